From an optimization exercise on the open Yosys and OpenROAD flow, aimed at a short achievable clock period and few clock cycles; shortcuts taken in it are not production practice. At most, simulation tests tie the RTL to the original design; equivalence was not proved. Runs are listed by start time; runs that overlapped did not see each other's results, and the first one shown may already differ from the original design. Not every run is shown, and edits may drop behaviour that the tests do not exercise. Only the layout flow was run in runs 5 to 17, 20 to 23, 29 to 33, 35 to 40, 42 to 44, 47, 50, 51, 56, 59 to 62, 65 to 67, 71 and 72; the RTL was not checked for function there. The clock port is modelled as an ideal driver; clocking choices that lean on that would not hold on a real chip. Power and IR drop assume default switching activity.

`flow/run.sh`:
```
#!/bin/bash
# synth_recipe.tcl (not shown) runs the flow's synth.tcl, then flattens the netlist and writes it again
# the make line also repeats each setting of config.mk as NAME=value (left out here)
make -C /OpenROAD-flow-scripts/flow DESIGN_CONFIG=/design/flow/config.mk WORK_HOME=/design/flow/orfs CLKGATE_MAP_FILE= SYNTH_SCRIPT=/design/flow/synth_recipe.tcl finish
```
`flow/config.mk`:
```
export PLATFORM = sky130hd
export DESIGN_NAME = MIPS_DLX
export DESIGN_NICKNAME = MIPS_DLX
export VERILOG_FILES = /design/flow/design.v
export SDC_FILE = /design/flow/constraint.sdc
export NUM_CORES = 8
export LEC_CHECK = 0
export CAP_MARGIN = 20
export CORE_MARGIN = 2
export CORE_UTILIZATION = 40
export SLEW_MARGIN = 20
```
`flow/constraint.sdc`:
```
create_clock -name core_clock -period 10.0 [get_ports {clock}]
set_input_delay 2.0000 -clock core_clock [delete_from_list [all_inputs] [get_ports {clock}]]
set_output_delay 2.0000 -clock core_clock [all_outputs]
set_load 0.01 [all_outputs]
```
`flow/design.v`:
```
`timescale 1ps / 1ps
module adder(
							in_a,
							in_b,
							sum
							);
parameter width = 10;
input  [width-1:0]in_a;
input  [width-1:0]in_b;
output [width-1:0]sum;
assign sum = in_a + in_b;
endmodule
`timescale 1ps / 1ps
module mux_2to1(in_a,in_b,sel,out);
parameter bus_size = 10;
input [bus_size-1:0]in_a;
input [bus_size-1:0]in_b;
input sel;
output reg [bus_size-1:0]out;
always@(sel,in_a,in_b)
begin
	case (sel)
	2'b0: out = in_a;	
	2'b1: out = in_b;
	endcase
end
endmodule
`timescale 1ns / 1ps
module mux_3to1(in_a,in_b,in_c,sel,out);
parameter bus_size = 10;
input [bus_size-1:0]in_a;
input [bus_size-1:0]in_b;
input [bus_size-1:0]in_c;
input [1:0]sel;
output reg [bus_size-1:0]out;
always@(sel,in_a,in_b, in_c)
begin
	case (sel)
	2'b00: out = in_a;	
	2'b10: out = in_b;
	2'b01: out = in_c;
	default: out = in_a;
	endcase
end
endmodule
`timescale 1ps / 1ps
module PC(
					input clock,
					input reset,
					input enable,
					input PC_write,
					input [9:0] PC_new,			 
					output reg [9:0]PC_current		 
					);
always@ (posedge clock)
begin
	if(reset)
		PC_current<=0;
	else if(enable)
		begin
			if(PC_write)
				PC_current<=PC_new;
			else
				PC_current<=PC_current;
		end
	else
		begin
			PC_current<=PC_current;
		end
end
endmodule
`timescale 1ns / 1ps
module instruction_fetch(
												input clock,
												input reset,
												input enable,
												input PC_sel,
												input jump_sel,
												input PC_write,
												input [9:0] branch_address,
												input [9:0] jump_address,
												input [31:0]imem_data,	 
												output [31:0]instruc,
												output [9:0]PC_current
												);
wire [9:0] PC;
wire [9:0] PC_plus_1;
wire PC_enable;
assign instruc = imem_data;
mux_3to1 #(9+1) mux_PC (
    .in_a(PC_plus_1), 
    .in_b(branch_address), 
    .in_c(jump_address), 
    .sel({PC_sel,jump_sel}), 
    .out(PC)
    );
PC pc_reg(
					.clock(clock),
					.reset(reset),
					.enable(enable),
					.PC_write(PC_write),
					.PC_new(PC),			 
					.PC_current(PC_current)		 
					 );
adder #(9+1) add_1(
									.in_a(PC_current),
									.in_b({{9{1'b0}},1'b1}),
									.sum(PC_plus_1)
									 );
endmodule
`timescale 1ns / 1ps
module IF_ID(
							input clock,
							input reset,
							input enable,
							input [31:0]instruc_in,
							input [9:0]PC_plus_1_in,
							input IF_ID_write,
							input branch_taken,
							input jump_sel,
							output reg[31:0]instruc_out,
							output reg[9:0]PC_plus_1_out
							);
always@(posedge clock)
begin
	if(reset)
		begin
			instruc_out <= 0;
			PC_plus_1_out <= 0;
		end
	else if(enable)
		begin
			if(branch_taken || jump_sel)  
				begin
					instruc_out <= 0;
					PC_plus_1_out <= 0;
				end
			else if(!IF_ID_write)
				begin
					instruc_out <= instruc_out;
					PC_plus_1_out <= PC_plus_1_out;
				end
			else
				begin
					instruc_out <= instruc_in;
					PC_plus_1_out <= PC_plus_1_in;  
				end
		end
end
endmodule
`timescale 1ps / 1ps
module register_bank(input reg_write,
							input clock,
							input [4:0] ra,
							input [4:0] rb,
							input [4:0] rw,  
							input [31:0] busw,
							output [31:0] bus_a,
							output [31:0] bus_b
    );
reg [31:0] registro[0:31];
assign bus_a = (ra == 0) ? 32'd0 : registro[ra];
assign bus_b = (rb == 0) ? 32'd0 : registro[rb];
always @(negedge clock) 
	begin
		if(reg_write == 1 && rw != 0)
			registro[rw] <= busw;
	end
endmodule
`timescale 1ns / 1ps
module comparer(a,b,cmp_out);
parameter BUS_SIZE = 10;
input [BUS_SIZE-1:0] a,b;
output cmp_out;
assign cmp_out = (a == b);
endmodule
`timescale 1ns / 1ps
module branch_logic(
							input [1:0] DE_control,
							input cmp,
							output reg PC_sel
							);
always @(*)
PC_sel = ((DE_control[0] ~^ cmp) & DE_control[1]);
endmodule
`timescale 1ps / 1ps
module control_unit(input [5:0] opcode,
							output reg [1:0] DE_control,
							output reg [3:0] EX_control,
							output reg [1:0] M_control,  
							output reg [1:0] WB_control
    );
always@(opcode)
begin
	case (opcode)
	6'b100011:  
		begin
			EX_control = 4'b0100;
			M_control = 2'b10;
			WB_control = 2'b10;
			DE_control = 2'b00;
		end
	6'b101011:   
		begin
			EX_control = 4'b0100;
			M_control = 2'b01;
			WB_control = 2'b00;
			DE_control = 2'b00;
		end
	6'b000100:  
		begin
			EX_control = 4'b0001;
			M_control = 2'b00;
			WB_control = 2'b00;
			DE_control = 2'b11;
		end
	6'b000101:  
		begin
			EX_control = 4'b0001;
			M_control = 2'b00;
			WB_control = 2'b00;
			DE_control = 2'b10;
		end
	6'b000000:  
		begin
			EX_control = 4'b1010;
			M_control = 2'b00;
			WB_control = 2'b11;
			DE_control = 2'b00;
		end
	6'b001000:  
		begin
			EX_control = 4'b0111;
			M_control = 2'b00;
			WB_control = 2'b11;
			DE_control = 2'b00;
		end	
	6'b001100:  
		begin
			EX_control = 4'b0111;
			M_control = 2'b00;
			WB_control = 2'b11;
			DE_control = 2'b00;
		end	
	6'b001010:  
		begin
			EX_control = 4'b0111;
			M_control = 2'b00;
			WB_control = 2'b11;
			DE_control = 2'b00;
		end	
	6'b001101:  
		begin
			EX_control = 4'b0111;
			M_control = 2'b00;
			WB_control = 2'b11;
			DE_control = 2'b00;
		end	
	6'b001110:  
		begin
			EX_control = 4'b0111;
			M_control = 2'b00;
			WB_control = 2'b11;
			DE_control = 2'b00;
		end	
	default: 
		begin
			EX_control = 4'b0000;
			M_control = 2'b00;
			WB_control = 2'b00;
			DE_control = 2'b00;
		end
	endcase
end
endmodule
`timescale 1ns / 1ps
module jump_decode(
											input [5:0] opcode,
											output reg jump_sel
										);
always@(opcode)
begin
	case (opcode)
	6'b000010:  
		begin
			jump_sel = 1;
		end
	default: 
		begin
			jump_sel = 0;
		end
	endcase
end
endmodule
`timescale 1ps / 1ps
module instruction_decode(
									input [31:0] instruc,
									input clock,
									input [9:0] current_PC,
									input [4:0] rw,
									input reg_write,
									input [31:0] busw,
									input mux_ctrl_signal_sel,
									output [3:0] EX_control,
									output [1:0] M_control,
									output [1:0] WB_control,
									output [31:0] bus_a,
									output [31:0] bus_b,
									output [31:0] immed_ext,
									output [9:0] branch_address,
									output [9:0] jump_address,
									output branch_sel, 
									output jump_sel
									);
assign immed_ext = {{16{instruc[15]}},{instruc[15:0]}};
wire cmp_out;
wire [1:0] DE_control;
comparer #(32) branch_cmp(
														.a(bus_a),
														.b(bus_b),
														.cmp_out(cmp_out)
														);
branch_logic branch_log(
							.DE_control(DE_control),
							.cmp(cmp_out),
							.PC_sel(branch_sel)
							);
adder #(9+1) add(
								.in_a(current_PC),
								.in_b(immed_ext[9:0]),
								.sum(branch_address)
								 );
register_bank registers(
							.reg_write(reg_write),
							.clock(clock),
							.ra(instruc[25:21]),
							.rb(instruc[20:16]),
							.rw(rw),  
							.busw(busw),
							.bus_a(bus_a),
							.bus_b(bus_b)
    );
wire [3:0] EX_control_out;
wire [1:0] M_control_out;
wire [1:0] WB_control_out;
control_unit ctrl_unit( .opcode(instruc[31:26]),
							.DE_control(DE_control),
							.EX_control(EX_control_out),
							.M_control(M_control_out),
							.WB_control(WB_control_out)
    );
wire [7:0] control;
mux_2to1 #(8) mux_ctrl_signal (
    .in_a(8'b0), 
    .in_b({EX_control_out,M_control_out,WB_control_out}), 
    .sel(mux_ctrl_signal_sel), 
    .out(control)
    );
assign EX_control = control[7:4];
assign M_control = control[3:2];
assign WB_control = control[1:0];
jump_decode jump_decode (
													 .opcode(instruc[31:26]), 
													 .jump_sel(jump_sel)
													 );
assign jump_address = instruc[9:0];
endmodule
`timescale 1ns / 1ps
module ID_EX(  
							input clock,
								input reset,
							input enable,
							input [3:0] EX_control_in,
							input [1:0] M_control_in,
							input [1:0] WB_control_in,
							input [31:0] bus_a_in,
							input [31:0] bus_b_in,
							input [31:0] immed_ext_in,
							input [31:0] instruc_in,
							output reg [3:0] EX_control_out,
							output reg [1:0] M_control_out,
							output reg [1:0] WB_control_out,
							output reg [31:0] bus_a_out,
							output reg [31:0] bus_b_out,
							output reg [31:0] immed_ext_out,
							output reg [31:0] instruc_out
							);
always@(posedge clock)
	begin
		if(reset)
			begin
				EX_control_out <= 0;
				M_control_out <= 0;
				WB_control_out <= 0;
				bus_a_out <= 0;
				bus_b_out <= 0;
				immed_ext_out <= 0;
				instruc_out <= 0;
			end
		else if(enable)
			begin
				EX_control_out <= EX_control_in;
				M_control_out <= M_control_in;
				WB_control_out <= WB_control_in;
				bus_a_out <= bus_a_in;
				bus_b_out <= bus_b_in;
				immed_ext_out <= immed_ext_in;
				instruc_out <= instruc_in;
			end
		else
			begin
				EX_control_out <= EX_control_out;
				M_control_out <= M_control_out;
				WB_control_out <= WB_control_out;
				bus_a_out <= bus_a_out;
				bus_b_out <= bus_b_out;
				immed_ext_out <= immed_ext_out;
				instruc_out <= instruc_out;
			end
	end
endmodule
`timescale 1ps / 1ps
module alu(a,b,op,rdo,zero);
	parameter b_dat = 32;
	parameter b_op = 4;
	input [b_dat-1:0] a,b;
	output [b_dat-1:0] rdo; 
	output zero ; 
	input [b_op-1:0] op ; 
	wire [b_dat:0] resultado;
	assign resultado = funcion_alu(a,b,op);
	assign rdo = resultado[b_dat-1:0]; 
	assign zero = bandera_Z(rdo) ; 
function [b_dat:0] funcion_alu; 
	input [b_dat-1:0] a,b ;
	input [b_op-1:0] op ; 
	case ( op ) 
		4'b0010: funcion_alu = a + b;
		4'b0110: funcion_alu = a - b;
		4'b0000: funcion_alu = a & b;
		4'b0001: funcion_alu = a | b;
		4'b0011: funcion_alu = {1'b0,~(a | b)}; 
		4'b0100: funcion_alu = a ^ b;
		4'b1100: funcion_alu = $signed(a) >>> b;
		4'b1010: funcion_alu = a >> b;
		4'b0101: funcion_alu = a << b;
		4'b1001: funcion_alu = $signed(a) << b[4:0];
		4'b1011: funcion_alu = a >> b[4:0];
		4'b1101: funcion_alu = $signed(a) >>> b[4:0];
		4'b1110: funcion_alu = $unsigned(a) + $unsigned(b);
		4'b1111: funcion_alu = $unsigned(a) - $unsigned(b);
		4'b0111: funcion_alu = $signed(a) < $signed(b);
		4'b1000: funcion_alu = $unsigned(a) < $unsigned(b);
		default : begin
			funcion_alu = {b_dat+1{1'b0}};
			$display("Operacion Ilegal Detectada!!"); 
		end
	endcase
endfunction
function bandera_Z ; 
	input [b_dat-1:0] res ;
	begin
		bandera_Z = (res == {b_dat+1{1'b0}});
	end 
endfunction 
endmodule
`timescale 1ps / 1ps
module ALU_ctrl(input [5:0] op,
					input [5:0] funct,
					input [1:0] ALU_op,
					output reg [3:0] ALU_ctrl
    );
always@(funct, ALU_op, op)
begin
	if(ALU_op == 2'b11)  
		begin
			case(op)
			6'b001000: ALU_ctrl = 4'b0010;	 
			6'b001100: ALU_ctrl = 4'b0000;	 
			6'b001101: ALU_ctrl = 4'b0001;	 
			6'b001110: ALU_ctrl = 4'b0100;	 
			6'b001010: ALU_ctrl = 4'b0111;	 
			default: ALU_ctrl = 4'b0010;
			endcase
		end
	else
	casex({funct,ALU_op})
	8'bXXXXXX00:  
		begin
			ALU_ctrl = 4'b0010;
		end
	8'bXXXXXX01:  
		begin
			ALU_ctrl = 4'b0110;
		end
	8'b10000010:  
		begin
			ALU_ctrl = 4'b0010;
		end
	8'b10001010:  
		begin
			ALU_ctrl = 4'b0110;
		end
	8'b10010010:  
		begin
			ALU_ctrl = 4'b0000;
		end
	8'b10010110:  
		begin
			ALU_ctrl = 4'b0001;
		end
	8'b10101010:  
		begin
			ALU_ctrl = 4'b0111;
		end
	8'b00010010:  
		begin
			ALU_ctrl = 4'b1001;
		end
	8'b10011110:  
		begin
			ALU_ctrl = 4'b0011;
		end
	8'b10011010:  
		begin
			ALU_ctrl = 4'b0100;
		end
	8'b00011010:  
		begin
			ALU_ctrl = 4'b1011;
		end
	8'b00011110:  
		begin
			ALU_ctrl = 4'b1101;
		end
	8'b00000010:  
		begin
			ALU_ctrl = 4'b0101;
		end
	8'b00001010:  
		begin
			ALU_ctrl = 4'b1010;
		end
	8'b00001110:  
		begin
			ALU_ctrl = 4'b1100;
		end
	8'b10000110:  
		begin
			ALU_ctrl = 4'b1110;
		end
	8'b10001110:  
		begin
			ALU_ctrl = 4'b1111;
		end
	8'b10101110:  
		begin
			ALU_ctrl = 4'b1000;
		end
	default: 
		begin
			ALU_ctrl = 4'b0000; 
		end
	endcase
end
endmodule
`timescale 1ps / 1ps
module execution( 
									input  [3:0] EX_control,
									input  [1:0] sel_a_forwarding,
									input  [1:0] sel_b_forwarding,
									input [31:0] bus_a,
									input [31:0] bus_b,
									input	[31:0] alu_out_forwarded,
									input	[31:0] bus_w_forwarded,
									input [31:0] immed_ext,
									input [31:0] instruc,
									output zero,
									output [31:0] ALU_out,
									output [31:0] data_write,  
									output [4:0] WB_register  
									);
wire [3:0] ALU_ctrl;
wire [31:0] ALU_a;
wire [31:0] ALU_b;
wire [31:0] mux_b_mux;
assign data_write=mux_b_mux;
alu ALU(
				.a(ALU_a),
				.b(ALU_b),
				.op(ALU_ctrl),
				.rdo(ALU_out),
				.zero(zero)
				);
mux_3to1 #(32) mux_op_a (
													 .in_a(bus_a), 
													 .in_b(alu_out_forwarded), 
													 .in_c(bus_w_forwarded), 
													 .sel(sel_a_forwarding), 
													 .out(ALU_a)
													 );
mux_3to1 #(32) mux_op_b (
													 .in_a(bus_b), 
													 .in_b(alu_out_forwarded), 
													 .in_c(bus_w_forwarded), 
													 .sel(sel_b_forwarding), 
													 .out(mux_b_mux)
													 );
mux_2to1 #(32) mux_alu_src (
														.in_a(mux_b_mux),
														.in_b(immed_ext),
														.sel(EX_control[2]), 
														.out(ALU_b)
														 );
mux_2to1 #(5) mux_reg_dst (
														.in_a(instruc[20:16]),
														.in_b(instruc[15:11]),
														.sel(EX_control[3]),
														.out(WB_register)
														 );
ALU_ctrl alu_ctrl(
								.op(instruc[31:26]),
								.funct(instruc[5:0]),
								.ALU_op(EX_control[1:0]),
								.ALU_ctrl(ALU_ctrl)
								);
endmodule
`timescale 1ns / 1ps
module EX_MEM(
								input clock,
								input reset,
								input enable,
								input [1:0] M_control_in,
								input [1:0] WB_control_in,
								input [31:0] ALU_out_in,
								input [31:0] data_write_in,
								input [4:0] rw_in,
								output reg [1:0] M_control_out,
								output reg [1:0] WB_control_out,
								output reg [31:0] ALU_out_out,
								output reg [31:0] data_write_out,
								output reg [4:0] rw_out
								);
always@(posedge clock)
	begin
		if(reset)
			begin
				M_control_out <= 0;
				WB_control_out <= 0;
				ALU_out_out <= 0;
				data_write_out <= 0;
				rw_out <= 0;
			end
		else if(enable)
			begin
				M_control_out <= M_control_in;
				WB_control_out <= WB_control_in;
				ALU_out_out <= ALU_out_in;
				data_write_out <= data_write_in;
				rw_out <= rw_in;
			end
		else
			begin
				M_control_out <= M_control_out;
				WB_control_out <= WB_control_out;
				ALU_out_out <= ALU_out_out;
				data_write_out <= data_write_out;
				rw_out <= rw_out;
			end
	end
endmodule
`timescale 1ns / 1ps
module MEM_WB( 
									input clock,
								input reset,
									input enable,
									input [1:0] WB_control_in,
									input [31:0] data_from_mem_in,
									input [31:0] data_from_ALU_in,
									input [4:0] rw_in,
									output reg[1:0] WB_control_out,
									output reg[31:0] data_from_mem_out,
									output reg[31:0] data_from_ALU_out,
									output reg [4:0] rw_out
									);
always@(posedge clock)
	begin
		if(reset)
			begin
				WB_control_out <= 0;
				data_from_mem_out <= 0;
				data_from_ALU_out <= 0;
				rw_out <= 0;
			end
		else if(enable)
			begin
				WB_control_out <= WB_control_in;
				data_from_mem_out <= data_from_mem_in;
				data_from_ALU_out <= data_from_ALU_in;
				rw_out <= rw_in;
			end
		else
			begin
				WB_control_out <= WB_control_out;
				data_from_mem_out <= data_from_mem_out;
				data_from_ALU_out <= data_from_ALU_out;
				rw_out <= rw_out;
			end
	end
endmodule
`timescale 1ns / 1ps
module write_back(
						input WB_control,
						input [31:0]data_from_mem,
						input [31:0]data_from_ALU,
						output [31:0]bus_w
    );
mux_2to1 #(32) mux (
	.in_a(data_from_mem),
	.in_b(data_from_ALU),
	.sel(WB_control),
	.out(bus_w)
    );
endmodule
`timescale 1ns / 1ps
module forwarding_unit(input [4:0] rt,
							  input [4:0] rs,
							  input [4:0] rw_EX_MEM,
							  input [4:0] rw_MEM_WB,
							  input write_reg_MEM_ctrl,	 
							  input write_reg_WB_ctrl,	 
							  output reg [1:0] mux_ALU_a,
							  output reg [1:0] mux_ALU_b);
	always @ (*)
	begin
		if(write_reg_MEM_ctrl
		&& (rw_EX_MEM !=0) 
		&& (rw_EX_MEM == rs))
			mux_ALU_a = 2'b10;
		else if(write_reg_WB_ctrl
				&& (rw_MEM_WB !=0) 
				&& (rw_MEM_WB == rs))
					mux_ALU_a = 2'b01;
		else 
			mux_ALU_a = 2'b00;
		if(write_reg_MEM_ctrl 
			&& (rw_EX_MEM !=0) 
			&& (rw_EX_MEM == rt))
			mux_ALU_b = 2'b10;
		else if(write_reg_WB_ctrl 
			&& (rw_MEM_WB !=0)
			&& (rw_MEM_WB == rt))
			mux_ALU_b = 2'b01;
		else
			mux_ALU_b = 2'b00;	
	end
endmodule
`timescale 1ns / 1ps
module hazard_detection_unit(input mem_read_MEM_ctrl,	 
										input [5:0] opcode_IF_ID,
										input [4:0] rs_IF_ID,
										input [4:0] rt_IF_ID,
										input [4:0] rt_ID_EX,
										input reg_write_ID_EX,		 
										input [4:0] rw_ID_EX,
										input reg_write_EX_MEM,		 
										input [4:0] rw_EX_MEM,
										output reg PC_write,
										output reg mux_ctrl_signal_sel,
										output reg IF_ID_write
										);
wire is_branch = (opcode_IF_ID == 6'b000100) || (opcode_IF_ID == 6'b000101);
wire branch_hazard = is_branch
	&& ((reg_write_ID_EX && (rw_ID_EX != 0) && ((rw_ID_EX == rs_IF_ID) || (rw_ID_EX == rt_IF_ID)))
	||  (reg_write_EX_MEM && (rw_EX_MEM != 0) && ((rw_EX_MEM == rs_IF_ID) || (rw_EX_MEM == rt_IF_ID))));
always @ *
begin
	if( (mem_read_MEM_ctrl
	&& ((rt_ID_EX == rs_IF_ID)
	||(rt_ID_EX == rt_IF_ID)))
	|| branch_hazard)
		begin
			PC_write = 0;
			mux_ctrl_signal_sel = 0;
			IF_ID_write = 0;
		end
	else
		begin
			PC_write = 1;
			mux_ctrl_signal_sel = 1;
			IF_ID_write = 1;
		end
end
endmodule
`timescale 1ps / 1ps
module MIPS_DLX(
									input clock,
									input reset,						 
									input enable,
									output [9:0] imem_addr,		 
									input [31:0] imem_data,			 
									output [9:0] dmem_addr,			 
									output [31:0] dmem_wdata,
									output dmem_we,					 
									input [31:0] dmem_rdata			 
									);
wire [31:0] instruc;
wire [9:0] PC_plus_1;
wire [9:0] branch_address;
wire [9:0] jump_address;
wire PC_sel;
wire jump_sel;
wire PC_write;
wire branch_sel_ID;
wire jump_sel_ID;
assign PC_sel = branch_sel_ID & PC_write;
assign jump_sel = jump_sel_ID & PC_write;
instruction_fetch IF_instance (
														.clock(clock),
														.reset(reset),
														.enable(enable),
														.PC_sel(PC_sel), 
														.jump_sel(jump_sel), 
														.PC_write(PC_write), 
														.branch_address(branch_address), 
														.jump_address(jump_address), 
														.imem_data(imem_data),
														.instruc(instruc), 
														.PC_current(PC_plus_1)
														);
assign imem_addr = PC_plus_1;	 
wire [31:0] instruc_latch_IF_ID;
wire [9:0] PC_plus_1_latch;
wire IF_ID_write;
IF_ID IF_ID_latch(
								.clock(clock),
								.reset(reset),
								.enable(enable),
								.instruc_in(instruc),
								.IF_ID_write(IF_ID_write),
								.branch_taken(PC_sel),
								.jump_sel(jump_sel),
								.PC_plus_1_in(PC_plus_1),
								.instruc_out(instruc_latch_IF_ID),
								.PC_plus_1_out(PC_plus_1_latch)
								);
wire [31:0] bus_a, bus_b, immed_ext;
wire [3:0]EX_control;
wire [1:0]M_control;
wire [1:0]WB_control;
wire [31:0] busw;
wire [4:0] rw_latch_MEM_WB;
wire [1:0] WB_control_latch_MEM_WB; 
wire mux_ctrl_signal_sel;
instruction_decode ID_instance(
									.instruc(instruc_latch_IF_ID),
									.clock(clock),
									.rw(rw_latch_MEM_WB),
									.current_PC(PC_plus_1_latch),
									.busw(busw),
									.mux_ctrl_signal_sel(mux_ctrl_signal_sel),
									.reg_write(WB_control_latch_MEM_WB[1]),
									.EX_control(EX_control),
									.M_control(M_control),  
									.WB_control(WB_control),
									.bus_a(bus_a),
									.bus_b(bus_b),
									.immed_ext(immed_ext),
									.branch_address(branch_address), 
									.jump_address(jump_address),
									.branch_sel(branch_sel_ID),
									.jump_sel(jump_sel_ID)
    );
wire [31:0] instruc_latch_ID_EX;
wire [31:0] bus_a_latch, bus_b_latch, immed_ext_latch;
wire [3:0]EX_control_latch;
wire [31:0] busw_latch;
wire [1:0]M_control_latch_ID_EX;
wire [1:0]WB_control_latch_ID_EX; 
ID_EX ID_EX_latch (
									.clock(clock),
									.reset(reset),
									.enable(enable), 
									.EX_control_in(EX_control), 
									.M_control_in(M_control), 
									.WB_control_in(WB_control), 
									.bus_a_in(bus_a), 
									.bus_b_in(bus_b), 
									.immed_ext_in(immed_ext), 
									.instruc_in(instruc_latch_IF_ID), 
									.EX_control_out(EX_control_latch), 
									.M_control_out(M_control_latch_ID_EX), 
									.WB_control_out(WB_control_latch_ID_EX), 
									.bus_a_out(bus_a_latch), 
									.bus_b_out(bus_b_latch), 
									.immed_ext_out(immed_ext_latch), 
									.instruc_out(instruc_latch_ID_EX)
									);
wire [31:0] data_write;
wire [31:0]ALU_out;
wire [31:0] ALU_out_latch;		
wire [4:0] rw;
wire [1:0] forward_sel_a;
wire [1:0] forward_sel_b;
execution EX_instance (
							 .EX_control(EX_control_latch), 
							 .sel_a_forwarding(forward_sel_a), 
							 .sel_b_forwarding(forward_sel_b), 
							 .bus_a(bus_a_latch), 
							 .bus_b(bus_b_latch), 
							 .alu_out_forwarded(ALU_out_latch), 
							 .bus_w_forwarded(busw), 
							 .immed_ext(immed_ext_latch), 
							 .instruc(instruc_latch_ID_EX), 
							 .zero(), 
							 .ALU_out(ALU_out), 
							 .data_write(data_write), 
							 .WB_register(rw)
							 );
wire [31:0] data_write_latch;
wire [1:0] M_control_latch_EX_MEM;
wire [1:0] WB_control_latch_EX_MEM; 
wire [4:0] rw_latch_EX_MEM;
EX_MEM EX_MEM_latch (
												.clock(clock),
									.reset(reset),
												.enable(enable), 
												.M_control_in(M_control_latch_ID_EX), 
												.WB_control_in(WB_control_latch_ID_EX), 
												.ALU_out_in(ALU_out), 
												.data_write_in(data_write), 
												.rw_in(rw), 
												.M_control_out(M_control_latch_EX_MEM), 
												.WB_control_out(WB_control_latch_EX_MEM), 
												.ALU_out_out(ALU_out_latch), 
												.data_write_out(data_write_latch), 
												.rw_out(rw_latch_EX_MEM)
												);
wire[31:0]data_from_mem;
wire[31:0]data_from_ALU;
assign dmem_addr = ALU_out_latch[9:0];
assign dmem_wdata = data_write_latch;
assign dmem_we = M_control_latch_EX_MEM[0] & enable;
assign data_from_mem = dmem_rdata;
assign data_from_ALU = ALU_out_latch;
wire[31:0] data_from_mem_latch;
wire[31:0] data_from_ALU_latch;
MEM_WB MEM_WB_latch  (
													.clock(clock),
									.reset(reset),
													.enable(enable), 
													.WB_control_in(WB_control_latch_EX_MEM), 
													.data_from_mem_in(data_from_mem), 
													.data_from_ALU_in(data_from_ALU), 
													.rw_in(rw_latch_EX_MEM), 
													.WB_control_out(WB_control_latch_MEM_WB), 
													.data_from_mem_out(data_from_mem_latch), 
													.data_from_ALU_out(data_from_ALU_latch), 
													.rw_out(rw_latch_MEM_WB)
													);
write_back WB_instance(
												.WB_control(WB_control_latch_MEM_WB[0]),
												.data_from_mem(data_from_mem_latch),
												.data_from_ALU(data_from_ALU_latch),
												.bus_w(busw)
												);
forwarding_unit forward_unit (
														 .rt(instruc_latch_ID_EX[20:16]), 
														 .rs(instruc_latch_ID_EX[25:21]), 
														 .rw_EX_MEM(rw_latch_EX_MEM), 
														 .rw_MEM_WB(rw_latch_MEM_WB), 
														 .write_reg_MEM_ctrl(WB_control_latch_EX_MEM[1]), 
														 .write_reg_WB_ctrl(WB_control_latch_MEM_WB[1]), 
														 .mux_ALU_a(forward_sel_a), 
														 .mux_ALU_b(forward_sel_b)
														 );
hazard_detection_unit hazard_detection_unit (
																					 .mem_read_MEM_ctrl(M_control_latch_ID_EX[1]),
																					 .rs_IF_ID(instruc_latch_IF_ID[25:21]),
																					 .rt_IF_ID(instruc_latch_IF_ID[20:16]),
																					 .rt_ID_EX(instruc_latch_ID_EX[20:16]),
																					 .opcode_IF_ID(instruc_latch_IF_ID[31:26]),
																					 .reg_write_ID_EX(WB_control_latch_ID_EX[1]),
																					 .rw_ID_EX(rw),
																					 .reg_write_EX_MEM(WB_control_latch_EX_MEM[1]),
																					 .rw_EX_MEM(rw_latch_EX_MEM),
																					 .PC_write(PC_write),
																					 .mux_ctrl_signal_sel(mux_ctrl_signal_sel),
																					 .IF_ID_write(IF_ID_write)
																					 );
endmodule
```
==> results of run 1 <==
flip-flops by register name (all words and copies together), names as in the netlist:
| signal | cells |
|---|---|
| MEM_WB_latch.rw_out | 5 |
| IF_ID_latch.instruc_out | 32 |
| ID_EX_latch.bus_a_out | 32 |
| EX_MEM_latch.M_control_out | 1 |
| ID_EX_latch.instruc_out | 17 |
| ID_EX_latch.EX_control_out | 4 |
| ID_EX_latch.bus_b_out | 32 |
| IF_instance.pc_reg.PC_current | 10 |
| EX_MEM_latch.data_write_out | 32 |
| ID_EX_latch.immed_ext_out | 15 |
| MEM_WB_latch.data_from_ALU_out | 32 |
| MEM_WB_latch.data_from_mem_out | 32 |
| ID_EX_latch.M_control_out | 2 |
| EX_MEM_latch.rw_out | 5 |
| MEM_WB_latch.WB_control_out | 2 |
| ID_EX_latch.WB_control_out | 2 |
| IF_ID_latch.PC_plus_1_out | 10 |
| EX_MEM_latch.WB_control_out | 2 |
| EX_MEM_latch.ALU_out_out | 32 |
| ID_instance.registers.registro | 1024 |
layout make-up:
cell class | instances | area [µm²]
diodes | 5 | 12.51
clock buffers | 170 | 4038
clock inverters | 1122 | 4880
fillers | 15450 | 91270
inverters | 134 | 515.5
multi-input cells | 3293 | 32830
flip-flops and latches | 1323 | 36770
well taps | 2340 | 2928
repair buffers | 333 | 3058
layer usage:
layer	routed length (µm)	GRT usage, %	vias up
li1	-	-	22670
met1	99260	35.83	27310
met2	125300	45.58	2984
met3	22950	6.792	653
met4	18790	20.26	6
met5	33	0	-
what timing repair did:
item | CTS | global route
pin swaps | 3 | 8
endpoints found under the setup margin | 52 | 52
gates resized for setup | 10 | 20
power groups by stage:
stage	combinational [mW]	clock (mW)	sequential [mW]
2_1_floorplan	1.64	0.606	6.18
3_3_place_gp	2.58	0.606	6.28
3_5_place_dp	2.58	0.606	6.28
4_1_cts	2.60	7.49	6.20
5_1_grt	2.79	8.00	6.20
6_report	2.68	7.33	6.20
cells in the mapped netlist, drive strengths merged (30+ instances only):
cell	number	area share, %
a211oi	45	0.48
a21oi	163	1.2
a22oi	58	0.61
buf	156	1.0
clkbuf	265	1.4
dfxtp	299	8.4
edfxtp	1024	43
ha	110	1.9
inv	133	0.70
mux2	30	0.48
mux2i	435	6.1
mux4	644	20
nand2	214	1.1
nand2b	30	0.26
nand3	89	0.63
nor2	530	2.8
nor3	60	0.42
o211ai	32	0.34
o21ai	211	1.5
o221ai	50	0.62
o22ai	40	0.35
xnor2	53	0.65
xor2	48	0.59
final timing paths:
| check | slack, ns | cells past startpoint | start | end |
|---|---|---|---|---|
| setup / recovery | 0.16 | 17 | ID_instance.registers.registro[31][14] | IF_instance.pc_reg.PC_current[3] |
| hold / removal | 0.48 | 2 | ID_EX_latch.WB_control_out[0] | ID_EX_latch.WB_control_out[0] |
| setup reg to reg | 0.16 | 17 | ID_instance.registers.registro[31][14] | IF_instance.pc_reg.PC_current[3] |
| hold reg to reg | 0.48 | 2 | ID_EX_latch.WB_control_out[0] | ID_EX_latch.WB_control_out[0] |
cells in the final DEF, fill, tap and decap left out, types with 45 or more instances in the layout:
cell type,instances
inv_1,1173
o221ai_1,45
dfxtp_1,288
nor2_1,490
edfxtp_1,1024
ha_1,109
nand2_1,214
buf_4,194
clkbuf_16,157
o21ai_0,207
nand3_1,89
a22oi_1,58
xnor2_1,53
clkdlybuf4s50_1,117
mux2i_1,425
a21oi_1,162
nor3_1,60
a211oi_1,45
mux4_2,644
cells by family (layout without fill, tap and decap cells):
family / count (synthesis) / in the layout
buffers and inverters: 556 / 1759
flip-flops: 1323 / 1323
other: 1 / 37
multiplexers: 1109 / 1109
AND/OR/NAND/NOR: 1072 / 1072
XOR/XNOR: 101 / 101
adder cells (fa/ha/maj): 113 / 113
AO/OA/AOI/OAI: 866 / 866
stage by stage:
step | cell area, µm² | hold slack, ns | util, % | setup WS (ns) | total power, mW
6_report | 85040 | 0.4767 | 48.23 | 0.1564 | 16.22
5_1_grt | 85020 | 0.5028 | 48.22 | -0.01509 | 16.99
4_1_cts | 84900 | 0.4788 | 48.15 | 0.003020 | 16.29
3_5_place_dp | 75940 | 0.4679 | 43.07 | -0.3618 | 9.468
3_3_place_gp | 75910 | 0.4600 | 43.05 | -1.323 | 9.467
2_1_floorplan | 71220 | 0.4456 | - | 0.8043 | 8.416
worst reg2reg max path, stage by stage (launching register included):
cell and delay (ns):
edfxtp_1 0.41, mux4_2 0.50, mux4_2 0.53, mux2i_1 0.25
buf_4 0.17, nor2_1 0.06, xnor2_1 0.18, nand4_1 0.36
or4_4 0.75, xor2_1 0.19, or2_4 0.29, ha_4 0.28
buf_12 0.13, inv_1 0.08, or3_1 0.34, o21ai_0 0.08
a22oi_1 0.11, nor2_1 0.09
==> run_results.csv, run 1 <==
group,metric,value,unit
synth,postSynthCellCount,5141,
place,dp_hpwl,171.9,mm
synth,synth_simple_gate_area_share,6.672,%
power,ir_worst_vdd,0.1825,mV
timing,skew,0.06531,ns
timing,hold_viol_final,0,
clocking,htree_levels,4,
clocking,clk_latency,0.82,ns
hold_path,hp-class,"reg -> reg",
synth,yosys.area_share.adder,2.020,%
setup_path,crit_arrival,10.59,ns
power,seqPwrFrac,38.3,%
clocking,clockRootBuffer,"clkbuf_16",
power,power_density,190.7,nW/µm²
global_route,gr-total-overflow,0,
timing,worst_slew_pin_slew,1.366,ns
floorplanning,rows,154,
setup_path,required,10.74,ns
synth,ys_seq_area_share,51.66,%
setup_path,critPathLaunchType,"flop",
power,combPwrFrac,16.5,%
synth,ys_ff_latch,1323,
global_route,track_usage,29.16,%
finish,layout.nets,6437,
finish,finalNonFillerCells,8720,
global_route,antenna_found_initial,6,
clocking,cts_tree,"built",
synth,synth_area,71110,µm²
synth,ys_types,89,
place,port_buffers,119,
timing,finalSetupViolations,0,
power,clock_power_share,45.2,%
timing,slew_headroom,7.952,%
clocking,cts_hold_buf,0,
setup_path,crit_slowest_cell,"or4_4",
synth,synth_top_family_by_area,"multiplexers",
place,place_congestion,1.025,
synth,syn_area_per_cell,13.83,µm²
synth,synthFlopType,"edfxtp_1",
routing,postRouteAntennaNets,0,
setup_path,worst-path-buf-inv,3,
synth,yosys_warnings,18,
setup_path,critPathKind,"reg -> reg",
routing,firstDrtPassIters,6,
power,switching_share,32.38,%
timing,finalMaxSlewViolations,0,
setup_path,end_kind,"flop",
routing,first_iter_violations,6501,
floorplanning,die_h,425.6,µm
routing,vias_per_cell,6.149,
routing,vias,53620,
synth,async_reset_ff_share,0,%
synth,synth_xor_area_share,1.244,%
global_route,grt_max_degree,99,
finish,area_delta_synth_final,19.59,%
floorplanning,core-area,176300,µm²
setup_path,crit_family,"simple AND/OR/NAND/NOR gates",
clocking,cts_sinks,1323,
routing,drt-wirelength-per-cell,30.54,µm
power,p_sw,5.251,mW
clocking,path_clk_slew,0.06,ns
global_route,grt_pass1_vias,54410,
synth,synthMuxAreaShare,27.00,%
floorplanning,num_io_pins,120,
floorplanning,start_util,40.33,%
power,internal_power,10.97,mW
setup_path,path_cells,"mux4_2 > mux4_2 > mux2i_1 > buf_4 > nor2_1 > xnor2_1 > nand4_1 > or4_4 > xor2_1 > or2_4 > ha_4 > buf_12 > inv_1 > or3_1 > o21ai_0 > a22oi_1 > nor2_1",
floorplanning,die-area,181200,µm²
clocking,numCtsBuffers,148,
timing,final.setup.tns,0,ns
power,leakage,33.00,nW
setup_path,critPathMaxFanout,16,
run_status,status,"timing/DRC/antenna clean",
clocking,cts_setup_buffers,0,
global_route,grt_first_pass_wirelength,378.6,mm
routing,routed_wl,266.3,mm
routing,drc_errors,0,
clocking,clockBufferDepth,3,
finish,drive_gt1_share,19.78,%
synth,synth-edff-count,1024,
synth,synth_compound_area_share,8.265,%
run,cap_violations,0,
setup_path,slowest_delay,0.75,ns
floorplanning,dieWidth,425.6,µm
place,placed_cells,7424,
Testbench counts, summed over its fixed seeds: cycles 44,514.
--- run 2: outline of the changes from run 1 ---
flow/design.v: 991 -> 174 lines; modules unchanged: 0
  MIPS_DLX: edited, 196 -> 173 lines, shown in part
  removed: adder, mux_2to1, mux_3to1, PC, instruction_fetch, IF_ID, register_bank, comparer, branch_logic, control_unit, jump_decode, instruction_decode, ID_EX, alu, ALU_ctrl, execution, EX_MEM, MEM_WB and 3 more
  code outside the modules changed too, not shown
==> module MIPS_DLX as of run 2, first 29 of 173 lines <==
module MIPS_DLX(
	input         clock,
	input         reset,
	input         enable,
	output [9:0]  imem_addr,
	input  [31:0] imem_data,
	output [9:0]  dmem_addr,
	output [31:0] dmem_wdata,
	output        dmem_we,
	input  [31:0] dmem_rdata
);
reg [9:0]  pc;
reg        e_we, e_load, e_store, e_br, e_bne, e_pred;
reg [4:0]  e_dst;
reg [9:0]  e_alt;
reg        e_fa_ld, e_fa_res, e_fb_ld, e_fb_res, e_fc_ld, e_fc_res;
reg [31:0] e_a, e_b, e_c;         
reg [9:0]  e_imm;
reg        e_sub, e_arith, e_and, e_or, e_xor, e_nor, e_slt, e_sltu;
reg        e_sll, e_sr, e_sra, e_big;
reg        m_we, m_load, m_store;
reg [4:0]  m_dst;
reg [31:0] m_res;
reg [9:0]  m_addr;
reg [31:0] m_wdata;
reg [31:0] rf [1:31];
wire [31:0] m_data = m_load ? dmem_rdata : m_res;
assign dmem_addr  = m_addr;
assign dmem_wdata = m_wdata;
==> run 2 against run 1 <==
  * Still clean on timing, DRC and antenna
  * Sequential share of layout area grew 6.5 points
  * Global-route usage fell by 3.4 points
  * Sequential cell count down 94
  * Routed wire length is 18% lower
  * Via count fell by 18%
  * Die area decreased by 7.8%
  * Total power shrank 20%
  * Clock-buffer cell count rose by 3
  * Clock power fell by 32%
  * Critical path depth down 1
  * Register-to-register slack improved by 4.0 ns
  * Worst setup slack gained 3.6 ns
  * Critical path type is now in -> reg
  * Largest power group is now registers
  * Highest routed layer unchanged
==> run_results.csv, run 2 <==
group,metric,value,unit
run_status,status,"timing/DRC/antenna clean",
finish,multi_input_area_share,36.77,%
routing,vias,43830,
finish,seqCellArea,36740,µm²
routing,firstDrtPassIters,8,
power,p_sw,3.550,mW
floorplanning,rows,148,
synth,synth-edff-count,1212,
setup_path,critPathMaxFanout,42,
run,cap_violations,0,
finish,drive_gt1_share,20.55,%
synth,synthMuxAreaShare,22.61,%
finish,seq_cells,1229,
synth,synth_top_family_by_area,"multiplexers",
synth,synthFlopType,"edfxtp_1",
finish,fillCellCount,14390,
finish,clkbuf_count,173,
global_route,antenna_found_initial,15,
synth,yosysMostFrequentCell,"edfxtp_1",
floorplanning,start_util,40.28,%
finish,dominant_cells,"flip-flops and latches",
setup_path,path_depth,16,
power,internal_power,9.465,mW
synth,syn_area_per_cell,14.59,µm²
finish,finalNonFillerCells,6829,
routing,first_iter_violations,5688,
finish,layout.nets,4719,
synth,async_reset_ff_share,0,%
routing,postRouteAntennaNets,0,
setup_path,timing.rr.end,"m_res[0]",
power,seqPwrFrac,45.5,%
setup_path,timing.rr.start,"e_fc_res",
global_route,grt_max_degree,85,
power,combPwrFrac,16.3,%
clocking,numCtsBuffers,137,
finish,clock_area_share,5.895,%
timing,finalMaxSlewViolations,0,
power,p_seq,5.93,mW
synth,yosys_warnings,1,
setup_path,critPathKind,"in -> reg",
synth,synth_xor_area_share,1.872,%
finish,n_all_inverters,159,
setup_path,regToRegSetupSlack,4.15,ns
setup_path,rr_worst_depth,17,
finish,largest-register,"rf",
finish,stdcell_area,73820,µm²
synth,synthTopCellsByCount,"edfxtp_1, mux4_2, mux2i_1",
place,place_congestion,0.9501,
floorplanning,num_io_pins,120,
-- run 2: cell types whose count changed after synthesis, moves of 84 or more --
cell / previous run / this run
dfxtp_1: 299 / 17
nor2_1: 530 / 258
mux4_2: 644 / 445
edfxtp_1: 1024 / 1212
a21oi_1: 162 / 327
a22o_1: 1 / 94
mux2i_1: 435 / 351
-- run 2: stage by stage --
stage	setup WS [ns]	utilization, %
after floorplan	4.145	-
after global routing	3.554	45.40
after global placement	3.089	42.70
after detailed placement	3.110	42.70
final	3.764	45.41
after CTS	3.914	45.37
-- run 2: worst register-to-register path, stage by stage, from the launching register on --
cell and delay, ns:
edfxtp_1 0.77, buf_4 0.41, nor2_2 0.08, buf_4 0.22, a21o_1 0.22, buf_4 0.26, inv_2 0.69, xnor2_1 0.17
ha_1 0.40, and3_1 0.19, a32o_1 0.28, o2111ai_1 0.40, nand4_1 0.23, a31o_2 0.36, a21oi_1 0.26, o31a_1 0.18
xnor2_1 0.09, a311o_1 0.36
-- run 2: worst min path at each step --
stage          cells after the start      end  slack (ns)
2_1_floorplan                      2  e_store        0.44
3_3_place_gp                       2     e_br        0.46
3_5_place_dp                       2     e_br        0.46
4_1_cts                            2     e_br        0.48
5_1_grt                            2     e_br        0.52
6_report                           2     e_br        0.48
-- run 2: per-layer routing --
layer	wire, µm	up-vias	GRT usage [%]
met5	62	-	0
met4	8333	10	9.594
met1	88370	22790	35.28
li1	-	18230	-
met3	20670	488	5.465
met2	101700	2315	40.37
Testbench counts for the RTL of run 2, summed over its fixed seeds: cycles 31,486.
==> run 3, diff against run 2 <==
--- a/flow/config.mk
+++ b/flow/config.mk
@@ -5,7 +5,9 @@
 export SDC_FILE = /design/flow/constraint.sdc
 export NUM_CORES = 8
 export LEC_CHECK = 0
+export ABC_CLOCK_PERIOD_IN_PS = 4000
 export CAP_MARGIN = 20
 export CORE_MARGIN = 2
 export CORE_UTILIZATION = 40
+export SETUP_SLACK_MARGIN = 5
 export SLEW_MARGIN = 20
==> run 3 against run 2 <==
  * Critical path type unchanged
  * Core utilization up 0.82 points
  * Highest routed layer unchanged
  * Sequential power hardly changed
  * Clock skew up 0.0059 ns
  * Worst setup slack better by 1.1 ns
  * Non-clock buffer count increased by 60
  * Routed wire length up 4.1%
  * Combinational power increased by 7%
  * Largest cell class unchanged
  * Area after synthesis stayed put
  * Critical path depth decreased by 9
  * Via count increased by 1.7%
==> run_results.csv, run 3 <==
group,metric,value,unit
hold_path,min_to,"e_store",
power,power_density,174.5,nW/µm²
finish,final_cell_mix,"edfxtp_1, mux4_2, mux2i_1",
synth,syn_area_per_cell,14.59,µm²
setup_path,end_kind,"flop",
global_route,grt_pass1_vias,43730,
floorplanning,start_util,40.28,%
power,combPwrFrac,17.4,%
global_route,antenna_found_initial,11,
setup_path,crit_slowest_cell,"o32ai_1",
clocking,numCtsBuffers,137,
setup_path,critPathLaunchType,"input pin",
run,cap_violations,0,
setup_path,critPathMaxFanout,63,
synth,yosys_warnings,1,
global_route,grt_first_pass_wirelength,322.3,mm
routing,postRouteAntennaNets,0,
synth,ys_top_cells_by_area,"edfxtp_1, mux4_2, mux2i_1",
hold_path,hp-class,"reg -> reg",
synth,postSynthCellCount,4487,
synth,synthFlopType,"edfxtp_1",
synth,synth_area,65480,µm²
setup_path,crit_start,"imem_data[17]",
setup_path,timing.rr.start,"e_fc_ld",
timing,hold_viol_final,0,
setup_path,required,10.41,ns
synth,synth_xor_area_share,1.872,%
finish,finalNonFillerCells,6884,
finish,fillCellCount,14210,
run_status,status,"timing/DRC/antenna clean",
setup_path,regToRegSetupSlack,5.26,ns
clocking,cts_sinks,1229,
timing,skew,0.03913,ns
power,switching_share,27.64,%
routing,vias,44580,
setup_path,crit_family,"compound AO/OA/AOI/OAI gates",
timing,finalSetupViolations,0,
finish,stdcell_area,75160,µm²
setup_path,rr_worst_depth,17,
synth,async_reset_ff_share,0,%
routing,routed_wl,228.0,mm
synth,yosysTopAreaCell,"edfxtp_1",
clocking,path_clk_slew,0.06,ns
synth,synthTopCellsByCount,"edfxtp_1, mux4_2, mux2i_1",
synth,ys_ff_latch,1229,
synth,ys_seq_area_share,56.10,%
setup_path,worst-path-buf-inv,2,
power,p_comb,2.28,mW
power,power-top-group,"registers",
==> run 3: changes by cell type in the layout (fill, tap and decap cells not counted), moves of 7 or more <==
cell / previous run / this run
o21ai_0: 159 / 152
clkinv_1: 33 / 26
buf_4: 131 / 164
a21oi_1: 326 / 298
clkdlybuf4s50_1: 108 / 100
a21oi_2: 1 / 20
bufbuf_16: 0 / 10
a21oi_4: 1 / 10
clkinv_2: 17 / 25
ha_1: 115 / 106
==> run 3: metal layers <==
metal  vias up  GRT usage (%)  part of all wire [%]
li1      18350              -                     -
met1     23270          36.40                    40
met2      2445          42.39                    47
met3       511          4.795                   8.9
met4         4          10.59                   4.5
met5         -              0                0.0096
==> run 3: worst max path at each step <==
stage                     slack [ns]        end
after floorplan                 4.64   m_res[0]
after global placement          3.33  m_res[28]
after detailed placement        3.34  m_res[28]
after CTS                       4.92  m_res[28]
after global routing            4.89   m_res[0]
final                           4.88     e_b[3]
==> run 3: cell type report <==
type / instances / share of cell area [%]
Antenna cell: 7 / 0.02331
Clock buffer: 171 / 4.828
Clock inverter: 75 / 0.9006
Inverter: 159 / 0.8490
Multi-Input combinational cell: 2757 / 36.69
Sequential cell: 1229 / 48.88
Tap cell: 2175 / 3.621
Timing Repair Buffer: 310 / 4.198
Timing Repair inverter: 1 / 0.01165
==> run 3: repair_timing <==
item | 4_1_cts | 5_1_grt
endpoints found under the setup margin | 53 | 30
endpoints found under the hold margin | 0 | 0
cloned | 11 | 2
pin swaps | 12 | 18
buffers inserted | 15 | 28
resized for setup | 88 | 50
==> run 4, diff against run 3 <==
--- a/flow/config.mk
+++ b/flow/config.mk
@@ -5,7 +5,6 @@
 export SDC_FILE = /design/flow/constraint.sdc
 export NUM_CORES = 8
 export LEC_CHECK = 0
-export ABC_CLOCK_PERIOD_IN_PS = 4000
 export CAP_MARGIN = 20
 export CORE_MARGIN = 2
 export CORE_UTILIZATION = 40
==> run 4 against run 3 <==
  * Still clean
  * Routed wire length did not move
  * Register-to-register slack about the same
  * Non-clock buffer count stayed put
  * Sequential cell count unchanged
  * Clock power about the same
  * Area after synthesis is the same
  * Sequential power about the same
  * Clock skew is the same
  * Fmax did not move
  * Via count stayed put
==> run_results.csv, run 4 <==
group,metric,value,unit
run_status,status,"timing/DRC/antenna clean",
clocking,cts_sinks,1229,
clocking,clockRootBuffer,"clkbuf_16",
routing,vias,44580,
timing,slew_headroom,11.47,%
finish,largest-register,"rf",
setup_path,path_cells,"buf_8 > buf_4 > mux4_2 > mux2i_1 > a21oi_1 > nor3_1 > o32ai_1",
synth,ys_ff_latch,1229,
clocking,cts_tree,"built",
synth,ys_seq_area_share,56.10,%
finish,final_cell_mix,"edfxtp_1, mux4_2, mux2i_1",
setup_path,critPathKind,"in -> reg",
synth,synth_top_area_share,55.58,%
synth,yosys_warnings,1,
synth,yosysTopAreaCell,"edfxtp_1",
routing,postRouteAntennaNets,0,
global_route,grt_first_pass_wirelength,322.3,mm
timing,fin_hold_ws,0.4691,ns
synth,synth_area,65480,µm²
clocking,htree_levels,4,
setup_path,rr_worst_depth,17,
hold_path,min_to,"e_store",
synth,synth-edff-count,1212,
power,p_total,13.12,mW
floorplanning,dieWidth,408.6,µm
routing,drt-wirelength-per-cell,33.12,µm
place,pre_cts_slack,3.340,ns
synth,synthTopCellsByCount,"edfxtp_1, mux4_2, mux2i_1",
floorplanning,start_util,40.28,%
synth,yosysMostFrequentCell,"edfxtp_1",
setup_path,end_kind,"flop",
place,dp_hpwl,143.1,mm
global_route,track_usage,26.69,%
clocking,path_clk_slew,0.06,ns
finish,layout_commonest_cell,"edfxtp_1",
floorplanning,rows,148,
routing,top_layer,"met5",
routing,first_iter_violations,5843,
place,place_congestion,0.9430,
global_route,gr-total-overflow,0,
setup_path,crit_arrival,5.53,ns
power,ir_worst_vdd,0.1522,mV
synth,synthFlopType,"edfxtp_1",
global_route,antenna_found_initial,11,
finish,fin_util,46.23,%
setup_path,required,10.41,ns
synth,syn_area_per_cell,14.59,µm²
floorplanning,core-area,162600,µm²
routing,drc_errors,0,
synth,postSynthCellCount,4487,
hold_path,whs_path_depth,2,
floorplanning,die-area,167000,µm²
clocking,clk_latency,0.80,ns
setup_path,timing.rr.start,"e_fc_ld",
setup_path,crit_slowest_cell,"o32ai_1",
floorplanning,die_h,408.6,µm
finish,layout.nets,4780,
finish,drive_gt1_share,23.31,%
finish,stdcell_area,75160,µm²
timing,finalMaxSlewViolations,0,
setup_path,timing.rr.end,"m_res[29]",
setup_path,worst-path-buf-inv,2,
floorplanning,num_io_pins,120,
timing,hold_viol_final,0,
routing,wl_met3,20.20,mm
global_route,grt_max_degree,108,
synth,ys_types,79,
finish,largest_register_ffs,992,
finish,finalNonFillerCells,6884,
global_route,grt_pass1_vias,43730,
finish,area_delta_synth_final,14.78,%
## run 4: cell counts after synthesis
No cell type changed its count.
## run 4: area by class of cell
cell class / instances / area [µm²]
repair inverters: 1 / 8.758
flip-flops and latches: 1229 / 36740
repair buffers: 310 / 3156
clock inverters: 75 / 676.9
well taps: 2175 / 2721
inverters: 159 / 638.1
diodes: 7 / 17.52
fillers: 14210 / 87430
clock buffers: 171 / 3628
multi-input cells: 2757 / 27580
## run 4: worst max path at each step
stage	from	endpoint	cells past startpoint
final	imem_data[17]	e_b[3]	7
after CTS	dmem_rdata[1]	m_res[28]	16
after global routing	dmem_rdata[15]	m_res[0]	11
after detailed placement	dmem_rdata[0]	m_res[28]	17
after floorplan	dmem_rdata[2]	m_res[0]	18
after global placement	dmem_rdata[0]	m_res[28]	17
## run 4: logic make-up after synthesis
family,Yosys count,synth area share (%)
mux,909,22.61
flops,1229,56.10
simple gates,609,4.158
buf+inv,501,2.992
compound gates,981,9.978
fa+ha+maj,118,2.289
xor+xnor,140,1.872
## run 4: metal layers
metal  vias up  GRT usage, %
met3       511         4.795
met4         4         10.59
met2      2445         42.39
met5         -             0
met1     23270         36.40
li1      18350             -
## run 4: report_power, final
group	internal, mW	leakage (nW)	switching, mW
Clock	2.77	2.11	2.13
Combinational	0.862	12.2	1.42
Sequential	5.86	11.0	0.0766
## run 4: timing repair
action,in CTS,in global routing
setup buffers,15,28
pin swaps,12,18
setup endpoints to repair,53,30
gates resized for setup,88,50
endpoints found under the hold margin,0,0
cloned,11,2
--- run 5: outline of the changes from run 4 ---
flow/design.v: 174 -> 219 lines; modules unchanged: 0
  MIPS_DLX: edited, 173 -> 218 lines, not shown
removed: flow/run.sh
==> flow/flow/run.sh (new file) <==
#!/bin/bash
# Standard ORFS layout, with repair_timing asked for more setup slack than the default.
set -euo pipefail
bash standard.sh SETUP_SLACK_MARGIN=6 finish > standard.log 2>&1
==> flow/standard.sh (new file) <==
#!/bin/bash
# synth_recipe.tcl (not shown) runs the flow's synth.tcl, then flattens the netlist and writes it again
# the make line also repeats each setting of config.mk as NAME=value (left out here)
make -C /OpenROAD-flow-scripts/flow DESIGN_CONFIG=/design/flow/config.mk WORK_HOME=/design/flow/orfs CLKGATE_MAP_FILE= SYNTH_SCRIPT=/design/flow/synth_recipe.tcl "${@:-finish}"
==> run 5 against run 4 <==
  * Sequential cell count rose by 294
  * Combinational power increased by 32%
  * First-iteration DRC count increased by 15%
  * Fmax grew 2.0%
  * Total power rose by 23%
  * Clock power is 18% higher
  * Critical path depth increased by 9
  * Routed wire length increased by 22%
  * Area after synthesis grew 20%
==> run_results.csv, run 5 <==
group,metric,value,unit
place,placed_cells,7799,
setup_path,crit_family,"compound AO/OA/AOI/OAI gates",
finish,final_cell_mix,"edfxtp_1, mux4_2, nor2_1",
finish,largest-register,"rf",
synth,synth-edff-count,1469,
synth,synth_area,78400,µm²
power,p_seq,7.32,mW
finish,layout_commonest_cell,"edfxtp_1",
clocking,clockBufferDepth,3,
synth,ys_top_cells_by_area,"edfxtp_1, mux4_2, mux2i_1",
setup_path,critPathKind,"in -> reg",
synth,synth_top_area_share,56.27,%
global_route,grt_first_pass_wirelength,390.7,mm
routing,wl_met3,27.10,mm
timing,slew_headroom,24.30,%
routing,met1Wirelength,108.3,mm
global_route,gr-max-usage-layer,"met2",
clocking,cts_sinks,1523,
power,seqPwrFrac,45.4,%
clocking,path_clk_slew,0.06,ns
clocking,clk_latency,0.84,ns
power,clock_power_share,35.9,%
setup_path,path_depth,16,
power,p_total,16.12,mW
synth,synthFlopType,"edfxtp_1",
power,power_clock,5.79,mW
synth,ys_seq_area_share,57.65,%
clocking,cts_resized,674,
clocking,cts_setup_buffers,191,
floorplanning,die-area,199600,µm²
floorplanning,rows,162,
synth,yosysTopAreaCell,"edfxtp_1",
finish,drive_gt1_share,30.62,%
timing,finalMaxSlewViolations,0,
synth,yosysMostFrequentCell,"edfxtp_1",
setup_path,path_cells,"buf_2 > a22o_1 > a21oi_4 > xnor2_2 > ha_4 > a21oi_4 > o211ai_1 > a311oi_2 > o31ai_4 > o31a_1 > o211a_4 > or4_4 > a31oi_4 > buf_12 > mux2i_2 > o21a_1",
finish,fin_util,47.99,%
run_status,status,"timing/DRC/antenna clean",
routing,drc_errors,0,
setup_path,crit_arrival,5.77,ns
finish,finalNonFillerCells,8360,
setup_path,crit_end,"pc[6]",
global_route,antenna_found_initial,15,
routing,top_layer,"met5",
place,dp_hpwl,169.5,mm
setup_path,timing.rr.start,"e_fa_ld",
finish,fillCellCount,16620,
routing,first_iter_violations,6728,
timing,hold_viol_final,0,
setup_path,slowest_delay,0.57,ns
finish,largest_register_ffs,992,
setup_path,timing.rr.end,"pc[6]",
routing,route.met2.wl,129.0,mm
timing,worst_slew_pin_slew,1.136,ns
finish,stdcell_area,93480,µm²
setup_path,required,10.75,ns
place,place_congestion,0.9468,
setup_path,worst-path-buf-inv,2,
setup_path,critPathLaunchType,"input pin",
power,ir_worst_vdd,0.1794,mV
setup_path,crit_start,"dmem_rdata[23]",
place,place_area,82900,µm²
timing,fin_hold_ws,0.4614,ns
floorplanning,die_h,446.7,µm
floorplanning,num_io_pins,120,
synth,synthTopCellsByCount,"edfxtp_1, mux4_2, nor2_1",
routing,postRouteAntennaNets,0,
floorplanning,dieWidth,446.7,µm
finish,area_delta_synth_final,19.23,%
routing,routed_wl,278.9,mm
clocking,cts_hold_buf,0,
==> run 5: cell count changes after synthesis, moves of 40 or more <==
cell / previous run / this run
o211ai_1: 28 / 68
o32ai_1: 44 / 0
a21oi_1: 327 / 269
a22oi_1: 26 / 81
a211oi_1: 32 / 119
nor2_1: 258 / 403
mux4_2: 445 / 535
nand2_1: 149 / 285
mux2_2: 113 / 69
o21ai_0: 160 / 97
edfxtp_1: 1212 / 1469
==> run 5: area by class of cell <==
type / instances / area (µm²) / share of cell area (%)
Sequential cell: 1523 / 45210 / 48.36
Multi-Input combinational cell: 3276 / 34020 / 36.40
Timing Repair Buffer: 499 / 5330 / 5.702
Clock buffer: 208 / 4320 / 4.622
Tap cell: 2624 / 3283 / 3.512
Clock inverter: 83 / 690.7 / 0.7389
Inverter: 140 / 588.1 / 0.6291
Timing Repair inverter: 2 / 17.52 / 0.01874
Antenna cell: 5 / 12.51 / 0.01339
==> run 5: worst min-delay path: cells and delay by family, from the launching register on <==
family / cells / cell delay [ns]
compound gates: 1 / 0.05
flops: 1 / 0.31
simple gates: 1 / 0.05
==> run 5: kinds of logic (layout without fill, tap and decap cells) <==
group	count (synthesis)	after routing	synth area share, %
compound gates	987	990	8.679
xor+xnor	137	137	1.551
fa+ha+maj	122	122	1.976
buf+inv	529	932	2.721
flops	1523	1523	57.65
mux	963	963	20.94
other cells	0	5	0
simple gates	1062	1064	6.483
==> run 6, diff against run 5 <==
==> flow/run.sh (new file) <==
#!/bin/bash
# synth_recipe.tcl (not shown) runs the flow's synth.tcl, then flattens the netlist and writes it again
# the make line also repeats each setting of config.mk as NAME=value (left out here)
make -C /OpenROAD-flow-scripts/flow DESIGN_CONFIG=/design/flow/config.mk WORK_HOME=/design/flow/orfs CLKGATE_MAP_FILE= SYNTH_SCRIPT=/design/flow/synth_recipe.tcl finish
removed: flow/flow/run.sh
removed: flow/standard.sh
==> run 6 against run 5 <==
  * Still clean on timing, DRC and antenna
  * Sequential power about the same
  * Critical path type unchanged
  * Sequential share of layout area increased by 1.7 points
  * Total power shrank 1.1%
  * Core utilization is 1.7 points lower
  * Highest routed layer unchanged
  * Synthesized cell count is the same
  * Critical path depth rose by 1
  * Fmax fell by 1.5%
==> run_results.csv, run 6 <==
group,metric,value,unit
finish,clock_area_share,5.738,%
finish,stdcell_area,90240,µm²
floorplanning,rows,162,
clocking,htree_levels,4,
timing,worst_slew_pin_slew,1.139,ns
routing,vias,52600,
routing,routed_wl,270.4,mm
finish,multiInputGateArea,32660,µm²
place,pre_cts_slack,2.848,ns
global_route,track_usage,26.64,%
floorplanning,die-area,199600,µm²
synth,synth-edff-count,1469,
timing,slew_headroom,21.89,%
synth,yosys_warnings,1,
floorplanning,num_io_pins,120,
finish,seqCellArea,45200,µm²
routing,postRouteAntennaNets,0,
finish,clkbuf_count,204,
clocking,cts_tree,"built",
timing,final.setup.tns,0,ns
timing,finalSetupViolations,0,
finish,final_cell_mix,"edfxtp_1, mux4_2, nor2_1",
run_status,status,"timing/DRC/antenna clean",
finish,multi_input_gates,3271,
routing,vias_per_cell,6.394,
clocking,numCtsBuffers,161,
power,ir_worst_vdd,0.1819,mV
floorplanning,nWellTaps,2624,
finish,seq-cell-share,50.09,%
finish,buffer_area_share,3.629,%
clocking,cts_sinks,1523,
setup_path,end_kind,"flop",
synth,syn_area_per_cell,14.73,µm²
synth,synth_top_area_share,56.27,%
hold_path,hp-class,"reg -> reg",
clocking,clockBufferDepth,3,
floorplanning,dieWidth,446.7,µm
power,p_total,15.95,mW
synth,ys_ff_latch,1523,
clocking,clk_latency,0.82,ns
place,dp_hpwl,167.8,mm
setup_path,crit_start,"dmem_rdata[31]",
finish,largest-register,"rf",
place,place_congestion,0.9929,
timing,fin_hold_ws,0.4684,ns
power,leakage,29.98,nW
global_route,gr-total-overflow,0,
finish,n_all_inverters,144,
finish,seq_cells,1523,
setup_path,timing.rr.start,"e_fc_ld",
global_route,grt_pass1_vias,50870,
setup_path,critPathKind,"in -> reg",
synth,async_reset_ff_share,0,%
finish,area_delta_synth_final,15.10,%
finish,fillCellCount,16770,
clocking,clockRootBuffer,"clkbuf_16",
synth,postSynthCellCount,5323,
finish,dominant_cells,"flip-flops and latches",
synth,synthFlopType,"edfxtp_1",
setup_path,crit_arrival,5.77,ns
finish,buffers,359,
finish,layout_commonest_cell,"edfxtp_1",
finish,finalNonFillerCells,8226,
synth,yosysTopAreaCell,"edfxtp_1",
timing,finalMaxSlewViolations,0,
timing,skew,0.03735,ns
floorplanning,die_h,446.7,µm
routing,firstDrtPassIters,6,
synth,synth_area,78400,µm²
routing,drt-wirelength-per-cell,32.87,µm
synth,synthTopCellsByCount,"edfxtp_1, mux4_2, nor2_1",
==> run 6: where the power goes <==
part           switching [mW]  internal (mW)  total (mW)
Sequential              0.109           7.21        7.32
Clock                    2.57           3.37        5.94
Combinational            1.67           1.03        2.70
==> run 6: cell families after synthesis <==
family,count (synthesis),share of synthesized area [%]
adders and majority gates,122,1.976
and+or+nand+nor,1062,6.483
DFF,1523,57.65
buffers and inverters,529,2.721
xor gates and xnor gates,137,1.551
muxes,963,20.94
AOI/OAI and AO/OA,987,8.679
==> run 6: timing repair <==
item	CTS	global route
resized for setup	279	75
setup endpoints to repair	131	74
pin swaps	67	48
setup buffers	88	22
endpoints found under the hold margin	0	0
cloned	9	1
==> run 6: path summary, 6_finish.rpt <==
check	to	slack (ns)	cells after the start
worst max-delay path	flop	4.90	17
worst min-delay path	bp_v[8]	0.47	2
worst max register to register	flop	5.08	19
worst min register to register	bp_v[8]	0.47	2
==> run 6: critical path: stages <==
cell	delay (ns)
clkdlybuf4s50_1	0.56
a22o_1	0.28
a21oi_1	0.12
buf_4	0.18
inv_1	0.05
ha_1	0.23
nor4_4	0.27
nand4_1	0.13
or4_1	0.56
o22ai_1	0.16
a31oi_1	0.07
o31ai_1	0.17
or4_4	0.25
a31oi_4	0.13
clkbuf_16	0.21
nor4_1	0.30
nor3_2	0.09
==> run 6: layer usage <==
metal	GRT usage (%)	vias up	wire length [µm]
met1	36.20	27410	107000
met5	0	-	57
met2	41.56	2883	124900
met4	12.26	8	13670
met3	4.947	602	24750
li1	-	21700	-
--- run 7: outline of the changes from run 6 ---
flow/design.v: 219 -> 244 lines; modules unchanged: 0
  MIPS_DLX: edited, 218 -> 243 lines, not shown
removed: flow/run.sh
==> flow/flow/run.sh (new file) <==
#!/bin/bash
# Standard ORFS layout, with repair_timing asked for more setup slack than the default.
set -euo pipefail
bash standard.sh SETUP_SLACK_MARGIN=6 finish > standard.log 2>&1
==> flow/standard.sh (new file) <==
#!/bin/bash
# synth_recipe.tcl (not shown) runs the flow's synth.tcl, then flattens the netlist and writes it again
# the make line also repeats each setting of config.mk as NAME=value (left out here)
make -C /OpenROAD-flow-scripts/flow DESIGN_CONFIG=/design/flow/config.mk WORK_HOME=/design/flow/orfs CLKGATE_MAP_FILE= SYNTH_SCRIPT=/design/flow/synth_recipe.tcl "${@:-finish}"
--- a/flow/config.mk
+++ b/flow/config.mk
@@ -8,5 +8,4 @@
 export CAP_MARGIN = 20
 export CORE_MARGIN = 2
 export CORE_UTILIZATION = 40
-export SETUP_SLACK_MARGIN = 5
 export SLEW_MARGIN = 20
==> run 7 against run 6 <==
  * Clock power up 3%
  * Clock skew up 0.019 ns
  * Cell area up 4.2%
  * Highest routed layer is now met4
==> run_results.csv, run 7 <==
group,metric,value,unit
synth,synth_area,78950,µm²
synth,yosysMostFrequentCell,"edfxtp_1",
synth,ys_types,95,
synth,postSynthCellCount,5329,
finish,drive_gt1_share,30.10,%
power,power_density,174.9,nW/µm²
timing,hold_viol_final,0,
setup_path,slowest_delay,0.33,ns
timing,worst_slew_pin_slew,1.150,ns
synth,synth_simple_gate_area_share,5.683,%
synth,synth_compound_area_share,7.393,%
routing,drt-wirelength-per-cell,33.53,µm
place,port_buffers,119,
setup_path,path_depth,14,
synth,ys_top_cells_by_area,"edfxtp_1, mux4_2, mux2i_1",
clocking,numCtsBuffers,165,
global_route,antenna_found_initial,26,
place,place_area,83390,µm²
finish,final_cell_mix,"edfxtp_1, mux4_2, nand2_1",
timing,finalMaxSlewViolations,0,
finish,area_delta_synth_final,19.08,%
finish,fin_util,47.77,%
place,dp_hpwl,167.8,mm
setup_path,critPathLaunchType,"input pin",
clocking,cts_sinks,1533,
global_route,grt_max_degree,68,
power,switching_share,27.69,%
setup_path,rr_worst_depth,16,
finish,fillCellCount,16810,
floorplanning,num_io_pins,120,
synth,syn_area_per_cell,14.82,µm²
clocking,clk_latency,0.87,ns
power,p_comb,2.99,mW
routing,drc_errors,0,
hold_path,hp-class,"reg -> reg",
floorplanning,die-area,200900,µm²
setup_path,path_cells,"clkdlybuf4s15_2 > mux2i_4 > xnor2_1 > ha_4 > and3_4 > and4_4 > a32oi_4 > o21a_1 > mux2_4 > o2111ai_4 > a311oi_2 > buf_4 > or2_4 > o311ai_4",
setup_path,critPathKind,"in -> reg",
finish,seqCellArea,45510,µm²
synth,yosys_warnings,1,
global_route,track_usage,27.39,%
finish,layout_commonest_cell,"edfxtp_1",
clocking,htree_levels,4,
power,leakage,31.38,nW
floorplanning,die_h,448.3,µm
timing,fin_hold_ws,0.4629,ns
run,cap_violations,0,
power,seqPwrFrac,44.6,%
timing,skew,0.05607,ns
clocking,cts_tree,"built",
clocking,clockBufferDepth,3,
floorplanning,dieWidth,448.3,µm
global_route,gr-total-overflow,0,
clocking,cts_hold_buf,0,
routing,routed_wl,280.6,mm
run_status,status,"timing/DRC/antenna clean",
power,ir_worst_vdd,0.1590,mV
clocking,clockRootBuffer,"clkbuf_16",
setup_path,crit_slowest_cell,"mux2_4",
power,p_total,16.45,mW
global_route,grt_pass1_vias,51640,
synth,synthMuxAreaShare,22.67,%
finish,finalNonFillerCells,8368,
setup_path,crit_family,"compound AO/OA/AOI/OAI gates",
setup_path,regToRegSetupSlack,5.49,ns
routing,first_iter_violations,6776,
place,placed_cells,7828,
routing,vias,52970,
setup_path,end_kind,"flop",
synth,synth_xor_area_share,1.859,%
synth,synthFlopType,"edfxtp_1",
==> run 7: cell count changes in the layout (fill, tap and decap cells not counted), sizes merged, moves of 70 or more <==
cell	change
buf	+103
nand2	+99
mux2	+85
nor2	-81
o21ai	+78
a21oi	-70
==> run 7: timing repair <==
action,in CTS,in global routing
gates cloned,25,8
pin swaps,94,65
setup endpoints to repair,246,452
buffers inserted,138,54
gates resized for setup,624,153
==> run 7: area by class of cell <==
class | instances | share of cell area, %
diodes | 11 | 0.02928
clock buffers | 220 | 4.686
clock inverters | 79 | 1.030
inverters | 153 | 0.6774
multi-input cells | 3270 | 36.20
flip-flops and latches | 1533 | 48.41
well taps | 2640 | 3.514
repair buffers | 462 | 5.449
==> run 7: worst min-delay path by stage <==
stage	from	end	slack [ns]	depth (start not counted)
after floorplan	bp_v[10]	bp_v[10]	0.43	2
after global placement	bp_v[10]	bp_v[10]	0.44	2
after detailed placement	bp_v[18]	bp_v[18]	0.45	2
after CTS	bp_v[18]	bp_v[18]	0.47	2
after global routing	bp_v[25]	bp_v[25]	0.49	2
final	bp_v[31]	bp_v[31]	0.46	2
==> run 7: per-layer routing <==
layer / track usage, % / part of all wire, % / vias to the layer above
met1: 36.63 / 39 / 27750
met5: 0 / 0 / -
met2: 44.76 / 48 / 2762
li1: - / - / 21860
met4: 11.04 / 4.6 / 0
met3: 4.305 / 8.4 / 603
==> run 8, diff against run 7 <==
--- a/flow/config.mk
+++ b/flow/config.mk
@@ -5,6 +5,7 @@
 export SDC_FILE = /design/flow/constraint.sdc
 export NUM_CORES = 8
 export LEC_CHECK = 0
+export ABC_CLOCK_PERIOD_IN_PS = 3000
 export CAP_MARGIN = 20
 export CORE_MARGIN = 2
 export CORE_UTILIZATION = 40
==> run 8 against run 7 <==
  * Hold slack did not move
  * Via count unchanged
  * Core utilization unchanged
  * Register-to-register slack hardly changed
  * Sequential share of layout area is the same
  * Fmax stayed put
  * Global-route usage did not move
  * First-iteration DRC count unchanged
==> run_results.csv, run 8 <==
group,metric,value,unit
timing,skew,0.05607,ns
global_route,gr-max-usage-layer,"met2",
setup_path,crit_family,"compound AO/OA/AOI/OAI gates",
setup_path,worst-path-buf-inv,2,
setup_path,rr_worst_depth,16,
routing,route.met2.wl,134.8,mm
clocking,numCtsBuffers,165,
clocking,cts_setup_buffers,138,
place,dp_hpwl,167.8,mm
floorplanning,start_util,40.12,%
synth,yosys_warnings,1,
setup_path,crit_start,"dmem_rdata[6]",
finish,area_delta_synth_final,19.08,%
finish,layout_commonest_cell,"edfxtp_1",
timing,finalSetupViolations,0,
floorplanning,rows,163,
setup_path,timing.rr.start,"e_fa_res",
hold_path,holdCritStartpoint,"bp_v[31]",
clocking,clockBufferDepth,3,
synth,synth_area,78950,µm²
setup_path,critPathLaunchType,"input pin",
synth,yosys.area_share.adder,1.991,%
synth,ys_seq_area_share,57.62,%
floorplanning,core-area,196800,µm²
setup_path,end_kind,"flop",
setup_path,critPathMaxFanout,5,
finish,largest_register_ffs,992,
place,port_buffers,119,
routing,drt-wirelength-per-cell,33.53,µm
power,leakage,31.38,nW
global_route,grt_use_met3,4.305,%
routing,vias,52970,
routing,postRouteAntennaNets,0,
timing,fin_hold_ws,0.4629,ns
run_status,status,"timing/DRC/antenna clean",
power,power_density,174.9,nW/µm²
synth,syn_area_per_cell,14.82,µm²
timing,slew_headroom,21.15,%
routing,wl_met3,23.47,mm
global_route,track_usage,27.39,%
setup_path,required,10.74,ns
place,place_congestion,0.9404,
setup_path,slowest_delay,0.33,ns
routing,met1Wirelength,109.5,mm
synth,synthTopCellsByCount,"edfxtp_1, mux4_2, mux2i_1",
synth,synth_top_area_share,56.25,%
setup_path,critPathKind,"in -> reg",
setup_path,path_depth,14,
finish,final_cell_mix,"edfxtp_1, mux4_2, nand2_1",
synth,yosysTopAreaCell,"edfxtp_1",
hold_path,hp-class,"reg -> reg",
routing,first_iter_violations,6776,
floorplanning,die-area,200900,µm²
synth,synthFlopType,"edfxtp_1",
global_route,grt_max_degree,68,
routing,firstDrtPassIters,5,
clocking,cts_hold_buf,0,
clocking,cts_resized,624,
synth,ys_types,95,
clocking,clk_latency,0.87,ns
synth,synth-edff-count,1479,
setup_path,crit_slowest_cell,"mux2_4",
clocking,htree_levels,4,
synth,ys_ff_latch,1533,
synth,async_reset_ff_share,0,%
synth,synth_top_family_by_area,"multiplexers",
synth,synth_xor_area_share,1.859,%
routing,vias_per_cell,6.330,
finish,layout.nets,5775,
synth,ys_top_cells_by_area,"edfxtp_1, mux4_2, mux2i_1",
finish,drive_gt1_share,30.10,%
run 8: cell counts after synthesis:
Identical to the previous run, type by type.
run 8: worst min-delay path: cells and delay by family (launching register included):
kind	cells	cell delay (ns)
flops	1	0.32
simple gates	2	0.10
run 8: final cells by class:
class	instances	area [µm²]
fill	16810	102800
sequential	1533	45510
multi-input combinational	3270	34030
timing repair buffer	462	5122
clock buffer	220	4405
tap	2640	3303
clock inverter	79	968.4
inverter	153	636.9
antenna	11	27.53
run 8: through the flow:
step	setup WS, ns	std cells	total power [mW]	cell area [µm²]	util, %
2_1_floorplan	4.879	5329	9.014	80080	-
3_3_place_gp	2.524	7828	9.854	83390	42.37
3_5_place_dp	2.537	7828	9.855	83390	42.37
4_1_cts	5.426	8290	16.34	92720	47.11
5_1_grt	5.353	8364	16.92	94000	47.76
6_report	5.405	8368	16.45	94010	47.77
run 8: final timing paths:
kind,endpoint,slack [ns]
max,flop,5.41
min,bp_v[31],0.46
max reg2reg,flop,5.49
min reg2reg,bp_v[31],0.46
run 8: logic make-up after synthesis:
logic type                 count (synthesis)
xor gates and xnor gates                 166
AOI/OAI and AO/OA                        872
muxes                                   1098
adders and majority gates                124
DFF                                     1533
and+or+nand+nor                         1005
buffers and inverters                    531
run 8: where the power goes:
| part | switching, mW | internal (mW) | leakage [nW] |
|---|---|---|---|
| sequential | 0.0869 | 7.25 | 13.8 |
| clock | 2.69 | 3.42 | 2.57 |
| combinational | 1.78 | 1.22 | 15.0 |
==> run 9, diff against run 8 <==
--- a/flow/design.v
+++ b/flow/design.v
@@ -130,12 +130,12 @@
 wire fwd_b = e_we & (e_dst == rt);
 wire same = rs == rt;
 wire spred = is_beq ? (same | ins[15]) : ~same;
-reg        bp_v   [0:31];
-reg [4:0]  bp_tag [0:31];
-reg [1:0]  bp_ctr [0:31];
+reg [31:0]  bp_v;
+reg [159:0] bp_tag;
+reg [63:0]  bp_ctr;
 wire [4:0] bp_i   = pc[4:0];
-wire       bp_hit = bp_v[bp_i] & (bp_tag[bp_i] == pc[9:5]);
-wire [1:0] bp_c   = bp_ctr[bp_i];
+wire       bp_hit = bp_v[bp_i] & (bp_tag[bp_i*5 +: 5] == pc[9:5]);
+wire [1:0] bp_c   = bp_ctr[bp_i*2 +: 2];
 wire dpred = bp_hit ? bp_c[1] : spred;
 wire [4:0] zr       = (rt == 5'd0) ? rs : rt;
 wire       early_ok = is_br & ~same & ((rt == 5'd0) | (rs == 5'd0)) &
@@ -223,18 +223,17 @@
 wire [1:0] ctr0  = e_hit ? e_ctr : (e_spred ? 2'b10 : 2'b01);
 wire [1:0] ctr1  = taken ? ((ctr0 == 2'b11) ? 2'b11 : ctr0 + 2'b01)
                          : ((ctr0 == 2'b00) ? 2'b00 : ctr0 - 2'b01);
-integer k;
 always @(posedge clock) begin
 	if (reset) begin
-		for (k = 0; k < 32; k = k + 1) bp_v[k] <= 1'b0;
+		bp_v <= 32'd0;
 	end else if (enable && e_br) begin
 		bp_v[e_pc[4:0]] <= 1'b1;
 	end
 end
 always @(posedge clock) begin
 	if (enable && e_br) begin
-		bp_tag[e_pc[4:0]] <= e_pc[9:5];
-		bp_ctr[e_pc[4:0]] <= ctr1;
+		bp_tag[e_pc[4:0]*5 +: 5] <= e_pc[9:5];
+		bp_ctr[e_pc[4:0]*2 +: 2] <= ctr1;
 	end
 end
 always @(posedge clock) begin
==> flow/flow/run.sh (replaced) <==
#!/bin/bash
# Standard ORFS layout with two changes: Yosys maps adders as plain logic
# (no full/half-adder cells), and repair_timing aims for more setup slack.
set -euo pipefail
bash standard.sh ADDER_MAP_FILE= SETUP_SLACK_MARGIN=6 finish > standard.log 2>&1
--- a/flow/config.mk
+++ b/flow/config.mk
@@ -5,7 +5,6 @@
 export SDC_FILE = /design/flow/constraint.sdc
 export NUM_CORES = 8
 export LEC_CHECK = 0
-export ABC_CLOCK_PERIOD_IN_PS = 3000
 export CAP_MARGIN = 20
 export CORE_MARGIN = 2
 export CORE_UTILIZATION = 40
==> run 9 against run 8 <==
  * Still clean
  * Non-clock buffer count grew 132
  * Clock-buffer cell count is the same
  * Via count grew 12%
  * Sequential power shrank 0.8%
  * Area after synthesis grew 3.2%
  * Hold slack gained 0.0033 ns
  * Routed wire length grew 6.4%
  * Worst setup slack lost 0.19 ns
  * Clock power shrank 2%
  * Combinational power grew 2%
  * Global-route usage grew 0.70 points
  * Sequential cell count shrank 5
  * Critical path type unchanged
  * Largest cell class unchanged
==> run_results.csv, run 9 <==
group,metric,value,unit
run_status,status,"timing/DRC/antenna clean",
finish,largest_register_ffs,992,
floorplanning,dieWidth,455.2,µm
finish,area_delta_synth_final,19.86,%
clocking,clockBufferDepth,3,
synth,synth_top_area_share,54.53,%
finish,stdcell_area,97630,µm²
clocking,htree_levels,4,
run,cap_violations,0,
global_route,met1_usage,37.68,%
power,power-top-group,"registers",
setup_path,end_kind,"flop",
power,power_clock,6.01,mW
timing,worst_slew_pin_slew,1.080,ns
synth,yosysTopAreaCell,"edfxtp_1",
timing,skew,0.06882,ns
routing,vias_per_cell,6.469,
hold_path,hp-class,"reg -> reg",
finish,multi_input_gates,4034,
finish,layout_commonest_cell,"edfxtp_1",
clocking,cts_hold_buf,0,
synth,async_reset_ff_share,0,%
power,p_sw,4.566,mW
finish,fin_util,48.25,%
clocking,clockRootBuffer,"clkbuf_16",
floorplanning,num_io_pins,120,
setup_path,required,10.69,ns
power,combPwrFrac,18.7,%
global_route,grt_pass1_vias,57000,
setup_path,crit_start,"dmem_rdata[3]",
finish,multi_input_area_share,37.71,%
setup_path,crit_slowest_cell,"mux2i_4",
routing,firstDrtPassIters,6,
synth,synthTopCellsByCount,"edfxtp_1, nand2_1, mux4_2",
place,port_buffers,119,
synth,ys_types,97,
setup_path,worst_path_most_repeated_cell,"buf_12",
routing,route.met2.wl,137.7,mm
finish,fillCellCount,17380,
setup_path,critPathLaunchType,"input pin",
global_route,gr-max-usage-layer,"met2",
synth,ys_seq_area_share,55.73,%
finish,multiInputGateArea,36820,µm²
setup_path,worst-path-buf-inv,3,
global_route,use_met2,44.01,%
power,leakage,32.45,nW
place,place_area,85970,µm²
clocking,cts_sinks,1528,
global_route,grt_first_pass_wirelength,419.9,mm
timing,finalMaxSlewViolations,0,
setup_path,crit_family,"compound AO/OA/AOI/OAI gates",
global_route,gr-total-overflow,0,
clocking,cts_tree,"built",
finish,clock_area_share,5.374,%
timing,final.setup.tns,0,ns
power,p_seq,7.28,mW
synth,yosys_warnings,1,
setup_path,timing.rr.start,"e_sub",
routing,met1Wirelength,115.6,mm
timing,slew_headroom,25.93,%
finish,n_antenna_cell,9,
floorplanning,core-area,202300,µm²
setup_path,regToRegSetupSlack,5.28,ns
timing,setup_ws,5.219,ns
routing,wl_met3,28.18,mm
global_route,antenna_found_initial,34,
finish,seq_cells,1528,
finish,clkbuf_count,220,
routing,postRouteAntennaNets,0,
floorplanning,nWellTaps,2672,
routing,vias,59580,
==> run 9: cell count changes after synthesis, sizes merged, moves of 35 or more <==
| cell | before | now |
|---|---|---|
| nand2 | 384 | 629 |
| mux4 | 527 | 490 |
| o32ai | 2 | 52 |
| o21ai | 178 | 411 |
| nor2 | 322 | 426 |
| clkbuf | 217 | 324 |
| ha | 120 | 0 |
| mux2 | 151 | 192 |
| mux2i | 420 | 385 |
| xnor2 | 115 | 197 |
| inv | 152 | 70 |
| a21oi | 199 | 327 |
==> run 9: final timing paths <==
path               to  cells past startpoint
max reg2reg     pc[0]                     16
max             pc[0]                     18
min          bp_v[31]                      2
min reg2reg  bp_v[31]                      2
==> run 9: repair_timing <==
item | CTS | global route
pin swaps | 142 | 101
gates cloned | 27 | 4
setup buffers | 219 | 65
endpoints found under the setup margin | 439 | 174
endpoints found under the hold margin | 0 | 0
gates resized for setup | 795 | 198
==> run 9: per-stage QoR <==
step	std cells	hold WS [ns]
global placement	8586	0.4430
global route	9208	0.4899
detailed placement	8587	0.4530
floorplan	6110	0.4315
CTS	9132	0.4678
finish	9210	0.4662
==> run 9: logic make-up (layout without fill, tap and decap cells) <==
kind of cell	count (synthesis)	after routing	share of synthesized area, %
mux	1067	1067	21.09
xor+xnor	236	236	2.547
flops	1528	1528	55.73
buf+inv	549	967	2.727
simple gates	1403	1403	7.391
compound gates	1295	1296	10.10
fa+ha+maj	32	32	0.4132
other cells	0	9	0
==> run 10, diff against run 9 <==
--- a/flow/design.v
+++ b/flow/design.v
@@ -22,7 +22,7 @@
 reg [9:0]  e_imm;
 reg        e_sub, e_arith, e_and, e_or, e_xor, e_nor, e_slt, e_sltu;
 reg        e_sll, e_sr, e_sra, e_big;
-reg        e_ek_addi, e_ek_andi, e_ek_slt, e_ek_sltu, e_ezk;
+reg        e_ek_addi, e_ek_andi, e_ezk;
 reg [31:0] e_negimm;
 reg        m_we, m_load, m_store;
 reg [4:0]  m_dst;
@@ -81,8 +81,7 @@
 wire        taken      = (a == b) ^ e_bne;
 wire        mispredict = e_br & (taken ^ e_pred);
 wire [9:0]  addr       = a[9:0] + e_imm;
-wire        ezero      = (e_ek_addi & (a == e_negimm)) | (e_ek_andi & ~|(a & c)) |
-                         (e_ek_slt & ~lt) | (e_ek_sltu & ~ltu);
+wire        ezero      = (e_ek_addi & (a == e_negimm)) | (e_ek_andi & ~|(a & c));
 wire [31:0] ins   = imem_data;
 wire [5:0]  op    = ins[31:26];
 wire [4:0]  rs    = ins[25:21];
@@ -197,9 +196,7 @@
 		e_big    <= f_sll | f_srl | f_sra;
 		e_ek_addi <= is_addi;
 		e_ek_andi <= is_andi;
-		e_ek_slt  <= f_slt | is_slti;
-		e_ek_sltu <= f_sltu;
-		e_ezk     <= is_addi | is_andi | f_slt | is_slti | f_sltu;
+		e_ezk     <= is_addi | is_andi;
 		e_negimm  <= 32'd0 - imm;
 	end
 end
==> run 10 against run 9 <==
  * Cell area increased by 0.88%
  * First-iteration DRC count shrank 0.20%
  * Die area shrank 0.18%
  * Critical path depth up 1
  * Sequential cell count did not move
  * Clock skew is 0.012 ns lower
  * Global-route usage up 0.56 points
  * Clock power rose by 4.8%
  * Fmax is essentially flat
  * Routed wire length rose by 2.2%
  * Clock-buffer cell count down 15
  * Combinational power decreased by 2%
  * Highest routed layer unchanged
==> run_results.csv, run 10 <==
group,metric,value,unit
run_status,status,"timing/DRC/antenna clean",
synth,postSynthCellCount,6112,
routing,drc_errors,0,
routing,wl_met3,32.55,mm
synth,ys_top_cells_by_area,"edfxtp_1, mux4_2, mux2i_1",
run,cap_violations,0,
routing,vias_per_cell,6.526,
clocking,htree_levels,4,
setup_path,crit_slowest_cell,"or3_4",
synth,synth_simple_gate_area_share,7.087,%
floorplanning,start_util,40.23,%
place,dp_hpwl,180.8,mm
timing,finalMaxSlewViolations,0,
setup_path,crit_arrival,5.33,ns
clocking,cts_sinks,1528,
synth,synth_top_family_by_area,"multiplexers",
routing,first_iter_violations,8371,
synth,ys_types,84,
routing,vias,60170,
synth,ys_ff_latch,1528,
timing,setup_ws,5.217,ns
finish,drive_gt1_share,30.34,%
finish,finalNonFillerCells,9220,
timing,hold_viol_final,0,
timing,final.setup.tns,0,ns
power,power_clock,6.30,mW
setup_path,critPathMaxFanout,3,
global_route,met1_usage,38.38,%
synth,synth_xor_area_share,2.488,%
place,placed_cells,8563,
global_route,use_met2,44.63,%
power,combPwrFrac,18.0,%
finish,fillCellCount,17200,
synth,yosysTopAreaCell,"edfxtp_1",
clocking,cts_tree,"built",
floorplanning,dieWidth,454.8,µm
setup_path,end_kind,"flop",
floorplanning,rows,165,
finish,area_delta_synth_final,21.13,%
synth,synth-edff-count,1479,
power,power-top-group,"registers",
clocking,clockRootBuffer,"clkbuf_16",
power,p_seq,7.28,mW
clocking,numCtsBuffers,169,
routing,firstDrtPassIters,8,
clocking,cts_hold_buf,0,
routing,routed_wl,304.8,mm
timing,slew_headroom,15.36,%
routing,drt-wirelength-per-cell,33.06,µm
place,pre_cts_slack,3.350,ns
power,seqPwrFrac,43.9,%
floorplanning,num_io_pins,120,
setup_path,worst-path-buf-inv,7,
synth,synthFlopType,"edfxtp_1",
synth,async_reset_ff_share,0,%
hold_path,hp-class,"reg -> reg",
setup_path,path_cells,"buf_12 > buf_4 > buf_6 > buf_6 > nand2b_4 > buf_6 > buf_6 > o211ai_1 > o211ai_1 > o22ai_4 > o2111ai_2 > o211ai_1 > buf_4 > a2111oi_4 > or3_4 > or3_4 > nand3_4 > xnor2_2 > a221o_1",
synth,yosys_warnings,1,
finish,largest_register_ffs,992,
finish,largest-register,"rf",
power,p_sw,4.613,mW
setup_path,critPathKind,"in -> reg",
routing,top_layer,"met5",
finish,stdcell_area,98490,µm²
synth,synth_compound_area_share,10.15,%
timing,worst_slew_pin_slew,1.265,ns
routing,postRouteAntennaNets,0,
global_route,grt_max_degree,167,
setup_path,worst_path_most_repeated_cell,"buf_6",
setup_path,critPathLaunchType,"input pin",
global_route,grt_pass1_vias,57380,
## run 10: cell types whose count changed in the layout (fill, tap and decap cells not counted), moves of 12 or more
cell | previous run | this run
o221ai_1 | 22 | 6
diode_2 | 9 | 23
o21ai_1 | 87 | 64
o21ai_2 | 60 | 77
o22ai_1 | 31 | 67
nand2_1 | 594 | 529
o22a_1 | 19 | 7
nor3_1 | 49 | 62
mux2i_1 | 367 | 400
nand2b_1 | 25 | 13
clkinv_2 | 18 | 36
clkbuf_1 | 48 | 32
nand2_2 | 22 | 34
## run 10: cell type report
cell class | instances | area, µm² | area share (%)
multi-input cells | 4024 | 37180 | 37.75
clock inverters | 104 | 1089 | 1.105
repair buffers | 587 | 6658 | 6.760
diodes | 23 | 57.56 | 0.05844
clock buffers | 205 | 4427 | 4.495
inverters | 77 | 319.1 | 0.3240
flip-flops and latches | 1528 | 45410 | 46.11
well taps | 2672 | 3343 | 3.395
## run 10: what timing repair did
action / CTS / global route
endpoints found under the hold margin: 0 / 0
setup endpoints to repair: 1212 / 320
pin swaps: 143 / 126
resized for setup: 771 / 211
buffers inserted: 235 / 47
gates cloned: 34 / 8
## run 10: path summary, 6_finish.rpt
kind	from	endpoint	slack (ns)	cells after the start
max	dmem_rdata[0]	m_res[31]	5.22	19
min reg2reg	bp_v[18]	bp_v[18]	0.47	2
min	bp_v[18]	bp_v[18]	0.47	2
max reg2reg	e_fa_res	m_addr[9]	5.43	13
==> run 11, diff against run 10 <==
--- a/flow/design.v
+++ b/flow/design.v
@@ -26,10 +26,17 @@
 reg [31:0] e_negimm;
 reg        m_we, m_load, m_store;
 reg [4:0]  m_dst;
-reg [31:0] m_res;
+reg [31:0] m_sum, m_log, m_shl, m_shr;
+reg        m_lt, m_big, m_sgn;
+reg        m_s_arith, m_s_log, m_s_shl, m_s_shr;
 reg [9:0]  m_addr;
 reg [31:0] m_wdata;
 reg [31:0] rf [1:31];
+wire [31:0] m_res = ({32{m_s_arith}} & m_sum)
+                  | ({32{m_s_log}}   & m_log)
+                  | ({32{m_s_shl}}   & m_shl)
+                  | ({32{m_s_shr}}   & (m_big ? {32{m_sgn}} : m_shr))
+                  | {31'd0, m_lt};
 wire [31:0] m_data = m_load ? dmem_rdata : m_res;
 assign dmem_addr  = m_addr;
 assign dmem_wdata = m_wdata;
@@ -65,19 +72,13 @@
 wire        lt   = (a[31] ^ c[31]) ? a[31] : sum[31];
 wire        ltu  = ~sum[32];
 wire [4:0]  sh   = c[4:0];
-wire        big  = e_big & (|c[31:5]);
+wire        big  = |c[31:5];
 wire [31:0] shl  = a << sh;
 wire [32:0] shr  = $signed({e_sra & a[31], a}) >>> sh;
-wire [31:0] res_shl = big ? 32'd0 : shl;
-wire [31:0] res_shr = big ? {32{e_sra & a[31]}} : shr[31:0];
-wire [31:0] res = ({32{e_arith}} & sum[31:0])
-                | ({32{e_and}}   & (a & c))
-                | ({32{e_or}}    & (a | c))
-                | ({32{e_xor}}   & (a ^ c))
-                | ({32{e_nor}}   & ~(a | c))
-                | {31'd0, (e_slt & lt) | (e_sltu & ltu)}
-                | ({32{e_sll}}   & res_shl)
-                | ({32{e_sr}}    & res_shr);
+wire [31:0] logic_res = ({32{e_and}} & (a & c))
+                      | ({32{e_or}}  & (a | c))
+                      | ({32{e_xor}} & (a ^ c))
+                      | ({32{e_nor}} & ~(a | c));
 wire        taken      = (a == b) ^ e_bne;
 wire        mispredict = e_br & (taken ^ e_pred);
 wire [9:0]  addr       = a[9:0] + e_imm;
@@ -212,7 +213,17 @@
 always @(posedge clock) begin
 	if (enable) begin
 		m_dst   <= e_dst;
-		m_res   <= res;
+		m_sum   <= sum[31:0];
+		m_log   <= logic_res;
+		m_shl   <= shl;
+		m_shr   <= shr[31:0];
+		m_lt    <= (e_slt & lt) | (e_sltu & ltu);
+		m_big   <= e_big & big;
+		m_sgn   <= e_sra & a[31];
+		m_s_arith <= e_arith;
+		m_s_log   <= e_and | e_or | e_xor | e_nor;
+		m_s_shl   <= e_sll & ~(e_big & big);
+		m_s_shr   <= e_sr;
 		m_addr  <= addr;
 		m_wdata <= b;
 	end
==> flow/flow/run.sh (replaced) <==
#!/bin/bash
# Standard ORFS layout, with repair_timing asked for more setup slack than the default.
set -euo pipefail
bash standard.sh SETUP_SLACK_MARGIN=5.6 finish > standard.log 2>&1
==> run 11 against run 10 <==
  * Still clean
  * Clock-buffer cell count up 17
  * Total power up 5.7%
  * Register-to-register slack worse by 0.52 ns
  * Largest cell class unchanged
==> run_results.csv, run 11 <==
group,metric,value,unit
run_status,status,"timing/DRC/antenna clean",
timing,finalSetupViolations,0,
routing,first_iter_violations,8312,
run,cap_violations,0,
synth,synthFlopType,"edfxtp_1",
finish,drive_gt1_share,22.53,%
power,ir_worst_vdd,0.1714,mV
timing,hold_viol_final,0,
finish,largest_register_ffs,992,
floorplanning,rows,169,
routing,met1Wirelength,119.0,mm
clocking,clk_latency,0.87,ns
synth,yosys_warnings,1,
global_route,grt_pass1_vias,56420,
finish,stdcell_area,97530,µm²
routing,vias_per_cell,6.471,
setup_path,timing.rr.start,"m_s_arith",
finish,n_antenna_cell,11,
routing,drt-wirelength-per-cell,32.96,µm
setup_path,critPathLaunchType,"input pin",
global_route,gr-total-overflow,0,
finish,n_all_inverters,166,
floorplanning,core-area,211500,µm²
global_route,grt_use_met3,6.188,%
finish,multi_input_gates,3786,
clocking,cts_sinks,1631,
place,port_buffers,119,
global_route,grt_max_degree,145,
timing,setup_ws,4.873,ns
synth,ys_ff_latch,1631,
global_route,grt_first_pass_wirelength,422.6,mm
floorplanning,nWellTaps,2821,
setup_path,critPathMaxFanout,6,
setup_path,timing.rr.end,"bp_ctr[56]",
synth,synthTopCellsByCount,"edfxtp_1, mux4_2, nand2_1",
finish,dominant_cells,"flip-flops and latches",
finish,area_delta_synth_final,14.89,%
synth,postSynthCellCount,6017,
power,leakage,33.00,nW
setup_path,rr_worst_depth,16,
timing,skew,0.08130,ns
setup_path,crit_start,"dmem_rdata[17]",
routing,routed_wl,300.2,mm
finish,multi_input_area_share,36.10,%
global_route,use_met2,42.10,%
finish,seqCellArea,48500,µm²
hold_path,min_to,"m_s_shr",
setup_path,regToRegSetupSlack,4.91,ns
finish,layout.nets,6337,
finish,fillCellCount,18470,
finish,seq-cell-share,49.72,%
power,p_total,17.53,mW
global_route,track_usage,27.04,%
routing,top_layer,"met5",
routing,firstDrtPassIters,7,
synth,yosysMostFrequentCell,"edfxtp_1",
synth,synth_area,84890,µm²
routing,wl_met3,32.22,mm
place,place_congestion,0.9800,
timing,final.setup.tns,0,ns
setup_path,critPathKind,"in -> reg",
clocking,numCtsBuffers,170,
synth,async_reset_ff_share,0,%
place,dp_hpwl,189.4,mm
power,power_density,179.7,nW/µm²
synth,synth_top_area_share,55.96,%
finish,largest-register,"rf",
finish,layout_commonest_cell,"edfxtp_1",
clocking,cts_tree,"built",
finish,seq_cells,1631,
clocking,path_clk_slew,0.07,ns
## run 11: report_power, final
group          switching (mW)  internal, mW  total, mW
registers               0.124          7.90       8.02
logic                    1.91          1.05       2.96
clock network            2.83          3.71       6.55
## run 11: worst max-delay path, stage by stage
cell	delay [ns]
clkdlybuf4s50_1	0.62
a22oi_1	0.31
o21ai_2	0.15
ha_1	0.33
nor4_4	0.49
nand4_1	0.23
nor3_4	0.30
nor3_1	0.09
nor2b_1	0.15
or4_4	0.55
o21ai_4	0.27
mux2i_1	0.25
o21ai_1	0.08
## run 11: logic make-up after synthesis
kind of cell	share of synthesized area, %
flip-flops	57.12
AO/OA/AOI/OAI	10.09
AND/OR/NAND/NOR	6.392
multiplexers	19.85
buffers and inverters	2.853
XOR/XNOR	1.789
adder cells (fa/ha/maj)	1.912
## run 11: stage by stage
stage	utilization (%)	cells
after global placement	42.34	8658
after global routing	46.12	9104
after CTS	45.72	9047
after detailed placement	42.34	8658
final	46.13	9108
after floorplan	-	6017
## run 11: worst max path at each step
stage	to	slack, ns
6_report	pc[2]	4.87
5_1_grt	pc[1]	4.77
4_1_cts	m_lt	4.92
3_5_place_dp	bp_ctr[0]	2.96
3_3_place_gp	bp_ctr[16]	2.98
2_1_floorplan	m_lt	4.77
## run 11: what timing repair did
| action | CTS | global route |
|---|---|---|
| gates cloned | 16 | 6 |
| gates resized for setup | 195 | 105 |
| pin swaps | 37 | 39 |
| setup buffers | 68 | 44 |
| endpoints found under the setup margin | 264 | 134 |
==> run 12, diff against run 11 <==
==> flow/run.sh (new file) <==
#!/bin/bash
# synth_recipe.tcl (not shown) runs the flow's synth.tcl, then flattens the netlist and writes it again
# the make line also repeats each setting of config.mk as NAME=value (left out here)
make -C /OpenROAD-flow-scripts/flow DESIGN_CONFIG=/design/flow/config.mk WORK_HOME=/design/flow/orfs CLKGATE_MAP_FILE= SYNTH_SCRIPT=/design/flow/synth_recipe.tcl finish
--- a/flow/config.mk
+++ b/flow/config.mk
@@ -8,4 +8,5 @@
 export CAP_MARGIN = 20
 export CORE_MARGIN = 2
 export CORE_UTILIZATION = 40
+export SETUP_SLACK_MARGIN = 5
 export SLEW_MARGIN = 20
removed: flow/flow/run.sh
removed: flow/standard.sh
==> run 12 against run 11 <==
  * Hold slack got worse by 0.00056 ns
  * Critical path depth rose by 6
  * Critical endpoint is now m_lt
  * Non-clock buffer count fell by 13
  * Largest cell class unchanged
  * Sequential share of layout area rose by 0.32 points
  * Synthesized cell count did not move
  * Total power fell by 1.6%
  * Worst setup slack got worse by 0.26 ns
  * Sequential cell count did not move
  * Clock-buffer cell count fell by 2
  * Core utilization fell by 0.29 points
  * Still clean on timing, DRC and antenna
  * Register-to-register slack got worse by 0.29 ns
  * Final cell count barely moved
==> run_results.csv, run 12 <==
group,metric,value,unit
setup_path,crit_start,"m_s_arith",
power,clock_power_share,36.7,%
timing,skew,0.04449,ns
run,cap_violations,0,
synth,ys_ff_latch,1631,
floorplanning,die-area,215900,µm²
place,place_congestion,0.9363,
synth,synth_top_family_by_area,"multiplexers",
hold_path,min_to,"m_s_shr",
routing,routed_wl,297.3,mm
synth,yosysMostFrequentCell,"edfxtp_1",
synth,async_reset_ff_share,0,%
power,switching_share,27.84,%
floorplanning,dieWidth,464.7,µm
global_route,grt_first_pass_wirelength,419.7,mm
finish,fillCellCount,18560,
setup_path,critPathKind,"reg -> reg",
place,placed_cells,8662,
clocking,cts_hold_buf,0,
synth,ys_seq_area_share,57.12,%
global_route,grt_max_degree,147,
setup_path,timing.rr.start,"m_s_arith",
timing,setup_ws,4.617,ns
global_route,track_usage,26.87,%
synth,postSynthCellCount,6017,
setup_path,required,10.58,ns
synth,ys_types,98,
clocking,path_clk_slew,0.06,ns
synth,synth_xor_area_share,1.789,%
synth,yosys_warnings,1,
power,combPwrFrac,16.8,%
floorplanning,core-area,211500,µm²
clocking,cts_setup_buffers,58,
setup_path,critPathMaxFanout,9,
routing,vias_per_cell,6.434,
clocking,numCtsBuffers,175,
run_status,status,"timing/DRC/antenna clean",
clocking,cts_sinks,1631,
finish,area_delta_synth_final,14.16,%
power,p_sw,4.805,mW
finish,largest_register_ffs,992,
global_route,antenna_found_initial,18,
setup_path,crit_end,"m_lt",
synth,synth-edff-count,1582,
routing,first_iter_violations,8551,
finish,final_cell_mix,"edfxtp_1, mux4_2, nand2_1",
place,dp_hpwl,188.1,mm
timing,fin_hold_ws,0.4281,ns
floorplanning,die_h,464.7,µm
power,internal_power,12.45,mW
hold_path,whs_path_depth,0,
timing,worst_slew_pin_slew,1.252,ns
synth,yosysTopAreaCell,"edfxtp_1",
global_route,grt_pass1_vias,56100,
finish,drive_gt1_share,21.78,%
setup_path,rr_worst_depth,19,
power,leakage,32.78,nW
timing,finalSetupViolations,0,
timing,finalMaxSlewViolations,0,
clocking,clockRootBuffer,"clkbuf_16",
floorplanning,num_io_pins,120,
synth,synth_simple_gate_area_share,6.392,%
setup_path,regToRegSetupSlack,4.62,ns
routing,drt-wirelength-per-cell,32.67,µm
finish,layout_commonest_cell,"edfxtp_1",
synth,synth_compound_area_share,10.09,%
setup_path,end_kind,"flop",
hold_path,holdCritStartpoint,"e_sr",
power,ir_worst_vdd,0.1952,mV
finish,finalNonFillerCells,9101,
setup_path,path_depth,19,
## run 12: cell counts after synthesis
Identical to the previous run, type by type.
## run 12: final cells by class
class / instances / area share, %
Timing Repair Buffer: 375 / 3.765
Clock buffer: 220 / 4.778
Sequential cell: 1631 / 50.04
Antenna cell: 14 / 0.03615
Multi-Input combinational cell: 3782 / 36.17
Clock inverter: 93 / 0.9050
Inverter: 165 / 0.6623
Tap cell: 2821 / 3.642
## run 12: power groups by stage
stage	sequential [mW]	clock, mW	combinational (mW)
after floorplan	8.09	0	1.67
after global placement	8.16	0	2.62
after detailed placement	8.16	0	2.63
after CTS	8.02	6.42	2.76
after global routing	8.03	6.68	3.05
final	8.02	6.34	2.89
## run 12: per-layer routing
layer | share of wire, % | up-vias | track usage [%]
met5 | 0.015 | - | 0
met4 | 3.9 | 6 | 9.937
met3 | 9.5 | 560 | 4.711
met2 | 46 | 3408 | 41.67
met1 | 40 | 30380 | 37.85
li1 | - | 24200 | -
## run 12: cell families after synthesis
kind of cell / after synthesis
flops: 1631
compound gates: 1258
simple gates: 1232
mux: 988
xor+xnor: 171
buf+inv: 609
fa+ha+maj: 128
## run 12: stage by stage
| step | power, mW | area, µm² | utilization, % |
|---|---|---|---|
| floorplan | 9.762 | 85040 | - |
| global placement | 10.78 | 89430 | 42.29 |
| detailed placement | 10.79 | 89440 | 42.30 |
| CTS | 17.20 | 96150 | 45.47 |
| global route | 17.76 | 96900 | 45.82 |
| finish | 17.26 | 96920 | 45.83 |
--- run 13: outline of the changes from run 12 ---
flow/design.v: 251 -> 314 lines; modules unchanged: 0
  dlx_add32: new, 24 lines, not shown
  dlx_eq32: new, 3 lines
  dlx_lmux: new, 3 lines
  MIPS_DLX: edited, 250 -> 283 lines, not shown
==> module dlx_eq32 as of run 13 <==
module dlx_eq32(input [31:0] x, input [31:0] y, output eq);
	assign eq = (x == y);
endmodule
==> module dlx_lmux as of run 13 <==
module dlx_lmux #(parameter W = 1) (input s, input [W-1:0] d1, input [W-1:0] d0, output [W-1:0] y);
	assign y = s ? d1 : d0;
endmodule
--- a/flow/config.mk
+++ b/flow/config.mk
@@ -10,3 +10,4 @@
 export CORE_UTILIZATION = 40
 export SETUP_SLACK_MARGIN = 5
 export SLEW_MARGIN = 20
+export SYNTH_HIERARCHICAL = 1
==> run 13 against run 12 <==
  * Clock skew rose by 0.0095 ns
  * Sequential power grew 7.0%
  * Worst setup slack better by 0.22 ns
  * Die area grew 9.7%
  * Highest routed layer unchanged
  * Final cell count is 11% higher
  * Total power grew 12%
  * Still clean on timing, DRC and antenna
  * Register-to-register slack gained 0.22 ns
  * Largest cell class unchanged
  * Clock power grew about 10%
  * Via count is 13% higher
  * Sequential cell count grew 89
  * Synthesized cell count grew 13%
==> run_results.csv, run 13 <==
group,metric,value,unit
setup_path,crit_slowest_cell,"edfxtp_1",
routing,route.met2.wl,159.5,mm
clocking,cts_resized,153,
place,dp_hpwl,221.1,mm
synth,synth_top_area_share,53.79,%
routing,vias,65890,
synth,postSynthCellCount,6791,
synth,yosysTopAreaCell,"edfxtp_1",
clocking,path_clk_slew,0.06,ns
clocking,cts_setup_buffers,27,
finish,layout.nets,7194,
routing,drt-wirelength-per-cell,34.57,µm
routing,routed_wl,350.7,mm
setup_path,required,10.63,ns
global_route,antenna_found_initial,34,
global_route,gr-total-overflow,0,
synth,synth_top_family_by_area,"multiplexers",
floorplanning,die_h,486.6,µm
place,placed_cells,9723,
global_route,grt_max_degree,158,
synth,yosysMostFrequentCell,"edfxtp_1",
synth,yosys.area_share.adder,2.691,%
floorplanning,dieWidth,486.6,µm
clocking,htree_levels,4,
timing,final.setup.tns,0,ns
synth,synth-edff-count,1669,
run_status,status,"timing/DRC/antenna clean",
synth,synth_simple_gate_area_share,6.713,%
synth,ys_ff_latch,1720,
setup_path,end_kind,"flop",
finish,area_delta_synth_final,14.23,%
setup_path,worst-path-buf-inv,2,
global_route,gr-max-usage-layer,"met2",
setup_path,critPathKind,"reg -> reg",
synth,synthFlopType,"edfxtp_1",
synth,syn_area_per_cell,13.72,µm²
floorplanning,die-area,236800,µm²
global_route,grt_pass1_vias,63150,
synth,synth_area,93170,µm²
synth,ys_types,90,
setup_path,worst_path_most_repeated_cell,"a31oi_4",
setup_path,crit_family,"compound AO/OA/AOI/OAI gates",
synth,synthMuxAreaShare,20.43,%
synth,async_reset_ff_share,0,%
power,leakage,36.30,nW
power,power_density,181.5,nW/µm²
global_route,met1_usage,38.95,%
synth,ys_top_cells_by_area,"edfxtp_1, mux4_2, mux2i_1",
finish,largest-register,"rf",
setup_path,critPathMaxFanout,16,
floorplanning,num_io_pins,120,
floorplanning,rows,177,
place,place_congestion,1.004,
finish,drive_gt1_share,20.64,%
clocking,cts_sinks,1720,
hold_path,hp-class,"reg -> reg",
synth,ys_seq_area_share,54.89,%
timing,finalMaxSlewViolations,0,
timing,skew,0.05397,ns
hold_path,whs_path_depth,0,
finish,finalNonFillerCells,10140,
place,port_buffers,119,
finish,layout_commonest_cell,"edfxtp_1",
setup_path,critPathLaunchType,"flop",
timing,slew_headroom,13.05,%
floorplanning,start_util,40.14,%
clocking,cts_tree,"built",
timing,hold_viol_final,0,
hold_path,min_to,"m_s_shr",
routing,firstDrtPassIters,8,
clocking,cts_hold_buf,0,
## run 13: through the flow
stage	total power [mW]	setup WS, ns	utilization, %	hold WS (ns)	cell area, µm²
2_1_floorplan	10.79	5.002	-	0.4003	93250
3_3_place_gp	12.16	3.168	42.40	0.4054	98410
6_report	19.32	4.835	45.85	0.4400	106400
4_1_cts	19.20	4.863	45.45	0.4378	105500
5_1_grt	19.86	4.826	45.85	0.4588	106400
3_5_place_dp	12.17	3.180	42.42	0.4261	98460
## run 13: logic make-up after synthesis
kind of cell,count (synthesis)
DFF,1720
and+or+nand+nor,1397
muxes,1202
buffers and inverters,579
xor gates and xnor gates,381
adders and majority gates,196
AOI/OAI and AO/OA,1316
## run 13: area by class of cell
cell class	count	area, µm²
fill	20470	125700
sequential	1720	51150
multi-input combinational	4493	41020
clock buffer	236	4916
tap	3043	3807
timing repair buffer	385	3754
clock inverter	107	1181
inverter	148	570.5
antenna	10	25.02
## run 13: worst max path at each step
| stage | startpoint | to | slack, ns | cells after the start |
|---|---|---|---|---|
| final | m_big | m_lt | 4.84 | 19 |
| after global routing | m_big | m_lt | 4.83 | 19 |
| after CTS | m_big | m_lt | 4.86 | 17 |
| after detailed placement | dmem_rdata[0] | m_lt | 3.18 | 15 |
| after global placement | dmem_rdata[0] | m_lt | 3.17 | 15 |
| after floorplan | imem_data[18] | pc[0] | 5.00 | 16 |
## run 13: power by group
group / switching [mW] / internal (mW)
registers: 0.182 / 8.40
logic: 2.43 / 1.31
clock network: 3.04 / 3.96
total: 5.65 / 13.7
==> run 14, diff against run 13 <==
--- a/flow/config.mk
+++ b/flow/config.mk
@@ -10,4 +10,3 @@
 export CORE_UTILIZATION = 40
 export SETUP_SLACK_MARGIN = 5
 export SLEW_MARGIN = 20
-export SYNTH_HIERARCHICAL = 1
==> run 14 against run 13 <==
  * Register-to-register slack improved by 0.02 ns
  * Via count decreased by 2.3%
  * Area after synthesis decreased by 0.20%
  * Sequential cell count unchanged
  * Critical endpoint is now bp_ctr[35]
  * Synthesized cell count decreased by 1.6%
  * Critical path depth decreased by 5
  * Clock-buffer cell count decreased by 3
==> run_results.csv, run 14 <==
group,metric,value,unit
routing,vias,64340,
place,place_area,98020,µm²
clocking,path_clk_slew,0.06,ns
finish,layout_commonest_cell,"edfxtp_1",
floorplanning,num_io_pins,120,
finish,final_cell_mix,"edfxtp_1, mux4_2, nand2_1",
power,ir_worst_vdd,0.1585,mV
synth,yosysMostFrequentCell,"edfxtp_1",
synth,yosys_warnings,2,
setup_path,worst_path_most_repeated_cell,"buf_4",
clocking,clockBufferDepth,3,
clocking,htree_levels,4,
global_route,antenna_found_initial,23,
routing,first_iter_violations,8042,
floorplanning,die-area,236300,µm²
run_status,status,"timing/DRC/antenna clean",
clocking,clk_latency,0.88,ns
timing,worst_slew_pin_slew,1.240,ns
synth,postSynthCellCount,6684,
setup_path,crit_arrival,5.75,ns
global_route,gr-total-overflow,0,
finish,drive_gt1_share,25.01,%
synth,synth_simple_gate_area_share,6.152,%
timing,finalMaxSlewViolations,0,
timing,finalSetupViolations,0,
setup_path,timing.rr.start,"m_big",
finish,layout.nets,7066,
timing,setup_ws,4.843,ns
setup_path,critPathLaunchType,"input pin",
clocking,cts_tree,"built",
synth,synthTopCellsByCount,"edfxtp_1, mux4_2, nand2_1",
timing,hold_viol_final,0,
synth,synthMuxAreaShare,21.27,%
place,placed_cells,9557,
routing,vias_per_cell,6.427,
finish,stdcell_area,106800,µm²
power,p_total,19.67,mW
hold_path,min_to,"bp_v[10]",
hold_path,holdCritStartpoint,"bp_v[10]",
synth,yosys.area_share.adder,2.594,%
clocking,cts_hold_buf,0,
synth,ys_seq_area_share,55.00,%
finish,area_delta_synth_final,14.83,%
power,power_density,184.2,nW/µm²
synth,yosysTopAreaCell,"edfxtp_1",
synth,synth_top_family_by_area,"multiplexers",
floorplanning,core-area,230600,µm²
routing,postRouteAntennaNets,0,
timing,fin_hold_ws,0.4627,ns
==> run 14: cell types whose count changed after synthesis, moves of 52 or more <==
cell / delta
mux2_2: +174
mux2i_1: -189
nand2_1: -72
xor2_1: -156
a21oi_1: +66
a22oi_1: -52
inv_1: +54
xnor2_1: +101
==> run 14: routing by layer <==
layer  vias to the layer above  share of wire, %  wire [µm]  track usage, %
met2                      3668                46     157300           44.39
li1                      26700                 -          -               -
met3                       817               9.7      33570           6.186
met4                         8               6.5      22480           15.95
met1                     33150                38     132300           37.48
met5                         -             0.014         47               0
==> run 14: repair_timing <==
action / 4_1_cts / 5_1_grt
setup endpoints to repair: 162 / 121
hold endpoints to repair: 0 / 0
gates resized for setup: 243 / 79
cloned: 5 / 2
pin swaps: 49 / 29
setup buffers: 65 / 13
==> run 14: cell type report <==
cell class	count	area, µm²	area share, %
Timing Repair Buffer	395	3846	3.602
Clock inverter	120	1473	1.379
Antenna cell	12	30.03	0.02812
Clock buffer	233	4923	4.611
Multi-Input combinational cell	4307	40800	38.21
Sequential cell	1720	51150	47.90
Inverter	199	768.2	0.7195
Tap cell	3026	3786	3.546
==> run 14: where the power goes <==
group          internal (mW)  switching [mW]
combinational           1.35            2.42
sequential              8.41           0.260
clock                   4.13            3.11
total                   13.9            5.79
==> run 14: critical path, delay by kind of cell <==
kind                      cells  cell delay, ns
muxes                         1            0.30
AOI/OAI and AO/OA             6            1.35
buffers and inverters         3            0.91
xor gates and xnor gates      1            0.16
and+or+nand+nor               3            1.00
--- run 15: outline of the changes from run 14 ---
new, not shown: flow/flow/run.sh
removed: flow/run.sh
==> flow/standard.sh (new file) <==
#!/bin/bash
# synth_recipe.tcl (not shown) runs the flow's synth.tcl, then flattens the netlist and writes it again
# the make line also repeats each setting of config.mk as NAME=value (left out here)
make -C /OpenROAD-flow-scripts/flow DESIGN_CONFIG=/design/flow/config.mk WORK_HOME=/design/flow/orfs CLKGATE_MAP_FILE= SYNTH_SCRIPT=/design/flow/synth_recipe.tcl "${@:-finish}"
--- a/flow/config.mk
+++ b/flow/config.mk
@@ -8,5 +8,4 @@
 export CAP_MARGIN = 20
 export CORE_MARGIN = 2
 export CORE_UTILIZATION = 40
-export SETUP_SLACK_MARGIN = 5
 export SLEW_MARGIN = 20
==> run 15 against run 14 <==
  * Still clean on timing, DRC and antenna
  * Worst setup slack worse by 0.15 ns
  * Clock skew is 0.0070 ns lower
  * Die area hardly changed
  * Final cell count is 1.1% higher
  * Area after synthesis hardly changed
  * Clock power is 3.9% lower
  * Fmax is 2.8% lower
  * Combinational power hardly changed
  * Register-to-register slack worse by 0.17 ns
  * Critical path type is now reg -> reg
==> run_results.csv, run 15 <==
group,metric,value,unit
run_status,status,"timing/DRC/antenna clean",
finish,fin_util,45.93,%
floorplanning,num_io_pins,120,
finish,drive_gt1_share,24.66,%
finish,area_delta_synth_final,13.89,%
synth,synth_simple_gate_area_share,6.155,%
clocking,htree_levels,4,
synth,synthMuxAreaShare,21.27,%
setup_path,crit_start,"m_s_shl",
finish,fillCellCount,20310,
global_route,grt_use_met3,6.009,%
power,p_total,19.42,mW
clocking,clockRootBuffer,"clkbuf_16",
power,power-top-group,"registers",
finish,stdcell_area,105900,µm²
hold_path,holdCritStartpoint,"bp_v[22]",
finish,largest-register,"rf",
clocking,cts_sinks,1720,
setup_path,crit_end,"bp_ctr[42]",
power,clock_power_share,35.8,%
setup_path,crit_arrival,5.90,ns
global_route,gr-max-usage-layer,"met2",
power,p_seq,8.73,mW
routing,routed_wl,352.3,mm
setup_path,critPathKind,"reg -> reg",
timing,skew,0.06460,ns
global_route,antenna_found_initial,29,
clocking,path_clk_slew,0.06,ns
routing,drc_errors,0,
timing,finalMaxSlewViolations,0,
setup_path,timing.rr.start,"m_s_shl",
timing,hold_viol_final,0,
power,p_sw,5.818,mW
global_route,use_met2,44.91,%
floorplanning,core-area,230600,µm²
place,pre_cts_slack,3.144,ns
global_route,gr-total-overflow,0,
power,power_density,183.4,nW/µm²
synth,ys_ff_latch,1720,
clocking,cts_tree,"built",
finish,final_cell_mix,"edfxtp_1, mux4_2, nand2_1",
synth,ys_top_cells_by_area,"edfxtp_1, mux4_2, mux2_2",
synth,ys_seq_area_share,55.00,%
global_route,grt_first_pass_wirelength,488.7,mm
synth,syn_area_per_cell,13.91,µm²
setup_path,required,10.59,ns
setup_path,timing.rr.end,"bp_ctr[42]",
power,ir_worst_vdd,0.1411,mV
routing,first_iter_violations,9228,
routing,firstDrtPassIters,7,
setup_path,critPathMaxFanout,12,
place,dp_hpwl,240.6,mm
routing,met1Wirelength,135.2,mm
setup_path,regToRegSetupSlack,4.69,ns
timing,fin_hold_ws,0.4657,ns
synth,synth_xor_area_share,3.071,%
synth,ys_types,97,
synth,yosysTopAreaCell,"edfxtp_1",
finish,layout_commonest_cell,"edfxtp_1",
timing,finalSetupViolations,0,
power,combPwrFrac,19.2,%
setup_path,rr_worst_depth,17,
finish,layout.nets,7171,
power,p_comb,3.74,mW
floorplanning,rows,176,
timing,setup_ws,4.693,ns
routing,postRouteAntennaNets,0,
place,place_area,96970,µm²
power,power_clock,6.96,mW
routing,route.met2.wl,159.1,mm
floorplanning,start_util,40.33,%
[run 15: cell types whose count changed after synthesis]
cell / previous run / this run
o21ai_0: 310 / 311
nor2_2: 1 / 2
clkbuf_1: 313 / 321
nor2_1: 377 / 376
o21ai_1: 8 / 7
buf_1: 94 / 84
buf_4: 8 / 7
buf_2: 37 / 40
[run 15: final cells by class]
| type | instances | area [µm²] | area share, % |
|---|---|---|---|
| flip-flops and latches | 1720 | 51150 | 48.30 |
| well taps | 3026 | 3786 | 3.575 |
| inverters | 199 | 778.2 | 0.7349 |
| diodes | 16 | 40.04 | 0.03781 |
| clock buffers | 238 | 5050 | 4.768 |
| repair buffers | 496 | 3020 | 2.852 |
| multi-input cells | 4306 | 41000 | 38.71 |
| clock inverters | 118 | 1084 | 1.023 |
[run 15: timing repair]
| action | in CTS | in global routing |
|---|---|---|
| pin swaps | 36 | 80 |
| cloned | 2 | 2 |
| setup buffers | 72 | 89 |
| setup endpoints to repair | 348 | 246 |
| resized for setup | 205 | 201 |
[run 15: worst max-delay path: stages (launching register included)]
cell,delay [ns]
edfxtp_1,0.39
buf_1,0.10
buf_4,0.17
buf_4,0.22
a22oi_2,0.31
o2111ai_4,0.29
buf_2,0.24
mux2i_4,0.30
o21ai_2,0.27
xnor2_1,0.26
nor4_2,0.32
nand4_1,0.40
o31a_1,0.56
xor2_2,0.31
maj3_2,0.32
mux2i_4,0.10
buf_6,0.16
mux2_1,0.31
--- run 16: outline of the changes from run 15 ---
flow/design.v: 314 -> 227 lines; modules unchanged: 0
  MIPS_DLX: edited, 283 -> 226 lines, shown in part
  removed: dlx_add32, dlx_eq32, dlx_lmux
==> module MIPS_DLX, changes in run 16, first 23 of 276 lines <==
@@ -14,87 +14,54 @@
 reg        e_mis_eq, e_mis_ne;            
 reg        e_pred, e_bne;
 reg [4:0]  e_dst;
-reg [9:0]  e_alt;                         
+reg [9:0]  e_pc1, e_tgt;                  
 reg [9:0]  e_pc;
 reg        e_hit, e_spred;
 reg [1:0]  e_ctr;
-reg        e_fa_ld, e_fa_res, e_fb_ld, e_fb_res, e_fc_ld, e_fc_res;
+reg        e_fa, e_fb, e_fc;              
 reg [31:0] e_a, e_b, e_c;                 
-reg [9:0]  e_imm;
 reg        e_sub, e_arith, e_and, e_or, e_xor, e_nor, e_slt, e_sltu;
 reg        e_sll, e_sr, e_sra, e_big;
-reg        e_ek_addi, e_ek_andi, e_ezk;
+reg        e_ek_addi, e_ek_andi, e_ek_slt, e_ek_sltu, e_ek_ld, e_ezk;
 reg [31:0] e_negimm;
-reg        m_we, m_load, m_store;
+reg [9:0]  x_base, x_off;                 
+reg [31:0] x_wdata;
+reg        m_we;
 reg [4:0]  m_dst;
changed, not shown: flow/flow/run.sh
==> run 16 against run 15 <==
  * Non-clock buffer count up 14
  * Core utilization up 0.30 points
  * Critical path depth down 5
  * Critical endpoint is now dmem_addr[9]
  * Largest power group unchanged
==> run_results.csv, run 16 <==
group,metric,value,unit
finish,fillCellCount,17460,
power,p_total,16.12,mW
timing,hold_viol_final,0,
synth,async_reset_ff_share,0,%
clocking,clockRootBuffer,"clkbuf_16",
run_status,status,"timing/DRC/antenna clean",
routing,vias_per_cell,6.402,
clocking,cts_hold_buf,0,
floorplanning,start_util,40.21,%
global_route,gr-total-overflow,0,
synth,synth_area,81270,µm²
place,place_congestion,0.9728,
finish,largest-register,"rf",
place,pre_cts_slack,3.479,ns
setup_path,critPathMaxFanout,2,
timing,fin_hold_ws,0.4649,ns
power,clock_power_share,36.8,%
power,p_seq,7.36,mW
finish,final_cell_mix,"edfxtp_1, mux4_2, nand2_1",
global_route,met1_usage,35.54,%
global_route,grt_first_pass_wirelength,391.6,mm
setup_path,critPathKind,"reg -> out",
clocking,cts_tree,"built",
power,leakage,30.52,nW
timing,finalSetupViolations,0,
setup_path,worst-path-buf-inv,1,
global_route,grt_use_met3,4.991,%
global_route,grt_pass1_vias,52200,
synth,ys_seq_area_share,55.78,%
floorplanning,die_h,454.8,µm
power,power_clock,5.92,mW
global_route,antenna_found_initial,22,
routing,postRouteAntennaNets,0,
timing,slew_headroom,17.04,%
routing,routed_wl,281.3,mm
finish,layout.nets,5880,
setup_path,crit_slowest_cell,"edfxtp_1",
place,place_area,84910,µm²
synth,yosys_warnings,1,
setup_path,slowest_delay,0.43,ns
power,power-top-group,"registers",
synth,synthFlopType,"edfxtp_1",
power,p_comb,2.84,mW
power,p_sw,4.569,mW
synth,synth_top_area_share,54.57,%
finish,layout_commonest_cell,"edfxtp_1",
clocking,htree_levels,4,
clocking,path_clk_slew,0.06,ns
timing,worst_slew_pin_slew,1.240,ns
setup_path,path_cells,"ha_1 > a21o_1 > a21oi_2 > o21bai_1 > a21oi_2 > nor2b_1 > o21a_1 > o21ai_1 > nand2b_1 > a21oi_2 > xnor2_1 > buf_2",
finish,largest_register_ffs,992,
finish,stdcell_area,93440,µm²
synth,syn_area_per_cell,15.03,µm²
synth,yosysMostFrequentCell,"edfxtp_1",
routing,top_layer,"met5",
clocking,numCtsBuffers,162,
timing,setup_ws,5.035,ns
routing,drt-wirelength-per-cell,33.08,µm
setup_path,critPathLaunchType,"flop",
clocking,clockBufferDepth,3,
synth,ys_types,93,
place,port_buffers,119,
timing,finalMaxSlewViolations,0,
synth,yosysTopAreaCell,"edfxtp_1",
hold_path,hp-class,"reg -> reg",
routing,route.met2.wl,130.7,mm
setup_path,end_kind,"output pin",
timing,skew,0.07497,ns
setup_path,crit_family,"compound AO/OA/AOI/OAI gates",
routing,met1Wirelength,108.6,mm
finish,finalNonFillerCells,8502,
## run 16: cell count changes after synthesis, moves of 92 or more
cell | previous run | this run
a21oi_1 | 336 | 217
nand2_1 | 473 | 331
mux2_2 | 305 | 213
a22oi_1 | 139 | 17
edfxtp_1 | 1669 | 1477
inv_1 | 193 | 101
o21ai_0 | 311 | 199
## run 16: layout make-up
cell class | count | area [µm²] | share of cell area (%)
Clock inverter | 101 | 927.1 | 0.9922
Antenna cell | 8 | 20.02 | 0.02142
Clock buffer | 198 | 4269 | 4.569
Inverter | 110 | 432.9 | 0.4633
Tap cell | 2672 | 3343 | 3.578
Timing Repair Buffer | 510 | 3706 | 3.966
Sequential cell | 1526 | 45350 | 48.53
Multi-Input combinational cell | 3377 | 35400 | 37.88
## run 16: repair_timing
action,in CTS,in global routing
cloned,12,10
pin swaps,25,44
gates resized for setup,247,154
setup endpoints to repair,781,343
buffers inserted,99,99
## run 16: final timing paths
path              startpoint            to  slack, ns  cells past startpoint
setup / recovery   x_base[1]  dmem_addr[9]       5.03                     12
hold / removal      bp_v[11]      bp_v[11]       0.46                      2
setup reg to reg        e_fc    x_wdata[5]       5.54                     11
hold reg to reg     bp_v[11]      bp_v[11]       0.46                      2
## run 16: cells by family after synthesis
logic type	synth area share, %
and+or+nand+nor	5.715
adders and majority gates	1.980
xor gates and xnor gates	2.285
muxes	25.16
AOI/OAI and AO/OA	6.563
DFF	55.78
buffers and inverters	2.522
==> run 17, diff against run 16 <==
--- a/flow/design.v
+++ b/flow/design.v
@@ -206,18 +206,32 @@
 wire [1:0] ctr0  = e_hit ? e_ctr : (e_spred ? 2'b10 : 2'b01);
 wire [1:0] ctr_t = (ctr0 == 2'b11) ? 2'b11 : ctr0 + 2'b01;
 wire [1:0] ctr_n = (ctr0 == 2'b00) ? 2'b00 : ctr0 - 2'b01;
-wire [1:0] ctr1  = taken ? ctr_t : ctr_n;
+reg        u_v;
+reg [9:0]  u_pc;
+reg [1:0]  u_ctr;
+always @(posedge clock) begin
+	if (reset)
+		u_v <= 1'b0;
+	else if (enable)
+		u_v <= e_br;
+end
+always @(posedge clock) begin
+	if (enable) begin
+		u_pc  <= e_pc;
+		u_ctr <= taken ? ctr_t : ctr_n;
+	end
+end
 always @(posedge clock) begin
 	if (reset) begin
 		bp_v <= 32'd0;
-	end else if (enable && e_br) begin
-		bp_v[e_pc[4:0]] <= 1'b1;
-	end
-end
-always @(posedge clock) begin
-	if (enable && e_br) begin
-		bp_tag[e_pc[4:0]*5 +: 5] <= e_pc[9:5];
-		bp_ctr[e_pc[4:0]*2 +: 2] <= ctr1;
+	end else if (enable && u_v) begin
+		bp_v[u_pc[4:0]] <= 1'b1;
+	end
+end
+always @(posedge clock) begin
+	if (enable && u_v) begin
+		bp_tag[u_pc[4:0]*5 +: 5] <= u_pc[9:5];
+		bp_ctr[u_pc[4:0]*2 +: 2] <= u_ctr;
 	end
 end
 always @(posedge clock) begin
==> run 17 against run 16 <==
  * Final cell count grew 4.0%
  * Combinational power is essentially flat
  * Core utilization shrank 0.27 points
  * Clock power is essentially flat
  * Total power grew 0.29%
  * Sequential share of layout area grew 0.19 points
  * First-iteration DRC count grew 9.2%
  * Sequential cell count grew 13
  * Worst setup slack lost 0.081 ns
  * Cell area grew 0.44%
  * Critical path depth grew 26
  * Synthesized cell count grew 6.1%
  * Largest power group unchanged
  * Highest routed layer is now met4
==> run_results.csv, run 17 <==
group,metric,value,unit
run_status,status,"timing/DRC/antenna clean",
power,seqPwrFrac,46.0,%
timing,slew_headroom,17.90,%
finish,multi_input_area_share,38.01,%
setup_path,timing.rr.end,"pc[3]",
routing,met1Wirelength,112.1,mm
setup_path,required,10.67,ns
routing,vias_per_cell,6.411,
global_route,grt_pass1_vias,54520,
finish,n_antenna_cell,12,
place,pre_cts_slack,3.632,ns
finish,multiInputGateArea,35680,µm²
setup_path,critPathKind,"reg -> reg",
floorplanning,dieWidth,456.5,µm
power,ir_worst_vdd,0.1177,mV
clocking,numCtsBuffers,163,
finish,multi_input_gates,3667,
finish,dominant_cells,"flip-flops and latches",
finish,n_all_inverters,128,
timing,final.setup.tns,0,ns
synth,syn_area_per_cell,14.28,µm²
global_route,grt_max_degree,191,
timing,worst_slew_pin_slew,1.230,ns
finish,layout.nets,6202,
clocking,cts_tree,"built",
timing,skew,0.04664,ns
synth,ys_types,86,
setup_path,rr_worst_depth,38,
synth,synth-edff-count,1489,
finish,largest_register_ffs,992,
setup_path,timing.rr.start,"x_off[0]",
global_route,met1_usage,36.51,%
hold_path,hp-class,"reg -> reg",
setup_path,regToRegSetupSlack,4.95,ns
synth,ys_seq_area_share,55.82,%
global_route,gr-total-overflow,0,
finish,area_delta_synth_final,14.60,%
routing,drc_errors,0,
clocking,clk_latency,0.83,ns
routing,wl_met3,28.45,mm
floorplanning,num_io_pins,120,
finish,buffer_area_share,3.608,%
timing,finalSetupViolations,0,
finish,buffers,510,
finish,final_cell_mix,"edfxtp_1, mux4_2, mux2i_1",
clocking,path_clk_slew,0.06,ns
clocking,cts_hold_buf,0,
routing,postRouteAntennaNets,0,
setup_path,crit_family,"buffers and inverters",
clocking,cts_sinks,1539,
finish,drive_gt1_share,23.94,%
hold_path,min_to,"u_pc[4]",
finish,clkbuf_count,210,
synth,ys_ff_latch,1539,
synth,yosysTopAreaCell,"edfxtp_1",
setup_path,critPathLaunchType,"flop",
place,port_buffers,119,
setup_path,crit_slowest_cell,"edfxtp_1",
routing,firstDrtPassIters,9,
floorplanning,die_h,456.5,µm
global_route,grt_use_met3,4.942,%
finish,seq-cell-share,48.72,%
finish,clock_area_share,5.517,%
place,place_area,85590,µm²
synth,synthTopCellsByCount,"edfxtp_1, mux4_2, mux2i_1",
global_route,track_usage,27.02,%
finish,largest-register,"rf",
clocking,clockBufferDepth,3,
synth,yosysMostFrequentCell,"edfxtp_1",
hold_path,holdCritStartpoint,"e_pc[4]",
power,power_density,172.3,nW/µm²
run 17: cell types whose count changed after synthesis, moves of 22 or more:
cell      previous run  this run
a211oi_1            56        97
nand2_1            331       426
mux2i_1            360       484
nor2_1             306       374
mux4_2             623       510
clkbuf_1           244       272
a221oi_1             8        30
a21oi_1            217       265
a22o_1              48        16
run 17: timing repair:
action / in CTS / in global routing
buffers inserted: 112 / 65
setup endpoints to repair: 853 / 75
gates cloned: 14 / 5
pin swaps: 38 / 60
gates resized for setup: 227 / 155
run 17: worst max path at each step:
| stage | start | to | slack [ns] | depth (start not counted) |
|---|---|---|---|---|
| detailed placement | enable | rf[23][23] | 3.63 | 4 |
| floorplan | imem_data[22] | pc[9] | 5.35 | 12 |
| finish | x_off[0] | pc[3] | 4.95 | 38 |
| CTS | x_base[0] | dmem_addr[9] | 5.04 | 13 |
| global route | x_off[0] | pc[3] | 4.72 | 38 |
| global placement | enable | rf[23][23] | 3.66 | 4 |
run 17: power groups by stage:
stage	combinational, mW	sequential, mW	clock (mW)
after floorplan	1.56	7.52	0
after global placement	2.41	7.58	0
after detailed placement	2.42	7.58	0
after CTS	2.62	7.43	5.99
after global routing	2.94	7.43	6.23
final	2.81	7.43	5.92
run 17: logic make-up after synthesis:
family / after synthesis / synth area share, %
compound gates: 940 / 7.520
simple gates: 1156 / 6.292
buf+inv: 534 / 2.597
xor+xnor: 212 / 2.267
fa+ha+maj: 127 / 1.965
flops: 1539 / 55.82
mux: 1227 / 23.54
--- run 18: outline of the changes from run 17 ---
flow/design.v: 241 -> 247 lines; modules unchanged: 0
  MIPS_DLX: edited, 240 -> 246 lines, shown in part
==> module MIPS_DLX, changes in run 18, first 22 of 41 lines <==
@@ -24,14 +24,15 @@
 reg        e_sll, e_sr, e_sra, e_big;
 reg        e_ek_addi, e_ek_andi, e_ek_slt, e_ek_sltu, e_ek_ld, e_ezk;
 reg [31:0] e_negimm;
-reg [9:0]  x_base, x_off;                 
+reg [4:0]  x_lo, x_hi0, x_hi1;
+reg        x_c;
 reg [31:0] x_wdata;
 reg        m_we;
 reg [4:0]  m_dst;
 reg [31:0] m_res;
 reg [31:0] rf [1:31];
 wire [31:0] R = dmem_rdata;
-assign dmem_addr  = x_base + x_off;
+assign dmem_addr  = {x_c ? x_hi1 : x_hi0, x_lo};
 assign dmem_wdata = x_wdata;
 assign dmem_we    = e_store & enable;
 wire [31:0] a = e_fa ? m_res : e_a;
@@ -111,6 +112,9 @@
 wire       e_addsub = e_arith;                   
 wire       stall    = is_mem & fwd_a & ~e_load & ~e_addsub;
 wire [9:0] base     = fwd_a ? (e_load ? R[9:0] : sum10) : val_a[9:0];
changed, not shown: flow/flow/run.sh
==> run 18 against run 17 <==
  * Still clean
  * Non-clock buffer count decreased by 138
  * First-iteration DRC count shrank 0.25%
  * Clock power is 4.2% higher
  * Cell area is 2.4% lower
  * Register-to-register slack about the same
  * Highest routed layer is now met5
  * Die area shrank 0.40%
  * Total power grew 1.7%
  * Critical path depth shrank 26
  * Sequential cell count is 3 lower
==> run_results.csv, run 18 <==
group,metric,value,unit
floorplanning,dieWidth,455.6,µm
synth,synth-edff-count,1486,
synth,syn_area_per_cell,13.61,µm²
routing,firstDrtPassIters,10,
timing,setup_ws,4.956,ns
finish,final_cell_mix,"edfxtp_1, nand2_1, mux2i_1",
power,p_total,16.44,mW
clocking,htree_levels,4,
place,placed_cells,8544,
power,power_density,179.4,nW/µm²
power,power_clock,6.17,mW
finish,largest-register,"rf",
global_route,grt_first_pass_wirelength,414.0,mm
clocking,cts_sinks,1536,
clocking,numCtsBuffers,166,
power,internal_power,11.71,mW
floorplanning,die_h,455.6,µm
finish,fillCellCount,17910,
global_route,use_met2,42.41,%
power,combPwrFrac,17.0,%
synth,yosys_warnings,1,
finish,stdcell_area,91640,µm²
power,seqPwrFrac,45.5,%
global_route,track_usage,27.57,%
setup_path,worst-path-buf-inv,3,
setup_path,crit_slowest_cell,"o21ai_0",
setup_path,crit_family,"compound AO/OA/AOI/OAI gates",
power,p_comb,2.79,mW
synth,synth_top_area_share,54.71,%
finish,layout_commonest_cell,"edfxtp_1",
synth,ys_top_cells_by_area,"edfxtp_1, mux4_2, mux2i_1",
setup_path,worst_path_most_repeated_cell,"o21ai_0",
timing,finalMaxSlewViolations,0,
power,leakage,30.46,nW
timing,hold_viol_final,0,
finish,largest_register_ffs,992,
finish,drive_gt1_share,17.76,%
synth,ys_seq_area_share,55.94,%
routing,routed_wl,294.1,mm
routing,vias_per_cell,6.442,
global_route,grt_max_degree,141,
routing,drc_errors,0,
synth,yosysMostFrequentCell,"edfxtp_1",
synth,yosysTopAreaCell,"edfxtp_1",
synth,synthFlopType,"edfxtp_1",
place,place_congestion,1.006,
setup_path,required,10.56,ns
clocking,cts_resized,95,
run_status,status,"timing/DRC/antenna clean",
timing,worst_slew_pin_slew,1.183,ns
synth,ys_ff_latch,1536,
setup_path,slowest_delay,0.71,ns
place,dp_hpwl,195.7,mm
setup_path,end_kind,"flop",
run,cap_violations,0,
synth,synth_area,81560,µm²
timing,skew,0.06636,ns
setup_path,critPathLaunchType,"flop",
synth,postSynthCellCount,5994,
routing,first_iter_violations,7722,
global_route,met1_usage,37.44,%
global_route,grt_use_met3,6.145,%
place,port_buffers,119,
clocking,path_clk_slew,0.06,ns
global_route,grt_pass1_vias,55620,
place,pre_cts_slack,2.990,ns
setup_path,critPathMaxFanout,46,
floorplanning,core-area,202500,µm²
routing,postRouteAntennaNets,0,
synth,synthTopCellsByCount,"edfxtp_1, nand2_1, mux2i_1",
synth,async_reset_ff_share,0,%
run 18: changes by cell type after synthesis, moves of 30 or more:
cell / change
nor2_1: -53
mux4_2: -80
a221oi_1: +45
a32o_1: +30
a22o_1: +34
a22oi_1: +38
mux2_2: -103
buf_1: -35
nand2_1: +194
o21ai_0: +56
buf_2: +54
a32oi_1: +31
run 18: final timing paths:
check                           cells past startpoint  slack [ns]  startpoint           to
worst max-delay path                               12        4.96        e_fc  x_wdata[26]
worst min-delay path                                0        0.41     e_pc[1]      u_pc[1]
worst max register to register                     12        4.96        e_fc  x_wdata[26]
worst min register to register                      0        0.41     e_pc[1]      u_pc[1]
run 18: logic make-up (layout without fill, tap and decap cells):
group                    Yosys count  count (layout)  share of synthesized area [%]
XOR/XNOR                         221             221                          2.373
other                              0               5                              0
AO/OA/AOI/OAI                   1161            1161                          9.643
adder cells (fa/ha/maj)          130             130                          2.028
buffers and inverters            573             814                          2.872
flip-flops                      1536            1536                          55.94
multiplexers                    1068            1068                          20.12
AND/OR/NAND/NOR                 1305            1309                          7.026
run 18: area by class of cell:
class                      count  area [µm²]  area share [%]
timing repair buffer         372        2376           2.593
sequential                  1536       45630           49.80
clock inverter                99        1064           1.161
multi-input combinational   3889       34290           37.41
inverter                     138       565.5          0.6171
antenna                        5       12.51         0.01365
clock buffer                 205        4362           4.759
tap                         2672        3343           3.648
run 18: routing by layer:
metal  share of wire, %  vias up
met5              0.039        -
met4                5.1       18
met3                9.6      676
met2                 45     3245
met1                 40    29570
li1                   -    23930
Testbench counts for the RTL of run 18, summed over its fixed seeds: cycles 30,452.
==> run 19, diff against run 18 <==
==> flow/flow/run.sh (replaced) <==
#!/bin/bash
# Standard ORFS layout with delay cells kept out of the netlist and
# repair_timing asked for more setup slack than the default.
set -euo pipefail
DONT_USE="sky130_fd_sc_hd__probe_p_8 sky130_fd_sc_hd__probec_p_8 sky130_fd_sc_hd__lpflow_bleeder_1 sky130_fd_sc_hd__lpflow_clkbufkapwr_1 sky130_fd_sc_hd__lpflow_clkbufkapwr_16 sky130_fd_sc_hd__lpflow_clkbufkapwr_2 sky130_fd_sc_hd__lpflow_clkbufkapwr_4 sky130_fd_sc_hd__lpflow_clkbufkapwr_8 sky130_fd_sc_hd__lpflow_clkinvkapwr_1 sky130_fd_sc_hd__lpflow_clkinvkapwr_16 sky130_fd_sc_hd__lpflow_clkinvkapwr_2 sky130_fd_sc_hd__lpflow_clkinvkapwr_4 sky130_fd_sc_hd__lpflow_clkinvkapwr_8 sky130_fd_sc_hd__lpflow_decapkapwr_12 sky130_fd_sc_hd__lpflow_decapkapwr_3 sky130_fd_sc_hd__lpflow_decapkapwr_4 sky130_fd_sc_hd__lpflow_decapkapwr_6 sky130_fd_sc_hd__lpflow_decapkapwr_8 sky130_fd_sc_hd__lpflow_inputiso0n_1 sky130_fd_sc_hd__lpflow_inputiso0p_1 sky130_fd_sc_hd__lpflow_inputiso1n_1 sky130_fd_sc_hd__lpflow_inputiso1p_1 sky130_fd_sc_hd__lpflow_inputisolatch_1 sky130_fd_sc_hd__lpflow_isobufsrc_1 sky130_fd_sc_hd__lpflow_isobufsrc_16 sky130_fd_sc_hd__lpflow_isobufsrc_2 sky130_fd_sc_hd__lpflow_isobufsrc_4 sky130_fd_sc_hd__lpflow_isobufsrc_8 sky130_fd_sc_hd__lpflow_isobufsrckapwr_16 sky130_fd_sc_hd__lpflow_lsbuf_lh_hl_isowell_tap_1 sky130_fd_sc_hd__lpflow_lsbuf_lh_hl_isowell_tap_2 sky130_fd_sc_hd__lpflow_lsbuf_lh_hl_isowell_tap_4 sky130_fd_sc_hd__lpflow_lsbuf_lh_isowell_4 sky130_fd_sc_hd__lpflow_lsbuf_lh_isowell_tap_1 sky130_fd_sc_hd__lpflow_lsbuf_lh_isowell_tap_2 sky130_fd_sc_hd__lpflow_lsbuf_lh_isowell_tap_4 sky130_fd_sc_hd__fill_1 sky130_fd_sc_hd__fill_2 sky130_fd_sc_hd__fill_4 sky130_fd_sc_hd__fill_8  sky130_fd_sc_hd__clkdlybuf4s15_1 sky130_fd_sc_hd__clkdlybuf4s15_2 sky130_fd_sc_hd__clkdlybuf4s18_1 sky130_fd_sc_hd__clkdlybuf4s18_2 sky130_fd_sc_hd__clkdlybuf4s25_1 sky130_fd_sc_hd__clkdlybuf4s25_2 sky130_fd_sc_hd__clkdlybuf4s50_1 sky130_fd_sc_hd__clkdlybuf4s50_2 sky130_fd_sc_hd__dlygate4sd1_1 sky130_fd_sc_hd__dlygate4sd2_1 sky130_fd_sc_hd__dlygate4sd3_1 sky130_fd_sc_hd__dlymetal6s2s_1 sky130_fd_sc_hd__dlymetal6s4s_1 sky130_fd_sc_hd__dlymetal6s6s_1"
bash standard.sh "DONT_USE_CELLS=$DONT_USE" SETUP_SLACK_MARGIN=5.6 finish > standard.log 2>&1
==> run 19 against run 18 <==
  * Fmax rose by 11%
  * Synthesized cell count did not move
  * Clock power shrank 0.6%
  * Total power up 1.3%
  * Sequential cell count is the same
  * Clock skew rose by 0.0040 ns
==> run_results.csv, run 19 <==
group,metric,value,unit
floorplanning,num_io_pins,120,
finish,layout.nets,6527,
finish,stdcell_area,94900,µm²
setup_path,timing.rr.start,"e_fa",
finish,largest_register_ffs,992,
power,ir_worst_vdd,0.1283,mV
synth,synth_simple_gate_area_share,7.026,%
timing,setup_ws,5.475,ns
global_route,gr-total-overflow,0,
clocking,clk_latency,0.85,ns
run,cap_violations,0,
clocking,path_clk_slew,0.06,ns
routing,drc_errors,0,
setup_path,required,10.53,ns
power,p_total,16.66,mW
clocking,cts_resized,292,
finish,fin_util,46.86,%
routing,vias,59370,
global_route,use_met2,43.58,%
global_route,antenna_found_initial,12,
timing,fin_hold_ws,0.4190,ns
floorplanning,die_h,455.6,µm
floorplanning,die-area,207500,µm²
synth,ys_ff_latch,1536,
timing,finalSetupViolations,0,
global_route,grt_use_met3,6.508,%
place,placed_cells,8545,
power,power_density,175.5,nW/µm²
synth,synth_top_family_by_area,"multiplexers",
setup_path,crit_start,"imem_data[21]",
setup_path,critPathKind,"in -> reg",
clocking,cts_sinks,1536,
place,place_area,85070,µm²
synth,synthMuxAreaShare,20.12,%
synth,yosysMostFrequentCell,"edfxtp_1",
timing,final.setup.tns,0,ns
finish,final_cell_mix,"edfxtp_1, nand2_1, mux2i_1",
floorplanning,start_util,40.27,%
setup_path,critPathMaxFanout,6,
place,pre_cts_slack,3.330,ns
routing,first_iter_violations,9120,
routing,drt-wirelength-per-cell,33.02,µm
synth,yosysTopAreaCell,"edfxtp_1",
floorplanning,dieWidth,455.6,µm
timing,slew_headroom,20.33,%
synth,synth_area,81560,µm²
finish,area_delta_synth_final,16.35,%
setup_path,critPathLaunchType,"input pin",
place,place_congestion,1.024,
synth,yosys.area_share.adder,2.028,%
synth,synth-edff-count,1486,
clocking,cts_setup_buffers,126,
finish,fillCellCount,17630,
clocking,htree_levels,4,
timing,finalMaxSlewViolations,0,
setup_path,crit_arrival,5.06,ns
global_route,grt_max_degree,187,
synth,syn_area_per_cell,13.61,µm²
routing,postRouteAntennaNets,0,
global_route,track_usage,27.87,%
finish,layout_commonest_cell,"edfxtp_1",
clocking,clockBufferDepth,3,
global_route,grt_pass1_vias,56110,
synth,synth_compound_area_share,9.643,%
synth,postSynthCellCount,5994,
routing,routed_wl,301.9,mm
synth,ys_seq_area_share,55.94,%
synth,ys_top_cells_by_area,"edfxtp_1, mux4_2, mux2i_1",
hold_path,holdCritStartpoint,"e_pc[8]",
run_status,status,"timing/DRC/antenna clean",
finish,drive_gt1_share,21.36,%
[run 19: worst paths after layout]
kind,endpoint
worst min-delay path,u_pc[8]
worst min register to register,u_pc[8]
worst max-delay path,x_lo[4]
worst max register to register,pc[0]
[run 19: cell families after synthesis]
kind of cell,count (synthesis)
buffers and inverters,573
adders and majority gates,130
muxes,1068
xor gates and xnor gates,221
and+or+nand+nor,1305
DFF,1536
AOI/OAI and AO/OA,1161
[run 19: layout make-up]
class                           count  area (µm²)  area share [%]
Antenna cell                        3       7.507        0.007910
Clock buffer                      220        4533           4.777
Clock inverter                     88       877.1          0.9242
Inverter                          138       603.1          0.6355
Multi-Input combinational cell   3899       35500           37.40
Sequential cell                  1536       45640           48.09
Tap cell                         2672        3343           3.523
Timing Repair Buffer              588        4405           4.642
[run 19: power by group]
part           leakage [nW]  total (mW)  switching, mW  internal (mW)
registers              13.8        7.46          0.183           7.28
logic                  15.3        3.07           1.97           1.10
clock network          2.62        6.13           2.66           3.47
[run 19: metal layers]
metal | wire length, µm | share of wire (%)
met5 | 218 | 0.072
met4 | 17020 | 5.6
met3 | 34050 | 11
met2 | 137200 | 45
met1 | 113400 | 38
[run 19: critical path, cell delays in order]
cell and delay [ns]:
clkbuf_16 0.15, buf_8 0.14, buf_8 0.13, buf_16 0.14, buf_6 0.13, mux2i_1 0.13, a221oi_2 0.34, nor2_1 0.07
o211ai_1 0.43, a32o_2 0.42, nor2_1 0.07, a21oi_1 0.15, ha_1 0.30, a21o_1 0.22, a21oi_2 0.14, xnor2_1 0.07
==> run 20, diff against run 19 <==
--- a/flow/design.v
+++ b/flow/design.v
@@ -241,7 +241,7 @@
 	end
 end
 always @(posedge clock) begin
-	if (enable && m_we)
+	if (m_we)
 		rf[m_dst] <= m_res;
 end
 endmodule
==> run 20 against run 19 <==
  * Still clean on timing, DRC and antenna
  * Worst setup slack lost 0.026 ns
  * Sequential share of layout area rose by 0.23 points
  * Critical path depth fell by 1
  * Clock-buffer cell count fell by 13
  * Total power decreased by 0.40%
  * Synthesized cell count increased by 0.27%
  * Critical endpoint is now x_hi1[4]
==> run_results.csv, run 20 <==
group,metric,value,unit
place,place_congestion,1.015,
synth,syn_area_per_cell,13.63,µm²
global_route,antenna_found_initial,18,
finish,drive_gt1_share,21.84,%
synth,synth_top_family_by_area,"multiplexers",
floorplanning,num_io_pins,120,
clocking,htree_levels,4,
synth,async_reset_ff_share,0,%
synth,synth_xor_area_share,2.353,%
setup_path,worst_path_most_repeated_cell,"xnor2_1",
routing,first_iter_violations,8756,
setup_path,crit_start,"imem_data[21]",
setup_path,end_kind,"flop",
synth,ys_seq_area_share,55.72,%
synth,synth_simple_gate_area_share,7.149,%
finish,area_delta_synth_final,15.33,%
clocking,cts_tree,"built",
routing,firstDrtPassIters,9,
synth,ys_ff_latch,1536,
clocking,clk_latency,0.82,ns
global_route,gr-total-overflow,0,
synth,postSynthCellCount,6010,
hold_path,hp-class,"reg -> reg",
power,leakage,31.35,nW
clocking,cts_hold_buf,0,
place,dp_hpwl,190.0,mm
routing,drc_errors,0,
timing,skew,0.06037,ns
setup_path,critPathKind,"in -> reg",
finish,final_cell_mix,"edfxtp_1, nand2_1, mux4_2",
setup_path,slowest_delay,0.53,ns
synth,yosys_warnings,1,
setup_path,crit_slowest_cell,"mux4_2",
synth,synthFlopType,"edfxtp_1",
synth,synth_top_area_share,54.49,%
synth,yosysMostFrequentCell,"edfxtp_1",
timing,fin_hold_ws,0.4172,ns
floorplanning,die_h,456.5,µm
global_route,grt_max_degree,122,
run,cap_violations,0,
floorplanning,core-area,204000,µm²
power,power_density,175.7,nW/µm²
clocking,clockBufferDepth,3,
power,p_total,16.59,mW
finish,stdcell_area,94440,µm²
floorplanning,dieWidth,456.5,µm
routing,vias_per_cell,6.466,
clocking,clockRootBuffer,"clkbuf_16",
finish,largest-register,"rf",
floorplanning,start_util,40.15,%
setup_path,worst-path-buf-inv,3,
setup_path,crit_arrival,5.10,ns
floorplanning,die-area,208400,µm²
global_route,grt_pass1_vias,56550,
place,pre_cts_slack,3.133,ns
timing,worst_slew_pin_slew,1.246,ns
setup_path,critPathLaunchType,"input pin",
setup_path,timing.rr.end,"pc[9]",
setup_path,rr_worst_depth,18,
global_route,grt_first_pass_wirelength,416.3,mm
timing,hold_viol_final,0,
clocking,path_clk_slew,0.06,ns
synth,synth-edff-count,1486,
timing,setup_ws,5.449,ns
synth,ys_top_cells_by_area,"edfxtp_1, mux4_2, mux2i_1",
setup_path,path_cells,"clkbuf_16 > bufbuf_16 > mux4_2 > mux4_2 > nor2_2 > o41ai_2 > buf_4 > nor2_4 > a21oi_1 > ha_1 > a21o_1 > a21oi_2 > xnor2_1 > xnor2_1 > xnor2_1",
setup_path,crit_family,"multiplexers",
run_status,status,"timing/DRC/antenna clean",
place,port_buffers,119,
finish,layout.nets,6464,
setup_path,required,10.55,ns
[run 20: metrics by stage]
stage	cells	util, %
after global placement	8564	41.87
after CTS	9000	45.61
final	9104	46.31
after detailed placement	8568	41.92
after floorplan	6010	-
after global routing	9103	46.30
[run 20: worst reg2reg max path, delay by kind of cell (launching register included)]
family / cells / cell delay [ns]
adders and majority gates: 1 / 0.24
buffers and inverters: 6 / 0.97
AOI/OAI and AO/OA: 4 / 0.68
DFF: 1 / 0.34
and+or+nand+nor: 6 / 1.82
muxes: 1 / 0.36
[run 20: power by group]
part	internal, mW	switching [mW]	total, mW
combinational	1.07	1.98	3.05
clock	3.40	2.67	6.08
sequential	7.29	0.183	7.47
[run 20: timing repair]
item / in CTS / in global routing
pin swaps: 23 / 38
resized for setup: 249 / 169
setup endpoints to repair: 316 / 74
setup buffers: 106 / 81
gates cloned: 25 / 9
[run 20: layout make-up]
class / instances / area, µm²
fill: 17890 / 109500
sequential: 1536 / 45640
multi-input combinational: 3907 / 35600
clock buffer: 207 / 4285
timing repair buffer: 518 / 3925
tap: 2688 / 3363
clock inverter: 94 / 1006
inverter: 141 / 586.8
antenna: 11 / 27.53
timing repair inverter: 2 / 13.76
[run 20: metal layers]
layer / routed length (µm) / track usage (%) / vias up
met4: 17170 / 13.45 / 8
li1: - / - / 24240
met2: 135800 / 42.63 / 3908
met5: 46 / 0 / -
met3: 32290 / 5.863 / 789
met1: 113200 / 37.11 / 29920
==> run 21, diff against run 20 <==
--- a/flow/design.v
+++ b/flow/design.v
@@ -28,8 +28,6 @@
 reg [4:0]  x_lo, x_hi0, x_hi1;
 reg        x_c;
 reg [31:0] x_wdata;
-reg        m_we;
-reg [4:0]  m_dst;
 reg [31:0] m_res;
 reg [31:0] rf [1:31];
 wire [31:0] R = dmem_rdata;
@@ -104,10 +102,8 @@
 wire [31:0] imm = {{16{ins[15]}}, ins[15:0]};
 wire [31:0] rf_a = (rs == 5'd0) ? 32'd0 : rf[rs];
 wire [31:0] rf_b = (rt == 5'd0) ? 32'd0 : rf[rt];
-wire        byp_a = m_we & (m_dst == rs);
-wire        byp_b = m_we & (m_dst == rt);
-wire [31:0] val_a = byp_a ? m_res : rf_a;
-wire [31:0] val_b = byp_b ? m_res : rf_b;
+wire [31:0] val_a = rf_a;
+wire [31:0] val_b = rf_b;
 wire fwd_a = e_we & (e_dst == rs);
 wire fwd_b = e_we & (e_dst == rt);
 wire       e_addsub = e_arith;                   
@@ -198,16 +194,8 @@
 	end
 end
 always @(posedge clock) begin
-	if (reset)
-		m_we <= 1'b0;
-	else if (enable)
-		m_we <= e_we;
-end
-always @(posedge clock) begin
-	if (enable) begin
-		m_dst <= e_dst;
+	if (enable)
 		m_res <= res;
-	end
 end
 wire [1:0] ctr0  = e_hit ? e_ctr : (e_spred ? 2'b10 : 2'b01);
 wire [1:0] ctr_t = (ctr0 == 2'b11) ? 2'b11 : ctr0 + 2'b01;
@@ -241,7 +229,7 @@
 	end
 end
 always @(posedge clock) begin
-	if (m_we)
-		rf[m_dst] <= m_res;
+	if (e_we)
+		rf[e_dst] <= res;
 end
 endmodule
==> run 21 against run 20 <==
  * Still clean
  * Hold slack improved by 0.0058 ns
  * Synthesized cell count is 10% lower
  * Core utilization up 0.74 points
  * Sequential share of layout area about the same
  * Worst setup slack improved by 0.021 ns
  * Non-clock buffer count shrank 20
  * Register-to-register slack got worse by 0.03 ns
  * Via count decreased by 7.9%
  * First-iteration DRC count is 21% lower
  * Area after synthesis down 1.5%
==> run_results.csv, run 21 <==
group,metric,value,unit
power,leakage,31.52,nW
routing,firstDrtPassIters,7,
synth,ys_seq_area_share,56.37,%
finish,final_cell_mix,"edfxtp_1, mux4_2, nand2_1",
synth,yosys_warnings,1,
routing,vias,54210,
global_route,grt_first_pass_wirelength,394.0,mm
place,port_buffers,119,
finish,layout_commonest_cell,"edfxtp_1",
routing,routed_wl,281.8,mm
global_route,grt_max_degree,132,
finish,drive_gt1_share,28.63,%
place,place_congestion,0.9759,
setup_path,end_kind,"flop",
routing,met1Wirelength,105.9,mm
floorplanning,die-area,205200,µm²
floorplanning,dieWidth,453.0,µm
setup_path,crit_family,"compound AO/OA/AOI/OAI gates",
setup_path,slowest_delay,0.49,ns
run,cap_violations,0,
setup_path,path_depth,13,
place,dp_hpwl,175.8,mm
hold_path,min_to,"u_pc[5]",
synth,ys_types,91,
setup_path,crit_slowest_cell,"xor2_1",
clocking,path_clk_slew,0.06,ns
run_status,status,"timing/DRC/antenna clean",
setup_path,worst-path-buf-inv,3,
global_route,met1_usage,35.30,%
setup_path,rr_worst_depth,13,
global_route,gr-max-usage-layer,"met2",
timing,finalSetupViolations,0,
setup_path,critPathLaunchType,"flop",
clocking,cts_tree,"built",
finish,fillCellCount,17170,
setup_path,regToRegSetupSlack,5.47,ns
clocking,cts_sinks,1530,
synth,synthFlopType,"edfxtp_1",
setup_path,required,10.70,ns
timing,hold_viol_final,0,
global_route,antenna_found_initial,12,
routing,drc_errors,0,
synth,yosysMostFrequentCell,"edfxtp_1",
synth,ys_top_cells_by_area,"edfxtp_1, mux4_2, mux2i_1",
setup_path,timing.rr.end,"pc[7]",
global_route,gr-total-overflow,0,
setup_path,critPathKind,"reg -> reg",
synth,synth_simple_gate_area_share,6.232,%
timing,skew,0.07010,ns
synth,ys_ff_latch,1530,
clocking,htree_levels,4,
routing,drt-wirelength-per-cell,33.22,µm
global_route,use_met2,42.47,%
synth,synth_top_family_by_area,"multiplexers",
synth,postSynthCellCount,5388,
synth,yosysTopAreaCell,"edfxtp_1",
routing,wl_met3,28.32,mm
synth,synth_area,80630,µm²
power,power_density,182.5,nW/µm²
routing,vias_per_cell,6.390,
setup_path,critPathMaxFanout,10,
clocking,clockRootBuffer,"clkbuf_16",
synth,synth_top_area_share,55.15,%
finish,largest-register,"rf",
hold_path,holdCritStartpoint,"e_pc[5]",
synth,syn_area_per_cell,14.97,µm²
floorplanning,core-area,200100,µm²
floorplanning,num_io_pins,120,
finish,largest_register_ffs,992,
synth,synthTopCellsByCount,"edfxtp_1, mux4_2, nand2_1",
timing,worst_slew_pin_slew,1.152,ns
[run 21: cell count changes in the layout (fill, tap and decap cells not counted), moves of 27 or more]
cell,delta
a21oi_1,-48
mux2_2,+45
mux4_2,+168
o21ai_0,-133
nand2_1,-158
a211oi_1,-75
a22oi_1,-41
mux2i_1,-126
a22o_1,-31
a221oi_1,-36
buf_1,-32
xnor2_1,-27
[run 21: timing repair]
action | 4_1_cts | 5_1_grt
gates cloned | 30 | 9
buffers inserted | 127 | 64
pin swaps | 46 | 49
resized for setup | 340 | 165
endpoints found under the setup margin | 1183 | 737
[run 21: where the power goes]
part	switching, mW	internal, mW	total, mW
registers	0.187	7.39	7.58
logic	2.22	1.30	3.52
clock network	2.65	3.43	6.08
[run 21: final cells by class]
class	count	share of cell area [%]
Tap cell	2656	3.531
Antenna cell	8	0.02127
Clock buffer	185	4.364
Clock inverter	108	1.298
Multi-Input combinational cell	3380	37.71
Inverter	117	0.5331
Timing Repair Buffer	498	4.213
Timing Repair inverter	2	0.01861
Sequential cell	1530	48.31
[run 21: stage by stage]
step	util (%)	setup WS, ns	hold slack (ns)	power, mW	instances
3_3_place_gp	42.24	3.190	0.4015	10.52	7952
4_1_cts	46.40	5.499	0.4187	16.96	8403
3_5_place_dp	42.25	3.235	0.4052	10.53	7953
5_1_grt	47.04	5.445	0.4273	17.63	8478
2_1_floorplan	-	4.834	0.4003	9.456	5388
6_report	47.04	5.470	0.4230	17.17	8484
==> run 22, diff against run 21 <==
==> flow/flow/run.sh (replaced) <==
#!/bin/bash
# Standard ORFS layout with delay cells kept out of the netlist and
# repair_timing asked for more setup slack than the default.
set -euo pipefail
DONT_USE="sky130_fd_sc_hd__probe_p_8 sky130_fd_sc_hd__probec_p_8 sky130_fd_sc_hd__lpflow_bleeder_1 sky130_fd_sc_hd__lpflow_clkbufkapwr_1 sky130_fd_sc_hd__lpflow_clkbufkapwr_16 sky130_fd_sc_hd__lpflow_clkbufkapwr_2 sky130_fd_sc_hd__lpflow_clkbufkapwr_4 sky130_fd_sc_hd__lpflow_clkbufkapwr_8 sky130_fd_sc_hd__lpflow_clkinvkapwr_1 sky130_fd_sc_hd__lpflow_clkinvkapwr_16 sky130_fd_sc_hd__lpflow_clkinvkapwr_2 sky130_fd_sc_hd__lpflow_clkinvkapwr_4 sky130_fd_sc_hd__lpflow_clkinvkapwr_8 sky130_fd_sc_hd__lpflow_decapkapwr_12 sky130_fd_sc_hd__lpflow_decapkapwr_3 sky130_fd_sc_hd__lpflow_decapkapwr_4 sky130_fd_sc_hd__lpflow_decapkapwr_6 sky130_fd_sc_hd__lpflow_decapkapwr_8 sky130_fd_sc_hd__lpflow_inputiso0n_1 sky130_fd_sc_hd__lpflow_inputiso0p_1 sky130_fd_sc_hd__lpflow_inputiso1n_1 sky130_fd_sc_hd__lpflow_inputiso1p_1 sky130_fd_sc_hd__lpflow_inputisolatch_1 sky130_fd_sc_hd__lpflow_isobufsrc_1 sky130_fd_sc_hd__lpflow_isobufsrc_16 sky130_fd_sc_hd__lpflow_isobufsrc_2 sky130_fd_sc_hd__lpflow_isobufsrc_4 sky130_fd_sc_hd__lpflow_isobufsrc_8 sky130_fd_sc_hd__lpflow_isobufsrckapwr_16 sky130_fd_sc_hd__lpflow_lsbuf_lh_hl_isowell_tap_1 sky130_fd_sc_hd__lpflow_lsbuf_lh_hl_isowell_tap_2 sky130_fd_sc_hd__lpflow_lsbuf_lh_hl_isowell_tap_4 sky130_fd_sc_hd__lpflow_lsbuf_lh_isowell_4 sky130_fd_sc_hd__lpflow_lsbuf_lh_isowell_tap_1 sky130_fd_sc_hd__lpflow_lsbuf_lh_isowell_tap_2 sky130_fd_sc_hd__lpflow_lsbuf_lh_isowell_tap_4 sky130_fd_sc_hd__fill_1 sky130_fd_sc_hd__fill_2 sky130_fd_sc_hd__fill_4 sky130_fd_sc_hd__fill_8  sky130_fd_sc_hd__clkdlybuf4s15_1 sky130_fd_sc_hd__clkdlybuf4s15_2 sky130_fd_sc_hd__clkdlybuf4s18_1 sky130_fd_sc_hd__clkdlybuf4s18_2 sky130_fd_sc_hd__clkdlybuf4s25_1 sky130_fd_sc_hd__clkdlybuf4s25_2 sky130_fd_sc_hd__clkdlybuf4s50_1 sky130_fd_sc_hd__clkdlybuf4s50_2 sky130_fd_sc_hd__dlygate4sd1_1 sky130_fd_sc_hd__dlygate4sd2_1 sky130_fd_sc_hd__dlygate4sd3_1 sky130_fd_sc_hd__dlymetal6s2s_1 sky130_fd_sc_hd__dlymetal6s4s_1 sky130_fd_sc_hd__dlymetal6s6s_1"
bash standard.sh "DONT_USE_CELLS=$DONT_USE" SETUP_SLACK_MARGIN=5.8 finish > standard.log 2>&1
==> run 22 against run 21 <==
  * Still clean
  * Core utilization rose by 1.0 points
  * Via count increased by 1.7%
  * Die area is the same
  * Routed wire length grew 2.3%
  * Fmax is 0.92% lower
  * Combinational power increased by 9.1%
  * Register-to-register slack lost 0.04 ns
  * Total power increased by 2.2%
  * Hold slack worse by 0.025 ns
  * Final cell count is 1.4% higher
  * Clock-buffer cell count increased by 13
  * Synthesized cell count is the same
  * Highest routed layer is now met5
==> run_results.csv, run 22 <==
group,metric,value,unit
finish,final_cell_mix,"edfxtp_1, mux4_2, nand2_1",
synth,synthFlopType,"edfxtp_1",
setup_path,crit_family,"compound AO/OA/AOI/OAI gates",
synth,async_reset_ff_share,0,%
finish,buffers,609,
timing,worst_slew_pin_slew,1.161,ns
finish,n_antenna_cell,13,
setup_path,critPathMaxFanout,17,
global_route,grt_max_degree,171,
finish,area_delta_synth_final,19.32,%
synth,postSynthCellCount,5388,
floorplanning,rows,164,
setup_path,path_cells,"buf_12 > mux2i_4 > buf_12 > inv_16 > mux2i_4 > fa_2 > a211oi_2 > o211ai_1 > buf_2 > a41oi_2 > nor2b_1 > a41oi_1 > xnor2_1 > nand2_1 > nand4_1 > buf_6 > buf_2 > mux2_2",
finish,fin_util,48.09,%
floorplanning,dieWidth,453.0,µm
routing,drc_errors,0,
routing,first_iter_violations,7787,
run,cap_violations,0,
finish,multiInputGateArea,36010,µm²
power,clock_power_share,35.0,%
setup_path,crit_slowest_cell,"a41oi_1",
clocking,clk_latency,0.81,ns
timing,finalMaxSlewViolations,0,
global_route,gr-total-overflow,0,
place,place_area,84620,µm²
run_status,status,"timing/DRC/antenna clean",
global_route,antenna_found_initial,20,
finish,largest_register_ffs,992,
finish,finalNonFillerCells,8607,
floorplanning,core-area,200100,µm²
synth,yosys_warnings,1,
place,pre_cts_slack,3.142,ns
finish,multi_input_gates,3383,
synth,ys_types,91,
routing,drt-wirelength-per-cell,33.49,µm
setup_path,crit_arrival,5.13,ns
synth,yosysMostFrequentCell,"edfxtp_1",
finish,layout_commonest_cell,"edfxtp_1",
setup_path,critPathKind,"reg -> reg",
synth,ys_ff_latch,1530,
clocking,clockBufferDepth,3,
finish,seqCellArea,45460,µm²
routing,vias,55130,
clocking,cts_hold_buf,0,
power,switching_share,29.29,%
clocking,cts_tree,"built",
finish,dominant_cells,"flip-flops and latches",
floorplanning,nWellTaps,2656,
clocking,clockRootBuffer,"clkbuf_16",
setup_path,worst-path-buf-inv,6,
timing,slew_headroom,21.86,%
place,dp_hpwl,176.0,mm
power,internal_power,12.41,mW
finish,largest-register,"rf",
finish,layout.nets,5998,
power,power-top-group,"registers",
power,p_comb,3.84,mW
routing,postRouteAntennaNets,0,
floorplanning,num_io_pins,120,
synth,synth_top_area_share,55.15,%
power,power_clock,6.13,mW
place,place_congestion,0.9611,
power,p_sw,5.138,mW
global_route,grt_pass1_vias,53740,
finish,seq_cells,1530,
floorplanning,die_h,453.0,µm
synth,yosysTopAreaCell,"edfxtp_1",
finish,buffer_area_share,5.721,%
finish,fillCellCount,17020,
power,power_density,182.3,nW/µm²
clocking,cts_sinks,1530,
-- run 22: worst register-to-register path: cells and delay by family (launching register included) --
family                     cells  cell delay [ns]
DFF                            1             0.38
adders and majority gates      1             0.40
muxes                          3             0.77
buffers and inverters          6             0.95
and+or+nand+nor                3             0.33
xor gates and xnor gates       1             0.17
AOI/OAI and AO/OA              4             1.30
-- run 22: routing by layer --
layer  wire, µm  GRT usage [%]  vias to the layer above
li1           -              -                    22430
met1     107600          36.72                    28550
met2     134000          43.65                     3483
met3      30830          5.530                      669
met4      15830          12.51                        2
met5          7              0                        -
-- run 22: kinds of logic after synthesis --
kind of cell / after synthesis / share of synthesized area, %
adders and majority gates: 129 / 2.036
AOI/OAI and AO/OA: 691 / 5.468
DFF: 1530 / 56.37
muxes: 1190 / 25.10
xor gates and xnor gates: 222 / 2.411
buffers and inverters: 488 / 2.382
and+or+nand+nor: 1138 / 6.232
-- run 22: path summary, 6_finish.rpt --
kind | startpoint | endpoint | slack, ns | cells past startpoint
min reg2reg | e_pc[7] | u_pc[7] | 0.40 | 0
max | e_fc | x_wdata[16] | 5.43 | 18
min | e_pc[7] | u_pc[7] | 0.40 | 0
max reg2reg | e_fc | x_wdata[16] | 5.43 | 18
-- run 22: what timing repair did --
action	4_1_cts	5_1_grt
resized for setup	539	175
setup buffers	185	86
cloned	54	9
endpoints found under the setup margin	1205	868
pin swaps	79	55
==> run 23, diff against run 22 <==
==> flow/flow/run.sh (replaced) <==
#!/bin/bash
# Standard ORFS layout with delay cells kept out of the netlist and
# repair_timing asked for more setup slack than the default.
set -euo pipefail
DONT_USE="sky130_fd_sc_hd__probe_p_8 sky130_fd_sc_hd__probec_p_8 sky130_fd_sc_hd__lpflow_bleeder_1 sky130_fd_sc_hd__lpflow_clkbufkapwr_1 sky130_fd_sc_hd__lpflow_clkbufkapwr_16 sky130_fd_sc_hd__lpflow_clkbufkapwr_2 sky130_fd_sc_hd__lpflow_clkbufkapwr_4 sky130_fd_sc_hd__lpflow_clkbufkapwr_8 sky130_fd_sc_hd__lpflow_clkinvkapwr_1 sky130_fd_sc_hd__lpflow_clkinvkapwr_16 sky130_fd_sc_hd__lpflow_clkinvkapwr_2 sky130_fd_sc_hd__lpflow_clkinvkapwr_4 sky130_fd_sc_hd__lpflow_clkinvkapwr_8 sky130_fd_sc_hd__lpflow_decapkapwr_12 sky130_fd_sc_hd__lpflow_decapkapwr_3 sky130_fd_sc_hd__lpflow_decapkapwr_4 sky130_fd_sc_hd__lpflow_decapkapwr_6 sky130_fd_sc_hd__lpflow_decapkapwr_8 sky130_fd_sc_hd__lpflow_inputiso0n_1 sky130_fd_sc_hd__lpflow_inputiso0p_1 sky130_fd_sc_hd__lpflow_inputiso1n_1 sky130_fd_sc_hd__lpflow_inputiso1p_1 sky130_fd_sc_hd__lpflow_inputisolatch_1 sky130_fd_sc_hd__lpflow_isobufsrc_1 sky130_fd_sc_hd__lpflow_isobufsrc_16 sky130_fd_sc_hd__lpflow_isobufsrc_2 sky130_fd_sc_hd__lpflow_isobufsrc_4 sky130_fd_sc_hd__lpflow_isobufsrc_8 sky130_fd_sc_hd__lpflow_isobufsrckapwr_16 sky130_fd_sc_hd__lpflow_lsbuf_lh_hl_isowell_tap_1 sky130_fd_sc_hd__lpflow_lsbuf_lh_hl_isowell_tap_2 sky130_fd_sc_hd__lpflow_lsbuf_lh_hl_isowell_tap_4 sky130_fd_sc_hd__lpflow_lsbuf_lh_isowell_4 sky130_fd_sc_hd__lpflow_lsbuf_lh_isowell_tap_1 sky130_fd_sc_hd__lpflow_lsbuf_lh_isowell_tap_2 sky130_fd_sc_hd__lpflow_lsbuf_lh_isowell_tap_4 sky130_fd_sc_hd__fill_1 sky130_fd_sc_hd__fill_2 sky130_fd_sc_hd__fill_4 sky130_fd_sc_hd__fill_8  sky130_fd_sc_hd__clkdlybuf4s15_1 sky130_fd_sc_hd__clkdlybuf4s15_2 sky130_fd_sc_hd__clkdlybuf4s18_1 sky130_fd_sc_hd__clkdlybuf4s18_2 sky130_fd_sc_hd__clkdlybuf4s25_1 sky130_fd_sc_hd__clkdlybuf4s25_2 sky130_fd_sc_hd__clkdlybuf4s50_1 sky130_fd_sc_hd__clkdlybuf4s50_2 sky130_fd_sc_hd__dlygate4sd1_1 sky130_fd_sc_hd__dlygate4sd2_1 sky130_fd_sc_hd__dlygate4sd3_1 sky130_fd_sc_hd__dlymetal6s2s_1 sky130_fd_sc_hd__dlymetal6s4s_1 sky130_fd_sc_hd__dlymetal6s6s_1"
bash standard.sh "DONT_USE_CELLS=$DONT_USE" SETUP_SLACK_MARGIN=5.6 SETUP_MOVE_SEQUENCE=unbuffer,sizeup,swap,clone,split finish > standard.log 2>&1
==> run 23 against run 22 <==
  * Now fails the layout checks on capacitance limit, slew limit
  * Total power shrank 2.5%
  * Hold slack gained 0.021 ns
  * Fmax shrank 16%
  * Non-clock buffer count shrank 281
  * Core utilization shrank 1.6 points
  * Clock-buffer cell count shrank 13
  * Cell area shrank 3.3%
  * Routed wire length shrank 1.5%
  * Sequential share of layout area grew 1.6 points
  * Via count shrank 2.4%
==> run_results.csv, run 23 <==
group,metric,value,unit
setup_path,slowest_delay,0.62,ns
routing,vias_per_cell,6.453,
synth,yosysMostFrequentCell,"edfxtp_1",
finish,area_delta_synth_final,15.44,%
floorplanning,die-area,205200,µm²
synth,yosys.area_share.adder,2.036,%
finish,fillCellCount,17240,
setup_path,critPathKind,"reg -> reg",
run_status,so_faults,"capacitance limit, slew limit",
finish,seqCellArea,45460,µm²
setup_path,path_cells,"mux2i_4 > buf_12 > inv_16 > mux2i_4 > fa_2 > a211oi_2 > o211ai_1 > and4b_1 > a221oi_2 > buf_4 > nor2_2 > nor4_1 > buf_2 > o211ai_1 > a41o_2 > o211a_1 > a311o_1",
place,placed_cells,7953,
setup_path,crit_end,"pc[3]",
synth,synth_simple_gate_area_share,6.232,%
routing,drc_errors,0,
routing,vias,53800,
clocking,clockBufferDepth,3,
clocking,cts_setup_buffers,4,
routing,first_iter_violations,7245,
routing,postRouteAntennaNets,0,
setup_path,crit_slowest_cell,"edfxtp_1",
place,place_area,84530,µm²
synth,synth_xor_area_share,2.411,%
finish,final_cell_mix,"edfxtp_1, mux4_2, nand2_1",
power,leakage,31.03,nW
run_status,status,"complete, but fails checks",
synth,yosysTopAreaCell,"edfxtp_1",
clocking,cts_tree,"built",
global_route,gr-max-usage-layer,"met2",
synth,async_reset_ff_share,0,%
timing,hold_viol_final,0,
synth,ys_seq_area_share,56.37,%
synth,ys_types,91,
timing,finalMaxSlewViolations,23,
floorplanning,die_h,453.0,µm
synth,ys_ff_latch,1530,
finish,layout.nets,5740,
floorplanning,core-area,200100,µm²
global_route,use_met2,42.27,%
finish,stdcell_area,93080,µm²
synth,synth_top_area_share,55.15,%
routing,routed_wl,283.9,mm
run,cap_violations,2,
timing,fin_hold_ws,0.4194,ns
setup_path,rr_worst_depth,17,
clocking,cts_resized,296,
finish,drive_gt1_share,27.33,%
global_route,track_usage,26.64,%
place,place_congestion,0.9759,
setup_path,crit_family,"compound AO/OA/AOI/OAI gates",
synth,synthMuxAreaShare,25.10,%
timing,slew_headroom,-6.245,%
setup_path,path_depth,17,
setup_path,critPathMaxFanout,8,
global_route,grt_use_met3,5.002,%
global_route,grt_first_pass_wirelength,391.9,mm
clocking,clk_latency,0.84,ns
synth,yosys_warnings,1,
power,power_density,183.7,nW/µm²
place,pre_cts_slack,3.235,ns
finish,fin_util,46.53,%
hold_path,hp-class,"reg -> reg",
setup_path,critPathLaunchType,"flop",
synth,synth_compound_area_share,5.468,%
synth,synth_area,80630,µm²
global_route,grt_pass1_vias,52430,
setup_path,timing.rr.end,"pc[3]",
place,dp_hpwl,175.8,mm
timing,finalSetupViolations,0,
setup_path,regToRegSetupSlack,4.57,ns
timing,skew,0.07541,ns
[run 23: area by class of cell]
| type | instances | area share, % |
|---|---|---|
| Clock buffer | 185 | 4.413 |
| Timing Repair Buffer | 328 | 3.136 |
| Inverter | 117 | 0.5498 |
| Sequential cell | 1530 | 48.84 |
| Timing Repair inverter | 5 | 0.04301 |
| Antenna cell | 5 | 0.01344 |
| Multi-Input combinational cell | 3403 | 38.12 |
| Clock inverter | 108 | 1.312 |
| Tap cell | 2656 | 3.570 |
[run 23: where the power goes]
part / internal [mW] / total (mW) / switching, mW
clock network: 3.43 / 6.08 / 2.65
logic: 1.19 / 3.44 / 2.25
registers: 7.39 / 7.58 / 0.191
total: 12.0 / 17.1 / 5.09
[run 23: metal layers]
metal / wire (µm) / share of wire [%]
met4: 14980 / 5.3
met1: 108300 / 38
met3: 28700 / 10
met5: 16 / 0.0056
met2: 131900 / 46
[run 23: worst min path at each step]
| stage | startpoint | to | slack, ns | depth (start not counted) |
|---|---|---|---|---|
| after detailed placement | e_pc[5] | u_pc[5] | 0.41 | 0 |
| final | e_pc[9] | u_pc[9] | 0.42 | 0 |
| after floorplan | e_pc[0] | u_pc[0] | 0.40 | 0 |
| after global placement | e_pc[0] | u_pc[0] | 0.40 | 0 |
| after CTS | e_pc[7] | u_pc[7] | 0.42 | 0 |
| after global routing | e_pc[5] | u_pc[5] | 0.43 | 0 |
--- run 24: outline of the changes from run 23 ---
flow/design.v: 235 -> 240 lines; modules unchanged: 0
  MIPS_DLX: edited, 234 -> 239 lines, shown in part
==> module MIPS_DLX, changes in run 24, first 22 of 49 lines <==
@@ -27,11 +27,12 @@
 reg [4:0]  x_lo, x_hi0, x_hi1;
 reg        x_c;
 reg [31:0] x_wdata;
+reg        x_sfwd;                        
 reg [31:0] m_res;
 reg [31:0] rf [1:31];
 wire [31:0] R = dmem_rdata;
 assign dmem_addr  = {x_c ? x_hi1 : x_hi0, x_lo};
-assign dmem_wdata = x_wdata;
+assign dmem_wdata = x_sfwd ? m_res : x_wdata;
 assign dmem_we    = e_store & enable;
 wire [31:0] a = e_fa ? m_res : e_a;
 wire [31:0] b = e_fb ? m_res : e_b;
@@ -55,10 +56,14 @@
                 | ({32{e_sll}}   & res_shl)
                 | ({32{e_sr}}    & res_shr)
                 | ({32{e_load}}  & R);
-wire        eq         = (a == b);
+wire        eq_rr      = (e_a == e_b);
+wire        eq_mr      = (m_res == e_b);
+wire        eq_rm      = (e_a == m_res);
changed, not shown: flow/flow/run.sh
==> run 24 against run 23 <==
  * The run now finishes clean
  * First-iteration DRC count increased by 2.3%
  * Sequential cell count decreased by 32
  * Fmax increased by 21%
  * Via count decreased by 1.4%
  * Largest power group unchanged
==> run_results.csv, run 24 <==
group,metric,value,unit
run_status,status,"timing/DRC/antenna clean",
routing,wl_met3,25.33,mm
global_route,grt_max_degree,115,
place,place_congestion,0.9569,
setup_path,crit_slowest_cell,"mux4_2",
finish,layout_commonest_cell,"edfxtp_1",
global_route,grt_pass1_vias,51520,
finish,buffer_area_share,3.520,%
clocking,cts_resized,215,
floorplanning,die-area,201200,µm²
finish,clkbuf_count,206,
setup_path,regToRegSetupSlack,5.52,ns
synth,ys_types,93,
routing,drt-wirelength-per-cell,32.88,µm
power,p_sw,4.793,mW
routing,vias_per_cell,6.372,
synth,syn_area_per_cell,14.85,µm²
floorplanning,nWellTaps,2640,
power,switching_share,29.46,%
finish,multi_input_area_share,37.51,%
power,p_seq,7.39,mW
clocking,cts_tree,"built",
finish,drive_gt1_share,25.29,%
routing,route.met2.wl,127.7,mm
power,p_total,16.27,mW
setup_path,critPathKind,"in -> reg",
hold_path,holdCritStartpoint,"e_pc[8]",
power,clock_power_share,35.5,%
floorplanning,num_io_pins,120,
finish,seq_cells,1498,
setup_path,critPathLaunchType,"input pin",
setup_path,slowest_delay,0.50,ns
setup_path,rr_worst_depth,16,
setup_path,worst-path-buf-inv,4,
global_route,gr-total-overflow,0,
synth,ys_seq_area_share,56.29,%
global_route,met1_usage,36.29,%
setup_path,path_depth,17,
synth,synth_area,79040,µm²
finish,buffers,407,
global_route,grt_use_met3,4.230,%
finish,largest-register,"rf",
clocking,numCtsBuffers,161,
timing,skew,0.08022,ns
power,power_clock,5.77,mW
floorplanning,rows,163,
clocking,cts_setup_buffers,66,
finish,layout.nets,5740,
synth,postSynthCellCount,5323,
setup_path,end_kind,"flop",
finish,seq-cell-share,49.15,%
timing,worst_slew_pin_slew,1.301,ns
routing,top_layer,"met4",
setup_path,crit_start,"imem_data[21]",
clocking,htree_levels,4,
global_route,gr-max-usage-layer,"met2",
power,ir_worst_vdd,0.1921,mV
power,p_comb,3.11,mW
place,dp_hpwl,176.6,mm
synth,synthFlopType,"edfxtp_1",
synth,ys_top_cells_by_area,"edfxtp_1, mux4_2, mux2i_1",
clocking,path_clk_slew,0.06,ns
setup_path,timing.rr.end,"rf[29][29]",
setup_path,crit_arrival,5.03,ns
power,seqPwrFrac,45.4,%
finish,clock_area_share,5.601,%
setup_path,worst_path_most_repeated_cell,"xnor2_1",
finish,largest_register_ffs,992,
synth,yosysTopAreaCell,"edfxtp_1",
synth,async_reset_ff_share,0,%
routing,firstDrtPassIters,9,
-- run 24: per-stage QoR --
| stage | cells | util (%) | hold slack [ns] | setup WS [ns] | area [µm²] |
|---|---|---|---|---|---|
| 4_1_cts | 8270 | 45.49 | 0.4169 | 5.486 | 89530 |
| 6_report | 8324 | 46.01 | 0.4155 | 5.510 | 90540 |
| 3_3_place_gp | 7882 | 42.00 | 0.4017 | 3.291 | 82660 |
| 2_1_floorplan | 5323 | - | 0.4003 | 4.004 | 79540 |
| 3_5_place_dp | 7895 | 42.13 | 0.4045 | 3.452 | 82920 |
| 5_1_grt | 8323 | 46.01 | 0.4196 | 5.401 | 90540 |
-- run 24: logic make-up (layout without fill, tap and decap cells) --
kind of cell               count (synthesis)  in the layout  share of synthesized area (%)
DFF                                     1498           1498                          56.29
and+or+nand+nor                         1131           1132                          6.323
muxes                                   1079           1080                          24.06
AOI/OAI and AO/OA                        801            803                          6.411
buffers and inverters                    478            829                          2.534
xor gates and xnor gates                 206            206                          2.283
adders and majority gates                130            130                          2.093
other                                      0              6                              0
-- run 24: worst reg2reg max path, cell delays in order (launching register included) --
cell	delay, ns
edfxtp_1	0.36
buf_6	0.18
clkbuf_4	0.22
mux2i_1	0.23
buf_4	0.22
inv_1	0.08
ha_1	0.41
nand4_1	0.16
or4_1	0.55
o211ai_4	0.29
a21boi_1	0.11
o21bai_1	0.19
a21oi_2	0.11
o31ai_2	0.25
mux2i_1	0.14
a221o_2	0.50
buf_6	0.23
Testbench counts for the RTL of run 24, summed over its fixed seeds: cycles 30,452.
==> run 25, diff against run 24 <==
==> flow/flow/run.sh (replaced) <==
#!/bin/bash
# Standard ORFS layout with delay cells kept out of the netlist and
# repair_timing asked for more setup slack than the default.
set -euo pipefail
DONT_USE="sky130_fd_sc_hd__probe_p_8 sky130_fd_sc_hd__probec_p_8 sky130_fd_sc_hd__lpflow_bleeder_1 sky130_fd_sc_hd__lpflow_clkbufkapwr_1 sky130_fd_sc_hd__lpflow_clkbufkapwr_16 sky130_fd_sc_hd__lpflow_clkbufkapwr_2 sky130_fd_sc_hd__lpflow_clkbufkapwr_4 sky130_fd_sc_hd__lpflow_clkbufkapwr_8 sky130_fd_sc_hd__lpflow_clkinvkapwr_1 sky130_fd_sc_hd__lpflow_clkinvkapwr_16 sky130_fd_sc_hd__lpflow_clkinvkapwr_2 sky130_fd_sc_hd__lpflow_clkinvkapwr_4 sky130_fd_sc_hd__lpflow_clkinvkapwr_8 sky130_fd_sc_hd__lpflow_decapkapwr_12 sky130_fd_sc_hd__lpflow_decapkapwr_3 sky130_fd_sc_hd__lpflow_decapkapwr_4 sky130_fd_sc_hd__lpflow_decapkapwr_6 sky130_fd_sc_hd__lpflow_decapkapwr_8 sky130_fd_sc_hd__lpflow_inputiso0n_1 sky130_fd_sc_hd__lpflow_inputiso0p_1 sky130_fd_sc_hd__lpflow_inputiso1n_1 sky130_fd_sc_hd__lpflow_inputiso1p_1 sky130_fd_sc_hd__lpflow_inputisolatch_1 sky130_fd_sc_hd__lpflow_isobufsrc_1 sky130_fd_sc_hd__lpflow_isobufsrc_16 sky130_fd_sc_hd__lpflow_isobufsrc_2 sky130_fd_sc_hd__lpflow_isobufsrc_4 sky130_fd_sc_hd__lpflow_isobufsrc_8 sky130_fd_sc_hd__lpflow_isobufsrckapwr_16 sky130_fd_sc_hd__lpflow_lsbuf_lh_hl_isowell_tap_1 sky130_fd_sc_hd__lpflow_lsbuf_lh_hl_isowell_tap_2 sky130_fd_sc_hd__lpflow_lsbuf_lh_hl_isowell_tap_4 sky130_fd_sc_hd__lpflow_lsbuf_lh_isowell_4 sky130_fd_sc_hd__lpflow_lsbuf_lh_isowell_tap_1 sky130_fd_sc_hd__lpflow_lsbuf_lh_isowell_tap_2 sky130_fd_sc_hd__lpflow_lsbuf_lh_isowell_tap_4 sky130_fd_sc_hd__fill_1 sky130_fd_sc_hd__fill_2 sky130_fd_sc_hd__fill_4 sky130_fd_sc_hd__fill_8  sky130_fd_sc_hd__clkdlybuf4s15_1 sky130_fd_sc_hd__clkdlybuf4s15_2 sky130_fd_sc_hd__clkdlybuf4s18_1 sky130_fd_sc_hd__clkdlybuf4s18_2 sky130_fd_sc_hd__clkdlybuf4s25_1 sky130_fd_sc_hd__clkdlybuf4s25_2 sky130_fd_sc_hd__clkdlybuf4s50_1 sky130_fd_sc_hd__clkdlybuf4s50_2 sky130_fd_sc_hd__dlygate4sd1_1 sky130_fd_sc_hd__dlygate4sd2_1 sky130_fd_sc_hd__dlygate4sd3_1 sky130_fd_sc_hd__dlymetal6s2s_1 sky130_fd_sc_hd__dlymetal6s4s_1 sky130_fd_sc_hd__dlymetal6s6s_1"
bash standard.sh "DONT_USE_CELLS=$DONT_USE" SETUP_SLACK_MARGIN=5.4 finish > standard.log 2>&1
==> run 25 against run 24 <==
  * Sequential share of layout area grew 0.18 points
  * Cell area shrank 0.36%
  * Clock-buffer cell count shrank 12
  * First-iteration DRC count fell by 4.1%
  * Routed wire length decreased by 0.69%
  * Critical path type is now reg -> reg
  * Largest cell class unchanged
==> run_results.csv, run 25 <==
group,metric,value,unit
run,cap_violations,0,
floorplanning,core-area,196800,µm²
clocking,cts_setup_buffers,47,
power,clock_power_share,37.2,%
power,internal_power,11.85,mW
clocking,clockRootBuffer,"clkbuf_16",
setup_path,required,10.44,ns
synth,yosys_warnings,1,
run_status,status,"timing/DRC/antenna clean",
power,power_density,184.3,nW/µm²
synth,synth-edff-count,1449,
routing,vias,52910,
synth,yosysMostFrequentCell,"edfxtp_1",
timing,slew_headroom,20.08,%
power,p_seq,7.39,mW
power,combPwrFrac,18.3,%
power,ir_worst_vdd,0.1524,mV
timing,skew,0.06728,ns
power,seqPwrFrac,44.5,%
synth,synth_top_area_share,55.05,%
synth,ys_seq_area_share,56.29,%
power,power-top-group,"registers",
power,p_sw,4.775,mW
clocking,cts_resized,169,
routing,drt-wirelength-per-cell,32.78,µm
finish,largest_register_ffs,992,
synth,yosysTopAreaCell,"edfxtp_1",
global_route,gr-total-overflow,0,
setup_path,crit_arrival,5.07,ns
routing,firstDrtPassIters,10,
clocking,cts_sinks,1498,
timing,finalSetupViolations,0,
routing,postRouteAntennaNets,0,
setup_path,critPathLaunchType,"flop",
place,place_congestion,0.9636,
synth,synthFlopType,"edfxtp_1",
setup_path,critPathMaxFanout,33,
finish,area_delta_synth_final,14.14,%
power,p_comb,3.05,mW
synth,synth_compound_area_share,6.411,%
timing,worst_slew_pin_slew,1.199,ns
finish,layout_commonest_cell,"edfxtp_1",
clocking,path_clk_slew,0.06,ns
finish,layout.nets,5708,
synth,synthMuxAreaShare,24.06,%
setup_path,crit_slowest_cell,"o221ai_4",
floorplanning,rows,163,
floorplanning,die-area,201200,µm²
power,switching_share,28.73,%
synth,synth_area,79040,µm²
clocking,clockBufferDepth,3,
clocking,cts_hold_buf,0,
setup_path,end_kind,"flop",
timing,fin_hold_ws,0.3674,ns
timing,final.setup.tns,0,ns
clocking,numCtsBuffers,163,
synth,synth_simple_gate_area_share,6.323,%
setup_path,critPathKind,"reg -> reg",
clocking,cts_tree,"built",
synth,synth_top_family_by_area,"multiplexers",
global_route,grt_first_pass_wirelength,382.7,mm
floorplanning,dieWidth,448.5,µm
routing,first_iter_violations,7113,
synth,synthTopCellsByCount,"edfxtp_1, mux4_2, nand2_1",
routing,vias_per_cell,6.380,
synth,ys_ff_latch,1498,
synth,syn_area_per_cell,14.85,µm²
setup_path,path_cells,"buf_6 > bufbuf_16 > nor4_2 > nand4_1 > a221o_1 > o21a_1 > buf_1 > nand2b_1 > nor2_1 > nand2_1 > o221ai_4",
global_route,grt_pass1_vias,51310,
timing,finalMaxSlewViolations,0,
global_route,antenna_found_initial,20,
==> run 25: cell counts after synthesis <==
No cell type changed its count.
==> run 25: cell type report <==
type | count | area [µm²] | area share, %
clock inverters | 103 | 1210 | 1.341
repair inverters | 2 | 10.01 | 0.01110
flip-flops and latches | 1498 | 44500 | 49.33
repair buffers | 375 | 2711 | 3.005
well taps | 2640 | 3303 | 3.661
inverters | 123 | 493.0 | 0.5464
clock buffers | 194 | 4247 | 4.707
diodes | 9 | 22.52 | 0.02496
multi-input cells | 3349 | 33720 | 37.37
==> run 25: stage by stage <==
stage | setup slack, ns | util [%] | cells
finish | 5.372 | 45.84 | 8293
floorplan | 4.004 | - | 5323
CTS | 5.276 | 45.47 | 8239
global route | 5.131 | 45.83 | 8290
detailed placement | 3.090 | 42.00 | 7883
global placement | 3.099 | 41.97 | 7881
==> run 25: path summary, 6_finish.rpt <==
kind                               from   endpoint  slack (ns)  depth (start not counted)
worst max-delay path               e_fc  rf[20][5]        5.37                         11
worst min-delay path            e_pc[4]    u_pc[4]        0.37                          0
worst max register to register     e_fc  rf[20][5]        5.37                         11
worst min register to register  e_pc[4]    u_pc[4]        0.37                          0
==> run 25: critical path, delay by kind of cell, from the launching register on <==
family          cells  cell delay [ns]
buf+inv             3             0.85
simple gates        5             1.42
compound gates      3             1.46
flops               1             0.45
==> run 25: routing by layer <==
metal	up-vias	part of all wire, %	GRT usage (%)
met5	-	0.021	0
met4	8	4.8	11.40
met3	545	9.6	4.402
met2	3147	46	40.83
met1	27560	40	36.71
li1	21650	-	-
==> run 26, diff against run 25 <==
==> flow/flow/run.sh (replaced) <==
#!/bin/bash
# Standard ORFS layout with delay cells kept out of the netlist and
# repair_timing asked for more setup slack than the default.
set -euo pipefail
DONT_USE="sky130_fd_sc_hd__probe_p_8 sky130_fd_sc_hd__probec_p_8 sky130_fd_sc_hd__lpflow_bleeder_1 sky130_fd_sc_hd__lpflow_clkbufkapwr_1 sky130_fd_sc_hd__lpflow_clkbufkapwr_16 sky130_fd_sc_hd__lpflow_clkbufkapwr_2 sky130_fd_sc_hd__lpflow_clkbufkapwr_4 sky130_fd_sc_hd__lpflow_clkbufkapwr_8 sky130_fd_sc_hd__lpflow_clkinvkapwr_1 sky130_fd_sc_hd__lpflow_clkinvkapwr_16 sky130_fd_sc_hd__lpflow_clkinvkapwr_2 sky130_fd_sc_hd__lpflow_clkinvkapwr_4 sky130_fd_sc_hd__lpflow_clkinvkapwr_8 sky130_fd_sc_hd__lpflow_decapkapwr_12 sky130_fd_sc_hd__lpflow_decapkapwr_3 sky130_fd_sc_hd__lpflow_decapkapwr_4 sky130_fd_sc_hd__lpflow_decapkapwr_6 sky130_fd_sc_hd__lpflow_decapkapwr_8 sky130_fd_sc_hd__lpflow_inputiso0n_1 sky130_fd_sc_hd__lpflow_inputiso0p_1 sky130_fd_sc_hd__lpflow_inputiso1n_1 sky130_fd_sc_hd__lpflow_inputiso1p_1 sky130_fd_sc_hd__lpflow_inputisolatch_1 sky130_fd_sc_hd__lpflow_isobufsrc_1 sky130_fd_sc_hd__lpflow_isobufsrc_16 sky130_fd_sc_hd__lpflow_isobufsrc_2 sky130_fd_sc_hd__lpflow_isobufsrc_4 sky130_fd_sc_hd__lpflow_isobufsrc_8 sky130_fd_sc_hd__lpflow_isobufsrckapwr_16 sky130_fd_sc_hd__lpflow_lsbuf_lh_hl_isowell_tap_1 sky130_fd_sc_hd__lpflow_lsbuf_lh_hl_isowell_tap_2 sky130_fd_sc_hd__lpflow_lsbuf_lh_hl_isowell_tap_4 sky130_fd_sc_hd__lpflow_lsbuf_lh_isowell_4 sky130_fd_sc_hd__lpflow_lsbuf_lh_isowell_tap_1 sky130_fd_sc_hd__lpflow_lsbuf_lh_isowell_tap_2 sky130_fd_sc_hd__lpflow_lsbuf_lh_isowell_tap_4 sky130_fd_sc_hd__fill_1 sky130_fd_sc_hd__fill_2 sky130_fd_sc_hd__fill_4 sky130_fd_sc_hd__fill_8  sky130_fd_sc_hd__clkdlybuf4s15_1 sky130_fd_sc_hd__clkdlybuf4s15_2 sky130_fd_sc_hd__clkdlybuf4s18_1 sky130_fd_sc_hd__clkdlybuf4s18_2 sky130_fd_sc_hd__clkdlybuf4s25_1 sky130_fd_sc_hd__clkdlybuf4s25_2 sky130_fd_sc_hd__clkdlybuf4s50_1 sky130_fd_sc_hd__clkdlybuf4s50_2 sky130_fd_sc_hd__dlygate4sd1_1 sky130_fd_sc_hd__dlygate4sd2_1 sky130_fd_sc_hd__dlygate4sd3_1 sky130_fd_sc_hd__dlymetal6s2s_1 sky130_fd_sc_hd__dlymetal6s4s_1 sky130_fd_sc_hd__dlymetal6s6s_1"
bash standard.sh "DONT_USE_CELLS=$DONT_USE" SETUP_SLACK_MARGIN=5.6 SLEW_MARGIN=75 CAP_MARGIN=75 finish > standard.log 2>&1
==> run 26 against run 25 <==
  * First-iteration DRC count grew 5.4%
  * Fmax grew 1.4%
  * Clock power shrank 5.3%
  * Sequential cell count is the same
  * Synthesized cell count is the same
  * Critical path type unchanged
  * Critical path depth grew 14
  * Non-clock buffer count grew 479
  * Routed wire length grew 2.2%
==> run_results.csv, run 26 <==
group,metric,value,unit
power,power_density,173.8,nW/µm²
setup_path,end_kind,"flop",
floorplanning,dieWidth,448.5,µm
timing,hold_viol_final,0,
finish,layout.nets,6182,
setup_path,timing.rr.start,"e_fc",
setup_path,worst_path_most_repeated_cell,"buf_1",
global_route,track_usage,26.78,%
synth,synth-edff-count,1449,
run_status,status,"timing/DRC/antenna clean",
timing,fin_hold_ws,0.4179,ns
clocking,path_clk_slew,0.06,ns
global_route,gr-total-overflow,0,
routing,routed_wl,277.7,mm
finish,largest-register,"rf",
place,place_congestion,0.9569,
finish,stdcell_area,97490,µm²
routing,wl_met3,26.70,mm
synth,yosysTopAreaCell,"edfxtp_1",
setup_path,required,10.56,ns
routing,firstDrtPassIters,9,
finish,final_cell_mix,"edfxtp_1, mux4_2, nand2_1",
setup_path,critPathLaunchType,"flop",
floorplanning,start_util,40.16,%
routing,route.met2.wl,130.6,mm
setup_path,timing.rr.end,"rf[17][29]",
setup_path,slowest_delay,0.53,ns
synth,ys_types,93,
setup_path,critPathKind,"reg -> reg",
finish,n_all_inverters,124,
synth,yosys.area_share.adder,2.093,%
place,port_buffers,119,
synth,async_reset_ff_share,0,%
setup_path,crit_family,"compound AO/OA/AOI/OAI gates",
hold_path,hp-class,"reg -> reg",
finish,clock_area_share,5.205,%
synth,yosysMostFrequentCell,"edfxtp_1",
clocking,cts_tree,"built",
synth,postSynthCellCount,5323,
routing,drt-wirelength-per-cell,31.72,µm
global_route,met1_usage,36.15,%
floorplanning,die_h,448.5,µm
routing,met1Wirelength,107.0,mm
finish,n_antenna_cell,5,
hold_path,whs_path_depth,0,
synth,synth_simple_gate_area_share,6.323,%
finish,drive_gt1_share,35.53,%
run,cap_violations,0,
clocking,cts_sinks,1498,
synth,synth_top_area_share,55.05,%
global_route,grt_max_degree,42,
routing,postRouteAntennaNets,0,
synth,syn_area_per_cell,14.85,µm²
timing,slew_headroom,42.52,%
synth,yosys_warnings,1,
finish,buffer_area_share,8.406,%
clocking,clk_latency,0.82,ns
floorplanning,die-area,201200,µm²
synth,synth_area,79040,µm²
finish,seq_cells,1498,
synth,ys_seq_area_share,56.29,%
setup_path,worst-path-buf-inv,12,
finish,dominant_cells,"flip-flops and latches",
finish,multi_input_area_share,36.80,%
place,place_area,89360,µm²
finish,fillCellCount,16360,
synth,synthMuxAreaShare,24.06,%
global_route,grt_pass1_vias,53830,
global_route,gr-max-usage-layer,"met2",
finish,largest_register_ffs,992,
finish,multi_input_gates,3348,
[run 26: repair_timing]
action / 4_1_cts / 5_1_grt
hold buffers: 0 / 0
pin swaps: 41 / 72
setup buffers: 95 / 75
hold endpoints to repair: 0 / 0
resized for setup: 142 / 201
cloned: 11 / 13
endpoints found under the setup margin: 743 / 502
[run 26: how the worst max path moves through the flow]
stage / depth (start not counted) / slack [ns] / start / end
after global routing: 25 / 5.30 / e_fc / rf[17][29]
final: 25 / 5.44 / e_fc / rf[17][29]
after detailed placement: 17 / 4.24 / imem_data[22] / x_hi1[4]
after CTS: 4 / 5.45 / enable / dmem_we
after global placement: 12 / 3.29 / imem_data[21] / pc[5]
after floorplan: 3 / 4.00 / enable / bp_ctr[0]
[run 26: through the flow]
stage | setup slack (ns) | instances | power (mW) | utilization (%)
finish | 5.435 | 8756 | 16.95 | 49.54
global route | 5.301 | 8753 | 17.43 | 49.53
CTS | 5.447 | 8649 | 16.66 | 48.70
detailed placement | 4.239 | 8256 | 10.70 | 45.41
global placement | 3.291 | 7882 | 10.25 | 42.00
floorplan | 4.004 | 5323 | 9.221 | -
[run 26: power breakdown]
group          leakage [nW]  internal (mW)  switching [mW]
clock                  2.46           3.29            2.55
sequential             13.7           7.23           0.132
combinational          17.2           1.49            2.25
==> run 27, diff against run 26 <==
==> flow/flow/run.sh (replaced) <==
#!/bin/bash
# Standard ORFS layout with delay cells kept out of the netlist and
# repair_timing asked for more setup slack than the default.
set -euo pipefail
DONT_USE="sky130_fd_sc_hd__probe_p_8 sky130_fd_sc_hd__probec_p_8 sky130_fd_sc_hd__lpflow_bleeder_1 sky130_fd_sc_hd__lpflow_clkbufkapwr_1 sky130_fd_sc_hd__lpflow_clkbufkapwr_16 sky130_fd_sc_hd__lpflow_clkbufkapwr_2 sky130_fd_sc_hd__lpflow_clkbufkapwr_4 sky130_fd_sc_hd__lpflow_clkbufkapwr_8 sky130_fd_sc_hd__lpflow_clkinvkapwr_1 sky130_fd_sc_hd__lpflow_clkinvkapwr_16 sky130_fd_sc_hd__lpflow_clkinvkapwr_2 sky130_fd_sc_hd__lpflow_clkinvkapwr_4 sky130_fd_sc_hd__lpflow_clkinvkapwr_8 sky130_fd_sc_hd__lpflow_decapkapwr_12 sky130_fd_sc_hd__lpflow_decapkapwr_3 sky130_fd_sc_hd__lpflow_decapkapwr_4 sky130_fd_sc_hd__lpflow_decapkapwr_6 sky130_fd_sc_hd__lpflow_decapkapwr_8 sky130_fd_sc_hd__lpflow_inputiso0n_1 sky130_fd_sc_hd__lpflow_inputiso0p_1 sky130_fd_sc_hd__lpflow_inputiso1n_1 sky130_fd_sc_hd__lpflow_inputiso1p_1 sky130_fd_sc_hd__lpflow_inputisolatch_1 sky130_fd_sc_hd__lpflow_isobufsrc_1 sky130_fd_sc_hd__lpflow_isobufsrc_16 sky130_fd_sc_hd__lpflow_isobufsrc_2 sky130_fd_sc_hd__lpflow_isobufsrc_4 sky130_fd_sc_hd__lpflow_isobufsrc_8 sky130_fd_sc_hd__lpflow_isobufsrckapwr_16 sky130_fd_sc_hd__lpflow_lsbuf_lh_hl_isowell_tap_1 sky130_fd_sc_hd__lpflow_lsbuf_lh_hl_isowell_tap_2 sky130_fd_sc_hd__lpflow_lsbuf_lh_hl_isowell_tap_4 sky130_fd_sc_hd__lpflow_lsbuf_lh_isowell_4 sky130_fd_sc_hd__lpflow_lsbuf_lh_isowell_tap_1 sky130_fd_sc_hd__lpflow_lsbuf_lh_isowell_tap_2 sky130_fd_sc_hd__lpflow_lsbuf_lh_isowell_tap_4 sky130_fd_sc_hd__fill_1 sky130_fd_sc_hd__fill_2 sky130_fd_sc_hd__fill_4 sky130_fd_sc_hd__fill_8  sky130_fd_sc_hd__clkdlybuf4s15_1 sky130_fd_sc_hd__clkdlybuf4s15_2 sky130_fd_sc_hd__clkdlybuf4s18_1 sky130_fd_sc_hd__clkdlybuf4s18_2 sky130_fd_sc_hd__clkdlybuf4s25_1 sky130_fd_sc_hd__clkdlybuf4s25_2 sky130_fd_sc_hd__clkdlybuf4s50_1 sky130_fd_sc_hd__clkdlybuf4s50_2 sky130_fd_sc_hd__dlygate4sd1_1 sky130_fd_sc_hd__dlygate4sd2_1 sky130_fd_sc_hd__dlygate4sd3_1 sky130_fd_sc_hd__dlymetal6s2s_1 sky130_fd_sc_hd__dlymetal6s4s_1 sky130_fd_sc_hd__dlymetal6s6s_1"
bash standard.sh "DONT_USE_CELLS=$DONT_USE" SETUP_SLACK_MARGIN=5.6 SLEW_MARGIN=50 CAP_MARGIN=50 finish > standard.log 2>&1
==> run 27 against run 26 <==
  * Routed wire length is 2.2% lower
  * Final cell count is 4.6% lower
  * Synthesized cell count unchanged
  * Die area is the same
  * Area after synthesis stayed put
  * Global-route usage shrank 0.50 points
  * Sequential share of layout area grew 3.0 points
  * Critical path type is now in -> reg
  * Critical endpoint is now x_hi1[4]
==> run_results.csv, run 27 <==
group,metric,value,unit
run_status,status,"timing/DRC/antenna clean",
finish,layout_commonest_cell,"edfxtp_1",
synth,ys_ff_latch,1498,
routing,wl_met3,25.81,mm
timing,slew_headroom,38.58,%
power,leakage,30.81,nW
setup_path,regToRegSetupSlack,5.62,ns
finish,final_cell_mix,"edfxtp_1, mux4_2, nand2_1",
floorplanning,dieWidth,448.5,µm
power,p_sw,4.759,mW
power,power_clock,6.01,mW
power,p_comb,3.09,mW
place,port_buffers,119,
finish,fin_util,46.43,%
timing,setup_ws,5.539,ns
floorplanning,start_util,40.16,%
synth,yosysTopAreaCell,"edfxtp_1",
setup_path,critPathMaxFanout,6,
global_route,use_met2,41.25,%
synth,synthFlopType,"edfxtp_1",
global_route,gr-max-usage-layer,"met2",
setup_path,crit_slowest_cell,"mux4_2",
routing,vias_per_cell,6.362,
setup_path,timing.rr.start,"e_fc",
power,combPwrFrac,18.7,%
synth,yosysMostFrequentCell,"edfxtp_1",
place,dp_hpwl,179.2,mm
finish,finalNonFillerCells,8350,
finish,largest-register,"rf",
timing,finalSetupViolations,0,
timing,finalMaxSlewViolations,0,
setup_path,worst_path_most_repeated_cell,"xnor2_1",
synth,ys_types,93,
hold_path,holdCritStartpoint,"e_pc[2]",
clocking,cts_tree,"built",
power,ir_worst_vdd,0.2020,mV
synth,postSynthCellCount,5323,
synth,syn_area_per_cell,14.85,µm²
hold_path,whs_path_depth,0,
setup_path,crit_family,"multiplexers",
power,seqPwrFrac,44.8,%
timing,skew,0.07353,ns
clocking,clockRootBuffer,"clkbuf_16",
place,place_congestion,0.9569,
synth,ys_top_cells_by_area,"edfxtp_1, mux4_2, mux2i_1",
clocking,htree_levels,4,
routing,met1Wirelength,105.7,mm
setup_path,critPathLaunchType,"input pin",
floorplanning,die_h,448.5,µm
power,p_seq,7.39,mW
clocking,clk_latency,0.85,ns
power,switching_share,28.87,%
clocking,cts_sinks,1498,
place,place_area,83830,µm²
setup_path,rr_worst_depth,16,
power,power-top-group,"registers",
floorplanning,core-area,196800,µm²
global_route,met1_usage,36.32,%
global_route,grt_pass1_vias,51630,
floorplanning,num_io_pins,120,
synth,synth_area,79040,µm²
synth,synthTopCellsByCount,"edfxtp_1, mux4_2, nand2_1",
global_route,grt_first_pass_wirelength,383.8,mm
power,internal_power,11.73,mW
clocking,clockBufferDepth,3,
hold_path,hp-class,"reg -> reg",
place,placed_cells,7928,
routing,routed_wl,271.7,mm
synth,synth-edff-count,1449,
routing,postRouteAntennaNets,0,
setup_path,crit_arrival,5.00,ns
==> run 27: cell counts after synthesis <==
No cell type changed its count.
==> run 27: final cells by class <==
class                   count  area (µm²)
inverters                 123       485.5
clock inverters           103        1142
flip-flops and latches   1498       44510
diodes                      7       17.52
well taps                2640        3303
repair buffers            436        3865
fillers                 16950      105400
clock buffers             195        4177
multi-input cells        3348       33890
==> run 27: worst max-delay path by stage <==
stage | start | end | slack [ns] | depth (start not counted)
global placement | imem_data[21] | pc[5] | 3.29 | 12
CTS | e_fc | x_hi1[4] | 5.45 | 19
global route | imem_data[21] | x_hi1[4] | 5.48 | 15
detailed placement | imem_data[21] | x_hi1[4] | 3.74 | 15
floorplan | enable | bp_ctr[0] | 4.00 | 3
finish | imem_data[21] | x_hi1[4] | 5.54 | 15
==> run 27: timing repair <==
action / 4_1_cts / 5_1_grt
buffers inserted: 39 / 55
endpoints found under the setup margin: 1111 / 820
gates cloned: 9 / 9
hold buffers: 0 / 0
resized for setup: 128 / 140
pin swaps: 11 / 21
==> run 27: kinds of logic (layout without fill, tap and decap cells) <==
family          after synthesis  in the layout  share of synthesized area (%)
compound gates              801            801                          6.411
flops                      1498           1498                          56.29
mux                        1079           1079                          24.06
buf+inv                     478            857                          2.534
xor+xnor                    206            206                          2.283
other cells                   0              7                              0
fa+ha+maj                   130            130                          2.093
simple gates               1131           1132                          6.323
--- run 28: outline of the changes from run 27 ---
changed, not shown: flow/flow/run.sh
==> flow/flow/post_cts.tcl (new file) <==
# Extra timing repair at the end of ORFS's CTS step (before 4_1_cts.odb is
# written): fix slow transitions, then more setup repair passes, then
# legalize the placement again.
puts "post_cts: extra repair"
estimate_parasitics -placement
repair_design -slew_margin 50 -cap_margin 50 -verbose
estimate_parasitics -placement
repair_timing -setup -setup_margin 5.6 -repair_tns 100 -verbose
detailed_placement
estimate_parasitics -placement
repair_timing -setup -setup_margin 5.6 -repair_tns 100 -verbose
detailed_placement
check_placement -verbose
report_worst_slack -max
==> flow/flow/post_grt.tcl (new file) <==
# Extra timing repair at the end of ORFS's global-route step, with global-route
# parasitics; the nets it changes are routed again incrementally.
puts "post_grt: extra repair"
estimate_parasitics -global_routing
repair_design -slew_margin 50 -cap_margin 50 -verbose
estimate_parasitics -global_routing
repair_timing -setup -setup_margin 5.6 -repair_tns 100 -verbose
global_route -start_incremental
detailed_placement
global_route -end_incremental
check_placement -verbose
estimate_parasitics -global_routing
report_worst_slack -max
==> run 28 against run 27 <==
  * Fmax increased by 0.24%
  * Sequential share of layout area is 0.080 points lower
  * Critical path depth down 2
  * Die area is the same
  * Combinational power is essentially flat
  * Still clean
  * Largest power group unchanged
  * Highest routed layer unchanged
  * Routed wire length up 0.16%
  * Final cell count increased by 0.26%
==> run_results.csv, run 28 <==
group,metric,value,unit
run_status,status,"timing/DRC/antenna clean",
setup_path,critPathLaunchType,"input pin",
global_route,gr-total-overflow,0,
timing,worst_slew_pin_slew,0.7605,ns
setup_path,regToRegSetupSlack,5.67,ns
finish,final_cell_mix,"edfxtp_1, mux4_2, nand2_1",
place,pre_cts_slack,3.737,ns
hold_path,min_to,"u_pc[2]",
finish,drive_gt1_share,26.52,%
power,switching_share,28.87,%
synth,synth_simple_gate_area_share,6.323,%
run,cap_violations,0,
synth,synthTopCellsByCount,"edfxtp_1, mux4_2, nand2_1",
finish,area_delta_synth_final,15.81,%
setup_path,timing.rr.end,"rf[3][29]",
power,p_total,16.51,mW
timing,final.setup.tns,0,ns
timing,finalMaxSlewViolations,0,
timing,fin_hold_ws,0.3876,ns
place,place_congestion,0.9569,
setup_path,required,10.54,ns
routing,routed_wl,272.1,mm
global_route,grt_first_pass_wirelength,385.7,mm
synth,syn_area_per_cell,14.85,µm²
power,ir_worst_vdd,0.2003,mV
synth,postSynthCellCount,5323,
clocking,path_clk_slew,0.06,ns
setup_path,crit_end,"x_hi1[4]",
synth,ys_seq_area_share,56.29,%
setup_path,rr_worst_depth,16,
finish,layout_commonest_cell,"edfxtp_1",
synth,synth_area,79040,µm²
timing,skew,0.07508,ns
timing,setup_ws,5.550,ns
hold_path,whs_path_depth,0,
synth,yosys.area_share.adder,2.093,%
hold_path,holdCritStartpoint,"e_pc[2]",
setup_path,crit_arrival,4.99,ns
synth,yosys_warnings,1,
floorplanning,start_util,40.16,%
routing,first_iter_violations,7376,
synth,synth_xor_area_share,2.283,%
global_route,antenna_found_initial,21,
floorplanning,rows,163,
finish,fin_util,46.51,%
hold_path,hp-class,"reg -> reg",
power,combPwrFrac,18.8,%
finish,layout.nets,5784,
global_route,grt_pass1_vias,51760,
floorplanning,die-area,201200,µm²
routing,drt-wirelength-per-cell,32.50,µm
floorplanning,core-area,196800,µm²
synth,synthMuxAreaShare,24.06,%
synth,async_reset_ff_share,0,%
synth,synth_top_area_share,55.05,%
synth,ys_top_cells_by_area,"edfxtp_1, mux4_2, mux2i_1",
setup_path,critPathKind,"in -> reg",
synth,yosysTopAreaCell,"edfxtp_1",
routing,vias,53130,
routing,firstDrtPassIters,9,
synth,ys_ff_latch,1498,
global_route,grt_max_degree,80,
floorplanning,dieWidth,448.5,µm
power,clock_power_share,36.4,%
synth,synth_top_family_by_area,"multiplexers",
place,dp_hpwl,179.2,mm
setup_path,critPathMaxFanout,6,
place,port_buffers,119,
clocking,cts_sinks,1498,
setup_path,end_kind,"flop",
synth,synth_compound_area_share,6.411,%
## run 28: cell counts after synthesis
Identical to the previous run, type by type.
## run 28: worst max-delay path, stage by stage
cell and delay [ns]:
clkbuf_16 0.18, buf_12 0.15, mux4_2 0.49, mux4_2 0.52, mux2i_4 0.31, nor2_2 0.08, a21o_1 0.20, ha_1 0.27
a21o_1 0.19, a21oi_2 0.16, xnor2_2 0.15, nand3_1 0.12, xnor2_1 0.14
## run 28: cells by family after synthesis
kind of cell	Yosys count
DFF	1498
muxes	1079
adders and majority gates	130
xor gates and xnor gates	206
AOI/OAI and AO/OA	801
buffers and inverters	478
and+or+nand+nor	1131
## run 28: final cells by class
cell class / count / area (µm²)
timing repair buffer: 456 / 3936
multi-input combinational: 3348 / 33960
inverter: 123 / 488.0
fill: 16960 / 105300
antenna: 8 / 20.02
clock buffer: 195 / 4177
clock inverter: 103 / 1142
timing repair inverter: 1 / 6.256
tap: 2640 / 3303
sequential: 1498 / 44510
## run 28: power groups by stage
stage | combinational [mW] | clock, mW | sequential (mW)
3_5_place_dp | 2.80 | 0 | 7.51
2_1_floorplan | 1.79 | 0 | 7.43
6_report | 3.11 | 6.01 | 7.39
3_3_place_gp | 2.72 | 0 | 7.53
## run 28: through the flow
step                area, µm²  cells
detailed placement      83830   7928
finish                  91540   8372
global placement        82660   7882
floorplan               79540   5323
## run 28: metal layers
metal  track usage, %  share of wire, %  vias up
li1                 -                 -    21810
met1            36.50                39    27650
met2            41.54                47     3155
met3            4.173               9.5      520
met4            11.59               4.8        2
met5                0            0.0048        -
--- run 29: outline of the changes from run 28 ---
flow/design.v: 240 -> 248 lines; modules unchanged: 0
  MIPS_DLX: edited, 239 -> 247 lines, shown in part
==> module MIPS_DLX, changes in run 29, first 18 of 51 lines <==
@@ -23,6 +23,7 @@
 reg        e_sub, e_arith, e_and, e_or, e_xor, e_nor, e_slt, e_sltu;
 reg        e_sll, e_sr, e_sra, e_big;
 reg        e_ek_addi, e_ek_andi, e_ek_slt, e_ek_sltu, e_ek_ld, e_ezk;
+reg        e_ek_sl;                       
 reg [31:0] e_negimm;
 reg [4:0]  x_lo, x_hi0, x_hi1;
 reg        x_c;
@@ -47,6 +48,14 @@
 wire [32:0] shr  = $signed({e_sra & a[31], a}) >>> sh;
 wire [31:0] res_shl = big ? 32'd0 : shl;
 wire [31:0] res_shr = big ? {32{e_sra & a[31]}} : shr[31:0];
+wire [9:0]  sum10 = a[9:0] + cx[9:0] + {9'd0, e_sub};
+wire [9:0]  res10 = ({10{e_arith}} & sum10)
+                  | ({10{e_and}}   & (a[9:0] & c[9:0]))
+                  | ({10{e_or}}    & (a[9:0] | c[9:0]))
+                  | ({10{e_xor}}   & (a[9:0] ^ c[9:0]))
+                  | ({10{e_nor}}   & ~(a[9:0] | c[9:0]))
changed, not shown: flow/flow/run.sh
removed: flow/flow/post_grt.tcl
==> run 29 against run 28 <==
  * Still clean
  * Core utilization grew 1.2 points
  * First-iteration DRC count grew 5.5%
  * Critical path depth grew 8
  * Fmax shrank 2.6%
  * Via count grew 3.0%
  * Global-route usage grew 2.5 points
  * Die area is essentially flat
  * Critical endpoint is now pc[9]
==> run_results.csv, run 29 <==
group,metric,value,unit
timing,worst_slew_pin_slew,0.8181,ns
synth,synthTopCellsByCount,"edfxtp_1, mux4_2, nand2_1",
setup_path,critPathLaunchType,"flop",
floorplanning,die-area,201000,µm²
routing,postRouteAntennaNets,0,
place,pre_cts_slack,3.545,ns
global_route,antenna_found_initial,10,
synth,yosys.area_share.adder,2.094,%
finish,largest-register,"rf",
timing,finalSetupViolations,0,
power,combPwrFrac,21.2,%
global_route,track_usage,28.95,%
setup_path,end_kind,"flop",
synth,synth_area,78970,µm²
power,ir_worst_vdd,0.1541,mV
power,switching_share,29.86,%
routing,drt-wirelength-per-cell,34.73,µm
clocking,cts_tree,"built",
floorplanning,dieWidth,448.3,µm
setup_path,required,10.70,ns
synth,syn_area_per_cell,14.82,µm²
finish,fin_util,47.67,%
routing,first_iter_violations,7781,
finish,largest_register_ffs,992,
synth,synthFlopType,"edfxtp_1",
floorplanning,rows,163,
run,cap_violations,0,
clocking,path_clk_slew,0.07,ns
routing,routed_wl,295.2,mm
finish,stdcell_area,93810,µm²
hold_path,whs_path_depth,0,
place,place_area,84050,µm²
setup_path,critPathMaxFanout,7,
finish,finalNonFillerCells,8501,
setup_path,slowest_delay,0.46,ns
timing,hold_viol_final,0,
synth,synth_top_family_by_area,"multiplexers",
timing,slew_headroom,45.46,%
floorplanning,start_util,40.13,%
synth,yosysTopAreaCell,"edfxtp_1",
floorplanning,num_io_pins,120,
synth,synth_top_area_share,55.13,%
run_status,status,"timing/DRC/antenna clean",
setup_path,crit_slowest_cell,"nor3b_4",
synth,postSynthCellCount,5328,
synth,async_reset_ff_share,0,%
power,clock_power_share,34.9,%
global_route,grt_first_pass_wirelength,408.1,mm
synth,ys_types,80,
global_route,grt_pass1_vias,52970,
timing,skew,0.06169,ns
floorplanning,die_h,448.3,µm
place,port_buffers,119,
power,p_sw,5.024,mW
power,p_total,16.83,mW
synth,synth_compound_area_share,6.687,%
timing,final.setup.tns,0,ns
place,placed_cells,7940,
clocking,clk_latency,0.84,ns
synth,synth_xor_area_share,2.262,%
power,power_density,179.4,nW/µm²
timing,finalMaxSlewViolations,0,
synth,ys_seq_area_share,56.38,%
finish,final_cell_mix,"edfxtp_1, mux4_2, nand2_1",
routing,vias_per_cell,6.438,
synth,synth_simple_gate_area_share,6.169,%
setup_path,critPathKind,"reg -> reg",
power,p_comb,3.57,mW
setup_path,path_cells,"buf_6 > buf_6 > clkbuf_2 > clkbuf_16 > buf_8 > mux2i_4 > inv_1 > ha_1 > nor4_4 > buf_4 > nand4_1 > nor3_1 > a311oi_1 > o211ai_1 > nor3b_4 > a31oi_4 > buf_2 > o311a_4 > buf_8 > and3_1 > a211oi_2",
global_route,grt_max_degree,147,
routing,vias,54730,
## run 29: cell types whose count changed in the layout (fill, tap and decap cells not counted), moves of 18 or more
cell / delta
mux2i_4: +23
nand2_1: -31
buf_2: +20
nor2_1: -41
o21ai_0: -62
a21oi_2: +26
xor2_1: -51
buf_1: +50
a22o_1: +33
nor4_1: -18
xnor2_1: +44
mux2i_2: -19
mux2_2: +29
mux2i_1: -24
## run 29: routing by layer
metal  global-route usage (%)  vias to the layer above  wire (µm)
met5                        0                        -         64
met4                    15.97                       10      19010
met3                    5.030                      650      28840
met2                    44.44                     3370     134000
met1                    39.20                    28550     113300
li1                         -                    22140          -
## run 29: final timing paths
path | from | endpoint | slack (ns)
hold / removal | e_pc[4] | u_pc[4] | 0.42
setup / recovery | e_fc | pc[9] | 5.43
hold reg to reg | e_pc[4] | u_pc[4] | 0.42
setup reg to reg | e_fc | pc[9] | 5.43
## run 29: worst max-delay path: cells and delay by family (launching register included)
kind,cells,cell delay (ns)
adders and majority gates,1,0.24
and+or+nand+nor,5,0.98
muxes,1,0.21
buffers and inverters,9,1.25
AOI/OAI and AO/OA,5,1.32
DFF,1,0.44
## run 29: final cells by class
cell class,count,area [µm²]
diodes,5,12.51
clock buffers,212,4250
clock inverters,88,864.6
fillers,16880,103000
inverters,124,573.1
multi-input cells,3342,34920
flip-flops and latches,1499,44530
well taps,2640,3303
repair buffers,590,5338
repair inverters,1,11.26
==> run 30, diff against run 29 <==
--- a/flow/design.v
+++ b/flow/design.v
@@ -121,9 +121,30 @@
 wire fwd_b = e_we & (e_dst == rt);
 wire       stall    = is_mem & fwd_a & e_ek_sl;
 wire [9:0] base     = fwd_a ? (e_load ? R[9:0] : res10) : val_a[9:0];
-wire [5:0] a_lo     = {1'b0, base[4:0]} + {1'b0, ins[4:0]};
-wire [4:0] a_hi0    = base[9:5] + ins[9:5];
-wire [4:0] a_hi1    = base[9:5] + ins[9:5] + 5'd1;
+function [5:0] add5;
+	input [4:0] x, y;
+	input       cin;
+	reg [4:0] p, g, gg, pp, gn, pn;
+	integer i, d;
+	begin
+		p = x ^ y;
+		g = x & y;
+		gg = g; gg[0] = g[0] | (p[0] & cin);
+		pp = p;
+		for (d = 1; d < 5; d = d * 2) begin
+			gn = gg; pn = pp;
+			for (i = d; i < 5; i = i + 1) begin
+				gn[i] = gg[i] | (pp[i] & gg[i-d]);
+				pn[i] = pp[i] & pp[i-d];
+			end
+			gg = gn; pp = pn;
+		end
+		add5 = {gg[4], p ^ {gg[3:0], cin}};
+	end
+endfunction
+wire [5:0] a_lo     = add5(base[4:0], ins[4:0], 1'b0);
+wire [5:0] a_hi0    = add5(base[9:5], ins[9:5], 1'b0);
+wire [5:0] a_hi1    = add5(base[9:5], ins[9:5], 1'b1);
 wire same  = rs == rt;
 wire spred = is_beq ? (same | ins[15]) : ~same;
 reg [31:0]  bp_v;
@@ -133,9 +154,8 @@
 wire       bp_hit = bp_v[bp_i] & (bp_tag[bp_i*5 +: 5] == pc[9:5]);
 wire [1:0] bp_c   = bp_ctr[bp_i*2 +: 2];
 wire       dpred  = bp_hit ? bp_c[1] : spred;
-wire [4:0] zr       = (rt == 5'd0) ? rs : rt;
-wire       early_ok = is_br & ~same & ((rt == 5'd0) | (rs == 5'd0)) &
-                      e_we & e_ezk & (e_dst == zr);
+wire       early_ok = is_br & ~same & e_ezk &
+                      (((rt == 5'd0) & fwd_a) | ((rs == 5'd0) & fwd_b));
 wire       pred     = early_ok ? (is_beq ? ezero : ~ezero) : dpred;
 wire [9:0] pc1 = pc + 10'd1;
 wire [9:0] tgt = pc + ins[9:0];
@@ -151,8 +171,9 @@
 always @(posedge clock) begin
 	if (reset) begin
 		e_we <= 1'b0; e_load <= 1'b0; e_store <= 1'b0; e_br <= 1'b0;
-		e_mis_eq <= 1'b0; e_mis_ne <= 1'b0;
+		e_mis_eq <= 1'b0; e_mis_ne <= 1'b0; e_ezk <= 1'b0;
 	end else if (enable) begin
+		e_ezk    <= we & ~kill & (is_addi | is_andi | f_slt | is_slti | f_sltu | is_lw);
 		e_we     <= we & ~kill;
 		e_load   <= is_lw & ~kill;
 		e_store  <= is_sw & ~kill;
@@ -196,12 +217,11 @@
 		e_ek_sltu <= f_sltu;
 		e_ek_ld   <= is_lw;
 		e_ek_sl   <= f_slt | is_slti | f_sltu;
-		e_ezk     <= is_addi | is_andi | f_slt | is_slti | f_sltu | is_lw;
 		e_negimm  <= 32'd0 - imm;
 		x_lo     <= a_lo[4:0];
 		x_c      <= a_lo[5];
-		x_hi0    <= a_hi0;
-		x_hi1    <= a_hi1;
+		x_hi0    <= a_hi0[4:0];
+		x_hi1    <= a_hi1[4:0];
 		x_wdata  <= val_b;
 		x_sfwd   <= fwd_b;
 	end
==> run 30 against run 29 <==
  * Fmax increased by 1.2%
  * Final cell count increased by 7.9%
  * Routed wire length increased by 2.2%
  * Still clean on timing, DRC and antenna
  * Via count increased by 8.4%
  * Critical path depth decreased by 3
  * Sequential share of layout area decreased by 0.39 points
  * Sequential power about the same
  * Global-route usage decreased by 0.28 points
==> run_results.csv, run 30 <==
group,metric,value,unit
global_route,met1_usage,37.72,%
finish,area_delta_synth_final,17.96,%
floorplanning,dieWidth,451.7,µm
global_route,antenna_found_initial,16,
setup_path,timing.rr.start,"e_fa",
hold_path,hp-class,"reg -> reg",
timing,worst_slew_pin_slew,0.9584,ns
synth,synth_compound_area_share,10.62,%
synth,yosys_warnings,1,
floorplanning,die_h,451.7,µm
synth,ys_ff_latch,1499,
routing,routed_wl,301.7,mm
synth,synthMuxAreaShare,20.12,%
setup_path,crit_arrival,5.03,ns
routing,drc_errors,0,
timing,setup_ws,5.485,ns
setup_path,required,10.52,ns
global_route,grt_use_met3,6.140,%
synth,yosys.area_share.adder,2.073,%
power,leakage,32.30,nW
floorplanning,start_util,40.19,%
setup_path,critPathMaxFanout,16,
global_route,use_met2,44.58,%
setup_path,critPathKind,"reg -> reg",
setup_path,worst-path-buf-inv,8,
setup_path,crit_family,"buffers and inverters",
routing,met1Wirelength,115.0,mm
finish,fin_util,47.41,%
synth,async_reset_ff_share,0,%
synth,ys_top_cells_by_area,"edfxtp_1, mux4_2, mux2i_1",
global_route,grt_first_pass_wirelength,422.6,mm
timing,skew,0.07020,ns
setup_path,critPathLaunchType,"flop",
finish,layout_commonest_cell,"edfxtp_1",
clocking,path_clk_slew,0.07,ns
power,ir_worst_vdd,0.1552,mV
synth,synth_xor_area_share,2.131,%
global_route,track_usage,28.67,%
setup_path,worst_path_most_repeated_cell,"buf_4",
synth,ys_seq_area_share,55.53,%
floorplanning,die-area,204000,µm²
synth,syn_area_per_cell,13.25,µm²
timing,finalSetupViolations,0,
place,pre_cts_slack,3.600,ns
global_route,grt_pass1_vias,57490,
routing,top_layer,"met5",
setup_path,slowest_delay,0.45,ns
run_status,status,"timing/DRC/antenna clean",
routing,wl_met3,31.31,mm
synth,synth_top_family_by_area,"multiplexers",
global_route,gr-total-overflow,0,
setup_path,end_kind,"flop",
routing,firstDrtPassIters,9,
synth,yosysMostFrequentCell,"edfxtp_1",
setup_path,rr_worst_depth,18,
synth,synth_area,80160,µm²
routing,vias_per_cell,6.470,
clocking,cts_sinks,1499,
synth,postSynthCellCount,6051,
floorplanning,core-area,199500,µm²
setup_path,crit_slowest_cell,"a221o_2",
clocking,clk_latency,0.84,ns
global_route,gr-max-usage-layer,"met2",
routing,vias,59340,
timing,slew_headroom,36.10,%
setup_path,regToRegSetupSlack,5.48,ns
clocking,cts_tree,"built",
synth,yosysTopAreaCell,"edfxtp_1",
timing,finalMaxSlewViolations,0,
finish,fillCellCount,17490,
finish,largest-register,"rf",
-- run 30: changes by cell type after synthesis, sizes merged, moves of 30 or more --
cell    change
mux4      -303
mux2i     +276
nor2       +61
mux2      +106
nor3       +40
a21oi     +178
a211oi     +33
buf        +44
nand2      -30
o221ai    +126
o22ai     +127
-- run 30: metrics by stage --
| step | power (mW) | hold slack, ns | instances | instance area [µm²] |
|---|---|---|---|---|
| floorplan | 9.209 | 0.4003 | 6051 | 80800 |
| global placement | 10.23 | 0.4014 | 8553 | 83570 |
| global route | 17.08 | 0.4213 | 9170 | 94560 |
| detailed placement | 10.29 | 0.4045 | 8623 | 85100 |
| finish | 16.63 | 0.4125 | 9172 | 94560 |
-- run 30: layout make-up --
type / instances / area [µm²] / share of cell area [%]
Antenna cell: 7 / 17.52 / 0.01852
Tap cell: 2656 / 3323 / 3.514
Inverter: 123 / 521.8 / 0.5517
Multi-Input combinational cell: 4005 / 35900 / 37.97
Clock inverter: 81 / 768.2 / 0.8124
Timing Repair inverter: 2 / 20.02 / 0.02117
Clock buffer: 208 / 4234 / 4.477
Timing Repair Buffer: 591 / 5254 / 5.556
Sequential cell: 1499 / 44520 / 47.08
-- run 30: power by group --
group | internal, mW | total [mW] | switching [mW]
Clock | 3.17 | 5.78 | 2.61
Sequential | 7.22 | 7.37 | 0.150
Combinational | 1.25 | 3.48 | 2.23
--- run 31: outline of the changes from run 30 ---
changed, not shown: flow/flow/run.sh
==> flow/flow/post_cts.tcl (replaced) <==
# Extra timing repair at the end of ORFS's CTS step (before 4_1_cts.odb is
# written): fix slow transitions, then more setup repair passes, then
# legalize the placement again.
puts "post_cts: extra repair"
estimate_parasitics -placement
repair_design -slew_margin 50 -cap_margin 50 -verbose
estimate_parasitics -placement
repair_timing -setup -setup_margin 5.8 -repair_tns 100 -verbose
detailed_placement
estimate_parasitics -placement
repair_timing -setup -setup_margin 5.8 -repair_tns 100 -verbose
detailed_placement
check_placement -verbose
report_worst_slack -max
==> run 31 against run 30 <==
  * Fmax shrank 2.3%
  * Non-clock buffer count grew 175
  * Clock-buffer cell count decreased by 12
  * Largest cell class unchanged
  * Total power up 3.5%
  * Cell area is 3.3% higher
  * Still clean
==> run_results.csv, run 31 <==
group,metric,value,unit
clocking,cts_tree,"built",
run_status,status,"timing/DRC/antenna clean",
setup_path,crit_arrival,5.14,ns
synth,synthTopCellsByCount,"edfxtp_1, mux2i_1, a21oi_1",
finish,seqCellArea,44530,µm²
power,power_density,176.2,nW/µm²
timing,finalMaxSlewViolations,0,
timing,fin_hold_ws,0.4169,ns
routing,wl_met3,35.81,mm
setup_path,required,10.51,ns
routing,top_layer,"met5",
timing,finalSetupViolations,0,
routing,postRouteAntennaNets,0,
global_route,antenna_found_initial,11,
setup_path,worst-path-buf-inv,5,
routing,drt-wirelength-per-cell,33.14,µm
global_route,track_usage,29.40,%
setup_path,worst_path_most_repeated_cell,"buf_6",
finish,area_delta_synth_final,21.82,%
floorplanning,rows,164,
timing,setup_ws,5.379,ns
timing,hold_viol_final,0,
timing,worst_slew_pin_slew,1.197,ns
setup_path,crit_family,"simple AND/OR/NAND/NOR gates",
finish,stdcell_area,97660,µm²
finish,layout_commonest_cell,"edfxtp_1",
clocking,clk_latency,0.84,ns
global_route,gr-max-usage-layer,"met2",
routing,met1Wirelength,115.3,mm
floorplanning,die-area,204000,µm²
setup_path,critPathKind,"reg -> reg",
routing,first_iter_violations,8618,
run,cap_violations,0,
synth,yosysTopAreaCell,"edfxtp_1",
routing,routed_wl,310.1,mm
floorplanning,core-area,199500,µm²
synth,synthFlopType,"edfxtp_1",
place,pre_cts_slack,3.848,ns
routing,route.met2.wl,139.8,mm
place,dp_hpwl,196.9,mm
finish,fin_util,48.96,%
power,p_total,17.21,mW
global_route,grt_first_pass_wirelength,433.7,mm
power,leakage,33.57,nW
synth,synth-edff-count,1449,
finish,multiInputGateArea,36920,µm²
synth,synth_area,80160,µm²
place,port_buffers,119,
floorplanning,dieWidth,451.7,µm
finish,largest_register_ffs,992,
floorplanning,start_util,40.19,%
hold_path,hp-class,"reg -> reg",
routing,vias_per_cell,6.529,
synth,synth_top_area_share,54.28,%
place,placed_cells,8624,
synth,postSynthCellCount,6051,
finish,layout.nets,6763,
floorplanning,num_io_pins,120,
synth,syn_area_per_cell,13.25,µm²
synth,ys_types,93,
setup_path,slowest_delay,0.62,ns
clocking,cts_sinks,1499,
setup_path,crit_slowest_cell,"or4_4",
global_route,grt_pass1_vias,59050,
place,place_area,85440,µm²
routing,firstDrtPassIters,8,
timing,final.setup.tns,0,ns
routing,vias,61100,
finish,largest-register,"rf",
timing,skew,0.05326,ns
synth,async_reset_ff_share,0,%
[run 31: cell types whose count changed in the layout (fill, tap and decap cells not counted), sizes merged, moves of 3 or more]
cell and change:
bufinv +3, inv -3, clkbuf +13, clkinvlp +5, clkinv +9, a221o +6, buf +154, bufbuf -4
a211o +4
[run 31: kinds of logic (layout without fill, tap and decap cells)]
kind of cell	Yosys count	in the layout	share of synthesized area, %
adder cells (fa/ha/maj)	130	130	2.073
XOR/XNOR	195	195	2.131
buffers and inverters	561	1182	2.856
flip-flops	1499	1499	55.53
multiplexers	1159	1159	20.12
AO/OA/AOI/OAI	1317	1337	10.62
AND/OR/NAND/NOR	1190	1195	6.677
other	0	5	0
[run 31: final timing paths]
| check | from | end | slack, ns | cells after the start |
|---|---|---|---|---|
| max | e_fc | rf[27][29] | 5.38 | 18 |
| min | e_pc[1] | u_pc[1] | 0.42 | 0 |
| max reg2reg | e_fc | rf[27][29] | 5.38 | 18 |
| min reg2reg | e_pc[1] | u_pc[1] | 0.42 | 0 |
[run 31: layout make-up]
class                   count  share of cell area (%)
diodes                      5                 0.01281
repair inverters            1                 0.01153
repair buffers            766                   7.361
well taps                2656                   3.403
inverters                 123                  0.5586
clock inverters            96                  0.8776
flip-flops and latches   1499                   45.59
multi-input cells        4016                   37.81
clock buffers             196                   4.375
[run 31: power by group]
group	internal (mW)	switching [mW]	leakage, nW
combinational	1.50	2.45	17.3
clock	3.29	2.59	2.51
sequential	7.22	0.154	13.8
total	12.0	5.20	33.6
--- run 32: outline of the changes from run 31 ---
changed, not shown: flow/flow/run.sh
==> flow/flow/post_cts.tcl (replaced) <==
# Extra timing repair at the end of ORFS's CTS step (before 4_1_cts.odb is
# written): fix slow transitions, then more setup repair passes, then
# legalize the placement again.
puts "post_cts: extra repair"
estimate_parasitics -placement
repair_design -slew_margin 50 -cap_margin 50 -verbose
estimate_parasitics -placement
repair_timing -setup -setup_margin 5.6 -repair_tns 100 -verbose
detailed_placement
estimate_parasitics -placement
repair_timing -setup -setup_margin 5.6 -repair_tns 100 -verbose
detailed_placement
check_placement -verbose
report_worst_slack -max
==> run 32 against run 31 <==
  * The run now fails in global routing (5_1_grt)
  * Area after synthesis did not move
  * Synthesized cell count unchanged
==> run_results.csv, run 32 <==
group,metric,value,unit
synth,ys_types,93,
floorplanning,die_h,330.9,µm
synth,yosys_warnings,1,
global_route,grt_max_degree,93,
synth,synthTopCellsByCount,"edfxtp_1, mux2i_1, a21oi_1",
place,place_congestion,1.051,
synth,postSynthCellCount,6051,
floorplanning,start_util,75.83,%
synth,ys_top_cells_by_area,"edfxtp_1, mux4_2, mux2i_1",
place,port_buffers,119,
synth,ys_seq_area_share,55.53,%
synth,synth_top_area_share,54.28,%
floorplanning,num_io_pins,120,
synth,syn_area_per_cell,13.25,µm²
global_route,gr-total-overflow,1641,
synth,synth-edff-count,1449,
floorplanning,dieWidth,330.9,µm
synth,synthFlopType,"edfxtp_1",
run_status,toolErrorMsg,"[ERROR GRT-0116] Global routing finished with congestion. Check the congestion regions in the DRC Viewer.",
synth,async_reset_ff_share,0,%
global_route,grt_first_pass_wirelength,710.6,mm
synth,yosysMostFrequentCell,"edfxtp_1",
floorplanning,rows,119,
global_route,track_usage,92.26,%
synth,yosysTopAreaCell,"edfxtp_1",
place,dp_hpwl,196.2,mm
global_route,grt_pass1_vias,85530,
run_status,stop_stage,"global routing (5_1_grt)",
run_status,status,"did not finish",
clocking,cts_sinks,1499,
synth,synth_area,80160,µm²
synth,ys_ff_latch,1499,
## run 32: worst max path at each step
stage | startpoint | end | slack [ns] | cells past startpoint
2_1_floorplan | imem_data[22] | x_c | 5.36 | 16
3_3_place_gp | imem_data[23] | x_hi0[4] | 3.47 | 16
3_5_place_dp | e_fc | x_hi1[4] | 3.86 | 19
## run 32: power groups by stage
stage,clock network [mW],registers (mW),logic (mW)
after detailed placement,0,7.50,2.72
after global placement,0,7.52,2.61
after floorplan,0,7.41,1.80
## run 32: cells by family after synthesis
group / Yosys count / share of synthesized area [%]
fa+ha+maj: 130 / 2.073
mux: 1159 / 20.12
buf+inv: 561 / 2.856
flops: 1499 / 55.53
simple gates: 1190 / 6.677
xor+xnor: 195 / 2.131
compound gates: 1317 / 10.62
## run 32: metal layers
| metal | GRT overflow | GRT usage, % |
|---|---|---|
| met4 | 536 | 91.61 |
| met1 | 201 | 91.81 |
| met2 | 697 | 98.73 |
| met3 | 180 | 87.14 |
| met5 | 27 | 74.96 |
## run 32: metrics by stage
stage | utilization (%) | instances | setup slack [ns] | area, µm² | total power [mW]
after detailed placement | 79.10 | 7365 | 3.855 | 83620 | 10.23
after floorplan | - | 6051 | 5.356 | 80800 | 9.209
after global placement | 77.46 | 7278 | 3.471 | 81880 | 10.13
==> run 33, diff against run 32 <==
==> flow/flow/run.sh (replaced) <==
#!/bin/bash
# Standard ORFS layout with delay cells kept out of the netlist and
# repair_timing asked for more setup slack than the default.
set -euo pipefail
DONT_USE="sky130_fd_sc_hd__probe_p_8 sky130_fd_sc_hd__probec_p_8 sky130_fd_sc_hd__lpflow_bleeder_1 sky130_fd_sc_hd__lpflow_clkbufkapwr_1 sky130_fd_sc_hd__lpflow_clkbufkapwr_16 sky130_fd_sc_hd__lpflow_clkbufkapwr_2 sky130_fd_sc_hd__lpflow_clkbufkapwr_4 sky130_fd_sc_hd__lpflow_clkbufkapwr_8 sky130_fd_sc_hd__lpflow_clkinvkapwr_1 sky130_fd_sc_hd__lpflow_clkinvkapwr_16 sky130_fd_sc_hd__lpflow_clkinvkapwr_2 sky130_fd_sc_hd__lpflow_clkinvkapwr_4 sky130_fd_sc_hd__lpflow_clkinvkapwr_8 sky130_fd_sc_hd__lpflow_decapkapwr_12 sky130_fd_sc_hd__lpflow_decapkapwr_3 sky130_fd_sc_hd__lpflow_decapkapwr_4 sky130_fd_sc_hd__lpflow_decapkapwr_6 sky130_fd_sc_hd__lpflow_decapkapwr_8 sky130_fd_sc_hd__lpflow_inputiso0n_1 sky130_fd_sc_hd__lpflow_inputiso0p_1 sky130_fd_sc_hd__lpflow_inputiso1n_1 sky130_fd_sc_hd__lpflow_inputiso1p_1 sky130_fd_sc_hd__lpflow_inputisolatch_1 sky130_fd_sc_hd__lpflow_isobufsrc_1 sky130_fd_sc_hd__lpflow_isobufsrc_16 sky130_fd_sc_hd__lpflow_isobufsrc_2 sky130_fd_sc_hd__lpflow_isobufsrc_4 sky130_fd_sc_hd__lpflow_isobufsrc_8 sky130_fd_sc_hd__lpflow_isobufsrckapwr_16 sky130_fd_sc_hd__lpflow_lsbuf_lh_hl_isowell_tap_1 sky130_fd_sc_hd__lpflow_lsbuf_lh_hl_isowell_tap_2 sky130_fd_sc_hd__lpflow_lsbuf_lh_hl_isowell_tap_4 sky130_fd_sc_hd__lpflow_lsbuf_lh_isowell_4 sky130_fd_sc_hd__lpflow_lsbuf_lh_isowell_tap_1 sky130_fd_sc_hd__lpflow_lsbuf_lh_isowell_tap_2 sky130_fd_sc_hd__lpflow_lsbuf_lh_isowell_tap_4 sky130_fd_sc_hd__fill_1 sky130_fd_sc_hd__fill_2 sky130_fd_sc_hd__fill_4 sky130_fd_sc_hd__fill_8  sky130_fd_sc_hd__clkdlybuf4s15_1 sky130_fd_sc_hd__clkdlybuf4s15_2 sky130_fd_sc_hd__clkdlybuf4s18_1 sky130_fd_sc_hd__clkdlybuf4s18_2 sky130_fd_sc_hd__clkdlybuf4s25_1 sky130_fd_sc_hd__clkdlybuf4s25_2 sky130_fd_sc_hd__clkdlybuf4s50_1 sky130_fd_sc_hd__clkdlybuf4s50_2 sky130_fd_sc_hd__dlygate4sd1_1 sky130_fd_sc_hd__dlygate4sd2_1 sky130_fd_sc_hd__dlygate4sd3_1 sky130_fd_sc_hd__dlymetal6s2s_1 sky130_fd_sc_hd__dlymetal6s4s_1 sky130_fd_sc_hd__dlymetal6s6s_1"
bash standard.sh "DONT_USE_CELLS=$DONT_USE" SETUP_SLACK_MARGIN=5.6 CORE_UTILIZATION=60 SLEW_MARGIN=50 CAP_MARGIN=50 POST_CTS_TCL="$PWD/flow/post_cts.tcl" finish > standard.log 2>&1
==> run 33 against run 32 <==
  * Now fails the layout checks on antenna rules
  * Area after synthesis stayed put
  * Synthesized cell count unchanged
==> run_results.csv, run 33 <==
group,metric,value,unit
run_status,status,"complete, but fails checks",
run_status,so_faults,"antenna rules",
setup_path,timing.rr.end,"rf[29][29]",
routing,vias,60180,
global_route,gr-total-overflow,0,
routing,drc_errors,0,
setup_path,critPathMaxFanout,15,
synth,synth_xor_area_share,2.131,%
finish,buffers,560,
power,power_clock,5.80,mW
timing,hold_viol_final,0,
clocking,clk_latency,0.81,ns
finish,seq-cell-share,47.75,%
synth,yosysTopAreaCell,"edfxtp_1",
timing,finalSetupViolations,0,
synth,synth_simple_gate_area_share,6.677,%
finish,layout_commonest_cell,"edfxtp_1",
finish,seq_cells,1499,
run,cap_violations,0,
routing,first_iter_violations,9326,
finish,final_cell_mix,"edfxtp_1, mux2i_1, nand2_1",
floorplanning,num_io_pins,120,
finish,clkbuf_count,195,
finish,dominant_cells,"flip-flops and latches",
finish,layout.nets,6539,
setup_path,critPathKind,"reg -> reg",
timing,finalMaxSlewViolations,0,
setup_path,path_depth,18,
synth,synth-edff-count,1449,
finish,drive_gt1_share,24.00,%
power,p_seq,7.39,mW
global_route,track_usage,41.66,%
synth,synth_area,80160,µm²
floorplanning,rows,134,
setup_path,crit_end,"rf[29][29]",
finish,n_antenna_cell,15,
floorplanning,die_h,369.5,µm
setup_path,worst_path_most_repeated_cell,"buf_6",
power,internal_power,11.73,mW
routing,postRouteAntennaNets,1,
setup_path,path_cells,"buf_6 > buf_16 > mux2i_4 > inv_2 > ha_4 > and3_4 > nand3_4 > or4_4 > a31oi_4 > o2111ai_2 > and2_4 > o22ai_4 > buf_6 > buf_6 > o22ai_4 > mux2i_4 > or4_4 > buf_12",
global_route,antenna_found_initial,10,
synth,yosys.area_share.adder,2.073,%
setup_path,crit_arrival,5.07,ns
power,p_comb,3.42,mW
finish,multi_input_area_share,38.45,%
timing,setup_ws,5.474,ns
power,power_density,178.1,nW/µm²
floorplanning,dieWidth,369.5,µm
setup_path,end_kind,"flop",
synth,synthTopCellsByCount,"edfxtp_1, mux2i_1, a21oi_1",
global_route,grt_max_degree,85,
setup_path,timing.rr.start,"e_fa",
synth,synth_top_family_by_area,"multiplexers",
synth,synthMuxAreaShare,20.12,%
synth,postSynthCellCount,6051,
finish,largest_register_ffs,992,
floorplanning,start_util,60.29,%
clocking,path_clk_slew,0.06,ns
floorplanning,die-area,136500,µm²
setup_path,crit_family,"simple AND/OR/NAND/NOR gates",
finish,fin_util,70.13,%
synth,syn_area_per_cell,13.25,µm²
setup_path,rr_worst_depth,18,
setup_path,regToRegSetupSlack,5.47,ns
finish,n_all_inverters,124,
power,switching_share,29.36,%
synth,synth_compound_area_share,10.62,%
setup_path,required,10.54,ns
place,place_congestion,1.032,
global_route,grt_pass1_vias,56860,
==> run 33: cell counts after synthesis <==
Identical to the previous run, type by type.
==> run 33: metrics by stage <==
stage | power, mW | cells | instance area, µm²
finish | 16.61 | 8251 | 93240
global route | 17.01 | 8238 | 93210
detailed placement | 10.24 | 7729 | 83830
global placement | 10.18 | 7661 | 82400
floorplan | 9.209 | 6051 | 80800
==> run 33: worst min-delay path by stage <==
stage / start / end / slack (ns) / depth (start not counted)
5_1_grt: e_pc[7] / u_pc[7] / 0.40 / 0
2_1_floorplan: e_pc[0] / u_pc[0] / 0.40 / 0
3_3_place_gp: e_pc[5] / u_pc[5] / 0.40 / 0
3_5_place_dp: e_pc[1] / u_pc[1] / 0.40 / 0
6_report: e_pc[7] / u_pc[7] / 0.38 / 0
==> run 33: cell families (layout without fill, tap and decap cells) <==
family / count (synthesis) / count (layout)
buffers and inverters: 561 / 967
muxes: 1159 / 1159
and+or+nand+nor: 1190 / 1195
DFF: 1499 / 1499
adders and majority gates: 130 / 130
AOI/OAI and AO/OA: 1317 / 1323
other: 0 / 15
xor gates and xnor gates: 195 / 195
==> run 33: routing by layer <==
metal	global-route usage, %	wire length [µm]	part of all wire, %
met4	22.13	17870	6.1
met5	0	23	0.0079
met3	11.33	37010	13
met1	56.32	107400	37
met2	61.85	129200	44
==> run 34, diff against run 33 <==
==> flow/design.v: back to that of run 24 <==
==> flow/flow/run.sh (replaced) <==
#!/bin/bash
# Standard ORFS layout with delay cells kept out of the netlist and
# repair_timing asked for more setup slack than the default.
set -euo pipefail
DONT_USE="sky130_fd_sc_hd__probe_p_8 sky130_fd_sc_hd__probec_p_8 sky130_fd_sc_hd__lpflow_bleeder_1 sky130_fd_sc_hd__lpflow_clkbufkapwr_1 sky130_fd_sc_hd__lpflow_clkbufkapwr_16 sky130_fd_sc_hd__lpflow_clkbufkapwr_2 sky130_fd_sc_hd__lpflow_clkbufkapwr_4 sky130_fd_sc_hd__lpflow_clkbufkapwr_8 sky130_fd_sc_hd__lpflow_clkinvkapwr_1 sky130_fd_sc_hd__lpflow_clkinvkapwr_16 sky130_fd_sc_hd__lpflow_clkinvkapwr_2 sky130_fd_sc_hd__lpflow_clkinvkapwr_4 sky130_fd_sc_hd__lpflow_clkinvkapwr_8 sky130_fd_sc_hd__lpflow_decapkapwr_12 sky130_fd_sc_hd__lpflow_decapkapwr_3 sky130_fd_sc_hd__lpflow_decapkapwr_4 sky130_fd_sc_hd__lpflow_decapkapwr_6 sky130_fd_sc_hd__lpflow_decapkapwr_8 sky130_fd_sc_hd__lpflow_inputiso0n_1 sky130_fd_sc_hd__lpflow_inputiso0p_1 sky130_fd_sc_hd__lpflow_inputiso1n_1 sky130_fd_sc_hd__lpflow_inputiso1p_1 sky130_fd_sc_hd__lpflow_inputisolatch_1 sky130_fd_sc_hd__lpflow_isobufsrc_1 sky130_fd_sc_hd__lpflow_isobufsrc_16 sky130_fd_sc_hd__lpflow_isobufsrc_2 sky130_fd_sc_hd__lpflow_isobufsrc_4 sky130_fd_sc_hd__lpflow_isobufsrc_8 sky130_fd_sc_hd__lpflow_isobufsrckapwr_16 sky130_fd_sc_hd__lpflow_lsbuf_lh_hl_isowell_tap_1 sky130_fd_sc_hd__lpflow_lsbuf_lh_hl_isowell_tap_2 sky130_fd_sc_hd__lpflow_lsbuf_lh_hl_isowell_tap_4 sky130_fd_sc_hd__lpflow_lsbuf_lh_isowell_4 sky130_fd_sc_hd__lpflow_lsbuf_lh_isowell_tap_1 sky130_fd_sc_hd__lpflow_lsbuf_lh_isowell_tap_2 sky130_fd_sc_hd__lpflow_lsbuf_lh_isowell_tap_4 sky130_fd_sc_hd__fill_1 sky130_fd_sc_hd__fill_2 sky130_fd_sc_hd__fill_4 sky130_fd_sc_hd__fill_8  sky130_fd_sc_hd__clkdlybuf4s15_1 sky130_fd_sc_hd__clkdlybuf4s15_2 sky130_fd_sc_hd__clkdlybuf4s18_1 sky130_fd_sc_hd__clkdlybuf4s18_2 sky130_fd_sc_hd__clkdlybuf4s25_1 sky130_fd_sc_hd__clkdlybuf4s25_2 sky130_fd_sc_hd__clkdlybuf4s50_1 sky130_fd_sc_hd__clkdlybuf4s50_2 sky130_fd_sc_hd__dlygate4sd1_1 sky130_fd_sc_hd__dlygate4sd2_1 sky130_fd_sc_hd__dlygate4sd3_1 sky130_fd_sc_hd__dlymetal6s2s_1 sky130_fd_sc_hd__dlymetal6s4s_1 sky130_fd_sc_hd__dlymetal6s6s_1"
bash standard.sh "DONT_USE_CELLS=$DONT_USE" SETUP_SLACK_MARGIN=5.6 SLEW_MARGIN=50 CAP_MARGIN=50 POST_CTS_TCL="$PWD/flow/post_cts.tcl" finish > standard.log 2>&1
==> run 34 against run 33 <==
  * Now clean on timing, DRC and antenna
  * Synthesized cell count is 12% lower
  * Via count is 12% lower
  * Critical path depth is 5 lower
  * Die area is 47% higher
  * Sequential power hardly changed
  * Worst setup slack better by 0.088 ns
  * First-iteration DRC count is 22% lower
  * Fmax is 2.0% higher
  * Routed wire length is 6.5% lower
  * Sequential cell count is 1 lower
  * Area after synthesis is 1.4% lower
==> run_results.csv, run 34 <==
group,metric,value,unit
setup_path,critPathMaxFanout,6,
synth,yosys_warnings,1,
power,p_seq,7.39,mW
run_status,status,"timing/DRC/antenna clean",
setup_path,worst-path-buf-inv,2,
setup_path,timing.rr.end,"rf[3][29]",
run,cap_violations,0,
power,power-top-group,"registers",
setup_path,path_cells,"clkbuf_16 > buf_12 > mux4_2 > mux4_2 > mux2i_4 > nor2_2 > a21o_1 > ha_1 > a21o_1 > a21oi_2 > xnor2_2 > nand3_1 > xnor2_1",
routing,vias_per_cell,6.354,
floorplanning,start_util,40.16,%
finish,fillCellCount,16950,
setup_path,timing.rr.start,"e_fc",
synth,synth_top_area_share,55.05,%
hold_path,hp-class,"reg -> reg",
synth,ys_seq_area_share,56.29,%
power,p_total,16.50,mW
floorplanning,die_h,448.5,µm
global_route,grt_max_degree,80,
synth,synthFlopType,"edfxtp_1",
synth,ys_types,93,
finish,multiInputGateArea,33940,µm²
global_route,grt_first_pass_wirelength,385.7,mm
power,p_sw,4.761,mW
finish,area_delta_synth_final,15.74,%
power,leakage,30.84,nW
power,combPwrFrac,18.8,%
hold_path,min_to,"u_pc[2]",
clocking,path_clk_slew,0.06,ns
timing,setup_ws,5.563,ns
routing,firstDrtPassIters,9,
finish,final_cell_mix,"edfxtp_1, mux4_2, nand2_1",
finish,seqCellArea,44510,µm²
timing,fin_hold_ws,0.3898,ns
routing,vias,53160,
finish,layout_commonest_cell,"edfxtp_1",
global_route,gr-total-overflow,0,
global_route,grt_pass1_vias,51760,
place,port_buffers,119,
setup_path,crit_family,"multiplexers",
finish,largest-register,"rf",
timing,slew_headroom,49.76,%
power,seqPwrFrac,44.8,%
synth,ys_top_cells_by_area,"edfxtp_1, mux4_2, mux2i_1",
finish,layout.nets,5779,
synth,synthTopCellsByCount,"edfxtp_1, mux4_2, nand2_1",
synth,postSynthCellCount,5323,
finish,drive_gt1_share,26.42,%
setup_path,rr_worst_depth,15,
floorplanning,die-area,201200,µm²
finish,largest_register_ffs,992,
routing,first_iter_violations,7242,
setup_path,crit_start,"imem_data[21]",
power,clock_power_share,36.4,%
timing,worst_slew_pin_slew,0.7326,ns
routing,drt-wirelength-per-cell,32.58,µm
hold_path,holdCritStartpoint,"e_pc[2]",
timing,finalMaxSlewViolations,0,
setup_path,required,10.54,ns
power,power_clock,6.00,mW
power,power_density,180.3,nW/µm²
timing,finalSetupViolations,0,
floorplanning,num_io_pins,120,
setup_path,slowest_delay,0.52,ns
power,switching_share,28.86,%
synth,synth_area,79040,µm²
clocking,cts_sinks,1498,
synth,ys_ff_latch,1498,
setup_path,regToRegSetupSlack,5.65,ns
place,place_congestion,0.9569,
setup_path,critPathLaunchType,"input pin",
run 34: cell count changes after synthesis, moves of 30 or more:
cell      previous run  this run
mux4_2             335       634
mux2i_1            583       330
a21oi_1            441       224
mux2_2             224        94
o22ai_1            136        11
o221ai_1           129        10
nand2_1            409       459
clkbuf_1           276       228
nor3_1              82        38
o21ai_0            231       262
xor2_1              64        95
buf_2               66        36
run 34: cell type report:
class | instances | area share (%)
diodes | 7 | 0.01915
clock inverters | 103 | 1.249
repair inverters | 1 | 0.006839
repair buffers | 451 | 4.262
clock buffers | 195 | 4.566
multi-input cells | 3348 | 37.10
flip-flops and latches | 1498 | 48.65
well taps | 2640 | 3.611
inverters | 123 | 0.5307
run 34: per-stage QoR:
stage               util, %  instance area, µm²  std cells
floorplan                 -               79540       5323
global placement      42.00               82660       7882
detailed placement    42.60               83830       7928
global route          46.48               91470       8365
finish                46.48               91480       8366
run 34: layer usage:
layer | global-route usage (%) | vias to the layer above | routed length, µm
met5 | 0 | - | 13
met4 | 11.59 | 2 | 13080
met3 | 4.173 | 527 | 24940
met2 | 41.54 | 3102 | 127700
met1 | 36.50 | 27740 | 106800
li1 | - | 21790 | -
run 34: cells by family after synthesis:
logic type / Yosys count / share of synthesized area, %
compound gates: 801 / 6.411
xor+xnor: 206 / 2.283
fa+ha+maj: 130 / 2.093
buf+inv: 478 / 2.534
flops: 1498 / 56.29
mux: 1079 / 24.06
simple gates: 1131 / 6.323
Testbench counts for the RTL of run 34, summed over its fixed seeds: cycles 30,452.
--- run 35: outline of the changes from run 34 ---
flow/design.v: 240 -> 341 lines; modules unchanged: 0
  MIPS_DLX: edited, 239 -> 340 lines, shown in part
==> module MIPS_DLX, changes in run 35, first 22 of 218 lines <==
@@ -12,6 +12,10 @@
 reg [9:0]  pc;
 reg        e_we, e_load, e_store, e_br;
 reg        e_mis_eq, e_mis_ne;            
+reg        e_fold, e_fbeq, e_fpred;       
+reg [9:0]  e_falt;                        
+reg [4:0]  e_fidx;
+reg [1:0]  e_fctr;
 reg        e_pred, e_bne;
 reg [4:0]  e_dst;
 reg [9:0]  e_pc1, e_tgt;                  
@@ -23,6 +27,7 @@
 reg        e_sub, e_arith, e_and, e_or, e_xor, e_nor, e_slt, e_sltu;
 reg        e_sll, e_sr, e_sra, e_big;
 reg        e_ek_addi, e_ek_andi, e_ek_slt, e_ek_sltu, e_ek_ld, e_ezk;
+reg        e_ek_sl;                       
 reg [31:0] e_negimm;
 reg [4:0]  x_lo, x_hi0, x_hi1;
 reg        x_c;
@@ -47,6 +52,14 @@
 wire [32:0] shr  = $signed({e_sra & a[31], a}) >>> sh;
 wire [31:0] res_shl = big ? 32'd0 : shl;
changed, not shown: flow/flow/run.sh
==> run 35 against run 34 <==
  * Still clean
  * Worst setup slack worse by 0.41 ns
  * Core utilization up 5.2 points
  * Via count up 91%
  * Clock skew up 0.042 ns
  * Critical path type is now reg -> reg
  * Largest cell class unchanged
==> run_results.csv, run 35 <==
group,metric,value,unit
routing,firstDrtPassIters,10,
setup_path,end_kind,"flop",
timing,skew,0.1145,ns
synth,yosys_warnings,1,
place,placed_cells,13420,
hold_path,holdCritStartpoint,"e_pc[8]",
finish,drive_gt1_share,35.36,%
routing,routed_wl,524.3,mm
routing,drc_errors,0,
run_status,status,"timing/DRC/antenna clean",
global_route,grt_use_met3,9.096,%
setup_path,rr_worst_depth,25,
setup_path,timing.rr.end,"fb_tgt[127]",
power,ir_worst_vdd,0.1521,mV
synth,ys_types,104,
place,pre_cts_slack,2.605,ns
power,switching_share,34.63,%
timing,fin_hold_ws,0.4193,ns
synth,ys_seq_area_share,54.99,%
setup_path,critPathKind,"reg -> reg",
synth,postSynthCellCount,9451,
timing,hold_viol_final,0,
power,internal_power,20.10,mW
finish,largest-register,"rf",
setup_path,required,10.61,ns
routing,postRouteAntennaNets,0,
setup_path,critPathLaunchType,"flop",
floorplanning,num_io_pins,120,
synth,yosysMostFrequentCell,"edfxtp_1",
synth,yosysTopAreaCell,"edfxtp_1",
hold_path,hp-class,"reg -> reg",
finish,stdcell_area,160900,µm²
floorplanning,die_h,562.9,µm
finish,layout.nets,10840,
floorplanning,die-area,316900,µm²
place,place_area,132200,µm²
synth,ys_ff_latch,2316,
power,leakage,56.33,nW
place,port_buffers,119,
synth,synth_top_area_share,53.64,%
clocking,path_clk_slew,0.06,ns
timing,worst_slew_pin_slew,0.9280,ns
setup_path,path_depth,25,
finish,layout_commonest_cell,"edfxtp_1",
synth,async_reset_ff_share,0,%
routing,vias_per_cell,6.769,
timing,setup_ws,5.148,ns
global_route,grt_first_pass_wirelength,718.1,mm
setup_path,crit_end,"fb_tgt[127]",
finish,largest_register_ffs,992,
synth,synthFlopType,"edfxtp_1",
global_route,gr-total-overflow,0,
power,p_sw,10.65,mW
synth,synth-edff-count,2232,
setup_path,crit_start,"pc[1]",
finish,area_delta_synth_final,28.74,%
floorplanning,start_util,40.13,%
setup_path,worst-path-buf-inv,9,
place,place_congestion,1.004,
finish,fin_util,51.66,%
clocking,clk_latency,0.95,ns
timing,finalSetupViolations,0,
finish,finalNonFillerCells,15000,
place,dp_hpwl,320.2,mm
timing,slew_headroom,37.86,%
clocking,cts_sinks,2316,
synth,synth_area,125000,µm²
power,combPwrFrac,31.5,%
synth,synthTopCellsByCount,"edfxtp_1, nand2_1, mux4_2",
setup_path,crit_arrival,5.46,ns
timing,final.setup.tns,0,ns
-- run 35: cell count changes in the layout (fill, tap and decap cells not counted), sizes merged, moves of 150 or more --
cell	previous run	this run
mux2i	335	509
buf	400	1392
a21oi	224	374
edfxtp	1449	2232
nor2	369	668
o21ai	268	636
a22o	34	352
nand2	459	1164
clkbuf	241	514
-- run 35: per-layer routing --
metal  wire length (µm)  up-vias
li1                   -    39930
met3              75620     1961
met2             225500     8410
met1             185600    51210
met5                106        -
met4              37520       14
-- run 35: layout make-up --
cell class | count | area [µm²]
inverter | 145 | 646.9
timing repair buffer | 1593 | 16630
tap | 4140 | 5180
timing repair inverter | 2 | 17.52
sequential | 2316 | 68730
clock buffer | 338 | 7156
antenna | 20 | 50.05
fill | 25700 | 150500
multi-input combinational | 6305 | 61060
clock inverter | 139 | 1391
-- run 35: power groups by stage --
stage | sequential, mW | combinational, mW | clock (mW)
6_report | 11.2 | 9.70 | 9.85
2_1_floorplan | 11.3 | 3.38 | 0
3_3_place_gp | 11.4 | 5.63 | 0
5_1_grt | 11.2 | 9.82 | 10.2
3_5_place_dp | 11.4 | 5.88 | 0
-- run 35: logic make-up after synthesis --
group                      share of synthesized area, %
AOI/OAI and AO/OA                                 11.48
xor gates and xnor gates                          1.752
adders and majority gates                         1.512
buffers and inverters                             2.808
DFF                                               54.99
muxes                                             19.63
and+or+nand+nor                                   7.837
==> run 36, diff against run 35 <==
--- a/flow/design.v
+++ b/flow/design.v
@@ -35,6 +35,9 @@
 reg [31:0] x_wdata;
 reg        x_sfwd;                        
 reg [31:0] m_res;
+reg        m_we;
+reg [4:0]  m_dst;
+reg [31:1] f_one, f_b0;                   
 reg [31:0] rf [1:31];
 wire [31:0] R = dmem_rdata;
 assign dmem_addr  = {x_c ? x_hi1 : x_hi0, x_lo};
@@ -182,7 +185,15 @@
 wire       fold_ok = fb_hit & ~is_br & ~is_j;
 wire       fold_j  = fold_ok & fb_isj;
 wire       fold_b  = fold_ok & ~fb_isj & we & x_ezk & (dst == fb_reg);
-wire       fpred   = fold_j | (fold_b & fb_c[1]);
+wire       x_dec1  = is_addi & (ins[15:0] == 16'hFFFF);
+wire       x_bit0  = is_andi & (ins[15:0] == 16'h0001);
+wire       m_wrs   = m_we & (m_dst == rs);
+wire       rs_one  = (rs != 5'd0) & (m_wrs ? (m_res == 32'd1) : f_one[rs]);
+wire       rs_b0   = (rs != 5'd0) & (m_wrs ? m_res[0] : f_b0[rs]);
+wire       x_known = (x_dec1 | x_bit0) & ~fwd_a;
+wire       x_zero  = x_dec1 ? rs_one : ~rs_b0;
+wire       fb_pred = x_known ? (fb_eq ? x_zero : ~x_zero) : fb_c[1];
+wire       fpred   = fold_j | (fold_b & fb_pred);
 wire [9:0] f_next = stall ? pc :
                     (fold_j | fold_b) ? (fpred ? fb_dst : pc2) :
                     (is_br & pred) ? tgt : (is_j ? ins[9:0] : pc1);
@@ -215,8 +226,8 @@
 		e_bne    <= is_bne;
 		e_pred   <= pred;
 		e_fbeq   <= fb_eq;
-		e_fpred  <= fb_c[1];
-		e_falt   <= fb_c[1] ? pc2 : fb_dst;
+		e_fpred  <= fb_pred;
+		e_falt   <= fb_pred ? pc2 : fb_dst;
 		e_fidx   <= fb_i;
 		e_fctr   <= fb_c;
 		e_pc1    <= pc1;
@@ -259,8 +270,22 @@
 	end
 end
 always @(posedge clock) begin
-	if (enable)
+	if (enable) begin
 		m_res <= res;
+		m_dst <= e_dst;
+	end
+end
+always @(posedge clock) begin
+	if (reset)
+		m_we <= 1'b0;
+	else if (enable)
+		m_we <= e_we;
+end
+always @(posedge clock) begin
+	if (m_we) begin
+		f_one[m_dst] <= (m_res == 32'd1);
+		f_b0[m_dst]  <= m_res[0];
+	end
 end
 wire [1:0] ctr0  = e_hit ? e_ctr : (e_spred ? 2'b10 : 2'b01);
 wire [1:0] ctr_t = (ctr0 == 2'b11) ? 2'b11 : ctr0 + 2'b01;
==> run 36 against run 35 <==
  * Hold slack got worse by 0.0059 ns
  * Sequential power barely moved
  * Fmax fell by 3.6%
  * Core utilization fell by 0.91 points
  * Largest cell class unchanged
  * Clock-buffer cell count rose by 9
  * Clock skew fell by 0.025 ns
  * Non-clock buffer count fell by 73
==> run_results.csv, run 36 <==
group,metric,value,unit
synth,async_reset_ff_share,0,%
clocking,cts_sinks,2385,
setup_path,crit_slowest_cell,"nor4_4",
timing,finalSetupViolations,0,
synth,yosysMostFrequentCell,"edfxtp_1",
global_route,antenna_found_initial,39,
synth,yosys_warnings,1,
synth,ys_top_cells_by_area,"edfxtp_1, mux4_2, mux2i_1",
timing,fin_hold_ws,0.4135,ns
setup_path,critPathKind,"reg -> reg",
timing,setup_ws,4.966,ns
power,power_density,197.0,nW/µm²
synth,synth-edff-count,2300,
timing,slew_headroom,40.87,%
global_route,gr-total-overflow,0,
power,seqPwrFrac,35.9,%
routing,drt-wirelength-per-cell,35.57,µm
synth,yosysTopAreaCell,"edfxtp_1",
routing,postRouteAntennaNets,0,
clocking,cts_tree,"built",
finish,drive_gt1_share,32.41,%
hold_path,holdCritStartpoint,"e_pc[3]",
setup_path,path_depth,27,
floorplanning,die_h,572.5,µm
place,place_area,136600,µm²
setup_path,slowest_delay,0.52,ns
finish,final_cell_mix,"edfxtp_1, nand2_1, mux4_2",
synth,synth_area,129300,µm²
power,p_seq,11.5,mW
floorplanning,start_util,40.22,%
power,p_comb,10.5,mW
floorplanning,die-area,327700,µm²
setup_path,worst_path_most_repeated_cell,"buf_6",
routing,drc_errors,0,
synth,synthTopCellsByCount,"edfxtp_1, nand2_1, o21ai_0",
global_route,grt_first_pass_wirelength,769.3,mm
timing,skew,0.08930,ns
setup_path,rr_worst_depth,27,
floorplanning,core-area,321400,µm²
power,p_sw,11.40,mW
setup_path,timing.rr.end,"fb_tgt[68]",
floorplanning,rows,208,
power,ir_worst_vdd,0.1830,mV
timing,finalMaxSlewViolations,0,
global_route,grt_max_degree,97,
synth,postSynthCellCount,10140,
finish,fin_util,50.75,%
setup_path,regToRegSetupSlack,4.97,ns
synth,ys_types,108,
finish,layout.nets,11460,
hold_path,whs_path_depth,0,
place,place_congestion,1.014,
power,power_clock,10.1,mW
run_status,status,"timing/DRC/antenna clean",
place,placed_cells,14240,
finish,area_delta_synth_final,26.18,%
synth,ys_seq_area_share,54.74,%
power,power-top-group,"registers",
power,clock_power_share,31.3,%
floorplanning,dieWidth,572.5,µm
floorplanning,num_io_pins,120,
run,cap_violations,0,
place,pre_cts_slack,3.061,ns
synth,syn_area_per_cell,12.75,µm²
clocking,path_clk_slew,0.07,ns
synth,synth_top_area_share,53.43,%
routing,vias,105700,
routing,firstDrtPassIters,21,
routing,routed_wl,561.0,mm
power,leakage,56.44,nW
synth,synthFlopType,"edfxtp_1",
## run 36: kinds of logic (layout without fill, tap and decap cells)
family	count (synthesis)	count (layout)	share of synthesized area, %
other	0	25	0
buffers and inverters	905	2180	2.952
adder cells (fa/ha/maj)	159	159	1.568
multiplexers	1495	1495	18.68
flip-flops	2385	2385	54.74
XOR/XNOR	250	250	1.705
AND/OR/NAND/NOR	2526	2538	8.317
AO/OA/AOI/OAI	2422	2436	12.03
## run 36: final cells by class
type | count | area, µm²
fillers | 27010 | 158300
flip-flops and latches | 2385 | 70800
multi-input cells | 6878 | 62990
repair buffers | 1520 | 14350
clock buffers | 347 | 7287
well taps | 4305 | 5386
clock inverters | 141 | 1419
inverters | 168 | 782.0
diodes | 25 | 62.56
repair inverters | 4 | 40.04
## run 36: worst reg2reg max path, delay by kind of cell, from the launching register on
family | cells | cell delay (ns)
adder cells (fa/ha/maj) | 4 | 0.83
AND/OR/NAND/NOR | 5 | 1.21
flip-flops | 1 | 0.38
buffers and inverters | 11 | 1.26
XOR/XNOR | 2 | 0.23
AO/OA/AOI/OAI | 5 | 0.89
## run 36: layer usage
layer  vias to the layer above  GRT usage, %  part of all wire (%)
met4                        16         21.51                   8.1
met1                     53300         41.98                    36
li1                      42170             -                     -
met5                         -        0.1029                 0.025
met2                      8139         49.86                    44
met3                      2062         8.143                    12
==> run 37, diff against run 36 <==
--- a/flow/design.v
+++ b/flow/design.v
@@ -318,11 +318,30 @@
 		bp_ctr[u_pc[4:0]*2 +: 2] <= u_ctr;
 	end
 end
-wire [9:0] pm1     = pc - 10'd1;
-wire [4:0] al_i    = pm1[4:0];
 wire       al_zt   = is_br & ~same & ((rt == 5'd0) | (rs == 5'd0));
+reg        a_v, a_j, a_beq, a_sp;
+reg [9:0]  a_pc, a_tgt;
+reg [4:0]  a_r;
+always @(posedge clock) begin
+	if (reset)
+		a_v <= 1'b0;
+	else if (enable)
+		a_v <= is_j | al_zt;
+end
+always @(posedge clock) begin
+	if (enable) begin
+		a_pc  <= pc;
+		a_j   <= is_j;
+		a_beq <= is_beq;
+		a_sp  <= spred;
+		a_r   <= (rt == 5'd0) ? rs : rt;
+		a_tgt <= is_j ? ins[9:0] : tgt;
+	end
+end
+wire [9:0] pm1     = a_pc - 10'd1;
+wire [4:0] al_i    = pm1[4:0];
 wire       al_have = fb_v[al_i] & (fb_tag[al_i*5 +: 5] == pm1[9:5]);
-wire       al      = (is_j | al_zt) & ~al_have;
+wire       al      = a_v & ~al_have;
 wire [1:0] fctr_t  = (e_fctr == 2'b11) ? 2'b11 : e_fctr + 2'b01;
 wire [1:0] fctr_n  = (e_fctr == 2'b00) ? 2'b00 : e_fctr - 2'b01;
 reg        fu_v;
@@ -350,11 +369,11 @@
 always @(posedge clock) begin
 	if (enable && al) begin
 		fb_tag[al_i*5 +: 5]   <= pm1[9:5];
-		fb_j[al_i]            <= is_j;
-		fb_beq[al_i]          <= is_beq;
-		fb_r[al_i*5 +: 5]     <= (rt == 5'd0) ? rs : rt;
-		fb_tgt[al_i*10 +: 10] <= is_j ? ins[9:0] : tgt;
-		fb_ctr[al_i*2 +: 2]   <= spred ? 2'b10 : 2'b01;
+		fb_j[al_i]            <= a_j;
+		fb_beq[al_i]          <= a_beq;
+		fb_r[al_i*5 +: 5]     <= a_r;
+		fb_tgt[al_i*10 +: 10] <= a_tgt;
+		fb_ctr[al_i*2 +: 2]   <= a_sp ? 2'b10 : 2'b01;
 	end else if (enable && fu_v) begin
 		fb_ctr[fu_i*2 +: 2]   <= fu_ctr;
 	end
==> run 37 against run 36 <==
  * Fmax rose by 3.3%
  * Non-clock buffer count decreased by 149
  * Combinational power fell by 24%
  * Synthesized cell count fell by 7.3%
  * Hold slack improved by 0.056 ns
  * Clock-buffer cell count shrank 8
  * Sequential power about the same
  * Core utilization is 0.94 points lower
  * Largest power group unchanged
==> run_results.csv, run 37 <==
group,metric,value,unit
power,switching_share,31.92,%
routing,first_iter_violations,14380,
finish,buffer_area_share,8.178,%
run,cap_violations,0,
setup_path,regToRegSetupSlack,5.13,ns
setup_path,timing.rr.end,"rf[25][21]",
timing,skew,0.08681,ns
power,power_density,186.0,nW/µm²
synth,yosysTopAreaCell,"edfxtp_1",
finish,seqCellArea,71320,µm²
synth,ys_top_cells_by_area,"edfxtp_1, mux4_2, mux2i_1",
finish,stdcell_area,160100,µm²
run_status,status,"timing/DRC/antenna clean",
setup_path,end_kind,"flop",
routing,postRouteAntennaNets,0,
timing,finalMaxSlewViolations,0,
floorplanning,dieWidth,572.6,µm
global_route,met1_usage,38.76,%
routing,routed_wl,504.7,mm
synth,synthTopCellsByCount,"edfxtp_1, nand2_1, mux4_2",
routing,met1Wirelength,184.2,mm
synth,synthFlopType,"edfxtp_1",
power,clock_power_share,33.8,%
global_route,gr-total-overflow,0,
timing,worst_slew_pin_slew,0.9469,ns
floorplanning,nWellTaps,4305,
synth,synth-edff-count,2317,
floorplanning,die-area,327900,µm²
setup_path,crit_slowest_cell,"edfxtp_1",
setup_path,critPathKind,"reg -> reg",
routing,drt-wirelength-per-cell,33.85,µm
timing,hold_viol_final,0,
finish,layout_commonest_cell,"edfxtp_1",
synth,syn_area_per_cell,13.76,µm²
synth,synth_top_area_share,53.79,%
power,p_sw,9.504,mW
global_route,grt_use_met3,6.595,%
setup_path,critPathLaunchType,"flop",
finish,multi_input_gates,6153,
finish,multiInputGateArea,60740,µm²
floorplanning,core-area,321400,µm²
synth,postSynthCellCount,9400,
synth,synth_top_family_by_area,"multiplexers",
floorplanning,num_io_pins,120,
power,seqPwrFrac,39.5,%
setup_path,worst_path_most_repeated_cell,"a21o_1",
routing,firstDrtPassIters,12,
setup_path,timing.rr.start,"e_fc",
finish,n_antenna_cell,30,
synth,yosys_warnings,1,
clocking,clk_latency,0.96,ns
timing,final.setup.tns,0,ns
synth,yosys.area_share.adder,1.538,%
finish,layout.nets,10590,
clocking,path_clk_slew,0.07,ns
routing,top_layer,"met5",
timing,finalSetupViolations,0,
finish,n_all_inverters,162,
finish,largest-register,"rf",
setup_path,required,10.68,ns
floorplanning,rows,208,
synth,yosysMostFrequentCell,"edfxtp_1",
global_route,track_usage,29.29,%
setup_path,slowest_delay,0.42,ns
place,place_area,136200,µm²
routing,vias_per_cell,6.617,
global_route,gr-max-usage-layer,"met2",
global_route,use_met2,44.76,%
finish,seq_cells,2403,
global_route,grt_max_degree,92,
setup_path,crit_start,"e_fc",
run 37: power groups by stage:
stage,Combinational [mW],Sequential [mW],Clock (mW)
after floorplan,3.09,11.8,0
after global placement,4.89,12.0,0
after detailed placement,5.07,12.0,0
after global routing,8.10,11.8,10.5
final,7.94,11.8,10.1
run 37: cells by family (layout without fill, tap and decap cells):
| group | after synthesis | in the layout |
|---|---|---|
| muxes | 1624 | 1625 |
| and+or+nand+nor | 2056 | 2060 |
| AOI/OAI and AO/OA | 2041 | 2051 |
| DFF | 2403 | 2403 |
| buffers and inverters | 859 | 2021 |
| adders and majority gates | 156 | 156 |
| other | 0 | 30 |
| xor gates and xnor gates | 261 | 261 |
run 37: worst min-delay path by stage:
stage | from | end | slack [ns] | cells past startpoint
after floorplan | e_fidx[3] | fu_i[3] | 0.42 | 0
after global placement | bp_v[11] | bp_v[11] | 0.44 | 2
after detailed placement | bp_v[22] | bp_v[22] | 0.46 | 2
after global routing | bp_v[1] | bp_v[1] | 0.49 | 2
final | bp_v[16] | bp_v[16] | 0.47 | 2
run 37: per-stage QoR:
stage / cells / worst slack [ns] / power, mW / hold WS, ns
global placement: 13390 / 2.734 / 16.87 / 0.4431
detailed placement: 13480 / 2.945 / 17.03 / 0.4557
finish: 14910 / 5.126 / 29.78 / 0.4693
global route: 14900 / 5.035 / 30.38 / 0.4904
floorplan: 9400 / 4.279 / 14.92 / 0.4244
--- run 38: outline of the changes from run 37 ---
flow/design.v: 385 -> 415 lines; modules unchanged: 0
  MIPS_DLX: edited, 384 -> 414 lines, shown in part
==> module MIPS_DLX, changes in run 38, first 19 of 118 lines <==
@@ -14,6 +14,9 @@
 reg        e_mis_eq, e_mis_ne;            
 reg        e_fold, e_fbeq, e_fpred;       
 reg [9:0]  e_falt;                        
+reg        e_fz;                          
+reg        e_fa2, e_fb2;                  
+reg [31:0] e_a2, e_b2;
 reg [4:0]  e_fidx;
 reg [1:0]  e_fctr;
 reg        e_pred, e_bne;
@@ -78,7 +81,10 @@
 wire        eq         = e_fa ? (e_fb ? 1'b1 : eq_mr) : (e_fb ? eq_rm : eq_rr);
 wire        taken      = eq ^ e_bne;
 wire        mispredict_b = eq ? e_mis_eq : e_mis_ne;
-wire        ftaken     = e_fbeq ? ezero : ~ezero;
+wire        eq2        = e_fa2 ? (e_fb2 ? 1'b1 : (m_res == e_b2)) :
+                                 (e_fb2 ? (e_a2 == m_res) : (e_a2 == e_b2));
+wire        fcond      = e_fz ? ezero : eq2;
+wire        ftaken     = e_fbeq ? fcond : ~fcond;
changed, not shown: flow/flow/run.sh
==> run 38 against run 37 <==
  * Area after synthesis increased by 30%
  * The run now fails in global routing (5_1_grt)
  * Synthesized cell count grew 44%
==> run_results.csv, run 38 <==
group,metric,value,unit
global_route,grt_max_degree,85,
place,port_buffers,119,
global_route,grt_first_pass_wirelength,1574,mm
global_route,grt_pass1_vias,176000,
synth,postSynthCellCount,13540,
place,place_area,177500,µm²
floorplanning,rows,237,
synth,ys_seq_area_share,50.22,%
floorplanning,die_h,651.5,µm
synth,yosys_warnings,1,
run_status,stop_stage,"global routing (5_1_grt)",
run_status,status,"did not finish",
synth,syn_area_per_cell,12.39,µm²
synth,ys_types,100,
place,pre_cts_slack,1.847,ns
synth,ys_top_cells_by_area,"edfxtp_1, mux4_2, mux2i_1",
synth,synth_top_area_share,49.19,%
run_status,toolErrorMsg,"[ERROR GRT-0116] Global routing finished with congestion. Check the congestion regions in the DRC Viewer.",
synth,synth-edff-count,2747,
synth,yosysTopAreaCell,"edfxtp_1",
floorplanning,num_io_pins,120,
floorplanning,dieWidth,651.5,µm
synth,synthTopCellsByCount,"edfxtp_1, nand2_1, mux4_2",
synth,synth_area,167700,µm²
synth,async_reset_ff_share,0,%
clocking,cts_sinks,2833,
synth,yosysMostFrequentCell,"edfxtp_1",
global_route,track_usage,53.28,%
global_route,gr-total-overflow,4234,
place,dp_hpwl,475.0,mm
place,placed_cells,18660,
floorplanning,start_util,40.22,%
place,place_congestion,1.073,
synth,ys_ff_latch,2833,
synth,synthFlopType,"edfxtp_1",
==> run 38: cell types whose count changed after synthesis, sizes merged, moves of 94 or more <==
cell    previous run  this run
nand2            909      1851
edfxtp          2317      2747
mux2i            444       775
a22o             433       741
clkbuf           476       751
nand3            110       322
a211oi            37       222
buf              223       389
mux4             863      1023
mux2             317       458
nor2             613       726
a311oi             4        98
==> run 38: worst min path at each step <==
stage	startpoint	to	depth (start not counted)
floorplan	e_fidx[3]	fu_i[3]	0
detailed placement	bp_v[1]	bp_v[1]	2
global placement	bp_v[4]	bp_v[4]	2
==> run 38: power groups by stage <==
stage | Clock [mW] | Combinational, mW | Sequential [mW]
global placement | 0 | 9.35 | 14.4
detailed placement | 0 | 9.73 | 14.4
floorplan | 0 | 5.82 | 14.1
==> run 38: kinds of logic after synthesis <==
| family | Yosys count | synth area share [%] |
|---|---|---|
| multiplexers | 2256 | 21.44 |
| AO/OA/AOI/OAI | 3061 | 12.77 |
| adder cells (fa/ha/maj) | 156 | 1.186 |
| buffers and inverters | 1336 | 3.291 |
| XOR/XNOR | 385 | 2.011 |
| flip-flops | 2833 | 50.22 |
| AND/OR/NAND/NOR | 3511 | 9.085 |
==> run 38: layer usage <==
layer	GRT overflow	track usage [%]
met4	805	46.12
met1	859	52.21
met5	103	35.25
met2	1734	63.41
met3	733	48.35
--- run 39: outline of the changes from run 38 ---
changed, not shown: flow/flow/run.sh
--- a/flow/design.v
+++ b/flow/design.v
@@ -200,7 +200,6 @@
 wire [31:0] g_b    = (fb_rti == 5'd0) ? 32'd0 : rf[fb_rti];
 wire        g_fa   = e_we & (e_dst == fb_rsi);
 wire        g_fb   = e_we & (e_dst == fb_rti);
-wire        g_eq   = (g_a == g_b);
 wire       x_dec1  = is_addi & (ins[15:0] == 16'hFFFF);
 wire       x_bit0  = is_andi & (ins[15:0] == 16'h0001);
 wire       m_wrs   = m_we & (m_dst == rs);
@@ -208,9 +207,7 @@
 wire       rs_b0   = (rs != 5'd0) & (m_wrs ? m_res[0] : f_b0[rs]);
 wire       x_known = (x_dec1 | x_bit0) & ~fwd_a;
 wire       x_zero  = x_dec1 ? rs_one : ~rs_b0;
-wire       g_known = ~g_fa & ~g_fb;
-wire       fb_pred = fold_z ? (x_known ? (fb_eq ? x_zero : ~x_zero) : fb_c[1])
-                            : (g_known ? (fb_eq ? g_eq : ~g_eq) : fb_c[1]);
+wire       fb_pred = (fold_z & x_known) ? (fb_eq ? x_zero : ~x_zero) : fb_c[1];
 wire       fpred   = fold_j | (fold_b & fb_pred);
 wire [9:0] f_next = stall ? pc :
                     (fold_j | fold_b) ? (fpred ? fb_dst : pc2) :
==> run 39 against run 38 <==
  * The run now finishes clean
  * Synthesized cell count grew 8.9%
  * Area after synthesis grew 1.2%
==> run_results.csv, run 39 <==
group,metric,value,unit
timing,final.setup.tns,0,ns
power,internal_power,25.36,mW
finish,area_delta_synth_final,22.03,%
setup_path,end_kind,"flop",
place,placed_cells,19830,
power,combPwrFrac,32.4,%
setup_path,crit_arrival,5.61,ns
synth,ys_top_cells_by_area,"edfxtp_1, mux4_2, nand2_1",
global_route,track_usage,33.24,%
power,p_total,39.49,mW
power,p_sw,14.13,mW
power,switching_share,35.78,%
synth,synthFlopType,"edfxtp_1",
floorplanning,rows,239,
finish,finalNonFillerCells,21570,
routing,routed_wl,768.1,mm
finish,drive_gt1_share,25.58,%
place,dp_hpwl,458.5,mm
setup_path,required,10.82,ns
synth,synth_xor_area_share,1.740,%
synth,synth_top_family_by_area,"multiplexers",
synth,yosysMostFrequentCell,"nand2_1",
timing,slew_headroom,39.37,%
finish,largest-register,"rf",
synth,syn_area_per_cell,11.51,µm²
global_route,antenna_found_initial,77,
power,leakage,71.67,nW
finish,layout.nets,15780,
power,p_comb,12.8,mW
floorplanning,die-area,429300,µm²
timing,skew,0.06666,ns
clocking,path_clk_slew,0.07,ns
synth,yosys.area_share.adder,1.173,%
clocking,cts_tree,"built",
timing,finalMaxSlewViolations,0,
routing,drt-wirelength-per-cell,35.60,µm
timing,finalSetupViolations,0,
place,place_area,178700,µm²
synth,yosysTopAreaCell,"edfxtp_1",
synth,yosys_warnings,1,
finish,layout_commonest_cell,"nand2_1",
synth,async_reset_ff_share,0,%
clocking,clk_latency,0.99,ns
global_route,grt_pass1_vias,135600,
global_route,grt_first_pass_wirelength,1031,mm
global_route,gr-total-overflow,0,
floorplanning,num_io_pins,120,
power,power_clock,12.6,mW
synth,ys_seq_area_share,49.64,%
finish,fin_util,48.92,%
synth,ys_ff_latch,2833,
place,port_buffers,119,
power,p_seq,14.1,mW
synth,synth_top_area_share,48.63,%
routing,first_iter_violations,29950,
synth,synth-edff-count,2747,
place,place_congestion,0.9790,
synth,synth_simple_gate_area_share,12.57,%
power,ir_worst_vdd,0.1892,mV
routing,postRouteAntennaNets,0,
routing,firstDrtPassIters,13,
finish,final_cell_mix,"nand2_1, edfxtp_1, mux4_2",
synth,synth_compound_area_share,12.71,%
setup_path,worst_path_most_repeated_cell,"buf_6",
finish,largest_register_ffs,992,
routing,vias,150000,
floorplanning,core-area,423100,µm²
power,power-top-group,"registers",
run_status,status,"timing/DRC/antenna clean",
synth,synthTopCellsByCount,"nand2_1, edfxtp_1, clkbuf_1",
routing,vias_per_cell,6.952,
-- run 39: cell types whose count changed after synthesis, moves of 45 or more --
cell	change
a211oi_1	-72
a21oi_1	+50
a311oi_1	+214
buf_2	-72
clkbuf_1	+212
mux2i_1	-137
mux4_2	-149
nand2_1	+1044
nand3_1	+323
nand4_1	-45
nor2_1	+75
nor3_1	+73
o21ai_0	-151
xor2_1	-81
-- run 39: area by class of cell --
cell class | count | area [µm²]
Fill cell | 36500 | 216100
Timing Repair Buffer | 1750 | 17490
Sequential cell | 2833 | 84230
Tap cell | 5663 | 7086
Timing Repair inverter | 2 | 17.52
Clock inverter | 191 | 2201
Multi-Input combinational cell | 10480 | 86370
Clock buffer | 397 | 8656
Antenna cell | 89 | 222.7
Inverter | 171 | 714.4
-- run 39: worst paths after layout --
kind,startpoint,end,slack [ns],depth (start not counted)
max,e_fa,pc[9],5.21,21
max reg2reg,e_fa,pc[9],5.21,21
min,bp_v[18],bp_v[18],0.46,2
min reg2reg,bp_v[18],bp_v[18],0.46,2
-- run 39: critical path, delay by kind of cell (launching register included) --
family                   cells  cell delay [ns]
adder cells (fa/ha/maj)      1             0.37
buffers and inverters        8             1.39
AND/OR/NAND/NOR              2             0.54
AO/OA/AOI/OAI                8             1.59
flip-flops                   1             0.37
multiplexers                 2             0.36
-- run 39: routing by layer --
metal / GRT usage, % / wire (µm)
met2: 47.70 / 316100
met4: 20.61 / 64430
met3: 12.40 / 124000
met1: 42.23 / 262500
met5: 1.347 / 1076
--- run 40: outline of the changes from run 39 ---
flow/design.v: 412 -> 411 lines; modules unchanged: 0
  MIPS_DLX: edited, 411 -> 410 lines, shown in part
==> module MIPS_DLX, changes in run 40, first 21 of 108 lines <==
@@ -17,7 +17,7 @@
 reg        e_fz;                          
 reg        e_fa2, e_fb2;                  
 reg [31:0] e_a2, e_b2;
-reg [4:0]  e_fidx;
+reg [3:0]  e_fidx;
 reg [1:0]  e_fctr;
 reg        e_pred, e_bne;
 reg [4:0]  e_dst;
@@ -29,7 +29,7 @@
 reg [31:0] e_a, e_b, e_c;                 
 reg        e_sub, e_arith, e_and, e_or, e_xor, e_nor, e_slt, e_sltu;
 reg        e_sll, e_sr, e_sra, e_big;
-reg        e_ek_addi, e_ek_andi, e_ek_slt, e_ek_sltu, e_ek_ld, e_ezk;
+reg        e_ek_addi, e_ek_andi, e_ek_ld, e_ezk;
 reg        e_ek_sl;                       
 reg [31:0] e_negimm;
 reg [4:0]  x_lo, x_hi0, x_hi1;
@@ -89,7 +89,7 @@
 wire        mispredict = mispredict_b | mispredict_f;
 wire        z_addi = e_fa ? (m_res == e_negimm) : (e_a == e_negimm);
==> run 40 against run 39 <==
  * Die area decreased by 17%
  * Hold slack improved by 0.0063 ns
  * Critical path depth unchanged
  * Cell area decreased by 20%
  * Non-clock buffer count decreased by 626
  * Fmax increased by 0.12%
  * Via count decreased by 27%
  * Clock-buffer cell count decreased by 106
  * Worst setup slack improved by 0.0055 ns
==> run_results.csv, run 40 <==
group,metric,value,unit
floorplanning,dieWidth,596.1,µm
synth,synth_simple_gate_area_share,7.047,%
timing,final.setup.tns,0,ns
setup_path,critPathMaxFanout,6,
routing,met1Wirelength,208.6,mm
run_status,status,"timing/DRC/antenna clean",
clocking,cts_tree,"built",
floorplanning,num_io_pins,120,
setup_path,path_cells,"buf_6 > buf_8 > buf_12 > buf_8 > mux2i_4 > xnor2_1 > ha_1 > nand2_1 > o21ai_2 > nand3_4 > a31oi_4 > buf_6 > a31oi_4 > buf_1 > o21ba_4 > nor2b_4 > nor2_1 > mux2_4 > a221o_4 > buf_6 > buf_8",
synth,synth_xor_area_share,2.132,%
power,combPwrFrac,31.2,%
global_route,grt_max_degree,112,
timing,finalMaxSlewViolations,0,
timing,slew_headroom,19.46,%
timing,skew,0.1521,ns
routing,top_layer,"met5",
power,p_sw,10.36,mW
synth,ys_types,108,
synth,ys_ff_latch,2273,
global_route,gr-max-usage-layer,"met2",
floorplanning,core-area,349200,µm²
power,internal_power,20.04,mW
global_route,use_met2,47.63,%
clocking,clk_latency,1.02,ns
routing,drc_errors,0,
place,dp_hpwl,368.5,mm
synth,synthTopCellsByCount,"edfxtp_1, nand2_1, mux4_2",
power,ir_worst_vdd,0.1858,mV
routing,wl_met3,69.08,mm
floorplanning,die-area,355300,µm²
routing,route.met2.wl,257.2,mm
routing,drt-wirelength-per-cell,36.19,µm
setup_path,end_kind,"flop",
timing,worst_slew_pin_slew,1.205,ns
synth,synth_top_family_by_area,"multiplexers",
finish,layout_commonest_cell,"edfxtp_1",
power,power_clock,9.50,mW
setup_path,crit_slowest_cell,"a221o_4",
synth,synth_area,140200,µm²
global_route,grt_pass1_vias,105300,
finish,largest-register,"rf",
routing,first_iter_violations,17190,
timing,finalSetupViolations,0,
setup_path,crit_family,"compound AO/OA/AOI/OAI gates",
routing,vias,109900,
power,leakage,57.30,nW
setup_path,worst-path-buf-inv,8,
routing,firstDrtPassIters,9,
clocking,path_clk_slew,0.06,ns
synth,yosysTopAreaCell,"edfxtp_1",
floorplanning,die_h,596.1,µm
global_route,grt_use_met3,7.440,%
synth,synthMuxAreaShare,27.44,%
synth,synth-edff-count,2203,
setup_path,critPathKind,"reg -> reg",
power,clock_power_share,31.3,%
timing,setup_ws,5.219,ns
finish,area_delta_synth_final,18.69,%
floorplanning,rows,217,
floorplanning,start_util,40.16,%
global_route,antenna_found_initial,42,
place,port_buffers,119,
synth,yosys_warnings,1,
synth,ys_top_cells_by_area,"edfxtp_1, mux4_2, mux2i_1",
routing,routed_wl,582.1,mm
synth,postSynthCellCount,10740,
power,p_seq,11.4,mW
routing,postRouteAntennaNets,0,
synth,yosys.area_share.adder,1.522,%
synth,synthFlopType,"edfxtp_1",
synth,synth_top_area_share,47.17,%
-- run 40: cell count changes in the layout (fill, tap and decap cells not counted), moves of 128 or more --
cell / before / now
nand3_1: 631 / 119
a22o_1: 703 / 371
buf_1: 513 / 332
mux4_2: 883 / 1047
nand2_1: 2809 / 1019
buf_2: 348 / 192
mux2i_1: 548 / 710
mux2_2: 415 / 575
edfxtp_1: 2747 / 2203
clkbuf_16: 414 / 286
a311oi_1: 217 / 1
o211ai_1: 53 / 207
nor2_1: 642 / 509
-- run 40: final cells by class --
cell class                      count  area, µm²
Fill cell                       30290     182700
Multi-Input combinational cell   7450      73120
Sequential cell                  2273      67580
Timing Repair Buffer             1124      11080
Clock buffer                      291       6474
Tap cell                         4599       5754
Clock inverter                    158       1639
Inverter                          164      739.5
Antenna cell                       24      60.06
-- run 40: through the flow --
step           hold slack [ns]  power (mW)  instance area, µm²  utilization [%]  std cells
2_1_floorplan           0.4244       16.30              140900                -      10740
3_3_place_gp            0.4422       18.97              145300            41.63      14890
3_5_place_dp            0.4541       19.15              147800            42.34      14990
5_1_grt                 0.4868       31.11              166400            47.66      16070
6_report                0.4682       30.39              166400            47.67      16080
-- run 40: worst paths after layout --
path / from / to / slack [ns] / cells after the start
min reg2reg: bp_v[13] / bp_v[13] / 0.47 / 2
min: bp_v[13] / bp_v[13] / 0.47 / 2
max: e_fc / rf[25][28] / 5.22 / 21
max reg2reg: e_fc / rf[25][28] / 5.22 / 21
==> run 41, diff against run 40 <==
--- a/flow/design.v
+++ b/flow/design.v
@@ -30,7 +30,7 @@
 reg [31:0] e_a, e_b, e_c;                 
 reg        e_sub, e_arith, e_and, e_or, e_xor, e_nor, e_slt, e_sltu;
 reg        e_sll, e_sr, e_sra, e_big;
-reg        e_ek_addi, e_ek_andi, e_ek_ld, e_ezk;
+reg        e_ek_addi, e_ek_andi, e_ek_slt, e_ek_sltu, e_ek_ld, e_ezk;
 reg        e_ek_sl;                       
 reg [31:0] e_negimm;
 reg [4:0]  x_lo, x_hi0, x_hi1;
@@ -90,7 +90,7 @@
 wire        mispredict = mispredict_b | mispredict_f;
 wire        z_addi = e_fa ? (m_res == e_negimm) : (e_a == e_negimm);
 wire        ezero = (e_ek_addi & z_addi) | (e_ek_andi & ~|(a & c)) |
-                    (e_ek_ld & ~|R);
+                    (e_ek_slt & ~lt) | (e_ek_sltu & ~ltu) | (e_ek_ld & ~|R);
 wire [31:0] ins   = imem_data;
 wire [5:0]  op    = ins[31:26];
 wire [4:0]  rs    = ins[25:21];
@@ -191,7 +191,7 @@
 wire       fb_z    = fb_zt[fb_i];
 wire [9:0] fb_dst  = fb_tgt[fb_i*10 +: 10];
 wire [1:0] fb_c    = fb_ctr[fb_i*2 +: 2];
-wire       x_ezk   = is_addi | is_andi | is_lw;
+wire       x_ezk   = is_addi | is_andi | f_slt | is_slti | f_sltu | is_lw;
 wire       fold_ok = fb_hit & ~is_br & ~is_j;
 wire       fold_j  = fold_ok & fb_isj;
 wire       fold_z  = fb_z & we & x_ezk & (dst == fb_reg);
@@ -227,7 +227,7 @@
 		e_mis_eq <= 1'b0; e_mis_ne <= 1'b0; e_ezk <= 1'b0; e_fold <= 1'b0;
 	end else if (enable) begin
 		e_fold   <= fold_b & ~kill;
-		e_ezk    <= we & ~kill & (is_addi | is_andi | is_lw);
+		e_ezk    <= we & ~kill & (is_addi | is_andi | f_slt | is_slti | f_sltu | is_lw);
 		e_we     <= we & ~kill;
 		e_load   <= is_lw & ~kill;
 		e_store  <= is_sw & ~kill;
@@ -277,6 +277,8 @@
 		e_big    <= f_sll | f_srl | f_sra;
 		e_ek_addi <= is_addi;
 		e_ek_andi <= is_andi;
+		e_ek_slt  <= f_slt | is_slti;
+		e_ek_sltu <= f_sltu;
 		e_ek_ld   <= is_lw;
 		e_ek_sl   <= f_slt | is_slti | f_sltu;
 		e_negimm  <= 32'd0 - imm;
==> run 41 against run 40 <==
  * Still clean
  * Core utilization is 0.57 points lower
  * Sequential cell count did not move
  * Area after synthesis decreased by 0.47%
  * Fmax is 0.57% higher
  * Sequential power barely moved
  * Final cell count up 0.49%
  * Via count is 1.5% higher
  * Register-to-register slack improved by 0.03 ns
  * Largest power group unchanged
  * Highest routed layer unchanged
==> run_results.csv, run 41 <==
group,metric,value,unit
finish,seq_cells,2273,
finish,dominant_cells,"multi-input gates",
synth,ys_ff_latch,2273,
finish,buffers,1051,
setup_path,end_kind,"flop",
floorplanning,nWellTaps,4578,
floorplanning,die_h,594.7,µm
timing,hold_viol_final,0,
finish,final_cell_mix,"edfxtp_1, nand2_1, mux4_2",
routing,wl_met3,76.91,mm
finish,layout.nets,11590,
global_route,grt_max_degree,141,
setup_path,path_cells,"buf_6 > buf_12 > or4bb_1 > o21ai_2 > nor2_2 > fa_2 > a21o_1 > a221oi_4 > o31ai_4 > nor3b_4 > o31a_1 > a311oi_4 > buf_6 > a31oi_4 > xnor2_2 > nor2_4 > buf_8 > or3_4 > buf_1 > a21oi_2 > o32ai_1",
routing,vias_per_cell,6.902,
global_route,use_met2,45.32,%
setup_path,critPathLaunchType,"flop",
global_route,grt_first_pass_wirelength,787.3,mm
floorplanning,rows,216,
place,port_buffers,119,
timing,finalSetupViolations,0,
finish,fillCellCount,30250,
finish,finalNonFillerCells,16160,
finish,fin_util,47.10,%
run,cap_violations,0,
finish,buffer_area_share,5.789,%
synth,synthFlopType,"edfxtp_1",
finish,n_all_inverters,168,
global_route,grt_use_met3,8.524,%
global_route,met1_usage,41.58,%
finish,largest_register_ffs,992,
routing,vias,111500,
setup_path,slowest_delay,0.45,ns
place,dp_hpwl,362.5,mm
power,internal_power,19.28,mW
timing,fin_hold_ws,0.4674,ns
timing,worst_slew_pin_slew,0.8554,ns
setup_path,crit_slowest_cell,"or4bb_1",
setup_path,crit_arrival,5.57,ns
clocking,path_clk_slew,0.06,ns
routing,drt-wirelength-per-cell,34.70,µm
timing,final.setup.tns,0,ns
setup_path,worst_path_most_repeated_cell,"buf_6",
run_status,status,"timing/DRC/antenna clean",
floorplanning,die-area,353700,µm²
finish,multi_input_area_share,43.96,%
global_route,gr-max-usage-layer,"met2",
finish,area_delta_synth_final,17.01,%
finish,seqCellArea,67580,µm²
power,p_sw,9.798,mW
global_route,antenna_found_initial,38,
synth,synth_area,139600,µm²
power,ir_worst_vdd,0.1870,mV
finish,n_antenna_cell,19,
synth,yosysMostFrequentCell,"edfxtp_1",
synth,synth-edff-count,2203,
power,combPwrFrac,29.0,%
global_route,gr-total-overflow,0,
synth,ys_seq_area_share,48.40,%
power,p_total,29.08,mW
clocking,cts_tree,"built",
floorplanning,start_util,40.25,%
synth,postSynthCellCount,11000,
routing,postRouteAntennaNets,0,
global_route,track_usage,30.51,%
floorplanning,num_io_pins,120,
clocking,cts_sinks,2273,
setup_path,critPathMaxFanout,6,
floorplanning,dieWidth,594.7,µm
place,pre_cts_slack,3.117,ns
global_route,grt_pass1_vias,106300,
finish,stdcell_area,163300,µm²
==> run 41: kinds of logic (layout without fill, tap and decap cells) <==
| family | Yosys count | in the layout | share of synthesized area [%] |
|---|---|---|---|
| adder cells (fa/ha/maj) | 167 | 167 | 1.529 |
| XOR/XNOR | 343 | 343 | 2.158 |
| AND/OR/NAND/NOR | 2670 | 2673 | 8.586 |
| buffers and inverters | 1116 | 1671 | 3.165 |
| other | 0 | 19 | 0 |
| multiplexers | 1931 | 1934 | 23.54 |
| AO/OA/AOI/OAI | 2501 | 2504 | 12.62 |
| flip-flops | 2273 | 2273 | 48.40 |
==> run 41: worst paths after layout <==
path                 from  cells after the start       to  slack, ns
hold / removal    bp_v[6]                      2  bp_v[6]       0.47
setup reg to reg     e_fa                     21    pc[9]       5.25
setup / recovery     e_fa                     21    pc[9]       5.25
hold reg to reg   bp_v[6]                      2  bp_v[6]       0.47
==> run 41: worst max-delay path, delay by kind of cell (launching register included) <==
family,cells,cell delay (ns)
AOI/OAI and AO/OA,9,1.66
buffers and inverters,5,0.79
DFF,1,0.41
xor gates and xnor gates,1,0.28
adders and majority gates,1,0.35
and+or+nand+nor,5,1.15
==> run 41: power groups by stage <==
stage                     logic [mW]  registers [mW]  clock network, mW
final                           8.42            11.3               9.32
after global routing            8.74            11.3               9.71
after detailed placement        7.07            11.6                  0
after global placement          6.80            11.6                  0
after floorplan                 4.55            11.3                  0
Testbench counts for the RTL of run 41, summed over its fixed seeds: cycles 26,046.
--- run 42: outline of the changes from run 41 ---
flow/design.v: 413 -> 430 lines; modules unchanged: 0
  MIPS_DLX: edited, 412 -> 429 lines, shown in part
==> module MIPS_DLX, changes in run 42, first 24 of 152 lines <==
@@ -17,6 +17,7 @@
 reg        e_fz;                          
 reg        e_fa2, e_fb2;                  
 reg [31:0] e_a2, e_b2;
+reg        e_wa2, e_wb2;                  
 reg [3:0]  e_fidx;
 reg [1:0]  e_fctr;
 reg        e_pred, e_bne;
@@ -27,6 +28,7 @@
 reg [1:0]  e_ctr;
 reg        e_fa, e_fb, e_fc;              
 reg [31:0] e_a, e_b, e_c;                 
+reg        e_wa, e_wb, e_wc;              
 reg        e_sub, e_arith, e_and, e_or, e_xor, e_nor, e_slt, e_sltu;
 reg        e_sll, e_sr, e_sra, e_big;
 reg        e_ek_addi, e_ek_andi, e_ek_slt, e_ek_sltu, e_ek_ld, e_ezk;
@@ -36,18 +38,23 @@
 reg        x_c;
 reg [31:0] x_wdata;
 reg        x_sfwd;                        
+reg        x_sfwd2;                       
 reg [31:0] m_res;
+reg [31:0] w_res;                         
 reg        m_we;
==> run 42 against run 41 <==
  * Still clean
  * Global-route usage grew 0.28 points
  * Synthesized cell count shrank 5.6%
  * Sequential share of layout area shrank 0.88 points
  * Cell area grew 3.8%
==> run_results.csv, run 42 <==
group,metric,value,unit
global_route,met1_usage,41.74,%
setup_path,required,10.79,ns
finish,buffer_area_share,6.458,%
timing,finalMaxSlewViolations,0,
finish,dominant_cells,"multi-input gates",
finish,stdcell_area,169600,µm²
routing,met1Wirelength,215.4,mm
synth,yosysTopAreaCell,"edfxtp_1",
finish,n_all_inverters,177,
synth,synthFlopType,"edfxtp_1",
synth,async_reset_ff_share,0,%
floorplanning,dieWidth,600.3,µm
power,leakage,57.17,nW
routing,top_layer,"met5",
setup_path,slowest_delay,0.62,ns
floorplanning,start_util,40.27,%
place,pre_cts_slack,3.136,ns
clocking,cts_tree,"built",
place,place_congestion,0.9962,
floorplanning,rows,218,
global_route,grt_use_met3,8.219,%
global_route,grt_pass1_vias,105300,
global_route,gr-total-overflow,0,
timing,fin_hold_ws,0.4648,ns
setup_path,crit_arrival,5.74,ns
global_route,use_met2,45.11,%
finish,layout_commonest_cell,"edfxtp_1",
setup_path,worst-path-buf-inv,5,
place,place_area,150000,µm²
finish,buffers,1276,
finish,final_cell_mix,"edfxtp_1, mux4_2, nand2_1",
setup_path,crit_slowest_cell,"nor2_1",
finish,multi_input_area_share,44.02,%
finish,seqCellArea,68680,µm²
setup_path,critPathKind,"reg -> reg",
finish,fillCellCount,30170,
power,combPwrFrac,29.7,%
synth,yosys_warnings,1,
power,internal_power,20.15,mW
routing,vias_per_cell,6.837,
run_status,status,"timing/DRC/antenna clean",
timing,worst_slew_pin_slew,0.8361,ns
hold_path,min_to,"bp_v[6]",
hold_path,holdCritStartpoint,"bp_v[6]",
synth,ys_seq_area_share,48.27,%
clocking,path_clk_slew,0.07,ns
floorplanning,core-area,353200,µm²
timing,final.setup.tns,0,ns
clocking,cts_sinks,2310,
setup_path,rr_worst_depth,17,
global_route,track_usage,30.80,%
synth,synth_area,142200,µm²
routing,firstDrtPassIters,8,
finish,layout.nets,11310,
synth,ys_top_cells_by_area,"edfxtp_1, mux4_2, mux2i_1",
setup_path,timing.rr.start,"x_sfwd2",
routing,routed_wl,578.6,mm
synth,synthTopCellsByCount,"edfxtp_1, mux4_2, nand2_1",
finish,drive_gt1_share,33.27,%
routing,wl_met3,75.03,mm
setup_path,timing.rr.end,"pc[4]",
timing,setup_ws,5.050,ns
synth,syn_area_per_cell,13.70,µm²
run,cap_violations,0,
power,ir_worst_vdd,0.1385,mV
finish,seq_cells,2310,
place,port_buffers,119,
global_route,grt_max_degree,96,
setup_path,critPathLaunchType,"flop",
routing,vias,109600,
synth,postSynthCellCount,10380,
-- run 42: cell count changes after synthesis, sizes merged, moves of 39 or more --
| cell | before | now |
|---|---|---|
| and2 | 255 | 37 |
| nor2 | 711 | 656 |
| mux4 | 1045 | 1235 |
| mux2 | 349 | 474 |
| a211oi | 526 | 195 |
| xnor2 | 181 | 235 |
| clkbuf | 683 | 554 |
| nand2 | 1131 | 778 |
| o21ai | 273 | 318 |
| a311oi | 105 | 15 |
| a21oi | 524 | 422 |
| o211ai | 46 | 85 |
| mux2i | 537 | 737 |
| a31oi | 181 | 59 |
-- run 42: how the worst max path moves through the flow --
stage / depth (start not counted) / slack, ns / end / from
floorplan: 16 / 4.76 / fb_ctr[0] / a_pc[0]
global placement: 14 / 2.73 / pc[0] / imem_data[22]
detailed placement: 18 / 3.14 / pc[6] / e_wc
global route: 23 / 4.97 / m_res[30] / e_wc
finish: 17 / 5.05 / pc[4] / x_sfwd2
-- run 42: power groups by stage --
stage / logic (mW) / registers, mW / clock network, mW
2_1_floorplan: 4.58 / 11.5 / 0
3_3_place_gp: 7.06 / 11.6 / 0
3_5_place_dp: 7.24 / 11.6 / 0
5_1_grt: 9.33 / 11.4 / 10.4
6_report: 9.03 / 11.4 / 9.96
-- run 42: cells by family after synthesis --
group	after synthesis	synth area share, %
flops	2310	48.27
mux	2446	28.66
xor+xnor	362	2.229
buf+inv	1031	2.958
compound gates	2000	9.852
simple gates	2064	6.491
fa+ha+maj	171	1.536
--- run 43: outline of the changes from run 42 ---
flow/design.v: 430 -> 433 lines; modules unchanged: 0
  MIPS_DLX: edited, 429 -> 432 lines, shown in part
==> module MIPS_DLX, changes in run 43, first 22 of 93 lines <==
@@ -10,14 +10,21 @@
 	input  [31:0] dmem_rdata
 );
 reg [9:0]  pc;
-reg        e_we, e_load, e_store, e_br;
-reg        e_mis_eq, e_mis_ne;            
-reg        e_fold, e_fbeq, e_fpred;       
+reg        e_v;
+reg        e_we_r, e_load_r, e_store_r, e_br_r, e_mis_eq_r, e_mis_ne_r, e_ezk_r, e_fold_r;
+wire       e_we     = e_we_r & e_v;
+wire       e_load   = e_load_r & e_v;
+wire       e_store  = e_store_r & e_v;
+wire       e_br     = e_br_r & e_v;
+wire       e_mis_eq = e_mis_eq_r & e_v;
+wire       e_mis_ne = e_mis_ne_r & e_v;
+wire       e_ezk    = e_ezk_r & e_v;
+wire       e_fold   = e_fold_r & e_v;
+reg        e_fbeq, e_fpred;               
 reg [9:0]  e_falt;                        
 reg        e_fz;                          
 reg        e_fa2, e_fb2;                  
 reg [31:0] e_a2, e_b2;
==> run 43 against run 42 <==
  * Critical path depth fell by 2
  * Sequential power barely moved
  * Largest cell class unchanged
  * Critical path type unchanged
  * Critical endpoint unchanged
  * Area after synthesis rose by 0.33%
  * Sequential cell count fell by 2
  * Fmax fell by 1.8%
  * Global-route usage rose by 0.18 points
  * Worst setup slack got worse by 0.091 ns
  * First-iteration DRC count rose by 5.6%
==> run_results.csv, run 43 <==
group,metric,value,unit
run_status,status,"timing/DRC/antenna clean",
power,p_seq,11.5,mW
finish,drive_gt1_share,28.38,%
floorplanning,start_util,40.16,%
setup_path,crit_arrival,5.85,ns
routing,first_iter_violations,18770,
floorplanning,dieWidth,601.3,µm
run,cap_violations,0,
clocking,clk_latency,0.94,ns
power,leakage,57.39,nW
finish,final_cell_mix,"edfxtp_1, nand2_1, mux4_2",
place,place_congestion,0.9633,
hold_path,min_to,"u_v",
finish,largest-register,"rf",
finish,fillCellCount,30700,
setup_path,timing.rr.start,"e_fb2",
routing,postRouteAntennaNets,0,
global_route,gr-total-overflow,0,
routing,routed_wl,585.2,mm
routing,top_layer,"met5",
global_route,grt_first_pass_wirelength,815.6,mm
timing,finalSetupViolations,0,
timing,fin_hold_ws,0.4687,ns
setup_path,worst_path_most_repeated_cell,"buf_6",
timing,setup_ws,4.960,ns
setup_path,critPathMaxFanout,30,
timing,skew,0.08381,ns
setup_path,worst-path-buf-inv,4,
setup_path,timing.rr.end,"pc[4]",
setup_path,rr_worst_depth,15,
floorplanning,core-area,355400,µm²
setup_path,critPathLaunchType,"flop",
power,power-top-group,"registers",
clocking,cts_tree,"built",
global_route,gr-max-usage-layer,"met2",
setup_path,slowest_delay,0.73,ns
synth,yosysMostFrequentCell,"edfxtp_1",
power,power_density,186.0,nW/µm²
setup_path,regToRegSetupSlack,4.96,ns
finish,layout.nets,11840,
synth,ys_seq_area_share,48.12,%
power,clock_power_share,32.2,%
routing,route.met2.wl,254.0,mm
clocking,cts_sinks,2308,
power,power_clock,10.1,mW
setup_path,crit_slowest_cell,"nor4_2",
hold_path,whs_path_depth,2,
place,port_buffers,119,
global_route,grt_pass1_vias,108100,
[run 43: per-stage QoR]
step / cells / utilization (%) / power (mW)
floorplan: 11080 / - / 16.87
global route: 16570 / 47.63 / 32.27
finish: 16590 / 47.64 / 31.49
detailed placement: 15430 / 42.29 / 19.87
global placement: 15360 / 41.70 / 19.66
[run 43: cell type report]
cell class | instances | area, µm² | share of cell area, %
Antenna cell | 22 | 55.05 | 0.03251
Sequential cell | 2308 | 68700 | 40.57
Timing Repair Buffer | 1157 | 10320 | 6.096
Timing Repair inverter | 1 | 8.758 | 0.005173
Multi-Input combinational cell | 7667 | 74630 | 44.07
Inverter | 190 | 835.8 | 0.4936
Tap cell | 4751 | 5944 | 3.511
Clock inverter | 148 | 1404 | 0.8291
Clock buffer | 342 | 7430 | 4.388
[run 43: worst max path at each step]
| stage | cells after the start | slack (ns) | start | endpoint |
|---|---|---|---|---|
| 5_1_grt | 30 | 5.04 | e_wc | pc[4] |
| 3_3_place_gp | 12 | 2.29 | imem_data[26] | pc[3] |
| 6_report | 15 | 4.96 | e_fb2 | pc[4] |
| 2_1_floorplan | 21 | 4.33 | imem_data[22] | pc[9] |
| 3_5_place_dp | 16 | 3.02 | e_fa | pc[3] |
[run 43: cell families after synthesis]
| group | synth area share, % |
|---|---|
| AO/OA/AOI/OAI | 11.33 |
| XOR/XNOR | 2.142 |
| adder cells (fa/ha/maj) | 1.531 |
| buffers and inverters | 3.081 |
| flip-flops | 48.12 |
| multiplexers | 25.59 |
| AND/OR/NAND/NOR | 8.208 |
--- run 44: outline of the changes from run 43 ---
flow/design.v: 433 -> 421 lines; modules unchanged: 0
  MIPS_DLX: edited, 432 -> 420 lines, shown in part
==> module MIPS_DLX, changes in run 44, first 22 of 140 lines <==
@@ -35,7 +35,6 @@
 reg [1:0]  e_ctr;
 reg        e_fa, e_fb, e_fc;              
 reg [31:0] e_a, e_b, e_c;                 
-reg        e_wa, e_wb, e_wc;              
 reg        e_sub, e_arith, e_and, e_or, e_xor, e_nor, e_slt, e_sltu;
 reg        e_sll, e_sr, e_sra, e_big;
 reg        e_ek_addi, e_ek_andi, e_ek_slt, e_ek_sltu, e_ek_ld;
@@ -45,23 +44,18 @@
 reg        x_c;
 reg [31:0] x_wdata;
 reg        x_sfwd;                        
-reg        x_sfwd2;                       
 reg [31:0] m_res;
-reg [31:0] w_res;                         
 reg        m_we;
 reg [4:0]  m_dst;
 reg [31:1] f_one, f_b0;                   
 reg [31:0] rf [1:31];
 wire [31:0] R = dmem_rdata;
 assign dmem_addr  = {x_c ? x_hi1 : x_hi0, x_lo};
-assign dmem_wdata = x_sfwd ? m_res : x_sfwd2 ? w_res : x_wdata;
==> run 44 against run 43 <==
  * Clock-buffer cell count is 46 lower
  * Still clean
  * Global-route usage hardly changed
  * Critical path type unchanged
  * Hold slack worse by 0.0076 ns
  * Worst setup slack better by 0.020 ns
  * Clock power shrank 9%
==> run_results.csv, run 44 <==
group,metric,value,unit
clocking,clk_latency,0.97,ns
global_route,gr-max-usage-layer,"met2",
floorplanning,die_h,592.1,µm
clocking,path_clk_slew,0.06,ns
global_route,grt_use_met3,9.656,%
setup_path,required,10.67,ns
global_route,antenna_found_initial,47,
synth,async_reset_ff_share,0,%
synth,ys_ff_latch,2273,
power,power_density,186.9,nW/µm²
setup_path,rr_worst_depth,31,
global_route,grt_max_degree,85,
timing,skew,0.08534,ns
setup_path,crit_start,"e_fc",
hold_path,whs_path_depth,2,
synth,postSynthCellCount,10030,
routing,drt-wirelength-per-cell,36.73,µm
finish,drive_gt1_share,31.70,%
routing,firstDrtPassIters,9,
setup_path,path_depth,31,
setup_path,worst_path_most_repeated_cell,"buf_2",
power,p_sw,10.56,mW
floorplanning,start_util,40.27,%
place,placed_cells,14260,
synth,ys_seq_area_share,48.88,%
routing,wl_met3,80.02,mm
timing,slew_headroom,45.71,%
finish,layout_commonest_cell,"edfxtp_1",
setup_path,critPathLaunchType,"flop",
timing,finalMaxSlewViolations,0,
synth,synth_top_area_share,47.97,%
setup_path,crit_slowest_cell,"edfxtp_1",
synth,yosysMostFrequentCell,"edfxtp_1",
synth,synthFlopType,"edfxtp_1",
timing,finalSetupViolations,0,
synth,yosysTopAreaCell,"edfxtp_1",
setup_path,regToRegSetupSlack,4.98,ns
place,pre_cts_slack,3.454,ns
setup_path,end_kind,"flop",
setup_path,critPathMaxFanout,8,
floorplanning,dieWidth,592.1,µm
setup_path,timing.rr.start,"e_fc",
timing,final.setup.tns,0,ns
power,combPwrFrac,32.1,%
place,port_buffers,119,
floorplanning,rows,215,
power,ir_worst_vdd,0.1674,mV
routing,vias,106600,
synth,synthTopCellsByCount,"edfxtp_1, mux4_2, nand2_1",
timing,worst_slew_pin_slew,0.8113,ns
power,seqPwrFrac,37.6,%
synth,ys_top_cells_by_area,"edfxtp_1, mux4_2, mux2i_1",
routing,first_iter_violations,18300,
clocking,cts_tree,"built",
finish,area_delta_synth_final,18.09,%
global_route,grt_pass1_vias,101200,
clocking,cts_sinks,2273,
hold_path,min_to,"pc[1]",
hold_path,hp-class,"reg -> reg",
floorplanning,core-area,343500,µm²
run_status,status,"timing/DRC/antenna clean",
power,p_seq,11.5,mW
synth,synth-edff-count,2210,
place,place_congestion,0.9875,
power,p_comb,9.81,mW
routing,routed_wl,562.5,mm
routing,vias_per_cell,6.963,
power,power_clock,9.24,mW
finish,largest_register_ffs,992,
hold_path,holdCritStartpoint,"e_falt[1]",
synth,syn_area_per_cell,13.80,µm²
run 44: cell types whose count changed after synthesis, moves of 38 or more:
cell,change
a221oi_1,+87
clkbuf_1,-103
a21oi_1,-89
nor2b_1,-185
nor3_1,-38
nand2_1,-462
mux4_2,+152
a211oi_1,-313
nor2_1,+80
o21ai_0,+53
mux2i_1,-110
mux2_2,-52
buf_1,-44
a22o_1,-78
run 44: through the flow:
step	hold slack (ns)	total power [mW]	area [µm²]	util, %
after global routing	0.4936	31.23	163300	47.55
after floorplan	0.4244	16.58	139100	-
final	0.4611	30.54	163400	47.56
after global placement	0.4424	19.40	143600	41.79
after detailed placement	0.4428	19.63	146000	42.51
run 44: cell type report:
type	count	area, µm²
flip-flops and latches	2273	67640
repair inverters	1	17.52
clock buffers	296	6384
fillers	29380	180100
clock inverters	156	1521
well taps	4557	5702
repair buffers	1077	10250
inverters	168	691.9
multi-input cells	6759	71100
diodes	29	72.57
run 44: tightest hold or removal path: cells and delay by family (launching register included):
kind | cells | cell delay (ns)
flip-flops | 1 | 0.32
AO/OA/AOI/OAI | 2 | 0.11
run 44: cells by family after synthesis:
group                    after synthesis  synth area share [%]
AO/OA/AOI/OAI                       1946                 9.917
XOR/XNOR                             345                 2.195
adder cells (fa/ha/maj)              167                 1.543
buffers and inverters               1000                 2.985
flip-flops                          2273                 48.88
multiplexers                        2235                 27.81
AND/OR/NAND/NOR                     2060                 6.671
--- run 45: outline of the changes from run 44 ---
flow/design.v: 421 -> 413 lines; modules unchanged: 0
  MIPS_DLX: edited, 420 -> 412 lines, shown in part
==> module MIPS_DLX, changes in run 45, first 22 of 65 lines <==
@@ -10,17 +10,9 @@
 	input  [31:0] dmem_rdata
 );
 reg [9:0]  pc;
-reg        e_v;
-reg        e_we_r, e_load_r, e_store_r, e_br_r, e_mis_eq_r, e_mis_ne_r, e_ezk_r, e_fold_r;
-wire       e_we     = e_we_r & e_v;
-wire       e_load   = e_load_r & e_v;
-wire       e_store  = e_store_r & e_v;
-wire       e_br     = e_br_r & e_v;
-wire       e_mis_eq = e_mis_eq_r & e_v;
-wire       e_mis_ne = e_mis_ne_r & e_v;
-wire       e_ezk    = e_ezk_r & e_v;
-wire       e_fold   = e_fold_r & e_v;
-reg        e_fbeq, e_fpred;               
+reg        e_we, e_load, e_store, e_br;
+reg        e_mis_eq, e_mis_ne;            
+reg        e_fold, e_fbeq, e_fpred;       
 reg [9:0]  e_falt;                        
 reg        e_fz;                          
 reg        e_fa2, e_fb2;                  
@@ -37,7 +29,7 @@
changed, not shown: flow/flow/run.sh
==> run 45 against run 44 <==
  * Sequential cell count unchanged
  * Register-to-register slack improved by 0.17 ns
  * Critical path type unchanged
  * Sequential share of layout area shrank 0.53 points
  * Still clean
  * Total power fell by 0.92%
  * Clock-buffer cell count up 27
==> run_results.csv, run 45 <==
group,metric,value,unit
setup_path,worst_path_most_repeated_cell,"buf_6",
place,dp_hpwl,365.5,mm
setup_path,timing.rr.end,"pc[3]",
finish,seq_cells,2273,
global_route,track_usage,39.86,%
finish,stdcell_area,165400,µm²
synth,ys_seq_area_share,48.40,%
global_route,gr-total-overflow,0,
routing,postRouteAntennaNets,0,
setup_path,crit_arrival,5.65,ns
synth,synth-edff-count,2203,
place,place_congestion,1.018,
setup_path,crit_family,"buffers and inverters",
synth,synth_top_area_share,47.40,%
floorplanning,rows,193,
power,p_total,30.26,mW
finish,dominant_cells,"multi-input gates",
run_status,status,"timing/DRC/antenna clean",
synth,postSynthCellCount,11000,
floorplanning,die_h,532.3,µm
finish,n_all_inverters,168,
synth,ys_types,91,
synth,synth_compound_area_share,12.62,%
timing,setup_ws,5.147,ns
routing,drc_errors,0,
finish,buffer_area_share,6.882,%
synth,yosysMostFrequentCell,"edfxtp_1",
setup_path,crit_end,"pc[3]",
synth,synthMuxAreaShare,23.54,%
finish,clock_area_share,5.047,%
routing,routed_wl,592.7,mm
clocking,path_clk_slew,0.06,ns
timing,finalSetupViolations,0,
setup_path,timing.rr.start,"e_fc",
place,port_buffers,119,
hold_path,whs_path_depth,2,
run,cap_violations,0,
place,placed_cells,14300,
synth,async_reset_ff_share,0,%
floorplanning,dieWidth,532.3,µm
finish,fillCellCount,21700,
synth,syn_area_per_cell,12.69,µm²
finish,area_delta_synth_final,18.49,%
clocking,cts_tree,"built",
finish,multi_input_area_share,43.94,%
finish,seqCellArea,67590,µm²
synth,synthTopCellsByCount,"edfxtp_1, nand2_1, mux4_2",
finish,multi_input_gates,7627,
timing,final.setup.tns,0,ns
finish,fin_util,59.71,%
finish,clkbuf_count,323,
finish,final_cell_mix,"edfxtp_1, nand2_1, mux4_2",
timing,worst_slew_pin_slew,1.019,ns
power,leakage,56.02,nW
global_route,grt_pass1_vias,106500,
finish,multiInputGateArea,72670,µm²
timing,slew_headroom,31.37,%
setup_path,critPathLaunchType,"flop",
finish,largest-register,"rf",
timing,fin_hold_ws,0.4665,ns
setup_path,critPathMaxFanout,13,
setup_path,end_kind,"flop",
floorplanning,die-area,283400,µm²
synth,yosys_warnings,1,
synth,synth_xor_area_share,2.158,%
power,ir_worst_vdd,0.1501,mV
clocking,cts_sinks,2273,
setup_path,required,10.80,ns
finish,finalNonFillerCells,15450,
floorplanning,num_io_pins,120,
finish,layout_commonest_cell,"edfxtp_1",
==> run 45: cell types whose count changed in the layout (fill, tap and decap cells not counted), sizes merged, moves of 48 or more <==
cell | before | now
xor2 | 114 | 162
xnor2 | 231 | 181
clkbuf | 373 | 428
a221oi | 109 | 34
a21oi | 361 | 524
and2 | 36 | 255
mux4 | 1243 | 1049
mux2i | 654 | 537
a31oi | 82 | 181
a211oi | 112 | 526
nand2 | 748 | 1133
o21ai | 363 | 274
a311oi | 15 | 105
buf | 980 | 1076
==> run 45: power breakdown <==
group	internal, mW	total (mW)	switching (mW)
clock network	5.46	9.65	4.19
logic	3.33	9.25	5.92
registers	11.0	11.4	0.332
==> run 45: worst min-delay path by stage <==
stage | from | to | slack (ns)
after floorplan | e_dst[0] | m_dst[0] | 0.42
after global placement | bp_v[23] | bp_v[23] | 0.44
after detailed placement | bp_v[8] | bp_v[8] | 0.46
after global routing | bp_v[2] | bp_v[2] | 0.48
final | e_mis_ne | e_mis_ne | 0.47
==> run 45: metal layers <==
layer / vias to the layer above / track usage (%) / part of all wire (%)
li1: 45050 / - / -
met1: 57400 / 54.07 / 36
met2: 9599 / 56.30 / 42
met3: 1904 / 14.07 / 16
met4: 36 / 20.72 / 6.5
met5: - / 0 / 0.041
==> run 45: tightest hold or removal path: stages (launching register included) <==
cell	delay (ns)
dfxtp_1	0.30
nand2_1	0.06
a21oi_1	0.06
Testbench counts for the RTL of run 45, summed over its fixed seeds: cycles 26,046.
--- run 46: outline of the changes from run 45 ---
flow/design.v: 413 -> 369 lines; modules unchanged: 0
  MIPS_DLX: edited, 412 -> 368 lines, shown in part
==> module MIPS_DLX, changes in run 46, first 23 of 74 lines <==
@@ -22,9 +22,6 @@
 reg        e_pred, e_bne;
 reg [4:0]  e_dst;
 reg [9:0]  e_pc1, e_tgt;                  
-reg [9:0]  e_pc;
-reg        e_hit, e_spred;
-reg [1:0]  e_ctr;
 reg        e_fa, e_fb, e_fc;              
 reg [31:0] e_a, e_b, e_c;                 
 reg        e_sub, e_arith, e_and, e_or, e_xor, e_nor, e_slt, e_sltu;
@@ -162,13 +159,7 @@
 wire [5:0] a_hi1    = add5(base[9:5], ins[9:5], 1'b1);
 wire same  = rs == rt;
 wire spred = is_beq ? (same | ins[15]) : ~same;
-reg [31:0]  bp_v;
-reg [159:0] bp_tag;
-reg [63:0]  bp_ctr;
-wire [4:0] bp_i   = pc[4:0];
-wire       bp_hit = bp_v[bp_i] & (bp_tag[bp_i*5 +: 5] == pc[9:5]);
-wire [1:0] bp_c   = bp_ctr[bp_i*2 +: 2];
-wire       dpred  = bp_hit ? bp_c[1] : spred;
+wire       dpred  = spred;
 wire       early_ok = is_br & ~same & e_ezk &
changed, not shown: flow/flow/run.sh
==> run 46 against run 45 <==
  * Still clean
  * Sequential power decreased by 11%
  * Core utilization fell by 12 points
  * Combinational power down 11%
  * Hold slack improved by 0.037 ns
  * Sequential share of layout area fell by 1.1 points
  * Largest power group unchanged
==> run_results.csv, run 46 <==
group,metric,value,unit
timing,finalSetupViolations,0,
timing,slew_headroom,42.84,%
routing,wl_met3,78.56,mm
clocking,cts_sinks,2003,
power,power_density,180.5,nW/µm²
setup_path,crit_slowest_cell,"a211o_4",
timing,finalMaxSlewViolations,0,
setup_path,critPathMaxFanout,8,
setup_path,required,10.64,ns
routing,drc_errors,0,
timing,hold_viol_final,0,
setup_path,crit_arrival,5.28,ns
floorplanning,dieWidth,566.5,µm
clocking,path_clk_slew,0.08,ns
timing,final.setup.tns,0,ns
setup_path,worst_path_most_repeated_cell,"o21ai_4",
place,place_congestion,0.9915,
finish,largest-register,"rf",
synth,async_reset_ff_share,0,%
synth,synth_area,126600,µm²
finish,layout_commonest_cell,"edfxtp_1",
floorplanning,core-area,315000,µm²
setup_path,end_kind,"flop",
timing,skew,0.09072,ns
hold_path,holdCritStartpoint,"fu_v",
floorplanning,die_h,566.5,µm
routing,top_layer,"met5",
finish,fillCellCount,27430,
synth,ys_top_cells_by_area,"edfxtp_1, mux4_2, nand2_1",
synth,yosysMostFrequentCell,"edfxtp_1",
floorplanning,die-area,320900,µm²
synth,postSynthCellCount,10180,
synth,ys_seq_area_share,47.24,%
setup_path,timing.rr.start,"e_fa",
synth,yosys_warnings,1,
synth,synth_top_family_by_area,"multiplexers",
setup_path,regToRegSetupSlack,5.35,ns
setup_path,rr_worst_depth,19,
synth,synthMuxAreaShare,23.02,%
setup_path,path_depth,19,
routing,vias,104800,
synth,yosys.area_share.adder,1.649,%
routing,route.met2.wl,228.0,mm
run_status,status,"timing/DRC/antenna clean",
place,port_buffers,119,
finish,layout.nets,10800,
hold_path,hp-class,"reg -> reg",
synth,ys_ff_latch,2003,
global_route,grt_pass1_vias,99260,
[run 46: changes by cell type after synthesis, moves of 90 or more]
| cell | change |
|---|---|
| mux2_2 | -142 |
| nand2_1 | +93 |
| edfxtp_1 | -236 |
| a22o_1 | -98 |
| clkbuf_1 | -90 |
| mux2i_1 | -119 |
[run 46: through the flow]
stage / power [mW] / cells / cell area, µm² / utilization (%) / setup slack [ns]
after floorplan: 14.36 / 10180 / 127200 / - / 4.847
after global placement: 16.68 / 13860 / 131000 / 41.60 / 3.004
after detailed placement: 16.89 / 13960 / 133500 / 42.38 / 3.509
after global routing: 27.81 / 14930 / 150400 / 47.76 / 5.318
final: 27.16 / 14940 / 150500 / 47.77 / 5.352
[run 46: final cells by class]
| cell class | instances | area [µm²] | share of cell area [%] |
|---|---|---|---|
| repair inverters | 3 | 21.27 | 0.01414 |
| clock inverters | 155 | 1934 | 1.286 |
| diodes | 14 | 35.03 | 0.02328 |
| well taps | 4160 | 5205 | 3.459 |
| inverters | 169 | 723.2 | 0.4806 |
| repair buffers | 1035 | 9997 | 6.644 |
| clock buffers | 257 | 5697 | 3.786 |
| multi-input cells | 7140 | 67060 | 44.56 |
| flip-flops and latches | 2003 | 59800 | 39.74 |
[run 46: worst min-delay path: stages (launching register included)]
cell and delay, ns:
dfxtp_1 0.33, mux2i_1 0.07, nor2_1 0.07
[run 46: power by group]
group	internal, mW	leakage, nW	switching, mW
Sequential	9.79	18.4	0.303
Combinational	2.96	28.4	5.29
Clock	5.10	3.68	3.72
Testbench counts for the RTL of run 46, summed over its fixed seeds: cycles 26,110.
--- run 47: outline of the changes from run 46 ---
flow/design.v: 369 -> 381 lines; modules unchanged: 0
  MIPS_DLX: edited, 368 -> 380 lines, shown in part
==> module MIPS_DLX, changes in run 47, first 22 of 140 lines <==
@@ -24,6 +24,7 @@
 reg [9:0]  e_pc1, e_tgt;                  
 reg        e_fa, e_fb, e_fc;              
 reg [31:0] e_a, e_b, e_c;                 
+reg        e_wa, e_wb, e_wc;              
 reg        e_sub, e_arith, e_and, e_or, e_xor, e_nor, e_slt, e_sltu;
 reg        e_sll, e_sr, e_sra, e_big;
 reg        e_ek_addi, e_ek_andi, e_ek_slt, e_ek_sltu, e_ek_ld, e_ezk;
@@ -33,18 +34,23 @@
 reg        x_c;
 reg [31:0] x_wdata;
 reg        x_sfwd;                        
+reg        x_sfwd2;                       
 reg [31:0] m_res;
+reg [31:0] w_res;                         
 reg        m_we;
 reg [4:0]  m_dst;
 reg [31:1] f_one, f_b0;                   
 reg [31:0] rf [1:31];
 wire [31:0] R = dmem_rdata;
 assign dmem_addr  = {x_c ? x_hi1 : x_hi0, x_lo};
-assign dmem_wdata = x_sfwd ? m_res : x_wdata;
==> run 47 against run 46 <==
  * Still clean on timing, DRC and antenna
  * Routed wire length increased by 2.5%
  * Sequential share of layout area is 0.68 points lower
  * Synthesized cell count decreased by 0.69%
  * Worst setup slack got worse by 0.43 ns
  * Global-route usage increased by 0.63 points
  * Clock skew up 0.0085 ns
  * Hold slack got worse by 0.024 ns
  * Core utilization grew 0.78 points
  * Cell area increased by 3.5%
  * First-iteration DRC count is 5.4% lower
  * Die area up 1.9%
  * Critical path type unchanged
  * Highest routed layer unchanged
==> run_results.csv, run 47 <==
group,metric,value,unit
setup_path,required,10.83,ns
setup_path,slowest_delay,0.42,ns
timing,finalSetupViolations,0,
floorplanning,start_util,40.21,%
global_route,gr-total-overflow,0,
synth,synthMuxAreaShare,25.61,%
setup_path,crit_arrival,5.91,ns
run_status,status,"timing/DRC/antenna clean",
hold_path,hp-class,"reg -> reg",
global_route,use_met2,49.81,%
place,dp_hpwl,339.2,mm
timing,slew_headroom,44.35,%
setup_path,critPathMaxFanout,8,
setup_path,crit_start,"e_wa",
finish,area_delta_synth_final,20.75,%
power,ir_worst_vdd,0.1525,mV
power,p_comb,9.32,mW
finish,largest_register_ffs,992,
power,p_sw,9.849,mW
setup_path,crit_family,"buffers and inverters",
setup_path,critPathKind,"reg -> reg",
power,leakage,52.71,nW
power,switching_share,34.96,%
setup_path,critPathLaunchType,"flop",
synth,yosysTopAreaCell,"edfxtp_1",
power,clock_power_share,30.9,%
synth,postSynthCellCount,10110,
synth,synth_compound_area_share,11.44,%
power,internal_power,18.33,mW
global_route,met1_usage,41.17,%
setup_path,crit_slowest_cell,"edfxtp_1",
synth,synth_top_area_share,46.60,%
place,port_buffers,119,
clocking,cts_sinks,2038,
routing,route.met2.wl,242.5,mm
routing,routed_wl,548.8,mm
global_route,grt_max_degree,88,
floorplanning,die_h,571.9,µm
timing,hold_viol_final,0,
hold_path,holdCritStartpoint,"e_ezk",
synth,synth_simple_gate_area_share,8.570,%
synth,yosysMostFrequentCell,"edfxtp_1",
routing,met1Wirelength,192.7,mm
routing,vias_per_cell,6.876,
clocking,path_clk_slew,0.06,ns
finish,fillCellCount,27640,
timing,finalMaxSlewViolations,0,
place,place_area,136200,µm²
synth,ys_ff_latch,2038,
timing,skew,0.09920,ns
synth,ys_types,100,
power,p_seq,10.2,mW
synth,synthTopCellsByCount,"edfxtp_1, nand2_1, mux4_2",
synth,ys_top_cells_by_area,"edfxtp_1, mux4_2, mux2i_1",
routing,drt-wirelength-per-cell,35.72,µm
routing,wl_met3,72.30,mm
floorplanning,dieWidth,571.9,µm
finish,final_cell_mix,"edfxtp_1, nand2_1, mux4_2",
global_route,grt_first_pass_wirelength,766.3,mm
synth,synth_top_family_by_area,"multiplexers",
routing,top_layer,"met5",
clocking,cts_tree,"built",
synth,async_reset_ff_share,0,%
synth,ys_seq_area_share,47.15,%
synth,yosys_warnings,1,
power,power-top-group,"registers",
routing,vias,105600,
power,power_clock,8.69,mW
timing,final.setup.tns,0,ns
routing,first_iter_violations,16500,
run,cap_violations,0,
-- run 47: layout make-up --
cell class,count,area [µm²],area share (%)
multi-input cells,7061,69790,44.80
inverters,172,792.0,0.5084
clock inverters,154,1603,1.029
repair inverters,1,8.758,0.005622
repair buffers,1353,11480,7.372
diodes,14,35.03,0.02249
flip-flops and latches,2038,60860,39.07
well taps,4305,5386,3.457
clock buffers,266,5827,3.740
-- run 47: through the flow --
step | hold WS (ns) | worst slack (ns) | std cells | total power, mW | util, %
after global routing | 0.5026 | 4.803 | 15350 | 28.85 | 48.54
after detailed placement | 0.4650 | 3.122 | 14040 | 17.64 | 42.44
final | 0.4794 | 4.919 | 15360 | 28.17 | 48.55
after global placement | 0.4565 | 2.519 | 13970 | 17.45 | 41.76
after floorplan | 0.4407 | 4.801 | 10110 | 14.88 | -
-- run 47: worst register-to-register path, delay by kind of cell, from the launching register on --
| kind | cells | cell delay [ns] |
|---|---|---|
| buffers and inverters | 10 | 1.36 |
| adders and majority gates | 1 | 0.30 |
| DFF | 1 | 0.42 |
| and+or+nand+nor | 7 | 1.20 |
| AOI/OAI and AO/OA | 4 | 0.80 |
| muxes | 3 | 0.92 |
-- run 47: path summary, 6_finish.rpt --
path,to,slack (ns),cells past startpoint
setup / recovery,e_ezk,4.92,25
hold / removal,e_ezk,0.48,2
setup reg to reg,e_ezk,4.92,25
hold reg to reg,e_ezk,0.48,2
--- run 48: outline of the changes from run 47 ---
changed, not shown: flow/flow/run.sh
new, not shown: flow/flow/dont_use.txt
==> flow/design.v: back to that of run 46 <==
==> flow/flow/post_cts.tcl (replaced) <==
# Extra timing repair at the end of ORFS's CTS step (before 4_1_cts.odb is
# written): fix slow transitions, then more setup repair passes, then
# legalize the placement again.
puts "post_cts: extra repair"
estimate_parasitics -placement
repair_design -slew_margin 50 -cap_margin 50 -verbose
estimate_parasitics -placement
repair_timing -setup -setup_margin 5.5 -repair_tns 100 -verbose
detailed_placement
estimate_parasitics -placement
repair_timing -setup -setup_margin 5.5 -repair_tns 100 -verbose
detailed_placement
check_placement -verbose
report_worst_slack -max
==> run 48 against run 47 <==
  * Via count fell by 1.9%
  * Cell area fell by 4.8%
  * Sequential share of layout area rose by 1.3 points
==> run_results.csv, run 48 <==
group,metric,value,unit
finish,drive_gt1_share,26.69,%
finish,clock_area_share,4.912,%
finish,finalNonFillerCells,14850,
finish,clkbuf_count,259,
finish,buffer_area_share,5.838,%
routing,drc_errors,0,
finish,multi_input_area_share,44.89,%
global_route,grt_pass1_vias,98460,
finish,seq_cells,2003,
power,power_density,179.0,nW/µm²
global_route,grt_max_degree,100,
power,ir_worst_vdd,0.1672,mV
finish,largest-register,"rf",
synth,ys_top_cells_by_area,"edfxtp_1, mux4_2, nand2_1",
synth,syn_area_per_cell,12.44,µm²
synth,synth_area,126600,µm²
finish,final_cell_mix,"edfxtp_1, nand2_1, mux4_2",
setup_path,crit_end,"rf[1][29]",
synth,yosys_warnings,1,
finish,seqCellArea,59800,µm²
finish,dominant_cells,"multi-input gates",
timing,fin_hold_ws,0.4971,ns
finish,multiInputGateArea,66590,µm²
setup_path,critPathMaxFanout,8,
place,dp_hpwl,339.8,mm
floorplanning,rows,206,
synth,synthTopCellsByCount,"edfxtp_1, nand2_1, mux4_2",
synth,ys_types,116,
global_route,antenna_found_initial,35,
routing,vias,103600,
run_status,status,"timing/DRC/antenna clean",
hold_path,hp-class,"reg -> reg",
place,place_congestion,1.015,
floorplanning,start_util,40.18,%
global_route,grt_first_pass_wirelength,734.3,mm
routing,vias_per_cell,6.977,
finish,largest_register_ffs,992,
synth,yosysMostFrequentCell,"edfxtp_1",
setup_path,critPathKind,"reg -> reg",
setup_path,critPathLaunchType,"flop",
synth,async_reset_ff_share,0,%
floorplanning,die-area,320900,µm²
clocking,cts_tree,"built",
routing,firstDrtPassIters,9,
synth,ys_ff_latch,2003,
place,place_area,133300,µm²
setup_path,crit_start,"e_fa",
run,cap_violations,0,
power,p_total,26.55,mW
place,port_buffers,119,
clocking,clk_latency,0.97,ns
routing,drt-wirelength-per-cell,35.29,µm
finish,fillCellCount,27570,
floorplanning,core-area,315000,µm²
routing,postRouteAntennaNets,0,
clocking,path_clk_slew,0.07,ns
finish,layout_commonest_cell,"edfxtp_1",
timing,slew_headroom,44.54,%
finish,seq-cell-share,40.32,%
finish,layout.nets,10730,
setup_path,crit_arrival,5.26,ns
synth,postSynthCellCount,10180,
setup_path,required,10.58,ns
floorplanning,die_h,566.5,µm
timing,skew,0.1099,ns
floorplanning,nWellTaps,4160,
finish,n_all_inverters,171,
timing,worst_slew_pin_slew,0.8318,ns
timing,final.setup.tns,0,ns
timing,finalMaxSlewViolations,0,
routing,routed_wl,524.2,mm
run 48: worst max-delay path: stages (launching register included):
cell,delay (ns)
edfxtp_1,0.38
buf_6,0.16
buf_12,0.13
mux2i_1,0.14
buf_4,0.20
clkinvlp_4,0.18
ha_4,0.34
nand2_4,0.08
o21ai_4,0.18
o21ai_2,0.09
or3_4,0.40
a21boi_4,0.20
o21a_1,0.21
o21ai_4,0.09
a2111oi_4,0.35
nor2_2,0.09
a211o_1,0.35
mux2i_4,0.30
a211o_4,0.48
run 48: worst min-delay path by stage:
stage | startpoint | endpoint | slack (ns) | cells past startpoint
finish | e_store | e_store | 0.50 | 2
detailed placement | e_store | e_store | 0.47 | 2
floorplan | e_dst[0] | m_dst[0] | 0.42 | 0
global route | e_store | e_store | 0.53 | 2
global placement | fb_v[14] | fb_v[14] | 0.47 | 2
run 48: cells by family after synthesis:
logic type / share of synthesized area, %
and+or+nand+nor: 9.414
AOI/OAI and AO/OA: 12.96
DFF: 47.24
muxes: 23.02
buffers and inverters: 3.408
xor gates and xnor gates: 2.304
adders and majority gates: 1.649
run 48: layer usage:
layer	global-route usage (%)	part of all wire (%)
met1	41.98	37
met2	45.80	43
met3	10.31	15
met4	14.85	5.6
met5	0	0.048
run 48: power by group:
group / switching, mW / internal, mW
registers: 0.317 / 9.79
logic: 5.18 / 2.79
clock network: 3.62 / 4.85
Testbench counts for the RTL of run 48, summed over its fixed seeds: cycles 26,110.
==> run 49, diff against run 48 <==
==> flow/flow/run.sh (replaced) <==
#!/bin/bash
# Layout: the standard ORFS flow (standard.sh, which runs the standard
# synthesis unchanged), with these settings changed:
#   - DONT_USE_CELLS: the platform's list plus the delay cells (clkdlybuf*,
#     dlygate*, dlymetal*), so that repair never puts them on data paths;
#   - SETUP_SLACK_MARGIN 5.7: repair_timing keeps working until paths are
#     about 4.3 ns long (the clock stays at the design's 10 ns);
#   - SLEW_MARGIN / CAP_MARGIN 50: repair_design aims further below the
#     library's slew and capacitance limits;
#   - POST_CTS_TCL: post_cts.tcl, more repair passes at the end of CTS.
# ORFS's own logs are under orfs/logs; make's output goes to standard.log.
set -euo pipefail
here="$PWD/flow"
DONT_USE="$(tr '\n' ' ' < "$here/dont_use.txt")"
bash standard.sh "DONT_USE_CELLS=$DONT_USE" SETUP_SLACK_MARGIN=5.7 \
	SLEW_MARGIN=50 CAP_MARGIN=50 POST_CTS_TCL="$here/post_cts.tcl" \
	finish > standard.log 2>&1
==> flow/flow/post_cts.tcl (replaced) <==
# Extra timing repair at the end of ORFS's CTS step (before 4_1_cts.odb is
# written): fix slow transitions, then more setup repair passes, then
# legalize the placement again.
puts "post_cts: extra repair"
estimate_parasitics -placement
repair_design -slew_margin 50 -cap_margin 50 -verbose
estimate_parasitics -placement
repair_timing -setup -setup_margin 5.7 -repair_tns 100 -verbose
detailed_placement
estimate_parasitics -placement
repair_timing -setup -setup_margin 5.7 -repair_tns 100 -verbose
detailed_placement
check_placement -verbose
report_worst_slack -max
==> run 49 against run 48 <==
  * Fmax down 1.7%
  * Final cell count increased by 1.6%
  * Core utilization up 1.4 points
  * Register-to-register slack worse by 0.08 ns
  * Sequential share of layout area shrank 1.1 points
  * Global-route usage up 0.20 points
  * First-iteration DRC count up 5.1%
  * Combinational power up 11%
  * Critical endpoint is now rf[9][0]
  * Hold slack got worse by 0.0027 ns
  * Clock power grew 2.8%
  * Clock skew is 0.011 ns lower
  * Synthesized cell count unchanged
==> run_results.csv, run 49 <==
group,metric,value,unit
setup_path,rr_worst_depth,22,
floorplanning,rows,206,
timing,skew,0.09858,ns
power,p_seq,10.1,mW
timing,finalMaxSlewViolations,0,
finish,largest_register_ffs,992,
place,place_congestion,0.9777,
synth,yosysMostFrequentCell,"edfxtp_1",
setup_path,regToRegSetupSlack,5.24,ns
global_route,gr-total-overflow,0,
timing,fin_hold_ws,0.4944,ns
setup_path,worst-path-buf-inv,11,
finish,final_cell_mix,"edfxtp_1, nand2_1, mux4_2",
power,combPwrFrac,32.0,%
power,internal_power,18.13,mW
routing,drt-wirelength-per-cell,35.43,µm
floorplanning,die_h,566.5,µm
floorplanning,start_util,40.18,%
run_status,status,"timing/DRC/antenna clean",
timing,setup_ws,5.238,ns
setup_path,crit_start,"e_fc",
synth,yosys_warnings,1,
finish,drive_gt1_share,29.29,%
setup_path,crit_family,"buffers and inverters",
floorplanning,core-area,315000,µm²
timing,final.setup.tns,0,ns
synth,synth-edff-count,1967,
place,place_area,133300,µm²
clocking,cts_sinks,2003,
routing,postRouteAntennaNets,0,
synth,synthFlopType,"edfxtp_1",
routing,firstDrtPassIters,9,
global_route,grt_max_degree,142,
timing,finalSetupViolations,0,
routing,vias,105800,
finish,layout_commonest_cell,"edfxtp_1",
power,switching_share,34.24,%
power,p_total,27.58,mW
setup_path,end_kind,"flop",
setup_path,timing.rr.start,"e_fc",
finish,stdcell_area,152700,µm²
power,clock_power_share,31.6,%
synth,yosysTopAreaCell,"edfxtp_1",
setup_path,required,10.63,ns
routing,routed_wl,534.6,mm
hold_path,hp-class,"reg -> reg",
power,p_sw,9.443,mW
setup_path,slowest_delay,0.53,ns
timing,slew_headroom,29.00,%
hold_path,holdCritStartpoint,"fb_v[5]",
power,ir_worst_vdd,0.1608,mV
finish,area_delta_synth_final,20.63,%
setup_path,critPathLaunchType,"flop",
synth,synth_top_area_share,46.67,%
synth,ys_ff_latch,2003,
synth,ys_top_cells_by_area,"edfxtp_1, mux4_2, nand2_1",
synth,ys_types,116,
finish,fillCellCount,27200,
setup_path,crit_arrival,5.39,ns
global_route,antenna_found_initial,30,
place,dp_hpwl,333.3,mm
hold_path,whs_path_depth,2,
setup_path,critPathKind,"reg -> reg",
global_route,track_usage,31.53,%
global_route,grt_pass1_vias,99760,
run,cap_violations,0,
timing,hold_viol_final,0,
finish,largest-register,"rf",
power,leakage,51.52,nW
finish,layout.nets,10960,
floorplanning,dieWidth,566.5,µm
==> run 49: cell counts after synthesis <==
Identical to the previous run, type by type.
==> run 49: metal layers <==
layer	part of all wire (%)	track usage, %	wire length [µm]	vias to the layer above
li1	-	-	-	41730
met1	36	41.66	191400	52970
met2	43	46.57	230800	9248
met3	15	9.861	79050	1826
met4	6.2	16.22	33090	16
met5	0.048	0	258	-
==> run 49: worst max path at each step <==
| stage | to |
|---|---|
| after floorplan | x_lo[4] |
| after global placement | e_store |
| after detailed placement | e_mis_ne |
| after global routing | rf[9][0] |
| final | rf[9][0] |
==> run 49: cells by family after synthesis <==
group | after synthesis | synth area share [%]
compound gates | 2345 | 12.96
mux | 1635 | 23.02
buf+inv | 1042 | 3.408
flops | 2003 | 47.24
fa+ha+maj | 163 | 1.649
simple gates | 2658 | 9.414
xor+xnor | 330 | 2.304
==> run 49: area by class of cell <==
class / count / area, µm² / area share, %
Timing Repair inverter: 3 / 35.03 / 0.02295
Clock buffer: 255 / 5709 / 3.740
Multi-Input combinational cell: 7148 / 67730 / 44.36
Clock inverter: 150 / 1814 / 1.188
Sequential cell: 2003 / 59810 / 39.17
Inverter: 169 / 728.2 / 0.4770
Antenna cell: 13 / 32.53 / 0.02131
Timing Repair Buffer: 1188 / 11610 / 7.605
Tap cell: 4160 / 5205 / 3.409
==> run 49: worst min-delay path, stage by stage (launching register included) <==
cell     delay, ns
dfxtp_1       0.34
nor2_1        0.05
nor2_1        0.07
==> run 50, diff against run 49 <==
--- a/flow/design.v
+++ b/flow/design.v
@@ -25,6 +25,7 @@
 reg [9:0]  e_pc1, e_tgt;                  
 reg        e_fa, e_fb, e_fc;              
 reg [31:0] e_a, e_b, e_c;                 
+reg [31:0] e_cx;                          
 reg        e_sub, e_arith, e_and, e_or, e_xor, e_nor, e_slt, e_sltu;
 reg        e_sll, e_sr, e_sra, e_big;
 reg        e_ek_addi, e_ek_andi, e_ek_slt, e_ek_sltu, e_ek_ld, e_ezk;
@@ -35,6 +36,7 @@
 reg [31:0] x_wdata;
 reg        x_sfwd;                        
 reg [31:0] m_res;
+reg [31:0] m_resn;                        
 reg        m_we;
 reg [4:0]  m_dst;
 reg [31:1] f_one, f_b0;                   
@@ -46,7 +48,7 @@
 wire [31:0] a = e_fa ? m_res : e_a;
 wire [31:0] b = e_fb ? m_res : e_b;
 wire [31:0] c = e_fc ? m_res : e_c;
-wire [31:0] cx   = c ^ {32{e_sub}};
+wire [31:0] cx   = e_fc ? (e_sub ? m_resn : m_res) : e_cx;
 wire [32:0] sum  = {1'b0, a} + {1'b0, cx} + {32'd0, e_sub};
 wire        lt   = (a[31] ^ c[31]) ? a[31] : sum[31];
 wire        ltu  = ~sum[32];
@@ -250,6 +252,7 @@
 		e_a      <= val_a;
 		e_b      <= val_b;
 		e_c      <= is_imm ? imm : val_b;
+		e_cx     <= (is_imm ? imm : val_b) ^ {32{f_sub | f_slt | f_sltu | is_slti}};
 		e_sub    <= f_sub | f_slt | f_sltu | is_slti;
 		e_arith  <= f_add | f_sub | is_addi;
 		e_and    <= f_and | is_andi;
@@ -280,6 +283,7 @@
 always @(posedge clock) begin
 	if (enable) begin
 		m_res <= res;
+		m_resn <= ~res;
 		m_dst <= e_dst;
 	end
 end
==> flow/flow/run.sh (replaced) <==
#!/bin/bash
# Layout: the standard ORFS flow (standard.sh, which runs the standard
# synthesis unchanged), with these settings changed:
#   - DONT_USE_CELLS: the platform's list plus the delay cells (clkdlybuf*,
#     dlygate*, dlymetal*), so that repair never puts them on data paths;
#   - SETUP_SLACK_MARGIN 5.6: repair_timing keeps working until paths are
#     about 4.4 ns long (the clock stays at the design's 10 ns);
#   - SLEW_MARGIN / CAP_MARGIN 50: repair_design aims further below the
#     library's slew and capacitance limits;
#   - POST_CTS_TCL: post_cts.tcl, more repair passes at the end of CTS.
# ORFS's own logs are under orfs/logs; make's output goes to standard.log.
set -euo pipefail
here="$PWD/flow"
DONT_USE="$(tr '\n' ' ' < "$here/dont_use.txt")"
bash standard.sh "DONT_USE_CELLS=$DONT_USE" SETUP_SLACK_MARGIN=5.6 \
	SLEW_MARGIN=50 CAP_MARGIN=50 POST_CTS_TCL="$here/post_cts.tcl" \
	finish > standard.log 2>&1
==> flow/flow/post_cts.tcl (replaced) <==
# Extra timing repair at the end of ORFS's CTS step (before 4_1_cts.odb is
# written): fix slow transitions, then more setup repair passes, then
# legalize the placement again.
puts "post_cts: extra repair"
estimate_parasitics -placement
repair_design -slew_margin 50 -cap_margin 50 -verbose
estimate_parasitics -placement
repair_timing -setup -setup_margin 5.6 -repair_tns 100 -verbose
detailed_placement
estimate_parasitics -placement
repair_timing -setup -setup_margin 5.6 -repair_tns 100 -verbose
detailed_placement
check_placement -verbose
report_worst_slack -max
==> run 50 against run 49 <==
  * Non-clock buffer count is 197 lower
  * Clock power about the same
  * Cell area is 1.0% lower
  * Critical path type unchanged
  * Clock-buffer cell count grew 24
  * Fmax is 0.42% higher
  * Highest routed layer unchanged
  * Via count is 7.0% lower
  * Combinational power decreased by 12%
  * Still clean
  * Largest power group unchanged
  * Register-to-register slack better by 0.02 ns
  * Global-route usage shrank 0.37 points
==> run_results.csv, run 50 <==
group,metric,value,unit
run_status,status,"timing/DRC/antenna clean",
timing,finalSetupViolations,0,
global_route,grt_first_pass_wirelength,722.9,mm
synth,syn_area_per_cell,13.55,µm²
synth,ys_top_cells_by_area,"edfxtp_1, mux4_2, mux2i_1",
setup_path,worst-path-buf-inv,10,
timing,hold_viol_final,0,
setup_path,end_kind,"flop",
routing,vias_per_cell,6.908,
setup_path,critPathKind,"reg -> reg",
floorplanning,die-area,323500,µm²
routing,postRouteAntennaNets,0,
power,leakage,50.80,nW
finish,layout_commonest_cell,"edfxtp_1",
global_route,gr-total-overflow,0,
setup_path,required,10.80,ns
hold_path,holdCritStartpoint,"e_falt[3]",
synth,yosysTopAreaCell,"edfxtp_1",
hold_path,hp-class,"reg -> reg",
synth,ys_seq_area_share,48.36,%
finish,drive_gt1_share,31.38,%
setup_path,slowest_delay,0.39,ns
timing,worst_slew_pin_slew,0.8293,ns
finish,stdcell_area,151100,µm²
setup_path,crit_slowest_cell,"edfxtp_1",
setup_path,critPathLaunchType,"flop",
setup_path,timing.rr.start,"e_fa",
timing,final.setup.tns,0,ns
routing,routed_wl,520.0,mm
routing,drt-wirelength-per-cell,36.53,µm
synth,ys_ff_latch,2067,
power,power_density,177.6,nW/µm²
synth,synth_top_area_share,47.80,%
finish,final_cell_mix,"edfxtp_1, mux4_2, nand2_1",
synth,postSynthCellCount,9420,
place,place_congestion,0.9939,
global_route,track_usage,31.16,%
power,ir_worst_vdd,0.1966,mV
finish,fin_util,47.56,%
synth,ys_types,98,
power,seqPwrFrac,38.7,%
global_route,grt_max_degree,85,
setup_path,worst_path_most_repeated_cell,"buf_6",
finish,area_delta_synth_final,18.46,%
finish,largest_register_ffs,992,
place,place_area,134900,µm²
timing,setup_ws,5.258,ns
setup_path,critPathMaxFanout,5,
timing,slew_headroom,43.13,%
place,placed_cells,13270,
floorplanning,dieWidth,568.8,µm
place,pre_cts_slack,3.239,ns
timing,skew,0.07535,ns
clocking,cts_tree,"built",
floorplanning,num_io_pins,120,
synth,synthTopCellsByCount,"edfxtp_1, mux4_2, nand2_1",
clocking,path_clk_slew,0.06,ns
floorplanning,rows,207,
clocking,clk_latency,0.93,ns
setup_path,crit_start,"e_fa",
finish,layout.nets,10080,
finish,fillCellCount,27260,
synth,synth-edff-count,2031,
power,p_sw,8.870,mW
routing,vias,98340,
setup_path,crit_arrival,5.54,ns
power,p_total,26.85,mW
place,dp_hpwl,331.3,mm
global_route,grt_pass1_vias,94890,
synth,async_reset_ff_share,0,%
power,switching_share,33.04,%
run 50: worst paths after layout:
check	endpoint	slack [ns]	cells after the start
min	pc[3]	0.47	2
min reg2reg	pc[3]	0.47	2
max	pc[1]	5.26	24
max reg2reg	pc[1]	5.26	24
run 50: layout make-up:
class,count,area [µm²],area share (%)
antenna,19,47.55,0.03146
timing repair buffer,991,9348,6.185
tap,4180,5230,3.460
clock inverter,133,1409,0.9321
multi-input combinational,6384,66590,44.06
clock buffer,279,6052,4.004
sequential,2067,61730,40.84
inverter,181,733.2,0.4851
run 50: routing by layer:
metal  part of all wire, %  vias to the layer above  track usage [%]
met5                 0.027                        -          0.01487
met1                    35                    50080            39.85
li1                      -                    39040                -
met4                   7.0                       18            17.64
met2                    45                     7528            47.55
met3                    13                     1673            8.830
run 50: power groups by stage:
stage	registers (mW)	clock network [mW]	logic, mW
6_report	10.4	8.69	7.77
5_1_grt	10.4	9.06	8.04
3_5_place_dp	10.6	0	6.37
3_3_place_gp	10.6	0	6.19
2_1_floorplan	10.4	0	4.11
run 50: worst min-delay path: stages (launching register included):
cell      delay, ns
edfxtp_1       0.32
a22oi_1        0.06
o21ai_1        0.07
run 50: cell families after synthesis:
logic type,count (synthesis),share of synthesized area (%)
and+or+nand+nor,2108,7.294
DFF,2067,48.36
muxes,1890,26.91
AOI/OAI and AO/OA,1874,10.45
buffers and inverters,978,2.996
xor gates and xnor gates,339,2.338
adders and majority gates,164,1.651
==> run 51, diff against run 50 <==
--- a/flow/design.v
+++ b/flow/design.v
@@ -11,9 +11,17 @@
 	input  [31:0] dmem_rdata
 );
 reg [9:0]  pc;
-reg        e_we, e_load, e_store, e_br;
-reg        e_mis_eq, e_mis_ne;            
-reg        e_fold, e_fbeq, e_fpred;       
+reg        e_v;
+reg        e_we_r, e_load_r, e_store_r, e_br_r, e_mis_eq_r, e_mis_ne_r, e_ezk_r, e_fold_r;
+wire       e_we     = e_we_r & e_v;
+wire       e_load   = e_load_r & e_v;
+wire       e_store  = e_store_r & e_v;
+wire       e_br     = e_br_r & e_v;
+wire       e_mis_eq = e_mis_eq_r & e_v;
+wire       e_mis_ne = e_mis_ne_r & e_v;
+wire       e_ezk    = e_ezk_r & e_v;
+wire       e_fold   = e_fold_r & e_v;
+reg        e_fbeq, e_fpred;               
 reg [9:0]  e_falt;                        
 reg        e_fz;                          
 reg        e_fa2, e_fb2;                  
@@ -28,7 +36,7 @@
 reg [31:0] e_cx;                          
 reg        e_sub, e_arith, e_and, e_or, e_xor, e_nor, e_slt, e_sltu;
 reg        e_sll, e_sr, e_sra, e_big;
-reg        e_ek_addi, e_ek_andi, e_ek_slt, e_ek_sltu, e_ek_ld, e_ezk;
+reg        e_ek_addi, e_ek_andi, e_ek_slt, e_ek_sltu, e_ek_ld;
 reg        e_ek_sl;                       
 reg [31:0] e_negimm;
 reg [4:0]  x_lo, x_hi0, x_hi1;
@@ -216,17 +224,9 @@
 wire kill = mispredict | stall;       
 always @(posedge clock) begin
 	if (reset) begin
-		e_we <= 1'b0; e_load <= 1'b0; e_store <= 1'b0; e_br <= 1'b0;
-		e_mis_eq <= 1'b0; e_mis_ne <= 1'b0; e_ezk <= 1'b0; e_fold <= 1'b0;
+		e_v <= 1'b0;
 	end else if (enable) begin
-		e_fold   <= fold_b & ~kill;
-		e_ezk    <= we & ~kill & (is_addi | is_andi | f_slt | is_slti | f_sltu | is_lw);
-		e_we     <= we & ~kill;
-		e_load   <= is_lw & ~kill;
-		e_store  <= is_sw & ~kill;
-		e_br     <= is_br & ~kill;
-		e_mis_eq <= is_br & ~kill & (is_bne == pred);
-		e_mis_ne <= is_br & ~kill & (is_bne != pred);
+		e_v      <= ~kill;
 	end
 end
 always @(posedge clock) begin
@@ -234,6 +234,14 @@
 		e_dst    <= dst;
 		e_bne    <= is_bne;
 		e_pred   <= pred;
+		e_fold_r   <= fold_b;
+		e_ezk_r    <= we & (is_addi | is_andi | f_slt | is_slti | f_sltu | is_lw);
+		e_we_r     <= we;
+		e_load_r   <= is_lw;
+		e_store_r  <= is_sw;
+		e_br_r     <= is_br;
+		e_mis_eq_r <= is_br & (is_bne == pred);
+		e_mis_ne_r <= is_br & (is_bne != pred);
 		e_fbeq   <= fb_eq;
 		e_fz     <= fold_z;
 		e_fa2    <= g_fa;
==> run 51 against run 50 <==
  * Worst setup slack got worse by 0.90 ns
  * Area after synthesis rose by 2.1%
  * Die area rose by 2.0%
  * Still clean on timing, DRC and antenna
  * Sequential power barely moved
  * Non-clock buffer count rose by 43
==> run_results.csv, run 51 <==
group,metric,value,unit
setup_path,path_depth,29,
global_route,grt_use_met3,9.957,%
routing,firstDrtPassIters,12,
clocking,cts_tree,"built",
place,pre_cts_slack,3.186,ns
setup_path,crit_end,"e_ezk_r",
finish,area_delta_synth_final,18.10,%
finish,largest-register,"rf",
routing,wl_met3,82.73,mm
synth,yosys_warnings,1,
finish,drive_gt1_share,22.48,%
synth,ys_ff_latch,2067,
synth,postSynthCellCount,11600,
place,port_buffers,119,
setup_path,crit_slowest_cell,"or4_4",
power,clock_power_share,29.6,%
global_route,met1_usage,43.56,%
timing,skew,0.1134,ns
routing,met1Wirelength,206.2,mm
setup_path,end_kind,"flop",
finish,fillCellCount,28420,
global_route,antenna_found_initial,27,
routing,vias_per_cell,6.947,
finish,finalNonFillerCells,16410,
place,place_area,137500,µm²
timing,final.setup.tns,0,ns
synth,synth_top_area_share,46.97,%
setup_path,rr_worst_depth,19,
timing,finalMaxSlewViolations,0,
power,internal_power,18.28,mW
synth,ys_types,93,
power,leakage,52.59,nW
finish,multiInputGateArea,68470,µm²
routing,drc_errors,0,
power,p_total,29.07,mW
setup_path,critPathLaunchType,"input pin",
synth,yosysMostFrequentCell,"nand2_1",
power,switching_share,37.10,%
hold_path,min_to,"fb_v[13]",
routing,routed_wl,564.2,mm
setup_path,timing.rr.end,"rf[21][27]",
floorplanning,die-area,330100,µm²
global_route,track_usage,32.67,%
routing,route.met2.wl,241.6,mm
finish,stdcell_area,153800,µm²
timing,hold_viol_final,0,
global_route,grt_pass1_vias,106600,
synth,ys_top_cells_by_area,"edfxtp_1, mux4_2, nand2_1",
synth,synth-edff-count,2037,
synth,synthTopCellsByCount,"nand2_1, edfxtp_1, clkbuf_1",
floorplanning,start_util,40.19,%
clocking,cts_sinks,2067,
global_route,gr-total-overflow,0,
run_status,status,"timing/DRC/antenna clean",
clocking,clk_latency,0.98,ns
power,power_density,189.0,nW/µm²
finish,seqCellArea,61790,µm²
floorplanning,rows,209,
timing,setup_ws,4.359,ns
synth,synthFlopType,"edfxtp_1",
clocking,path_clk_slew,0.06,ns
place,dp_hpwl,356.7,mm
global_route,use_met2,48.26,%
floorplanning,num_io_pins,120,
synth,syn_area_per_cell,11.23,µm²
setup_path,worst_path_most_repeated_cell,"buf_1",
routing,top_layer,"met5",
global_route,grt_max_degree,118,
setup_path,timing.rr.start,"e_sub",
timing,worst_slew_pin_slew,0.8452,ns
timing,finalSetupViolations,0,
run 51: cell types whose count changed in the layout (fill, tap and decap cells not counted), moves of 65 or more:
cell      change
a21oi_1      +94
nand2_1    +1344
mux4_2      -418
mux2i_1      -65
a31oi_1     +176
and3_1       +84
a311oi_1    +192
o21ai_0      +65
nand3_1     +278
nor2b_1     +219
and2_1       -77
run 51: area by class of cell:
type,count,area share [%]
multi-input cells,8366,44.52
flip-flops and latches,2067,40.17
repair buffers,1034,6.489
clock buffers,279,3.957
well taps,4325,3.518
clock inverters,139,0.8135
inverters,183,0.5011
diodes,12,0.01952
repair inverters,1,0.007322
run 51: power groups by stage:
stage,Clock (mW),Sequential (mW),Combinational (mW)
3_3_place_gp,0,10.8,7.90
5_1_grt,8.96,10.6,10.2
2_1_floorplan,0,10.5,5.20
3_5_place_dp,0,10.7,8.18
6_report,8.59,10.6,9.92
run 51: cells by family (layout without fill, tap and decap cells):
family                     after synthesis  after routing  share of synthesized area (%)
AOI/OAI and AO/OA                     2511           2515                          13.69
xor gates and xnor gates               334            334                          2.246
adders and majority gates              166            166                          1.637
buffers and inverters                 1173           1636                          3.445
DFF                                   2067           2067                          47.43
muxes                                 1344           1347                          18.11
other                                    0             12                              0
and+or+nand+nor                       4002           4004                          13.45
run 51: worst min-delay path: stages (launching register included):
cell and delay, ns:
dfxtp_1 0.35, a31oi_1 0.05, nor2_1 0.07
==> run 52, diff against run 51 <==
==> flow/design.v: back to that of run 46 <==
==> flow/flow/post_cts.tcl (replaced) <==
# Extra timing repair at the end of ORFS's CTS step (before 4_1_cts.odb is
# written): fix slow transitions, then a setup repair pass that only resizes,
# swaps pins and clones (no new buffers), then legalize the placement again.
puts "post_cts: extra repair"
estimate_parasitics -placement
repair_design -slew_margin 50 -cap_margin 50 -verbose
estimate_parasitics -placement
repair_timing -setup -setup_margin 5.6 -repair_tns 100 -skip_buffering -verbose
detailed_placement
check_placement -verbose
report_worst_slack -max
==> run 52 against run 51 <==
  * Clock skew decreased by 0.038 ns
  * Fmax increased by 25%
  * Total power decreased by 6.6%
  * Global-route usage decreased by 0.90 points
  * Routed wire length decreased by 5.0%
  * Critical path type is now reg -> reg
  * Largest power group unchanged
==> run_results.csv, run 52 <==
group,metric,value,unit
power,p_seq,10.1,mW
finish,layout.nets,10810,
clocking,cts_tree,"built",
floorplanning,core-area,315000,µm²
synth,synth_top_area_share,46.67,%
place,dp_hpwl,338.8,mm
synth,yosysTopAreaCell,"edfxtp_1",
finish,final_cell_mix,"edfxtp_1, nand2_1, mux4_2",
setup_path,worst_path_most_repeated_cell,"o21ai_4",
routing,postRouteAntennaNets,0,
clocking,path_clk_slew,0.08,ns
run_status,status,"timing/DRC/antenna clean",
power,power_clock,8.82,mW
synth,postSynthCellCount,10180,
timing,slew_headroom,43.30,%
power,p_comb,8.25,mW
timing,final.setup.tns,0,ns
clocking,cts_sinks,2003,
power,clock_power_share,32.5,%
setup_path,worst-path-buf-inv,6,
finish,fin_util,47.79,%
synth,synth-edff-count,1967,
floorplanning,die-area,320900,µm²
floorplanning,start_util,40.18,%
synth,yosysMostFrequentCell,"edfxtp_1",
timing,finalMaxSlewViolations,0,
power,p_sw,9.311,mW
synth,ys_top_cells_by_area,"edfxtp_1, mux4_2, nand2_1",
floorplanning,die_h,566.5,µm
synth,ys_seq_area_share,47.24,%
synth,syn_area_per_cell,12.44,µm²
power,leakage,50.45,nW
power,combPwrFrac,30.4,%
power,power-top-group,"registers",
routing,vias,104800,
setup_path,critPathMaxFanout,6,
finish,fillCellCount,27380,
synth,synthFlopType,"edfxtp_1",
setup_path,crit_arrival,5.18,ns
synth,synthTopCellsByCount,"edfxtp_1, nand2_1, mux4_2",
power,ir_worst_vdd,0.1542,mV
setup_path,critPathKind,"reg -> reg",
hold_path,hp-class,"reg -> reg",
timing,fin_hold_ws,0.5021,ns
finish,layout_commonest_cell,"edfxtp_1",
power,internal_power,17.84,mW
clocking,clk_latency,0.96,ns
power,seqPwrFrac,37.2,%
global_route,track_usage,31.78,%
timing,finalSetupViolations,0,
routing,firstDrtPassIters,9,
place,place_congestion,0.9915,
run,cap_violations,0,
global_route,antenna_found_initial,34,
routing,vias_per_cell,7.008,
finish,stdcell_area,150500,µm²
finish,area_delta_synth_final,18.94,%
finish,multiInputGateArea,67160,µm²
finish,largest-register,"rf",
setup_path,crit_family,"compound AO/OA/AOI/OAI gates",
finish,drive_gt1_share,27.89,%
routing,routed_wl,535.9,mm
synth,async_reset_ff_share,0,%
global_route,grt_pass1_vias,98490,
setup_path,crit_slowest_cell,"a211o_4",
setup_path,end_kind,"flop",
synth,ys_ff_latch,2003,
global_route,grt_first_pass_wirelength,743.1,mm
routing,drc_errors,0,
setup_path,path_cells,"buf_6 > clkbuf_16 > mux2i_1 > buf_4 > clkinvlp_4 > ha_4 > nand2_4 > o21ai_4 > a311oi_2 > or3_4 > a21boi_2 > o21a_2 > o21ai_4 > a2111oi_4 > buf_2 > o31ai_2 > nand3b_1 > o21ai_2 > a211o_4 > buf_8",
power,p_total,27.15,mW
==> run 52: worst paths after layout <==
kind                start         to  slack, ns  cells after the start
setup / recovery     e_fa  m_res[27]       5.48                     20
hold / removal    e_store    e_store       0.50                      2
setup reg to reg     e_fa  m_res[27]       5.48                     20
hold reg to reg   e_store    e_store       0.50                      2
==> run 52: per-layer routing <==
metal  up-vias  track usage, %  share of wire, %
li1      41370               -                 -
met1     52600           42.43                36
met2      8995           46.44                43
met3      1814           10.16                15
met4        22           15.92               6.2
met5         -               0             0.026
==> run 52: area by class of cell <==
cell class / instances / area share [%]
diodes: 18 / 0.02992
multi-input cells: 7140 / 44.62
well taps: 4160 / 3.458
clock buffers: 257 / 3.784
clock inverters: 155 / 1.285
repair inverters: 3 / 0.01413
inverters: 169 / 0.4904
repair buffers: 1048 / 6.593
flip-flops and latches: 2003 / 39.73
==> run 52: kinds of logic (layout without fill, tap and decap cells) <==
logic type	count (synthesis)	in the layout	synth area share [%]
other	0	18	0
AND/OR/NAND/NOR	2658	2663	9.414
AO/OA/AOI/OAI	2345	2349	12.96
multiplexers	1635	1635	23.02
XOR/XNOR	330	330	2.304
flip-flops	2003	2003	47.24
buffers and inverters	1042	1632	3.408
adder cells (fa/ha/maj)	163	163	1.649
==> run 52: stage by stage <==
stage	setup slack, ns	cells
floorplan	4.847	10180
global placement	3.004	13860
detailed placement	3.509	13960
global route	5.416	14940
finish	5.478	14950
Testbench counts for the RTL of run 52, summed over its fixed seeds: cycles 26,110.
==> run 53, diff against run 52 <==
--- a/flow/flow/run.sh
+++ b/flow/flow/run.sh
@@ -7,7 +7,8 @@
 #     about 4.4 ns long (the clock stays at the design's 10 ns);
 #   - SLEW_MARGIN / CAP_MARGIN 50: repair_design aims further below the
 #     library's slew and capacitance limits;
-#   - POST_CTS_TCL: post_cts.tcl, more repair passes at the end of CTS.
+#   - POST_CTS_TCL: post_cts.tcl, one more repair pass at the end of CTS
+#     that resizes, swaps pins and clones but adds no buffers.
 # ORFS's own logs are under orfs/logs; make's output goes to standard.log.
 set -euo pipefail
 here="$PWD/flow"
==> run 53 against run 52 <==
  * Clock-buffer cell count unchanged
  * Critical path depth did not move
  * Sequential share of layout area stayed put
  * Global-route usage stayed put
  * Non-clock buffer count unchanged
  * Largest power group unchanged
==> run_results.csv, run 53 <==
group,metric,value,unit
timing,finalMaxSlewViolations,0,
power,ir_worst_vdd,0.1542,mV
finish,largest_register_ffs,992,
run_status,status,"timing/DRC/antenna clean",
global_route,gr-total-overflow,0,
timing,final.setup.tns,0,ns
clocking,cts_sinks,2003,
run,cap_violations,0,
synth,synthTopCellsByCount,"edfxtp_1, nand2_1, mux4_2",
clocking,cts_tree,"built",
timing,skew,0.07555,ns
finish,drive_gt1_share,27.89,%
setup_path,critPathMaxFanout,6,
timing,slew_headroom,43.30,%
floorplanning,start_util,40.18,%
hold_path,hp-class,"reg -> reg",
timing,finalSetupViolations,0,
clocking,clk_latency,0.96,ns
power,p_comb,8.25,mW
synth,synth_top_area_share,46.67,%
finish,finalNonFillerCells,14950,
power,combPwrFrac,30.4,%
synth,ys_seq_area_share,47.24,%
global_route,grt_first_pass_wirelength,743.1,mm
power,switching_share,34.29,%
synth,yosysMostFrequentCell,"edfxtp_1",
clocking,path_clk_slew,0.08,ns
floorplanning,die_h,566.5,µm
power,seqPwrFrac,37.2,%
setup_path,critPathLaunchType,"flop",
global_route,grt_max_degree,155,
finish,area_delta_synth_final,18.94,%
floorplanning,dieWidth,566.5,µm
floorplanning,rows,206,
timing,worst_slew_pin_slew,0.8506,ns
power,clock_power_share,32.5,%
finish,stdcell_area,150500,µm²
setup_path,end_kind,"flop",
finish,layout.nets,10810,
setup_path,crit_slowest_cell,"a211o_4",
floorplanning,die-area,320900,µm²
finish,final_cell_mix,"edfxtp_1, nand2_1, mux4_2",
synth,yosysTopAreaCell,"edfxtp_1",
routing,postRouteAntennaNets,0,
setup_path,critPathKind,"reg -> reg",
place,pre_cts_slack,3.509,ns
place,place_area,133500,µm²
synth,synthFlopType,"edfxtp_1",
place,place_congestion,0.9915,
synth,synth-edff-count,1967,
synth,postSynthCellCount,10180,
place,placed_cells,13960,
finish,fin_util,47.79,%
setup_path,slowest_delay,0.47,ns
routing,routed_wl,535.9,mm
global_route,track_usage,31.78,%
timing,fin_hold_ws,0.5021,ns
synth,ys_types,116,
global_route,grt_pass1_vias,98490,
place,dp_hpwl,338.8,mm
power,leakage,50.45,nW
power,power-top-group,"registers",
setup_path,path_cells,"buf_6 > clkbuf_16 > mux2i_1 > buf_4 > clkinvlp_4 > ha_4 > nand2_4 > o21ai_4 > a311oi_2 > or3_4 > a21boi_2 > o21a_2 > o21ai_4 > a2111oi_4 > buf_2 > o31ai_2 > nand3b_1 > o21ai_2 > a211o_4 > buf_8",
finish,largest-register,"rf",
routing,firstDrtPassIters,9,
power,p_total,27.15,mW
routing,drc_errors,0,
power,power_density,180.4,nW/µm²
finish,layout_commonest_cell,"edfxtp_1",
setup_path,crit_arrival,5.18,ns
power,internal_power,17.84,mW
-- run 53: cell type report --
| type | count | area, µm² |
|---|---|---|
| clock buffers | 257 | 5697 |
| repair inverters | 3 | 21.27 |
| diodes | 18 | 45.04 |
| flip-flops and latches | 2003 | 59800 |
| repair buffers | 1048 | 9925 |
| well taps | 4160 | 5205 |
| multi-input cells | 7140 | 67160 |
| fillers | 27380 | 164400 |
| inverters | 169 | 738.2 |
| clock inverters | 155 | 1934 |
-- run 53: per-layer routing --
metal	routed length (µm)	vias to the layer above	global-route usage [%]
met5	142	-	0
met3	79690	1814	10.16
met2	228100	8995	46.44
met1	194800	52600	42.43
met4	33120	22	15.92
li1	-	41370	-
-- run 53: logic make-up after synthesis --
group                      after synthesis  share of synthesized area (%)
AOI/OAI and AO/OA                     2345                          12.96
xor gates and xnor gates               330                          2.304
adders and majority gates              163                          1.649
buffers and inverters                 1042                          3.408
DFF                                   2003                          47.24
muxes                                 1635                          23.02
and+or+nand+nor                       2658                          9.414
-- run 53: final timing paths --
check / cells after the start / slack [ns] / to / from
min: 2 / 0.50 / e_store / e_store
max reg2reg: 20 / 5.48 / m_res[27] / e_fa
max: 20 / 5.48 / m_res[27] / e_fa
min reg2reg: 2 / 0.50 / e_store / e_store
-- run 53: worst max-delay path: cells and delay by family, from the launching register on --
family,cells,cell delay (ns)
fa+ha+maj,1,0.33
compound gates,9,1.68
flops,1,0.39
buf+inv,6,1.04
simple gates,3,0.62
mux,1,0.18
==> run 54, diff against run 53 <==
--- a/flow/flow/run.sh
+++ b/flow/flow/run.sh
@@ -14,5 +14,5 @@
 here="$PWD/flow"
 DONT_USE="$(tr '\n' ' ' < "$here/dont_use.txt")"
 bash standard.sh "DONT_USE_CELLS=$DONT_USE" SETUP_SLACK_MARGIN=5.6 \
-	SLEW_MARGIN=50 CAP_MARGIN=50 POST_CTS_TCL="$here/post_cts.tcl" \
+	SLEW_MARGIN=50 CAP_MARGIN=50 POST_CTS_TCL="$here/post_cts.tcl" IO_CONSTRAINTS="$here/io.tcl" \
 	finish > standard.log 2>&1
==> flow/flow/io.tcl (new file) <==
# Keep the enable input and the dmem_we output next to each other: the path
# between them (enable gates every store) goes straight through.
set_io_pin_constraint -group -order -pin_names {enable dmem_we}
==> run 54 against run 53 <==
  * Clock power decreased by 2.9%
  * Cell area decreased by 0.59%
  * Global-route usage increased by 0.060 points
  * Die area unchanged
  * Combinational power about the same
==> run_results.csv, run 54 <==
group,metric,value,unit
run_status,status,"timing/DRC/antenna clean",
synth,ys_top_cells_by_area,"edfxtp_1, mux4_2, nand2_1",
global_route,gr-total-overflow,0,
finish,buffer_area_share,6.315,%
setup_path,crit_start,"m_res[14]",
setup_path,crit_arrival,5.24,ns
routing,vias_per_cell,7.049,
timing,hold_viol_final,0,
synth,synth_area,126600,µm²
setup_path,regToRegSetupSlack,5.42,ns
finish,clkbuf_count,265,
setup_path,path_depth,18,
hold_path,hp-class,"reg -> reg",
finish,fillCellCount,27400,
floorplanning,rows,206,
floorplanning,start_util,40.18,%
floorplanning,die-area,320900,µm²
synth,synth-edff-count,1967,
floorplanning,die_h,566.5,µm
synth,synth_top_family_by_area,"multiplexers",
synth,synth_top_area_share,46.67,%
finish,largest-register,"rf",
run,cap_violations,0,
place,dp_hpwl,334.3,mm
finish,stdcell_area,149600,µm²
global_route,met1_usage,42.18,%
routing,met1Wirelength,194.6,mm
synth,synth_simple_gate_area_share,9.414,%
power,ir_worst_vdd,0.1478,mV
synth,ys_seq_area_share,47.24,%
synth,yosys_warnings,1,
global_route,track_usage,31.84,%
timing,finalSetupViolations,0,
finish,drive_gt1_share,27.13,%
routing,drc_errors,0,
timing,skew,0.1199,ns
synth,synthMuxAreaShare,23.02,%
setup_path,timing.rr.start,"m_res[14]",
synth,synthFlopType,"edfxtp_1",
global_route,antenna_found_initial,30,
floorplanning,dieWidth,566.5,µm
place,placed_cells,13930,
global_route,grt_use_met3,10.89,%
floorplanning,num_io_pins,120,
place,place_congestion,1.015,
clocking,cts_sinks,2003,
synth,yosys.area_share.adder,1.649,%
routing,firstDrtPassIters,13,
power,leakage,50.06,nW
setup_path,slowest_delay,0.80,ns
routing,top_layer,"met5",
routing,first_iter_violations,17200,
finish,buffers,988,
finish,n_all_inverters,174,
setup_path,critPathLaunchType,"flop",
finish,seqCellArea,59800,µm²
finish,multi_input_area_share,44.80,%
setup_path,required,10.66,ns
finish,clock_area_share,4.905,%
synth,syn_area_per_cell,12.44,µm²
timing,final.setup.tns,0,ns
synth,yosysMostFrequentCell,"edfxtp_1",
synth,yosysTopAreaCell,"edfxtp_1",
routing,route.met2.wl,229.1,mm
setup_path,crit_end,"rf[31][27]",
finish,seq_cells,2003,
global_route,grt_pass1_vias,98940,
global_route,use_met2,46.27,%
setup_path,crit_family,"compound AO/OA/AOI/OAI gates",
global_route,grt_max_degree,115,
finish,multiInputGateArea,67040,µm²
## run 54: cell counts after synthesis
No cell type changed its count.
## run 54: worst min-delay path by stage
stage                         from  endpoint  slack, ns  cells past startpoint
after floorplan           e_dst[0]  m_dst[0]       0.42                      0
after global placement    fb_v[15]  fb_v[15]       0.46                      2
after detailed placement  fb_v[14]  fb_v[14]       0.49                      2
after global routing      fb_v[12]  fb_v[12]       0.53                      2
final                      fb_v[5]   fb_v[5]       0.50                      2
## run 54: per-stage QoR
step / util, % / power, mW / setup slack, ns
3_5_place_dp: 42.22 / 16.88 / 3.582
5_1_grt: 47.51 / 27.49 / 5.384
3_3_place_gp: 41.59 / 16.70 / 3.121
2_1_floorplan: - / 14.36 / 4.847
6_report: 47.51 / 26.89 / 5.415
## run 54: worst register-to-register path, cell delays in order, from the launching register on
cell and delay [ns]:
edfxtp_1 0.80, mux2i_4 0.21, xnor2_2 0.20, ha_4 0.32, and4_4 0.25, nand2_1 0.06
or3_4 0.39, a21boi_2 0.18, o21a_1 0.22, o21ai_4 0.10, a2111oi_4 0.35, buf_1 0.13
buf_2 0.11, o31ai_2 0.07, nand3b_1 0.12, o21ai_2 0.07, a211o_4 0.45, buf_6 0.19
buf_16 0.13
## run 54: where the power goes
group	total, mW	switching (mW)	internal [mW]
Combinational	8.23	5.28	2.95
Clock	8.56	3.65	4.90
Sequential	10.1	0.310	9.79
==> run 55, diff against run 54 <==
--- a/flow/design.v
+++ b/flow/design.v
@@ -23,6 +23,9 @@
 reg        e_pred, e_bne;
 reg [4:0]  e_dst;
 reg [9:0]  e_pc1, e_tgt;                  
+reg [9:0]  e_pc;
+reg        e_hit, e_spred;
+reg [1:0]  e_ctr;
 reg        e_fa, e_fb, e_fc;              
 reg [31:0] e_a, e_b, e_c;                 
 reg        e_sub, e_arith, e_and, e_or, e_xor, e_nor, e_slt, e_sltu;
@@ -160,7 +163,13 @@
 wire [5:0] a_hi1    = add5(base[9:5], ins[9:5], 1'b1);
 wire same  = rs == rt;
 wire spred = is_beq ? (same | ins[15]) : ~same;
-wire       dpred  = spred;
+reg [31:0]  bp_v;
+reg [159:0] bp_tag;
+reg [63:0]  bp_ctr;
+wire [4:0] bp_i   = pc[4:0];
+wire       bp_hit = bp_v[bp_i] & (bp_tag[bp_i*5 +: 5] == pc[9:5]);
+wire [1:0] bp_c   = bp_ctr[bp_i*2 +: 2];
+wire       dpred  = bp_hit ? bp_c[1] : spred;
 wire       early_ok = is_br & ~same & e_ezk &
                       (((rt == 5'd0) & fwd_a) | ((rs == 5'd0) & fwd_b));
 wire       pred     = early_ok ? (is_beq ? ezero : ~ezero) : dpred;
@@ -244,6 +253,10 @@
 		e_fctr   <= fb_c;
 		e_pc1    <= pc1;
 		e_tgt    <= tgt;
+		e_pc     <= pc;
+		e_hit    <= bp_hit;
+		e_spred  <= spred;
+		e_ctr    <= bp_c;
 		e_fa     <= fwd_a;
 		e_fb     <= fwd_b;
 		e_fc     <= fwd_b & ~is_imm;
@@ -295,6 +308,37 @@
 		f_b0[m_dst]  <= m_res[0];
 	end
 end
+wire [1:0] ctr0  = e_hit ? e_ctr : (e_spred ? 2'b10 : 2'b01);
+wire [1:0] ctr_t = (ctr0 == 2'b11) ? 2'b11 : ctr0 + 2'b01;
+wire [1:0] ctr_n = (ctr0 == 2'b00) ? 2'b00 : ctr0 - 2'b01;
+reg        u_v;
+reg [9:0]  u_pc;
+reg [1:0]  u_ctr;
+always @(posedge clock) begin
+	if (reset)
+		u_v <= 1'b0;
+	else if (enable)
+		u_v <= e_br;
+end
+always @(posedge clock) begin
+	if (enable) begin
+		u_pc  <= e_pc;
+		u_ctr <= taken ? ctr_t : ctr_n;
+	end
+end
+always @(posedge clock) begin
+	if (reset) begin
+		bp_v <= 32'd0;
+	end else if (enable && u_v) begin
+		bp_v[u_pc[4:0]] <= 1'b1;
+	end
+end
+always @(posedge clock) begin
+	if (enable && u_v) begin
+		bp_tag[u_pc[4:0]*5 +: 5] <= u_pc[9:5];
+		bp_ctr[u_pc[4:0]*2 +: 2] <= u_ctr;
+	end
+end
 wire       al_zt   = is_br & ~same & ((rt == 5'd0) | (rs == 5'd0));
 reg        a_v, a_j, a_beq, a_sp, a_zt;
 reg [4:0]  a_rs, a_rt;
--- a/flow/flow/run.sh
+++ b/flow/flow/run.sh
@@ -14,5 +14,5 @@
 here="$PWD/flow"
 DONT_USE="$(tr '\n' ' ' < "$here/dont_use.txt")"
 bash standard.sh "DONT_USE_CELLS=$DONT_USE" SETUP_SLACK_MARGIN=5.6 \
-	SLEW_MARGIN=50 CAP_MARGIN=50 POST_CTS_TCL="$here/post_cts.tcl" IO_CONSTRAINTS="$here/io.tcl" \
+	SLEW_MARGIN=50 CAP_MARGIN=50 POST_CTS_TCL="$here/post_cts.tcl" \
 	finish > standard.log 2>&1
removed: flow/flow/io.tcl
==> run 55 against run 54 <==
  * Largest power group unchanged
  * Hold slack got worse by 0.034 ns
  * Still clean on timing, DRC and antenna
  * Clock-buffer cell count up 27
  * Register-to-register slack lost 0.11 ns
  * Sequential cell count up 270
  * Total power is 7.9% higher
  * First-iteration DRC count rose by 7.3%
==> run_results.csv, run 55 <==
group,metric,value,unit
run_status,status,"timing/DRC/antenna clean",
synth,ys_ff_latch,2273,
clocking,path_clk_slew,0.06,ns
setup_path,worst-path-buf-inv,5,
finish,stdcell_area,162800,µm²
finish,seqCellArea,67580,µm²
synth,yosysMostFrequentCell,"edfxtp_1",
synth,ys_top_cells_by_area,"edfxtp_1, mux4_2, mux2i_1",
routing,routed_wl,559.2,mm
timing,skew,0.08460,ns
floorplanning,rows,216,
setup_path,required,10.86,ns
global_route,grt_max_degree,141,
routing,postRouteAntennaNets,0,
timing,fin_hold_ws,0.4699,ns
timing,final.setup.tns,0,ns
finish,layout_commonest_cell,"edfxtp_1",
finish,final_cell_mix,"edfxtp_1, nand2_1, mux4_2",
timing,setup_ws,5.310,ns
floorplanning,core-area,346700,µm²
setup_path,worst_path_most_repeated_cell,"buf_6",
finish,area_delta_synth_final,16.61,%
clocking,cts_sinks,2273,
synth,ys_types,91,
place,placed_cells,15160,
synth,postSynthCellCount,11000,
routing,firstDrtPassIters,8,
floorplanning,dieWidth,594.7,µm
synth,yosysTopAreaCell,"edfxtp_1",
place,pre_cts_slack,3.117,ns
synth,syn_area_per_cell,12.69,µm²
floorplanning,start_util,40.25,%
finish,multiInputGateArea,71730,µm²
synth,synth_top_area_share,47.40,%
setup_path,critPathKind,"reg -> reg",
timing,finalSetupViolations,0,
power,power_density,178.2,nW/µm²
routing,first_iter_violations,18450,
setup_path,path_cells,"buf_6 > buf_12 > or4bb_1 > o21ai_2 > nor2_2 > fa_2 > a21o_1 > a221oi_4 > o31ai_4 > nor3b_4 > o31a_1 > a311oi_4 > buf_6 > a31oi_4 > xnor2_2 > nor2_4 > buf_1 > buf_4 > mux2_2 > o2111a_1 > nor3_2",
global_route,grt_pass1_vias,105900,
routing,drc_errors,0,
timing,hold_viol_final,0,
timing,worst_slew_pin_slew,0.8155,ns
floorplanning,num_io_pins,120,
synth,synthFlopType,"edfxtp_1",
power,p_total,29.00,mW
finish,fillCellCount,30300,
place,dp_hpwl,362.5,mm
routing,vias_per_cell,6.938,
==> run 55: logic make-up (layout without fill, tap and decap cells) <==
family | Yosys count | in the layout | share of synthesized area (%)
compound gates | 2501 | 2504 | 12.62
xor+xnor | 343 | 343 | 2.158
fa+ha+maj | 167 | 167 | 1.529
buf+inv | 1116 | 1601 | 3.165
flops | 2273 | 2273 | 48.40
mux | 1931 | 1934 | 23.54
other cells | 0 | 21 | 0
simple gates | 2670 | 2674 | 8.586
==> run 55: final timing paths <==
path              endpoint    start  cells after the start
hold / removal     bp_v[6]  bp_v[6]                      2
setup / recovery     pc[0]     e_fa                     21
setup reg to reg     pc[0]     e_fa                     21
hold reg to reg    bp_v[6]  bp_v[6]                      2
==> run 55: where the power goes <==
part	internal, mW	total [mW]	switching, mW
combinational	2.96	8.36	5.39
sequential	11.0	11.3	0.319
clock	5.26	9.31	4.05
==> run 55: final cells by class <==
type | instances | share of cell area (%)
timing repair inverter | 1 | 0.005381
sequential | 2273 | 41.52
timing repair buffer | 981 | 5.508
clock inverter | 160 | 0.9563
inverter | 167 | 0.4374
antenna | 21 | 0.03229
tap | 4578 | 3.519
multi-input combinational | 7622 | 44.07
clock buffer | 292 | 3.946
==> run 55: metal layers <==
metal | global-route usage [%] | routed length [µm] | up-vias | share of wire, %
li1 | - | - | 44560 | -
met1 | 41.38 | 207900 | 56730 | 37
met2 | 45.20 | 243000 | 8741 | 43
met3 | 8.553 | 78100 | 1626 | 14
met4 | 13.71 | 29950 | 16 | 5.4
met5 | 0 | 263 | - | 0.047
Testbench counts for the RTL of run 55, summed over its fixed seeds: cycles 26,046.
--- run 56: outline of the changes from run 55 ---
flow/design.v: 413 -> 368 lines; modules unchanged: 0
  MIPS_DLX: edited, 412 -> 367 lines, shown in part
==> module MIPS_DLX, changes in run 56, first 25 of 133 lines <==
@@ -17,14 +17,11 @@
 reg        e_fz;                          
 reg        e_fa2, e_fb2;                  
 reg [31:0] e_a2, e_b2;
-reg [3:0]  e_fidx;
+reg [4:0]  e_fidx;
 reg [1:0]  e_fctr;
 reg        e_pred, e_bne;
 reg [4:0]  e_dst;
 reg [9:0]  e_pc1, e_tgt;                  
-reg [9:0]  e_pc;
-reg        e_hit, e_spred;
-reg [1:0]  e_ctr;
 reg        e_fa, e_fb, e_fc;              
 reg [31:0] e_a, e_b, e_c;                 
 reg        e_sub, e_arith, e_and, e_or, e_xor, e_nor, e_slt, e_sltu;
@@ -162,26 +159,19 @@
 wire [5:0] a_hi1    = add5(base[9:5], ins[9:5], 1'b1);
 wire same  = rs == rt;
 wire spred = is_beq ? (same | ins[15]) : ~same;
-reg [31:0]  bp_v;
-reg [159:0] bp_tag;
-reg [63:0]  bp_ctr;
-wire [4:0] bp_i   = pc[4:0];
-wire       bp_hit = bp_v[bp_i] & (bp_tag[bp_i*5 +: 5] == pc[9:5]);
==> run 56 against run 55 <==
  * Routed wire length is 22% higher
  * Core utilization is 1.5 points higher
  * Clock-buffer cell count is 72 higher
  * First-iteration DRC count is 37% higher
  * Highest routed layer unchanged
  * Die area is 11% higher
  * Worst setup slack worse by 0.19 ns
  * Critical path depth is 8 higher
  * Hold slack worse by 0.010 ns
  * Cell area is 15% higher
  * Sequential power is 12% higher
  * Area after synthesis is 11% higher
==> run_results.csv, run 56 <==
group,metric,value,unit
setup_path,end_kind,"flop",
global_route,grt_pass1_vias,122100,
synth,syn_area_per_cell,11.37,µm²
finish,largest_register_ffs,992,
power,power-top-group,"registers",
setup_path,critPathMaxFanout,17,
place,pre_cts_slack,2.972,ns
run,cap_violations,0,
setup_path,crit_arrival,5.55,ns
synth,synthTopCellsByCount,"nand2_1, edfxtp_1, mux4_2",
routing,drt-wirelength-per-cell,34.89,µm
synth,ys_ff_latch,2564,
power,p_sw,12.38,mW
place,place_congestion,0.9702,
setup_path,required,10.67,ns
finish,stdcell_area,186900,µm²
routing,firstDrtPassIters,10,
routing,routed_wl,684.5,mm
hold_path,hp-class,"reg -> reg",
power,p_comb,11.2,mW
synth,ys_seq_area_share,49.22,%
finish,largest-register,"rf",
place,place_area,163200,µm²
run_status,status,"timing/DRC/antenna clean",
power,internal_power,22.66,mW
clocking,path_clk_slew,0.06,ns
power,power_density,187.4,nW/µm²
synth,synthFlopType,"edfxtp_1",
timing,hold_viol_final,0,
synth,async_reset_ff_share,0,%
finish,area_delta_synth_final,20.31,%
timing,fin_hold_ws,0.4597,ns
synth,synth_area,155400,µm²
global_route,antenna_found_initial,65,
routing,vias_per_cell,6.911,
routing,drc_errors,0,
synth,synth_top_area_share,48.55,%
clocking,cts_tree,"built",
power,p_seq,12.6,mW
global_route,grt_first_pass_wirelength,930.1,mm
finish,fin_util,48.40,%
clocking,cts_sinks,2564,
timing,finalMaxSlewViolations,0,
floorplanning,core-area,386300,µm²
floorplanning,num_io_pins,120,
finish,drive_gt1_share,23.60,%
place,port_buffers,119,
place,placed_cells,18270,
timing,finalSetupViolations,0,
finish,layout_commonest_cell,"nand2_1",
timing,slew_headroom,42.48,%
hold_path,holdCritStartpoint,"a_v",
setup_path,crit_slowest_cell,"edfxtp_1",
setup_path,regToRegSetupSlack,5.12,ns
synth,postSynthCellCount,13660,
power,seqPwrFrac,36.1,%
power,clock_power_share,31.9,%
floorplanning,start_util,40.23,%
power,leakage,64.49,nW
synth,yosysMostFrequentCell,"nand2_1",
power,ir_worst_vdd,0.1815,mV
power,combPwrFrac,32.0,%
finish,fillCellCount,33910,
synth,ys_top_cells_by_area,"edfxtp_1, mux4_2, nand2_1",
routing,vias,135600,
finish,seqCellArea,76500,µm²
floorplanning,rows,228,
timing,setup_ws,5.122,ns
synth,yosysTopAreaCell,"edfxtp_1",
floorplanning,die_h,627.3,µm
setup_path,slowest_delay,0.38,ns
-- run 56: cell types whose count changed in the layout (fill, tap and decap cells not counted), moves of 277 or more --
cell / before / now
nand2_1: 1099 / 2696
a211oi_1: 510 / 55
nand3_1: 130 / 577
edfxtp_1: 2203 / 2512
a22o_1: 445 / 745
o21ai_0: 202 / 479
-- run 56: cell type report --
type,count,area share [%]
clock inverter,150,0.9384
sequential,2564,40.92
inverter,160,0.3641
tap,5175,3.464
antenna,35,0.04685
timing repair inverter,1,0.003347
clock buffer,364,4.189
timing repair buffer,1446,7.929
multi-input combinational,9724,42.14
-- run 56: kinds of logic (layout without fill, tap and decap cells) --
logic type | Yosys count | in the layout | synth area share, %
AND/OR/NAND/NOR | 4743 | 4747 | 13.03
AO/OA/AOI/OAI | 2875 | 2880 | 13.21
flip-flops | 2564 | 2564 | 49.22
multiplexers | 1601 | 1601 | 17.65
buffers and inverters | 1384 | 2121 | 3.690
XOR/XNOR | 343 | 343 | 1.938
adder cells (fa/ha/maj) | 153 | 153 | 1.258
other | 0 | 35 | 0
-- run 56: final timing paths --
| check | to | depth (start not counted) |
|---|---|---|
| setup / recovery | x_c | 29 |
| hold / removal | a_v | 2 |
| setup reg to reg | x_c | 29 |
| hold reg to reg | a_v | 2 |
-- run 56: metal layers --
layer | vias up | global-route usage, % | wire length, µm
li1 | 53930 | - | -
met1 | 66790 | 43.26 | 242200
met2 | 12220 | 46.08 | 280600
met3 | 2604 | 11.64 | 112500
met4 | 44 | 18.25 | 48860
met5 | - | 0 | 356
==> run 57, diff against run 56 <==
--- a/flow/design.v
+++ b/flow/design.v
@@ -18,7 +18,7 @@
 reg        e_fz;                          
 reg        e_fa2, e_fb2;                  
 reg [31:0] e_a2, e_b2;
-reg [4:0]  e_fidx;
+reg [3:0]  e_fidx;
 reg [1:0]  e_fctr;
 reg        e_pred, e_bne;
 reg [4:0]  e_dst;
@@ -167,12 +167,13 @@
 wire [9:0] pc1 = pc + 10'd1;
 wire [9:0] pc2 = pc + 10'd2;
 wire [9:0] tgt = pc + ins[9:0];
-reg [31:0]  fb_v, fb_j, fb_beq, fb_zt;
-reg [159:0] fb_tag, fb_r, fb_rs, fb_rt;
-reg [319:0] fb_tgt;
-reg [63:0]  fb_ctr;
-wire [4:0] fb_i    = pc[4:0];
-wire       fb_hit  = fb_v[fb_i] & (fb_tag[fb_i*5 +: 5] == pc[9:5]);
+reg [15:0]  fb_v, fb_j, fb_beq, fb_zt;
+reg [95:0]  fb_tag;
+reg [79:0]  fb_r, fb_rs, fb_rt;
+reg [159:0] fb_tgt;
+reg [31:0]  fb_ctr;
+wire [3:0] fb_i    = pc[3:0];
+wire       fb_hit  = fb_v[fb_i] & (fb_tag[fb_i*6 +: 6] == pc[9:4]);
 wire       fb_isj  = fb_j[fb_i];
 wire       fb_eq   = fb_beq[fb_i];
 wire [4:0] fb_reg  = fb_r[fb_i*5 +: 5];
@@ -319,13 +320,13 @@
 	end
 end
 wire [9:0] pm1     = a_pc - 10'd1;
-wire [4:0] al_i    = pm1[4:0];
-wire       al_have = fb_v[al_i] & (fb_tag[al_i*5 +: 5] == pm1[9:5]);
+wire [3:0] al_i    = pm1[3:0];
+wire       al_have = fb_v[al_i] & (fb_tag[al_i*6 +: 6] == pm1[9:4]);
 wire       al      = a_v & ~al_have;
 wire [1:0] fctr_t  = (e_fctr == 2'b11) ? 2'b11 : e_fctr + 2'b01;
 wire [1:0] fctr_n  = (e_fctr == 2'b00) ? 2'b00 : e_fctr - 2'b01;
 reg        fu_v;
-reg [4:0]  fu_i;
+reg [3:0]  fu_i;
 reg [1:0]  fu_ctr;
 always @(posedge clock) begin
 	if (reset)
@@ -341,14 +342,14 @@
 end
 always @(posedge clock) begin
 	if (reset) begin
-		fb_v <= 32'd0;
+		fb_v <= 16'd0;
 	end else if (enable && al) begin
 		fb_v[al_i] <= 1'b1;
 	end
 end
 always @(posedge clock) begin
 	if (enable && al) begin
-		fb_tag[al_i*5 +: 5]   <= pm1[9:5];
+		fb_tag[al_i*6 +: 6]   <= pm1[9:4];
 		fb_j[al_i]            <= a_j;
 		fb_beq[al_i]          <= a_beq;
 		fb_r[al_i*5 +: 5]     <= a_r;
--- a/flow/flow/post_cts.tcl
+++ b/flow/flow/post_cts.tcl
@@ -5,7 +5,7 @@
 estimate_parasitics -placement
 repair_design -slew_margin 50 -cap_margin 50 -verbose
 estimate_parasitics -placement
-repair_timing -setup -setup_margin 5.6 -repair_tns 100 -skip_buffering -verbose
+repair_timing -setup -setup_margin 5.8 -repair_tns 100 -skip_buffering -verbose
 detailed_placement
 check_placement -verbose
 report_worst_slack -max
==> run 57 against run 56 <==
  * Synthesized cell count decreased by 26%
  * Sequential share of layout area decreased by 1.4 points
  * Final cell count fell by 24%
  * Clock skew grew 0.023 ns
  * Clock-buffer cell count decreased by 107
  * Critical path type unchanged
  * Critical endpoint is now rf[20][0]
  * Routed wire length down 21%
  * Sequential power decreased by about 20%
  * Hold slack better by 0.043 ns
  * Register-to-register slack better by 0.17 ns
  * Global-route usage is 0.31 points lower
  * Cell area is 19% lower
  * Largest cell class unchanged
  * Clock power decreased by 21%
==> run_results.csv, run 57 <==
group,metric,value,unit
timing,final.setup.tns,0,ns
setup_path,timing.rr.start,"e_fc",
hold_path,whs_path_depth,2,
global_route,grt_max_degree,99,
synth,yosysMostFrequentCell,"edfxtp_1",
power,leakage,50.74,nW
power,internal_power,17.90,mW
setup_path,crit_arrival,5.36,ns
timing,setup_ws,5.296,ns
finish,stdcell_area,151200,µm²
clocking,cts_tree,"built",
power,p_sw,9.386,mW
synth,synthFlopType,"edfxtp_1",
synth,ys_types,116,
hold_path,holdCritStartpoint,"e_store",
setup_path,regToRegSetupSlack,5.30,ns
timing,skew,0.08145,ns
finish,largest_register_ffs,992,
setup_path,critPathMaxFanout,14,
finish,layout.nets,10760,
setup_path,crit_slowest_cell,"edfxtp_1",
floorplanning,die-area,320900,µm²
place,place_congestion,0.9915,
finish,drive_gt1_share,28.23,%
synth,synth-edff-count,1967,
routing,postRouteAntennaNets,0,
timing,hold_viol_final,0,
place,place_area,133500,µm²
routing,routed_wl,540.5,mm
floorplanning,die_h,566.5,µm
setup_path,rr_worst_depth,23,
synth,yosys_warnings,1,
setup_path,end_kind,"flop",
finish,fin_util,47.99,%
floorplanning,core-area,315000,µm²
setup_path,crit_family,"buffers and inverters",
routing,drc_errors,0,
clocking,cts_sinks,2003,
floorplanning,rows,206,
run_status,status,"timing/DRC/antenna clean",
clocking,clk_latency,0.96,ns
power,p_total,27.29,mW
setup_path,worst-path-buf-inv,17,
synth,synth_top_area_share,46.67,%
hold_path,min_to,"e_store",
synth,ys_top_cells_by_area,"edfxtp_1, mux4_2, nand2_1",
place,placed_cells,13960,
timing,worst_slew_pin_slew,0.8209,ns
floorplanning,start_util,40.18,%
run 57: cell count changes after synthesis, sizes merged, moves of 228 or more:
cell,change
a22o,-395
clkbuf,-252
nand3,-495
edfxtp,-545
a211oi,+397
o21ai,-286
and2,+228
nand2,-1535
run 57: metal layers:
metal / GRT usage (%) / vias up / part of all wire [%]
met5: 0 / - / 0.024
met4: 16.86 / 18 / 6.3
met3: 10.66 / 1850 / 15
met2: 46.93 / 9297 / 43
met1: 42.85 / 52680 / 36
li1: - / 41290 / -
run 57: kinds of logic after synthesis:
| group | count (synthesis) | synth area share, % |
|---|---|---|
| flip-flops | 2003 | 47.24 |
| AO/OA/AOI/OAI | 2345 | 12.96 |
| XOR/XNOR | 330 | 2.304 |
| multiplexers | 1635 | 23.02 |
| adder cells (fa/ha/maj) | 163 | 1.649 |
| AND/OR/NAND/NOR | 2658 | 9.414 |
| buffers and inverters | 1042 | 3.408 |
run 57: final cells by class:
type / instances / area [µm²]
sequential: 2003 / 59800
tap: 4160 / 5205
inverter: 169 / 706.9
clock inverter: 155 / 1934
multi-input combinational: 7148 / 67440
antenna: 15 / 37.54
fill: 27310 / 163800
timing repair inverter: 3 / 15.01
timing repair buffer: 991 / 10330
clock buffer: 257 / 5697
run 57: worst max-delay path by stage:
stage / start / to / cells after the start
global route: e_fc / rf[30][0] / 23
global placement: e_fidx[1] / fb_tgt[63] / 16
detailed placement: e_fidx[1] / fb_tgt[125] / 16
floorplan: imem_data[21] / x_lo[4] / 15
finish: e_fc / rf[20][0] / 23
Testbench counts for the RTL of run 57, summed over its fixed seeds: cycles 26,110.
==> run 58, diff against run 57 <==
--- a/flow/flow/post_cts.tcl
+++ b/flow/flow/post_cts.tcl
@@ -5,7 +5,10 @@
 estimate_parasitics -placement
 repair_design -slew_margin 50 -cap_margin 50 -verbose
 estimate_parasitics -placement
-repair_timing -setup -setup_margin 5.8 -repair_tns 100 -skip_buffering -verbose
+repair_timing -setup -setup_margin 5.6 -repair_tns 100 -skip_buffering -verbose
+detailed_placement
+estimate_parasitics -placement
+repair_timing -setup -setup_margin 5.6 -repair_tns 100 -skip_buffering -verbose
 detailed_placement
 check_placement -verbose
 report_worst_slack -max
==> run 58 against run 57 <==
  * Register-to-register slack better by 0.10 ns
  * Still clean on timing, DRC and antenna
  * Critical path depth shrank 8
  * Clock power about the same
  * Global-route usage is 0.46 points lower
  * Sequential cell count unchanged
  * Clock skew is 0.0032 ns lower
  * Synthesized cell count unchanged
  * Via count down 1.1%
  * Critical path type unchanged
  * First-iteration DRC count down 3.4%
  * Cell area fell by 1.2%
  * Largest power group unchanged
==> run_results.csv, run 58 <==
group,metric,value,unit
timing,finalMaxSlewViolations,0,
synth,syn_area_per_cell,12.44,µm²
global_route,track_usage,31.82,%
floorplanning,num_io_pins,120,
synth,yosysTopAreaCell,"edfxtp_1",
place,dp_hpwl,338.8,mm
finish,largest-register,"rf",
place,port_buffers,119,
synth,yosysMostFrequentCell,"edfxtp_1",
floorplanning,start_util,40.18,%
synth,synth_top_family_by_area,"multiplexers",
global_route,grt_pass1_vias,98510,
floorplanning,nWellTaps,4160,
floorplanning,core-area,315000,µm²
setup_path,critPathMaxFanout,11,
finish,multi_input_area_share,44.71,%
synth,ys_top_cells_by_area,"edfxtp_1, mux4_2, nand2_1",
run,cap_violations,0,
run_status,status,"timing/DRC/antenna clean",
setup_path,critPathKind,"reg -> reg",
synth,synth-edff-count,1967,
place,placed_cells,13960,
timing,slew_headroom,42.42,%
routing,firstDrtPassIters,10,
finish,multi_input_gates,7140,
setup_path,crit_arrival,5.37,ns
synth,synth_simple_gate_area_share,9.414,%
finish,seqCellArea,59800,µm²
floorplanning,die_h,566.5,µm
routing,drt-wirelength-per-cell,35.83,µm
finish,buffer_area_share,6.174,%
finish,buffers,957,
synth,synth_compound_area_share,12.96,%
finish,multiInputGateArea,66800,µm²
floorplanning,rows,206,
clocking,clk_latency,0.96,ns
finish,finalNonFillerCells,14850,
synth,synthTopCellsByCount,"edfxtp_1, nand2_1, mux4_2",
global_route,antenna_found_initial,26,
finish,fin_util,47.43,%
timing,final.setup.tns,0,ns
timing,setup_ws,5.399,ns
synth,synth_xor_area_share,2.304,%
finish,layout_commonest_cell,"edfxtp_1",
place,place_area,133500,µm²
setup_path,end_kind,"flop",
finish,dominant_cells,"multi-input gates",
finish,stdcell_area,149400,µm²
power,leakage,50.02,nW
hold_path,hp-class,"reg -> reg",
clocking,path_clk_slew,0.08,ns
finish,drive_gt1_share,27.12,%
place,pre_cts_slack,3.509,ns
global_route,grt_max_degree,155,
synth,yosys.area_share.adder,1.649,%
power,power_density,180.7,nW/µm²
routing,first_iter_violations,17400,
finish,n_all_inverters,171,
floorplanning,die-area,320900,µm²
synth,synth_area,126600,µm²
timing,fin_hold_ws,0.5059,ns
finish,clock_area_share,5.108,%
routing,vias,104000,
finish,seq-cell-share,40.03,%
routing,routed_wl,532.2,mm
routing,vias_per_cell,6.999,
synth,synth_top_area_share,46.67,%
timing,worst_slew_pin_slew,0.8558,ns
global_route,grt_first_pass_wirelength,744.1,mm
finish,fillCellCount,27530,
finish,largest_register_ffs,992,
run 58: cell types whose count changed in the layout (fill, tap and decap cells not counted), moves of 11 or more:
cell / before / now
clkbuf_16: 257 / 236
mux2_4: 43 / 21
o21ai_0: 205 / 216
buf_2: 159 / 184
buf_4: 117 / 105
buf_1: 260 / 279
mux2_2: 170 / 191
nor2_2: 44 / 31
buf_6: 132 / 104
run 58: metal layers:
metal  wire (µm)  vias up  share of wire [%]  global-route usage, %
met5         133        -              0.025                      0
met4       33000       20                6.2                  15.79
met3       77670     1769                 15                  9.959
met2      226600     8680                 43                  46.51
met1      194900    52310                 37                  42.71
li1            -    41180                  -                      -
run 58: power by group:
part | switching, mW | internal [mW]
Combinational | 5.22 | 2.87
Sequential | 0.302 | 9.79
Clock | 3.72 | 5.10
Total | 9.24 | 17.8
run 58: final timing paths:
kind / to / cells after the start / slack [ns] / startpoint
min: fu_v / 2 / 0.51 / fu_v
max: pc[2] / 15 / 5.40 / e_fa
min reg2reg: fu_v / 2 / 0.51 / fu_v
max reg2reg: pc[2] / 15 / 5.40 / e_fa
run 58: critical path, stage by stage (launching register included):
cell	delay (ns)
edfxtp_1	0.44
buf_12	0.19
bufbuf_16	0.31
mux2i_4	0.22
buf_1	0.23
nor4_1	0.79
a21oi_1	0.35
nor4_2	0.50
a211oi_4	0.07
buf_6	0.16
and2_1	0.19
a221oi_4	0.35
o31a_1	0.29
buf_2	0.15
o22a_1	0.12
o22ai_1	0.07
==> run 59, diff against run 58 <==
--- a/flow/design.v
+++ b/flow/design.v
@@ -197,8 +197,15 @@
 wire       m_wrs   = m_we & (m_dst == rs);
 wire       rs_one  = (rs != 5'd0) & (m_wrs ? (m_res == 32'd1) : f_one[rs]);
 wire       rs_b0   = (rs != 5'd0) & (m_wrs ? m_res[0] : f_b0[rs]);
-wire       x_known = (x_dec1 | x_bit0) & ~fwd_a;
-wire       x_zero  = x_dec1 ? rs_one : ~rs_b0;
+wire       x_slt   = f_slt | is_slti | f_sltu;
+wire       m_wrt   = m_we & (m_dst == rt);
+wire       sa_ok   = (rs == 5'd0) | (fwd_a ? e_load : m_wrs);
+wire       sb_ok   = is_slti | (rt == 5'd0) | (fwd_b ? e_load : m_wrt);
+wire [31:0] sa     = (rs == 5'd0) ? 32'd0 : fwd_a ? R : m_res;
+wire [31:0] sb     = is_slti ? imm : (rt == 5'd0) ? 32'd0 : fwd_b ? R : m_res;
+wire       s_lt    = f_sltu ? (sa < sb) : ($signed(sa) < $signed(sb));
+wire       x_known = ((x_dec1 | x_bit0) & ~fwd_a) | (x_slt & sa_ok & sb_ok);
+wire       x_zero  = x_slt ? ~s_lt : x_dec1 ? rs_one : ~rs_b0;
 wire       fb_pred = (fold_z & x_known) ? (fb_eq ? x_zero : ~x_zero) : fb_c[1];
 wire       fpred   = fold_j | (fold_b & fb_pred);
 wire [9:0] f_next = stall ? pc :
--- a/flow/flow/post_cts.tcl
+++ b/flow/flow/post_cts.tcl
@@ -7,8 +7,5 @@
 estimate_parasitics -placement
 repair_timing -setup -setup_margin 5.6 -repair_tns 100 -skip_buffering -verbose
 detailed_placement
-estimate_parasitics -placement
-repair_timing -setup -setup_margin 5.6 -repair_tns 100 -skip_buffering -verbose
-detailed_placement
 check_placement -verbose
 report_worst_slack -max
==> run 59 against run 58 <==
  * Still clean on timing, DRC and antenna
  * Hold slack got worse by 0.0084 ns
  * Global-route usage increased by 2.8 points
  * Sequential cell count unchanged
  * Sequential share of layout area decreased by 2.6 points
  * Die area increased by 2.4%
  * Area after synthesis increased by 2.5%
  * First-iteration DRC count increased by 20%
  * Register-to-register slack got worse by 0.79 ns
  * Worst setup slack got worse by 1.1 ns
  * Largest cell class unchanged
  * Largest power group is now combinational cells
==> run_results.csv, run 59 <==
group,metric,value,unit
setup_path,regToRegSetupSlack,4.61,ns
floorplanning,rows,209,
synth,ys_seq_area_share,46.11,%
floorplanning,start_util,40.09,%
clocking,cts_sinks,2003,
floorplanning,dieWidth,573.4,µm
routing,drt-wirelength-per-cell,35.95,µm
synth,yosys_warnings,1,
synth,ys_types,100,
global_route,met1_usage,44.84,%
finish,clkbuf_count,262,
power,p_total,29.75,mW
run_status,status,"timing/DRC/antenna clean",
finish,multi_input_area_share,44.75,%
routing,vias_per_cell,7.016,
routing,wl_met3,97.26,mm
setup_path,timing.rr.end,"x_lo[4]",
place,dp_hpwl,369.6,mm
timing,skew,0.08408,ns
routing,first_iter_violations,20850,
power,leakage,55.44,nW
place,place_congestion,0.9762,
finish,seq_cells,2003,
synth,postSynthCellCount,11720,
synth,yosysMostFrequentCell,"nand2_1",
synth,async_reset_ff_share,0,%
power,power_density,186.1,nW/µm²
floorplanning,num_io_pins,120,
global_route,gr-total-overflow,0,
global_route,use_met2,50.12,%
timing,fin_hold_ws,0.4975,ns
timing,worst_slew_pin_slew,1.453,ns
finish,largest-register,"rf",
hold_path,holdCritStartpoint,"fb_v[14]",
finish,final_cell_mix,"nand2_1, edfxtp_1, mux4_2",
floorplanning,die-area,328800,µm²
timing,finalSetupViolations,0,
finish,seqCellArea,59810,µm²
timing,final.setup.tns,0,ns
timing,hold_viol_final,0,
setup_path,timing.rr.start,"e_fc",
floorplanning,nWellTaps,4325,
setup_path,rr_worst_depth,38,
timing,setup_ws,4.327,ns
global_route,grt_pass1_vias,110300,
finish,buffers,1391,
routing,vias,118400,
finish,n_antenna_cell,25,
global_route,grt_first_pass_wirelength,830.1,mm
routing,met1Wirelength,211.4,mm
setup_path,critPathMaxFanout,6,
finish,layout_commonest_cell,"nand2_1",
setup_path,crit_start,"imem_data[17]",
finish,multiInputGateArea,71530,µm²
synth,ys_top_cells_by_area,"edfxtp_1, mux4_2, nand2_1",
setup_path,crit_end,"pc[7]",
synth,ys_ff_latch,2003,
finish,clock_area_share,4.824,%
finish,finalNonFillerCells,16880,
finish,multi_input_gates,8544,
synth,synth_area,129700,µm²
power,ir_worst_vdd,0.1547,mV
finish,fin_util,49.42,%
place,pre_cts_slack,1.805,ns
floorplanning,core-area,323500,µm²
setup_path,required,10.85,ns
global_route,grt_max_degree,130,
finish,fillCellCount,27740,
synth,syn_area_per_cell,11.06,µm²
routing,firstDrtPassIters,7,
routing,routed_wl,606.9,mm
-- run 59: changes by cell type in the layout (fill, tap and decap cells not counted), sizes merged, moves of 40 or more --
| cell | before | now |
|---|---|---|
| and2 | 282 | 44 |
| buf | 849 | 1252 |
| mux2i | 429 | 373 |
| nor2b | 32 | 250 |
| nand3 | 104 | 373 |
| a311oi | 136 | 302 |
| and3 | 37 | 129 |
| mux4 | 993 | 767 |
| nand2 | 1226 | 2195 |
| a21oi | 493 | 572 |
| a21o | 52 | 92 |
-- run 59: cell families after synthesis --
kind of cell	Yosys count	share of synthesized area, %
mux	1357	18.14
xor+xnor	333	2.272
simple gates	3949	13.37
flops	2003	46.11
compound gates	2690	14.54
fa+ha+maj	194	1.909
buf+inv	1194	3.671
-- run 59: power breakdown --
part           leakage, nW  internal [mW]  switching (mW)  total [mW]
registers             18.4           9.82           0.306        10.1
logic                 33.3           3.85            6.86        10.7
clock network         3.72           5.08            3.83        8.91
-- run 59: critical path, cell delays in order --
cell and delay [ns]:
clkbuf_16 0.14, xor2_4 0.16, nor4_4 0.31, buf_6 0.13, buf_6 0.08, buf_6 0.11
and2_4 0.19, buf_1 0.13, mux2_4 0.31, a21oi_2 0.14, ha_1 0.18, and4_4 0.23
nand4_1 0.10, o311a_1 0.37, a211o_1 0.27, o211ai_1 0.09, buf_4 0.17, o22ai_4 0.08
o31ai_4 0.25, buf_6 0.15, o2bb2ai_4 0.13, buf_6 0.13, buf_6 0.10, buf_1 0.09
and2_4 0.13, o31ai_2 0.05, a311oi_1 0.27
==> run 60, diff against run 59 <==
--- a/flow/flow/run.sh
+++ b/flow/flow/run.sh
@@ -5,7 +5,7 @@
 #     dlygate*, dlymetal*), so that repair never puts them on data paths;
 #   - SETUP_SLACK_MARGIN 5.6: repair_timing keeps working until paths are
 #     about 4.4 ns long (the clock stays at the design's 10 ns);
-#   - SLEW_MARGIN / CAP_MARGIN 50: repair_design aims further below the
+#   - SLEW_MARGIN / CAP_MARGIN 40: repair_design aims further below the
 #     library's slew and capacitance limits;
 #   - POST_CTS_TCL: post_cts.tcl, one more repair pass at the end of CTS
 #     that resizes, swaps pins and clones but adds no buffers.
@@ -14,5 +14,5 @@
 here="$PWD/flow"
 DONT_USE="$(tr '\n' ' ' < "$here/dont_use.txt")"
 bash standard.sh "DONT_USE_CELLS=$DONT_USE" SETUP_SLACK_MARGIN=5.6 \
-	SLEW_MARGIN=50 CAP_MARGIN=50 POST_CTS_TCL="$here/post_cts.tcl" \
+	SLEW_MARGIN=40 CAP_MARGIN=40 POST_CTS_TCL="$here/post_cts.tcl" \
 	finish > standard.log 2>&1
--- a/flow/flow/post_cts.tcl
+++ b/flow/flow/post_cts.tcl
@@ -3,7 +3,7 @@
 # swaps pins and clones (no new buffers), then legalize the placement again.
 puts "post_cts: extra repair"
 estimate_parasitics -placement
-repair_design -slew_margin 50 -cap_margin 50 -verbose
+repair_design -slew_margin 40 -cap_margin 40 -verbose
 estimate_parasitics -placement
 repair_timing -setup -setup_margin 5.6 -repair_tns 100 -skip_buffering -verbose
 detailed_placement
==> run 60 against run 59 <==
  * Total power fell by 4.0%
  * Routed wire length fell by 1.6%
  * Hold slack improved by 0.0023 ns
  * Clock power fell by 2.7%
  * Fmax barely moved
  * Register-to-register slack barely moved
  * Sequential power barely moved
  * Critical path type unchanged
  * Critical endpoint is now e_falt[2]
==> run_results.csv, run 60 <==
group,metric,value,unit
setup_path,crit_arrival,6.39,ns
global_route,grt_pass1_vias,109000,
synth,synth_top_family_by_area,"multiplexers",
finish,largest_register_ffs,992,
setup_path,critPathLaunchType,"input pin",
finish,fin_util,47.73,%
timing,skew,0.09601,ns
synth,synth_simple_gate_area_share,13.37,%
setup_path,end_kind,"flop",
timing,fin_hold_ws,0.4998,ns
synth,ys_top_cells_by_area,"edfxtp_1, mux4_2, nand2_1",
timing,slew_headroom,29.01,%
synth,synth-edff-count,1967,
power,switching_share,36.87,%
power,leakage,52.94,nW
timing,worst_slew_pin_slew,1.062,ns
clocking,path_clk_slew,0.06,ns
finish,layout_commonest_cell,"nand2_1",
synth,ys_ff_latch,2003,
synth,syn_area_per_cell,11.06,µm²
timing,finalMaxSlewViolations,0,
synth,ys_types,100,
synth,postSynthCellCount,11720,
floorplanning,num_io_pins,120,
place,place_area,135900,µm²
routing,vias_per_cell,7.045,
power,combPwrFrac,34.2,%
synth,synthFlopType,"edfxtp_1",
routing,postRouteAntennaNets,0,
synth,synth_xor_area_share,2.272,%
run_status,status,"timing/DRC/antenna clean",
power,seqPwrFrac,35.5,%
floorplanning,start_util,40.09,%
floorplanning,rows,209,
finish,stdcell_area,154400,µm²
routing,drt-wirelength-per-cell,35.90,µm
timing,setup_ws,4.323,ns
floorplanning,die-area,328800,µm²
setup_path,critPathKind,"in -> reg",
synth,yosysMostFrequentCell,"nand2_1",
finish,drive_gt1_share,22.88,%
setup_path,worst_path_most_repeated_cell,"buf_6",
routing,first_iter_violations,20960,
setup_path,path_cells,"clkbuf_16 > xor2_4 > nor4_4 > and2_4 > buf_6 > mux2i_1 > nor2_1 > a21oi_1 > ha_1 > a211oi_2 > nand3_1 > a211oi_2 > o311a_1 > a211o_1 > o211ai_1 > buf_4 > o311a_4 > o31ai_4 > buf_6 > buf_1 > buf_2 > buf_6 > buf_8 > mux2_4",
timing,hold_viol_final,0,
floorplanning,die_h,573.4,µm
place,port_buffers,119,
setup_path,critPathMaxFanout,4,
clocking,cts_sinks,2003,
global_route,grt_max_degree,131,
place,pre_cts_slack,1.747,ns
synth,yosys.area_share.adder,1.909,%
synth,yosys_warnings,1,
synth,synth_top_area_share,45.55,%
place,dp_hpwl,364.8,mm
hold_path,hp-class,"reg -> reg",
run,cap_violations,0,
setup_path,crit_slowest_cell,"nor4_4",
synth,synth_area,129700,µm²
routing,drc_errors,0,
synth,async_reset_ff_share,0,%
routing,routed_wl,597.0,mm
place,place_congestion,0.9762,
synth,ys_seq_area_share,46.11,%
floorplanning,dieWidth,573.4,µm
clocking,clk_latency,0.99,ns
routing,firstDrtPassIters,10,
timing,finalSetupViolations,0,
clocking,cts_tree,"built",
setup_path,required,10.72,ns
setup_path,worst-path-buf-inv,8,
-- run 60: cell counts after synthesis --
No cell type changed its count.
-- run 60: power groups by stage --
| stage | registers (mW) | logic, mW | clock network (mW) |
|---|---|---|---|
| after floorplan | 10.1 | 4.83 | 0 |
| after global placement | 10.3 | 7.34 | 0 |
| after detailed placement | 10.3 | 7.52 | 0 |
| after global routing | 10.1 | 10.0 | 9.02 |
| final | 10.1 | 9.76 | 8.67 |
-- run 60: final cells by class --
type | instances | area (µm²)
antenna | 31 | 77.57
clock buffer | 273 | 5938
clock inverter | 144 | 1491
fill | 28450 | 169100
inverter | 167 | 703.2
multi-input combinational | 8550 | 70080
sequential | 2003 | 59800
tap | 4325 | 5411
timing repair buffer | 1131 | 10820
timing repair inverter | 7 | 58.81
-- run 60: final timing paths --
path	to	depth (start not counted)	startpoint	slack (ns)
worst max-delay path	e_falt[2]	24	imem_data[18]	4.32
worst min register to register	fb_v[15]	2	fb_v[15]	0.50
worst max register to register	e_falt[2]	23	e_dst[2]	4.61
worst min-delay path	fb_v[15]	2	fb_v[15]	0.50
-- run 60: layer usage --
layer | up-vias | part of all wire (%) | GRT usage (%) | wire, µm
met5 | - | 0.10 | 0 | 617
met2 | 10420 | 42 | 50.10 | 249800
met1 | 58000 | 35 | 44.23 | 209900
met4 | 50 | 7.3 | 19.79 | 43710
li1 | 46260 | - | - | -
met3 | 2427 | 16 | 12.72 | 92950
==> run 61, diff against run 60 <==
--- a/flow/design.v
+++ b/flow/design.v
@@ -197,14 +197,16 @@
 wire       m_wrs   = m_we & (m_dst == rs);
 wire       rs_one  = (rs != 5'd0) & (m_wrs ? (m_res == 32'd1) : f_one[rs]);
 wire       rs_b0   = (rs != 5'd0) & (m_wrs ? m_res[0] : f_b0[rs]);
-wire       x_slt   = f_slt | is_slti | f_sltu;
+wire       x_slt   = f_slt | f_sltu;
 wire       m_wrt   = m_we & (m_dst == rt);
-wire       sa_ok   = (rs == 5'd0) | (fwd_a ? e_load : m_wrs);
-wire       sb_ok   = is_slti | (rt == 5'd0) | (fwd_b ? e_load : m_wrt);
-wire [31:0] sa     = (rs == 5'd0) ? 32'd0 : fwd_a ? R : m_res;
-wire [31:0] sb     = is_slti ? imm : (rt == 5'd0) ? 32'd0 : fwd_b ? R : m_res;
-wire       s_lt    = f_sltu ? (sa < sb) : ($signed(sa) < $signed(sb));
-wire       x_known = ((x_dec1 | x_bit0) & ~fwd_a) | (x_slt & sa_ok & sb_ok);
+wire       s_rm    = fwd_a & e_load & ~fwd_b & m_wrt;    
+wire       s_mr    = fwd_b & e_load & ~fwd_a & m_wrs;    
+wire       u_rm    = R < m_res;
+wire       u_mr    = m_res < R;
+wire       i_rm    = $signed(R) < $signed(m_res);
+wire       i_mr    = $signed(m_res) < $signed(R);
+wire       s_lt    = f_sltu ? (s_rm ? u_rm : u_mr) : (s_rm ? i_rm : i_mr);
+wire       x_known = ((x_dec1 | x_bit0) & ~fwd_a) | (x_slt & (s_rm | s_mr));
 wire       x_zero  = x_slt ? ~s_lt : x_dec1 ? rs_one : ~rs_b0;
 wire       fb_pred = (fold_z & x_known) ? (fb_eq ? x_zero : ~x_zero) : fb_c[1];
 wire       fpred   = fold_j | (fold_b & fb_pred);
--- a/flow/flow/run.sh
+++ b/flow/flow/run.sh
@@ -5,7 +5,7 @@
 #     dlygate*, dlymetal*), so that repair never puts them on data paths;
 #   - SETUP_SLACK_MARGIN 5.6: repair_timing keeps working until paths are
 #     about 4.4 ns long (the clock stays at the design's 10 ns);
-#   - SLEW_MARGIN / CAP_MARGIN 40: repair_design aims further below the
+#   - SLEW_MARGIN / CAP_MARGIN 50: repair_design aims further below the
 #     library's slew and capacitance limits;
 #   - POST_CTS_TCL: post_cts.tcl, one more repair pass at the end of CTS
 #     that resizes, swaps pins and clones but adds no buffers.
@@ -14,5 +14,5 @@
 here="$PWD/flow"
 DONT_USE="$(tr '\n' ' ' < "$here/dont_use.txt")"
 bash standard.sh "DONT_USE_CELLS=$DONT_USE" SETUP_SLACK_MARGIN=5.6 \
-	SLEW_MARGIN=40 CAP_MARGIN=40 POST_CTS_TCL="$here/post_cts.tcl" \
+	SLEW_MARGIN=50 CAP_MARGIN=50 POST_CTS_TCL="$here/post_cts.tcl" \
 	finish > standard.log 2>&1
--- a/flow/flow/post_cts.tcl
+++ b/flow/flow/post_cts.tcl
@@ -3,7 +3,7 @@
 # swaps pins and clones (no new buffers), then legalize the placement again.
 puts "post_cts: extra repair"
 estimate_parasitics -placement
-repair_design -slew_margin 40 -cap_margin 40 -verbose
+repair_design -slew_margin 50 -cap_margin 50 -verbose
 estimate_parasitics -placement
 repair_timing -setup -setup_margin 5.6 -repair_tns 100 -skip_buffering -verbose
 detailed_placement
==> run 61 against run 60 <==
  * Combinational power fell by 5.8%
  * Synthesized cell count fell by 12%
  * Largest cell class unchanged
  * Critical path type unchanged
  * Non-clock buffer count fell by 98
  * Critical endpoint is now pc[2]
  * Area after synthesis fell by 1.3%
  * Still clean on timing, DRC and antenna
==> run_results.csv, run 61 <==
group,metric,value,unit
synth,yosysTopAreaCell,"edfxtp_1",
setup_path,slowest_delay,0.54,ns
timing,hold_viol_final,0,
synth,synthMuxAreaShare,23.14,%
hold_path,holdCritStartpoint,"fb_v[12]",
hold_path,whs_path_depth,2,
run_status,status,"timing/DRC/antenna clean",
timing,fin_hold_ws,0.4902,ns
global_route,grt_pass1_vias,99360,
finish,layout.nets,11000,
power,leakage,51.45,nW
synth,synthTopCellsByCount,"edfxtp_1, nand2_1, mux4_2",
place,placed_cells,14130,
global_route,antenna_found_initial,34,
timing,worst_slew_pin_slew,0.9526,ns
finish,drive_gt1_share,28.33,%
clocking,path_clk_slew,0.06,ns
timing,slew_headroom,36.49,%
routing,vias,105600,
floorplanning,core-area,318300,µm²
hold_path,min_to,"fb_v[12]",
routing,drt-wirelength-per-cell,36.08,µm
finish,finalNonFillerCells,15070,
synth,synth_simple_gate_area_share,9.186,%
global_route,grt_first_pass_wirelength,750.0,mm
place,pre_cts_slack,3.327,ns
floorplanning,rows,207,
timing,finalMaxSlewViolations,0,
setup_path,crit_slowest_cell,"mux4_2",
synth,async_reset_ff_share,0,%
floorplanning,dieWidth,569.7,µm
synth,ys_types,96,
setup_path,required,10.78,ns
routing,routed_wl,543.6,mm
routing,firstDrtPassIters,9,
synth,postSynthCellCount,10310,
synth,synth_area,128000,µm²
synth,synthFlopType,"edfxtp_1",
power,ir_worst_vdd,0.1693,mV
floorplanning,num_io_pins,120,
synth,synth_top_family_by_area,"multiplexers",
setup_path,path_cells,"clkbuf_16 > inv_8 > ha_4 > buf_6 > mux4_2 > mux4_2 > nor2b_4 > o211a_1 > o22ai_2 > and2_1 > o31a_1 > a211o_4 > clkbuf_2 > a31oi_1 > a311o_1 > a311oi_2",
hold_path,hp-class,"reg -> reg",
global_route,grt_max_degree,118,
setup_path,timing.rr.end,"pc[1]",
setup_path,crit_start,"imem_data[21]",
global_route,gr-total-overflow,0,
floorplanning,start_util,40.21,%
place,place_congestion,0.9914,
synth,yosys_warnings,1,
synth,yosysMostFrequentCell,"edfxtp_1",
finish,largest_register_ffs,992,
finish,largest-register,"rf",
place,place_area,135500,µm²
floorplanning,die-area,324500,µm²
global_route,track_usage,32.03,%
clocking,clk_latency,0.94,ns
setup_path,worst-path-buf-inv,4,
place,dp_hpwl,349.0,mm
setup_path,end_kind,"flop",
routing,first_iter_violations,18030,
run,cap_violations,0,
synth,synth-edff-count,1967,
power,power_density,181.6,nW/µm²
synth,synth_compound_area_share,13.01,%
setup_path,critPathLaunchType,"input pin",
synth,ys_ff_latch,2003,
setup_path,worst_path_most_repeated_cell,"mux4_2",
setup_path,crit_arrival,5.64,ns
timing,setup_ws,5.137,ns
place,port_buffers,119,
## run 61: changes by cell type after synthesis, sizes merged, moves of 120 or more
cell	previous run	this run
a21oi	572	452
a311oi	302	148
and2	42	248
clkbuf	827	630
mux4	765	1008
nand2	2189	1155
nand3	373	116
nor2b	250	51
## run 61: tightest hold or removal path: cells and delay by family (launching register included)
family | cells | cell delay (ns)
simple gates | 1 | 0.07
flops | 1 | 0.34
compound gates | 1 | 0.05
## run 61: routing by layer
metal | routed length (µm) | track usage (%) | part of all wire (%)
met2 | 232600 | 47.01 | 43
met5 | 267 | 0 | 0.049
met4 | 33830 | 16.32 | 6.2
met3 | 76910 | 9.243 | 14
met1 | 200000 | 43.14 | 37
## run 61: where the power goes
group | switching (mW) | internal (mW)
sequential | 0.359 | 9.83
combinational | 5.88 | 3.31
clock | 3.59 | 4.69
total | 9.83 | 17.8
## run 61: how the worst max path moves through the flow
stage / slack [ns] / depth (start not counted) / end
floorplan: 4.06 / 21 / pc[0]
global placement: 2.31 / 13 / pc[2]
detailed placement: 3.33 / 15 / pc[2]
global route: 5.12 / 21 / pc[2]
finish: 5.14 / 16 / pc[2]
## run 61: area by class of cell
type,instances,area [µm²]
diodes,10,25.02
clock buffers,259,5713
clock inverters,134,1339
fillers,27480,166000
inverters,229,932.1
multi-input cells,7217,69070
flip-flops and latches,2003,59810
well taps,4180,5230
repair buffers,1033,10140
repair inverters,1,6.256
==> run 62, diff against run 61 <==
--- a/flow/flow/run.sh
+++ b/flow/flow/run.sh
@@ -5,7 +5,7 @@
 #     dlygate*, dlymetal*), so that repair never puts them on data paths;
 #   - SETUP_SLACK_MARGIN 5.6: repair_timing keeps working until paths are
 #     about 4.4 ns long (the clock stays at the design's 10 ns);
-#   - SLEW_MARGIN / CAP_MARGIN 50: repair_design aims further below the
+#   - SLEW_MARGIN / CAP_MARGIN 60: repair_design aims further below the
 #     library's slew and capacitance limits;
 #   - POST_CTS_TCL: post_cts.tcl, one more repair pass at the end of CTS
 #     that resizes, swaps pins and clones but adds no buffers.
@@ -14,5 +14,5 @@
 here="$PWD/flow"
 DONT_USE="$(tr '\n' ' ' < "$here/dont_use.txt")"
 bash standard.sh "DONT_USE_CELLS=$DONT_USE" SETUP_SLACK_MARGIN=5.6 \
-	SLEW_MARGIN=50 CAP_MARGIN=50 POST_CTS_TCL="$here/post_cts.tcl" \
+	SLEW_MARGIN=60 CAP_MARGIN=60 POST_CTS_TCL="$here/post_cts.tcl" \
 	finish > standard.log 2>&1
--- a/flow/flow/post_cts.tcl
+++ b/flow/flow/post_cts.tcl
@@ -3,7 +3,7 @@
 # swaps pins and clones (no new buffers), then legalize the placement again.
 puts "post_cts: extra repair"
 estimate_parasitics -placement
-repair_design -slew_margin 50 -cap_margin 50 -verbose
+repair_design -slew_margin 60 -cap_margin 60 -verbose
 estimate_parasitics -placement
 repair_timing -setup -setup_margin 5.6 -repair_tns 100 -skip_buffering -verbose
 detailed_placement
==> run 62 against run 61 <==
  * Largest power group unchanged
  * First-iteration DRC count barely moved
  * Non-clock buffer count rose by 198
  * Clock-buffer cell count shrank 9
  * Hold slack improved by 0.010 ns
  * Critical endpoint is now pc[1]
  * Routed wire length grew 1.7%
==> run_results.csv, run 62 <==
group,metric,value,unit
timing,worst_slew_pin_slew,0.7167,ns
finish,buffers,1231,
timing,hold_viol_final,0,
finish,seq_cells,2003,
finish,fillCellCount,27100,
routing,route.met2.wl,238.5,mm
clocking,path_clk_slew,0.06,ns
finish,largest_register_ffs,992,
finish,multi_input_area_share,44.70,%
finish,seq-cell-share,38.29,%
clocking,cts_sinks,2003,
global_route,gr-max-usage-layer,"met2",
timing,final.setup.tns,0,ns
finish,drive_gt1_share,30.57,%
synth,postSynthCellCount,10310,
floorplanning,die-area,324500,µm²
synth,ys_ff_latch,2003,
floorplanning,core-area,318300,µm²
run_status,status,"timing/DRC/antenna clean",
finish,seqCellArea,59810,µm²
setup_path,critPathKind,"reg -> reg",
finish,layout_commonest_cell,"edfxtp_1",
routing,wl_met3,78.48,mm
floorplanning,rows,207,
finish,buffer_area_share,8.215,%
finish,final_cell_mix,"edfxtp_1, nand2_1, mux4_2",
floorplanning,start_util,40.21,%
power,power_density,183.4,nW/µm²
synth,synthFlopType,"edfxtp_1",
synth,yosys.area_share.adder,2.256,%
synth,synth_xor_area_share,2.319,%
timing,finalMaxSlewViolations,0,
global_route,grt_first_pass_wirelength,761.4,mm
global_route,grt_use_met3,9.178,%
routing,routed_wl,552.7,mm
finish,n_antenna_cell,16,
floorplanning,nWellTaps,4180,
global_route,track_usage,32.57,%
setup_path,critPathMaxFanout,5,
synth,yosysMostFrequentCell,"edfxtp_1",
floorplanning,dieWidth,569.7,µm
routing,drc_errors,0,
finish,dominant_cells,"multi-input gates",
finish,largest-register,"rf",
routing,vias,106700,
routing,postRouteAntennaNets,0,
setup_path,required,10.80,ns
clocking,clk_latency,0.96,ns
global_route,grt_max_degree,90,
global_route,antenna_found_initial,39,
synth,synth_area,128000,µm²
floorplanning,num_io_pins,120,
global_route,met1_usage,43.92,%
run,cap_violations,0,
routing,vias_per_cell,6.984,
synth,yosys_warnings,1,
synth,ys_types,96,
synth,synth_top_area_share,46.15,%
routing,met1Wirelength,201.9,mm
synth,yosysTopAreaCell,"edfxtp_1",
timing,setup_ws,5.206,ns
setup_path,crit_arrival,5.59,ns
place,dp_hpwl,356.4,mm
synth,synthTopCellsByCount,"edfxtp_1, nand2_1, mux4_2",
clocking,cts_tree,"built",
synth,synth_compound_area_share,13.01,%
timing,skew,0.1055,ns
timing,slew_headroom,52.22,%
synth,async_reset_ff_share,0,%
synth,synth_top_family_by_area,"multiplexers",
finish,area_delta_synth_final,22.03,%
[run 62: worst max-delay path: stages (launching register included)]
cell and delay (ns):
edfxtp_1 0.41, buf_8 0.18, buf_12 0.14, buf_16 0.15, mux2i_4 0.19, buf_6 0.17, xnor2_4 0.13, ha_4 0.29
a211oi_4 0.23, o211ai_1 0.17, a41oi_2 0.28, a21boi_2 0.12, o2111a_1 0.28, nor4_4 0.25, buf_6 0.22, a31oi_4 0.13
xnor2_4 0.23, mux2_4 0.37, or3_4 0.48, a311oi_2 0.24
[run 62: metrics by stage]
| step | power [mW] | instance area [µm²] | util, % | hold WS [ns] | std cells |
|---|---|---|---|---|---|
| 2_1_floorplan | 15.02 | 129300 | - | 0.4206 | 10310 |
| 3_3_place_gp | 17.69 | 133000 | 41.79 | 0.4651 | 14020 |
| 3_5_place_dp | 18.12 | 137400 | 43.17 | 0.4754 | 14220 |
| 5_1_grt | 29.30 | 156200 | 49.06 | 0.5113 | 15270 |
| 6_report | 28.65 | 156200 | 49.07 | 0.5007 | 15280 |
[run 62: final timing paths]
path              startpoint  slack [ns]        to  depth (start not counted)
setup / recovery        e_fc        5.21     pc[1]                         19
hold / removal      e_mis_ne        0.50  e_mis_ne                          2
setup reg to reg        e_fc        5.21     pc[1]                         19
hold reg to reg     e_mis_ne        0.50  e_mis_ne                          2
[run 62: power breakdown]
group	internal [mW]	switching, mW
combinational	3.63	6.14
clock	5.08	3.66
sequential	9.83	0.317
==> run 63, diff against run 62 <==
--- a/flow/design.v
+++ b/flow/design.v
@@ -197,17 +197,8 @@
 wire       m_wrs   = m_we & (m_dst == rs);
 wire       rs_one  = (rs != 5'd0) & (m_wrs ? (m_res == 32'd1) : f_one[rs]);
 wire       rs_b0   = (rs != 5'd0) & (m_wrs ? m_res[0] : f_b0[rs]);
-wire       x_slt   = f_slt | f_sltu;
-wire       m_wrt   = m_we & (m_dst == rt);
-wire       s_rm    = fwd_a & e_load & ~fwd_b & m_wrt;    
-wire       s_mr    = fwd_b & e_load & ~fwd_a & m_wrs;    
-wire       u_rm    = R < m_res;
-wire       u_mr    = m_res < R;
-wire       i_rm    = $signed(R) < $signed(m_res);
-wire       i_mr    = $signed(m_res) < $signed(R);
-wire       s_lt    = f_sltu ? (s_rm ? u_rm : u_mr) : (s_rm ? i_rm : i_mr);
-wire       x_known = ((x_dec1 | x_bit0) & ~fwd_a) | (x_slt & (s_rm | s_mr));
-wire       x_zero  = x_slt ? ~s_lt : x_dec1 ? rs_one : ~rs_b0;
+wire       x_known = (x_dec1 | x_bit0) & ~fwd_a;
+wire       x_zero  = x_dec1 ? rs_one : ~rs_b0;
 wire       fb_pred = (fold_z & x_known) ? (fb_eq ? x_zero : ~x_zero) : fb_c[1];
 wire       fpred   = fold_j | (fold_b & fb_pred);
 wire [9:0] f_next = stall ? pc :
--- a/flow/flow/run.sh
+++ b/flow/flow/run.sh
@@ -5,7 +5,7 @@
 #     dlygate*, dlymetal*), so that repair never puts them on data paths;
 #   - SETUP_SLACK_MARGIN 5.6: repair_timing keeps working until paths are
 #     about 4.4 ns long (the clock stays at the design's 10 ns);
-#   - SLEW_MARGIN / CAP_MARGIN 60: repair_design aims further below the
+#   - SLEW_MARGIN / CAP_MARGIN 50: repair_design aims further below the
 #     library's slew and capacitance limits;
 #   - POST_CTS_TCL: post_cts.tcl, one more repair pass at the end of CTS
 #     that resizes, swaps pins and clones but adds no buffers.
@@ -14,5 +14,5 @@
 here="$PWD/flow"
 DONT_USE="$(tr '\n' ' ' < "$here/dont_use.txt")"
 bash standard.sh "DONT_USE_CELLS=$DONT_USE" SETUP_SLACK_MARGIN=5.6 \
-	SLEW_MARGIN=60 CAP_MARGIN=60 POST_CTS_TCL="$here/post_cts.tcl" \
+	SLEW_MARGIN=40 CAP_MARGIN=40 POST_CTS_TCL="$here/post_cts.tcl" IO_CONSTRAINTS="$here/io.tcl" \
 	finish > standard.log 2>&1
==> flow/flow/io.tcl (new file) <==
# Keep the enable input and the dmem_we output next to each other: the path
# between them (enable gates every store) goes straight through.
set_io_pin_constraint -group -order -pin_names {enable dmem_we}
--- a/flow/flow/post_cts.tcl
+++ b/flow/flow/post_cts.tcl
@@ -3,7 +3,7 @@
 # swaps pins and clones (no new buffers), then legalize the placement again.
 puts "post_cts: extra repair"
 estimate_parasitics -placement
-repair_design -slew_margin 60 -cap_margin 60 -verbose
+repair_design -slew_margin 40 -cap_margin 40 -verbose
 estimate_parasitics -placement
 repair_timing -setup -setup_margin 5.6 -repair_tns 100 -skip_buffering -verbose
 detailed_placement
==> run 63 against run 62 <==
  * Still clean
  * First-iteration DRC count rose by 0.41%
  * Sequential share of layout area rose by 2.1 points
  * Total power fell by 6.5%
  * Sequential power barely moved
  * Fmax fell by 0.31%
  * Via count fell by 1.9%
  * Clock-buffer cell count rose by 8
  * Clock skew fell by 0.0040 ns
  * Cell area fell by 5.2%
  * Routed wire length fell by 2.1%
  * Global-route usage fell by 0.36 points
  * Area after synthesis fell by 1.1%
  * Critical endpoint is now rf[24][27]
  * Largest cell class unchanged
  * Highest routed layer unchanged
==> run_results.csv, run 63 <==
group,metric,value,unit
run_status,status,"timing/DRC/antenna clean",
setup_path,path_cells,"buf_6 > buf_8 > buf_16 > mux2i_4 > xnor2_1 > ha_1 > buf_6 > a21oi_2 > o21ai_4 > a311oi_2 > or3_4 > a21boi_2 > o21a_1 > o21ai_4 > a2111oi_4 > buf_1 > buf_4 > o31ai_4 > buf_1 > o21ai_2 > a211o_4 > buf_2 > buf_12",
setup_path,worst-path-buf-inv,9,
setup_path,timing.rr.start,"e_fc",
routing,firstDrtPassIters,11,
clocking,cts_sinks,2003,
finish,final_cell_mix,"edfxtp_1, nand2_1, mux4_2",
setup_path,crit_family,"compound AO/OA/AOI/OAI gates",
synth,ys_seq_area_share,47.24,%
synth,synth_top_family_by_area,"multiplexers",
routing,first_iter_violations,18120,
synth,yosysTopAreaCell,"edfxtp_1",
power,leakage,49.43,nW
synth,synthTopCellsByCount,"edfxtp_1, nand2_1, mux4_2",
synth,yosys_warnings,1,
global_route,grt_pass1_vias,99080,
synth,synthFlopType,"edfxtp_1",
synth,syn_area_per_cell,12.44,µm²
run,cap_violations,0,
global_route,grt_first_pass_wirelength,749.8,mm
setup_path,crit_start,"e_fc",
routing,postRouteAntennaNets,0,
floorplanning,die-area,320900,µm²
routing,routed_wl,540.9,mm
synth,ys_top_cells_by_area,"edfxtp_1, mux4_2, nand2_1",
setup_path,end_kind,"flop",
timing,setup_ws,5.191,ns
timing,hold_viol_final,0,
synth,synth_compound_area_share,12.96,%
timing,fin_hold_ws,0.5036,ns
floorplanning,rows,206,
finish,finalNonFillerCells,14800,
global_route,antenna_found_initial,29,
clocking,clk_latency,0.95,ns
finish,layout.nets,10680,
setup_path,slowest_delay,0.44,ns
timing,slew_headroom,32.90,%
finish,area_delta_synth_final,16.99,%
synth,synth_simple_gate_area_share,9.414,%
setup_path,crit_arrival,5.45,ns
timing,skew,0.1015,ns
setup_path,critPathMaxFanout,8,
power,p_total,26.80,mW
floorplanning,start_util,40.18,%
synth,synth_xor_area_share,2.304,%
power,ir_worst_vdd,0.1665,mV
synth,synth_top_area_share,46.67,%
timing,worst_slew_pin_slew,1.007,ns
place,placed_cells,13890,
==> run 63: final timing paths <==
check                     to  slack [ns]  depth (start not counted)
setup / recovery  rf[24][27]        5.19                         23
hold / removal       fb_v[5]        0.50                          2
setup reg to reg  rf[24][27]        5.19                         23
hold reg to reg      fb_v[5]        0.50                          2
==> run 63: layout make-up <==
type	instances	area (µm²)	area share, %
Multi-Input combinational cell	7149	66620	45.00
Sequential cell	2003	59800	40.39
Timing Repair Buffer	904	8409	5.680
Clock buffer	258	5690	3.843
Tap cell	4160	5205	3.516
Clock inverter	139	1563	1.056
Inverter	169	704.4	0.4758
Timing Repair inverter	4	31.28	0.02113
Antenna cell	11	27.53	0.01859
==> run 63: kinds of logic (layout without fill, tap and decap cells) <==
group / Yosys count / after routing
flip-flops: 2003 / 2003
AND/OR/NAND/NOR: 2658 / 2669
other: 0 / 11
AO/OA/AOI/OAI: 2345 / 2352
adder cells (fa/ha/maj): 163 / 163
multiplexers: 1635 / 1635
XOR/XNOR: 330 / 330
buffers and inverters: 1042 / 1474
==> run 63: metal layers <==
| metal | track usage, % | up-vias | share of wire (%) |
|---|---|---|---|
| met1 | 42.60 | 52680 | 36 |
| met4 | 15.95 | 24 | 6.2 |
| met2 | 46.74 | 9077 | 42 |
| met5 | 0.1190 | - | 0.071 |
| met3 | 11.44 | 1841 | 16 |
| li1 | - | 41110 | - |
==> run 63: power breakdown <==
group / switching, mW / internal, mW
combinational: 5.32 / 2.86
clock: 3.64 / 4.86
sequential: 0.323 / 9.79
total: 9.28 / 17.5
Testbench counts for the RTL of run 63, summed over its fixed seeds: cycles 26,110.
==> run 64, diff against run 63 <==
--- a/flow/flow/run.sh
+++ b/flow/flow/run.sh
@@ -13,6 +13,6 @@
 set -euo pipefail
 here="$PWD/flow"
 DONT_USE="$(tr '\n' ' ' < "$here/dont_use.txt")"
-bash standard.sh "DONT_USE_CELLS=$DONT_USE" SETUP_SLACK_MARGIN=5.6 \
-	SLEW_MARGIN=40 CAP_MARGIN=40 POST_CTS_TCL="$here/post_cts.tcl" IO_CONSTRAINTS="$here/io.tcl" \
+bash standard.sh "DONT_USE_CELLS=$DONT_USE" SETUP_SLACK_MARGIN=5.7 \
+	SLEW_MARGIN=50 CAP_MARGIN=50 POST_CTS_TCL="$here/post_cts.tcl" IO_CONSTRAINTS="$here/io.tcl" \
 	finish > standard.log 2>&1
--- a/flow/flow/post_cts.tcl
+++ b/flow/flow/post_cts.tcl
@@ -3,7 +3,7 @@
 # swaps pins and clones (no new buffers), then legalize the placement again.
 puts "post_cts: extra repair"
 estimate_parasitics -placement
-repair_design -slew_margin 40 -cap_margin 40 -verbose
+repair_design -slew_margin 50 -cap_margin 50 -verbose
 estimate_parasitics -placement
 repair_timing -setup -setup_margin 5.6 -repair_tns 100 -skip_buffering -verbose
 detailed_placement
==> run 64 against run 63 <==
  * Sequential share of layout area down 1.1 points
  * Critical path type is now in -> reg
  * Synthesized cell count is the same
  * Register-to-register slack improved by 0.17 ns
  * Critical endpoint is now pc[5]
  * Fmax increased by 2.8%
  * Hold slack worse by 0.0039 ns
  * Clock power increased by 3.2%
  * Sequential power hardly changed
  * Clock-buffer cell count grew 4
  * Highest routed layer unchanged
  * Worst setup slack improved by 0.13 ns
  * Still clean
==> run_results.csv, run 64 <==
group,metric,value,unit
synth,synth_area,126600,µm²
global_route,grt_first_pass_wirelength,734.5,mm
setup_path,required,10.80,ns
global_route,gr-max-usage-layer,"met2",
setup_path,worst-path-buf-inv,3,
synth,synthTopCellsByCount,"edfxtp_1, nand2_1, mux4_2",
setup_path,worst_path_most_repeated_cell,"o21ai_1",
routing,drt-wirelength-per-cell,35.21,µm
finish,final_cell_mix,"edfxtp_1, nand2_1, mux4_2",
routing,vias_per_cell,6.985,
setup_path,timing.rr.start,"e_fc",
synth,yosysMostFrequentCell,"edfxtp_1",
hold_path,holdCritStartpoint,"fb_v[8]",
synth,synth-edff-count,1967,
setup_path,path_depth,10,
floorplanning,die_h,566.5,µm
clocking,clk_latency,1.00,ns
global_route,grt_use_met3,9.891,%
floorplanning,start_util,40.18,%
synth,ys_seq_area_share,47.24,%
synth,ys_top_cells_by_area,"edfxtp_1, mux4_2, nand2_1",
setup_path,critPathMaxFanout,20,
place,place_congestion,0.9913,
routing,route.met2.wl,229.9,mm
timing,worst_slew_pin_slew,0.8303,ns
synth,ys_ff_latch,2003,
setup_path,crit_end,"pc[5]",
routing,postRouteAntennaNets,0,
routing,first_iter_violations,18350,
power,leakage,51.09,nW
setup_path,path_cells,"clkbuf_8 > buf_4 > xnor2_1 > nand3_1 > nand4_1 > o31a_2 > buf_6 > mux2_4 > o21ai_1 > o21ai_1",
timing,finalSetupViolations,0,
power,power_density,180.8,nW/µm²
finish,drive_gt1_share,29.03,%
finish,largest-register,"rf",
floorplanning,die-area,320900,µm²
finish,fillCellCount,27140,
finish,fin_util,48.28,%
synth,async_reset_ff_share,0,%
timing,fin_hold_ws,0.4997,ns
power,p_total,27.49,mW
floorplanning,dieWidth,566.5,µm
routing,firstDrtPassIters,7,
setup_path,rr_worst_depth,19,
global_route,use_met2,46.64,%
timing,slew_headroom,44.65,%
synth,yosys_warnings,1,
place,dp_hpwl,333.6,mm
finish,area_delta_synth_final,20.15,%
hold_path,min_to,"fb_v[8]",
synth,synth_top_area_share,46.67,%
global_route,gr-total-overflow,0,
setup_path,timing.rr.end,"rf[10][27]",
finish,layout.nets,10930,
global_route,met1_usage,41.25,%
floorplanning,rows,206,
routing,vias,105300,
run_status,status,"timing/DRC/antenna clean",
routing,top_layer,"met5",
setup_path,critPathKind,"in -> reg",
timing,final.setup.tns,0,ns
routing,routed_wl,530.5,mm
timing,finalMaxSlewViolations,0,
global_route,grt_max_degree,101,
setup_path,slowest_delay,0.73,ns
place,port_buffers,119,
routing,wl_met3,78.32,mm
hold_path,whs_path_depth,2,
clocking,path_clk_slew,0.07,ns
global_route,antenna_found_initial,37,
routing,met1Wirelength,190.3,mm
## run 64: cell counts after synthesis
Identical to the previous run, type by type.
## run 64: cells by family after synthesis
group	after synthesis	share of synthesized area (%)
adder cells (fa/ha/maj)	163	1.649
flip-flops	2003	47.24
XOR/XNOR	330	2.304
multiplexers	1635	23.02
AND/OR/NAND/NOR	2658	9.414
buffers and inverters	1042	3.408
AO/OA/AOI/OAI	2345	12.96
## run 64: final cells by class
type                       count  area (µm²)  area share, %
clock inverter               145        1762          1.159
timing repair inverter         1       8.758       0.005760
multi-input combinational   7139       67760          44.56
clock buffer                 262        5779          3.801
sequential                  2003       59800          39.33
tap                         4160        5205          3.423
inverter                     169       740.7         0.4871
timing repair buffer        1166       10950          7.198
antenna                       24       60.06        0.03950
## run 64: report_power, final
part | internal (mW) | switching, mW | total (mW)
clock network | 5.12 | 3.65 | 8.77
registers | 9.79 | 0.280 | 10.1
logic | 3.20 | 5.45 | 8.65
total | 18.1 | 9.38 | 27.5
## run 64: worst min-delay path: cells and delay by family, from the launching register on
family             cells  cell delay [ns]
and+or+nand+nor        1             0.07
AOI/OAI and AO/OA      1             0.05
DFF                    1             0.35
## run 64: metrics by stage
step	setup WS [ns]	instance area, µm²	instances
2_1_floorplan	4.847	127200	10180
3_3_place_gp	3.135	131100	13880
3_5_place_dp	3.208	133300	13970
5_1_grt	5.256	152000	15050
6_report	5.321	152100	15070
==> run 65, diff against run 64 <==
--- a/flow/design.v
+++ b/flow/design.v
@@ -25,6 +25,7 @@
 reg [9:0]  e_pc1, e_tgt;                  
 reg        e_fa, e_fb, e_fc;              
 reg [31:0] e_a, e_b, e_c;                 
+reg [31:0] e_cx;                          
 reg        e_sub, e_arith, e_and, e_or, e_xor, e_nor, e_slt, e_sltu;
 reg        e_sll, e_sr, e_sra, e_big;
 reg        e_ek_addi, e_ek_andi, e_ek_slt, e_ek_sltu, e_ek_ld, e_ezk;
@@ -35,6 +36,7 @@
 reg [31:0] x_wdata;
 reg        x_sfwd;                        
 reg [31:0] m_res;
+reg [31:0] m_resn;                        
 reg        m_we;
 reg [4:0]  m_dst;
 reg [31:1] f_one, f_b0;                   
@@ -46,7 +48,7 @@
 wire [31:0] a = e_fa ? m_res : e_a;
 wire [31:0] b = e_fb ? m_res : e_b;
 wire [31:0] c = e_fc ? m_res : e_c;
-wire [31:0] cx   = c ^ {32{e_sub}};
+wire [31:0] cx   = e_fc ? (e_sub ? m_resn : m_res) : e_cx;
 wire [32:0] sum  = {1'b0, a} + {1'b0, cx} + {32'd0, e_sub};
 wire        lt   = (a[31] ^ c[31]) ? a[31] : sum[31];
 wire        ltu  = ~sum[32];
@@ -250,6 +252,7 @@
 		e_a      <= val_a;
 		e_b      <= val_b;
 		e_c      <= is_imm ? imm : val_b;
+		e_cx     <= (is_imm ? imm : val_b) ^ {32{f_sub | f_slt | f_sltu | is_slti}};
 		e_sub    <= f_sub | f_slt | f_sltu | is_slti;
 		e_arith  <= f_add | f_sub | is_addi;
 		e_and    <= f_and | is_andi;
@@ -280,6 +283,7 @@
 always @(posedge clock) begin
 	if (enable) begin
 		m_res <= res;
+		m_resn <= ~res;
 		m_dst <= e_dst;
 	end
 end
--- a/flow/flow/run.sh
+++ b/flow/flow/run.sh
@@ -13,6 +13,6 @@
 set -euo pipefail
 here="$PWD/flow"
 DONT_USE="$(tr '\n' ' ' < "$here/dont_use.txt")"
-bash standard.sh "DONT_USE_CELLS=$DONT_USE" SETUP_SLACK_MARGIN=5.7 \
-	SLEW_MARGIN=50 CAP_MARGIN=50 POST_CTS_TCL="$here/post_cts.tcl" IO_CONSTRAINTS="$here/io.tcl" \
+bash standard.sh "DONT_USE_CELLS=$DONT_USE" SETUP_SLACK_MARGIN=5.6 \
+	SLEW_MARGIN=50 CAP_MARGIN=50 POST_CTS_TCL="$here/post_cts.tcl" \
 	finish > standard.log 2>&1
removed: flow/flow/io.tcl
==> run 65 against run 64 <==
  * Hold slack lost 0.028 ns
  * Critical path depth grew 11
  * Core utilization shrank 0.71 points
  * Fmax shrank 1.5%
  * Area after synthesis grew 0.82%
  * Largest cell class unchanged
==> run_results.csv, run 65 <==
group,metric,value,unit
finish,multiInputGateArea,66690,µm²
synth,ys_seq_area_share,48.36,%
routing,top_layer,"met5",
timing,setup_ws,5.252,ns
place,pre_cts_slack,3.239,ns
finish,fin_util,47.57,%
finish,stdcell_area,151200,µm²
timing,worst_slew_pin_slew,0.8410,ns
synth,synthFlopType,"edfxtp_1",
synth,synth_top_area_share,47.80,%
finish,area_delta_synth_final,18.47,%
finish,seqCellArea,61730,µm²
global_route,grt_first_pass_wirelength,721.1,mm
routing,vias_per_cell,6.910,
clocking,cts_sinks,2067,
routing,routed_wl,519.9,mm
floorplanning,num_io_pins,120,
synth,ys_top_cells_by_area,"edfxtp_1, mux4_2, mux2i_1",
setup_path,regToRegSetupSlack,5.25,ns
synth,postSynthCellCount,9420,
setup_path,crit_start,"e_fa",
setup_path,end_kind,"flop",
floorplanning,die-area,323500,µm²
setup_path,crit_end,"pc[2]",
timing,finalMaxSlewViolations,0,
finish,layout.nets,10060,
finish,fillCellCount,27230,
setup_path,worst-path-buf-inv,7,
routing,drt-wirelength-per-cell,36.59,µm
synth,synth_xor_area_share,2.338,%
global_route,antenna_found_initial,30,
synth,async_reset_ff_share,0,%
finish,finalNonFillerCells,14210,
synth,synth_simple_gate_area_share,7.294,%
timing,fin_hold_ws,0.4721,ns
finish,layout_commonest_cell,"edfxtp_1",
synth,synth_area,127600,µm²
global_route,grt_max_degree,85,
synth,synth-edff-count,2031,
run_status,status,"timing/DRC/antenna clean",
clocking,cts_tree,"built",
clocking,clk_latency,0.93,ns
synth,yosys_warnings,1,
routing,vias,98170,
routing,postRouteAntennaNets,0,
global_route,gr-max-usage-layer,"met2",
synth,syn_area_per_cell,13.55,µm²
finish,drive_gt1_share,31.57,%
finish,largest-register,"rf",
synth,ys_types,98,
timing,final.setup.tns,0,ns
setup_path,path_depth,21,
setup_path,crit_arrival,5.52,ns
routing,route.met2.wl,231.9,mm
routing,first_iter_violations,15250,
place,placed_cells,13270,
timing,hold_viol_final,0,
setup_path,timing.rr.end,"pc[2]",
setup_path,critPathMaxFanout,7,
setup_path,critPathLaunchType,"flop",
global_route,grt_use_met3,8.864,%
place,place_area,134900,µm²
setup_path,crit_family,"compound AO/OA/AOI/OAI gates",
setup_path,path_cells,"buf_6 > clkbuf_4 > mux2i_1 > buf_4 > inv_1 > ha_1 > a21oi_2 > o2111ai_2 > o21ba_4 > o21a_1 > a41oi_4 > buf_8 > mux2i_4 > buf_6 > a31o_4 > buf_6 > o21ai_4 > a31o_4 > nor2b_4 > a222oi_1 > o31ai_4",
routing,drc_errors,0,
global_route,grt_pass1_vias,94500,
clocking,path_clk_slew,0.06,ns
global_route,met1_usage,39.66,%
hold_path,hp-class,"reg -> reg",
setup_path,worst_path_most_repeated_cell,"buf_6",
floorplanning,dieWidth,568.8,µm
## run 65: cell count changes in the layout (fill, tap and decap cells not counted), moves of 64 or more
| cell | previous run | this run |
|---|---|---|
| a211oi_1 | 454 | 288 |
| a21oi_1 | 396 | 257 |
| a311oi_1 | 133 | 65 |
| a31oi_1 | 189 | 97 |
| and2_1 | 255 | 94 |
| buf_1 | 352 | 288 |
| edfxtp_1 | 1967 | 2031 |
| mux4_2 | 992 | 1211 |
| nand2_1 | 1161 | 808 |
## run 65: area by class of cell
cell class	instances	area share, %
Clock buffer	279	4.004
Antenna cell	19	0.03145
Inverter	181	0.4776
Timing Repair Buffer	963	6.136
Sequential cell	2067	40.84
Tap cell	4180	3.460
Multi-Input combinational cell	6386	44.12
Clock inverter	133	0.9320
## run 65: power by group
part	total, mW	internal, mW	switching (mW)
Clock	8.69	5.02	3.67
Sequential	10.4	10.1	0.288
Combinational	7.81	2.88	4.93
## run 65: how the worst min path moves through the flow
stage              start  depth (start not counted)        to
2_1_floorplan   e_dst[0]                          0  m_dst[0]
3_3_place_gp     fb_v[5]                          2   fb_v[5]
3_5_place_dp   e_falt[3]                          2     pc[3]
5_1_grt        e_falt[7]                          2     pc[7]
6_report       e_falt[3]                          2     pc[3]
## run 65: cells by family after synthesis
family                     after synthesis
and+or+nand+nor                       2108
DFF                                   2067
muxes                                 1890
AOI/OAI and AO/OA                     1874
buffers and inverters                  978
xor gates and xnor gates               339
adders and majority gates              164
--- run 66: outline of the changes from run 65 ---
flow/design.v: 373 -> 377 lines; modules unchanged: 0
  MIPS_DLX: edited, 372 -> 376 lines, shown in part
==> module MIPS_DLX, changes in run 66, first 22 of 101 lines <==
@@ -10,9 +10,17 @@
 	input  [31:0] dmem_rdata
 );
 reg [9:0]  pc;
-reg        e_we, e_load, e_store, e_br;
-reg        e_mis_eq, e_mis_ne;            
-reg        e_fold, e_fbeq, e_fpred;       
+reg        e_v;
+reg        e_we_r, e_load_r, e_store_r, e_br_r, e_mis_eq_r, e_mis_ne_r, e_ezk_r, e_fold_r;
+wire       e_we     = e_we_r & e_v;
+wire       e_load   = e_load_r & e_v;
+wire       e_store  = e_store_r & e_v;
+wire       e_br     = e_br_r & e_v;
+wire       e_mis_eq = e_mis_eq_r & e_v;
+wire       e_mis_ne = e_mis_ne_r & e_v;
+wire       e_ezk    = e_ezk_r & e_v;
+wire       e_fold   = e_fold_r & e_v;
+reg        e_fbeq, e_fpred;               
 reg [9:0]  e_falt;                        
 reg        e_fz;                          
 reg        e_fa2, e_fb2;                  
@@ -24,10 +32,9 @@
==> run 66 against run 65 <==
  * Sequential power about the same
  * Register-to-register slack got worse by 0.29 ns
  * Routed wire length increased by 2.3%
  * Highest routed layer unchanged
  * Critical path type unchanged
  * Largest cell class unchanged
  * Core utilization increased by 0.27 points
  * Clock skew increased by 0.026 ns
==> run_results.csv, run 66 <==
group,metric,value,unit
synth,ys_ff_latch,2003,
floorplanning,start_util,40.25,%
timing,setup_ws,4.966,ns
clocking,clk_latency,0.96,ns
power,seqPwrFrac,35.2,%
floorplanning,die-area,318600,µm²
global_route,track_usage,31.96,%
power,ir_worst_vdd,0.1491,mV
clocking,cts_tree,"built",
setup_path,required,10.82,ns
floorplanning,rows,205,
finish,layout_commonest_cell,"edfxtp_1",
setup_path,slowest_delay,0.52,ns
finish,layout.nets,10680,
synth,synth_simple_gate_area_share,10.34,%
place,dp_hpwl,337.0,mm
synth,async_reset_ff_share,0,%
synth,ys_seq_area_share,47.63,%
finish,fin_util,47.83,%
setup_path,path_cells,"buf_6 > buf_16 > or4bb_1 > o21ai_2 > nor2_2 > fa_2 > nand3_4 > a21boi_4 > o311ai_4 > nand3_2 > o2111ai_2 > nand2_2 > a2111oi_4 > buf_6 > buf_6 > a21oi_4 > xnor2_2 > mux2i_4 > buf_6 > buf_4 > clkbuf_16 > or3_4 > a221oi_2",
power,power-top-group,"combinational cells",
floorplanning,dieWidth,564.5,µm
synth,synth_compound_area_share,11.09,%
setup_path,crit_arrival,5.86,ns
finish,largest_register_ffs,992,
power,internal_power,18.51,mW
synth,synth_top_family_by_area,"multiplexers",
global_route,gr-total-overflow,0,
global_route,grt_pass1_vias,97290,
synth,synthTopCellsByCount,"edfxtp_1, nand2_1, mux4_2",
routing,vias,103900,
synth,postSynthCellCount,10110,
place,place_congestion,1.036,
synth,yosys.area_share.adder,1.681,%
timing,final.setup.tns,0,ns
power,switching_share,36.98,%
finish,area_delta_synth_final,18.84,%
run_status,status,"timing/DRC/antenna clean",
clocking,cts_sinks,2003,
routing,firstDrtPassIters,7,
power,power_clock,8.27,mW
floorplanning,num_io_pins,120,
synth,ys_top_cells_by_area,"edfxtp_1, mux4_2, nand2_1",
finish,drive_gt1_share,26.90,%
routing,postRouteAntennaNets,0,
routing,routed_wl,531.9,mm
synth,synthMuxAreaShare,23.84,%
setup_path,critPathLaunchType,"flop",
timing,finalSetupViolations,0,
==> run 66: cell count changes after synthesis, moves of 97 or more <==
cell      before   now
nor2_1       664   567
mux4_2      1211  1041
a211oi_1     304   149
o21ai_0      222   417
nand3_1      108   246
nand2_1      847  1477
==> run 66: worst paths after layout <==
kind         startpoint      end  slack (ns)  cells after the start
max                e_fc    pc[4]        4.97                     23
min             fb_v[9]  fb_v[9]        0.50                      2
max reg2reg        e_fc    pc[4]        4.97                     23
min reg2reg     fb_v[9]  fb_v[9]        0.50                      2
==> run 66: metal layers <==
layer	part of all wire (%)	track usage [%]	vias up
met5	0.041	0	-
met4	6.2	16.23	36
li1	-	-	40830
met3	15	10.45	1904
met2	43	47.09	8895
met1	36	42.14	52270
==> run 66: cell type report <==
type / count / area (µm²)
Clock buffer: 261 / 5752
Tap cell: 4140 / 5180
Multi-Input combinational cell: 7126 / 66510
Antenna cell: 15 / 37.54
Timing Repair Buffer: 936 / 9912
Clock inverter: 129 / 1343
Fill cell: 26930 / 162800
Inverter: 164 / 713.2
Timing Repair inverter: 1 / 6.256
Sequential cell: 2003 / 59860
==> run 66: kinds of logic after synthesis <==
group	after synthesis
flip-flops	2003
adder cells (fa/ha/maj)	165
AO/OA/AOI/OAI	2021
multiplexers	1668
AND/OR/NAND/NOR	2923
XOR/XNOR	337
buffers and inverters	992
==> run 66: per-stage QoR <==
step,instances,power (mW)
after global routing,14760,30.05
final,14780,29.38
after detailed placement,13900,19.24
after global placement,13810,18.94
after floorplan,10110,15.82
==> run 67, diff against run 66 <==
--- a/flow/flow/post_cts.tcl
+++ b/flow/flow/post_cts.tcl
@@ -2,6 +2,11 @@
 # written): fix slow transitions, then a setup repair pass that only resizes,
 # swaps pins and clones (no new buffers), then legalize the placement again.
 puts "post_cts: extra repair"
+# the buffers the standard flow's flow put on the input ports: make them all strong, since
+# every input arrives late and several drive many loads
+foreach inst [get_cells input*] {
+  replace_cell $inst sky130_fd_sc_hd__buf_12
+}
 estimate_parasitics -placement
 repair_design -slew_margin 50 -cap_margin 50 -verbose
 estimate_parasitics -placement
==> run 67 against run 66 <==
  * Global-route usage about the same
  * Combinational power about the same
  * Die area unchanged
==> run_results.csv, run 67 <==
group,metric,value,unit
run_status,status,"timing/DRC/antenna clean",
power,power_clock,8.28,mW
setup_path,critPathMaxFanout,11,
finish,drive_gt1_share,27.35,%
hold_path,whs_path_depth,2,
timing,finalSetupViolations,0,
clocking,cts_sinks,2003,
finish,fillCellCount,26840,
power,power-top-group,"combinational cells",
global_route,gr-total-overflow,0,
timing,skew,0.1075,ns
routing,route.met2.wl,226.5,mm
setup_path,end_kind,"flop",
finish,multiInputGateArea,66490,µm²
power,ir_worst_vdd,0.1516,mV
routing,wl_met3,78.72,mm
setup_path,rr_worst_depth,23,
global_route,grt_use_met3,10.40,%
setup_path,critPathLaunchType,"flop",
synth,synthTopCellsByCount,"edfxtp_1, nand2_1, mux4_2",
setup_path,required,10.81,ns
floorplanning,start_util,40.25,%
power,leakage,51.07,nW
global_route,grt_max_degree,105,
power,combPwrFrac,36.6,%
power,seqPwrFrac,35.2,%
setup_path,critPathKind,"reg -> reg",
run,cap_violations,0,
synth,syn_area_per_cell,12.43,µm²
finish,largest_register_ffs,992,
synth,async_reset_ff_share,0,%
timing,final.setup.tns,0,ns
finish,area_delta_synth_final,19.40,%
routing,top_layer,"met5",
finish,layout_commonest_cell,"edfxtp_1",
floorplanning,die_h,564.5,µm
timing,setup_ws,5.021,ns
finish,layout.nets,10660,
setup_path,crit_family,"compound AO/OA/AOI/OAI gates",
floorplanning,num_io_pins,120,
synth,synthFlopType,"edfxtp_1",
routing,vias,103200,
floorplanning,die-area,318600,µm²
timing,worst_slew_pin_slew,0.8796,ns
routing,firstDrtPassIters,7,
synth,yosysMostFrequentCell,"edfxtp_1",
global_route,track_usage,32.00,%
routing,drc_errors,0,
finish,seqCellArea,59860,µm²
global_route,use_met2,47.00,%
power,clock_power_share,28.2,%
setup_path,crit_arrival,5.79,ns
power,internal_power,18.54,mW
routing,met1Wirelength,189.8,mm
power,p_seq,10.3,mW
setup_path,worst-path-buf-inv,6,
power,p_comb,10.8,mW
hold_path,hp-class,"reg -> reg",
global_route,met1_usage,42.24,%
synth,ys_top_cells_by_area,"edfxtp_1, mux4_2, nand2_1",
power,switching_share,36.92,%
synth,yosysTopAreaCell,"edfxtp_1",
clocking,cts_tree,"built",
setup_path,slowest_delay,0.52,ns
setup_path,crit_slowest_cell,"or4bb_1",
clocking,clk_latency,0.97,ns
synth,synth-edff-count,1973,
synth,ys_types,98,
synth,synth_area,125600,µm²
synth,ys_seq_area_share,47.63,%
global_route,antenna_found_initial,33,
## run 67: worst paths after layout
check                           from  endpoint  slack [ns]
worst max-delay path            e_fc     pc[5]        5.02
worst max register to register  e_fc     pc[5]        5.02
worst min-delay path            fu_v      fu_v        0.50
worst min register to register  fu_v      fu_v        0.50
## run 67: layout make-up
cell class	instances	area share (%)
antenna	10	0.01668
clock inverter	129	0.8949
timing repair inverter	1	0.004170
multi-input combinational	7125	44.32
timing repair buffer	914	7.098
clock buffer	261	3.834
inverter	164	0.4770
tap	4140	3.453
sequential	2003	39.90
## run 67: kinds of logic (layout without fill, tap and decap cells)
family                     count (synthesis)  in the layout  share of synthesized area, %
AOI/OAI and AO/OA                       2021           2028                         11.09
xor gates and xnor gates                 337            337                         2.361
adders and majority gates                165            165                         1.681
buffers and inverters                    992           1469                         3.053
DFF                                     2003           2003                         47.63
muxes                                   1668           1670                         23.84
other                                      0             10                             0
and+or+nand+nor                         2923           2925                         10.34
## run 67: through the flow
stage          instance area, µm²  total power, mW  utilization, %  hold slack, ns  std cells
5_1_grt                    150000            30.07           48.06          0.5129      14740
3_3_place_gp               130500            18.94           41.81          0.4645      13810
2_1_floorplan              126500            15.82               -          0.4244      10110
3_5_place_dp               133000            19.24           42.61          0.4772      13900
6_report                   150000            29.39           48.06          0.4968      14750
## run 67: tightest hold or removal path, delay by kind of cell, from the launching register on
family,cells,cell delay (ns)
AOI/OAI and AO/OA,1,0.06
and+or+nand+nor,1,0.06
DFF,1,0.33
==> run 68, diff against run 67 <==
--- a/flow/design.v
+++ b/flow/design.v
@@ -11,17 +11,9 @@
 	input  [31:0] dmem_rdata
 );
 reg [9:0]  pc;
-reg        e_v;
-reg        e_we_r, e_load_r, e_store_r, e_br_r, e_mis_eq_r, e_mis_ne_r, e_ezk_r, e_fold_r;
-wire       e_we     = e_we_r & e_v;
-wire       e_load   = e_load_r & e_v;
-wire       e_store  = e_store_r & e_v;
-wire       e_br     = e_br_r & e_v;
-wire       e_mis_eq = e_mis_eq_r & e_v;
-wire       e_mis_ne = e_mis_ne_r & e_v;
-wire       e_ezk    = e_ezk_r & e_v;
-wire       e_fold   = e_fold_r & e_v;
-reg        e_fbeq, e_fpred;               
+reg        e_we, e_load, e_store, e_br;
+reg        e_mis_eq, e_mis_ne;            
+reg        e_fold, e_fbeq, e_fpred;       
 reg [9:0]  e_falt;                        
 reg        e_fz;                          
 reg        e_fa2, e_fb2;                  
@@ -35,7 +27,7 @@
 reg [31:0] e_a, e_b, e_c;                 
 reg        e_sub, e_arith, e_and, e_or, e_xor, e_nor, e_slt, e_sltu;
 reg        e_sll, e_sr, e_sra, e_big;
-reg        e_ek_addi, e_ek_andi, e_ek_slt, e_ek_sltu, e_ek_ld;
+reg        e_ek_addi, e_ek_andi, e_ek_slt, e_ek_sltu, e_ek_ld, e_ezk;
 reg        e_ek_sl;                       
 reg [31:0] e_negimm;
 reg [4:0]  x_lo, x_hi0, x_hi1;
@@ -222,9 +214,17 @@
 wire kill = mispredict | stall;       
 always @(posedge clock) begin
 	if (reset) begin
-		e_v <= 1'b0;
+		e_we <= 1'b0; e_load <= 1'b0; e_store <= 1'b0; e_br <= 1'b0;
+		e_mis_eq <= 1'b0; e_mis_ne <= 1'b0; e_ezk <= 1'b0; e_fold <= 1'b0;
 	end else if (enable) begin
-		e_v      <= ~kill;
+		e_fold   <= fold_b & ~kill;
+		e_ezk    <= we & ~kill & (is_addi | is_andi | f_slt | is_slti | f_sltu | is_lw);
+		e_we     <= we & ~kill;
+		e_load   <= is_lw & ~kill;
+		e_store  <= is_sw & ~kill;
+		e_br     <= is_br & ~kill;
+		e_mis_eq <= is_br & ~kill & (is_bne == pred);
+		e_mis_ne <= is_br & ~kill & (is_bne != pred);
 	end
 end
 always @(posedge clock) begin
@@ -232,14 +232,6 @@
 		e_dst    <= dst;
 		e_bne    <= is_bne;
 		e_pred   <= pred;
-		e_fold_r   <= fold_b;
-		e_ezk_r    <= we & (is_addi | is_andi | f_slt | is_slti | f_sltu | is_lw);
-		e_we_r     <= we;
-		e_load_r   <= is_lw;
-		e_store_r  <= is_sw;
-		e_br_r     <= is_br;
-		e_mis_eq_r <= is_br & (is_bne == pred);
-		e_mis_ne_r <= is_br & (is_bne != pred);
 		e_fbeq   <= fb_eq;
 		e_fz     <= fold_z;
 		e_fa2    <= g_fa;
==> run 68 against run 67 <==
  * Cell area up 0.52%
  * First-iteration DRC count grew 1.6%
  * Critical endpoint is now m_res[27]
  * Non-clock buffer count increased by 73
  * Fmax rose by 8.1%
  * Core utilization is 0.18 points lower
  * Synthesized cell count increased by 0.66%
==> run_results.csv, run 68 <==
group,metric,value,unit
setup_path,path_cells,"buf_6 > buf_12 > mux2i_2 > buf_4 > inv_1 > ha_4 > nand2_4 > o21ai_4 > a311oi_2 > or3_4 > a21boi_2 > o21a_2 > o21ai_4 > a2111oi_4 > buf_2 > o31ai_4 > nand3b_1 > o21ai_2 > a211o_4 > buf_8",
setup_path,timing.rr.start,"e_fa",
setup_path,path_depth,20,
routing,vias,104400,
floorplanning,core-area,315000,µm²
routing,drc_errors,0,
setup_path,critPathLaunchType,"flop",
setup_path,crit_slowest_cell,"a211o_4",
power,power_density,179.8,nW/µm²
power,ir_worst_vdd,0.1715,mV
place,dp_hpwl,338.8,mm
routing,first_iter_violations,17770,
global_route,grt_pass1_vias,98470,
global_route,use_met2,46.49,%
setup_path,worst_path_most_repeated_cell,"o21ai_4",
synth,synth-edff-count,1967,
floorplanning,start_util,40.18,%
global_route,met1_usage,42.61,%
setup_path,critPathKind,"reg -> reg",
routing,met1Wirelength,192.4,mm
timing,finalSetupViolations,0,
synth,yosys_warnings,1,
synth,ys_ff_latch,2003,
timing,worst_slew_pin_slew,0.8592,ns
clocking,cts_tree,"built",
timing,skew,0.08326,ns
setup_path,end_kind,"flop",
routing,route.met2.wl,228.2,mm
synth,syn_area_per_cell,12.44,µm²
finish,layout.nets,10750,
synth,ys_seq_area_share,47.24,%
timing,fin_hold_ws,0.5045,ns
global_route,track_usage,31.81,%
synth,synthFlopType,"edfxtp_1",
synth,postSynthCellCount,10180,
timing,hold_viol_final,0,
run_status,status,"timing/DRC/antenna clean",
setup_path,required,10.66,ns
hold_path,hp-class,"reg -> reg",
setup_path,worst-path-buf-inv,6,
setup_path,crit_start,"e_fa",
finish,layout_commonest_cell,"edfxtp_1",
place,place_congestion,0.9915,
finish,area_delta_synth_final,19.16,%
finish,finalNonFillerCells,14880,
timing,setup_ws,5.396,ns
floorplanning,num_io_pins,120,
global_route,grt_use_met3,10.16,%
global_route,antenna_found_initial,21,
run 68: changes by cell type after synthesis, moves of 79 or more:
cell | previous run | this run
a211oi_1 | 149 | 467
nand2_1 | 1477 | 1224
o21ai_0 | 417 | 264
nand3_1 | 246 | 104
a21oi_1 | 351 | 491
and2_1 | 127 | 262
nor2_1 | 567 | 648
o211ai_1 | 108 | 29
run 68: cell type report:
type / count / area (µm²)
Inverter: 169 / 729.5
Clock inverter: 155 / 1934
Clock buffer: 257 / 5697
Timing Repair inverter: 3 / 21.27
Sequential cell: 2003 / 59800
Multi-Input combinational cell: 7140 / 67030
Fill cell: 27360 / 164200
Timing Repair Buffer: 987 / 10380
Antenna cell: 6 / 15.01
Tap cell: 4160 / 5205
run 68: power by group through the flow:
stage	logic [mW]	registers (mW)	clock network [mW]
2_1_floorplan	4.29	10.1	0
3_3_place_gp	6.37	10.3	0
3_5_place_dp	6.61	10.3	0
5_1_grt	8.49	10.1	9.17
6_report	8.21	10.1	8.82
run 68: stage by stage:
stage / instance area [µm²] / total power [mW]
floorplan: 127200 / 14.36
global placement: 131000 / 16.68
detailed placement: 133500 / 16.89
global route: 150800 / 27.76
finish: 150800 / 27.12
run 68: kinds of logic (layout without fill, tap and decap cells):
kind of cell	count (synthesis)	in the layout	synth area share, %
AOI/OAI and AO/OA	2345	2349	12.96
DFF	2003	2003	47.24
adders and majority gates	163	163	1.649
and+or+nand+nor	2658	2663	9.414
xor gates and xnor gates	330	330	2.304
other	0	6	0
muxes	1635	1635	23.02
buffers and inverters	1042	1571	3.408
Testbench counts for the RTL of run 68, summed over its fixed seeds: cycles 26,110.
==> run 69, diff against run 68 <==
--- a/flow/flow/run.sh
+++ b/flow/flow/run.sh
@@ -14,5 +14,5 @@
 here="$PWD/flow"
 DONT_USE="$(tr '\n' ' ' < "$here/dont_use.txt")"
 bash standard.sh "DONT_USE_CELLS=$DONT_USE" SETUP_SLACK_MARGIN=5.6 \
-	SLEW_MARGIN=50 CAP_MARGIN=50 POST_CTS_TCL="$here/post_cts.tcl" \
+	SLEW_MARGIN=50 CAP_MARGIN=50 CTS_CLUSTER_SIZE=20 CTS_CLUSTER_DIAMETER=60 POST_CTS_TCL="$here/post_cts.tcl" \
 	finish > standard.log 2>&1
==> flow/flow/post_cts.tcl (replaced) <==
# Extra timing repair at the end of ORFS's CTS step (before 4_1_cts.odb is
# written): fix slow transitions, then a setup repair pass that only resizes,
# swaps pins and clones (no new buffers), then legalize the placement again.
puts "post_cts: extra repair"
estimate_parasitics -placement
repair_design -slew_margin 50 -cap_margin 50 -verbose
estimate_parasitics -placement
repair_timing -setup -setup_margin 5.6 -repair_tns 100 -skip_buffering -verbose
detailed_placement
check_placement -verbose
report_worst_slack -max
==> run 69 against run 68 <==
  * Cell area down 1.4%
  * Total power down 4.1%
  * Core utilization down 0.69 points
  * Sequential share of layout area up 0.58 points
  * Area after synthesis unchanged
  * Global-route usage down 0.065 points
  * Fmax up 0.18%
  * Sequential cell count unchanged
  * Non-clock buffer count down 31
  * Routed wire length down 0.39%
  * Synthesized cell count unchanged
  * Critical endpoint is now pc[0]
  * Largest power group unchanged
==> run_results.csv, run 69 <==
group,metric,value,unit
run_status,status,"timing/DRC/antenna clean",
floorplanning,die-area,320900,µm²
synth,synth_simple_gate_area_share,9.414,%
setup_path,timing.rr.end,"rf[26][27]",
finish,n_antenna_cell,13,
synth,syn_area_per_cell,12.44,µm²
power,power_clock,7.79,mW
setup_path,crit_arrival,5.35,ns
place,place_congestion,0.9915,
floorplanning,num_io_pins,120,
timing,skew,0.1133,ns
finish,multi_input_gates,7143,
finish,dominant_cells,"multi-input gates",
global_route,grt_max_degree,155,
synth,synth-edff-count,1967,
setup_path,required,10.76,ns
floorplanning,nWellTaps,4160,
synth,async_reset_ff_share,0,%
finish,layout.nets,10690,
setup_path,critPathLaunchType,"input pin",
clocking,clk_latency,0.93,ns
global_route,antenna_found_initial,31,
finish,clkbuf_count,187,
routing,drc_errors,0,
power,ir_worst_vdd,0.1422,mV
synth,yosysMostFrequentCell,"edfxtp_1",
synth,synth_xor_area_share,2.304,%
clocking,cts_sinks,2003,
power,power_density,174.9,nW/µm²
power,seqPwrFrac,38.8,%
floorplanning,rows,206,
finish,final_cell_mix,"edfxtp_1, nand2_1, mux4_2",
finish,n_all_inverters,172,
synth,yosys.area_share.adder,1.649,%
synth,synth_top_family_by_area,"multiplexers",
power,p_comb,8.12,mW
global_route,met1_usage,42.52,%
setup_path,critPathMaxFanout,18,
power,power-top-group,"registers",
place,pre_cts_slack,3.509,ns
finish,layout_commonest_cell,"edfxtp_1",
timing,finalSetupViolations,0,
synth,yosysTopAreaCell,"edfxtp_1",
finish,fillCellCount,27550,
setup_path,crit_end,"pc[0]",
power,combPwrFrac,31.3,%
global_route,grt_use_met3,10.12,%
finish,stdcell_area,148600,µm²
finish,multi_input_area_share,45.06,%
place,port_buffers,119,
finish,multiInputGateArea,66980,µm²
global_route,grt_first_pass_wirelength,741.8,mm
floorplanning,start_util,40.18,%
power,switching_share,35.82,%
finish,buffers,956,
routing,vias_per_cell,7.054,
synth,synth_area,126600,µm²
routing,postRouteAntennaNets,0,
setup_path,end_kind,"flop",
synth,synthMuxAreaShare,23.02,%
power,clock_power_share,30.0,%
power,leakage,49.56,nW
synth,ys_seq_area_share,47.24,%
clocking,path_clk_slew,0.08,ns
timing,hold_viol_final,0,
finish,area_delta_synth_final,17.44,%
routing,drt-wirelength-per-cell,36.00,µm
finish,largest-register,"rf",
finish,seqCellArea,59800,µm²
routing,first_iter_violations,18090,
global_route,grt_pass1_vias,97960,
run 69: cell types whose count changed in the layout (fill, tap and decap cells not counted), moves of 17 or more:
cell,previous run,this run
buf_12,150,86
clkinv_1,42,7
clkinv_2,41,7
clkbuf_1,34,2
buf_1,241,271
inv_6,5,34
clkbuf_16,233,209
bufinv_16,39,18
clkinv_8,0,21
inv_8,1,22
buf_6,105,88
run 69: through the flow:
step           util [%]  instances  hold WS (ns)
2_1_floorplan         -      10180        0.4244
3_3_place_gp      41.60      13860        0.4599
3_5_place_dp      42.38      13960        0.4844
5_1_grt           47.18      14760        0.5245
6_report          47.19      14770        0.5083
run 69: critical path, stage by stage:
cell	delay, ns
buf_1	0.43
nor4_4	0.09
buf_1	0.15
nand2_4	0.24
clkinvlp_4	0.34
nor2_2	0.32
and3_1	0.25
nand4_4	0.21
a41oi_1	0.38
and2_4	0.31
a31oi_1	0.11
o31a_1	0.12
a211o_1	0.29
o31ai_1	0.07
run 69: layer usage:
metal | part of all wire (%) | up-vias
li1 | - | 41140
met1 | 36 | 52490
met4 | 6.0 | 24
met3 | 15 | 1764
met2 | 43 | 8762
met5 | 0.033 | -
run 69: how the worst min path moves through the flow:
| stage | startpoint | to | depth (start not counted) |
|---|---|---|---|
| global placement | e_mis_ne | e_mis_ne | 2 |
| global route | fb_v[5] | fb_v[5] | 2 |
| floorplan | e_dst[0] | m_dst[0] | 0 |
| finish | fb_v[6] | fb_v[6] | 2 |
| detailed placement | e_store | e_store | 2 |
==> run 70, diff against run 69 <==
--- a/flow/flow/run.sh
+++ b/flow/flow/run.sh
@@ -14,5 +14,5 @@
 here="$PWD/flow"
 DONT_USE="$(tr '\n' ' ' < "$here/dont_use.txt")"
 bash standard.sh "DONT_USE_CELLS=$DONT_USE" SETUP_SLACK_MARGIN=5.6 \
-	SLEW_MARGIN=50 CAP_MARGIN=50 CTS_CLUSTER_SIZE=20 CTS_CLUSTER_DIAMETER=60 POST_CTS_TCL="$here/post_cts.tcl" \
+	SLEW_MARGIN=50 CAP_MARGIN=50 GPL_ROUTABILITY_DRIVEN=0 POST_CTS_TCL="$here/post_cts.tcl" \
 	finish > standard.log 2>&1
==> run 70 against run 69 <==
  * Die area unchanged
  * Still clean on timing, DRC and antenna
  * Worst setup slack got worse by 0.074 ns
  * Largest cell class unchanged
  * Routed wire length decreased by 2.2%
  * Sequential share of layout area decreased by 0.23 points
  * Highest routed layer unchanged
  * Critical path type is now reg -> reg
==> run_results.csv, run 70 <==
group,metric,value,unit
floorplanning,die-area,320900,µm²
setup_path,rr_worst_depth,21,
floorplanning,dieWidth,566.5,µm
timing,final.setup.tns,0,ns
routing,routed_wl,519.8,mm
power,power_density,177.2,nW/µm²
synth,synth_compound_area_share,12.96,%
synth,synthFlopType,"edfxtp_1",
synth,synth_top_area_share,46.67,%
place,port_buffers,119,
global_route,grt_first_pass_wirelength,727.8,mm
synth,yosysMostFrequentCell,"edfxtp_1",
timing,finalMaxSlewViolations,0,
global_route,grt_max_degree,114,
run_status,status,"timing/DRC/antenna clean",
power,p_sw,9.123,mW
floorplanning,num_io_pins,120,
hold_path,hp-class,"reg -> reg",
synth,yosysTopAreaCell,"edfxtp_1",
hold_path,min_to,"fb_v[0]",
power,p_comb,8.20,mW
synth,yosys_warnings,1,
power,leakage,49.87,nW
floorplanning,core-area,315000,µm²
finish,fin_util,47.47,%
timing,slew_headroom,45.64,%
setup_path,required,10.62,ns
finish,area_delta_synth_final,18.13,%
timing,finalSetupViolations,0,
synth,synth_top_family_by_area,"multiplexers",
synth,ys_ff_latch,2003,
routing,vias,105300,
setup_path,critPathMaxFanout,8,
synth,synth-edff-count,1967,
global_route,track_usage,30.88,%
power,combPwrFrac,30.9,%
finish,layout_commonest_cell,"edfxtp_1",
finish,layout.nets,10750,
synth,async_reset_ff_share,0,%
synth,yosys.area_share.adder,1.649,%
routing,firstDrtPassIters,10,
power,ir_worst_vdd,0.1724,mV
global_route,grt_pass1_vias,99300,
power,switching_share,34.43,%
place,dp_hpwl,319.4,mm
power,p_seq,10.1,mW
clocking,cts_tree,"built",
synth,synth_simple_gate_area_share,9.414,%
routing,first_iter_violations,20000,
routing,drc_errors,0,
hold_path,holdCritStartpoint,"fb_v[0]",
timing,worst_slew_pin_slew,0.8154,ns
clocking,cts_sinks,2003,
synth,postSynthCellCount,10180,
routing,vias_per_cell,7.085,
global_route,antenna_found_initial,27,
finish,largest-register,"rf",
setup_path,crit_arrival,5.29,ns
place,pre_cts_slack,3.600,ns
routing,drt-wirelength-per-cell,34.96,µm
power,seqPwrFrac,38.1,%
synth,syn_area_per_cell,12.44,µm²
power,power-top-group,"registers",
setup_path,critPathLaunchType,"flop",
synth,synthMuxAreaShare,23.02,%
setup_path,timing.rr.end,"rf[14][27]",
hold_path,whs_path_depth,2,
timing,skew,0.1264,ns
finish,final_cell_mix,"edfxtp_1, nand2_1, mux4_2",
timing,fin_hold_ws,0.4940,ns
power,internal_power,17.37,mW
-- run 70: worst max-delay path, cell delays in order (launching register included) --
cell and delay [ns]:
edfxtp_1 0.44, clkbuf_2 0.15, buf_6 0.12, mux2i_2 0.19
buf_6 0.16, clkinvlp_4 0.15, ha_4 0.34, nand2_4 0.07
o21ai_4 0.16, a311oi_2 0.08, or3_4 0.42, a21boi_4 0.20
o21a_1 0.22, o21ai_4 0.08, a2111oi_4 0.35, buf_4 0.19
o31ai_4 0.06, nand3b_1 0.12, o21ai_2 0.08, a211o_4 0.44
buf_6 0.18, buf_16 0.13
-- run 70: metrics by stage --
stage / area (µm²) / cells
detailed placement: 133100 / 13930
global route: 149500 / 14860
finish: 149500 / 14870
floorplan: 127200 / 10180
global placement: 130900 / 13840
-- run 70: final cells by class --
type	instances	area, µm²	share of cell area [%]
Timing Repair inverter	4	30.03	0.02009
Clock inverter	115	1140	0.7624
Antenna cell	16	40.04	0.02678
Timing Repair Buffer	970	9395	6.284
Clock buffer	283	5926	3.964
Multi-Input combinational cell	7149	67250	44.99
Inverter	169	710.7	0.4754
Tap cell	4160	5205	3.482
Sequential cell	2003	59800	40.00
-- run 70: routing by layer --
| layer | vias to the layer above | global-route usage [%] | share of wire, % |
|---|---|---|---|
| met1 | 52100 | 40.47 | 35 |
| met4 | 14 | 16.32 | 6.6 |
| met3 | 2045 | 11.24 | 17 |
| li1 | 41260 | - | - |
| met2 | 9928 | 44.60 | 42 |
| met5 | - | 0 | 0.018 |
--- run 71: outline of the changes from run 70 ---
flow/design.v: 369 -> 388 lines; modules unchanged: 0
  MIPS_DLX: edited, 368 -> 387 lines, not shown
--- a/flow/flow/run.sh
+++ b/flow/flow/run.sh
@@ -14,5 +14,5 @@
 here="$PWD/flow"
 DONT_USE="$(tr '\n' ' ' < "$here/dont_use.txt")"
 bash standard.sh "DONT_USE_CELLS=$DONT_USE" SETUP_SLACK_MARGIN=5.6 \
-	SLEW_MARGIN=50 CAP_MARGIN=50 GPL_ROUTABILITY_DRIVEN=0 POST_CTS_TCL="$here/post_cts.tcl" \
+	SLEW_MARGIN=50 CAP_MARGIN=50 POST_CTS_TCL="$here/post_cts.tcl" \
 	finish > standard.log 2>&1
==> run 71 against run 70 <==
  * Clock skew decreased by 0.046 ns
  * Critical path type unchanged
  * Total power increased by 3.9%
  * Critical path depth unchanged
  * Combinational power increased by 7.9%
  * Clock-buffer cell count decreased by 3
  * First-iteration DRC count decreased by 18%
  * Via count decreased by 1.2%
  * Non-clock buffer count increased by 62
  * Fmax decreased by 7.0%
  * Sequential share of layout area decreased by 0.29 points
==> run_results.csv, run 71 <==
group,metric,value,unit
setup_path,timing.rr.start,"e_fc",
power,power-top-group,"registers",
routing,firstDrtPassIters,8,
timing,hold_viol_final,0,
finish,drive_gt1_share,28.22,%
setup_path,worst_path_most_repeated_cell,"mux2i_4",
routing,vias,104100,
global_route,gr-total-overflow,0,
routing,routed_wl,544.5,mm
setup_path,path_depth,21,
power,clock_power_share,30.5,%
setup_path,crit_slowest_cell,"a311o_2",
timing,slew_headroom,35.27,%
power,combPwrFrac,32.1,%
floorplanning,start_util,40.13,%
routing,drc_errors,0,
place,port_buffers,119,
place,placed_cells,14100,
hold_path,whs_path_depth,2,
run_status,status,"timing/DRC/antenna clean",
global_route,grt_max_degree,113,
hold_path,min_to,"fb_v[15]",
setup_path,critPathLaunchType,"flop",
global_route,met1_usage,41.58,%
synth,yosysTopAreaCell,"edfxtp_1",
timing,skew,0.08019,ns
finish,fin_util,47.38,%
synth,yosysMostFrequentCell,"edfxtp_1",
timing,finalSetupViolations,0,
place,place_congestion,0.9855,
power,p_total,27.54,mW
setup_path,crit_start,"e_fc",
setup_path,worst-path-buf-inv,5,
clocking,clk_latency,0.94,ns
timing,fin_hold_ws,0.4964,ns
clocking,path_clk_slew,0.06,ns
setup_path,crit_family,"compound AO/OA/AOI/OAI gates",
power,power_clock,8.40,mW
synth,synth-edff-count,2002,
clocking,cts_sinks,2038,
synth,ys_ff_latch,2038,
finish,layout_commonest_cell,"edfxtp_1",
floorplanning,die_h,573.7,µm
run,cap_violations,0,
power,power_density,179.7,nW/µm²
floorplanning,num_io_pins,120,
synth,ys_types,108,
synth,synthFlopType,"edfxtp_1",
hold_path,holdCritStartpoint,"fb_v[15]",
[run 71: changes by cell type after synthesis, sizes merged, moves of 48 or more]
| cell | previous run | this run |
|---|---|---|
| nor2b | 32 | 218 |
| a31oi | 193 | 41 |
| o22ai | 50 | 98 |
| a311oi | 136 | 74 |
| inv | 164 | 239 |
| ha | 154 | 220 |
| and2 | 281 | 27 |
| a21oi | 492 | 601 |
| mux2i | 429 | 666 |
| nand2 | 1225 | 765 |
[run 71: area by class of cell]
cell class                      instances  area (µm²)
Timing Repair Buffer                 1032        9678
Fill cell                           28190      170200
Multi-Input combinational cell       7014       69190
Antenna cell                           18       45.04
Inverter                              243       948.4
Clock inverter                        124        1156
Clock buffer                          280        5984
Sequential cell                      2038       60860
Tap cell                             4325        5411
[run 71: layer usage]
layer	vias to the layer above	share of wire (%)	wire length, µm
met5	-	0.030	162
met4	28	6.5	35460
met3	1618	13	70560
met2	8010	44	241200
met1	52990	36	197000
li1	41460	-	-
[run 71: cells by family (layout without fill, tap and decap cells)]
family	count (synthesis)	after routing	synth area share [%]
AOI/OAI and AO/OA	2360	2364	12.43
muxes	1911	1913	24.95
and+or+nand+nor	2148	2153	7.595
adders and majority gates	228	228	2.236
other	0	18	0
DFF	2038	2038	46.87
buffers and inverters	1113	1679	3.489
xor gates and xnor gates	356	356	2.428
[run 71: worst min-delay path: stages (launching register included)]
cell and delay, ns:
dfxtp_1 0.35, a31oi_1 0.05, nor2_1 0.07
==> run 72, diff against run 71 <==
--- a/flow/flow/post_cts.tcl
+++ b/flow/flow/post_cts.tcl
@@ -2,6 +2,11 @@
 # written): fix slow transitions, then a setup repair pass that only resizes,
 # swaps pins and clones (no new buffers), then legalize the placement again.
 puts "post_cts: extra repair"
+# the buffers the standard flow's flow put on the input ports: make them all strong, since
+# every input arrives late and several drive many loads
+foreach inst [get_cells input*] {
+  replace_cell $inst sky130_fd_sc_hd__buf_12
+}
 estimate_parasitics -placement
 repair_design -slew_margin 50 -cap_margin 50 -verbose
 estimate_parasitics -placement
==> run 72 against run 71 <==
  * Via count hardly changed
  * Total power up 0.35%
  * Still clean on timing, DRC and antenna
  * Highest routed layer unchanged
  * Combinational power is 1% higher
  * Sequential cell count unchanged
  * Area after synthesis unchanged
==> run_results.csv, run 72 <==
group,metric,value,unit
routing,vias_per_cell,6.894,
timing,skew,0.07845,ns
hold_path,holdCritStartpoint,"fu_v",
setup_path,timing.rr.end,"e_load",
finish,area_delta_synth_final,18.93,%
synth,synth_area,129800,µm²
power,seqPwrFrac,37.2,%
finish,layout.nets,10890,
setup_path,crit_arrival,5.88,ns
place,dp_hpwl,351.5,mm
routing,route.met2.wl,240.4,mm
run,cap_violations,0,
place,port_buffers,119,
place,pre_cts_slack,2.976,ns
synth,ys_top_cells_by_area,"edfxtp_1, mux4_2, mux2i_1",
clocking,cts_tree,"built",
floorplanning,die_h,573.7,µm
power,ir_worst_vdd,0.1702,mV
timing,finalSetupViolations,0,
floorplanning,rows,209,
place,placed_cells,14100,
clocking,cts_sinks,2038,
finish,drive_gt1_share,28.75,%
finish,largest-register,"rf",
hold_path,hp-class,"reg -> reg",
global_route,met1_usage,41.62,%
timing,hold_viol_final,0,
routing,drc_errors,0,
global_route,use_met2,48.18,%
setup_path,rr_worst_depth,19,
setup_path,critPathKind,"reg -> reg",
floorplanning,start_util,40.13,%
routing,met1Wirelength,196.4,mm
synth,synthMuxAreaShare,24.95,%
power,internal_power,18.00,mW
synth,postSynthCellCount,10150,
routing,first_iter_violations,16600,
floorplanning,dieWidth,573.7,µm
setup_path,critPathMaxFanout,20,
floorplanning,die-area,329100,µm²
synth,synthFlopType,"edfxtp_1",
synth,yosysMostFrequentCell,"edfxtp_1",
synth,yosys_warnings,1,
synth,synth_simple_gate_area_share,7.595,%
power,switching_share,34.85,%
power,combPwrFrac,32.4,%
clocking,path_clk_slew,0.06,ns
synth,ys_ff_latch,2038,
synth,yosysTopAreaCell,"edfxtp_1",
floorplanning,core-area,323500,µm²
place,place_congestion,0.9855,
synth,synth_top_family_by_area,"multiplexers",
finish,layout_commonest_cell,"edfxtp_1",
finish,finalNonFillerCells,15100,
routing,routed_wl,542.7,mm
floorplanning,num_io_pins,120,
setup_path,critPathLaunchType,"flop",
timing,slew_headroom,44.08,%
power,p_sw,9.629,mW
synth,async_reset_ff_share,0,%
finish,largest_register_ffs,992,
power,power_density,179.0,nW/µm²
synth,synth_top_area_share,46.31,%
place,place_area,137100,µm²
synth,ys_seq_area_share,46.87,%
global_route,grt_use_met3,7.970,%
global_route,grt_pass1_vias,99030,
synth,synth_compound_area_share,12.43,%
run_status,status,"timing/DRC/antenna clean",
hold_path,whs_path_depth,2,
timing,worst_slew_pin_slew,0.8154,ns
-- run 72: power by group through the flow --
stage	registers (mW)	logic, mW	clock network, mW
global route	10.3	9.25	8.75
finish	10.3	8.94	8.40
global placement	10.5	7.00	0
floorplan	10.3	4.66	0
detailed placement	10.5	7.23	0
-- run 72: worst max-delay path by stage --
stage	from	cells past startpoint	end	slack, ns
after global routing	e_fc	20	e_load	4.89
after global placement	imem_data[23]	13	pc[5]	2.55
after floorplan	imem_data[22]	22	pc[7]	4.49
after detailed placement	e_fc	16	e_load	2.98
final	e_fa	19	e_load	4.96
-- run 72: final cells by class --
cell class / count / area, µm²
tap: 4325 / 5411
sequential: 2038 / 60860
clock inverter: 124 / 1156
antenna: 11 / 27.53
timing repair buffer: 1067 / 10660
multi-input combinational: 7012 / 69330
inverter: 243 / 945.9
clock buffer: 280 / 5984
fill: 28030 / 169100
-- run 72: critical path: stages (launching register included) --
cell      delay, ns
edfxtp_1       0.38
buf_6          0.17
buf_16         0.19
or2_4          0.28
mux2i_4        0.15
buf_2          0.15
nor2_2         0.04
fa_2           0.39
a211oi_4       0.26
o211ai_1       0.18
nand4_1        0.16
and4_4         0.29
a21oi_4        0.11
a311o_2        0.51
o31ai_4        0.32
xnor2_4        0.19
mux2i_4        0.28
nand4_1        0.21
or4_1          0.61
a21oi_2        0.12

==> port drivers added, routing unchanged <==
No port has a modelled driver above. Below, the same layouts with a new extraction and two added sets of constraints. Step 1, drivers: a clkbuf_16 drives clock and a buf_2 each remaining input, both assumed. Step 2 also shifts input and output timing later by t, the mid clock arrival at the registers, as if the neighbouring blocks saw the same clock. Slacks: ideal / step 1 / step 2; pairs: ideal / step 1.
run	t, ns	slack for setup (ns)	worst hold slack (ns)	worst setup path at the end	clock arrival spread, ns
run 2	0.849	3.764 / 3.790 / 2.942	0.478 / 0.478 / 0.478	input to register	0.034 / 0.033
run 3	0.865	4.878 / 4.828 / 4.014	0.469 / 0.469 / 0.469	input to register	0.043 / 0.043
run 4	0.865	4.878 / 4.828 / 4.014	0.469 / 0.469 / 0.469	input to register	0.043 / 0.043
run 5	0.885	4.977 / 4.985 / 4.100	0.461 / 0.461 / 0.461	input to register	0.085 / 0.085
run 6	0.893	4.901 / 4.915 / 4.052	0.468 / 0.468 / 0.468	input to register	0.039 / 0.040
run 7	0.920	5.405 / 5.313 / 4.393	0.463 / 0.463 / 0.463	input to register	0.086 / 0.086
run 8	0.920	5.405 / 5.313 / 4.393	0.463 / 0.463 / 0.463	input to register	0.086 / 0.086
run 9	0.899	5.219 / 5.108 / 4.210	0.466 / 0.466 / 0.466	input to register	0.069 / 0.069
run 10	0.907	5.217 / 5.165 / 4.258	0.466 / 0.466 / 0.466	input to register	0.057 / 0.058
run 11	0.909	4.873 / 4.906 / 4.002	0.429 / 0.429 / 0.429	input to register	0.081 / 0.081
run 12	0.917	4.617 / 4.617 / 3.773	0.428 / 0.428 / 0.428	input to register	0.051 / 0.051
run 13	0.946	4.835 / 4.659 / 3.866	0.440 / 0.440 / 0.440	input to register	0.071 / 0.071
run 14	0.935	4.843 / 4.759 / 3.975	0.463 / 0.463 / 0.463	input to register	0.071 / 0.071
run 15	0.933	4.693 / 4.693 / 3.857	0.466 / 0.466 / 0.466	input to register	0.064 / 0.064
run 16	0.884	5.035 / 4.951 / 4.502	0.465 / 0.465 / 0.465	input to register	0.082 / 0.082
run 17	0.893	4.953 / 4.953 / 4.357	0.414 / 0.414 / 0.414	input to register	0.050 / 0.050
run 18	0.904	4.956 / 4.956 / 4.148	0.411 / 0.411 / 0.411	input to register	0.067 / 0.068
run 19	0.904	5.475 / 5.328 / 4.424	0.419 / 0.419 / 0.419	input to register	0.071 / 0.071
run 20	0.880	5.449 / 5.207 / 4.418	0.417 / 0.417 / 0.417	input to register	0.073 / 0.074
run 21	0.895	5.470 / 5.341 / 4.447	0.423 / 0.423 / 0.423	input to register	0.070 / 0.071
run 22	0.884	5.428 / 5.302 / 4.418	0.398 / 0.398 / 0.398	input to register	0.058 / 0.058
run 23	0.887	4.570 / 4.570 / 4.008	0.419 / 0.419 / 0.419	input to register	0.076 / 0.076
run 24	0.900	5.510 / 5.311 / 4.410	0.415 / 0.415 / 0.415	input to register	0.081 / 0.081
run 25	0.893	5.372 / 5.252 / 4.359	0.367 / 0.367 / 0.367	input to register	0.074 / 0.074
run 26	0.889	5.435 / 5.338 / 4.456	0.418 / 0.418 / 0.418	input to register	0.070 / 0.070
run 27	0.885	5.539 / 5.284 / 4.400	0.384 / 0.384 / 0.384	input to register	0.073 / 0.073
run 28	0.891	5.550 / 5.277 / 4.386	0.388 / 0.388 / 0.388	input to register	0.075 / 0.075
run 29	0.902	5.430 / 5.152 / 4.250	0.416 / 0.416 / 0.416	input to register	0.062 / 0.062
run 30	0.899	5.485 / 5.478 / 4.633	0.412 / 0.412 / 0.412	input to register	0.075 / 0.074
run 31	0.909	5.379 / 5.379 / 4.538	0.417 / 0.417 / 0.417	input to register	0.058 / 0.058
run 33	0.852	5.474 / 5.339 / 4.550	0.383 / 0.383 / 0.383	input to register	0.082 / 0.082
run 34	0.889	5.563 / 5.296 / 4.407	0.390 / 0.390 / 0.390	input to register	0.073 / 0.072
run 35	0.975	5.148 / 5.148 / 4.261	0.419 / 0.419 / 0.419	input to register	0.114 / 0.115
run 36	0.998	4.966 / 4.966 / 4.131	0.413 / 0.413 / 0.413	input to register	0.105 / 0.105
run 37	1.015	5.126 / 5.126 / 4.145	0.469 / 0.469 / 0.469	input to register	0.087 / 0.087
run 39	1.065	5.213 / 5.017 / 3.952	0.462 / 0.462 / 0.462	input to register	0.074 / 0.074
run 40	1.043	5.219 / 5.219 / 4.186	0.468 / 0.468 / 0.468	input to register	0.158 / 0.158
run 41	1.047	5.246 / 5.180 / 4.133	0.467 / 0.467 / 0.467	input to register	0.088 / 0.088
run 42	1.031	5.050 / 4.987 / 4.072	0.465 / 0.465 / 0.465	input to register	0.068 / 0.068
run 43	1.012	4.960 / 4.834 / 3.821	0.469 / 0.469 / 0.469	input to register	0.097 / 0.097
run 44	1.026	4.979 / 4.979 / 4.083	0.461 / 0.461 / 0.461	input to register	0.091 / 0.091
run 45	1.014	5.147 / 5.081 / 4.068	0.467 / 0.467 / 0.467	input to register	0.091 / 0.091
run 46	1.026	5.352 / 5.193 / 4.167	0.503 / 0.503 / 0.503	input to register	0.092 / 0.091
run 47	1.022	4.919 / 4.919 / 3.955	0.479 / 0.479 / 0.479	input to register	0.100 / 0.100
run 48	1.020	5.320 / 5.060 / 4.039	0.497 / 0.497 / 0.497	input to register	0.114 / 0.115
run 49	1.026	5.238 / 5.193 / 4.168	0.494 / 0.494 / 0.494	input to register	0.102 / 0.101
run 50	1.008	5.258 / 5.251 / 4.244	0.472 / 0.472 / 0.472	input to register	0.082 / 0.081
run 51	1.033	4.359 / 4.391 / 3.358	0.503 / 0.503 / 0.503	input to register	0.114 / 0.114
run 52	1.022	5.478 / 5.217 / 4.195	0.502 / 0.502 / 0.502	input to register	0.076 / 0.077
run 53	1.022	5.478 / 5.217 / 4.195	0.502 / 0.502 / 0.502	input to register	0.076 / 0.077
run 54	1.025	5.415 / 5.169 / 4.144	0.504 / 0.504 / 0.504	input to register	0.124 / 0.124
run 55	1.063	5.310 / 5.160 / 4.097	0.470 / 0.470 / 0.470	input to register	0.089 / 0.089
run 56	1.043	5.122 / 5.038 / 3.995	0.460 / 0.460 / 0.460	input to register	0.086 / 0.086
run 57	1.024	5.296 / 5.263 / 4.239	0.503 / 0.503 / 0.503	input to register	0.082 / 0.082
run 58	1.022	5.399 / 5.213 / 4.191	0.506 / 0.506 / 0.506	input to register	0.079 / 0.079
run 59	1.069	4.327 / 4.242 / 3.173	0.498 / 0.498 / 0.498	input to register	0.092 / 0.092
run 60	1.050	4.323 / 4.157 / 3.107	0.500 / 0.500 / 0.500	input to register	0.097 / 0.097
run 61	1.006	5.137 / 4.962 / 3.957	0.490 / 0.490 / 0.490	input to register	0.091 / 0.091
run 62	1.010	5.206 / 5.066 / 4.056	0.501 / 0.501 / 0.501	input to register	0.105 / 0.106
run 63	1.002	5.191 / 5.150 / 4.149	0.504 / 0.504 / 0.504	input to register	0.107 / 0.107
run 64	1.043	5.321 / 5.269 / 4.245	0.500 / 0.500 / 0.500	input to register	0.110 / 0.111
run 65	1.007	5.252 / 5.247 / 4.240	0.472 / 0.472 / 0.472	input to register	0.083 / 0.083
run 66	1.014	4.966 / 4.676 / 3.661	0.498 / 0.498 / 0.498	input to register	0.104 / 0.105
run 67	1.016	5.021 / 4.820 / 3.804	0.497 / 0.497 / 0.497	input to register	0.108 / 0.108
run 68	1.021	5.396 / 5.254 / 4.233	0.504 / 0.504 / 0.504	input to register	0.085 / 0.084
run 69	0.978	5.404 / 5.244 / 4.267	0.508 / 0.508 / 0.508	input to register	0.113 / 0.113
run 70	1.024	5.330 / 5.233 / 4.209	0.494 / 0.494 / 0.494	input to register	0.143 / 0.143
run 71	1.000	4.980 / 4.980 / 4.195	0.496 / 0.496 / 0.496	input to register	0.082 / 0.082
run 72	1.001	4.959 / 4.959 / 4.181	0.496 / 0.496 / 0.496	input to register	0.080 / 0.080
For run 66, which loses most, drivers alone change the setup slack by -0.290 ns; drivers and shift together by -1.305 ns.
